Source: an optimization exercise on an open RTL-to-GDS flow (aim: small area, a short achievable clock period and few clock cycles per item). Production flows keep margins and buffers that such runs may drop. At most, simulation tests tie the RTL to the original design; equivalence was not proved. Order is by start time. A run may have started before the one above it ended, and the first run may already hold edits. Not every run is shown, and edits may drop behaviour that the tests do not exercise. The RTL of runs 2 to 4, 13 and 16 was laid out without a check of its function. Power figures rest on the tool's default switching activity, not on a simulated workload.

<file path="flow/run.sh">
#!/bin/bash
# synth_recipe.tcl (not shown) runs the flow's synth.tcl, then flattens the netlist and writes it again
# the make line also repeats each setting of config.mk as NAME=value (left out here)
make -C /OpenROAD-flow-scripts/flow DESIGN_CONFIG=/design/flow/config.mk WORK_HOME=/design/flow/orfs CLKGATE_MAP_FILE= SYNTH_SCRIPT=/design/flow/synth_recipe.tcl finish
</file>
<file path="flow/config.mk">
export PLATFORM = sky130hd
export DESIGN_NAME = vector_mul_simple
export DESIGN_NICKNAME = vector_mul_simple
export VERILOG_FILES = /design/flow/design.v
export SDC_FILE = /design/flow/constraint.sdc
export NUM_CORES = 4
export LEC_CHECK = 0
export CAP_MARGIN = 20
export CORE_MARGIN = 2
export CORE_UTILIZATION = 40
export SLEW_MARGIN = 20
</file>
<file path="flow/constraint.sdc">
create_clock -name core_clock -period 8.0 [get_ports {clk_i}]
set_input_delay 1.6000 -clock core_clock [delete_from_list [all_inputs] [get_ports {clk_i}]]
set_output_delay 1.6000 -clock core_clock [all_outputs]
set_load 0.01 [all_outputs]
</file>
<file path="flow/design.v">
module vproc_mul_block #(
        parameter bit BUF_OPS  = 1'b0,  
        parameter bit BUF_MUL  = 1'b0,  
        parameter bit BUF_RES  = 1'b0   
    )(
        input  logic        clk_i,
        input  logic        async_rst_ni,
        input  logic        sync_rst_ni,
        input  logic [16:0] op1_i,
        input  logic [16:0] op2_i,
        input  logic [15:0] acc_i,
        input  logic        acc_flag_i,  
        input  logic        acc_sub_i,   
        output logic [32:0] res_o
    );
    logic [16:0] op1_q, op2_q;
    logic [32:0] mul_q, mul_d;
    logic [32:0] res_q, res_d;
    logic unused_acc_inputs;
    assign unused_acc_inputs = ^{acc_i, acc_flag_i, acc_sub_i};
    generate
        if (BUF_OPS) begin : gen_buf_ops
            always_ff @(posedge clk_i) begin
                op1_q <= op1_i;
                op2_q <= op2_i;
            end
        end else begin : gen_no_buf_ops
            always_comb begin
                op1_q = op1_i;
                op2_q = op2_i;
            end
        end
        if (BUF_MUL) begin : gen_buf_mul
            always_ff @(posedge clk_i) begin
                mul_q     <= mul_d;
            end
        end else begin : gen_no_buf_mul
            always_comb begin
                mul_q     = mul_d;
            end
        end
        if (BUF_RES) begin : gen_buf_res
            always_ff @(posedge clk_i) begin
                res_q <= res_d;
            end
        end else begin : gen_no_buf_res
            always_comb begin
                res_q = res_d;
            end
        end
    endgenerate
    assign mul_d = $signed(op1_q) * $signed(op2_q);
    assign res_d = mul_q;  
    assign res_o = res_q;
endmodule
module vector_mul_simple (
    input  logic               clk_i,
    input  logic               rst_ni,
    input  logic               in_valid_i,
    input  logic signed [31:0] in_a_i,
    input  logic signed [31:0] in_b_i,
    output logic               out_valid_o,
    output logic signed [63:0] out_result_o
);
    logic in_valid_q1, in_valid_q2;
    always_ff @(posedge clk_i or negedge rst_ni) begin
        if (!rst_ni) begin
            in_valid_q1 <= 1'b0;
            in_valid_q2 <= 1'b0;
        end else begin
            in_valid_q1 <= in_valid_i;
            in_valid_q2 <= in_valid_q1;
        end
    end
  logic signed [16:0] a_hi, b_hi;
  logic signed [16:0] a_lo, b_lo;
  always_comb begin
    a_hi = {in_a_i[31], in_a_i[31:16]};
    b_hi = {in_b_i[31], in_b_i[31:16]};
    a_lo = {1'b0, in_a_i[15:0]};
    b_lo = {1'b0, in_b_i[15:0]};
  end
  logic signed [32:0] pp_ll;  
  logic signed [32:0] pp_hl;  
  logic signed [32:0] pp_lh;  
  logic signed [32:0] pp_hh;  
  vproc_mul_block #(
      .BUF_OPS(1'b1),
      .BUF_MUL(1'b0),
      .BUF_RES(1'b1)
  ) u_mul_ll (
      .clk_i(clk_i),
      .async_rst_ni(rst_ni),
      .sync_rst_ni(rst_ni),
      .op1_i(a_lo),
      .op2_i(b_lo),
      .acc_i('0),
      .acc_flag_i(1'b0),
      .acc_sub_i(1'b0),
      .res_o(pp_ll)
  );
  vproc_mul_block #(
      .BUF_OPS(1'b1),
      .BUF_MUL(1'b0),
      .BUF_RES(1'b1)
  ) u_mul_hl (
      .clk_i(clk_i),
      .async_rst_ni(rst_ni),
      .sync_rst_ni(rst_ni),
      .op1_i(a_hi),
      .op2_i(b_lo),
      .acc_i('0),
      .acc_flag_i(1'b0),
      .acc_sub_i(1'b0),
      .res_o(pp_hl)
  );
  vproc_mul_block #(
      .BUF_OPS(1'b1),
      .BUF_MUL(1'b0),
      .BUF_RES(1'b1)
  ) u_mul_lh (
      .clk_i(clk_i),
      .async_rst_ni(rst_ni),
      .sync_rst_ni(rst_ni),
      .op1_i(a_lo),
      .op2_i(b_hi),
      .acc_i('0),
      .acc_flag_i(1'b0),
      .acc_sub_i(1'b0),
      .res_o(pp_lh)
  );
  vproc_mul_block #(
      .BUF_OPS(1'b1),
      .BUF_MUL(1'b0),
      .BUF_RES(1'b1)
  ) u_mul_hh (
      .clk_i(clk_i),
      .async_rst_ni(rst_ni),
      .sync_rst_ni(rst_ni),
      .op1_i(a_hi),
      .op2_i(b_hi),
      .acc_i('0),
      .acc_flag_i(1'b0),
      .acc_sub_i(1'b0),
      .res_o(pp_hh)
  );
    logic signed [63:0] mult_comb;
    logic signed [63:0] pp_ll_64, pp_hl_64, pp_lh_64, pp_hh_64;
    always_comb begin
        pp_ll_64 = {{(64-33){pp_ll[32]}}, pp_ll};
        pp_hl_64 = {{(64-33){pp_hl[32]}}, pp_hl};
        pp_lh_64 = {{(64-33){pp_lh[32]}}, pp_lh};
        pp_hh_64 = {{(64-33){pp_hh[32]}}, pp_hh};
        mult_comb = pp_ll_64 + ((pp_hl_64 + pp_lh_64) <<< 16) + (pp_hh_64 <<< 32);
    end
    assign out_valid_o = in_valid_q2;
    assign out_result_o = in_valid_q2 ? mult_comb : '0;
endmodule
</file>
==> metrics.cfg, run 1 <==
[yosys]
ys_seq_elements=196
yosys-top-cells-count=inv_1 (1012), fa_1 (846), nand2_1 (579), and2_1 (517), ha_1 (510)
postSynthCellCount=4953
synthDominantCellAreaShare_pct=38.3
yosysMostFrequentCell=inv_1
yosys_warnings=2
ys_seq_area_share_pct=8.90
ys_types=75
synthFlopType=dfxtp_1
synth_top_area_cell=fa_1
syn_area_sq_mm=0.0442
syn_area_per_cell_sq_um=8.92
synth_edf_count=0
synth_area_leaders=fa_1 (38%), ha_1 (14%), dfxtp_1 (8.8%), inv_1 (8.6%), and2_1 (7.3%)
async_flop_share_pct=1.02

[route]
drt_iter0_markers=1963
dr.pass1.iters=7
routedWlPerCell_um=18.5
postRouteAntennaNets=0
drc_errors=0
vias_per_cell=5.04
vias=32700
wirelength_mm=120

[setup_path]
critPathKind=flop to output port
cp_slowest_stage_delay_ps=550
path_common_cell=ha_1
path_buf_inv=3
cp_top_family=compound AO/OA/AOI/OAI gates
r2r-start=u_mul_lh.op2_q[1]$_DFF_P_
crit_arrival_ps=6030
worstPathRequired_ps=6400
cp_max_fo=5
start_kind=flop
r2r_end=u_mul_hh.res_q[30]$_DFF_P_
slowest_stage=clkdlybuf4s50_1
worstSetupEndpointType=output port
r2r_slack_ps=720
r2r_cells=19
crit_chain=ha_1, inv_1, fa_1, nor2b_1, o21a_1, o21ai_1, a21oi_2, a211oi_2, o31ai_2, buf_4, a31oi_1, o21bai_1, xor2_1, ha_1, and2_1, and4_1, o211ai_1, a41oi_2, a31oi_2, o31ai_1, xnor2_1, nor2_1, clkdlybuf4s50_1

[timing]
slew_headroom_pct=31.2
fin_setup_tns_ps=0
period_needed_ps=7630
finalSetupViolCount=0
finalMaxSlewViolations=0
skew_ps=28.4
max_freq_mhz=131
tightest_slew_ps=1030
rsz0062_at_grt=false
hold_viol_final=0
timing.final.crit_share_pct=95.4

[global_route]
grt_pass1_wl_mm=194
grt_max_degree=44
first_global_vias=34500
grtUsageTotal_pct=22.2
antenna_found_initial=6
overflow=0

[floorplanning]
core_sq_mm=0.109
die_h_um=336
fp.dieArea_sq_mm=0.113
die_x_um=336
row_count=121
ios=132
initial_core_util_pct=40.5

[clock_tree]
cts-buffers-inserted=17
cts_sinks=196
clkTransAtPathRegs_ps=80
ctsHoldBuffers=0
clockBufferDepth=2
cts_tree=done
cts-root-buf=clkbuf_16
cts.htree.levels=4
clk-insertion-delay-late_ps=540

[finish]
nets=6426
drive_above_1_share_pct=3.91
syn_to_final_growth_pct=9.13

[placed_design]
place_hpwl_mm=98.7
port_buffers=131
place_congestion=0.899

[min_path]
hold_start=in_valid_q1$_DFF_PN0_
hold_depth=0
min_delay_worst_endpoint=in_valid_q2$_DFF_PN0_
hold_path_class=flop to flop

[job]
max_cap_violations=0

[status]
outcome=finished clean

-- flip-flops by register name, summed over array words and instances (netlist names) --
name            cells
in_valid_q1         1
u_mul_hl.op2_q     16
u_mul_lh.res_q     33
u_mul_hh.res_q     32
u_mul_ll.res_q     32
u_mul_lh.op2_q     16
u_mul_lh.op1_q     16
u_mul_hl.res_q     33
u_mul_hl.op1_q     16
in_valid_q2         1
-- logic make-up after synthesis --
logic type / share of synthesized area [%]
compound gates: 7.86
xor+xnor: 3.59
fa+ha+maj: 52.8
buf+inv: 10.5
flops: 8.90
mux: 0.0934
simple gates: 16.3
-- what timing repair did --
action	in CTS	in global routing
hold endpoints to repair	0	0
cloned	0	0
gates resized for setup	6	11
setup endpoints to repair	6	12
buffers inserted	0	7
pin swaps	0	8
-- worst reg2reg max path, delay by kind of cell, from the launching register on --
family,cells,cell delay (ps)
xor gates and xnor gates,1,150
AOI/OAI and AO/OA,3,730
adders and majority gates,7,3980
DFF,1,940
buffers and inverters,3,290
and+or+nand+nor,5,1090
-- cell usage in the layout, fill, tap and decap left out, types with 17 or more instances in the layout --
cell type,instances
a211oi_1,17
a21o_1,89
a21oi_1,150
and2_1,517
buf_4,122
clkbuf_16,17
clkdlybuf4s50_1,130
dfxtp_1,188
fa_1,846
ha_1,509
inv_1,1012
nand2_1,579
nand2b_1,43
nand3_1,39
nand4_1,18
nor2_1,165
nor3_1,29
o211ai_1,18
o21a_1,30
o21ai_0,92
o21bai_1,22
xnor2_1,119
xor2_1,62
-- per-layer routing --
metal | vias to the layer above | track usage [%] | share of wire (%)
met5 | - | 0 | 0
met4 | 0 | 5.51 | 2.1
met3 | 122 | 4.60 | 7.1
met2 | 863 | 34.7 | 45
met1 | 16500 | 31.4 | 46
li1 | 15200 | - | -
-- through the flow --
stage / util [%] / cell area [sq um] / instances / worst slack (ps) / hold WS [ps]
detailed placement: 43.5 / 47400 / 6453 / 362 / 336
floorplan: - / 44200 / 4953 / 1270 / 331
finish: 44.2 / 48200 / 6493 / 371 / 353
CTS: 44.1 / 48100 / 6485 / 10.7 / 355
global placement: 43.5 / 47400 / 6453 / 383 / 335
global route: 44.2 / 48200 / 6492 / 18.4 / 367
-- how the worst max path moves through the flow --
| stage | slack [ps] | start | cells after the start | to |
|---|---|---|---|---|
| 6_report | 370 | u_mul_hl.res_q[0]$_DFF_P_ | 23 | out_result_o[61] |
| 2_1_floorplan | 1270 | u_mul_hl.res_q[1]$_DFF_P_ | 19 | out_result_o[63] |
| 3_5_place_dp | 360 | u_mul_hl.res_q[1]$_DFF_P_ | 20 | out_result_o[63] |
| 4_1_cts | 10 | u_mul_hl.res_q[0]$_DFF_P_ | 23 | out_result_o[63] |
| 5_1_grt | 20 | u_mul_lh.res_q[0]$_DFF_P_ | 23 | out_result_o[61] |
| 3_3_place_gp | 380 | u_mul_hl.res_q[1]$_DFF_P_ | 20 | out_result_o[63] |
-- final cells by class --
type,count,area [sq um]
diodes,1,2.50
clock buffers,19,443
clock inverters,13,184
fillers,10700,60900
inverters,1014,3810
multi-input cells,3518,35700
flip-flops and latches,196,3940
well taps,1476,1850
repair buffers,256,2290
Testbench counts, summed over its fixed seeds: cycles 16,008, items 16,000.
Power of run 1 is left out: the tool's default activity adds up to more than one toggle a clock period on the data nets, which glitch-free logic cannot reach.
## Run 2: large edit since run 1, in outline
flow/design.v: 158 -> 3702 lines; modules unchanged: 1
  vector_mul_simple: edited, 103 -> 3647 lines, shown in part
==> module vector_mul_simple, changes in run 2, first 67 of 3731 lines <==
@@ -8,96 +8,3640 @@
     output logic signed [63:0] out_result_o
 );
-    logic in_valid_q1, in_valid_q2;
-    always_ff @(posedge clk_i or negedge rst_ni) begin
-        if (!rst_ni) begin
-            in_valid_q1 <= 1'b0;
-            in_valid_q2 <= 1'b0;
-        end else begin
-            in_valid_q1 <= in_valid_i;
-            in_valid_q2 <= in_valid_q1;
-        end
+  logic v1_q, v2_q, v3_q;
+  always_ff @(posedge clk_i or negedge rst_ni) begin
+    if (!rst_ni) begin
+      v1_q <= 1'b0; v2_q <= 1'b0; v3_q <= 1'b0;
+    end else begin
+      v1_q <= in_valid_i; v2_q <= v1_q; v3_q <= v2_q;
     end
-  logic signed [16:0] a_hi, b_hi;
-  logic signed [16:0] a_lo, b_lo;
-  always_comb begin
-    a_hi = {in_a_i[31], in_a_i[31:16]};
-    b_hi = {in_b_i[31], in_b_i[31:16]};
-    a_lo = {1'b0, in_a_i[15:0]};
-    b_lo = {1'b0, in_b_i[15:0]};
   end
-  logic signed [32:0] pp_ll;  
-  logic signed [32:0] pp_hl;  
-  logic signed [32:0] pp_lh;  
-  logic signed [32:0] pp_hh;  
-  vproc_mul_block #(
-      .BUF_OPS(1'b1),
-      .BUF_MUL(1'b0),
-      .BUF_RES(1'b1)
-  ) u_mul_ll (
-      .clk_i(clk_i),
-      .async_rst_ni(rst_ni),
-      .sync_rst_ni(rst_ni),
-      .op1_i(a_lo),
-      .op2_i(b_lo),
-      .acc_i('0),
-      .acc_flag_i(1'b0),
-      .acc_sub_i(1'b0),
-      .res_o(pp_ll)
-  );
-  vproc_mul_block #(
-      .BUF_OPS(1'b1),
-      .BUF_MUL(1'b0),
-      .BUF_RES(1'b1)
-  ) u_mul_hl (
-      .clk_i(clk_i),
-      .async_rst_ni(rst_ni),
-      .sync_rst_ni(rst_ni),
-      .op1_i(a_hi),
-      .op2_i(b_lo),
-      .acc_i('0),
-      .acc_flag_i(1'b0),
-      .acc_sub_i(1'b0),
-      .res_o(pp_hl)
-  );
-  vproc_mul_block #(
-      .BUF_OPS(1'b1),
-      .BUF_MUL(1'b0),
-      .BUF_RES(1'b1)
-  ) u_mul_lh (
-      .clk_i(clk_i),
--- a/flow/config.mk
+++ b/flow/config.mk
@@ -9,3 +9,4 @@
 export CORE_MARGIN = 2
 export CORE_UTILIZATION = 40
+export SETUP_SLACK_MARGIN = 5
 export SLEW_MARGIN = 20
==> run 2 against run 1 <==
Against the previous run: global-route usage grew 4.1 points; first-iteration DRC count grew 35%; die area shrank 25%; worst hold slack lost 2.3 ps; sequential share of layout area grew 8.9 points; design area shrank 9.5%; final cell count shrank 23%; wire length shrank 3.2%; critical path depth shrank 6.
==> metrics.cfg, run 2 <==
[status]
outcome=finished clean  ; unchanged

[min_path]
hold_path_class=flop to flop  ; unchanged

[setup_path]
crit_arrival_ps=4740  ; was 6030 ps
cp_max_fo=6  ; was 5
worstSetupEndpointType=flop  ; was output port
worstPathRequired_ps=8530  ; was 6400 ps
critPathKind=flop to flop  ; was flop to output port
start_kind=flop  ; unchanged

[global_route]
antenna_found_initial=0  ; was 6
overflow=0  ; unchanged
grt_pass1_wl_mm=170  ; was 194 mm
first_global_vias=27800  ; was 34.5k
grt_max_degree=64  ; was 44
grtUsageTotal_pct=26.3  ; was 22.2%

[yosys]
syn_area_per_cell_sq_um=9.16  ; was 8.92 sq um
synth_area_leaders=fa_1 (26%), dfxtp_1 (22%), inv_1 (8.0%), xor2_1 (7.8%), xnor2_1 (6.5%)  ; was fa_1 (38%), ha_1 (14%), dfxtp_1 (8.8%), inv_1 (8.6%), and2_1 (7.3%)
ys_types=71  ; was 75
syn_area_sq_mm=0.0332  ; was 0.0442 sq mm
async_flop_share_pct=0.817  ; was 1.02%
synthAdderAreaFrac_pct=31.4  ; was 52.8%
synth.area.mux_share_pct=0.392  ; was 0.0934%
ys_seq_elements=367  ; was 196
synth_top_area_cell=fa_1  ; unchanged
synth-compound-area-share_pct=15.2  ; was 7.86%
synth_simple_gate_area_share_pct=5.68  ; was 16.3%
synthDominantCellAreaShare_pct=26.3  ; was 38.3%
ys_seq_area_share_pct=22.2  ; was 8.90%
synthFlopType=dfxtp_1  ; unchanged
yosys_warnings=1  ; was 2
synth_xor_area_share_pct=14.3  ; was 3.59%
synth_top_family_by_area=adder cells  ; unchanged
postSynthCellCount=3621  ; was 4953
yosys-top-cells-count=inv_1 (704), fa_1 (436), dfxtp_1 (364), xor2_1 (296), a22oi_1 (260)  ; was inv_1 (1012), fa_1 (846), nand2_1 (579), and2_1 (517), ha_1 (510)
yosysMostFrequentCell=inv_1  ; unchanged
synth_edf_count=0  ; unchanged

[clock_tree]
clk-insertion-delay-late_ps=590  ; was 540 ps
ctsHoldBuffers=0  ; unchanged
cts-buffers-inserted=46  ; was 17
clockBufferDepth=3  ; was 2
clkTransAtPathRegs_ps=60  ; was 80 ps
cts_sinks=367  ; was 196
cts_tree=done  ; unchanged
cts-root-buf=clkbuf_16  ; unchanged
cts.htree.levels=2  ; was 4

[placed_design]
place_congestion=0.916  ; was 0.899
port_buffers=131  ; unchanged
place_hpwl_mm=80.6  ; was 98.7 mm

[timing]
finalSetupViolCount=0  ; unchanged
hold_viol_final=0  ; unchanged
skew_ps=29.5  ; was 28.4 ps
max_freq_mhz=237  ; was 131 MHz
finalMaxSlewViolations=0  ; unchanged
tightest_slew_ps=712  ; was 1030 ps
fin_setup_tns_ps=0  ; unchanged
rsz0062_at_grt=true  ; was false
period_needed_ps=4210  ; was 7630 ps
slew_headroom_pct=52.5  ; was 31.2%
timing.final.crit_share_pct=52.7  ; was 95.4%

[finish]
syn_to_final_growth_pct=31.6  ; was 9.13%
drive_above_1_share_pct=27.1  ; was 3.91%
largest_reg_flops=64
final_cell_mix=inv_1 (587), dfxtp_1 (333), fa_1 (272)  ; was inv_1 (1012), fa_1 (846), nand2_1 (579)
nets=4516  ; was 6426
regMostFlops=res_q
largestRegisters=res_q: 64 flops, a_q: 32 flops, b_q: 32 flops  ; was u_mul_hl.res_q: 33 flops, u_mul_lh.res_q: 33 flops
layout_commonest_cell=inv_1  ; unchanged

[floorplanning]
ios=132  ; unchanged
initial_core_util_pct=40.4  ; was 40.5%
fp.dieArea_sq_mm=0.0852  ; was 0.113 sq mm
row_count=105  ; was 121
die_x_um=292  ; was 336 um
die_h_um=292  ; was 336 um
core_sq_mm=0.0821  ; was 0.109 sq mm

[route]
wirelength_mm=116  ; was 120 mm
drc_errors=0  ; unchanged
drt_iter0_markers=2651  ; was 1963
postRouteAntennaNets=0  ; unchanged
vias=27300  ; was 32.7k
dr.pass1.iters=6  ; was 7
routedWlPerCell_um=23.4  ; was 18.5 um
vias_per_cell=5.48  ; was 5.04

[job]
max_cap_violations=0  ; unchanged

-- run 2: cell types whose count changed in the layout (fill, tap and decap cells not counted), sizes merged, moves of 170 or more --
cell / change
and2: -515
xor2: +234
nand2: -439
inv: -315
buf: +184
dfxtp: +170
fa: -410
ha: -376
a22oi: +260
-- run 2: area by class of cell --
type | count | area, sq um
timing repair buffer | 452 | 4820
sequential | 367 | 7430
tap | 1070 | 1340
timing repair inverter | 4 | 46.3
clock inverter | 29 | 388
multi-input combinational | 2300 | 25600
clock buffer | 53 | 1240
inverter | 708 | 2760
fill | 7139 | 38500
antenna | 1 | 2.50
-- run 2: path summary, 6_finish.rpt --
check / from / end / slack (ps) / depth (start not counted)
min in group asynchronous: rst_ni / v2_q$_DFF_PN0_ / 1200 / 1
setup reg to reg: r1346$_DFF_P_ / res_q[53]$_DFF_P_ / 3790 / 17
hold reg to reg: v2_q$_DFF_PN0_ / v3_q$_DFF_PN0_ / 350 / 0
setup / recovery: r1346$_DFF_P_ / res_q[53]$_DFF_P_ / 3790 / 17
hold / removal: v2_q$_DFF_PN0_ / v3_q$_DFF_PN0_ / 350 / 0
max in group asynchronous: rst_ni / v1_q$_DFF_PN0_ / 6660 / 1
-- run 2: kinds of logic (layout without fill, tap and decap cells) --
| kind of cell | after synthesis | count (layout) |
|---|---|---|
| buffers and inverters | 955 | 1246 |
| adder cells (fa/ha/maj) | 570 | 570 |
| AND/OR/NAND/NOR | 406 | 407 |
| multiplexers | 13 | 13 |
| flip-flops | 367 | 367 |
| XOR/XNOR | 541 | 541 |
| other | 0 | 1 |
| AO/OA/AOI/OAI | 769 | 769 |
-- run 2: routing by layer --
layer  vias to the layer above  GRT usage (%)  part of all wire (%)  wire length [um]
met5                         -              0                     0                 0
met4                         0           10.4                   4.7              5430
met3                       390           6.51                    10             12200
met2                      1437           42.0                    45             52000
met1                     13400           34.3                    40             46800
li1                      12000              -                     -                 -
-- run 2: metrics by stage --
stage | cell area [sq um] | worst slack (ps) | utilization [%] | hold slack [ps] | instances
finish | 43600 | 3790 | 53.1 | 350 | 4984
global route | 43600 | 3650 | 53.1 | 363 | 4983
CTS | 41800 | 3760 | 50.9 | 353 | 4880
detailed placement | 36400 | 3260 | 44.3 | 343 | 4640
global placement | 36400 | 3280 | 44.3 | 336 | 4640
floorplan | 34800 | 4140 | - | 331 | 3621
-- run 2: repair_timing --
| action | 4_1_cts | 5_1_grt |
|---|---|---|
| pin swaps | 164 | 134 |
| setup endpoints to repair | 269 | 185 |
| buffers inserted | 136 | 100 |
| gates cloned | 22 | 3 |
| resized for setup | 552 | 236 |
-- run 2: critical path, stage by stage, from the launching register on --
cell and delay, ps:
dfxtp_2 320, inv_2 30, fa_2 560, fa_1 430, inv_2 90, ha_4 220
a21o_1 190, a31oi_1 150, nor3_1 80, or4b_4 520, o21ai_4 300, a2111oi_4 120
buf_6 160, o211ai_1 160, buf_4 150, or3b_4 390, a21oi_2 160, xnor2_1 120
Power of run 2 is left out for the same reason.
==> run 3, diff against run 2 <==
--- a/flow/config.mk
+++ b/flow/config.mk
@@ -9,4 +9,3 @@
 export CORE_MARGIN = 2
 export CORE_UTILIZATION = 40
-export SETUP_SLACK_MARGIN = 5
 export SLEW_MARGIN = 20
==> run 3 against run 2 <==
Against the previous run: fmax is 17% lower; area after synthesis did not move; design area down 15%; clock skew up 3.4 ps; global-route usage shrank 2.3 points; worst setup slack lost 860 ps; worst hold slack worse by 1.7 ps; highest routed layer is now met5.
==> metrics.cfg, run 3 <==
[clock_tree]
ctsHoldBuffers=0  ; unchanged
cts_tree=done  ; unchanged
clkTransAtPathRegs_ps=60  ; about the same
cts_sinks=367  ; unchanged
cts_setup_buffers=0  ; was 136
clk-insertion-delay-late_ps=600  ; was 590 ps
cts-buffers-inserted=44  ; was 46
ctsResizeCount=0  ; was 552
cts-root-buf=clkbuf_16  ; unchanged
clockBufferDepth=3  ; unchanged
cts.htree.levels=2  ; unchanged

[global_route]
overflow=0  ; unchanged
first_global_vias=25900  ; was 27.8k
grtUsageTotal_pct=24.0  ; was 26.3%
antenna_found_initial=4  ; was 0
grt_max_degree=69  ; was 64
grt_pass1_wl_mm=156  ; was 170 mm

[finish]
final_cell_mix=inv_1 (704), fa_1 (436), dfxtp_1 (362)  ; was inv_1 (587), dfxtp_1 (333), fa_1 (272)
regMostFlops=res_q  ; unchanged
syn_to_final_growth_pct=11.9  ; was 31.6%
layout_commonest_cell=inv_1  ; unchanged
final_cells=4740  ; was 4984
largest_reg_flops=64  ; unchanged
largestRegisters=res_q: 64 flops, a_q: 32 flops, b_q: 32 flops  ; unchanged
nets=4273  ; was 4516
fillers=7907  ; was 7139
drive_above_1_share_pct=5.21  ; was 27.1%
final_area_sq_mm=0.0371  ; was 0.0436 sq mm

[yosys]
yosys-top-cells-count=inv_1 (704), fa_1 (436), dfxtp_1 (364), xor2_1 (296), a22oi_1 (260)  ; unchanged
async_flop_share_pct=0.817  ; unchanged
ys_types=71  ; unchanged
postSynthCellCount=3621  ; unchanged
synthDominantCellAreaShare_pct=26.3  ; unchanged
syn_area_per_cell_sq_um=9.16  ; unchanged
ys_seq_area_share_pct=22.2  ; unchanged
synth_area_leaders=fa_1 (26%), dfxtp_1 (22%), inv_1 (8.0%), xor2_1 (7.8%), xnor2_1 (6.5%)  ; unchanged
synth_edf_count=0  ; unchanged
ys_seq_elements=367  ; unchanged
yosys_warnings=1  ; unchanged
synth_top_area_cell=fa_1  ; unchanged
yosysMostFrequentCell=inv_1  ; unchanged
syn_area_sq_mm=0.0332  ; unchanged
synthFlopType=dfxtp_1  ; unchanged

[setup_path]
start_kind=flop  ; unchanged
r2r_slack_ps=2920  ; was 3790 ps
worstSetupEndpointType=flop  ; unchanged
crit_chain=buf_4, ha_1, inv_1, a21boi_0, fa_1, fa_1, inv_1, fa_1, fa_1, inv_1  ; was inv_2, fa_2, fa_1, inv_2, ha_4, a21o_1, a31oi_1, nor3_1, or4b_4, o21ai_4, a2111oi_4, buf_6, o211ai_1, buf_4, or3b_4, a21oi_2, xnor2_1
crit_arrival_ps=5550  ; was 4740 ps
cp_slowest_stage_delay_ps=920  ; was 560 ps
worstPathRequired_ps=8480  ; was 8530 ps
cp_max_fo=68  ; was 6
critPathKind=flop to flop  ; unchanged
r2r_cells=10  ; was 17
path_common_cell=fa_1  ; was inv_2
slowest_stage=a21boi_0  ; was fa_2

[timing]
skew_ps=32.8  ; was 29.5 ps
hold_viol_final=0  ; unchanged
rsz0062_at_grt=false  ; was true
slew_headroom_pct=24.1  ; was 52.5%
tightest_slew_ps=1140  ; was 712 ps
fin_setup_tns_ps=0  ; unchanged
period_needed_ps=5080  ; was 4210 ps
finalSetupViolCount=0  ; unchanged
timing.final.crit_share_pct=63.4  ; was 52.7%
max_freq_mhz=197  ; was 237 MHz
finalMaxSlewViolations=0  ; unchanged

[floorplanning]
row_count=105  ; unchanged
core_sq_mm=0.0821  ; unchanged
die_h_um=292  ; unchanged
ios=132  ; unchanged
fp.dieArea_sq_mm=0.0852  ; unchanged
initial_core_util_pct=40.4  ; unchanged
die_x_um=292  ; unchanged

[route]
dr.pass1.iters=6  ; unchanged
drc_errors=0  ; unchanged
vias_per_cell=5.35  ; was 5.48
postRouteAntennaNets=0  ; unchanged
wirelength_mm=102  ; was 116 mm
routedWlPerCell_um=21.5  ; was 23.4 um
vias=25400  ; was 27.3k
drt_iter0_markers=2173  ; was 2651

[job]
max_cap_violations=0  ; unchanged

[placed_design]
dp.cells=4660  ; was 4640
place_hpwl_mm=78.6  ; was 80.6 mm
dpl_cell_area_sq_mm=0.0356  ; was 0.0364 sq mm
place_congestion=0.971  ; was 0.916
port_buffers=131  ; unchanged

[min_path]
hold_path_class=flop to flop  ; unchanged
hold_depth=0  ; unchanged

[status]
outcome=finished clean  ; unchanged

## run 3: cell counts after synthesis
No cell type changed its count.
## run 3: path summary, 6_finish.rpt
path,start,endpoint
worst max register to register,a_q[1]$_DFF_P_,r1442$_DFF_P_
min in group asynchronous,rst_ni,v3_q$_DFF_PN0_
worst max-delay path,a_q[1]$_DFF_P_,r1442$_DFF_P_
worst min register to register,v1_q$_DFF_PN0_,v2_q$_DFF_PN0_
worst min-delay path,v1_q$_DFF_PN0_,v2_q$_DFF_PN0_
max in group asynchronous,rst_ni,v1_q$_DFF_PN0_
## run 3: critical path: cells and delay by family, from the launching register on
kind	cells	cell delay (ps)
buffers and inverters	4	1020
adder cells (fa/ha/maj)	5	2690
AO/OA/AOI/OAI	1	920
flip-flops	1	310
## run 3: per-layer routing
layer	vias to the layer above	routed length, um	track usage [%]
met5	-	8	0
met4	2	3510	7.83
met3	228	8960	5.27
met2	1108	45200	37.9
met1	12500	44200	32.6
li1	11500	-	-
## run 3: cells by family after synthesis
| family | count (synthesis) | share of synthesized area [%] |
|---|---|---|
| buffers and inverters | 955 | 10.8 |
| AOI/OAI and AO/OA | 769 | 15.2 |
| xor gates and xnor gates | 541 | 14.3 |
| and+or+nand+nor | 406 | 5.68 |
| DFF | 367 | 22.2 |
| adders and majority gates | 570 | 31.4 |
| muxes | 13 | 0.392 |
## run 3: final cells by class
class | count | area [sq um] | share of cell area (%)
clock buffer | 52 | 1210 | 3.27
tap | 1070 | 1340 | 3.61
timing repair buffer | 216 | 1950 | 5.25
sequential | 367 | 7360 | 19.8
clock inverter | 26 | 280 | 0.755
multi-input combinational | 2299 | 22300 | 60.1
antenna | 2 | 5.00 | 0.0135
inverter | 708 | 2660 | 7.16
## run 3: metrics by stage
step,hold slack [ps],worst slack [ps],utilization [%]
floorplan,331,3890,-
global placement,334,2920,43.4
detailed placement,339,2910,43.4
CTS,350,2900,45.2
global route,353,2630,45.2
finish,349,2920,45.2
Power of run 3 is not shown: the default activity estimate is doubtful for this run.
--- run 4: outline of the changes from run 3 ---
flow/design.v: 3702 -> 3247 lines; modules unchanged: 1
  vector_mul_simple: edited, 3647 -> 3178 lines, shown in part
  mul_pp: new, 3 lines
  mul_ppn: new, 3 lines
  mul_fa: new, 4 lines
  mul_ha: new, 4 lines
==> module vector_mul_simple, changes in run 4, first 56 of 3772 lines <==
@@ -11,58 +11,64 @@
   always_ff @(posedge clk_i or negedge rst_ni) begin
     if (!rst_ni) begin
-      v1_q <= 1'b0; v2_q <= 1'b0; v3_q <= 1'b0;
+      v1_q <= 1'b0;
+      v2_q <= 1'b0;
+      v3_q <= 1'b0;
     end else begin
-      v1_q <= in_valid_i; v2_q <= v1_q; v3_q <= v2_q;
+      v1_q <= in_valid_i;
+      v2_q <= v1_q;
+      v3_q <= v2_q;
     end
   end
   assign out_valid_o = v3_q;
+  logic [15:0] n1, n2, neg, nneg;
   logic [31:0] b_q;
   always_ff @(posedge clk_i) b_q <= in_b_i;
-  logic [31:0] a_q;
-  always_ff @(posedge clk_i) a_q <= in_a_i;
-  logic [15:0] one, two, neg;
+  logic [15:0] n1_d, n2_d, neg_d;
   always_comb begin
     for (int i = 0; i < 16; i++) begin
-      logic hi, mid, lo;
-      hi  = a_q[2*i+1];
-      mid = a_q[2*i];
-      lo  = (i == 0) ? 1'b0 : a_q[2*i-1];
-      one[i] = mid ^ lo;
-      two[i] = (hi & ~mid & ~lo) | (~hi & mid & lo);
-      neg[i] = hi & ~(mid & lo);
+      n1_d[i] = ~(in_a_i[2*i] ^ ((i == 0) ? 1'b0 : in_a_i[2*i-1]));
+      n2_d[i] = ~((in_a_i[2*i+1] & ~in_a_i[2*i] & ~((i == 0) ? 1'b0 : in_a_i[2*i-1])) |
+                 (~in_a_i[2*i+1] & in_a_i[2*i] & ((i == 0) ? 1'b0 : in_a_i[2*i-1])));
+      neg_d[i] = in_a_i[2*i+1] & ~(in_a_i[2*i] & ((i == 0) ? 1'b0 : in_a_i[2*i-1]));
     end
   end
-  logic [31:0] x0;
-  assign x0 = b_q ^ {32{neg[0]}};
-  logic [31:0] x1;
-  assign x1 = b_q ^ {32{neg[1]}};
-  logic [31:0] x2;
-  assign x2 = b_q ^ {32{neg[2]}};
-  logic [31:0] x3;
-  assign x3 = b_q ^ {32{neg[3]}};
-  logic [31:0] x4;
-  assign x4 = b_q ^ {32{neg[4]}};
-  logic [31:0] x5;
-  assign x5 = b_q ^ {32{neg[5]}};
-  logic [31:0] x6;
-  assign x6 = b_q ^ {32{neg[6]}};
-  logic [31:0] x7;
-  assign x7 = b_q ^ {32{neg[7]}};
-  logic [31:0] x8;
-  assign x8 = b_q ^ {32{neg[8]}};
-  logic [31:0] x9;
==> module mul_pp as of run 4 <==
module mul_pp (input logic n1, n2, nx0, nx1, output logic p);
  assign p = ~((n1 | nx0) & (n2 | nx1));
endmodule
==> module mul_ppn as of run 4 <==
module mul_ppn (input logic n1, n2, nx0, nx1, output logic pn);
  assign pn = (n1 | nx0) & (n2 | nx1);
endmodule
==> module mul_fa as of run 4 <==
module mul_fa (input logic a, b, c, output logic s, co);
  assign s = a ^ b ^ c;
  assign co = (a & b) | (c & (a ^ b));
endmodule
==> module mul_ha as of run 4 <==
module mul_ha (input logic a, b, output logic s, co);
  assign s = a ^ b;
  assign co = a & b;
endmodule
--- a/flow/config.mk
+++ b/flow/config.mk
@@ -10,2 +10,4 @@
 export CORE_UTILIZATION = 40
 export SLEW_MARGIN = 20
+export SYNTH_HIERARCHICAL = 1
+export SYNTH_MINIMUM_KEEP_SIZE = 0
==> run 4 against run 3 <==
Against the previous run: sequential share of layout area increased by 1.6 points; first-iteration DRC count increased by 22%; design area shrank 8.6%; area after synthesis shrank 9.5%; fmax up 12%; critical path depth grew 2; critical path type unchanged; largest cell class unchanged; highest routed layer unchanged.
==> metrics.cfg, run 4 <==
[timing]
slew_headroom_pct=25.0  ; was 24.1%
tightest_slew_ps=1130  ; was 1140 ps
max_freq_mhz=220  ; was 197 MHz
finalMaxSlewViolations=0  ; unchanged
period_needed_ps=4540  ; was 5080 ps
finalSetupViolCount=0  ; unchanged
timing.final.ws_setup_ps=3460  ; was 2920 ps
hold_viol_final=0  ; unchanged
timing.final.crit_share_pct=56.8  ; was 63.4%
skew_ps=33.4  ; was 32.8 ps
rsz0062_at_grt=false  ; unchanged
fin_setup_tns_ps=0  ; unchanged

[floorplanning]
die_h_um=278  ; was 292 um
core_sq_mm=0.0743  ; was 0.0821 sq mm
ios=132  ; unchanged
fp.dieArea_sq_mm=0.0772  ; was 0.0852 sq mm
row_count=100  ; was 105
initial_core_util_pct=40.4  ; about the same
die_x_um=278  ; was 292 um

[clock_tree]
cts-buffers-inserted=43  ; was 44
cts_tree=done  ; unchanged
clockBufferDepth=3  ; unchanged
cts-root-buf=clkbuf_16  ; unchanged
cts_sinks=361  ; was 367
ctsHoldBuffers=0  ; unchanged
clk-insertion-delay-late_ps=590  ; was 600 ps
cts_setup_buffers=0  ; unchanged
cts.htree.levels=2  ; unchanged
ctsResizeCount=0  ; unchanged
clkTransAtPathRegs_ps=60  ; about the same

[placed_design]
place_hpwl_mm=72.3  ; was 78.6 mm
place_congestion=0.911  ; was 0.971
port_buffers=131  ; unchanged
dpl_cell_area_sq_mm=0.0325  ; was 0.0356 sq mm
post-place-ws_ps=3540  ; was 2910 ps

[yosys]
synth_area_leaders=fa_1 (30%), dfxtp_1 (24%), xnor2_1 (16%), o22ai_1 (11%), ha_1 (6.1%)  ; was fa_1 (26%), dfxtp_1 (22%), inv_1 (8.0%), xor2_1 (7.8%), xnor2_1 (6.5%)
ys_seq_area_share_pct=24.1  ; was 22.2%
synth_edf_count=0  ; unchanged
yosys_warnings=7  ; was 1
syn_area_per_cell_sq_um=11.0  ; was 9.16 sq um
synth_top_area_cell=fa_1  ; unchanged
yosysMostFrequentCell=xnor2_1  ; was inv_1
yosys-top-cells-count=xnor2_1 (552), o22ai_1 (528), fa_1 (454), dfxtp_1 (358), ha_1 (146)  ; was inv_1 (704), fa_1 (436), dfxtp_1 (364), xor2_1 (296), a22oi_1 (260)
ys_types=60  ; was 71
synthFlopType=dfxtp_1  ; unchanged
syn_area_sq_mm=0.0300  ; was 0.0332 sq mm
ys_seq_elements=361  ; was 367
postSynthCellCount=2730  ; was 3621
synthDominantCellAreaShare_pct=30.3  ; was 26.3%
async_flop_share_pct=0.831  ; was 0.817%

[setup_path]
crit_arrival_ps=4990  ; was 5550 ps
startpoint=m1441$_DFF_P_  ; was a_q[1]$_DFF_P_
r2r-start=m1441$_DFF_P_  ; was a_q[1]$_DFF_P_
start_kind=flop  ; unchanged
r2r_end=res_q[63]$_DFF_P_  ; was r1442$_DFF_P_
critPathKind=flop to flop  ; unchanged
cp-endpoint=res_q[63]$_DFF_P_  ; was r1442$_DFF_P_
r2r_cells=12  ; was 10
worstPathRequired_ps=8450  ; was 8480 ps
cp_max_fo=7  ; was 68
worstSetupEndpointType=flop  ; unchanged
r2r_slack_ps=3460  ; was 2920 ps

[route]
dr.pass1.iters=6  ; unchanged
drc_errors=0  ; unchanged
vias_per_cell=6.06  ; was 5.35
postRouteAntennaNets=0  ; unchanged
drt_iter0_markers=2643  ; was 2173
routedWlPerCell_um=25.4  ; was 21.5 um
wirelength_mm=97.0  ; was 102 mm
vias=23200  ; was 25.4k

[finish]
final_cell_mix=xnor2_1 (552), o22ai_1 (528), fa_1 (454)  ; was inv_1 (704), fa_1 (436), dfxtp_1 (362)
layout_commonest_cell=xnor2_1  ; was inv_1
largest_reg_flops=64  ; unchanged
drive_above_1_share_pct=5.82  ; was 5.21%
final_area_sq_mm=0.0339  ; was 0.0371 sq mm
largestRegisters=res_q: 64 flops, b_q: 32 flops  ; was res_q: 64 flops, a_q: 32 flops, b_q: 32 flops
regMostFlops=res_q  ; unchanged
nets=3490  ; was 4273
syn_to_final_growth_pct=13.1  ; was 11.9%

[global_route]
grt_pass1_wl_mm=148  ; was 156 mm
first_global_vias=24400  ; was 25.9k
grt_max_degree=35  ; was 69
antenna_found_initial=5  ; was 4
overflow=0  ; unchanged
grtUsageTotal_pct=24.9  ; was 24.0%

[status]
outcome=finished clean  ; unchanged

[job]
max_cap_violations=0  ; unchanged

[min_path]
hold_path_class=flop to flop  ; unchanged

run 4: cell count changes after synthesis, moves of 32 or more:
cell and delta:
nand2b_1 -32, xor2_1 -276, inv_1 -658, nand2_1 -91, a22oi_1 -258, xnor2_1 +307
o22ai_1 +428, nor2_1 -75, clkbuf_1 -81, o21ai_0 -77, a21oi_1 -75
run 4: logic make-up after synthesis:
kind of cell	Yosys count	synth area share, %
xor gates and xnor gates	572	16.7
and+or+nand+nor	222	3.83
adders and majority gates	600	36.4
other	1	0.0125
DFF	361	24.1
buffers and inverters	206	2.61
AOI/OAI and AO/OA	768	16.3
run 4: area by class of cell:
| cell class | instances | area, sq um |
|---|---|---|
| fillers | 6848 | 40400 |
| multi-input cells | 2178 | 22000 |
| flip-flops and latches | 361 | 7280 |
| repair buffers | 193 | 1780 |
| well taps | 969 | 1210 |
| clock buffers | 54 | 1170 |
| clock inverters | 19 | 274 |
| inverters | 46 | 173 |
| diodes | 4 | 10.0 |
run 4: per-module statistics from Yosys (local to each module, per instance):
module	cells inside	cell area, sq um	times used	flops+latches
mul_fa	1	20.0	454	0
mul_ha	1	12.5	73	0
vector_mul_simple	1659	16500	1	361
mul_ppn	1	8.76	16	0
mul_pp	1	6.26	528	0
run 4: critical path, stage by stage, from the launching register on:
cell and delay (ps):
dfxtp_1 320, fa_1 500, fa_1 520, fa_1 490, ha_1 410, nand2_1 170, nor4_1 470, o211ai_1 170
nand3_1 310, o2111ai_1 220, nor2b_1 220, o41ai_1 500, xnor2_1 130
run 4: worst min-delay path by stage:
stage / cells past startpoint / endpoint / startpoint / slack, ps
2_1_floorplan: 0 / m1358$_DFF_P_ / neg[0]$_DFF_P_ / 330
3_3_place_gp: 0 / v3_q$_DFF_PN0_ / v2_q$_DFF_PN0_ / 340
3_5_place_dp: 0 / v2_q$_DFF_PN0_ / v1_q$_DFF_PN0_ / 340
4_1_cts: 0 / v2_q$_DFF_PN0_ / v1_q$_DFF_PN0_ / 350
5_1_grt: 0 / v2_q$_DFF_PN0_ / v1_q$_DFF_PN0_ / 350
6_report: 0 / v2_q$_DFF_PN0_ / v1_q$_DFF_PN0_ / 350
run 4: per-layer routing:
metal | GRT usage (%) | up-vias | part of all wire, %
met5 | 0 | - | 0.013
met4 | 8.87 | 2 | 3.0
met3 | 8.25 | 220 | 12
met2 | 36.6 | 1489 | 42
met1 | 34.1 | 11500 | 42
li1 | - | 9959 | -
run 4: through the flow:
step                      hold WS [ps]  std cells  util [%]
final                              347       3824      45.6
after CTS                          348       3820      45.6
after global placement             335       3747      43.7
after floorplan                    329       2745         -
after global routing               351       3824      45.6
after detailed placement           339       3747      43.7
Power of run 4 is not shown: default switching activity piles up to over one toggle a cycle in this logic, so the estimate is an artifact.
==> run 5, diff against run 4 <==
--- a/flow/design.v
+++ b/flow/design.v
@@ -1482,124 +1482,124 @@
   logic s1355;
   logic c1356;
-  logic m1357;
-  logic m1358;
-  logic m1359;
-  logic m1360;
-  logic m1361;
-  logic m1362;
-  logic m1363;
-  logic m1364;
-  logic m1365;
-  logic m1366;
-  logic m1367;
-  logic m1368;
-  logic m1369;
-  logic m1370;
-  logic m1371;
-  logic m1372;
-  logic m1373;
-  logic m1374;
-  logic m1375;
-  logic m1376;
-  logic m1377;
-  logic m1378;
-  logic m1379;
-  logic m1380;
-  logic m1381;
-  logic m1382;
-  logic m1383;
-  logic m1384;
-  logic m1385;
-  logic m1386;
-  logic m1387;
-  logic m1388;
-  logic m1389;
-  logic m1390;
-  logic m1391;
-  logic m1392;
-  logic m1393;
-  logic m1394;
-  logic m1395;
-  logic m1396;
-  logic m1397;
-  logic m1398;
-  logic m1399;
-  logic m1400;
-  logic m1401;
-  logic m1402;
-  logic m1403;
-  logic m1404;
-  logic m1405;
-  logic m1406;
-  logic m1407;
-  logic m1408;
-  logic m1409;
-  logic m1410;
-  logic m1411;
-  logic m1412;
-  logic m1413;
-  logic m1414;
-  logic m1415;
-  logic m1416;
-  logic m1417;
-  logic m1418;
-  logic m1419;
-  logic m1420;
-  logic m1421;
-  logic m1422;
-  logic m1423;
-  logic m1424;
-  logic m1425;
-  logic m1426;
-  logic m1427;
-  logic m1428;
-  logic m1429;
-  logic m1430;
-  logic m1431;
-  logic m1432;
-  logic m1433;
-  logic m1434;
-  logic m1435;
-  logic m1436;
-  logic m1437;
-  logic m1438;
-  logic m1439;
-  logic m1440;
-  logic m1441;
-  logic m1442;
-  logic m1443;
-  logic m1444;
-  logic m1445;
-  logic m1446;
-  logic m1447;
-  logic m1448;
-  logic m1449;
-  logic m1450;
-  logic m1451;
-  logic m1452;
-  logic m1453;
-  logic m1454;
-  logic m1455;
-  logic m1456;
-  logic m1457;
-  logic m1458;
-  logic m1459;
-  logic m1460;
-  logic m1461;
-  logic m1462;
-  logic m1463;
-  logic m1464;
-  logic m1465;
-  logic m1466;
-  logic m1467;
-  logic m1468;
-  logic m1469;
-  logic m1470;
-  logic m1471;
-  logic m1472;
-  logic m1473;
-  logic m1474;
-  logic m1475;
-  logic m1476;
+  logic s1357;
+  logic c1358;
+  logic s1359;
+  logic c1360;
+  logic s1361;
+  logic c1362;
+  logic s1363;
+  logic c1364;
+  logic s1365;
+  logic c1366;
+  logic s1367;
+  logic c1368;
+  logic s1369;
+  logic c1370;
+  logic s1371;
+  logic c1372;
+  logic s1373;
+  logic c1374;
+  logic s1375;
+  logic c1376;
+  logic s1377;
+  logic c1378;
+  logic s1379;
+  logic c1380;
+  logic s1381;
+  logic c1382;
+  logic s1383;
+  logic c1384;
+  logic s1385;
+  logic c1386;
+  logic s1387;
+  logic c1388;
+  logic s1389;
+  logic c1390;
+  logic s1391;
+  logic c1392;
+  logic s1393;
+  logic c1394;
+  logic s1395;
+  logic c1396;
+  logic s1397;
+  logic c1398;
+  logic s1399;
+  logic c1400;
+  logic s1401;
+  logic c1402;
+  logic s1403;
+  logic c1404;
+  logic s1405;
+  logic c1406;
+  logic s1407;
+  logic c1408;
+  logic s1409;
+  logic c1410;
+  logic s1411;
+  logic c1412;
+  logic s1413;
+  logic c1414;
+  logic s1415;
+  logic c1416;
+  logic s1417;
+  logic c1418;
+  logic s1419;
+  logic c1420;
+  logic s1421;
+  logic c1422;
+  logic s1423;
+  logic c1424;
+  logic s1425;
+  logic c1426;
+  logic s1427;
+  logic c1428;
+  logic s1429;
+  logic c1430;
+  logic s1431;
+  logic c1432;
+  logic s1433;
+  logic c1434;
+  logic s1435;
+  logic c1436;
+  logic s1437;
+  logic c1438;
+  logic s1439;
+  logic c1440;
+  logic s1441;
+  logic c1442;
+  logic s1443;
+  logic c1444;
+  logic s1445;
+  logic c1446;
+  logic s1447;
+  logic c1448;
+  logic s1449;
+  logic c1450;
+  logic s1451;
+  logic c1452;
+  logic s1453;
+  logic c1454;
+  logic s1455;
+  logic c1456;
+  logic s1457;
+  logic c1458;
+  logic s1459;
+  logic c1460;
+  logic s1461;
+  logic c1462;
+  logic s1463;
+  logic c1464;
+  logic s1465;
+  logic c1466;
+  logic s1467;
+  logic c1468;
+  logic s1469;
+  logic c1470;
+  logic s1471;
+  logic c1472;
+  logic s1473;
+  logic c1474;
+  logic s1475;
+  logic c1476;
   logic m1477;
   logic m1478;
@@ -1696,72 +1696,72 @@
   logic m1569;
   logic m1570;
-  logic s1571;
-  logic c1572;
-  logic s1573;
-  logic c1574;
-  logic s1575;
-  logic c1576;
-  logic s1577;
-  logic c1578;
-  logic s1579;
-  logic c1580;
-  logic s1581;
-  logic c1582;
-  logic s1583;
-  logic c1584;
-  logic s1585;
-  logic c1586;
-  logic s1587;
-  logic c1588;
-  logic s1589;
-  logic c1590;
-  logic s1591;
-  logic c1592;
-  logic s1593;
-  logic c1594;
-  logic s1595;
-  logic c1596;
-  logic s1597;
-  logic c1598;
-  logic s1599;
-  logic c1600;
-  logic s1601;
-  logic c1602;
-  logic s1603;
-  logic c1604;
-  logic s1605;
-  logic c1606;
-  logic s1607;
-  logic c1608;
-  logic s1609;
-  logic c1610;
-  logic s1611;
-  logic c1612;
-  logic s1613;
-  logic c1614;
-  logic s1615;
-  logic c1616;
-  logic s1617;
-  logic c1618;
-  logic s1619;
-  logic c1620;
-  logic s1621;
-  logic c1622;
-  logic s1623;
-  logic c1624;
-  logic s1625;
-  logic c1626;
-  logic s1627;
-  logic c1628;
-  logic s1629;
-  logic c1630;
-  logic s1631;
-  logic c1632;
-  logic s1633;
-  logic c1634;
-  logic s1635;
-  logic c1636;
-  logic s1637;
-  logic c1638;
+  logic m1571;
+  logic m1572;
+  logic m1573;
+  logic m1574;
+  logic m1575;
+  logic m1576;
+  logic m1577;
+  logic m1578;
+  logic m1579;
+  logic m1580;
+  logic m1581;
+  logic m1582;
+  logic m1583;
+  logic m1584;
+  logic m1585;
+  logic m1586;
+  logic m1587;
+  logic m1588;
+  logic m1589;
+  logic m1590;
+  logic m1591;
+  logic m1592;
+  logic m1593;
+  logic m1594;
+  logic m1595;
+  logic m1596;
+  logic m1597;
+  logic m1598;
+  logic m1599;
+  logic m1600;
+  logic m1601;
+  logic m1602;
+  logic m1603;
+  logic m1604;
+  logic m1605;
+  logic m1606;
+  logic m1607;
+  logic m1608;
+  logic m1609;
+  logic m1610;
+  logic m1611;
+  logic m1612;
+  logic m1613;
+  logic m1614;
+  logic m1615;
+  logic m1616;
+  logic m1617;
+  logic m1618;
+  logic m1619;
+  logic m1620;
+  logic m1621;
+  logic m1622;
+  logic m1623;
+  logic m1624;
+  logic m1625;
+  logic m1626;
+  logic m1627;
+  logic m1628;
+  logic m1629;
+  logic m1630;
+  logic m1631;
+  logic m1632;
+  logic m1633;
+  logic m1634;
+  logic m1635;
+  logic m1636;
+  logic m1637;
+  logic m1638;
   logic s1639;
   logic c1640;
@@ -1892,50 +1892,4 @@
   logic s1765;
   logic c1766;
-  logic s1767;
-  logic c1768;
-  logic s1769;
-  logic c1770;
-  logic s1771;
-  logic c1772;
-  logic s1773;
-  logic c1774;
-  logic s1775;
-  logic c1776;
-  logic s1777;
-  logic c1778;
-  logic s1779;
-  logic c1780;
-  logic s1781;
-  logic c1782;
-  logic s1783;
-  logic c1784;
-  logic s1785;
-  logic c1786;
-  logic s1787;
-  logic c1788;
-  logic s1789;
-  logic c1790;
-  logic s1791;
-  logic c1792;
-  logic s1793;
-  logic c1794;
-  logic s1795;
-  logic c1796;
-  logic s1797;
-  logic c1798;
-  logic s1799;
-  logic c1800;
-  logic s1801;
-  logic c1802;
-  logic s1803;
-  logic c1804;
-  logic s1805;
-  logic c1806;
-  logic s1807;
-  logic c1808;
-  logic s1809;
-  logic c1810;
-  logic s1811;
-  logic c1812;
   mul_pp u_p1 (.n1(n1[0]), .n2(n2[0]), .nx0(nx0[0]), .nx1(nneg[0]), .p(p1));
   mul_pp u_p2 (.n1(n1[0]), .n2(n2[0]), .nx0(nx0[1]), .nx1(nx0[0]), .p(p2));
@@ -2888,344 +2842,295 @@
   mul_fa u_s1353 (.a(c1176), .b(c916), .c(s917), .s(s1353), .co(c1354));
   mul_fa u_s1355 (.a(c1178), .b(p543), .c(1'b1), .s(s1355), .co(c1356));
-  mul_ha u_s1571 (.a(m1422), .b(m1423), .s(s1571), .co(c1572));
-  mul_ha u_s1573 (.a(m1427), .b(m1428), .s(s1573), .co(c1574));
-  mul_fa u_s1575 (.a(m1431), .b(m1432), .c(m1433), .s(s1575), .co(c1576));
-  mul_fa u_s1577 (.a(m1436), .b(m1437), .c(m1438), .s(s1577), .co(c1578));
-  mul_fa u_s1579 (.a(m1441), .b(m1442), .c(m1443), .s(s1579), .co(c1580));
-  mul_fa u_s1581 (.a(m1446), .b(m1447), .c(m1448), .s(s1581), .co(c1582));
-  mul_ha u_s1583 (.a(m1449), .b(m1450), .s(s1583), .co(c1584));
-  mul_fa u_s1585 (.a(m1452), .b(m1453), .c(m1454), .s(s1585), .co(c1586));
-  mul_ha u_s1587 (.a(m1455), .b(m1456), .s(s1587), .co(c1588));
-  mul_fa u_s1589 (.a(m1457), .b(m1458), .c(m1459), .s(s1589), .co(c1590));
-  mul_fa u_s1591 (.a(m1460), .b(m1461), .c(m1462), .s(s1591), .co(c1592));
-  mul_fa u_s1593 (.a(m1463), .b(m1464), .c(m1465), .s(s1593), .co(c1594));
-  mul_fa u_s1595 (.a(m1466), .b(m1467), .c(m1468), .s(s1595), .co(c1596));
-  mul_fa u_s1597 (.a(m1469), .b(m1470), .c(m1471), .s(s1597), .co(c1598));
-  mul_fa u_s1599 (.a(m1472), .b(m1473), .c(m1474), .s(s1599), .co(c1600));
-  mul_fa u_s1601 (.a(m1475), .b(m1476), .c(m1477), .s(s1601), .co(c1602));
-  mul_fa u_s1603 (.a(m1478), .b(m1479), .c(m1480), .s(s1603), .co(c1604));
-  mul_fa u_s1605 (.a(m1481), .b(m1482), .c(m1483), .s(s1605), .co(c1606));
-  mul_fa u_s1607 (.a(m1484), .b(m1485), .c(m1486), .s(s1607), .co(c1608));
-  mul_fa u_s1609 (.a(m1487), .b(m1488), .c(m1489), .s(s1609), .co(c1610));
-  mul_ha u_s1611 (.a(m1490), .b(m1491), .s(s1611), .co(c1612));
-  mul_fa u_s1613 (.a(m1492), .b(m1493), .c(m1494), .s(s1613), .co(c1614));
-  mul_ha u_s1615 (.a(m1495), .b(m1496), .s(s1615), .co(c1616));
-  mul_fa u_s1617 (.a(m1497), .b(m1498), .c(m1499), .s(s1617), .co(c1618));
-  mul_ha u_s1619 (.a(m1500), .b(m1501), .s(s1619), .co(c1620));
-  mul_fa u_s1621 (.a(m1502), .b(m1503), .c(m1504), .s(s1621), .co(c1622));
-  mul_ha u_s1623 (.a(m1506), .b(m1507), .s(s1623), .co(c1624));
-  mul_ha u_s1625 (.a(m1510), .b(m1511), .s(s1625), .co(c1626));
-  mul_ha u_s1627 (.a(m1514), .b(m1515), .s(s1627), .co(c1628));
-  mul_ha u_s1629 (.a(m1518), .b(m1519), .s(s1629), .co(c1630));
-  mul_ha u_s1631 (.a(m1522), .b(m1523), .s(s1631), .co(c1632));
-  mul_ha u_s1633 (.a(m1526), .b(m1527), .s(s1633), .co(c1634));
-  mul_ha u_s1635 (.a(m1530), .b(m1531), .s(s1635), .co(c1636));
-  mul_ha u_s1637 (.a(m1391), .b(m1392), .s(s1637), .co(c1638));
-  mul_ha u_s1639 (.a(m1395), .b(m1396), .s(s1639), .co(c1640));
-  mul_fa u_s1641 (.a(m1398), .b(m1399), .c(m1400), .s(s1641), .co(c1642));
-  mul_fa u_s1643 (.a(m1402), .b(m1403), .c(m1404), .s(s1643), .co(c1644));
-  mul_fa u_s1645 (.a(m1406), .b(m1407), .c(m1408), .s(s1645), .co(c1646));
-  mul_fa u_s1647 (.a(m1410), .b(m1411), .c(m1412), .s(s1647), .co(c1648));
-  mul_fa u_s1649 (.a(m1414), .b(m1415), .c(m1416), .s(s1649), .co(c1650));
-  mul_fa u_s1651 (.a(m1418), .b(m1419), .c(m1420), .s(s1651), .co(c1652));
-  mul_fa u_s1653 (.a(s1571), .b(m1424), .c(m1425), .s(s1653), .co(c1654));
-  mul_fa u_s1655 (.a(s1573), .b(m1429), .c(m1430), .s(s1655), .co(c1656));
-  mul_fa u_s1657 (.a(s1575), .b(m1434), .c(m1435), .s(s1657), .co(c1658));
-  mul_fa u_s1659 (.a(s1577), .b(m1439), .c(m1440), .s(s1659), .co(c1660));
-  mul_fa u_s1661 (.a(s1579), .b(m1444), .c(m1445), .s(s1661), .co(c1662));
-  mul_fa u_s1663 (.a(s1581), .b(s1583), .c(m1451), .s(s1663), .co(c1664));
-  mul_fa u_s1665 (.a(s1585), .b(s1587), .c(c1582), .s(s1665), .co(c1666));
-  mul_fa u_s1667 (.a(s1589), .b(s1591), .c(c1586), .s(s1667), .co(c1668));
-  mul_fa u_s1669 (.a(s1593), .b(s1595), .c(c1590), .s(s1669), .co(c1670));
-  mul_fa u_s1671 (.a(s1597), .b(s1599), .c(c1594), .s(s1671), .co(c1672));
-  mul_fa u_s1673 (.a(s1601), .b(s1603), .c(c1598), .s(s1673), .co(c1674));
-  mul_fa u_s1675 (.a(s1605), .b(s1607), .c(c1602), .s(s1675), .co(c1676));
-  mul_fa u_s1677 (.a(s1609), .b(s1611), .c(c1606), .s(s1677), .co(c1678));
-  mul_fa u_s1679 (.a(s1613), .b(s1615), .c(c1610), .s(s1679), .co(c1680));
-  mul_fa u_s1681 (.a(s1617), .b(s1619), .c(c1614), .s(s1681), .co(c1682));
-  mul_fa u_s1683 (.a(s1621), .b(m1505), .c(c1618), .s(s1683), .co(c1684));
-  mul_fa u_s1685 (.a(s1623), .b(m1508), .c(m1509), .s(s1685), .co(c1686));
-  mul_fa u_s1687 (.a(s1625), .b(m1512), .c(m1513), .s(s1687), .co(c1688));
-  mul_fa u_s1689 (.a(s1627), .b(m1516), .c(m1517), .s(s1689), .co(c1690));
-  mul_fa u_s1691 (.a(s1629), .b(m1520), .c(m1521), .s(s1691), .co(c1692));
-  mul_fa u_s1693 (.a(s1631), .b(m1524), .c(m1525), .s(s1693), .co(c1694));
-  mul_fa u_s1695 (.a(s1633), .b(m1528), .c(m1529), .s(s1695), .co(c1696));
-  mul_fa u_s1697 (.a(s1635), .b(m1532), .c(m1533), .s(s1697), .co(c1698));
-  mul_fa u_s1699 (.a(m1534), .b(m1535), .c(m1536), .s(s1699), .co(c1700));
-  mul_ha u_s1701 (.a(m1537), .b(m1538), .s(s1701), .co(c1702));
-  mul_ha u_s1703 (.a(m1540), .b(m1541), .s(s1703), .co(c1704));
-  mul_ha u_s1705 (.a(m1543), .b(m1544), .s(s1705), .co(c1706));
-  mul_ha u_s1707 (.a(m1546), .b(m1547), .s(s1707), .co(c1708));
-  mul_ha u_s1709 (.a(m1549), .b(m1550), .s(s1709), .co(c1710));
-  mul_ha u_s1711 (.a(m1363), .b(m1364), .s(s1711), .co(c1712));
-  mul_ha u_s1713 (.a(m1368), .b(m1369), .s(s1713), .co(c1714));
-  mul_ha u_s1715 (.a(m1374), .b(m1375), .s(s1715), .co(c1716));
-  mul_ha u_s1717 (.a(m1377), .b(m1378), .s(s1717), .co(c1718));
-  mul_fa u_s1719 (.a(m1379), .b(m1380), .c(m1381), .s(s1719), .co(c1720));
-  mul_fa u_s1721 (.a(m1382), .b(m1383), .c(m1384), .s(s1721), .co(c1722));
-  mul_fa u_s1723 (.a(m1385), .b(m1386), .c(m1387), .s(s1723), .co(c1724));
-  mul_fa u_s1725 (.a(m1388), .b(m1389), .c(m1390), .s(s1725), .co(c1726));
-  mul_fa u_s1727 (.a(s1637), .b(m1393), .c(m1394), .s(s1727), .co(c1728));
-  mul_fa u_s1729 (.a(s1639), .b(m1397), .c(c1638), .s(s1729), .co(c1730));
-  mul_fa u_s1731 (.a(s1641), .b(m1401), .c(c1640), .s(s1731), .co(c1732));
-  mul_fa u_s1733 (.a(s1643), .b(m1405), .c(c1642), .s(s1733), .co(c1734));
-  mul_fa u_s1735 (.a(s1645), .b(m1409), .c(c1644), .s(s1735), .co(c1736));
-  mul_fa u_s1737 (.a(s1647), .b(m1413), .c(c1646), .s(s1737), .co(c1738));
-  mul_fa u_s1739 (.a(s1649), .b(m1417), .c(c1648), .s(s1739), .co(c1740));
-  mul_fa u_s1741 (.a(s1651), .b(m1421), .c(c1650), .s(s1741), .co(c1742));
-  mul_fa u_s1743 (.a(s1653), .b(m1426), .c(c1652), .s(s1743), .co(c1744));
-  mul_fa u_s1745 (.a(s1655), .b(c1572), .c(c1654), .s(s1745), .co(c1746));
-  mul_fa u_s1747 (.a(s1657), .b(c1574), .c(c1656), .s(s1747), .co(c1748));
-  mul_fa u_s1749 (.a(s1659), .b(c1576), .c(c1658), .s(s1749), .co(c1750));
-  mul_fa u_s1751 (.a(s1661), .b(c1578), .c(c1660), .s(s1751), .co(c1752));
-  mul_fa u_s1753 (.a(s1663), .b(c1580), .c(c1662), .s(s1753), .co(c1754));
-  mul_fa u_s1755 (.a(s1665), .b(c1584), .c(c1664), .s(s1755), .co(c1756));
-  mul_fa u_s1757 (.a(s1667), .b(c1588), .c(c1666), .s(s1757), .co(c1758));
-  mul_fa u_s1759 (.a(s1669), .b(c1592), .c(c1668), .s(s1759), .co(c1760));
-  mul_fa u_s1761 (.a(s1671), .b(c1596), .c(c1670), .s(s1761), .co(c1762));
-  mul_fa u_s1763 (.a(s1673), .b(c1600), .c(c1672), .s(s1763), .co(c1764));
-  mul_fa u_s1765 (.a(s1675), .b(c1604), .c(c1674), .s(s1765), .co(c1766));
-  mul_fa u_s1767 (.a(s1677), .b(c1608), .c(c1676), .s(s1767), .co(c1768));
-  mul_fa u_s1769 (.a(s1679), .b(c1612), .c(c1678), .s(s1769), .co(c1770));
-  mul_fa u_s1771 (.a(s1681), .b(c1616), .c(c1680), .s(s1771), .co(c1772));
-  mul_fa u_s1773 (.a(s1683), .b(c1620), .c(c1682), .s(s1773), .co(c1774));
-  mul_fa u_s1775 (.a(s1685), .b(c1622), .c(c1684), .s(s1775), .co(c1776));
-  mul_fa u_s1777 (.a(s1687), .b(c1624), .c(c1686), .s(s1777), .co(c1778));
-  mul_fa u_s1779 (.a(s1689), .b(c1626), .c(c1688), .s(s1779), .co(c1780));
-  mul_fa u_s1781 (.a(s1691), .b(c1628), .c(c1690), .s(s1781), .co(c1782));
-  mul_fa u_s1783 (.a(s1693), .b(c1630), .c(c1692), .s(s1783), .co(c1784));
-  mul_fa u_s1785 (.a(s1695), .b(c1632), .c(c1694), .s(s1785), .co(c1786));
-  mul_fa u_s1787 (.a(s1697), .b(c1634), .c(c1696), .s(s1787), .co(c1788));
-  mul_fa u_s1789 (.a(s1699), .b(c1636), .c(c1698), .s(s1789), .co(c1790));
-  mul_fa u_s1791 (.a(s1701), .b(m1539), .c(c1700), .s(s1791), .co(c1792));
-  mul_fa u_s1793 (.a(s1703), .b(m1542), .c(c1702), .s(s1793), .co(c1794));
-  mul_fa u_s1795 (.a(s1705), .b(m1545), .c(c1704), .s(s1795), .co(c1796));
-  mul_fa u_s1797 (.a(s1707), .b(m1548), .c(c1706), .s(s1797), .co(c1798));
-  mul_fa u_s1799 (.a(s1709), .b(m1551), .c(c1708), .s(s1799), .co(c1800));
-  mul_fa u_s1801 (.a(m1552), .b(m1553), .c(c1710), .s(s1801), .co(c1802));
-  mul_ha u_s1803 (.a(m1554), .b(m1555), .s(s1803), .co(c1804));
-  mul_ha u_s1805 (.a(m1556), .b(m1557), .s(s1805), .co(c1806));
-  mul_ha u_s1807 (.a(m1558), .b(m1559), .s(s1807), .co(c1808));
-  mul_fa u_s1809 (.a(m1560), .b(m1561), .c(m1562), .s(s1809), .co(c1810));
-  mul_ha u_s1811 (.a(m1564), .b(m1565), .s(s1811), .co(c1812));
+  mul_fa u_s1357 (.a(c1180), .b(c548), .c(s549), .s(s1357), .co(c1358));
+  mul_fa u_s1359 (.a(c1182), .b(c926), .c(s927), .s(s1359), .co(c1360));
+  mul_fa u_s1361 (.a(c1186), .b(s1187), .c(s571), .s(s1361), .co(c1362));
+  mul_fa u_s1363 (.a(c1190), .b(s1191), .c(s943), .s(s1363), .co(c1364));
+  mul_fa u_s1365 (.a(c1192), .b(s1193), .c(s947), .s(s1365), .co(c1366));
+  mul_fa u_s1367 (.a(c1194), .b(s1195), .c(s951), .s(s1367), .co(c1368));
+  mul_fa u_s1369 (.a(c1196), .b(s1197), .c(s1199), .s(s1369), .co(c1370));
+  mul_fa u_s1371 (.a(c1198), .b(c1200), .c(s1201), .s(s1371), .co(c1372));
+  mul_fa u_s1373 (.a(c1202), .b(s1203), .c(s1205), .s(s1373), .co(c1374));
+  mul_fa u_s1375 (.a(c1204), .b(c1206), .c(s1207), .s(s1375), .co(c1376));
+  mul_fa u_s1377 (.a(c1208), .b(c1210), .c(s1211), .s(s1377), .co(c1378));
+  mul_fa u_s1379 (.a(c1212), .b(c1214), .c(s1215), .s(s1379), .co(c1380));
+  mul_fa u_s1381 (.a(c1216), .b(c1218), .c(s1219), .s(s1381), .co(c1382));
+  mul_fa u_s1383 (.a(c1220), .b(c1222), .c(s1223), .s(s1383), .co(c1384));
+  mul_fa u_s1385 (.a(c1224), .b(c1226), .c(s1227), .s(s1385), .co(c1386));
+  mul_fa u_s1387 (.a(c1228), .b(c1230), .c(s1231), .s(s1387), .co(c1388));
+  mul_ha u_s1389 (.a(s1233), .b(p410), .s(s1389), .co(c1390));
+  mul_fa u_s1391 (.a(c1232), .b(c1234), .c(s1235), .s(s1391), .co(c1392));
+  mul_fa u_s1393 (.a(c1236), .b(c1238), .c(s1239), .s(s1393), .co(c1394));
+  mul_ha u_s1395 (.a(s1241), .b(s689), .s(s1395), .co(c1396));
+  mul_fa u_s1397 (.a(c1240), .b(c1242), .c(s1243), .s(s1397), .co(c1398));
+  mul_ha u_s1399 (.a(s1245), .b(s1023), .s(s1399), .co(c1400));
+  mul_fa u_s1401 (.a(c1244), .b(c1246), .c(s1247), .s(s1401), .co(c1402));
+  mul_ha u_s1403 (.a(s1249), .b(s1251), .s(s1403), .co(c1404));
+  mul_fa u_s1405 (.a(c1248), .b(c1250), .c(c1252), .s(s1405), .co(c1406));
+  mul_fa u_s1407 (.a(s1253), .b(s1255), .c(s1037), .s(s1407), .co(c1408));
+  mul_fa u_s1409 (.a(c1254), .b(c1256), .c(s1257), .s(s1409), .co(c1410));
+  mul_ha u_s1411 (.a(s1259), .b(s1261), .s(s1411), .co(c1412));
+  mul_fa u_s1413 (.a(c1258), .b(c1260), .c(c1262), .s(s1413), .co(c1414));
+  mul_fa u_s1415 (.a(s1263), .b(s1265), .c(s1267), .s(s1415), .co(c1416));
+  mul_fa u_s1417 (.a(c1264), .b(c1266), .c(c1268), .s(s1417), .co(c1418));
+  mul_fa u_s1419 (.a(s1269), .b(s1271), .c(s1273), .s(s1419), .co(c1420));
+  mul_fa u_s1421 (.a(c1270), .b(c1272), .c(c1274), .s(s1421), .co(c1422));
+  mul_fa u_s1423 (.a(s1275), .b(s1277), .c(s1279), .s(s1423), .co(c1424));
+  mul_fa u_s1425 (.a(c1276), .b(c1278), .c(c1280), .s(s1425), .co(c1426));
+  mul_fa u_s1427 (.a(s1281), .b(s1283), .c(s1285), .s(s1427), .co(c1428));
+  mul_fa u_s1429 (.a(c1282), .b(c1284), .c(c1286), .s(s1429), .co(c1430));
+  mul_fa u_s1431 (.a(s1287), .b(s1289), .c(s783), .s(s1431), .co(c1432));
+  mul_fa u_s1433 (.a(c1288), .b(c1290), .c(s1291), .s(s1433), .co(c1434));
+  mul_ha u_s1435 (.a(s1293), .b(s793), .s(s1435), .co(c1436));
+  mul_fa u_s1437 (.a(c1292), .b(c1294), .c(s1295), .s(s1437), .co(c1438));
+  mul_ha u_s1439 (.a(s1297), .b(s803), .s(s1439), .co(c1440));
+  mul_fa u_s1441 (.a(c1296), .b(c1298), .c(s1299), .s(s1441), .co(c1442));
+  mul_ha u_s1443 (.a(s1301), .b(p520), .s(s1443), .co(c1444));
+  mul_fa u_s1445 (.a(c1300), .b(c1302), .c(s1303), .s(s1445), .co(c1446));
+  mul_fa u_s1447 (.a(c1304), .b(c1306), .c(s1307), .s(s1447), .co(c1448));
+  mul_fa u_s1449 (.a(c1308), .b(c1310), .c(s1311), .s(s1449), .co(c1450));
+  mul_fa u_s1451 (.a(c1312), .b(c1314), .c(s1315), .s(s1451), .co(c1452));
+  mul_fa u_s1453 (.a(c1316), .b(c1318), .c(s1319), .s(s1453), .co(c1454));
+  mul_fa u_s1455 (.a(c1320), .b(c1322), .c(s1323), .s(s1455), .co(c1456));
+  mul_fa u_s1457 (.a(c1324), .b(c1326), .c(s1327), .s(s1457), .co(c1458));
+  mul_fa u_s1459 (.a(c1328), .b(c1330), .c(s1331), .s(s1459), .co(c1460));
+  mul_fa u_s1461 (.a(c1332), .b(s1333), .c(s1147), .s(s1461), .co(c1462));
+  mul_fa u_s1463 (.a(c1334), .b(s1335), .c(s1151), .s(s1463), .co(c1464));
+  mul_fa u_s1465 (.a(c1336), .b(s1337), .c(s1155), .s(s1465), .co(c1466));
+  mul_fa u_s1467 (.a(c1338), .b(s1339), .c(s1159), .s(s1467), .co(c1468));
+  mul_fa u_s1469 (.a(c1340), .b(s1341), .c(s1163), .s(s1469), .co(c1470));
+  mul_fa u_s1471 (.a(c1342), .b(s1343), .c(s899), .s(s1471), .co(c1472));
+  mul_fa u_s1473 (.a(c1352), .b(c1174), .c(s1175), .s(s1473), .co(c1474));
+  mul_fa u_s1475 (.a(c1354), .b(c918), .c(s919), .s(s1475), .co(c1476));
+  mul_ha u_s1639 (.a(m1529), .b(m1530), .s(s1639), .co(c1640));
+  mul_ha u_s1641 (.a(m1533), .b(m1534), .s(s1641), .co(c1642));
+  mul_fa u_s1643 (.a(m1536), .b(m1537), .c(m1538), .s(s1643), .co(c1644));
+  mul_fa u_s1645 (.a(m1540), .b(m1541), .c(m1542), .s(s1645), .co(c1646));
+  mul_fa u_s1647 (.a(m1544), .b(m1545), .c(m1546), .s(s1647), .co(c1648));
+  mul_fa u_s1649 (.a(m1548), .b(m1549), .c(m1550), .s(s1649), .co(c1650));
+  mul_fa u_s1651 (.a(m1552), .b(m1553), .c(m1554), .s(s1651), .co(c1652));
+  mul_fa u_s1653 (.a(m1556), .b(m1557), .c(m1558), .s(s1653), .co(c1654));
+  mul_fa u_s1655 (.a(m1560), .b(m1561), .c(m1562), .s(s1655), .co(c1656));
+  mul_fa u_s1657 (.a(m1564), .b(m1565), .c(m1566), .s(s1657), .co(c1658));
+  mul_fa u_s1659 (.a(m1568), .b(m1569), .c(m1570), .s(s1659), .co(c1660));
+  mul_fa u_s1661 (.a(m1572), .b(m1573), .c(m1574), .s(s1661), .co(c1662));
+  mul_fa u_s1663 (.a(m1576), .b(m1577), .c(m1578), .s(s1663), .co(c1664));
+  mul_fa u_s1665 (.a(m1580), .b(m1581), .c(m1582), .s(s1665), .co(c1666));
+  mul_fa u_s1667 (.a(m1584), .b(m1585), .c(m1586), .s(s1667), .co(c1668));
+  mul_ha u_s1669 (.a(m1588), .b(m1589), .s(s1669), .co(c1670));
+  mul_ha u_s1671 (.a(m1591), .b(m1592), .s(s1671), .co(c1672));
+  mul_ha u_s1673 (.a(m1594), .b(m1595), .s(s1673), .co(c1674));
+  mul_ha u_s1675 (.a(m1597), .b(m1598), .s(s1675), .co(c1676));
+  mul_ha u_s1677 (.a(m1600), .b(m1601), .s(s1677), .co(c1678));
+  mul_ha u_s1679 (.a(m1603), .b(m1604), .s(s1679), .co(c1680));
+  mul_ha u_s1681 (.a(m1606), .b(m1607), .s(s1681), .co(c1682));
+  mul_ha u_s1683 (.a(m1493), .b(m1494), .s(s1683), .co(c1684));
+  mul_ha u_s1685 (.a(m1503), .b(m1504), .s(s1685), .co(c1686));
+  mul_ha u_s1687 (.a(m1506), .b(m1507), .s(s1687), .co(c1688));
+  mul_fa u_s1689 (.a(m1508), .b(m1509), .c(m1510), .s(s1689), .co(c1690));
+  mul_fa u_s1691 (.a(m1511), .b(m1512), .c(m1513), .s(s1691), .co(c1692));
+  mul_fa u_s1693 (.a(m1514), .b(m1515), .c(m1516), .s(s1693), .co(c1694));
+  mul_fa u_s1695 (.a(m1517), .b(m1518), .c(m1519), .s(s1695), .co(c1696));
+  mul_fa u_s1697 (.a(m1520), .b(m1521), .c(m1522), .s(s1697), .co(c1698));
+  mul_fa u_s1699 (.a(m1523), .b(m1524), .c(m1525), .s(s1699), .co(c1700));
+  mul_fa u_s1701 (.a(m1526), .b(m1527), .c(m1528), .s(s1701), .co(c1702));
+  mul_fa u_s1703 (.a(s1639), .b(m1531), .c(m1532), .s(s1703), .co(c1704));
+  mul_fa u_s1705 (.a(s1641), .b(m1535), .c(c1640), .s(s1705), .co(c1706));
+  mul_fa u_s1707 (.a(s1643), .b(m1539), .c(c1642), .s(s1707), .co(c1708));
+  mul_fa u_s1709 (.a(s1645), .b(m1543), .c(c1644), .s(s1709), .co(c1710));
+  mul_fa u_s1711 (.a(s1647), .b(m1547), .c(c1646), .s(s1711), .co(c1712));
+  mul_fa u_s1713 (.a(s1649), .b(m1551), .c(c1648), .s(s1713), .co(c1714));
+  mul_fa u_s1715 (.a(s1651), .b(m1555), .c(c1650), .s(s1715), .co(c1716));
+  mul_fa u_s1717 (.a(s1653), .b(m1559), .c(c1652), .s(s1717), .co(c1718));
+  mul_fa u_s1719 (.a(s1655), .b(m1563), .c(c1654), .s(s1719), .co(c1720));
+  mul_fa u_s1721 (.a(s1657), .b(m1567), .c(c1656), .s(s1721), .co(c1722));
+  mul_fa u_s1723 (.a(s1659), .b(m1571), .c(c1658), .s(s1723), .co(c1724));
+  mul_fa u_s1725 (.a(s1661), .b(m1575), .c(c1660), .s(s1725), .co(c1726));
+  mul_fa u_s1727 (.a(s1663), .b(m1579), .c(c1662), .s(s1727), .co(c1728));
+  mul_fa u_s1729 (.a(s1665), .b(m1583), .c(c1664), .s(s1729), .co(c1730));
+  mul_fa u_s1731 (.a(s1667), .b(m1587), .c(c1666), .s(s1731), .co(c1732));
+  mul_fa u_s1733 (.a(s1669), .b(m1590), .c(c1668), .s(s1733), .co(c1734));
+  mul_fa u_s1735 (.a(s1671), .b(m1593), .c(c1670), .s(s1735), .co(c1736));
+  mul_fa u_s1737 (.a(s1673), .b(m1596), .c(c1672), .s(s1737), .co(c1738));
+  mul_fa u_s1739 (.a(s1675), .b(m1599), .c(c1674), .s(s1739), .co(c1740));
+  mul_fa u_s1741 (.a(s1677), .b(m1602), .c(c1676), .s(s1741), .co(c1742));
+  mul_fa u_s1743 (.a(s1679), .b(m1605), .c(c1678), .s(s1743), .co(c1744));
+  mul_fa u_s1745 (.a(s1681), .b(m1608), .c(c1680), .s(s1745), .co(c1746));
+  mul_fa u_s1747 (.a(m1609), .b(m1610), .c(c1682), .s(s1747), .co(c1748));
+  mul_ha u_s1749 (.a(m1611), .b(m1612), .s(s1749), .co(c1750));
+  mul_ha u_s1751 (.a(m1613), .b(m1614), .s(s1751), .co(c1752));
+  mul_ha u_s1753 (.a(m1615), .b(m1616), .s(s1753), .co(c1754));
+  mul_ha u_s1755 (.a(m1617), .b(m1618), .s(s1755), .co(c1756));
+  mul_ha u_s1757 (.a(m1619), .b(m1620), .s(s1757), .co(c1758));
+  mul_fa u_s1759 (.a(m1621), .b(m1622), .c(m1623), .s(s1759), .co(c1760));
+  mul_ha u_s1761 (.a(m1624), .b(m1625), .s(s1761), .co(c1762));
+  mul_ha u_s1763 (.a(m1626), .b(m1627), .s(s1763), .co(c1764));
+  mul_ha u_s1765 (.a(m1628), .b(m1629), .s(s1765), .co(c1766));
   always_ff @(posedge clk_i) begin
-    m1357 <= p1;
-    m1358 <= neg[0];
-    m1359 <= p2;
-    m1360 <= s545;
-    m1361 <= s921;
-    m1362 <= s1179;
-    m1363 <= c1180;
-    m1364 <= c548;
-    m1365 <= s549;
-    m1366 <= s923;
-    m1367 <= s1181;
-    m1368 <= c1182;
-    m1369 <= c926;
-    m1370 <= s927;
-    m1371 <= s1183;
-    m1372 <= c1184;
-    m1373 <= s1185;
-    m1374 <= c1186;
-    m1375 <= s1187;
-    m1376 <= s571;
-    m1377 <= c1188;
-    m1378 <= s1189;
-    m1379 <= c1190;
-    m1380 <= s1191;
-    m1381 <= s943;
-    m1382 <= c1192;
-    m1383 <= s1193;
-    m1384 <= s947;
-    m1385 <= c1194;
-    m1386 <= s1195;
-    m1387 <= s951;
-    m1388 <= c1196;
-    m1389 <= s1197;
-    m1390 <= s1199;
-    m1391 <= c1198;
-    m1392 <= c1200;
-    m1393 <= s1201;
-    m1394 <= s959;
-    m1395 <= c1202;
-    m1396 <= s1203;
-    m1397 <= s1205;
-    m1398 <= c1204;
-    m1399 <= c1206;
-    m1400 <= s1207;
-    m1401 <= s1209;
-    m1402 <= c1208;
-    m1403 <= c1210;
-    m1404 <= s1211;
-    m1405 <= s1213;
-    m1406 <= c1212;
-    m1407 <= c1214;
-    m1408 <= s1215;
-    m1409 <= s1217;
-    m1410 <= c1216;
-    m1411 <= c1218;
-    m1412 <= s1219;
-    m1413 <= s1221;
-    m1414 <= c1220;
-    m1415 <= c1222;
-    m1416 <= s1223;
-    m1417 <= s1225;
-    m1418 <= c1224;
-    m1419 <= c1226;
-    m1420 <= s1227;
-    m1421 <= s1229;
-    m1422 <= c1228;
-    m1423 <= c1230;
-    m1424 <= s1231;
-    m1425 <= s1233;
-    m1426 <= p410;
-    m1427 <= c1232;
-    m1428 <= c1234;
-    m1429 <= s1235;
-    m1430 <= s1237;
-    m1431 <= c1236;
-    m1432 <= c1238;
-    m1433 <= s1239;
-    m1434 <= s1241;
-    m1435 <= s689;
-    m1436 <= c1240;
-    m1437 <= c1242;
-    m1438 <= s1243;
-    m1439 <= s1245;
-    m1440 <= s1023;
-    m1441 <= c1244;
-    m1442 <= c1246;
-    m1443 <= s1247;
-    m1444 <= s1249;
-    m1445 <= s1251;
-    m1446 <= c1248;
-    m1447 <= c1250;
-    m1448 <= c1252;
-    m1449 <= s1253;
-    m1450 <= s1255;
-    m1451 <= s1037;
-    m1452 <= c1254;
-    m1453 <= c1256;
-    m1454 <= s1257;
-    m1455 <= s1259;
-    m1456 <= s1261;
-    m1457 <= c1258;
-    m1458 <= c1260;
-    m1459 <= c1262;
-    m1460 <= s1263;
-    m1461 <= s1265;
-    m1462 <= s1267;
-    m1463 <= c1264;
-    m1464 <= c1266;
-    m1465 <= c1268;
-    m1466 <= s1269;
-    m1467 <= s1271;
-    m1468 <= s1273;
-    m1469 <= c1270;
-    m1470 <= c1272;
-    m1471 <= c1274;
-    m1472 <= s1275;
-    m1473 <= s1277;
-    m1474 <= s1279;
-    m1475 <= c1276;
-    m1476 <= c1278;
-    m1477 <= c1280;
-    m1478 <= s1281;
-    m1479 <= s1283;
-    m1480 <= s1285;
-    m1481 <= c1282;
-    m1482 <= c1284;
-    m1483 <= c1286;
-    m1484 <= s1287;
-    m1485 <= s1289;
-    m1486 <= s783;
-    m1487 <= c1288;
-    m1488 <= c1290;
-    m1489 <= s1291;
-    m1490 <= s1293;
-    m1491 <= s793;
-    m1492 <= c1292;
-    m1493 <= c1294;
-    m1494 <= s1295;
-    m1495 <= s1297;
-    m1496 <= s803;
-    m1497 <= c1296;
-    m1498 <= c1298;
-    m1499 <= s1299;
-    m1500 <= s1301;
-    m1501 <= p520;
-    m1502 <= c1300;
-    m1503 <= c1302;
-    m1504 <= s1303;
-    m1505 <= s1305;
-    m1506 <= c1304;
-    m1507 <= c1306;
-    m1508 <= s1307;
-    m1509 <= s1309;
-    m1510 <= c1308;
-    m1511 <= c1310;
-    m1512 <= s1311;
-    m1513 <= s1313;
-    m1514 <= c1312;
-    m1515 <= c1314;
-    m1516 <= s1315;
-    m1517 <= s1317;
-    m1518 <= c1316;
-    m1519 <= c1318;
-    m1520 <= s1319;
-    m1521 <= s1321;
-    m1522 <= c1320;
-    m1523 <= c1322;
-    m1524 <= s1323;
-    m1525 <= s1325;
-    m1526 <= c1324;
-    m1527 <= c1326;
-    m1528 <= s1327;
-    m1529 <= s1329;
-    m1530 <= c1328;
-    m1531 <= c1330;
-    m1532 <= s1331;
-    m1533 <= s1143;
-    m1534 <= c1332;
-    m1535 <= s1333;
-    m1536 <= s1147;
-    m1537 <= c1334;
-    m1538 <= s1335;
-    m1539 <= s1151;
-    m1540 <= c1336;
-    m1541 <= s1337;
-    m1542 <= s1155;
-    m1543 <= c1338;
-    m1544 <= s1339;
-    m1545 <= s1159;
-    m1546 <= c1340;
-    m1547 <= s1341;
-    m1548 <= s1163;
-    m1549 <= c1342;
-    m1550 <= s1343;
-    m1551 <= s899;
-    m1552 <= c1344;
-    m1553 <= s1345;
-    m1554 <= c1346;
-    m1555 <= s1347;
-    m1556 <= c1348;
-    m1557 <= s1349;
-    m1558 <= c1350;
-    m1559 <= s1351;
-    m1560 <= c1352;
-    m1561 <= c1174;
-    m1562 <= s1175;
-    m1563 <= s1353;
-    m1564 <= c1354;
-    m1565 <= c918;
-    m1566 <= s919;
-    m1567 <= s1177;
-    m1568 <= s1355;
-    m1569 <= c1356;
-    m1570 <= p544;
+    m1477 <= p1;
+    m1478 <= neg[0];
+    m1479 <= p2;
+    m1480 <= s545;
+    m1481 <= s921;
+    m1482 <= s1179;
+    m1483 <= s1357;
+    m1484 <= c1358;
+    m1485 <= s923;
+    m1486 <= s1181;
+    m1487 <= s1359;
+    m1488 <= c1360;
+    m1489 <= s1183;
+    m1490 <= c1184;
+    m1491 <= s1185;
+    m1492 <= s1361;
+    m1493 <= c1362;
+    m1494 <= c1188;
+    m1495 <= s1189;
+    m1496 <= s1363;
+    m1497 <= c1364;
+    m1498 <= s1365;
+    m1499 <= c1366;
+    m1500 <= s1367;
+    m1501 <= c1368;
+    m1502 <= s1369;
+    m1503 <= c1370;
+    m1504 <= s1371;
+    m1505 <= s959;
+    m1506 <= c1372;
+    m1507 <= s1373;
+    m1508 <= c1374;
+    m1509 <= s1375;
+    m1510 <= s1209;
+    m1511 <= c1376;
+    m1512 <= s1377;
+    m1513 <= s1213;
+    m1514 <= c1378;
+    m1515 <= s1379;
+    m1516 <= s1217;
+    m1517 <= c1380;
+    m1518 <= s1381;
+    m1519 <= s1221;
+    m1520 <= c1382;
+    m1521 <= s1383;
+    m1522 <= s1225;
+    m1523 <= c1384;
+    m1524 <= s1385;
+    m1525 <= s1229;
+    m1526 <= c1386;
+    m1527 <= s1387;
+    m1528 <= s1389;
+    m1529 <= c1388;
+    m1530 <= c1390;
+    m1531 <= s1391;
+    m1532 <= s1237;
+    m1533 <= c1392;
+    m1534 <= s1393;
+    m1535 <= s1395;
+    m1536 <= c1394;
+    m1537 <= c1396;
+    m1538 <= s1397;
+    m1539 <= s1399;
+    m1540 <= c1398;
+    m1541 <= c1400;
+    m1542 <= s1401;
+    m1543 <= s1403;
+    m1544 <= c1402;
+    m1545 <= c1404;
+    m1546 <= s1405;
+    m1547 <= s1407;
+    m1548 <= c1406;
+    m1549 <= c1408;
+    m1550 <= s1409;
+    m1551 <= s1411;
+    m1552 <= c1410;
+    m1553 <= c1412;
+    m1554 <= s1413;
+    m1555 <= s1415;
+    m1556 <= c1414;
+    m1557 <= c1416;
+    m1558 <= s1417;
+    m1559 <= s1419;
+    m1560 <= c1418;
+    m1561 <= c1420;
+    m1562 <= s1421;
+    m1563 <= s1423;
+    m1564 <= c1422;
+    m1565 <= c1424;
+    m1566 <= s1425;
+    m1567 <= s1427;
+    m1568 <= c1426;
+    m1569 <= c1428;
+    m1570 <= s1429;
+    m1571 <= s1431;
+    m1572 <= c1430;
+    m1573 <= c1432;
+    m1574 <= s1433;
+    m1575 <= s1435;
+    m1576 <= c1434;
+    m1577 <= c1436;
+    m1578 <= s1437;
+    m1579 <= s1439;
+    m1580 <= c1438;
+    m1581 <= c1440;
+    m1582 <= s1441;
+    m1583 <= s1443;
+    m1584 <= c1442;
+    m1585 <= c1444;
+    m1586 <= s1445;
+    m1587 <= s1305;
+    m1588 <= c1446;
+    m1589 <= s1447;
+    m1590 <= s1309;
+    m1591 <= c1448;
+    m1592 <= s1449;
+    m1593 <= s1313;
+    m1594 <= c1450;
+    m1595 <= s1451;
+    m1596 <= s1317;
+    m1597 <= c1452;
+    m1598 <= s1453;
+    m1599 <= s1321;
+    m1600 <= c1454;
+    m1601 <= s1455;
+    m1602 <= s1325;
+    m1603 <= c1456;
+    m1604 <= s1457;
+    m1605 <= s1329;
+    m1606 <= c1458;
+    m1607 <= s1459;
+    m1608 <= s1143;
+    m1609 <= c1460;
+    m1610 <= s1461;
+    m1611 <= c1462;
+    m1612 <= s1463;
+    m1613 <= c1464;
+    m1614 <= s1465;
+    m1615 <= c1466;
+    m1616 <= s1467;
+    m1617 <= c1468;
+    m1618 <= s1469;
+    m1619 <= c1470;
+    m1620 <= s1471;
+    m1621 <= c1472;
+    m1622 <= c1344;
+    m1623 <= s1345;
+    m1624 <= c1346;
+    m1625 <= s1347;
+    m1626 <= c1348;
+    m1627 <= s1349;
+    m1628 <= c1350;
+    m1629 <= s1351;
+    m1630 <= s1473;
+    m1631 <= c1474;
+    m1632 <= s1353;
+    m1633 <= s1475;
+    m1634 <= c1476;
+    m1635 <= s1177;
+    m1636 <= s1355;
+    m1637 <= c1356;
+    m1638 <= p544;
   end
   logic [63:0] ra, rb;
-  assign ra = {m1569, m1568, m1567, s1811, m1563, s1809, s1807, s1805, s1803, s1801, s1799, s1797, s1795, s1793, s1791, s1789, s1787, s1785, s1783, s1781, s1779, s1777, s1775, s1773, s1771, s1769, s1767, s1765, s1763, s1761, s1759, s1757, s1755, s1753, s1751, s1749, s1747, s1745, s1743, s1741, s1739, s1737, s1735, s1733, s1731, s1729, s1727, s1725, s1723, s1721, s1719, s1717, s1715, m1372, m1371, s1713, m1367, m1366, s1711, m1362, m1361, m1360, m1359, m1357};
-  assign rb = {m1570, 1'b0, c1812, m1566, c1810, c1808, c1806, c1804, c1802, c1800, c1798, c1796, c1794, c1792, c1790, c1788, c1786, c1784, c1782, c1780, c1778, c1776, c1774, c1772, c1770, c1768, c1766, c1764, c1762, c1760, c1758, c1756, c1754, c1752, c1750, c1748, c1746, c1744, c1742, c1740, c1738, c1736, c1734, c1732, c1730, c1728, c1726, c1724, c1722, c1720, c1718, c1716, m1376, m1373, c1714, m1370, 1'b0, c1712, m1365, 1'b0, 1'b0, 1'b0, 1'b0, m1358};
+  assign ra = {m1637, m1636, m1634, m1633, m1631, m1630, s1765, s1763, s1761, s1759, s1757, s1755, s1753, s1751, s1749, s1747, s1745, s1743, s1741, s1739, s1737, s1735, s1733, s1731, s1729, s1727, s1725, s1723, s1721, s1719, s1717, s1715, s1713, s1711, s1709, s1707, s1705, s1703, s1701, s1699, s1697, s1695, s1693, s1691, s1689, s1687, s1685, m1501, m1499, m1497, m1496, s1683, m1492, m1490, m1488, m1487, m1486, m1484, m1483, m1482, m1481, m1480, m1479, m1477};
+  assign rb = {m1638, 1'b0, m1635, 1'b0, m1632, c1766, c1764, c1762, c1760, c1758, c1756, c1754, c1752, c1750, c1748, c1746, c1744, c1742, c1740, c1738, c1736, c1734, c1732, c1730, c1728, c1726, c1724, c1722, c1720, c1718, c1716, c1714, c1712, c1710, c1708, c1706, c1704, c1702, c1700, c1698, c1696, c1694, c1692, c1690, c1688, c1686, m1505, m1502, m1500, m1498, c1684, m1495, 1'b0, m1491, m1489, 1'b0, 1'b0, m1485, 1'b0, 1'b0, 1'b0, 1'b0, 1'b0, m1478};
   logic [63:0] res_q;
   always_ff @(posedge clk_i) res_q <= ra + rb;
==> run 5 against run 4 <==
Against the previous run: still clean; register-to-register slack improved by 420 ps; worst hold slack improved by 4.5 ps; area after synthesis decreased by 3.8%; largest cell class unchanged.
==> metrics.cfg, run 5 <==
[finish]
nets=3418  ; was 3490
final_area_sq_mm=0.0327  ; was 0.0339 sq mm
final_cell_mix=xnor2_1 (547), o22ai_1 (530), fa_1 (458)  ; was xnor2_1 (552), o22ai_1 (528), fa_1 (454)
regMostFlops=res_q  ; unchanged
syn_to_final_growth_pct=13.3  ; was 13.1%
layout_commonest_cell=xnor2_1  ; unchanged
diodes=0  ; was 4
largestRegisters=res_q: 64 flops, b_q: 32 flops  ; unchanged
largest_reg_flops=64  ; unchanged
drive_above_1_share_pct=6.15  ; was 5.82%

[clock_tree]
cts_sinks=309  ; was 361
ctsResizeCount=0  ; unchanged
cts_setup_buffers=0  ; unchanged
clockBufferDepth=3  ; unchanged
clkTransAtPathRegs_ps=60  ; about the same
ctsHoldBuffers=0  ; unchanged
cts.htree.levels=2  ; unchanged
clk-insertion-delay-late_ps=590  ; about the same
cts_tree=done  ; unchanged
cts-buffers-inserted=38  ; was 43
cts-root-buf=clkbuf_16  ; unchanged

[timing]
timing.final.ws_setup_ps=3880  ; was 3460 ps
timing.final.crit_share_pct=51.5  ; was 56.8%
period_needed_ps=4120  ; was 4540 ps
fin_setup_tns_ps=0  ; unchanged
max_freq_mhz=243  ; was 220 MHz
finalSetupViolCount=0  ; unchanged
finalMaxSlewViolations=0  ; unchanged
slew_headroom_pct=24.8  ; was 25.0%
hold_viol_final=0  ; unchanged
skew_ps=50.6  ; was 33.4 ps
rsz0062_at_grt=false  ; unchanged
tightest_slew_ps=1130  ; about the same
holdWs_ps=351  ; was 347 ps

[yosys]
syn_area_per_cell_sq_um=10.9  ; was 11.0 sq um
async_flop_share_pct=0.971  ; was 0.831%
ys_types=67  ; was 60
yosysMostFrequentCell=xnor2_1  ; unchanged
ys_seq_area_share_pct=21.5  ; was 24.1%
synth_top_area_cell=fa_1  ; unchanged
synthDominantCellAreaShare_pct=31.8  ; was 30.3%
syn_area_sq_mm=0.0288  ; was 0.0300 sq mm
postSynthCellCount=2655  ; was 2730
synth_edf_count=0  ; unchanged
synthFlopType=dfxtp_1  ; unchanged
ys_seq_elements=309  ; was 361
yosys-top-cells-count=xnor2_1 (547), o22ai_1 (530), fa_1 (458), dfxtp_1 (306), clkbuf_1 (143)  ; was xnor2_1 (552), o22ai_1 (528), fa_1 (454), dfxtp_1 (358), ha_1 (146)
synth_area_leaders=fa_1 (32%), dfxtp_1 (21%), xnor2_1 (17%), o22ai_1 (11%), ha_1 (6.1%)  ; was fa_1 (30%), dfxtp_1 (24%), xnor2_1 (16%), o22ai_1 (11%), ha_1 (6.1%)
yosys_warnings=7  ; unchanged

[setup_path]
critPathKind=flop to flop  ; unchanged
crit_arrival_ps=4570  ; was 4990 ps
start_kind=flop  ; unchanged
slowest_stage=a2111oi_1  ; was fa_1
worstSetupEndpointType=flop  ; unchanged
worstPathRequired_ps=8450  ; about the same
cp_slowest_stage_delay_ps=710  ; was 520 ps
cp_max_fo=7  ; unchanged
crit_chain=fa_1, fa_1, ha_1, a21oi_1, o21ai_1, a21oi_1, nor3b_1, a2111oi_1, o21ai_0, or4_1, and3_1  ; was fa_1, fa_1, fa_1, ha_1, nand2_1, nor4_1, o211ai_1, nand3_1, o2111ai_1, nor2b_1, o41ai_1, xnor2_1

[floorplanning]
ios=132  ; unchanged
core_sq_mm=0.0715  ; was 0.0743 sq mm
die_h_um=273  ; was 278 um
initial_core_util_pct=40.3  ; was 40.4%
die_x_um=273  ; was 278 um
row_count=98  ; was 100
fp.dieArea_sq_mm=0.0743  ; was 0.0772 sq mm

[global_route]
antenna_found_initial=2  ; was 5
first_global_vias=23500  ; was 24.4k
grt_pass1_wl_mm=146  ; was 148 mm
grt_max_degree=35  ; unchanged
grtUsageTotal_pct=25.6  ; was 24.9%
overflow=0  ; unchanged

[status]
outcome=finished clean  ; unchanged

[placed_design]
post-place-ws_ps=3950  ; was 3540 ps
place_hpwl_mm=70.0  ; was 72.3 mm
port_buffers=131  ; unchanged
place_congestion=0.955  ; was 0.911
dpl_cell_area_sq_mm=0.0313  ; was 0.0325 sq mm

[job]
max_cap_violations=0  ; unchanged

[route]
dr.pass1.iters=7  ; was 6
vias_per_cell=6.09  ; was 6.06
vias=22700  ; was 23.2k
drt_iter0_markers=2706  ; was 2643
postRouteAntennaNets=0  ; unchanged
wirelength_mm=95.9  ; was 97.0 mm
drc_errors=0  ; unchanged
routedWlPerCell_um=25.7  ; was 25.4 um

[min_path]
hold_path_class=flop to flop  ; unchanged

[run 5: layout make-up]
| class | count | area (sq um) |
|---|---|---|
| Clock buffer | 47 | 1070 |
| Clock inverter | 20 | 282 |
| Fill cell | 6605 | 38800 |
| Inverter | 43 | 161 |
| Multi-Input combinational cell | 2169 | 22000 |
| Sequential cell | 309 | 6250 |
| Tap cell | 950 | 1190 |
| Timing Repair Buffer | 191 | 1760 |
[run 5: worst max-delay path: cells and delay by family (launching register included)]
family,cells,cell delay (ps)
compound gates,5,1600
fa+ha+maj,3,1410
flops,1,320
simple gates,3,680
[run 5: final timing paths]
path	start	endpoint	slack [ps]	depth (start not counted)
worst max-delay path	m1576$_DFF_P_	res_q[63]$_DFF_P_	3880	11
worst min-delay path	v1_q$_DFF_PN0_	v2_q$_DFF_PN0_	350	0
worst max register to register	m1576$_DFF_P_	res_q[63]$_DFF_P_	3880	11
worst min register to register	v1_q$_DFF_PN0_	v2_q$_DFF_PN0_	350	0
max in group asynchronous	rst_ni	v3_q$_DFF_PN0_	6630	1
min in group asynchronous	rst_ni	v2_q$_DFF_PN0_	1220	1
[run 5: per-layer routing]
layer / GRT usage [%] / up-vias / routed length [um]
met5: 0 / - / 11
met2: 37.8 / 1502 / 40300
li1: - / 9717 / -
met3: 8.49 / 264 / 11700
met4: 9.96 / 2 / 3790
met1: 34.9 / 11200 / 40100
[run 5: kinds of logic after synthesis]
group | synth area share [%]
compound gates | 16.6
fa+ha+maj | 37.9
xor+xnor | 17.3
flops | 21.5
simple gates | 4.10
buf+inv | 2.52
other cells | 0.0130
[run 5: stage by stage]
step / util [%] / instances
final: 45.7 / 3729
after global routing: 45.7 / 3729
after CTS: 45.7 / 3729
after detailed placement: 43.8 / 3662
after global placement: 43.8 / 3662
after floorplan: - / 2670
[run 5: per-module statistics from Yosys, one instance, submodules excluded]
module             flops+latches  cells  area [sq um]  copies in the design
vector_mul_simple            309   1581         15300                     1
mul_fa                         0      1          20.0                   458
mul_ha                         0      1          12.5                    72
mul_ppn                        0      1          8.76                    16
mul_pp                         0      1          6.26                   528
Testbench counts for the RTL of run 5, summed over its fixed seeds: cycles 16,016, items 16,000.
Power of run 5 is not shown: the default activity estimate is doubtful for this run.
==> run 6, diff against run 5 <==
--- a/flow/config.mk
+++ b/flow/config.mk
@@ -9,4 +9,5 @@
 export CORE_MARGIN = 2
 export CORE_UTILIZATION = 40
+export SETUP_SLACK_MARGIN = 4.3
 export SLEW_MARGIN = 20
 export SYNTH_HIERARCHICAL = 1
==> run 6 against run 5 <==
Against the previous run: still clean; critical path depth did not move; first-iteration DRC count fell by 6.1%; register-to-register slack improved by 530 ps; wire length barely moved; non-clock buffer count rose by 3; die area did not move; design area rose by 0.49%; via count rose by 0.18%; flip-flop and latch count did not move; critical path type unchanged; highest routed layer unchanged.
==> metrics.cfg, run 6 <==
[yosys]
synth_edf_count=0  ; unchanged
syn_area_per_cell_sq_um=10.9  ; unchanged
synth_area_leaders=fa_1 (32%), dfxtp_1 (21%), xnor2_1 (17%), o22ai_1 (11%), ha_1 (6.1%)  ; unchanged
yosys-top-cells-count=xnor2_1 (547), o22ai_1 (530), fa_1 (458), dfxtp_1 (306), clkbuf_1 (143)  ; unchanged
async_flop_share_pct=0.971  ; unchanged
postSynthCellCount=2655  ; unchanged
ys_seq_elements=309  ; unchanged
synthFlopType=dfxtp_1  ; unchanged
synth_top_area_cell=fa_1  ; unchanged
ys_seq_area_share_pct=21.5  ; unchanged
syn_area_sq_mm=0.0288  ; unchanged
yosys_warnings=7  ; unchanged
yosysMostFrequentCell=xnor2_1  ; unchanged
synthDominantCellAreaShare_pct=31.8  ; unchanged
ys_types=67  ; unchanged

[route]
dr.pass1.iters=8  ; was 7
vias_per_cell=6.09  ; about the same
routedWlPerCell_um=25.7  ; about the same
wirelength_mm=96.0  ; was 95.9 mm
drc_errors=0  ; unchanged
vias=22700  ; about the same
drt_iter0_markers=2542  ; was 2706
postRouteAntennaNets=0  ; unchanged

[finish]
drive_above_1_share_pct=7.12  ; was 6.15%
nets=3421  ; was 3418
diodes=0  ; unchanged
final_cell_mix=xnor2_1 (547), o22ai_1 (530), fa_1 (458)  ; unchanged
seq_area_sq_mm=0.00625  ; about the same
syn_to_final_growth_pct=13.8  ; was 13.3%
multi_input_area_sq_mm=0.0221  ; was 0.0220 sq mm
regMostFlops=res_q  ; unchanged
largest_reg_flops=64  ; unchanged
layout_commonest_cell=xnor2_1  ; unchanged
largestRegisters=res_q: 64 flops, b_q: 32 flops  ; unchanged
fillers=6592  ; was 6605

[floorplanning]
die_x_um=273  ; unchanged
die_h_um=273  ; unchanged
row_count=98  ; unchanged
ios=132  ; unchanged
fp.dieArea_sq_mm=0.0743  ; unchanged
initial_core_util_pct=40.3  ; unchanged
core_sq_mm=0.0715  ; unchanged

[timing]
timing.final.crit_share_pct=45.0  ; was 51.5%
hold_viol_final=0  ; unchanged
finalSetupViolCount=0  ; unchanged
period_needed_ps=3600  ; was 4120 ps
skew_ps=47.8  ; was 50.6 ps
finalMaxSlewViolations=0  ; unchanged
rsz0062_at_grt=true  ; was false
slew_headroom_pct=29.1  ; was 24.8%
tightest_slew_ps=1060  ; was 1130 ps
timing.final.ws_setup_ps=4400  ; was 3880 ps
max_freq_mhz=278  ; was 243 MHz
fin_setup_tns_ps=0  ; unchanged

[setup_path]
r2r_end=res_q[63]$_DFF_P_  ; unchanged
r2r-start=m1544$_DFF_P_  ; was m1576$_DFF_P_
worstPathRequired_ps=8450  ; about the same
r2r_cells=11  ; unchanged
cp_max_fo=5  ; was 7
critPathKind=flop to flop  ; unchanged
start_kind=flop  ; unchanged
r2r_slack_ps=4400  ; was 3880 ps
startpoint=m1544$_DFF_P_  ; was m1576$_DFF_P_
crit_arrival_ps=4050  ; was 4570 ps
worstSetupEndpointType=flop  ; unchanged
cp-endpoint=res_q[63]$_DFF_P_  ; unchanged

[clock_tree]
cts-root-buf=clkbuf_16  ; unchanged
cts-buffers-inserted=38  ; unchanged
ctsHoldBuffers=0  ; unchanged
cts_sinks=309  ; unchanged
clockBufferDepth=3  ; unchanged
cts.htree.levels=2  ; unchanged
clkTransAtPathRegs_ps=60  ; about the same
clk-insertion-delay-late_ps=590  ; about the same
cts_tree=done  ; unchanged

[global_route]
grt_max_degree=35  ; unchanged
antenna_found_initial=2  ; unchanged
grt_pass1_wl_mm=146  ; about the same
overflow=0  ; unchanged
grtUsageTotal_pct=25.7  ; was 25.6%
first_global_vias=23400  ; was 23.5k

[placed_design]
place_congestion=0.955  ; unchanged
post-place-ws_ps=3950  ; unchanged
place_hpwl_mm=70.0  ; unchanged
port_buffers=131  ; unchanged

[min_path]
hold_start=v1_q$_DFF_PN0_  ; unchanged
hold_path_class=flop to flop  ; unchanged

[status]
outcome=finished clean  ; unchanged

[job]
max_cap_violations=0  ; unchanged

-- run 6: cell families (layout without fill, tap and decap cells) --
group | after synthesis | in the layout | synth area share, %
compound gates | 751 | 751 | 16.6
buf+inv | 192 | 304 | 2.52
other cells | 1 | 16 | 0.0130
simple gates | 232 | 232 | 4.10
fa+ha+maj | 599 | 599 | 37.9
xor+xnor | 571 | 571 | 17.3
flops | 309 | 309 | 21.5
-- run 6: through the flow --
step / instance area [sq um] / hold WS (ps) / instances / util, %
after global placement: 31300 / 339 / 3662 / 43.8
final: 32800 / 352 / 3732 / 45.9
after global routing: 32800 / 373 / 3732 / 45.9
after CTS: 32800 / 355 / 3731 / 45.8
after detailed placement: 31300 / 342 / 3662 / 43.8
after floorplan: 28900 / 329 / 2670 / -
-- run 6: area by class of cell --
cell class | count | area share, %
multi-input cells | 2169 | 67.3
well taps | 950 | 3.62
flip-flops and latches | 309 | 19.0
inverters | 43 | 0.492
clock inverters | 20 | 0.857
clock buffers | 47 | 3.25
repair buffers | 194 | 5.43
-- run 6: modules after synthesis (local to each module, per instance) --
module / area [sq um] / copies in the design
mul_fa: 20.0 / 458
mul_ha: 12.5 / 72
mul_pp: 6.26 / 528
mul_ppn: 8.76 / 16
vector_mul_simple: 15300 / 1
-- run 6: worst min-delay path by stage --
stage | depth (start not counted) | slack (ps) | to
6_report | 0 | 350 | v2_q$_DFF_PN0_
3_3_place_gp | 0 | 340 | v2_q$_DFF_PN0_
2_1_floorplan | 0 | 330 | m1478$_DFF_P_
5_1_grt | 0 | 370 | v2_q$_DFF_PN0_
3_5_place_dp | 0 | 340 | v2_q$_DFF_PN0_
4_1_cts | 0 | 350 | v2_q$_DFF_PN0_
-- run 6: repair_timing --
item,in CTS,in global routing
pin swaps,3,1
buffers inserted,2,1
gates resized for setup,15,18
setup endpoints to repair,39,12
-- run 6: routing by layer --
layer	vias up	global-route usage, %	part of all wire [%]	wire (um)
li1	9727	-	-	-
met4	2	9.98	3.9	3740
met5	-	0	0.011	11
met3	253	8.47	12	12000
met2	1509	37.8	42	40500
met1	11200	34.9	41	39800
-- run 6: worst max-delay path, stage by stage (launching register included) --
cell and delay, ps:
dfxtp_1 310, fa_1 500, fa_1 500, ha_1 380
a21oi_2 210, o21ai_0 160, a21oi_1 190, nor2_1 100
a2111oi_4 370, o21ai_0 180, or4_1 400, and3_1 170
Power of run 6 is not shown: the default activity estimate is doubtful for this run.
==> run 7, diff against run 6 <==
--- a/flow/config.mk
+++ b/flow/config.mk
@@ -9,5 +9,5 @@
 export CORE_MARGIN = 2
 export CORE_UTILIZATION = 40
-export SETUP_SLACK_MARGIN = 4.3
+export SETUP_SLACK_MARGIN = 4.7
 export SLEW_MARGIN = 20
 export SYNTH_HIERARCHICAL = 1
==> run 7 against run 6 <==
Against the previous run: still clean; global-route usage up 0.78 points; count of clock-buffer cells in the layout is 2 higher; via count increased by 3.9%; design area grew 4.8%; final cell count up 1.4%; utilization up 2.2 points; die area unchanged; critical path type unchanged.
==> metrics.cfg, run 7 <==
[finish]
drive_above_1_share_pct=11.5  ; was 7.12%
layout_commonest_cell=o22ai_1  ; was xnor2_1
fin_util_pct=48.2  ; was 45.9%
nets=3469  ; was 3421
largest_reg_flops=64  ; unchanged
regMostFlops=res_q  ; unchanged
multi_input_area_sq_mm=0.0228  ; was 0.0221 sq mm
fillers=6410  ; was 6592
final_cells=3784  ; was 3732
final_cell_mix=o22ai_1 (530), xnor2_1 (525), fa_1 (457)  ; was xnor2_1 (547), o22ai_1 (530), fa_1 (458)
syn_to_final_growth_pct=19.3  ; was 13.8%
largestRegisters=res_q: 64 flops, b_q: 32 flops  ; unchanged
seq_area_sq_mm=0.00631  ; was 0.00625 sq mm

[global_route]
first_global_vias=24400  ; was 23.4k
grtUsageTotal_pct=26.4  ; was 25.7%
antenna_found_initial=2  ; unchanged
grt_max_degree=35  ; unchanged
overflow=0  ; unchanged
grt_pass1_wl_mm=150  ; was 146 mm

[yosys]
yosys-top-cells-count=xnor2_1 (547), o22ai_1 (530), fa_1 (458), dfxtp_1 (306), clkbuf_1 (143)  ; unchanged
synth_edf_count=0  ; unchanged
synth_top_family_by_area=adder cells  ; unchanged
synth-compound-area-share_pct=16.6  ; unchanged
ys_types=67  ; unchanged
synth_area_leaders=fa_1 (32%), dfxtp_1 (21%), xnor2_1 (17%), o22ai_1 (11%), ha_1 (6.1%)  ; unchanged
yosysMostFrequentCell=xnor2_1  ; unchanged
synth_xor_area_share_pct=17.3  ; unchanged
synthAdderAreaFrac_pct=37.9  ; unchanged
ys_seq_area_share_pct=21.5  ; unchanged
syn_area_per_cell_sq_um=10.9  ; unchanged
syn_area_sq_mm=0.0288  ; unchanged
synth_top_area_cell=fa_1  ; unchanged
ys_seq_elements=309  ; unchanged
synth_simple_gate_area_share_pct=4.10  ; unchanged
async_flop_share_pct=0.971  ; unchanged
synthDominantCellAreaShare_pct=31.8  ; unchanged
postSynthCellCount=2655  ; unchanged
synthFlopType=dfxtp_1  ; unchanged
synth.area.mux_share_pct=0  ; unchanged
yosys_warnings=7  ; unchanged

[floorplanning]
die_x_um=273  ; unchanged
core_sq_mm=0.0715  ; unchanged
fp.dieArea_sq_mm=0.0743  ; unchanged
initial_core_util_pct=40.3  ; unchanged
die_h_um=273  ; unchanged
row_count=98  ; unchanged
ios=132  ; unchanged

[route]
vias=23600  ; was 22.7k
dr.pass1.iters=6  ; was 8
wirelength_mm=100  ; was 96.0 mm
drt_iter0_markers=2894  ; was 2542
postRouteAntennaNets=0  ; unchanged
routedWlPerCell_um=26.5  ; was 25.7 um
vias_per_cell=6.24  ; was 6.09
drc_errors=0  ; unchanged

[setup_path]
path_common_cell=fa_1
critPathKind=flop to flop  ; unchanged
crit_arrival_ps=3890  ; was 4050 ps
path_buf_inv=0  ; unchanged
worst-path-stages=11  ; unchanged
cp_slowest_stage_delay_ps=560  ; was 500 ps
r2r_end=res_q[58]$_DFF_P_  ; was res_q[63]$_DFF_P_
startpoint=m1540$_DFF_P_  ; was m1544$_DFF_P_
worstSetupEndpointType=flop  ; unchanged
cp-endpoint=res_q[58]$_DFF_P_  ; was res_q[63]$_DFF_P_
r2r_slack_ps=4560  ; was 4400 ps
start_kind=flop  ; unchanged
crit_chain=fa_1, fa_1, ha_4, nand4_1, nor3_2, a22o_1, a22oi_2, a31o_4, a211oi_4, o31ai_2, xnor2_1  ; was fa_1, fa_1, ha_1, a21oi_2, o21ai_0, a21oi_1, nor2_1, a2111oi_4, o21ai_0, or4_1, and3_1
cp_top_family=adder cells  ; unchanged
r2r-start=m1540$_DFF_P_  ; was m1544$_DFF_P_
cp_max_fo=5  ; unchanged
r2r_cells=11  ; unchanged
worstPathRequired_ps=8450  ; about the same
slowest_stage=fa_1  ; unchanged

[clock_tree]
cts-root-buf=clkbuf_16  ; unchanged
clk-insertion-delay-late_ps=580  ; was 590 ps
cts.htree.levels=2  ; unchanged
cts_tree=done  ; unchanged
clkTransAtPathRegs_ps=70  ; was 60 ps
ctsHoldBuffers=0  ; unchanged
clockBufferDepth=3  ; unchanged
cts_sinks=309  ; unchanged
cts-buffers-inserted=39  ; was 38

[timing]
finalSetupViolCount=0  ; unchanged
timing.final.ws_setup_ps=4560  ; was 4400 ps
period_needed_ps=3440  ; was 3600 ps
finalMaxSlewViolations=0  ; unchanged
max_freq_mhz=291  ; was 278 MHz
hold_viol_final=0  ; unchanged
rsz0062_at_grt=true  ; unchanged
timing.final.crit_share_pct=43.0  ; was 45.0%
skew_ps=20.5  ; was 47.8 ps
slew_headroom_pct=51.4  ; was 29.1%
tightest_slew_ps=726  ; was 1060 ps
fin_setup_tns_ps=0  ; unchanged

[min_path]
hold_path_class=flop to flop  ; unchanged

[placed_design]
dp.cells=3658  ; was 3662
place_hpwl_mm=69.7  ; was 70.0 mm
post-place-ws_ps=4110  ; was 3950 ps
place_congestion=0.974  ; was 0.955
port_buffers=131  ; unchanged

[status]
outcome=finished clean  ; unchanged

[job]
max_cap_violations=0  ; unchanged

run 7: cell counts after synthesis:
No cell type changed its count.
run 7: logic make-up after synthesis:
family                   count (synthesis)
buffers and inverters                  192
flip-flops                             309
AND/OR/NAND/NOR                        232
adder cells (fa/ha/maj)                599
other                                    1
AO/OA/AOI/OAI                          751
XOR/XNOR                               571
run 7: Yosys stat by module, one instance, submodules excluded:
module	flops+latches	cells
vector_mul_simple	309	1581
mul_ppn	0	1
mul_pp	0	1
mul_fa	0	1
mul_ha	0	1
run 7: per-layer routing:
metal / track usage, % / vias to the layer above / routed length, um
met5: 0 / - / 13
met4: 10.9 / 2 / 4370
met3: 11.2 / 349 / 14300
met2: 38.5 / 1778 / 42300
met1: 34.5 / 11600 / 39100
li1: - / 9837 / -
run 7: layout make-up:
cell class / count / share of cell area [%]
sequential: 309 / 18.3
inverter: 43 / 0.469
tap: 950 / 3.45
antenna: 1 / 0.00727
multi-input combinational: 2169 / 66.1
clock buffer: 49 / 3.09
clock inverter: 22 / 0.920
timing repair buffer: 241 / 7.63
run 7: worst min path at each step:
stage | end | slack, ps | cells after the start | start
floorplan | m1478$_DFF_P_ | 330 | 0 | neg[0]$_DFF_P_
global placement | v2_q$_DFF_PN0_ | 340 | 0 | v1_q$_DFF_PN0_
detailed placement | v3_q$_DFF_PN0_ | 340 | 0 | v2_q$_DFF_PN0_
CTS | v2_q$_DFF_PN0_ | 360 | 0 | v1_q$_DFF_PN0_
global route | v2_q$_DFF_PN0_ | 370 | 0 | v1_q$_DFF_PN0_
finish | v2_q$_DFF_PN0_ | 360 | 0 | v1_q$_DFF_PN0_
run 7: timing repair:
action / CTS / global route
gates resized for setup: 122 / 119
cloned: 0 / 2
pin swaps: 28 / 26
buffers inserted: 22 / 30
setup endpoints to repair: 160 / 111
run 7: through the flow:
step	hold slack, ps	cell area [sq um]
finish	357	34400
global route	373	34400
CTS	359	33500
detailed placement	336	31300
global placement	339	31300
floorplan	329	29000
Power of run 7 is not shown: the default activity estimate is doubtful for this run.
==> run 8, diff against run 7 <==
--- a/flow/design.v
+++ b/flow/design.v
@@ -3130,9 +3130,962 @@
     m1638 <= p544;
   end
-  logic [63:0] ra, rb;
-  assign ra = {m1637, m1636, m1634, m1633, m1631, m1630, s1765, s1763, s1761, s1759, s1757, s1755, s1753, s1751, s1749, s1747, s1745, s1743, s1741, s1739, s1737, s1735, s1733, s1731, s1729, s1727, s1725, s1723, s1721, s1719, s1717, s1715, s1713, s1711, s1709, s1707, s1705, s1703, s1701, s1699, s1697, s1695, s1693, s1691, s1689, s1687, s1685, m1501, m1499, m1497, m1496, s1683, m1492, m1490, m1488, m1487, m1486, m1484, m1483, m1482, m1481, m1480, m1479, m1477};
-  assign rb = {m1638, 1'b0, m1635, 1'b0, m1632, c1766, c1764, c1762, c1760, c1758, c1756, c1754, c1752, c1750, c1748, c1746, c1744, c1742, c1740, c1738, c1736, c1734, c1732, c1730, c1728, c1726, c1724, c1722, c1720, c1718, c1716, c1714, c1712, c1710, c1708, c1706, c1704, c1702, c1700, c1698, c1696, c1694, c1692, c1690, c1688, c1686, m1505, m1502, m1500, m1498, c1684, m1495, 1'b0, m1491, m1489, 1'b0, 1'b0, m1485, 1'b0, 1'b0, 1'b0, 1'b0, 1'b0, m1478};
+  logic g1767;
+  logic q1768;
+  logic g1769;
+  logic q1770;
+  logic g1771;
+  logic q1772;
+  logic g1773;
+  logic q1774;
+  logic g1775;
+  logic q1776;
+  logic g1777;
+  logic q1778;
+  logic g1779;
+  logic q1780;
+  logic g1781;
+  logic q1782;
+  logic g1783;
+  logic q1784;
+  logic g1785;
+  logic q1786;
+  logic g1787;
+  logic q1788;
+  logic g1789;
+  logic q1790;
+  logic g1791;
+  logic q1792;
+  logic g1793;
+  logic q1794;
+  logic g1795;
+  logic q1796;
+  logic g1797;
+  logic q1798;
+  logic g1799;
+  logic q1800;
+  logic g1801;
+  logic q1802;
+  logic g1803;
+  logic q1804;
+  logic g1805;
+  logic q1806;
+  logic g1807;
+  logic q1808;
+  logic g1809;
+  logic q1810;
+  logic g1811;
+  logic q1812;
+  logic g1813;
+  logic q1814;
+  logic g1815;
+  logic q1816;
+  logic g1817;
+  logic q1818;
+  logic g1819;
+  logic q1820;
+  logic g1821;
+  logic q1822;
+  logic g1823;
+  logic q1824;
+  logic g1825;
+  logic q1826;
+  logic g1827;
+  logic q1828;
+  logic g1829;
+  logic q1830;
+  logic g1831;
+  logic q1832;
+  logic g1833;
+  logic q1834;
+  logic g1835;
+  logic q1836;
+  logic g1837;
+  logic q1838;
+  logic g1839;
+  logic q1840;
+  logic g1841;
+  logic q1842;
+  logic g1843;
+  logic q1844;
+  logic g1845;
+  logic q1846;
+  logic g1847;
+  logic q1848;
+  logic g1849;
+  logic q1850;
+  logic g1851;
+  logic q1852;
+  logic g1853;
+  logic q1854;
+  logic g1855;
+  logic q1856;
+  logic g1857;
+  logic q1858;
+  logic g1859;
+  logic q1860;
+  logic g1861;
+  logic q1862;
+  logic g1863;
+  logic q1864;
+  logic g1865;
+  logic q1866;
+  logic g1867;
+  logic q1868;
+  logic g1869;
+  logic q1870;
+  logic g1871;
+  logic q1872;
+  logic g1873;
+  logic q1874;
+  logic g1875;
+  logic q1876;
+  logic q1877;
+  logic g1878;
+  logic q1879;
+  logic q1880;
+  logic g1881;
+  logic q1882;
+  logic g1883;
+  logic q1884;
+  logic g1885;
+  logic q1886;
+  logic g1887;
+  logic q1888;
+  logic g1889;
+  logic q1890;
+  logic g1891;
+  logic q1892;
+  logic g1893;
+  logic q1894;
+  logic g1895;
+  logic q1896;
+  logic g1897;
+  logic q1898;
+  logic g1899;
+  logic q1900;
+  logic g1901;
+  logic q1902;
+  logic g1903;
+  logic q1904;
+  logic g1905;
+  logic q1906;
+  logic g1907;
+  logic q1908;
+  logic g1909;
+  logic q1910;
+  logic g1911;
+  logic q1912;
+  logic g1913;
+  logic q1914;
+  logic g1915;
+  logic q1916;
+  logic g1917;
+  logic q1918;
+  logic g1919;
+  logic q1920;
+  logic g1921;
+  logic q1922;
+  logic g1923;
+  logic q1924;
+  logic g1925;
+  logic q1926;
+  logic g1927;
+  logic q1928;
+  logic g1929;
+  logic q1930;
+  logic q1931;
+  logic q1932;
+  logic g1933;
+  logic q1934;
+  logic q1935;
+  logic g1936;
+  logic i1937;
+  logic q1938;
+  logic g1939;
+  logic q1940;
+  logic g1941;
+  logic q1942;
+  logic g1943;
+  logic q1944;
+  logic g1945;
+  logic q1946;
+  logic g1947;
+  logic q1948;
+  logic g1949;
+  logic q1950;
+  logic g1951;
+  logic q1952;
+  logic g1953;
+  logic q1954;
+  logic g1955;
+  logic q1956;
+  logic g1957;
+  logic q1958;
+  logic g1959;
+  logic q1960;
+  logic g1961;
+  logic q1962;
+  logic g1963;
+  logic q1964;
+  logic g1965;
+  logic q1966;
+  logic g1967;
+  logic q1968;
+  logic g1969;
+  logic q1970;
+  logic g1971;
+  logic q1972;
+  logic g1973;
+  logic q1974;
+  logic g1975;
+  logic q1976;
+  logic g1977;
+  logic q1978;
+  logic g1979;
+  logic q1980;
+  logic g1981;
+  logic q1982;
+  logic g1983;
+  logic q1984;
+  logic g1985;
+  logic q1986;
+  logic g1987;
+  logic q1988;
+  logic g1989;
+  logic i1990;
+  logic q1991;
+  logic g1992;
+  logic i1993;
+  logic q1994;
+  logic g1995;
+  logic i1996;
+  logic g1997;
+  logic i1998;
+  logic q1999;
+  logic g2000;
+  logic q2001;
+  logic g2002;
+  logic q2003;
+  logic g2004;
+  logic q2005;
+  logic g2006;
+  logic q2007;
+  logic g2008;
+  logic q2009;
+  logic g2010;
+  logic q2011;
+  logic g2012;
+  logic q2013;
+  logic g2014;
+  logic q2015;
+  logic g2016;
+  logic q2017;
+  logic g2018;
+  logic q2019;
+  logic g2020;
+  logic q2021;
+  logic g2022;
+  logic q2023;
+  logic g2024;
+  logic q2025;
+  logic g2026;
+  logic q2027;
+  logic g2028;
+  logic q2029;
+  logic g2030;
+  logic q2031;
+  logic g2032;
+  logic q2033;
+  logic g2034;
+  logic q2035;
+  logic g2036;
+  logic q2037;
+  logic g2038;
+  logic q2039;
+  logic g2040;
+  logic q2041;
+  logic g2042;
+  logic q2043;
+  logic g2044;
+  logic q2045;
+  logic g2046;
+  logic q2047;
+  logic g2048;
+  logic q2049;
+  logic g2050;
+  logic q2051;
+  logic g2052;
+  logic q2053;
+  logic g2054;
+  logic i2055;
+  logic g2056;
+  logic i2057;
+  logic g2058;
+  logic g2059;
+  logic g2060;
+  logic q2061;
+  logic g2062;
+  logic q2063;
+  logic g2064;
+  logic q2065;
+  logic g2066;
+  logic q2067;
+  logic g2068;
+  logic q2069;
+  logic g2070;
+  logic q2071;
+  logic g2072;
+  logic q2073;
+  logic g2074;
+  logic q2075;
+  logic g2076;
+  logic q2077;
+  logic g2078;
+  logic q2079;
+  logic g2080;
+  logic q2081;
+  logic g2082;
+  logic q2083;
+  logic g2084;
+  logic q2085;
+  logic g2086;
+  logic q2087;
+  logic g2088;
+  logic q2089;
+  logic g2090;
+  logic q2091;
+  logic g2092;
+  logic q2093;
+  logic g2094;
+  logic q2095;
+  logic g2096;
+  logic q2097;
+  logic g2098;
+  logic q2099;
+  logic g2100;
+  logic q2101;
+  logic g2102;
+  logic q2103;
+  logic g2104;
+  logic q2105;
+  logic g2106;
+  logic q2107;
+  logic g2108;
+  logic g2109;
+  logic g2110;
+  logic i2111;
+  logic g2112;
+  logic i2113;
+  logic g2114;
+  logic g2115;
+  logic g2116;
+  logic g2117;
+  logic g2118;
+  logic q2119;
+  logic g2120;
+  logic q2121;
+  logic g2122;
+  logic q2123;
+  logic g2124;
+  logic q2125;
+  logic g2126;
+  logic q2127;
+  logic g2128;
+  logic q2129;
+  logic g2130;
+  logic q2131;
+  logic g2132;
+  logic q2133;
+  logic g2134;
+  logic q2135;
+  logic g2136;
+  logic q2137;
+  logic g2138;
+  logic q2139;
+  logic g2140;
+  logic q2141;
+  logic g2142;
+  logic q2143;
+  logic g2144;
+  logic q2145;
+  logic g2146;
+  logic q2147;
+  logic g2148;
+  logic q2149;
+  logic g2150;
+  logic g2151;
+  logic g2152;
+  logic g2153;
+  logic g2154;
+  logic i2155;
+  logic g2156;
+  logic i2157;
+  logic g2158;
+  logic i2159;
+  logic g2160;
+  logic i2161;
+  logic g2162;
+  logic g2163;
+  logic g2164;
+  logic g2165;
+  logic g2166;
+  logic g2167;
+  logic g2168;
+  logic g2169;
+  logic g2170;
+  logic g2171;
+  logic g2172;
+  logic g2173;
+  logic g2174;
+  logic g2175;
+  logic g2176;
+  logic g2177;
+  logic g2178;
+  logic i2179;
+  logic g2180;
+  logic i2181;
+  logic g2182;
+  logic i2183;
+  logic g2184;
+  logic i2185;
+  logic g2186;
+  logic i2187;
+  logic g2188;
+  logic i2189;
+  logic g2190;
+  logic i2191;
+  logic g2192;
+  logic i2193;
+  logic g2194;
+  logic g2195;
+  logic g2196;
+  logic g2197;
+  logic g2198;
+  logic g2199;
+  logic g2200;
+  logic g2201;
+  logic g2202;
+  logic g2203;
+  logic g2204;
+  logic g2205;
+  logic g2206;
+  logic g2207;
+  logic g2208;
+  logic r2209;
+  logic r2210;
+  logic r2211;
+  logic r2212;
+  logic r2213;
+  logic r2214;
+  logic r2215;
+  logic r2216;
+  logic r2217;
+  logic r2218;
+  logic r2219;
+  logic r2220;
+  logic r2221;
+  logic r2222;
+  logic r2223;
+  logic r2224;
+  logic r2225;
+  logic r2226;
+  logic r2227;
+  logic r2228;
+  logic r2229;
+  logic r2230;
+  logic r2231;
+  logic r2232;
+  logic r2233;
+  logic r2234;
+  logic r2235;
+  logic r2236;
+  logic r2237;
+  logic r2238;
+  logic r2239;
+  logic r2240;
+  logic r2241;
+  logic r2242;
+  logic r2243;
+  logic r2244;
+  logic r2245;
+  logic r2246;
+  logic r2247;
+  logic r2248;
+  logic r2249;
+  logic r2250;
+  logic r2251;
+  logic r2252;
+  logic r2253;
+  logic r2254;
+  logic r2255;
+  logic r2256;
+  logic r2257;
+  logic r2258;
+  logic r2259;
+  logic r2260;
+  logic r2261;
+  logic r2262;
+  logic r2263;
+  logic r2264;
+  logic r2265;
+  logic r2266;
+  logic r2267;
+  logic r2268;
+  logic r2269;
+  logic r2270;
+  logic r2271;
+  mul_ha u_g1767 (.a(m1477), .b(m1478), .s(q1768), .co(g1767));
+  mul_ha u_g1769 (.a(m1484), .b(m1485), .s(q1770), .co(g1769));
+  mul_ha u_g1771 (.a(m1488), .b(m1489), .s(q1772), .co(g1771));
+  mul_ha u_g1773 (.a(m1490), .b(m1491), .s(q1774), .co(g1773));
+  mul_ha u_g1775 (.a(s1683), .b(m1495), .s(q1776), .co(g1775));
+  mul_ha u_g1777 (.a(m1496), .b(c1684), .s(q1778), .co(g1777));
+  mul_ha u_g1779 (.a(m1497), .b(m1498), .s(q1780), .co(g1779));
+  mul_ha u_g1781 (.a(m1499), .b(m1500), .s(q1782), .co(g1781));
+  mul_ha u_g1783 (.a(m1501), .b(m1502), .s(q1784), .co(g1783));
+  mul_ha u_g1785 (.a(s1685), .b(m1505), .s(q1786), .co(g1785));
+  mul_ha u_g1787 (.a(s1687), .b(c1686), .s(q1788), .co(g1787));
+  mul_ha u_g1789 (.a(s1689), .b(c1688), .s(q1790), .co(g1789));
+  mul_ha u_g1791 (.a(s1691), .b(c1690), .s(q1792), .co(g1791));
+  mul_ha u_g1793 (.a(s1693), .b(c1692), .s(q1794), .co(g1793));
+  mul_ha u_g1795 (.a(s1695), .b(c1694), .s(q1796), .co(g1795));
+  mul_ha u_g1797 (.a(s1697), .b(c1696), .s(q1798), .co(g1797));
+  mul_ha u_g1799 (.a(s1699), .b(c1698), .s(q1800), .co(g1799));
+  mul_ha u_g1801 (.a(s1701), .b(c1700), .s(q1802), .co(g1801));
+  mul_ha u_g1803 (.a(s1703), .b(c1702), .s(q1804), .co(g1803));
+  mul_ha u_g1805 (.a(s1705), .b(c1704), .s(q1806), .co(g1805));
+  mul_ha u_g1807 (.a(s1707), .b(c1706), .s(q1808), .co(g1807));
+  mul_ha u_g1809 (.a(s1709), .b(c1708), .s(q1810), .co(g1809));
+  mul_ha u_g1811 (.a(s1711), .b(c1710), .s(q1812), .co(g1811));
+  mul_ha u_g1813 (.a(s1713), .b(c1712), .s(q1814), .co(g1813));
+  mul_ha u_g1815 (.a(s1715), .b(c1714), .s(q1816), .co(g1815));
+  mul_ha u_g1817 (.a(s1717), .b(c1716), .s(q1818), .co(g1817));
+  mul_ha u_g1819 (.a(s1719), .b(c1718), .s(q1820), .co(g1819));
+  mul_ha u_g1821 (.a(s1721), .b(c1720), .s(q1822), .co(g1821));
+  mul_ha u_g1823 (.a(s1723), .b(c1722), .s(q1824), .co(g1823));
+  mul_ha u_g1825 (.a(s1725), .b(c1724), .s(q1826), .co(g1825));
+  mul_ha u_g1827 (.a(s1727), .b(c1726), .s(q1828), .co(g1827));
+  mul_ha u_g1829 (.a(s1729), .b(c1728), .s(q1830), .co(g1829));
+  mul_ha u_g1831 (.a(s1731), .b(c1730), .s(q1832), .co(g1831));
+  mul_ha u_g1833 (.a(s1733), .b(c1732), .s(q1834), .co(g1833));
+  mul_ha u_g1835 (.a(s1735), .b(c1734), .s(q1836), .co(g1835));
+  mul_ha u_g1837 (.a(s1737), .b(c1736), .s(q1838), .co(g1837));
+  mul_ha u_g1839 (.a(s1739), .b(c1738), .s(q1840), .co(g1839));
+  mul_ha u_g1841 (.a(s1741), .b(c1740), .s(q1842), .co(g1841));
+  mul_ha u_g1843 (.a(s1743), .b(c1742), .s(q1844), .co(g1843));
+  mul_ha u_g1845 (.a(s1745), .b(c1744), .s(q1846), .co(g1845));
+  mul_ha u_g1847 (.a(s1747), .b(c1746), .s(q1848), .co(g1847));
+  mul_ha u_g1849 (.a(s1749), .b(c1748), .s(q1850), .co(g1849));
+  mul_ha u_g1851 (.a(s1751), .b(c1750), .s(q1852), .co(g1851));
+  mul_ha u_g1853 (.a(s1753), .b(c1752), .s(q1854), .co(g1853));
+  mul_ha u_g1855 (.a(s1755), .b(c1754), .s(q1856), .co(g1855));
+  mul_ha u_g1857 (.a(s1757), .b(c1756), .s(q1858), .co(g1857));
+  mul_ha u_g1859 (.a(s1759), .b(c1758), .s(q1860), .co(g1859));
+  mul_ha u_g1861 (.a(s1761), .b(c1760), .s(q1862), .co(g1861));
+  mul_ha u_g1863 (.a(s1763), .b(c1762), .s(q1864), .co(g1863));
+  mul_ha u_g1865 (.a(s1765), .b(c1764), .s(q1866), .co(g1865));
+  mul_ha u_g1867 (.a(m1630), .b(c1766), .s(q1868), .co(g1867));
+  mul_ha u_g1869 (.a(m1631), .b(m1632), .s(q1870), .co(g1869));
+  mul_ha u_g1871 (.a(m1634), .b(m1635), .s(q1872), .co(g1871));
+  mul_ha u_g1873 (.a(m1637), .b(m1638), .s(q1874), .co(g1873));
+  mul_nand u_g1875 (.a(m1479), .b(g1767), .y(g1875));
+  mul_nand u_q1876 (.a(m1481), .b(m1480), .y(q1876));
+  mul_nand u_q1877 (.a(m1483), .b(m1482), .y(q1877));
+  mul_nand u_g1878 (.a(m1486), .b(g1769), .y(g1878));
+  mul_nand u_q1879 (.a(m1486), .b(q1770), .y(q1879));
+  mul_nand u_q1880 (.a(q1772), .b(m1487), .y(q1880));
+  mul_nand u_g1881 (.a(m1492), .b(g1773), .y(g1881));
+  mul_nand u_q1882 (.a(m1492), .b(q1774), .y(q1882));
+  mul_aoi u_g1883 (.a(g1777), .b(q1778), .c(g1775), .y(g1883));
+  mul_nand u_q1884 (.a(q1778), .b(q1776), .y(q1884));
+  mul_aoi u_g1885 (.a(g1781), .b(q1782), .c(g1779), .y(g1885));
+  mul_nand u_q1886 (.a(q1782), .b(q1780), .y(q1886));
+  mul_aoi u_g1887 (.a(g1785), .b(q1786), .c(g1783), .y(g1887));
+  mul_nand u_q1888 (.a(q1786), .b(q1784), .y(q1888));
+  mul_aoi u_g1889 (.a(g1789), .b(q1790), .c(g1787), .y(g1889));
+  mul_nand u_q1890 (.a(q1790), .b(q1788), .y(q1890));
+  mul_aoi u_g1891 (.a(g1793), .b(q1794), .c(g1791), .y(g1891));
+  mul_nand u_q1892 (.a(q1794), .b(q1792), .y(q1892));
+  mul_aoi u_g1893 (.a(g1797), .b(q1798), .c(g1795), .y(g1893));
+  mul_nand u_q1894 (.a(q1798), .b(q1796), .y(q1894));
+  mul_aoi u_g1895 (.a(g1801), .b(q1802), .c(g1799), .y(g1895));
+  mul_nand u_q1896 (.a(q1802), .b(q1800), .y(q1896));
+  mul_aoi u_g1897 (.a(g1805), .b(q1806), .c(g1803), .y(g1897));
+  mul_nand u_q1898 (.a(q1806), .b(q1804), .y(q1898));
+  mul_aoi u_g1899 (.a(g1809), .b(q1810), .c(g1807), .y(g1899));
+  mul_nand u_q1900 (.a(q1810), .b(q1808), .y(q1900));
+  mul_aoi u_g1901 (.a(g1813), .b(q1814), .c(g1811), .y(g1901));
+  mul_nand u_q1902 (.a(q1814), .b(q1812), .y(q1902));
+  mul_aoi u_g1903 (.a(g1817), .b(q1818), .c(g1815), .y(g1903));
+  mul_nand u_q1904 (.a(q1818), .b(q1816), .y(q1904));
+  mul_aoi u_g1905 (.a(g1821), .b(q1822), .c(g1819), .y(g1905));
+  mul_nand u_q1906 (.a(q1822), .b(q1820), .y(q1906));
+  mul_aoi u_g1907 (.a(g1825), .b(q1826), .c(g1823), .y(g1907));
+  mul_nand u_q1908 (.a(q1826), .b(q1824), .y(q1908));
+  mul_aoi u_g1909 (.a(g1829), .b(q1830), .c(g1827), .y(g1909));
+  mul_nand u_q1910 (.a(q1830), .b(q1828), .y(q1910));
+  mul_aoi u_g1911 (.a(g1833), .b(q1834), .c(g1831), .y(g1911));
+  mul_nand u_q1912 (.a(q1834), .b(q1832), .y(q1912));
+  mul_aoi u_g1913 (.a(g1837), .b(q1838), .c(g1835), .y(g1913));
+  mul_nand u_q1914 (.a(q1838), .b(q1836), .y(q1914));
+  mul_aoi u_g1915 (.a(g1841), .b(q1842), .c(g1839), .y(g1915));
+  mul_nand u_q1916 (.a(q1842), .b(q1840), .y(q1916));
+  mul_aoi u_g1917 (.a(g1845), .b(q1846), .c(g1843), .y(g1917));
+  mul_nand u_q1918 (.a(q1846), .b(q1844), .y(q1918));
+  mul_aoi u_g1919 (.a(g1849), .b(q1850), .c(g1847), .y(g1919));
+  mul_nand u_q1920 (.a(q1850), .b(q1848), .y(q1920));
+  mul_aoi u_g1921 (.a(g1853), .b(q1854), .c(g1851), .y(g1921));
+  mul_nand u_q1922 (.a(q1854), .b(q1852), .y(q1922));
+  mul_aoi u_g1923 (.a(g1857), .b(q1858), .c(g1855), .y(g1923));
+  mul_nand u_q1924 (.a(q1858), .b(q1856), .y(q1924));
+  mul_aoi u_g1925 (.a(g1861), .b(q1862), .c(g1859), .y(g1925));
+  mul_nand u_q1926 (.a(q1862), .b(q1860), .y(q1926));
+  mul_aoi u_g1927 (.a(g1865), .b(q1866), .c(g1863), .y(g1927));
+  mul_nand u_q1928 (.a(q1866), .b(q1864), .y(q1928));
+  mul_aoi u_g1929 (.a(g1869), .b(q1870), .c(g1867), .y(g1929));
+  mul_nand u_q1930 (.a(q1870), .b(q1868), .y(q1930));
+  mul_nand u_q1931 (.a(q1872), .b(m1633), .y(q1931));
+  mul_nand u_q1932 (.a(q1874), .b(m1636), .y(q1932));
+  mul_nor u_g1933 (.a(q1876), .b(g1875), .y(g1933));
+  mul_nor u_q1934 (.a(q1877), .b(q1876), .y(q1934));
+  mul_nor u_q1935 (.a(q1879), .b(q1877), .y(q1935));
+  mul_inv u_i1937 (.a(g1771), .y(i1937));
+  mul_oai u_g1936 (.a(i1937), .b(q1880), .c(g1878), .y(g1936));
+  mul_nor u_q1938 (.a(q1880), .b(q1879), .y(q1938));
+  mul_oai u_g1939 (.a(g1881), .b(q1882), .c(i1937), .y(g1939));
+  mul_nor u_q1940 (.a(q1882), .b(q1880), .y(q1940));
+  mul_oai u_g1941 (.a(g1883), .b(q1884), .c(g1881), .y(g1941));
+  mul_nor u_q1942 (.a(q1884), .b(q1882), .y(q1942));
+  mul_oai u_g1943 (.a(g1885), .b(q1886), .c(g1883), .y(g1943));
+  mul_nor u_q1944 (.a(q1886), .b(q1884), .y(q1944));
+  mul_oai u_g1945 (.a(g1887), .b(q1888), .c(g1885), .y(g1945));
+  mul_nor u_q1946 (.a(q1888), .b(q1886), .y(q1946));
+  mul_oai u_g1947 (.a(g1889), .b(q1890), .c(g1887), .y(g1947));
+  mul_nor u_q1948 (.a(q1890), .b(q1888), .y(q1948));
+  mul_oai u_g1949 (.a(g1891), .b(q1892), .c(g1889), .y(g1949));
+  mul_nor u_q1950 (.a(q1892), .b(q1890), .y(q1950));
+  mul_oai u_g1951 (.a(g1893), .b(q1894), .c(g1891), .y(g1951));
+  mul_nor u_q1952 (.a(q1894), .b(q1892), .y(q1952));
+  mul_oai u_g1953 (.a(g1895), .b(q1896), .c(g1893), .y(g1953));
+  mul_nor u_q1954 (.a(q1896), .b(q1894), .y(q1954));
+  mul_oai u_g1955 (.a(g1897), .b(q1898), .c(g1895), .y(g1955));
+  mul_nor u_q1956 (.a(q1898), .b(q1896), .y(q1956));
+  mul_oai u_g1957 (.a(g1899), .b(q1900), .c(g1897), .y(g1957));
+  mul_nor u_q1958 (.a(q1900), .b(q1898), .y(q1958));
+  mul_oai u_g1959 (.a(g1901), .b(q1902), .c(g1899), .y(g1959));
+  mul_nor u_q1960 (.a(q1902), .b(q1900), .y(q1960));
+  mul_oai u_g1961 (.a(g1903), .b(q1904), .c(g1901), .y(g1961));
+  mul_nor u_q1962 (.a(q1904), .b(q1902), .y(q1962));
+  mul_oai u_g1963 (.a(g1905), .b(q1906), .c(g1903), .y(g1963));
+  mul_nor u_q1964 (.a(q1906), .b(q1904), .y(q1964));
+  mul_oai u_g1965 (.a(g1907), .b(q1908), .c(g1905), .y(g1965));
+  mul_nor u_q1966 (.a(q1908), .b(q1906), .y(q1966));
+  mul_oai u_g1967 (.a(g1909), .b(q1910), .c(g1907), .y(g1967));
+  mul_nor u_q1968 (.a(q1910), .b(q1908), .y(q1968));
+  mul_oai u_g1969 (.a(g1911), .b(q1912), .c(g1909), .y(g1969));
+  mul_nor u_q1970 (.a(q1912), .b(q1910), .y(q1970));
+  mul_oai u_g1971 (.a(g1913), .b(q1914), .c(g1911), .y(g1971));
+  mul_nor u_q1972 (.a(q1914), .b(q1912), .y(q1972));
+  mul_oai u_g1973 (.a(g1915), .b(q1916), .c(g1913), .y(g1973));
+  mul_nor u_q1974 (.a(q1916), .b(q1914), .y(q1974));
+  mul_oai u_g1975 (.a(g1917), .b(q1918), .c(g1915), .y(g1975));
+  mul_nor u_q1976 (.a(q1918), .b(q1916), .y(q1976));
+  mul_oai u_g1977 (.a(g1919), .b(q1920), .c(g1917), .y(g1977));
+  mul_nor u_q1978 (.a(q1920), .b(q1918), .y(q1978));
+  mul_oai u_g1979 (.a(g1921), .b(q1922), .c(g1919), .y(g1979));
+  mul_nor u_q1980 (.a(q1922), .b(q1920), .y(q1980));
+  mul_oai u_g1981 (.a(g1923), .b(q1924), .c(g1921), .y(g1981));
+  mul_nor u_q1982 (.a(q1924), .b(q1922), .y(q1982));
+  mul_oai u_g1983 (.a(g1925), .b(q1926), .c(g1923), .y(g1983));
+  mul_nor u_q1984 (.a(q1926), .b(q1924), .y(q1984));
+  mul_oai u_g1985 (.a(g1927), .b(q1928), .c(g1925), .y(g1985));
+  mul_nor u_q1986 (.a(q1928), .b(q1926), .y(q1986));
+  mul_oai u_g1987 (.a(g1929), .b(q1930), .c(g1927), .y(g1987));
+  mul_nor u_q1988 (.a(q1930), .b(q1928), .y(q1988));
+  mul_inv u_i1990 (.a(g1871), .y(i1990));
+  mul_oai u_g1989 (.a(i1990), .b(q1931), .c(g1929), .y(g1989));
+  mul_nor u_q1991 (.a(q1931), .b(q1930), .y(q1991));
+  mul_inv u_i1993 (.a(g1873), .y(i1993));
+  mul_oai u_g1992 (.a(i1993), .b(q1932), .c(i1990), .y(g1992));
+  mul_nor u_q1994 (.a(q1932), .b(q1931), .y(q1994));
+  mul_inv u_i1996 (.a(g1875), .y(i1996));
+  mul_nand u_g1995 (.a(q1934), .b(i1996), .y(g1995));
+  mul_inv u_i1998 (.a(g1878), .y(i1998));
+  mul_aoi u_g1997 (.a(i1998), .b(q1935), .c(g1933), .y(g1997));
+  mul_nand u_q1999 (.a(q1938), .b(q1934), .y(q1999));
+  mul_aoi u_g2000 (.a(g1939), .b(q1940), .c(i1998), .y(g2000));
+  mul_nand u_q2001 (.a(q1940), .b(q1935), .y(q2001));
+  mul_aoi u_g2002 (.a(g1941), .b(q1942), .c(g1936), .y(g2002));
+  mul_nand u_q2003 (.a(q1942), .b(q1938), .y(q2003));
+  mul_aoi u_g2004 (.a(g1943), .b(q1944), .c(g1939), .y(g2004));
+  mul_nand u_q2005 (.a(q1944), .b(q1940), .y(q2005));
+  mul_aoi u_g2006 (.a(g1945), .b(q1946), .c(g1941), .y(g2006));
+  mul_nand u_q2007 (.a(q1946), .b(q1942), .y(q2007));
+  mul_aoi u_g2008 (.a(g1947), .b(q1948), .c(g1943), .y(g2008));
+  mul_nand u_q2009 (.a(q1948), .b(q1944), .y(q2009));
+  mul_aoi u_g2010 (.a(g1949), .b(q1950), .c(g1945), .y(g2010));
+  mul_nand u_q2011 (.a(q1950), .b(q1946), .y(q2011));
+  mul_aoi u_g2012 (.a(g1951), .b(q1952), .c(g1947), .y(g2012));
+  mul_nand u_q2013 (.a(q1952), .b(q1948), .y(q2013));
+  mul_aoi u_g2014 (.a(g1953), .b(q1954), .c(g1949), .y(g2014));
+  mul_nand u_q2015 (.a(q1954), .b(q1950), .y(q2015));
+  mul_aoi u_g2016 (.a(g1955), .b(q1956), .c(g1951), .y(g2016));
+  mul_nand u_q2017 (.a(q1956), .b(q1952), .y(q2017));
+  mul_aoi u_g2018 (.a(g1957), .b(q1958), .c(g1953), .y(g2018));
+  mul_nand u_q2019 (.a(q1958), .b(q1954), .y(q2019));
+  mul_aoi u_g2020 (.a(g1959), .b(q1960), .c(g1955), .y(g2020));
+  mul_nand u_q2021 (.a(q1960), .b(q1956), .y(q2021));
+  mul_aoi u_g2022 (.a(g1961), .b(q1962), .c(g1957), .y(g2022));
+  mul_nand u_q2023 (.a(q1962), .b(q1958), .y(q2023));
+  mul_aoi u_g2024 (.a(g1963), .b(q1964), .c(g1959), .y(g2024));
+  mul_nand u_q2025 (.a(q1964), .b(q1960), .y(q2025));
+  mul_aoi u_g2026 (.a(g1965), .b(q1966), .c(g1961), .y(g2026));
+  mul_nand u_q2027 (.a(q1966), .b(q1962), .y(q2027));
+  mul_aoi u_g2028 (.a(g1967), .b(q1968), .c(g1963), .y(g2028));
+  mul_nand u_q2029 (.a(q1968), .b(q1964), .y(q2029));
+  mul_aoi u_g2030 (.a(g1969), .b(q1970), .c(g1965), .y(g2030));
+  mul_nand u_q2031 (.a(q1970), .b(q1966), .y(q2031));
+  mul_aoi u_g2032 (.a(g1971), .b(q1972), .c(g1967), .y(g2032));
+  mul_nand u_q2033 (.a(q1972), .b(q1968), .y(q2033));
+  mul_aoi u_g2034 (.a(g1973), .b(q1974), .c(g1969), .y(g2034));
+  mul_nand u_q2035 (.a(q1974), .b(q1970), .y(q2035));
+  mul_aoi u_g2036 (.a(g1975), .b(q1976), .c(g1971), .y(g2036));
+  mul_nand u_q2037 (.a(q1976), .b(q1972), .y(q2037));
+  mul_aoi u_g2038 (.a(g1977), .b(q1978), .c(g1973), .y(g2038));
+  mul_nand u_q2039 (.a(q1978), .b(q1974), .y(q2039));
+  mul_aoi u_g2040 (.a(g1979), .b(q1980), .c(g1975), .y(g2040));
+  mul_nand u_q2041 (.a(q1980), .b(q1976), .y(q2041));
+  mul_aoi u_g2042 (.a(g1981), .b(q1982), .c(g1977), .y(g2042));
+  mul_nand u_q2043 (.a(q1982), .b(q1978), .y(q2043));
+  mul_aoi u_g2044 (.a(g1983), .b(q1984), .c(g1979), .y(g2044));
+  mul_nand u_q2045 (.a(q1984), .b(q1980), .y(q2045));
+  mul_aoi u_g2046 (.a(g1985), .b(q1986), .c(g1981), .y(g2046));
+  mul_nand u_q2047 (.a(q1986), .b(q1982), .y(q2047));
+  mul_aoi u_g2048 (.a(g1987), .b(q1988), .c(g1983), .y(g2048));
+  mul_nand u_q2049 (.a(q1988), .b(q1984), .y(q2049));
+  mul_aoi u_g2050 (.a(g1989), .b(q1991), .c(g1985), .y(g2050));
+  mul_nand u_q2051 (.a(q1991), .b(q1986), .y(q2051));
+  mul_aoi u_g2052 (.a(g1992), .b(q1994), .c(g1987), .y(g2052));
+  mul_nand u_q2053 (.a(q1994), .b(q1988), .y(q2053));
+  mul_inv u_i2055 (.a(g1936), .y(i2055));
+  mul_oai u_g2054 (.a(i2055), .b(q1999), .c(g1875), .y(g2054));
+  mul_inv u_i2057 (.a(g1933), .y(i2057));
+  mul_oai u_g2056 (.a(g2000), .b(q2001), .c(i2057), .y(g2056));
+  mul_oai u_g2058 (.a(g2002), .b(q2003), .c(g1995), .y(g2058));
+  mul_oai u_g2059 (.a(g2004), .b(q2005), .c(g1997), .y(g2059));
+  mul_oai u_g2060 (.a(g2006), .b(q2007), .c(i2055), .y(g2060));
+  mul_nor u_q2061 (.a(q2007), .b(q1999), .y(q2061));
+  mul_oai u_g2062 (.a(g2008), .b(q2009), .c(g2000), .y(g2062));
+  mul_nor u_q2063 (.a(q2009), .b(q2001), .y(q2063));
+  mul_oai u_g2064 (.a(g2010), .b(q2011), .c(g2002), .y(g2064));
+  mul_nor u_q2065 (.a(q2011), .b(q2003), .y(q2065));
+  mul_oai u_g2066 (.a(g2012), .b(q2013), .c(g2004), .y(g2066));
+  mul_nor u_q2067 (.a(q2013), .b(q2005), .y(q2067));
+  mul_oai u_g2068 (.a(g2014), .b(q2015), .c(g2006), .y(g2068));
+  mul_nor u_q2069 (.a(q2015), .b(q2007), .y(q2069));
+  mul_oai u_g2070 (.a(g2016), .b(q2017), .c(g2008), .y(g2070));
+  mul_nor u_q2071 (.a(q2017), .b(q2009), .y(q2071));
+  mul_oai u_g2072 (.a(g2018), .b(q2019), .c(g2010), .y(g2072));
+  mul_nor u_q2073 (.a(q2019), .b(q2011), .y(q2073));
+  mul_oai u_g2074 (.a(g2020), .b(q2021), .c(g2012), .y(g2074));
+  mul_nor u_q2075 (.a(q2021), .b(q2013), .y(q2075));
+  mul_oai u_g2076 (.a(g2022), .b(q2023), .c(g2014), .y(g2076));
+  mul_nor u_q2077 (.a(q2023), .b(q2015), .y(q2077));
+  mul_oai u_g2078 (.a(g2024), .b(q2025), .c(g2016), .y(g2078));
+  mul_nor u_q2079 (.a(q2025), .b(q2017), .y(q2079));
+  mul_oai u_g2080 (.a(g2026), .b(q2027), .c(g2018), .y(g2080));
+  mul_nor u_q2081 (.a(q2027), .b(q2019), .y(q2081));
+  mul_oai u_g2082 (.a(g2028), .b(q2029), .c(g2020), .y(g2082));
+  mul_nor u_q2083 (.a(q2029), .b(q2021), .y(q2083));
+  mul_oai u_g2084 (.a(g2030), .b(q2031), .c(g2022), .y(g2084));
+  mul_nor u_q2085 (.a(q2031), .b(q2023), .y(q2085));
+  mul_oai u_g2086 (.a(g2032), .b(q2033), .c(g2024), .y(g2086));
+  mul_nor u_q2087 (.a(q2033), .b(q2025), .y(q2087));
+  mul_oai u_g2088 (.a(g2034), .b(q2035), .c(g2026), .y(g2088));
+  mul_nor u_q2089 (.a(q2035), .b(q2027), .y(q2089));
+  mul_oai u_g2090 (.a(g2036), .b(q2037), .c(g2028), .y(g2090));
+  mul_nor u_q2091 (.a(q2037), .b(q2029), .y(q2091));
+  mul_oai u_g2092 (.a(g2038), .b(q2039), .c(g2030), .y(g2092));
+  mul_nor u_q2093 (.a(q2039), .b(q2031), .y(q2093));
+  mul_oai u_g2094 (.a(g2040), .b(q2041), .c(g2032), .y(g2094));
+  mul_nor u_q2095 (.a(q2041), .b(q2033), .y(q2095));
+  mul_oai u_g2096 (.a(g2042), .b(q2043), .c(g2034), .y(g2096));
+  mul_nor u_q2097 (.a(q2043), .b(q2035), .y(q2097));
+  mul_oai u_g2098 (.a(g2044), .b(q2045), .c(g2036), .y(g2098));
+  mul_nor u_q2099 (.a(q2045), .b(q2037), .y(q2099));
+  mul_oai u_g2100 (.a(g2046), .b(q2047), .c(g2038), .y(g2100));
+  mul_nor u_q2101 (.a(q2047), .b(q2039), .y(q2101));
+  mul_oai u_g2102 (.a(g2048), .b(q2049), .c(g2040), .y(g2102));
+  mul_nor u_q2103 (.a(q2049), .b(q2041), .y(q2103));
+  mul_oai u_g2104 (.a(g2050), .b(q2051), .c(g2042), .y(g2104));
+  mul_nor u_q2105 (.a(q2051), .b(q2043), .y(q2105));
+  mul_oai u_g2106 (.a(g2052), .b(q2053), .c(g2044), .y(g2106));
+  mul_nor u_q2107 (.a(q2053), .b(q2045), .y(q2107));
+  mul_aoi u_g2108 (.a(g2060), .b(q2061), .c(i1996), .y(g2108));
+  mul_aoi u_g2109 (.a(g2062), .b(q2063), .c(g1933), .y(g2109));
+  mul_inv u_i2111 (.a(g1995), .y(i2111));
+  mul_aoi u_g2110 (.a(g2064), .b(q2065), .c(i2111), .y(g2110));
+  mul_inv u_i2113 (.a(g1997), .y(i2113));
+  mul_aoi u_g2112 (.a(g2066), .b(q2067), .c(i2113), .y(g2112));
+  mul_aoi u_g2114 (.a(g2068), .b(q2069), .c(g2054), .y(g2114));
+  mul_aoi u_g2115 (.a(g2070), .b(q2071), .c(g2056), .y(g2115));
+  mul_aoi u_g2116 (.a(g2072), .b(q2073), .c(g2058), .y(g2116));
+  mul_aoi u_g2117 (.a(g2074), .b(q2075), .c(g2059), .y(g2117));
+  mul_aoi u_g2118 (.a(g2076), .b(q2077), .c(g2060), .y(g2118));
+  mul_nand u_q2119 (.a(q2077), .b(q2061), .y(q2119));
+  mul_aoi u_g2120 (.a(g2078), .b(q2079), .c(g2062), .y(g2120));
+  mul_nand u_q2121 (.a(q2079), .b(q2063), .y(q2121));
+  mul_aoi u_g2122 (.a(g2080), .b(q2081), .c(g2064), .y(g2122));
+  mul_nand u_q2123 (.a(q2081), .b(q2065), .y(q2123));
+  mul_aoi u_g2124 (.a(g2082), .b(q2083), .c(g2066), .y(g2124));
+  mul_nand u_q2125 (.a(q2083), .b(q2067), .y(q2125));
+  mul_aoi u_g2126 (.a(g2084), .b(q2085), .c(g2068), .y(g2126));
+  mul_nand u_q2127 (.a(q2085), .b(q2069), .y(q2127));
+  mul_aoi u_g2128 (.a(g2086), .b(q2087), .c(g2070), .y(g2128));
+  mul_nand u_q2129 (.a(q2087), .b(q2071), .y(q2129));
+  mul_aoi u_g2130 (.a(g2088), .b(q2089), .c(g2072), .y(g2130));
+  mul_nand u_q2131 (.a(q2089), .b(q2073), .y(q2131));
+  mul_aoi u_g2132 (.a(g2090), .b(q2091), .c(g2074), .y(g2132));
+  mul_nand u_q2133 (.a(q2091), .b(q2075), .y(q2133));
+  mul_aoi u_g2134 (.a(g2092), .b(q2093), .c(g2076), .y(g2134));
+  mul_nand u_q2135 (.a(q2093), .b(q2077), .y(q2135));
+  mul_aoi u_g2136 (.a(g2094), .b(q2095), .c(g2078), .y(g2136));
+  mul_nand u_q2137 (.a(q2095), .b(q2079), .y(q2137));
+  mul_aoi u_g2138 (.a(g2096), .b(q2097), .c(g2080), .y(g2138));
+  mul_nand u_q2139 (.a(q2097), .b(q2081), .y(q2139));
+  mul_aoi u_g2140 (.a(g2098), .b(q2099), .c(g2082), .y(g2140));
+  mul_nand u_q2141 (.a(q2099), .b(q2083), .y(q2141));
+  mul_aoi u_g2142 (.a(g2100), .b(q2101), .c(g2084), .y(g2142));
+  mul_nand u_q2143 (.a(q2101), .b(q2085), .y(q2143));
+  mul_aoi u_g2144 (.a(g2102), .b(q2103), .c(g2086), .y(g2144));
+  mul_nand u_q2145 (.a(q2103), .b(q2087), .y(q2145));
+  mul_aoi u_g2146 (.a(g2104), .b(q2105), .c(g2088), .y(g2146));
+  mul_nand u_q2147 (.a(q2105), .b(q2089), .y(q2147));
+  mul_aoi u_g2148 (.a(g2106), .b(q2107), .c(g2090), .y(g2148));
+  mul_nand u_q2149 (.a(q2107), .b(q2091), .y(q2149));
+  mul_oai u_g2150 (.a(g2118), .b(q2119), .c(g1875), .y(g2150));
+  mul_oai u_g2151 (.a(g2120), .b(q2121), .c(i2057), .y(g2151));
+  mul_oai u_g2152 (.a(g2122), .b(q2123), .c(g1995), .y(g2152));
+  mul_oai u_g2153 (.a(g2124), .b(q2125), .c(g1997), .y(g2153));
+  mul_inv u_i2155 (.a(g2054), .y(i2155));
+  mul_oai u_g2154 (.a(g2126), .b(q2127), .c(i2155), .y(g2154));
+  mul_inv u_i2157 (.a(g2056), .y(i2157));
+  mul_oai u_g2156 (.a(g2128), .b(q2129), .c(i2157), .y(g2156));
+  mul_inv u_i2159 (.a(g2058), .y(i2159));
+  mul_oai u_g2158 (.a(g2130), .b(q2131), .c(i2159), .y(g2158));
+  mul_inv u_i2161 (.a(g2059), .y(i2161));
+  mul_oai u_g2160 (.a(g2132), .b(q2133), .c(i2161), .y(g2160));
+  mul_oai u_g2162 (.a(g2134), .b(q2135), .c(g2108), .y(g2162));
+  mul_oai u_g2163 (.a(g2136), .b(q2137), .c(g2109), .y(g2163));
+  mul_oai u_g2164 (.a(g2138), .b(q2139), .c(g2110), .y(g2164));
+  mul_oai u_g2165 (.a(g2140), .b(q2141), .c(g2112), .y(g2165));
+  mul_oai u_g2166 (.a(g2142), .b(q2143), .c(g2114), .y(g2166));
+  mul_oai u_g2167 (.a(g2144), .b(q2145), .c(g2115), .y(g2167));
+  mul_oai u_g2168 (.a(g2146), .b(q2147), .c(g2116), .y(g2168));
+  mul_oai u_g2169 (.a(g2148), .b(q2149), .c(g2117), .y(g2169));
+  mul_nand u_g2170 (.a(m1480), .b(i1996), .y(g2170));
+  mul_nand u_g2171 (.a(m1482), .b(g1933), .y(g2171));
+  mul_aoi u_g2172 (.a(g1769), .b(q1770), .c(i2111), .y(g2172));
+  mul_nand u_g2173 (.a(m1487), .b(i2113), .y(g2173));
+  mul_aoi u_g2174 (.a(g1773), .b(q1774), .c(g2054), .y(g2174));
+  mul_aoi u_g2175 (.a(g1775), .b(q1776), .c(g2056), .y(g2175));
+  mul_aoi u_g2176 (.a(g1779), .b(q1780), .c(g2058), .y(g2176));
+  mul_aoi u_g2177 (.a(g1783), .b(q1784), .c(g2059), .y(g2177));
+  mul_inv u_i2179 (.a(g2108), .y(i2179));
+  mul_aoi u_g2178 (.a(g1787), .b(q1788), .c(i2179), .y(g2178));
+  mul_inv u_i2181 (.a(g2109), .y(i2181));
+  mul_aoi u_g2180 (.a(g1791), .b(q1792), .c(i2181), .y(g2180));
+  mul_inv u_i2183 (.a(g2110), .y(i2183));
+  mul_aoi u_g2182 (.a(g1795), .b(q1796), .c(i2183), .y(g2182));
+  mul_inv u_i2185 (.a(g2112), .y(i2185));
+  mul_aoi u_g2184 (.a(g1799), .b(q1800), .c(i2185), .y(g2184));
+  mul_inv u_i2187 (.a(g2114), .y(i2187));
+  mul_aoi u_g2186 (.a(g1803), .b(q1804), .c(i2187), .y(g2186));
+  mul_inv u_i2189 (.a(g2115), .y(i2189));
+  mul_aoi u_g2188 (.a(g1807), .b(q1808), .c(i2189), .y(g2188));
+  mul_inv u_i2191 (.a(g2116), .y(i2191));
+  mul_aoi u_g2190 (.a(g1811), .b(q1812), .c(i2191), .y(g2190));
+  mul_inv u_i2193 (.a(g2117), .y(i2193));
+  mul_aoi u_g2192 (.a(g1815), .b(q1816), .c(i2193), .y(g2192));
+  mul_aoi u_g2194 (.a(g1819), .b(q1820), .c(g2150), .y(g2194));
+  mul_aoi u_g2195 (.a(g1823), .b(q1824), .c(g2151), .y(g2195));
+  mul_aoi u_g2196 (.a(g1827), .b(q1828), .c(g2152), .y(g2196));
+  mul_aoi u_g2197 (.a(g1831), .b(q1832), .c(g2153), .y(g2197));
+  mul_aoi u_g2198 (.a(g1835), .b(q1836), .c(g2154), .y(g2198));
+  mul_aoi u_g2199 (.a(g1839), .b(q1840), .c(g2156), .y(g2199));
+  mul_aoi u_g2200 (.a(g1843), .b(q1844), .c(g2158), .y(g2200));
+  mul_aoi u_g2201 (.a(g1847), .b(q1848), .c(g2160), .y(g2201));
+  mul_aoi u_g2202 (.a(g1851), .b(q1852), .c(g2162), .y(g2202));
+  mul_aoi u_g2203 (.a(g1855), .b(q1856), .c(g2163), .y(g2203));
+  mul_aoi u_g2204 (.a(g1859), .b(q1860), .c(g2164), .y(g2204));
+  mul_aoi u_g2205 (.a(g1863), .b(q1864), .c(g2165), .y(g2205));
+  mul_aoi u_g2206 (.a(g1867), .b(q1868), .c(g2166), .y(g2206));
+  mul_nand u_g2207 (.a(m1633), .b(g2167), .y(g2207));
+  mul_nand u_g2208 (.a(m1636), .b(g2168), .y(g2208));
+  assign r2209 = (m1479 ^ g1767);
+  assign r2210 = ~(m1480 ^ g1875);
+  assign r2211 = ~(m1481 ^ g2170);
+  assign r2212 = (m1482 ^ g1933);
+  assign r2213 = ~(m1483 ^ g2171);
+  assign r2214 = ~(q1770 ^ g1995);
+  assign r2215 = ~(m1486 ^ g2172);
+  assign r2216 = ~(m1487 ^ g1997);
+  assign r2217 = ~(q1772 ^ g2173);
+  assign r2218 = (q1774 ^ g2054);
+  assign r2219 = ~(m1492 ^ g2174);
+  assign r2220 = (q1776 ^ g2056);
+  assign r2221 = ~(q1778 ^ g2175);
+  assign r2222 = (q1780 ^ g2058);
+  assign r2223 = ~(q1782 ^ g2176);
+  assign r2224 = (q1784 ^ g2059);
+  assign r2225 = ~(q1786 ^ g2177);
+  assign r2226 = ~(q1788 ^ g2108);
+  assign r2227 = ~(q1790 ^ g2178);
+  assign r2228 = ~(q1792 ^ g2109);
+  assign r2229 = ~(q1794 ^ g2180);
+  assign r2230 = ~(q1796 ^ g2110);
+  assign r2231 = ~(q1798 ^ g2182);
+  assign r2232 = ~(q1800 ^ g2112);
+  assign r2233 = ~(q1802 ^ g2184);
+  assign r2234 = ~(q1804 ^ g2114);
+  assign r2235 = ~(q1806 ^ g2186);
+  assign r2236 = ~(q1808 ^ g2115);
+  assign r2237 = ~(q1810 ^ g2188);
+  assign r2238 = ~(q1812 ^ g2116);
+  assign r2239 = ~(q1814 ^ g2190);
+  assign r2240 = ~(q1816 ^ g2117);
+  assign r2241 = ~(q1818 ^ g2192);
+  assign r2242 = (q1820 ^ g2150);
+  assign r2243 = ~(q1822 ^ g2194);
+  assign r2244 = (q1824 ^ g2151);
+  assign r2245 = ~(q1826 ^ g2195);
+  assign r2246 = (q1828 ^ g2152);
+  assign r2247 = ~(q1830 ^ g2196);
+  assign r2248 = (q1832 ^ g2153);
+  assign r2249 = ~(q1834 ^ g2197);
+  assign r2250 = (q1836 ^ g2154);
+  assign r2251 = ~(q1838 ^ g2198);
+  assign r2252 = (q1840 ^ g2156);
+  assign r2253 = ~(q1842 ^ g2199);
+  assign r2254 = (q1844 ^ g2158);
+  assign r2255 = ~(q1846 ^ g2200);
+  assign r2256 = (q1848 ^ g2160);
+  assign r2257 = ~(q1850 ^ g2201);
+  assign r2258 = (q1852 ^ g2162);
+  assign r2259 = ~(q1854 ^ g2202);
+  assign r2260 = (q1856 ^ g2163);
+  assign r2261 = ~(q1858 ^ g2203);
+  assign r2262 = (q1860 ^ g2164);
+  assign r2263 = ~(q1862 ^ g2204);
+  assign r2264 = (q1864 ^ g2165);
+  assign r2265 = ~(q1866 ^ g2205);
+  assign r2266 = (q1868 ^ g2166);
+  assign r2267 = ~(q1870 ^ g2206);
+  assign r2268 = (m1633 ^ g2167);
+  assign r2269 = ~(q1872 ^ g2207);
+  assign r2270 = (m1636 ^ g2168);
+  assign r2271 = ~(q1874 ^ g2208);
   logic [63:0] res_q;
-  always_ff @(posedge clk_i) res_q <= ra + rb;
+  always_ff @(posedge clk_i) res_q <= {r2271, r2270, r2269, r2268, r2267, r2266, r2265, r2264, r2263, r2262, r2261, r2260, r2259, r2258, r2257, r2256, r2255, r2254, r2253, r2252, r2251, r2250, r2249, r2248, r2247, r2246, r2245, r2244, r2243, r2242, r2241, r2240, r2239, r2238, r2237, r2236, r2235, r2234, r2233, r2232, r2231, r2230, r2229, r2228, r2227, r2226, r2225, r2224, r2223, r2222, r2221, r2220, r2219, r2218, r2217, r2216, r2215, r2214, r2213, r2212, r2211, r2210, r2209, q1768};
   assign out_result_o = res_q;
 endmodule
@@ -3147,4 +4100,19 @@
   assign co = (a & b) | (c & (a ^ b));
 endmodule
+module mul_aoi (input logic a, b, c, output logic y);
+  assign y = ~(a | (b & c));
+endmodule
+module mul_oai (input logic a, b, c, output logic y);
+  assign y = ~(a & (b | c));
+endmodule
+module mul_nand (input logic a, b, output logic y);
+  assign y = ~(a & b);
+endmodule
+module mul_nor (input logic a, b, output logic y);
+  assign y = ~(a | b);
+endmodule
+module mul_inv (input logic a, output logic y);
+  assign y = ~a;
+endmodule
 module mul_ha (input logic a, b, output logic s, co);
   assign s = a ^ b;
--- a/flow/config.mk
+++ b/flow/config.mk
@@ -9,5 +9,7 @@
 export CORE_MARGIN = 2
 export CORE_UTILIZATION = 40
-export SETUP_SLACK_MARGIN = 4.7
+export CTS_BUF_LIST = sky130_fd_sc_hd__clkbuf_8
+export CTS_CLUSTER_SIZE = 30
+export SETUP_SLACK_MARGIN = 4.5
 export SLEW_MARGIN = 20
 export SYNTH_HIERARCHICAL = 1
==> run 8 against run 7 <==
Against the previous run: largest cell class unchanged; clock skew is 25 ps higher; final cell count is 2.0% lower; critical path depth is 6 lower; wire length is 2.1% lower; worst setup slack worse by 26 ps; sequential share of layout area is 1.0 points higher; via count is 5.7% lower; synthesized cell count is 3.1% lower; first-iteration DRC count is 2.8% lower; highest routed layer unchanged; flip-flop and latch count stayed put; utilization is 3.8 points lower; area after synthesis is 3.0% higher.
==> metrics.cfg, run 8 <==
[timing]
timing.final.ws_setup_ps=4530  ; was 4560 ps
rsz0062_at_grt=true  ; unchanged
fin_setup_tns_ps=0  ; unchanged
finalMaxSlewViolations=0  ; unchanged
slew_headroom_pct=37.9  ; was 51.4%
holdWs_ps=349  ; was 357 ps
period_needed_ps=3470  ; was 3440 ps
finalSetupViolCount=0  ; unchanged
tightest_slew_ps=931  ; was 726 ps
skew_ps=45.6  ; was 20.5 ps
hold_viol_final=0  ; unchanged
timing.final.crit_share_pct=43.3  ; was 43.0%
max_freq_mhz=288  ; was 291 MHz

[global_route]
grt_max_degree=35  ; unchanged
first_global_vias=23300  ; was 24.4k
overflow=0  ; unchanged
grt_pass1_wl_mm=146  ; was 150 mm
grtUsageTotal_pct=25.2  ; was 26.4%
antenna_found_initial=5  ; was 2

[yosys]
syn_area_sq_mm=0.0297  ; was 0.0288 sq mm
postSynthCellCount=2572  ; was 2655
synthDominantCellAreaShare_pct=30.9  ; was 31.8%
yosys-top-cells-count=xnor2_1 (553), o22ai_1 (528), fa_1 (458), dfxtp_1 (306), ha_1 (141)  ; was xnor2_1 (547), o22ai_1 (530), fa_1 (458), dfxtp_1 (306), clkbuf_1 (143)
ys_seq_area_share_pct=20.9  ; was 21.5%
async_flop_share_pct=0.971  ; unchanged
yosysMostFrequentCell=xnor2_1  ; unchanged
synth_area_leaders=fa_1 (31%), dfxtp_1 (21%), xnor2_1 (16%), o22ai_1 (11%), ha_1 (5.9%)  ; was fa_1 (32%), dfxtp_1 (21%), xnor2_1 (17%), o22ai_1 (11%), ha_1 (6.1%)
synth_top_area_cell=fa_1  ; unchanged
synth.area.mux_share_pct=0  ; unchanged
synth_simple_gate_area_share_pct=2.71  ; was 4.10%
synthAdderAreaFrac_pct=36.8  ; was 37.9%
yosys_warnings=7  ; unchanged
synthFlopType=dfxtp_1  ; unchanged
ys_types=22  ; was 67
synth_xor_area_share_pct=17.0  ; was 17.3%
synth_top_family_by_area=adder cells  ; unchanged
syn_area_per_cell_sq_um=11.5  ; was 10.9 sq um
synth-compound-area-share_pct=16.0  ; was 16.6%
ys_seq_elements=309  ; unchanged
synth_edf_count=0  ; unchanged

[floorplanning]
fp.dieArea_sq_mm=0.0765  ; was 0.0743 sq mm
die_h_um=277  ; was 273 um
row_count=99  ; was 98
core_sq_mm=0.0732  ; was 0.0715 sq mm
die_x_um=277  ; was 273 um
ios=132  ; unchanged
initial_core_util_pct=40.6  ; was 40.3%

[clock_tree]
clockBufferDepth=3  ; unchanged
clk-insertion-delay-late_ps=700  ; was 580 ps
cts_sinks=309  ; unchanged
cts-root-buf=clkbuf_8  ; was clkbuf_16
ctsHoldBuffers=0  ; unchanged
clkTransAtPathRegs_ps=60  ; was 70 ps
cts-buffers-inserted=56  ; was 39
cts.htree.levels=2  ; unchanged
cts_tree=done  ; unchanged

[setup_path]
cp_max_fo=34  ; was 5
start_kind=flop  ; unchanged
cp-endpoint=m1531$_DFF_P_  ; was res_q[58]$_DFF_P_
worstPathRequired_ps=8590  ; was 8450 ps
slowest_stage=dfxtp_2  ; was fa_1
r2r-start=n2[6]$_DFF_P_  ; was m1540$_DFF_P_
r2r_cells=5  ; was 11
critPathKind=flop to flop  ; unchanged
worst-path-stages=5  ; was 11
path_buf_inv=0  ; unchanged
crit_chain=o22ai_1, fa_1, fa_1, fa_1, fa_1  ; was fa_1, fa_1, ha_4, nand4_1, nor3_2, a22o_1, a22oi_2, a31o_4, a211oi_4, o31ai_2, xnor2_1
r2r_slack_ps=4530  ; was 4560 ps
r2r_end=m1531$_DFF_P_  ; was res_q[58]$_DFF_P_
startpoint=n2[6]$_DFF_P_  ; was m1540$_DFF_P_
cp_top_family=adder cells  ; unchanged
worstSetupEndpointType=flop  ; unchanged
crit_arrival_ps=4060  ; was 3890 ps
cp_slowest_stage_delay_ps=910  ; was 560 ps
path_common_cell=fa_1  ; unchanged

[route]
wirelength_mm=98.1  ; was 100 mm
postRouteAntennaNets=0  ; unchanged
dr.pass1.iters=5  ; was 6
vias=22300  ; was 23.6k
vias_per_cell=6.01  ; was 6.24
drt_iter0_markers=2814  ; was 2894
routedWlPerCell_um=26.4  ; was 26.5 um
drc_errors=0  ; unchanged

[finish]
syn_to_final_growth_pct=9.21  ; was 19.3%
regMostFlops=res_q  ; unchanged
largestRegisters=res_q: 64 flops, b_q: 32 flops  ; unchanged
fin_util_pct=44.3  ; was 48.2%
layout_commonest_cell=xnor2_1  ; was o22ai_1
largest_reg_flops=64  ; unchanged
drive_above_1_share_pct=11.0  ; was 11.5%
nets=3372  ; was 3469
final_cell_mix=xnor2_1 (545), o22ai_1 (528), fa_1 (458)  ; was o22ai_1 (530), xnor2_1 (525), fa_1 (457)

[placed_design]
place_hpwl_mm=71.5  ; was 69.7 mm
post-place-ws_ps=4320  ; was 4110 ps
place_congestion=0.935  ; was 0.974
port_buffers=131  ; unchanged

[min_path]
hold_depth=0  ; unchanged
hold_path_class=flop to flop  ; unchanged

[job]
max_cap_violations=0  ; unchanged

[status]
outcome=finished clean  ; unchanged

## run 8: cell count changes in the layout (fill, tap and decap cells not counted), sizes merged, moves of 9 or more
cell	delta
o21ai	+34
nor2	+9
a31oi	-12
o21a	-10
buf	-54
a21oi	+39
clkbuf	+17
nand2	+20
a21o	-16
nor3	-11
nand3	-18
o21bai	-11
nand4	-23
inv	+16
## run 8: worst register-to-register path: cells and delay by family, from the launching register on
kind | cells | cell delay, ps
fa+ha+maj | 4 | 2160
flops | 1 | 910
compound gates | 1 | 290
## run 8: final cells by class
cell class                      instances  area (sq um)
Antenna cell                            2          5.00
Clock buffer                           64           881
Clock inverter                         35           322
Fill cell                            6794         40800
Inverter                               52           195
Multi-Input combinational cell       2098         21700
Sequential cell                       309          6280
Tap cell                              959          1200
Timing Repair Buffer                  189          1850
## run 8: cell families after synthesis
family,count (synthesis)
flip-flops,309
adder cells (fa/ha/maj),599
buffers and inverters,180
XOR/XNOR,575
AO/OA/AOI/OAI,728
AND/OR/NAND/NOR,180
other,1
## run 8: metrics by stage
step,cells,instance area [sq um]
after floorplan,2587,29800
final,3708,32400
after global routing,3707,32400
after detailed placement,3606,31000
after global placement,3606,31000
after CTS,3705,32200
## run 8: what timing repair did
| item | in CTS | in global routing |
|---|---|---|
| setup endpoints to repair | 43 | 67 |
| hold endpoints to repair | 0 | 0 |
| buffers inserted | 0 | 1 |
| gates resized for setup | 15 | 47 |
| gates cloned | 0 | 0 |
## run 8: how the worst min path moves through the flow
stage	start	endpoint	slack [ps]
final	v1_q$_DFF_PN0_	v2_q$_DFF_PN0_	350
after global routing	v1_q$_DFF_PN0_	v2_q$_DFF_PN0_	370
after CTS	v1_q$_DFF_PN0_	v2_q$_DFF_PN0_	350
after detailed placement	v1_q$_DFF_PN0_	v2_q$_DFF_PN0_	340
after global placement	v2_q$_DFF_PN0_	v3_q$_DFF_PN0_	340
after floorplan	v1_q$_DFF_PN0_	v2_q$_DFF_PN0_	330
## run 8: per-layer routing
metal | vias to the layer above | part of all wire, % | wire length (um) | global-route usage [%]
li1 | 9374 | - | - | -
met1 | 10900 | 39 | 38400 | 32.6
met2 | 1633 | 43 | 42200 | 37.9
met3 | 337 | 13 | 12500 | 8.64
met4 | 2 | 5.1 | 4970 | 11.5
met5 | - | 0.0092 | 9 | 0
## run 8: per-module statistics from Yosys, one instance, submodules excluded, a selection
module / cells / copies in the design
vector_mul_simple: 1121 / 1
mul_fa: 1 / 458
mul_ha: 1 / 126
mul_aoi: 1 / 100
mul_pp: 1 / 528
mul_nor: 1 / 53
mul_inv: 1 / 20
Testbench counts for the RTL of run 8, summed over its fixed seeds: cycles 16,016, items 16,000.
Power of run 8 is not shown: the default activity estimate is doubtful for this run.
==> run 9, diff against run 8 <==
--- a/flow/config.mk
+++ b/flow/config.mk
@@ -11,5 +11,5 @@
 export CTS_BUF_LIST = sky130_fd_sc_hd__clkbuf_8
 export CTS_CLUSTER_SIZE = 30
-export SETUP_SLACK_MARGIN = 4.5
+export SETUP_SLACK_MARGIN = 4.8
 export SLEW_MARGIN = 20
 export SYNTH_HIERARCHICAL = 1
==> run 9 against run 8 <==
Against the previous run: clock skew increased by 4.8 ps; flip-flop and latch count unchanged; critical endpoint is now m1589$_DFF_P_; via count increased by 3.6%; count of clock-buffer cells in the layout unchanged; largest cell class unchanged; design area increased by 7.5%; critical path type unchanged; global-route usage increased by 0.78 points; highest routed layer unchanged; first-iteration DRC count decreased by 1.1%; utilization increased by 3.3 points.
==> metrics.cfg, run 9 <==
[clock_tree]
ctsHoldBuffers=0  ; unchanged
clk-insertion-delay-late_ps=720  ; was 700 ps
cts-root-buf=clkbuf_8  ; unchanged
cts-buffers-inserted=56  ; unchanged
cts.htree.levels=2  ; unchanged
cts_sinks=309  ; unchanged
cts_tree=done  ; unchanged
clockBufferDepth=3  ; unchanged
clkTransAtPathRegs_ps=60  ; about the same

[floorplanning]
fp.dieArea_sq_mm=0.0765  ; unchanged
die_x_um=277  ; unchanged
die_h_um=277  ; unchanged
initial_core_util_pct=40.6  ; unchanged
row_count=99  ; unchanged
core_sq_mm=0.0732  ; unchanged
ios=132  ; unchanged

[yosys]
syn_area_per_cell_sq_um=11.5  ; unchanged
synth_top_family_by_area=adder cells  ; unchanged
postSynthCellCount=2572  ; unchanged
ys_types=22  ; unchanged
synthFlopType=dfxtp_1  ; unchanged
synth-compound-area-share_pct=16.0  ; unchanged
yosys_warnings=7  ; unchanged
async_flop_share_pct=0.971  ; unchanged
synthDominantCellAreaShare_pct=30.9  ; unchanged
synth_edf_count=0  ; unchanged
synthAdderAreaFrac_pct=36.8  ; unchanged
syn_area_sq_mm=0.0297  ; unchanged
synth_area_leaders=fa_1 (31%), dfxtp_1 (21%), xnor2_1 (16%), o22ai_1 (11%), ha_1 (5.9%)  ; unchanged
yosysMostFrequentCell=xnor2_1  ; unchanged
synth.area.mux_share_pct=0  ; unchanged
ys_seq_elements=309  ; unchanged
ys_seq_area_share_pct=20.9  ; unchanged
synth_xor_area_share_pct=17.0  ; unchanged
synth_simple_gate_area_share_pct=2.71  ; unchanged
synth_top_area_cell=fa_1  ; unchanged
yosys-top-cells-count=xnor2_1 (553), o22ai_1 (528), fa_1 (458), dfxtp_1 (306), ha_1 (141)  ; unchanged

[global_route]
grt_pass1_wl_mm=150  ; was 146 mm
overflow=0  ; unchanged
first_global_vias=23700  ; was 23.3k
antenna_found_initial=4  ; was 5
grtUsageTotal_pct=26.0  ; was 25.2%
grt_max_degree=35  ; unchanged

[placed_design]
place_congestion=0.935  ; unchanged
place_hpwl_mm=71.5  ; unchanged
dp.cells=3606  ; unchanged
port_buffers=131  ; unchanged

[timing]
finalMaxSlewViolations=0  ; unchanged
fin_setup_tns_ps=0  ; unchanged
slew_headroom_pct=44.3  ; was 37.9%
max_freq_mhz=305  ; was 288 MHz
tightest_slew_ps=829  ; was 931 ps
hold_viol_final=0  ; unchanged
rsz0062_at_grt=true  ; unchanged
timing.final.crit_share_pct=41.0  ; was 43.3%
period_needed_ps=3280  ; was 3470 ps
finalSetupViolCount=0  ; unchanged
holdWs_ps=349  ; unchanged
skew_ps=50.4  ; was 45.6 ps

[setup_path]
start_kind=flop  ; unchanged
slowest_stage=fa_2  ; was dfxtp_2
path_common_cell=fa_1  ; unchanged
worstPathRequired_ps=8590  ; about the same
path_buf_inv=1  ; was 0
worstSetupEndpointType=flop  ; unchanged
cp_max_fo=16  ; was 34
r2r_end=m1589$_DFF_P_  ; was m1531$_DFF_P_
cp_slowest_stage_delay_ps=640  ; was 910 ps
r2r_cells=7  ; was 5
critPathKind=flop to flop  ; unchanged
cp_top_family=adder cells  ; unchanged
r2r-start=b_q[20]$_DFF_P_  ; was n2[6]$_DFF_P_
crit_arrival_ps=3870  ; was 4060 ps
startpoint=b_q[20]$_DFF_P_  ; was n2[6]$_DFF_P_
r2r_slack_ps=4720  ; was 4530 ps
crit_chain=clkbuf_8, xnor2_1, o22ai_1, fa_1, fa_1, fa_1, fa_2  ; was o22ai_1, fa_1, fa_1, fa_1, fa_1

[finish]
largest_reg_flops=64  ; unchanged
drive_above_1_share_pct=18.6  ; was 11.0%
final_cells=3764  ; was 3708
nets=3428  ; was 3372
final_cell_mix=o22ai_1 (509), xnor2_1 (488), fa_1 (419)  ; was xnor2_1 (545), o22ai_1 (528), fa_1 (458)
regMostFlops=res_q  ; unchanged
largestRegisters=res_q: 64 flops, b_q: 32 flops  ; unchanged
layout_commonest_cell=o22ai_1  ; was xnor2_1
syn_to_final_growth_pct=17.4  ; was 9.21%

[route]
drc_errors=0  ; unchanged
dr.pass1.iters=9  ; was 5
postRouteAntennaNets=0  ; unchanged
routedWlPerCell_um=27.7  ; was 26.4 um
vias=23100  ; was 22.3k
wirelength_mm=104  ; was 98.1 mm
drt_iter0_markers=2782  ; was 2814
vias_per_cell=6.13  ; was 6.01

[job]
max_cap_violations=0  ; unchanged

[min_path]
hold_path_class=flop to flop  ; unchanged
min_delay_worst_endpoint=v2_q$_DFF_PN0_  ; unchanged
hold_depth=0  ; unchanged
hold_start=v1_q$_DFF_PN0_  ; unchanged

[status]
outcome=finished clean  ; unchanged

[run 9: cell counts after synthesis]
Identical to the previous run, type by type.
[run 9: per-stage QoR]
step	utilization (%)	worst slack [ps]	instance area (sq um)
floorplan	-	4890	29800
global placement	42.3	4340	31000
detailed placement	42.3	4320	31000
CTS	45.6	4730	33400
global route	47.6	4680	34900
finish	47.6	4720	34900
[run 9: cell type report]
type	instances	area [sq um]
Sequential cell	309	6320
Inverter	52	195
Clock inverter	35	322
Clock buffer	64	881
Antenna cell	2	5.00
Tap cell	959	1200
Fill cell	6543	38300
Timing Repair Buffer	245	3140
Multi-Input combinational cell	2098	22800
[run 9: logic make-up (layout without fill, tap and decap cells)]
family	Yosys count	in the layout
AOI/OAI and AO/OA	728	728
xor gates and xnor gates	575	575
adders and majority gates	599	599
buffers and inverters	180	396
DFF	309	309
other	1	18
and+or+nand+nor	180	180
[run 9: worst max-delay path by stage]
stage,to,slack (ps),cells after the start
6_report,m1589$_DFF_P_,4720,7
4_1_cts,res_q[37]$_DFF_P_,4730,11
2_1_floorplan,m1547$_DFF_P_,4890,5
3_3_place_gp,res_q[37]$_DFF_P_,4340,11
3_5_place_dp,m1592$_DFF_P_,4320,7
5_1_grt,m1571$_DFF_P_,4680,7
[run 9: timing repair]
action / CTS / global route
cloned: 8 / 10
setup buffers: 22 / 17
endpoints found under the setup margin: 157 / 135
pin swaps: 1 / 30
resized for setup: 177 / 213
[run 9: per-layer routing]
| metal | wire [um] | up-vias | part of all wire [%] | global-route usage, % |
|---|---|---|---|---|
| met5 | 106 | - | 0.10 | 0 |
| met4 | 6070 | 9 | 5.8 | 12.5 |
| met3 | 13700 | 404 | 13 | 8.89 |
| met2 | 44800 | 1864 | 43 | 39.4 |
| met1 | 39500 | 11300 | 38 | 33.1 |
| li1 | - | 9532 | - | - |
[run 9: per-module statistics from Yosys, one instance, submodules excluded]
module | flops+latches | cells
mul_nand | 0 | 1
mul_oai | 0 | 1
mul_nor | 0 | 1
mul_pp | 0 | 1
mul_inv | 0 | 1
mul_aoi | 0 | 1
mul_ha | 0 | 1
mul_ppn | 0 | 1
vector_mul_simple | 309 | 1121
mul_fa | 0 | 1
Power of run 9 is not shown: the default activity estimate is doubtful for this run.
==> run 10, diff against run 9 <==
--- a/flow/config.mk
+++ b/flow/config.mk
@@ -9,7 +9,5 @@
 export CORE_MARGIN = 2
 export CORE_UTILIZATION = 40
-export CTS_BUF_LIST = sky130_fd_sc_hd__clkbuf_8
-export CTS_CLUSTER_SIZE = 30
-export SETUP_SLACK_MARGIN = 4.8
+export SETUP_SLACK_MARGIN = 4.5
 export SLEW_MARGIN = 20
 export SYNTH_HIERARCHICAL = 1
==> run 10 against run 9 <==
Against the previous run: via count decreased by 3.5%; first-iteration DRC count down 5.5%; count of clock-buffer cells in the layout shrank 14; synthesized cell count stayed put; area after synthesis unchanged; critical endpoint unchanged.
==> metrics.cfg, run 10 <==
[setup_path]
path_common_cell=fa_1  ; unchanged
worstSetupEndpointType=flop  ; unchanged
worstPathRequired_ps=8460  ; was 8590 ps
critPathKind=flop to flop  ; unchanged
path_buf_inv=0  ; was 1
crit_chain=o22ai_1, fa_1, fa_1, fa_1, fa_1  ; was clkbuf_8, xnor2_1, o22ai_1, fa_1, fa_1, fa_1, fa_2
cp_slowest_stage_delay_ps=930  ; was 640 ps
r2r_slack_ps=4530  ; was 4720 ps
crit_arrival_ps=3930  ; was 3870 ps
cp_top_family=adder cells  ; unchanged
slowest_stage=dfxtp_2  ; was fa_2
cp_max_fo=34  ; was 16
start_kind=flop  ; unchanged

[clock_tree]
cts.htree.levels=2  ; unchanged
ctsHoldBuffers=0  ; unchanged
cts_tree=done  ; unchanged
cts-root-buf=clkbuf_16  ; was clkbuf_8
clockBufferDepth=3  ; unchanged
clkTransAtPathRegs_ps=60  ; about the same
clk-insertion-delay-late_ps=600  ; was 720 ps
cts_sinks=309  ; unchanged
cts-buffers-inserted=39  ; was 56

[floorplanning]
core_sq_mm=0.0732  ; unchanged
initial_core_util_pct=40.6  ; unchanged
die_h_um=277  ; unchanged
ios=132  ; unchanged
row_count=99  ; unchanged
fp.dieArea_sq_mm=0.0765  ; unchanged
die_x_um=277  ; unchanged

[placed_design]
port_buffers=131  ; unchanged
post-place-ws_ps=4320  ; unchanged
place_hpwl_mm=71.5  ; unchanged
place_congestion=0.935  ; unchanged

[global_route]
grtUsageTotal_pct=25.2  ; was 26.0%
grt_pass1_wl_mm=146  ; was 150 mm
grt_max_degree=35  ; unchanged
first_global_vias=23100  ; was 23.7k
overflow=0  ; unchanged
antenna_found_initial=4  ; unchanged

[yosys]
synthDominantCellAreaShare_pct=30.9  ; unchanged
synthFlopType=dfxtp_1  ; unchanged
synth_area_leaders=fa_1 (31%), dfxtp_1 (21%), xnor2_1 (16%), o22ai_1 (11%), ha_1 (5.9%)  ; unchanged
ys_seq_area_share_pct=20.9  ; unchanged
async_flop_share_pct=0.971  ; unchanged
syn_area_per_cell_sq_um=11.5  ; unchanged
ys_types=22  ; unchanged
syn_area_sq_mm=0.0297  ; unchanged
synth_edf_count=0  ; unchanged
yosysMostFrequentCell=xnor2_1  ; unchanged
yosys-top-cells-count=xnor2_1 (553), o22ai_1 (528), fa_1 (458), dfxtp_1 (306), ha_1 (141)  ; unchanged
synth_top_area_cell=fa_1  ; unchanged
postSynthCellCount=2572  ; unchanged
ys_seq_elements=309  ; unchanged
yosys_warnings=7  ; unchanged

[finish]
largestRegisters=res_q: 64 flops, b_q: 32 flops  ; unchanged
multi_input_area_sq_mm=0.0217  ; was 0.0228 sq mm
seq_area_sq_mm=0.00627  ; was 0.00632 sq mm
fillers=6755  ; was 6543
drive_above_1_share_pct=10.4  ; was 18.6%
final_cell_mix=xnor2_1 (543), o22ai_1 (528), fa_1 (458)  ; was o22ai_1 (509), xnor2_1 (488), fa_1 (419)
syn_to_final_growth_pct=9.66  ; was 17.4%
nets=3355  ; was 3428
largest_reg_flops=64  ; unchanged
layout_commonest_cell=xnor2_1  ; was o22ai_1
regMostFlops=res_q  ; unchanged

[route]
drc_errors=0  ; unchanged
vias=22300  ; was 23.1k
drt_iter0_markers=2628  ; was 2782
wirelength_mm=97.9  ; was 104 mm
postRouteAntennaNets=0  ; unchanged
routedWlPerCell_um=26.6  ; was 27.7 um
vias_per_cell=6.05  ; was 6.13
dr.pass1.iters=8  ; was 9

[timing]
tightest_slew_ps=978  ; was 829 ps
fin_setup_tns_ps=0  ; unchanged
skew_ps=42.3  ; was 50.4 ps
timing.final.ws_setup_ps=4530  ; was 4720 ps
finalMaxSlewViolations=0  ; unchanged
max_freq_mhz=288  ; was 305 MHz
period_needed_ps=3470  ; was 3280 ps
finalSetupViolCount=0  ; unchanged
timing.final.crit_share_pct=43.4  ; was 41.0%
rsz0062_at_grt=true  ; unchanged
slew_headroom_pct=34.8  ; was 44.3%
hold_viol_final=0  ; unchanged

[job]
max_cap_violations=0  ; unchanged

[status]
outcome=finished clean  ; unchanged

[min_path]
hold_path_class=flop to flop  ; unchanged

## run 10: final cells by class
type | count | area share, %
multi-input combinational | 2098 | 66.6
sequential | 309 | 19.3
timing repair buffer | 189 | 5.68
tap | 959 | 3.68
clock buffer | 50 | 3.28
clock inverter | 21 | 0.864
inverter | 52 | 0.599
antenna | 1 | 0.00768
## run 10: per-layer routing
metal,share of wire (%),vias up,track usage (%)
met2,43,1648,37.8
met4,5.0,0,11.1
met5,0,-,0
li1,-,9327,-
met3,13,324,8.02
met1,39,11000,33.2
## run 10: worst register-to-register path, delay by kind of cell, from the launching register on
| kind | cells | cell delay [ps] |
|---|---|---|
| AOI/OAI and AO/OA | 1 | 260 |
| adders and majority gates | 4 | 2170 |
| DFF | 1 | 930 |
## run 10: path summary, 6_finish.rpt
kind | cells past startpoint | end | from
min reg2reg | 0 | v2_q$_DFF_PN0_ | v1_q$_DFF_PN0_
max in group asynchronous | 1 | v1_q$_DFF_PN0_ | rst_ni
min in group asynchronous | 1 | v2_q$_DFF_PN0_ | rst_ni
min | 0 | v2_q$_DFF_PN0_ | v1_q$_DFF_PN0_
max reg2reg | 5 | m1589$_DFF_P_ | n1[7]$_DFF_P_
max | 5 | m1589$_DFF_P_ | n1[7]$_DFF_P_
## run 10: cells by family (layout without fill, tap and decap cells)
kind of cell / Yosys count / count (layout) / synth area share (%)
other: 1 / 17 / 0.0126
AO/OA/AOI/OAI: 728 / 728 / 16.0
adder cells (fa/ha/maj): 599 / 599 / 36.8
XOR/XNOR: 575 / 575 / 17.0
buffers and inverters: 180 / 312 / 6.66
flip-flops: 309 / 309 / 20.9
AND/OR/NAND/NOR: 180 / 180 / 2.71
## run 10: modules after synthesis (local to each module, per instance)
module | flip-flops and latches | area, sq um | times used | cells inside
mul_aoi | 0 | 8.76 | 100 | 1
mul_fa | 0 | 20.0 | 458 | 1
mul_ha | 0 | 12.5 | 126 | 1
mul_inv | 0 | 3.75 | 20 | 1
mul_nand | 0 | 3.75 | 81 | 1
mul_nor | 0 | 3.75 | 53 | 1
mul_oai | 0 | 5.00 | 69 | 1
mul_pp | 0 | 6.26 | 528 | 1
mul_ppn | 0 | 8.76 | 16 | 1
vector_mul_simple | 309 | 13700 | 1 | 1121
## run 10: through the flow
stage / util (%) / instance area (sq um) / instances / hold WS, ps
2_1_floorplan: - / 29800 / 2587 / 331
3_3_place_gp: 42.3 / 31000 / 3606 / 341
3_5_place_dp: 42.3 / 31000 / 3606 / 340
4_1_cts: 44.2 / 32400 / 3677 / 354
5_1_grt: 44.5 / 32600 / 3678 / 368
6_report: 44.5 / 32600 / 3679 / 349
## run 10: what timing repair did
item / 4_1_cts / 5_1_grt
hold endpoints to repair: 0 / 0
gates cloned: 0 / 0
setup endpoints to repair: 47 / 70
resized for setup: 14 / 46
pin swaps: 0 / 0
setup buffers: 0 / 1
Power of run 10 is not shown: the default activity estimate is doubtful for this run.
==> run 11, diff against run 10 <==
==> flow/flow/run.sh (new file) <==
#!/bin/bash
# Layout flow: the standard ORFS flow (standard.sh, unchanged synthesis), except that the
# buffers placed on the input and output ports are sky130_fd_sc_hd__buf_2 instead of the
# resizer's default pick (clkdlybuf4s50_1, which is twice the area and slow).
set -euo pipefail
export BUFFER_PORTS_ARGS="-buffer_cell sky130_fd_sc_hd__buf_2"
bash standard.sh > standard.log 2>&1
==> flow/standard.sh (new file) <==
#!/bin/bash
# synth_recipe.tcl (not shown) runs the flow's synth.tcl, then flattens the netlist and writes it again
# the make line also repeats each setting of config.mk as NAME=value (left out here)
make -C /OpenROAD-flow-scripts/flow DESIGN_CONFIG=/design/flow/config.mk WORK_HOME=/design/flow/orfs CLKGATE_MAP_FILE= SYNTH_SCRIPT=/design/flow/synth_recipe.tcl "${@:-finish}"
removed: flow/run.sh
==> run 11 against run 10 <==
Against the previous run: worst setup slack worse by 5.0 ps; clock skew is 20 ps lower; count of clock-buffer cells in the layout is 6 higher; die area stayed put; critical path depth is 2 higher; non-clock buffer count is 2 lower; sequential share of layout area is 0.41 points higher; still clean; final cell count hardly changed; flip-flop and latch count stayed put; first-iteration DRC count is 4.2% higher; register-to-register slack hardly changed.
==> metrics.cfg, run 11 <==
[setup_path]
r2r_slack_ps=4520  ; was 4530 ps
worstPathRequired_ps=8480  ; was 8460 ps
cp_slowest_stage_delay_ps=680  ; was 930 ps
critPathKind=flop to flop  ; unchanged
path_common_cell=fa_1  ; unchanged
worstSetupEndpointType=flop  ; unchanged
slowest_stage=fa_1  ; was dfxtp_2
cp_max_fo=16  ; was 34
path_buf_inv=1  ; was 0
crit_arrival_ps=3950  ; was 3930 ps
cp_top_family=adder cells  ; unchanged
start_kind=flop  ; unchanged
crit_chain=buf_4, xnor2_1, o22ai_1, fa_1, fa_1, fa_1, fa_1  ; was o22ai_1, fa_1, fa_1, fa_1, fa_1

[route]
postRouteAntennaNets=0  ; unchanged
vias_per_cell=6.08  ; was 6.05
drt_iter0_markers=2739  ; was 2628
wirelength_mm=97.4  ; was 97.9 mm
drc_errors=0  ; unchanged
wl_met1_mm=38.6  ; was 38.5 mm
routedWlPerCell_um=26.5  ; was 26.6 um
vias=22400  ; was 22.3k
dr_wl_met3_mm=11.6  ; was 12.5 mm
wl_met2_mm=42.0  ; was 41.9 mm
highest_layer=met5  ; was met4
dr.pass1.iters=7  ; was 8

[yosys]
syn_area_per_cell_sq_um=11.5  ; unchanged
synth_top_area_cell=fa_1  ; unchanged
synth_edf_count=0  ; unchanged
synthDominantCellAreaShare_pct=30.9  ; unchanged
synthFlopType=dfxtp_1  ; unchanged
syn_area_sq_mm=0.0297  ; unchanged
async_flop_share_pct=0.971  ; unchanged
postSynthCellCount=2572  ; unchanged
ys_types=22  ; unchanged
ys_seq_elements=309  ; unchanged
yosys-top-cells-count=xnor2_1 (553), o22ai_1 (528), fa_1 (458), dfxtp_1 (306), ha_1 (141)  ; unchanged
ys_seq_area_share_pct=20.9  ; unchanged
yosysMostFrequentCell=xnor2_1  ; unchanged
yosys_warnings=7  ; unchanged
synth_area_leaders=fa_1 (31%), dfxtp_1 (21%), xnor2_1 (16%), o22ai_1 (11%), ha_1 (5.9%)  ; unchanged

[clock_tree]
cts-buffers-inserted=41  ; was 39
cts_tree=done  ; unchanged
cts_sinks=309  ; unchanged
cts.htree.levels=2  ; unchanged
clkTransAtPathRegs_ps=60  ; about the same
cts-root-buf=clkbuf_16  ; unchanged
clockBufferDepth=3  ; unchanged
clk-insertion-delay-late_ps=580  ; was 600 ps

[timing]
finalSetupViolCount=0  ; unchanged
fin_setup_tns_ps=0  ; unchanged
tightest_slew_ps=982  ; was 978 ps
max_freq_mhz=288  ; about the same
timing.final.crit_share_pct=43.5  ; was 43.4%
hold_viol_final=0  ; unchanged
slew_headroom_pct=34.6  ; was 34.8%
skew_ps=21.9  ; was 42.3 ps
rsz0062_at_grt=true  ; unchanged
finalMaxSlewViolations=0  ; unchanged
period_needed_ps=3480  ; was 3470 ps

[global_route]
antenna_found_initial=1  ; was 4
grt_max_degree=35  ; unchanged
grt_pass1_wl_mm=147  ; was 146 mm
grtUsageTotal_pct=25.1  ; was 25.2%
overflow=0  ; unchanged
first_global_vias=23500  ; was 23.1k

[finish]
fillers=6809  ; was 6755
fin_util_pct=43.5  ; was 44.5%
regMostFlops=res_q  ; unchanged
diodes=0  ; was 1
drive_above_1_share_pct=15.0  ; was 10.4%
largest_reg_flops=64  ; unchanged
seq_area_sq_mm=0.00626  ; was 0.00627 sq mm
final_area_sq_mm=0.0319  ; was 0.0326 sq mm
largestRegisters=res_q: 64 flops, b_q: 32 flops  ; unchanged
multi_input_area_sq_mm=0.0217  ; about the same
layout_commonest_cell=xnor2_1  ; unchanged
nets=3355  ; unchanged
final_cell_mix=xnor2_1 (547), o22ai_1 (528), fa_1 (458)  ; was xnor2_1 (543), o22ai_1 (528), fa_1 (458)
syn_to_final_growth_pct=7.25  ; was 9.66%

[placed_design]
place_congestion=0.936  ; was 0.935
port_buffers=131  ; unchanged
place_hpwl_mm=71.4  ; was 71.5 mm
dpl_cell_area_sq_mm=0.0303  ; was 0.0310 sq mm

[job]
max_cap_violations=0  ; unchanged

[floorplanning]
row_count=99  ; unchanged
ios=132  ; unchanged
core_sq_mm=0.0732  ; unchanged
die_h_um=277  ; unchanged
die_x_um=277  ; unchanged
initial_core_util_pct=40.6  ; unchanged
fp.dieArea_sq_mm=0.0765  ; unchanged

[min_path]
hold_path_class=flop to flop  ; unchanged

[status]
outcome=finished clean  ; unchanged

run 11: cell counts after synthesis:
No cell type changed its count.
run 11: cells by family after synthesis:
| family | Yosys count | synth area share [%] |
|---|---|---|
| AOI/OAI and AO/OA | 728 | 16.0 |
| adders and majority gates | 599 | 36.8 |
| xor gates and xnor gates | 575 | 17.0 |
| DFF | 309 | 20.9 |
| buffers and inverters | 180 | 6.66 |
| and+or+nand+nor | 180 | 2.71 |
| other | 1 | 0.0126 |
run 11: path summary, 6_finish.rpt:
path                             endpoint       startpoint  cells past startpoint
setup / recovery            m1586$_DFF_P_  b_q[18]$_DFF_P_                      7
hold / removal             v3_q$_DFF_PN0_   v2_q$_DFF_PN0_                      0
setup reg to reg            m1586$_DFF_P_  b_q[18]$_DFF_P_                      7
hold reg to reg            v3_q$_DFF_PN0_   v2_q$_DFF_PN0_                      0
max in group asynchronous  v1_q$_DFF_PN0_           rst_ni                      1
min in group asynchronous  v2_q$_DFF_PN0_           rst_ni                      1
run 11: repair_timing:
item                       CTS  global route
gates cloned                 0             0
setup endpoints to repair   97            52
buffers inserted             0             1
hold buffers                 0             0
pin swaps                    0             0
resized for setup           16            28
run 11: routing by layer:
metal  vias up  global-route usage, %
met5         -                      0
met4         2                   12.6
met3       320                   7.76
met2      1631                   37.6
met1     11100                   32.7
li1       9350                      -
run 11: area by class of cell:
| type | count | area share (%) |
|---|---|---|
| Tap cell | 959 | 3.77 |
| Multi-Input combinational cell | 2098 | 68.0 |
| Clock inverter | 16 | 0.699 |
| Inverter | 52 | 0.613 |
| Sequential cell | 309 | 19.7 |
| Clock buffer | 56 | 3.62 |
| Timing Repair Buffer | 187 | 3.61 |
run 11: stage by stage:
stage / instances / worst slack, ps / hold slack [ps]
finish: 3677 / 4520 / 351
global route: 3677 / 4470 / 368
CTS: 3676 / 4500 / 355
detailed placement: 3604 / 4200 / 341
global placement: 3604 / 4240 / 339
floorplan: 2587 / 4890 / 331
run 11: per-module statistics from Yosys, one instance, submodules excluded:
module | cells inside | cell area [sq um] | flops+latches
mul_oai | 1 | 5.00 | 0
mul_nor | 1 | 3.75 | 0
mul_ha | 1 | 12.5 | 0
mul_ppn | 1 | 8.76 | 0
mul_inv | 1 | 3.75 | 0
vector_mul_simple | 1121 | 13700 | 309
mul_pp | 1 | 6.26 | 0
mul_aoi | 1 | 8.76 | 0
mul_nand | 1 | 3.75 | 0
mul_fa | 1 | 20.0 | 0
Power of run 11 is not shown: the default activity estimate is doubtful for this run.
==> run 12, diff against run 11 <==
==> flow/flow/run.sh (replaced) <==
#!/bin/bash
# Layout flow: the standard ORFS flow (standard.sh, unchanged synthesis), except that
#  - the buffers placed on the input and output ports are sky130_fd_sc_hd__buf_2 instead of the
#    resizer's default pick (clkdlybuf4s50_1, twice the area and slow), and
#  - the buffers that abc put in the synthesized netlist are removed at floorplan, so that the
#    resizer buffers the design for the layout it actually has.
set -euo pipefail
export BUFFER_PORTS_ARGS="-buffer_cell sky130_fd_sc_hd__buf_2"
export REMOVE_ABC_BUFFERS=1
bash standard.sh > standard.log 2>&1
==> run 12 against run 11 <==
Against the previous run: critical path depth is 3 higher; final cell count is the same; fmax is 0.96% lower; utilization rose by 0.13 points; area after synthesis stayed put; synthesized cell count is the same; global-route usage up 0.74 points; critical path type unchanged.
==> metrics.cfg, run 12 <==
[route]
drt_iter0_markers=2707  ; was 2739
wirelength_mm=101  ; was 97.4 mm
postRouteAntennaNets=0  ; unchanged
vias_per_cell=6.13  ; was 6.08
drc_errors=0  ; unchanged
vias=22500  ; was 22.4k
routedWlPerCell_um=27.3  ; was 26.5 um
dr.pass1.iters=6  ; was 7

[finish]
largest_reg_flops=64  ; unchanged
regMostFlops=res_q  ; unchanged
final_area_sq_mm=0.0320  ; was 0.0319 sq mm
nets=3354  ; was 3355
multi_input_area_sq_mm=0.0217  ; about the same
syn_to_final_growth_pct=7.57  ; was 7.25%
largestRegisters=res_q: 64 flops, b_q: 32 flops  ; unchanged
fillers=6832  ; was 6809
fin_util_pct=43.6  ; was 43.5%
layout_commonest_cell=xnor2_1  ; unchanged
final_cell_mix=xnor2_1 (545), o22ai_1 (527), fa_1 (458)  ; was xnor2_1 (547), o22ai_1 (528), fa_1 (458)
seq_area_sq_mm=0.00628  ; was 0.00626 sq mm
diodes=0  ; unchanged
drive_above_1_share_pct=15.3  ; was 15.0%

[clock_tree]
cts.htree.levels=2  ; unchanged
clk-insertion-delay-late_ps=560  ; was 580 ps
clkTransAtPathRegs_ps=60  ; about the same
cts-buffers-inserted=39  ; was 41
cts-root-buf=clkbuf_16  ; unchanged
cts_sinks=309  ; unchanged
clockBufferDepth=3  ; unchanged
cts_tree=done  ; unchanged
ctsHoldBuffers=0  ; unchanged

[setup_path]
worstPathRequired_ps=8440  ; was 8480 ps
cp_max_fo=3  ; was 16
critPathKind=flop to flop  ; unchanged
startpoint=m1523$_DFF_P_  ; was b_q[18]$_DFF_P_
crit_arrival_ps=3950  ; about the same
worstSetupEndpointType=flop  ; unchanged
start_kind=flop  ; unchanged
r2r-start=m1523$_DFF_P_  ; was b_q[18]$_DFF_P_

[yosys]
async_flop_share_pct=0.971  ; unchanged
synth_simple_gate_area_share_pct=2.71  ; unchanged
synth_xor_area_share_pct=17.0  ; unchanged
synth_edf_count=0  ; unchanged
syn_area_sq_mm=0.0297  ; unchanged
yosysMostFrequentCell=xnor2_1  ; unchanged
ys_seq_area_share_pct=20.9  ; unchanged
ys_types=22  ; unchanged
postSynthCellCount=2572  ; unchanged
synth_top_area_cell=fa_1  ; unchanged
yosys-top-cells-count=xnor2_1 (553), o22ai_1 (528), fa_1 (458), dfxtp_1 (306), ha_1 (141)  ; unchanged
synth_top_family_by_area=adder cells  ; unchanged
yosys_warnings=7  ; unchanged
syn_area_per_cell_sq_um=11.5  ; unchanged
synthAdderAreaFrac_pct=36.8  ; unchanged
synth_area_leaders=fa_1 (31%), dfxtp_1 (21%), xnor2_1 (16%), o22ai_1 (11%), ha_1 (5.9%)  ; unchanged
synth-compound-area-share_pct=16.0  ; unchanged
ys_seq_elements=309  ; unchanged
synthDominantCellAreaShare_pct=30.9  ; unchanged
synthFlopType=dfxtp_1  ; unchanged
synth.area.mux_share_pct=0  ; unchanged

[timing]
fin_setup_tns_ps=0  ; unchanged
period_needed_ps=3510  ; was 3480 ps
timing.final.ws_setup_ps=4490  ; was 4520 ps
finalMaxSlewViolations=0  ; unchanged
hold_viol_final=0  ; unchanged
finalSetupViolCount=0  ; unchanged
timing.final.crit_share_pct=43.9  ; was 43.5%
tightest_slew_ps=990  ; was 982 ps
skew_ps=18.3  ; was 21.9 ps
slew_headroom_pct=34.0  ; was 34.6%
rsz0062_at_grt=true  ; unchanged
max_freq_mhz=285  ; was 288 MHz

[placed_design]
port_buffers=131  ; unchanged
dpl_cell_area_sq_mm=0.0303  ; unchanged
post-place-ws_ps=4110  ; was 4200 ps
place_hpwl_mm=71.4  ; about the same
place_congestion=0.921  ; was 0.936

[status]
outcome=finished clean  ; unchanged

[floorplanning]
die_h_um=277  ; unchanged
core_sq_mm=0.0732  ; unchanged
initial_core_util_pct=40.6  ; unchanged
die_x_um=277  ; unchanged
row_count=99  ; unchanged
ios=132  ; unchanged
fp.dieArea_sq_mm=0.0765  ; unchanged

[global_route]
antenna_found_initial=1  ; unchanged
grt_max_degree=35  ; unchanged
first_global_vias=23700  ; was 23.5k
grtUsageTotal_pct=25.8  ; was 25.1%
overflow=0  ; unchanged
grt_pass1_wl_mm=150  ; was 147 mm

[job]
max_cap_violations=0  ; unchanged

[min_path]
hold_start=v1_q$_DFF_PN0_  ; was v2_q$_DFF_PN0_
hold_path_class=flop to flop  ; unchanged

==> run 12: cell count changes in the layout (fill, tap and decap cells not counted), moves of 2 or more <==
cell       change
inv_8          +2
clkbuf_1       -4
bufinv_16      +2
nor2_1         +2
clkinv_4       +2
xnor2_1        -2
xnor2_2        +2
nor2_2         -3
dfxtp_2        -5
dfxtp_4        +5
==> run 12: final cells by class <==
cell class                 count  area share (%)
sequential                   309            19.6
clock buffer                  51            3.49
tap                          959            3.76
clock inverter                20           0.905
timing repair buffer         188            3.67
inverter                      52           0.611
multi-input combinational   2098            67.9
==> run 12: Yosys stat by module, one instance, submodules excluded <==
| module | cells inside | cell area (sq um) | copies in the design |
|---|---|---|---|
| mul_nor | 1 | 3.75 | 53 |
| mul_fa | 1 | 20.0 | 458 |
| mul_oai | 1 | 5.00 | 69 |
| mul_nand | 1 | 3.75 | 81 |
| mul_pp | 1 | 6.26 | 528 |
| vector_mul_simple | 1121 | 13700 | 1 |
| mul_aoi | 1 | 8.76 | 100 |
| mul_ha | 1 | 12.5 | 126 |
| mul_ppn | 1 | 8.76 | 16 |
| mul_inv | 1 | 3.75 | 20 |
==> run 12: timing repair <==
item,CTS,global route
hold endpoints to repair,0,0
endpoints found under the setup margin,99,77
resized for setup,14,40
setup buffers,0,2
pin swaps,0,0
==> run 12: through the flow <==
stage / hold WS [ps] / cells
2_1_floorplan: 331 / 2459
3_3_place_gp: 338 / 3604
3_5_place_dp: 336 / 3604
4_1_cts: 350 / 3675
5_1_grt: 367 / 3677
6_report: 346 / 3677
==> run 12: cells by family (layout without fill, tap and decap cells) <==
group	after synthesis	in the layout
other cells	1	16
compound gates	728	728
buf+inv	180	311
flops	309	309
xor+xnor	575	575
simple gates	180	180
fa+ha+maj	599	599
==> run 12: worst max-delay path, stage by stage (launching register included) <==
cell,delay (ps)
dfxtp_1,360
fa_1,490
ha_1,390
nand2_1,240
nor2_1,420
nand2_1,280
nor2_1,420
a21oi_2,220
o21ai_1,350
a21oi_2,100
xnor2_1,130
==> run 12: final timing paths <==
kind | cells past startpoint | slack (ps) | to
setup / recovery | 10 | 4490 | res_q[59]$_DFF_P_
setup reg to reg | 10 | 4490 | res_q[59]$_DFF_P_
min in group asynchronous | 1 | 820 | v2_q$_DFF_PN0_
max in group asynchronous | 1 | 7070 | v1_q$_DFF_PN0_
hold reg to reg | 0 | 350 | v2_q$_DFF_PN0_
hold / removal | 0 | 350 | v2_q$_DFF_PN0_
==> run 12: layer usage <==
layer  part of all wire (%)  track usage [%]  vias to the layer above
li1                       -                -                     9351
met1                     39             33.5                    11100
met2                     43             39.3                     1784
met3                     12             8.21                      330
met4                    5.0             11.9                        2
met5                 0.0099            0.625                        -
Power of run 12 is not shown: the default activity estimate is doubtful for this run.
## Run 13: large edit since run 12, in outline
flow/design.v: 4120 -> 4177 lines; modules unchanged: 10
  vector_mul_simple: edited, 4036 -> 4086 lines, shown in part
  mul_rec: new, 7 lines
==> module vector_mul_simple, changes in run 13, first 32 of 1290 lines <==
@@ -21,54 +21,104 @@
   end
   assign out_valid_o = v3_q;
-  logic [15:0] n1, n2, neg, nneg;
+  logic [31:0] n1, n2, neg;
+  logic [15:0] nneg;
   logic [31:0] b_q;
   always_ff @(posedge clk_i) b_q <= in_b_i;
-  logic [15:0] n1_d, n2_d, neg_d;
-  always_comb begin
-    for (int i = 0; i < 16; i++) begin
-      n1_d[i] = ~(in_a_i[2*i] ^ ((i == 0) ? 1'b0 : in_a_i[2*i-1]));
-      n2_d[i] = ~((in_a_i[2*i+1] & ~in_a_i[2*i] & ~((i == 0) ? 1'b0 : in_a_i[2*i-1])) |
-                 (~in_a_i[2*i+1] & in_a_i[2*i] & ((i == 0) ? 1'b0 : in_a_i[2*i-1])));
-      neg_d[i] = in_a_i[2*i+1] & ~(in_a_i[2*i] & ((i == 0) ? 1'b0 : in_a_i[2*i-1]));
-    end
-  end
-  always_ff @(posedge clk_i) begin
-    n1 <= n1_d;
-    n2 <= n2_d;
-    neg <= neg_d;
-  end
-  assign nneg = ~neg;
+  mul_rec u_rec0_0 (.clk(clk_i), .a({in_a_i[1], in_a_i[0], 1'b0}), .n1(n1[0]), .n2(n2[0]), .neg(neg[0]));
+  mul_rec u_rec0_1 (.clk(clk_i), .a({in_a_i[1], in_a_i[0], 1'b0}), .n1(n1[1]), .n2(n2[1]), .neg(neg[1]));
+  mul_rec u_rec1_0 (.clk(clk_i), .a({in_a_i[3], in_a_i[2], in_a_i[1]}), .n1(n1[2]), .n2(n2[2]), .neg(neg[2]));
+  mul_rec u_rec1_1 (.clk(clk_i), .a({in_a_i[3], in_a_i[2], in_a_i[1]}), .n1(n1[3]), .n2(n2[3]), .neg(neg[3]));
+  mul_rec u_rec2_0 (.clk(clk_i), .a({in_a_i[5], in_a_i[4], in_a_i[3]}), .n1(n1[4]), .n2(n2[4]), .neg(neg[4]));
+  mul_rec u_rec2_1 (.clk(clk_i), .a({in_a_i[5], in_a_i[4], in_a_i[3]}), .n1(n1[5]), .n2(n2[5]), .neg(neg[5]));
+  mul_rec u_rec3_0 (.clk(clk_i), .a({in_a_i[7], in_a_i[6], in_a_i[5]}), .n1(n1[6]), .n2(n2[6]), .neg(neg[6]));
+  mul_rec u_rec3_1 (.clk(clk_i), .a({in_a_i[7], in_a_i[6], in_a_i[5]}), .n1(n1[7]), .n2(n2[7]), .neg(neg[7]));
+  mul_rec u_rec4_0 (.clk(clk_i), .a({in_a_i[9], in_a_i[8], in_a_i[7]}), .n1(n1[8]), .n2(n2[8]), .neg(neg[8]));
==> module mul_rec as of run 13 <==
module mul_rec (input logic clk, input logic [2:0] a, output logic n1, n2, neg);
  always_ff @(posedge clk) begin
    n1 <= ~(a[1] ^ a[0]);
    n2 <= ~((a[2] & ~a[1] & ~a[0]) | (~a[2] & a[1] & a[0]));
    neg <= a[2] & ~(a[1] & a[0]);
  end
endmodule
==> run 13 against run 12 <==
Against the previous run: wire length shrank 13%; design area grew 5.3%; first-iteration DRC count shrank 25%; clock skew shrank 3.3 ps; flip-flop and latch count grew 48; final cell count grew 6.2%; via count shrank 2.9%; register-to-register slack gained 110 ps.
==> metrics.cfg, run 13 <==
[status]
outcome=finished clean  ; unchanged

[placed_design]
place_hpwl_mm=72.0  ; was 71.4 mm
place_congestion=0.934  ; was 0.921
port_buffers=131  ; unchanged

[timing]
max_freq_mhz=294  ; was 285 MHz
finalMaxSlewViolations=0  ; unchanged
hold_viol_final=0  ; unchanged
skew_ps=14.9  ; was 18.3 ps
slew_headroom_pct=45.2  ; was 34.0%
finalSetupViolCount=0  ; unchanged
rsz0062_at_grt=true  ; unchanged
timing.final.crit_share_pct=42.5  ; was 43.9%
period_needed_ps=3400  ; was 3510 ps
fin_setup_tns_ps=0  ; unchanged
tightest_slew_ps=821  ; was 990 ps

[floorplanning]
fp.dieArea_sq_mm=0.0815  ; was 0.0765 sq mm
initial_core_util_pct=40.3  ; was 40.6%
die_h_um=286  ; was 277 um
core_sq_mm=0.0787  ; was 0.0732 sq mm
die_x_um=286  ; was 277 um
row_count=103  ; was 99
ios=132  ; unchanged

[yosys]
ys_types=19  ; was 22
ys_seq_area_share_pct=22.6  ; was 20.9%
synth_xor_area_share_pct=15.9  ; was 17.0%
synth_top_family_by_area=adder cells  ; unchanged
yosysMostFrequentCell=xnor2_1  ; unchanged
syn_area_per_cell_sq_um=11.6  ; was 11.5 sq um
synth_edf_count=0  ; unchanged
synthDominantCellAreaShare_pct=28.9  ; was 30.9%
postSynthCellCount=2721  ; was 2572
async_flop_share_pct=0.840  ; was 0.971%
synth.area.mux_share_pct=0  ; unchanged
synth_area_leaders=fa_1 (29%), dfxtp_1 (22%), xnor2_1 (15%), o22ai_1 (10%), ha_1 (6.2%)  ; was fa_1 (31%), dfxtp_1 (21%), xnor2_1 (16%), o22ai_1 (11%), ha_1 (5.9%)
yosys_warnings=8  ; was 7
synthFlopType=dfxtp_1  ; unchanged
synth-compound-area-share_pct=15.6  ; was 16.0%
yosys-top-cells-count=xnor2_1 (554), o22ai_1 (528), fa_1 (458), dfxtp_1 (354), ha_1 (158)  ; was xnor2_1 (553), o22ai_1 (528), fa_1 (458), dfxtp_1 (306), ha_1 (141)
synth_simple_gate_area_share_pct=4.11  ; was 2.71%
synthAdderAreaFrac_pct=35.2  ; was 36.8%
ys_seq_elements=357  ; was 309
synth_top_area_cell=fa_1  ; unchanged
syn_area_sq_mm=0.0317  ; was 0.0297 sq mm

[clock_tree]
ctsHoldBuffers=0  ; unchanged
clkTransAtPathRegs_ps=60  ; about the same
cts_setup_buffers=0  ; unchanged
cts-buffers-inserted=41  ; was 39
clk-insertion-delay-late_ps=570  ; was 560 ps
cts_sinks=357  ; was 309
cts-root-buf=clkbuf_16  ; unchanged
ctsResizeCount=27  ; was 14
clockBufferDepth=3  ; unchanged
cts.htree.levels=2  ; unchanged
cts_tree=done  ; unchanged

[finish]
largestRegisters=res_q: 64 flops, b_q: 32 flops  ; unchanged
largest_reg_flops=64  ; unchanged
layout_commonest_cell=xnor2_1  ; unchanged
regMostFlops=res_q  ; unchanged
nets=3506  ; was 3354
final_cell_mix=xnor2_1 (552), o22ai_1 (528), fa_1 (458)  ; was xnor2_1 (545), o22ai_1 (527), fa_1 (458)
syn_to_final_growth_pct=6.14  ; was 7.57%
fillers=7525  ; was 6832
drive_above_1_share_pct=15.7  ; was 15.3%

[setup_path]
startpoint=m1556$_DFF_P_  ; was m1523$_DFF_P_
path_common_cell=nand2_1
worstSetupEndpointType=flop  ; unchanged
critPathKind=flop to flop  ; unchanged
slowest_stage=fa_1  ; unchanged
cp_slowest_stage_delay_ps=510  ; was 490 ps
crit_arrival_ps=3850  ; was 3950 ps
r2r-start=m1556$_DFF_P_  ; was m1523$_DFF_P_
start_kind=flop  ; unchanged
cp_max_fo=3  ; unchanged
crit_chain=fa_1, fa_1, ha_1, nand2_1, nor2_1, nand2_1, nor2_1, nand2_1, o21ai_2, a21oi_2, xnor2_1  ; was fa_1, ha_1, nand2_1, nor2_1, nand2_1, nor2_1, a21oi_2, o21ai_1, a21oi_2, xnor2_1
worstPathRequired_ps=8450  ; was 8440 ps

[min_path]
hold_start=v2_q$_DFF_PN0_  ; was v1_q$_DFF_PN0_
hold_path_class=flop to flop  ; unchanged

[global_route]
antenna_found_initial=3  ; was 1
grtUsageTotal_pct=21.3  ; was 25.8%
overflow=0  ; unchanged
grt_max_degree=19  ; was 35
first_global_vias=22700  ; was 23.7k
grt_pass1_wl_mm=135  ; was 150 mm

[route]
vias_per_cell=5.60  ; was 6.13
routedWlPerCell_um=22.3  ; was 27.3 um
vias=21900  ; was 22.5k
wirelength_mm=87.1  ; was 101 mm
dr.pass1.iters=7  ; was 6
drc_errors=0  ; unchanged
postRouteAntennaNets=0  ; unchanged
drt_iter0_markers=2037  ; was 2707

[job]
max_cap_violations=0  ; unchanged

[run 13: changes by cell type after synthesis, sizes merged]
| cell | delta |
|---|---|
| nand2 | -1 |
| dfxtp | +48 |
| inv | +16 |
| and3b | -1 |
| nor2b | +35 |
| nor3b | +18 |
| a21oi | +17 |
| conb | +1 |
| ha | +17 |
| nor2 | -1 |
[run 13: routing by layer]
layer,vias to the layer above,share of wire (%),track usage [%]
met5,-,0.015,0
met4,2,3.6,7.62
met3,194,8.6,4.41
met2,1024,44,32.9
met1,10900,44,29.5
li1,9809,-,-
[run 13: critical path, delay by kind of cell, from the launching register on]
family / cells / cell delay, ps
adder cells (fa/ha/maj): 3 / 1360
AO/OA/AOI/OAI: 2 / 350
XOR/XNOR: 1 / 300
flip-flops: 1 / 320
AND/OR/NAND/NOR: 5 / 950
[run 13: per-module statistics from Yosys, one instance, submodules excluded]
module / cells / cell area (sq um)
mul_nor: 1 / 3.75
mul_oai: 1 / 5.00
mul_nand: 1 / 3.75
mul_fa: 1 / 20.0
mul_inv: 1 / 3.75
mul_ppn: 1 / 8.76
vector_mul_simple: 982 / 12200
mul_pp: 1 / 6.26
mul_aoi: 1 / 8.76
mul_rec: 9 / 110
mul_ha: 1 / 12.5
[run 13: final timing paths]
check                                    end  slack [ps]  depth (start not counted)
max in group asynchronous     v1_q$_DFF_PN0_        7080                          1
setup / recovery           res_q[37]$_DFF_P_        4600                         11
setup reg to reg           res_q[37]$_DFF_P_        4600                         11
hold reg to reg               v3_q$_DFF_PN0_         340                          0
hold / removal                v3_q$_DFF_PN0_         340                          0
min in group asynchronous     v3_q$_DFF_PN0_         810                          1
[run 13: logic make-up after synthesis]
| kind of cell | after synthesis |
|---|---|
| buffers and inverters | 196 |
| adders and majority gates | 616 |
| DFF | 357 |
| other | 2 |
| AOI/OAI and AO/OA | 745 |
| xor gates and xnor gates | 575 |
| and+or+nand+nor | 230 |
[run 13: area by class of cell]
class                   count  area, sq um  area share, %
multi-input cells        2188        22600           67.1
clock buffers              51         1130           3.37
well taps                1050         1310           3.90
flip-flops and latches    357         7200           21.4
diodes                      1         2.50        0.00744
inverters                  68          255          0.759
repair buffers            167          930           2.76
clock inverters            24          234          0.695
[run 13: metrics by stage]
step | setup WS [ps] | std cells | util (%) | hold slack, ps | cell area (sq um)
after detailed placement | 4290 | 3830 | 40.9 | 335 | 32200
after global routing | 4440 | 3906 | 42.7 | 362 | 33600
after floorplan | 4680 | 2613 | - | 331 | 29900
after global placement | 4310 | 3830 | 40.9 | 332 | 32200
after CTS | 4520 | 3905 | 42.6 | 344 | 33600
final | 4600 | 3906 | 42.7 | 345 | 33600
Power of run 13 is not shown: the default activity estimate is doubtful for this run.
==> run 14, diff against run 13 <==
==> flow/design.v: back to that of run 8 <==
==> flow/flow/run.sh (replaced) <==
#!/bin/bash
# Layout flow: the standard ORFS flow (standard.sh, unchanged synthesis), except that the
# buffers placed on the input and output ports are sky130_fd_sc_hd__buf_2 instead of the
# resizer's default pick (clkdlybuf4s50_1, which is twice the area and slow).
set -euo pipefail
export BUFFER_PORTS_ARGS="-buffer_cell sky130_fd_sc_hd__buf_2"
bash standard.sh > standard.log 2>&1
--- a/flow/config.mk
+++ b/flow/config.mk
@@ -8,5 +8,5 @@
 export CAP_MARGIN = 20
 export CORE_MARGIN = 2
-export CORE_UTILIZATION = 40
+export CORE_UTILIZATION = 70
 export SETUP_SLACK_MARGIN = 4.5
 export SLEW_MARGIN = 20
==> run 14 against run 13 <==
Against the previous run: first-iteration DRC count rose by 82%; utilization rose by 32 points; synthesized cell count fell by 5.5%; flip-flop and latch count fell by 48; final cell count fell by 16%; clock skew rose by 1.3 ps; critical path depth did not move; die area fell by 46%; critical path type unchanged; worst setup slack got worse by 110 ps; area after synthesis fell by 6.3%.
==> metrics.cfg, run 14 <==
[status]
outcome=finished clean  ; unchanged

[setup_path]
worstPathRequired_ps=8450  ; about the same
start_kind=flop  ; unchanged
cp_max_fo=3  ; unchanged
slowest_stage=fa_1  ; unchanged
worstSetupEndpointType=flop  ; unchanged
path_common_cell=nand2_1  ; unchanged
crit_chain=fa_1, fa_1, ha_1, nand2_1, nor2_1, nand2_1, nor2_2, nand2_1, o21ai_4, a21oi_2, xnor2_2  ; was fa_1, fa_1, ha_1, nand2_1, nor2_1, nand2_1, nor2_1, nand2_1, o21ai_2, a21oi_2, xnor2_1
cp_slowest_stage_delay_ps=520  ; was 510 ps
crit_arrival_ps=3960  ; was 3850 ps
critPathKind=flop to flop  ; unchanged

[clock_tree]
cts.htree.levels=2  ; unchanged
cts-root-buf=clkbuf_16  ; unchanged
cts_tree=done  ; unchanged
clk-insertion-delay-late_ps=560  ; was 570 ps
clockBufferDepth=3  ; unchanged
cts-buffers-inserted=36  ; was 41
cts_sinks=309  ; was 357
clkTransAtPathRegs_ps=60  ; about the same

[floorplanning]
ios=132  ; unchanged
row_count=75  ; was 103
die_x_um=210  ; was 286 um
fp.dieArea_sq_mm=0.0441  ; was 0.0815 sq mm
die_h_um=210  ; was 286 um
initial_core_util_pct=70.8  ; was 40.3%
core_sq_mm=0.0419  ; was 0.0787 sq mm

[min_path]
hold_path_class=flop to flop  ; unchanged

[route]
highest_layer=met5  ; unchanged
wl_met2_mm=39.7  ; was 38.5 mm
postRouteAntennaNets=0  ; unchanged
wl_met1_mm=34.9  ; was 38.0 mm
drt_iter0_markers=3705  ; was 2037
vias_per_cell=7.09  ; was 5.60
dr.pass1.iters=9  ; was 7
drc_errors=0  ; unchanged
wirelength_mm=95.2  ; was 87.1 mm
routedWlPerCell_um=29.1  ; was 22.3 um
vias=23200  ; was 21.9k
dr_wl_met3_mm=14.7  ; was 7.51 mm

[global_route]
overflow=0  ; unchanged
grt_pass1_wl_mm=141  ; was 135 mm
grtUsageTotal_pct=42.9  ; was 21.3%
antenna_found_initial=5  ; was 3
grt_max_degree=35  ; was 19
first_global_vias=23600  ; was 22.7k

[yosys]
synthDominantCellAreaShare_pct=30.9  ; was 28.9%
synth_simple_gate_area_share_pct=2.71  ; was 4.11%
yosys-top-cells-count=xnor2_1 (553), o22ai_1 (528), fa_1 (458), dfxtp_1 (306), ha_1 (141)  ; was xnor2_1 (554), o22ai_1 (528), fa_1 (458), dfxtp_1 (354), ha_1 (158)
synth_xor_area_share_pct=17.0  ; was 15.9%
syn_area_sq_mm=0.0297  ; was 0.0317 sq mm
synth-compound-area-share_pct=16.0  ; was 15.6%
yosysMostFrequentCell=xnor2_1  ; unchanged
synth_area_leaders=fa_1 (31%), dfxtp_1 (21%), xnor2_1 (16%), o22ai_1 (11%), ha_1 (5.9%)  ; was fa_1 (29%), dfxtp_1 (22%), xnor2_1 (15%), o22ai_1 (10%), ha_1 (6.2%)
syn_area_per_cell_sq_um=11.5  ; was 11.6 sq um
ys_seq_area_share_pct=20.9  ; was 22.6%
synth_edf_count=0  ; unchanged
synth_top_family_by_area=adder cells  ; unchanged
synthFlopType=dfxtp_1  ; unchanged
ys_types=22  ; was 19
synthAdderAreaFrac_pct=36.8  ; was 35.2%
synth_top_area_cell=fa_1  ; unchanged
yosys_warnings=7  ; was 8
synth.area.mux_share_pct=0  ; unchanged
ys_seq_elements=309  ; was 357
async_flop_share_pct=0.971  ; was 0.840%
postSynthCellCount=2572  ; was 2721

[finish]
drive_above_1_share_pct=14.8  ; was 15.7%
fillers=2924  ; was 7525
largestRegisters=res_q: 64 flops, b_q: 32 flops  ; unchanged
nets=3369  ; was 3506
final_cell_mix=xnor2_1 (551), o22ai_1 (528), fa_1 (458)  ; was xnor2_1 (552), o22ai_1 (528), fa_1 (458)
layout_commonest_cell=xnor2_1  ; unchanged
syn_to_final_growth_pct=5.82  ; was 6.14%
largest_reg_flops=64  ; unchanged
regMostFlops=res_q  ; unchanged

[timing]
skew_ps=16.2  ; was 14.9 ps
finalMaxSlewViolations=0  ; unchanged
max_freq_mhz=285  ; was 294 MHz
finalSetupViolCount=0  ; unchanged
slew_headroom_pct=35.2  ; was 45.2%
fin_setup_tns_ps=0  ; unchanged
hold_viol_final=0  ; unchanged
period_needed_ps=3510  ; was 3400 ps
holdWs_ps=360  ; was 345 ps
timing.final.crit_share_pct=43.9  ; was 42.5%
tightest_slew_ps=971  ; was 821 ps
rsz0062_at_grt=true  ; unchanged

[placed_design]
place_hpwl_mm=66.1  ; was 72.0 mm
place_congestion=1.00  ; was 0.934
port_buffers=131  ; unchanged

[job]
max_cap_violations=0  ; unchanged

[run 14: cell types whose count changed after synthesis, sizes merged]
| cell | previous run | this run |
|---|---|---|
| dfxtp | 354 | 306 |
| nor2b | 64 | 29 |
| nor3b | 32 | 14 |
| a21oi | 132 | 115 |
| ha | 158 | 141 |
| inv | 68 | 52 |
| and3b | 0 | 1 |
| conb | 2 | 1 |
| nand2 | 81 | 82 |
| nor2 | 53 | 54 |
[run 14: final timing paths]
check | from | slack (ps) | end | depth (start not counted)
worst max-delay path | m1560$_DFF_P_ | 4490 | res_q[41]$_DFF_P_ | 11
worst min-delay path | v1_q$_DFF_PN0_ | 360 | v2_q$_DFF_PN0_ | 0
worst max register to register | m1560$_DFF_P_ | 4490 | res_q[41]$_DFF_P_ | 11
worst min register to register | v1_q$_DFF_PN0_ | 360 | v2_q$_DFF_PN0_ | 0
max in group asynchronous | rst_ni | 7060 | v3_q$_DFF_PN0_ | 1
min in group asynchronous | rst_ni | 830 | v2_q$_DFF_PN0_ | 1
[run 14: critical path, delay by kind of cell, from the launching register on]
| kind | cells | cell delay (ps) |
|---|---|---|
| DFF | 1 | 320 |
| adders and majority gates | 3 | 1420 |
| and+or+nand+nor | 5 | 990 |
| AOI/OAI and AO/OA | 2 | 390 |
| xor gates and xnor gates | 1 | 300 |
[run 14: logic make-up (layout without fill, tap and decap cells)]
family | after synthesis | in the layout
AOI/OAI and AO/OA | 728 | 728
adders and majority gates | 599 | 599
xor gates and xnor gates | 575 | 575
DFF | 309 | 309
and+or+nand+nor | 180 | 180
buffers and inverters | 180 | 321
other | 1 | 17
[run 14: stage by stage]
step	instances	setup slack, ps	area [sq um]	utilization, %
floorplan	2587	4890	29800	-
global placement	3196	4160	29800	71.1
detailed placement	3196	4100	29800	71.1
CTS	3259	4500	31200	74.4
global route	3267	4450	31400	74.9
finish	3268	4490	31400	74.9
[run 14: cell type report]
cell class | count | area, sq um | area share, %
multi-input cells | 2098 | 21700 | 68.9
flip-flops and latches | 309 | 6270 | 19.9
repair buffers | 206 | 1340 | 4.26
clock buffers | 43 | 968 | 3.08
well taps | 539 | 674 | 2.15
clock inverters | 20 | 335 | 1.07
inverters | 52 | 195 | 0.621
diodes | 1 | 2.50 | 0.00796
[run 14: metal layers]
metal	GRT usage, %	vias to the layer above
met2	62.5	2168
met3	15.8	452
met1	57.4	11200
met4	19.6	10
li1	-	9375
met5	1.11	-
[run 14: Yosys stat by module, one instance, submodules excluded]
module,cell area [sq um],flops+latches,copies in the design,cells inside
vector_mul_simple,13700,309,1,1121
mul_fa,20.0,0,458,1
mul_ha,12.5,0,126,1
mul_aoi,8.76,0,100,1
mul_ppn,8.76,0,16,1
mul_pp,6.26,0,528,1
mul_oai,5.00,0,69,1
mul_inv,3.75,0,20,1
mul_nand,3.75,0,81,1
mul_nor,3.75,0,53,1
[run 14: repair_timing]
| action | 4_1_cts | 5_1_grt |
|---|---|---|
| setup buffers | 0 | 8 |
| setup endpoints to repair | 122 | 56 |
| resized for setup | 28 | 17 |
| endpoints found under the hold margin | 0 | 0 |
| hold buffers | 0 | 0 |
Testbench counts for the RTL of run 14, summed over its fixed seeds: cycles 16,016, items 16,000.
Power of run 14 is not shown: the default activity estimate is doubtful for this run.
==> run 15, diff against run 14 <==
--- a/flow/config.mk
+++ b/flow/config.mk
@@ -8,5 +8,5 @@
 export CAP_MARGIN = 20
 export CORE_MARGIN = 2
-export CORE_UTILIZATION = 70
+export CORE_UTILIZATION = 55
 export SETUP_SLACK_MARGIN = 4.5
 export SLEW_MARGIN = 20
==> run 15 against run 14 <==
Against the previous run: critical endpoint is now m1504$_DFF_P_; flip-flop and latch count unchanged; register-to-register slack improved by 60 ps; still clean on timing, DRC and antenna; count of clock-buffer cells in the layout rose by 5; first-iteration DRC count fell by 16%; clock skew increased by 8.1 ps; largest cell class unchanged; fmax up 1.8%; final cell count is 4.2% higher.
==> metrics.cfg, run 15 <==
[status]
outcome=finished clean  ; unchanged

[route]
vias_per_cell=6.53  ; was 7.09
wl_met2_mm=40.9  ; was 39.7 mm
wirelength_mm=96.9  ; was 95.2 mm
dr.pass1.iters=6  ; was 9
dr_wl_met3_mm=12.3  ; was 14.7 mm
routedWlPerCell_um=28.5  ; was 29.1 um
drt_iter0_markers=3096  ; was 3705
postRouteAntennaNets=0  ; unchanged
highest_layer=met4  ; was met5
vias=22200  ; was 23.2k
drc_errors=0  ; unchanged
wl_met1_mm=39.7  ; was 34.9 mm

[timing]
holdWs_ps=348  ; was 360 ps
fin_setup_tns_ps=0  ; unchanged
period_needed_ps=3450  ; was 3510 ps
tightest_slew_ps=999  ; was 971 ps
finalMaxSlewViolations=0  ; unchanged
max_freq_mhz=290  ; was 285 MHz
hold_viol_final=0  ; unchanged
skew_ps=24.3  ; was 16.2 ps
timing.final.crit_share_pct=43.1  ; was 43.9%
rsz0062_at_grt=true  ; unchanged
finalSetupViolCount=0  ; unchanged
slew_headroom_pct=33.4  ; was 35.2%

[clock_tree]
cts-buffers-inserted=39  ; was 36
cts-root-buf=clkbuf_16  ; unchanged
cts_sinks=309  ; unchanged
clkTransAtPathRegs_ps=60  ; about the same
cts_tree=done  ; unchanged
cts.htree.levels=2  ; unchanged
clk-insertion-delay-late_ps=580  ; was 560 ps
clockBufferDepth=3  ; unchanged

[finish]
layout_commonest_cell=xnor2_1  ; unchanged
fillers=4685  ; was 2924
drive_above_1_share_pct=14.9  ; was 14.8%
regMostFlops=res_q  ; unchanged
largestRegisters=res_q: 64 flops, b_q: 32 flops  ; unchanged
syn_to_final_growth_pct=5.51  ; was 5.82%
diodes=0  ; was 1
largest_reg_flops=64  ; unchanged
nets=3349  ; was 3369
final_cell_mix=xnor2_1 (552), o22ai_1 (528), fa_1 (458)  ; was xnor2_1 (551), o22ai_1 (528), fa_1 (458)

[global_route]
grt_pass1_wl_mm=144  ; was 141 mm
grt_max_degree=35  ; unchanged
first_global_vias=23000  ; was 23.6k
overflow=0  ; unchanged
grtUsageTotal_pct=34.5  ; was 42.9%
antenna_found_initial=0  ; was 5

[job]
max_cap_violations=0  ; unchanged

[floorplanning]
core_sq_mm=0.0536  ; was 0.0419 sq mm
ios=132  ; unchanged
fp.dieArea_sq_mm=0.0559  ; was 0.0441 sq mm
die_x_um=236  ; was 210 um
row_count=85  ; was 75
die_h_um=236  ; was 210 um
initial_core_util_pct=55.4  ; was 70.8%

[yosys]
yosysMostFrequentCell=xnor2_1  ; unchanged
postSynthCellCount=2572  ; unchanged
async_flop_share_pct=0.971  ; unchanged
syn_area_per_cell_sq_um=11.5  ; unchanged
ys_seq_area_share_pct=20.9  ; unchanged
synthDominantCellAreaShare_pct=30.9  ; unchanged
synthFlopType=dfxtp_1  ; unchanged
ys_types=22  ; unchanged
ys_seq_elements=309  ; unchanged
synth_top_area_cell=fa_1  ; unchanged
syn_area_sq_mm=0.0297  ; unchanged
synth_edf_count=0  ; unchanged
yosys_warnings=7  ; unchanged
synth_area_leaders=fa_1 (31%), dfxtp_1 (21%), xnor2_1 (16%), o22ai_1 (11%), ha_1 (5.9%)  ; unchanged
yosys-top-cells-count=xnor2_1 (553), o22ai_1 (528), fa_1 (458), dfxtp_1 (306), ha_1 (141)  ; unchanged

[min_path]
hold_path_class=flop to flop  ; unchanged

[placed_design]
place_hpwl_mm=68.7  ; was 66.1 mm
port_buffers=131  ; unchanged
place_congestion=0.954  ; was 1.00

[setup_path]
worstPathRequired_ps=8440  ; was 8450 ps
crit_arrival_ps=3890  ; was 3960 ps
critPathKind=flop to flop  ; unchanged
worstSetupEndpointType=flop  ; unchanged
start_kind=flop  ; unchanged
cp_max_fo=16  ; was 3

[run 15: worst paths after layout]
kind                                     start              to  slack (ps)  cells after the start
min in group asynchronous               rst_ni  v1_q$_DFF_PN0_         810                      1
worst max-delay path            b_q[4]$_DFF_P_   m1504$_DFF_P_        4550                      6
max in group asynchronous               rst_ni  v3_q$_DFF_PN0_        7080                      1
worst min-delay path            v1_q$_DFF_PN0_  v2_q$_DFF_PN0_         350                      0
worst max register to register  b_q[4]$_DFF_P_   m1504$_DFF_P_        4550                      6
worst min register to register  v1_q$_DFF_PN0_  v2_q$_DFF_PN0_         350                      0
[run 15: worst max-delay path: stages (launching register included)]
cell and delay (ps):
dfxtp_2 880, xnor2_1 260, o22ai_1 280, fa_1 470, fa_1 410, fa_1 540, fa_1 460
[run 15: kinds of logic (layout without fill, tap and decap cells)]
group           count (synthesis)  in the layout  share of synthesized area (%)
flops                         309            309                           20.9
fa+ha+maj                     599            599                           36.8
xor+xnor                      575            575                           17.0
other cells                     1             16                         0.0126
simple gates                  180            180                           2.71
buf+inv                       180            303                           6.66
compound gates                728            728                           16.0
[run 15: layout make-up]
type | instances | area (sq um) | share of cell area (%)
clock buffer | 48 | 1050 | 3.35
clock inverter | 20 | 205 | 0.655
inverter | 52 | 195 | 0.623
multi-input combinational | 2098 | 21600 | 69.0
sequential | 309 | 6270 | 20.0
tap | 696 | 871 | 2.78
timing repair buffer | 183 | 1120 | 3.56
[run 15: metal layers]
metal  vias to the layer above  global-route usage, %
met4                         0                   12.9
li1                       9305                      -
met2                      1633                   50.0
met1                     11000                   47.6
met5                         -                      0
met3                       282                   12.3
[run 15: timing repair]
item / 4_1_cts / 5_1_grt
endpoints found under the hold margin: 0 / 0
setup buffers: 0 / 2
hold buffers: 0 / 0
endpoints found under the setup margin: 95 / 80
pin swaps: 0 / 0
resized for setup: 7 / 24
[run 15: Yosys stat by module (local to each module, per instance)]
module	copies in the design	cell area (sq um)
mul_nor	53	3.75
mul_nand	81	3.75
mul_oai	69	5.00
mul_ppn	16	8.76
mul_pp	528	6.26
mul_ha	126	12.5
mul_aoi	100	8.76
mul_fa	458	20.0
mul_inv	20	3.75
vector_mul_simple	1	13700
[run 15: metrics by stage]
stage | setup slack (ps) | area (sq um) | utilization, % | instances
detailed placement | 4160 | 29900 | 55.8 | 3336
global route | 4410 | 31300 | 58.5 | 3406
floorplan | 4890 | 29800 | - | 2587
CTS | 4500 | 31200 | 58.2 | 3404
finish | 4550 | 31300 | 58.5 | 3406
global placement | 4160 | 29900 | 55.8 | 3336
Power of run 15 is not shown: the default activity estimate is doubtful for this run.
==> run 16, diff against run 15 <==
--- a/flow/design.v
+++ b/flow/design.v
@@ -76,5 +76,6 @@
   end
   assign out_valid_o = v3_q;
-  logic [15:0] n1, n2, neg, nneg;
+  logic [15:0] n1, n2, neg;
+  logic [15:0] nneg;
   logic [31:0] b_q;
   always_ff @(posedge clk_i) b_q <= in_b_i;
@@ -93,37 +94,52 @@
     neg <= neg_d;
   end
-  assign nneg = ~neg;
+  assign nneg[0] = ~neg[0];
+  assign nneg[1] = ~neg[1];
+  assign nneg[2] = ~neg[2];
+  assign nneg[3] = ~neg[3];
+  assign nneg[4] = ~neg[4];
+  assign nneg[5] = ~neg[5];
+  assign nneg[6] = ~neg[6];
+  assign nneg[7] = ~neg[7];
+  assign nneg[8] = ~neg[8];
+  assign nneg[9] = ~neg[9];
+  assign nneg[10] = ~neg[10];
+  assign nneg[11] = ~neg[11];
+  assign nneg[12] = ~neg[12];
+  assign nneg[13] = ~neg[13];
+  assign nneg[14] = ~neg[14];
+  assign nneg[15] = ~neg[15];
   logic [31:0] nx0;
-  assign nx0 = ~(b_q ^ {32{neg[0]}});
+  assign nx0[31:0] = ~(b_q[31:0] ^ {32{neg[0]}});
   logic [31:0] nx1;
-  assign nx1 = ~(b_q ^ {32{neg[1]}});
+  assign nx1[31:0] = ~(b_q[31:0] ^ {32{neg[1]}});
   logic [31:0] nx2;
-  assign nx2 = ~(b_q ^ {32{neg[2]}});
+  assign nx2[31:0] = ~(b_q[31:0] ^ {32{neg[2]}});
   logic [31:0] nx3;
-  assign nx3 = ~(b_q ^ {32{neg[3]}});
+  assign nx3[31:0] = ~(b_q[31:0] ^ {32{neg[3]}});
   logic [31:0] nx4;
-  assign nx4 = ~(b_q ^ {32{neg[4]}});
+  assign nx4[31:0] = ~(b_q[31:0] ^ {32{neg[4]}});
   logic [31:0] nx5;
-  assign nx5 = ~(b_q ^ {32{neg[5]}});
+  assign nx5[31:0] = ~(b_q[31:0] ^ {32{neg[5]}});
   logic [31:0] nx6;
-  assign nx6 = ~(b_q ^ {32{neg[6]}});
+  assign nx6[31:0] = ~(b_q[31:0] ^ {32{neg[6]}});
   logic [31:0] nx7;
-  assign nx7 = ~(b_q ^ {32{neg[7]}});
+  assign nx7[31:0] = ~(b_q[31:0] ^ {32{neg[7]}});
   logic [31:0] nx8;
-  assign nx8 = ~(b_q ^ {32{neg[8]}});
+  assign nx8[31:0] = ~(b_q[31:0] ^ {32{neg[8]}});
   logic [31:0] nx9;
-  assign nx9 = ~(b_q ^ {32{neg[9]}});
+  assign nx9[31:0] = ~(b_q[31:0] ^ {32{neg[9]}});
   logic [31:0] nx10;
-  assign nx10 = ~(b_q ^ {32{neg[10]}});
+  assign nx10[31:0] = ~(b_q[31:0] ^ {32{neg[10]}});
   logic [31:0] nx11;
-  assign nx11 = ~(b_q ^ {32{neg[11]}});
+  assign nx11[31:0] = ~(b_q[31:0] ^ {32{neg[11]}});
   logic [31:0] nx12;
-  assign nx12 = ~(b_q ^ {32{neg[12]}});
+  assign nx12[31:0] = ~(b_q[31:0] ^ {32{neg[12]}});
   logic [31:0] nx13;
-  assign nx13 = ~(b_q ^ {32{neg[13]}});
+  assign nx13[31:0] = ~(b_q[31:0] ^ {32{neg[13]}});
   logic [31:0] nx14;
-  assign nx14 = ~(b_q ^ {32{neg[14]}});
+  assign nx14[31:0] = ~(b_q[31:0] ^ {32{neg[14]}});
   logic [31:0] nx15;
-  assign nx15 = ~(b_q ^ {32{neg[15]}});
+  assign nx15[31:0] = ~(b_q[31:0] ^ {32{neg[15]}});
   logic p1;
   logic p2;
@@ -2555,5 +2571,5 @@
   mul_fa u_s779 (.a(p293), .b(p325), .c(p357), .s(s779), .co(c780));
   mul_fa u_s781 (.a(p389), .b(p421), .c(p453), .s(s781), .co(c782));
-  mul_fa u_s783 (.a(p485), .b(p517), .c(1'b1), .s(s783), .co(c784));
+  mul_fa u_s783 (.a(1'b1), .b(p485), .c(p517), .s(s783), .co(c784));
   mul_fa u_s785 (.a(p102), .b(p134), .c(p166), .s(s785), .co(c786));
   mul_fa u_s787 (.a(p198), .b(p230), .c(p262), .s(s787), .co(c788));
@@ -2581,5 +2597,5 @@
   mul_fa u_s831 (.a(p299), .b(p331), .c(p363), .s(s831), .co(c832));
   mul_fa u_s833 (.a(p395), .b(p427), .c(p459), .s(s833), .co(c834));
-  mul_fa u_s835 (.a(p491), .b(p523), .c(1'b1), .s(s835), .co(c836));
+  mul_fa u_s835 (.a(1'b1), .b(p491), .c(p523), .s(s835), .co(c836));
   mul_fa u_s837 (.a(p204), .b(p236), .c(p268), .s(s837), .co(c838));
   mul_fa u_s839 (.a(p300), .b(p332), .c(p364), .s(s839), .co(c840));
@@ -2601,5 +2617,5 @@
   mul_fa u_s871 (.a(p305), .b(p337), .c(p369), .s(s871), .co(c872));
   mul_fa u_s873 (.a(p401), .b(p433), .c(p465), .s(s873), .co(c874));
-  mul_fa u_s875 (.a(p497), .b(p529), .c(1'b1), .s(s875), .co(c876));
+  mul_fa u_s875 (.a(1'b1), .b(p497), .c(p529), .s(s875), .co(c876));
   mul_fa u_s877 (.a(p306), .b(p338), .c(p370), .s(s877), .co(c878));
   mul_fa u_s879 (.a(p402), .b(p434), .c(p466), .s(s879), .co(c880));
@@ -2615,5 +2631,5 @@
   mul_fa u_s899 (.a(p470), .b(p502), .c(p534), .s(s899), .co(c900));
   mul_fa u_s901 (.a(p407), .b(p439), .c(p471), .s(s901), .co(c902));
-  mul_fa u_s903 (.a(p503), .b(p535), .c(1'b1), .s(s903), .co(c904));
+  mul_fa u_s903 (.a(1'b1), .b(p503), .c(p535), .s(s903), .co(c904));
   mul_fa u_s905 (.a(p408), .b(p440), .c(p472), .s(s905), .co(c906));
   mul_ha u_s907 (.a(p504), .b(p536), .s(s907), .co(c908));
@@ -2623,113 +2639,113 @@
   mul_fa u_s915 (.a(p475), .b(p507), .c(p539), .s(s915), .co(c916));
   mul_fa u_s917 (.a(p476), .b(p508), .c(p540), .s(s917), .co(c918));
-  mul_fa u_s919 (.a(p509), .b(p541), .c(1'b1), .s(s919), .co(c920));
-  mul_fa u_s921 (.a(c546), .b(p4), .c(p36), .s(s921), .co(c922));
-  mul_fa u_s923 (.a(c550), .b(s551), .c(s553), .s(s923), .co(c924));
-  mul_fa u_s925 (.a(c552), .b(c554), .c(s555), .s(s925), .co(c926));
+  mul_fa u_s919 (.a(1'b1), .b(p509), .c(p541), .s(s919), .co(c920));
+  mul_fa u_s921 (.a(p4), .b(p36), .c(c546), .s(s921), .co(c922));
+  mul_fa u_s923 (.a(s553), .b(c550), .c(s551), .s(s923), .co(c924));
+  mul_fa u_s925 (.a(p104), .b(c554), .c(c552), .s(s925), .co(c926));
   mul_fa u_s927 (.a(c556), .b(s557), .c(s559), .s(s927), .co(c928));
-  mul_fa u_s929 (.a(c558), .b(c560), .c(s561), .s(s929), .co(c930));
-  mul_fa u_s931 (.a(c562), .b(c564), .c(s565), .s(s931), .co(c932));
-  mul_ha u_s933 (.a(s567), .b(neg[5]), .s(s933), .co(c934));
+  mul_fa u_s929 (.a(s563), .b(c558), .c(c560), .s(s929), .co(c930));
+  mul_fa u_s931 (.a(neg[5]), .b(c564), .c(c562), .s(s931), .co(c932));
+  mul_ha u_s933 (.a(s565), .b(s567), .s(s933), .co(c934));
   mul_fa u_s935 (.a(c566), .b(c568), .c(s569), .s(s935), .co(c936));
-  mul_fa u_s937 (.a(c570), .b(c572), .c(s573), .s(s937), .co(c938));
-  mul_ha u_s939 (.a(s575), .b(s577), .s(s939), .co(c940));
-  mul_fa u_s941 (.a(c574), .b(c576), .c(c578), .s(s941), .co(c942));
-  mul_fa u_s943 (.a(s579), .b(s581), .c(p206), .s(s943), .co(c944));
+  mul_fa u_s937 (.a(s577), .b(c570), .c(c572), .s(s937), .co(c938));
+  mul_ha u_s939 (.a(s573), .b(s575), .s(s939), .co(c940));
+  mul_fa u_s941 (.a(p206), .b(c578), .c(c574), .s(s941), .co(c942));
+  mul_fa u_s943 (.a(c576), .b(s579), .c(s581), .s(s943), .co(c944));
   mul_fa u_s945 (.a(c580), .b(c582), .c(s583), .s(s945), .co(c946));
   mul_ha u_s947 (.a(s585), .b(s587), .s(s947), .co(c948));
-  mul_fa u_s949 (.a(c584), .b(c586), .c(c588), .s(s949), .co(c950));
-  mul_fa u_s951 (.a(s589), .b(s591), .c(s593), .s(s951), .co(c952));
-  mul_fa u_s953 (.a(c590), .b(c592), .c(c594), .s(s953), .co(c954));
-  mul_fa u_s955 (.a(s595), .b(s597), .c(s599), .s(s955), .co(c956));
+  mul_fa u_s949 (.a(s593), .b(c584), .c(c586), .s(s949), .co(c950));
+  mul_fa u_s951 (.a(c588), .b(s589), .c(s591), .s(s951), .co(c952));
+  mul_fa u_s953 (.a(neg[8]), .b(c594), .c(c590), .s(s953), .co(c954));
+  mul_fa u_s955 (.a(c592), .b(s595), .c(s597), .s(s955), .co(c956));
   mul_fa u_s957 (.a(c596), .b(c598), .c(c600), .s(s957), .co(c958));
   mul_fa u_s959 (.a(s601), .b(s603), .c(s605), .s(s959), .co(c960));
-  mul_fa u_s961 (.a(c602), .b(c604), .c(c606), .s(s961), .co(c962));
-  mul_fa u_s963 (.a(s607), .b(s609), .c(s611), .s(s963), .co(c964));
-  mul_fa u_s965 (.a(c608), .b(c610), .c(c612), .s(s965), .co(c966));
-  mul_fa u_s967 (.a(c614), .b(s615), .c(s617), .s(s967), .co(c968));
-  mul_ha u_s969 (.a(s619), .b(p308), .s(s969), .co(c970));
+  mul_fa u_s961 (.a(s613), .b(c602), .c(c604), .s(s961), .co(c962));
+  mul_fa u_s963 (.a(c606), .b(s607), .c(s609), .s(s963), .co(c964));
+  mul_fa u_s965 (.a(p308), .b(c614), .c(c608), .s(s965), .co(c966));
+  mul_fa u_s967 (.a(c610), .b(c612), .c(s615), .s(s967), .co(c968));
+  mul_ha u_s969 (.a(s617), .b(s619), .s(s969), .co(c970));
   mul_fa u_s971 (.a(c616), .b(c618), .c(c620), .s(s971), .co(c972));
   mul_fa u_s973 (.a(s621), .b(s623), .c(s625), .s(s973), .co(c974));
-  mul_fa u_s975 (.a(c622), .b(c624), .c(c626), .s(s975), .co(c976));
-  mul_fa u_s977 (.a(c628), .b(s629), .c(s631), .s(s977), .co(c978));
-  mul_ha u_s979 (.a(s633), .b(s635), .s(s979), .co(c980));
-  mul_fa u_s981 (.a(c630), .b(c632), .c(c634), .s(s981), .co(c982));
-  mul_fa u_s983 (.a(c636), .b(s637), .c(s639), .s(s983), .co(c984));
-  mul_fa u_s985 (.a(s641), .b(s643), .c(neg[11]), .s(s985), .co(c986));
+  mul_fa u_s975 (.a(s635), .b(c622), .c(c624), .s(s975), .co(c976));
+  mul_fa u_s977 (.a(c626), .b(c628), .c(s629), .s(s977), .co(c978));
+  mul_ha u_s979 (.a(s631), .b(s633), .s(s979), .co(c980));
+  mul_fa u_s981 (.a(neg[11]), .b(c636), .c(c630), .s(s981), .co(c982));
+  mul_fa u_s983 (.a(c632), .b(c634), .c(s637), .s(s983), .co(c984));
+  mul_fa u_s985 (.a(s639), .b(s641), .c(s643), .s(s985), .co(c986));
   mul_fa u_s987 (.a(c638), .b(c640), .c(c642), .s(s987), .co(c988));
   mul_fa u_s989 (.a(c644), .b(s645), .c(s647), .s(s989), .co(c990));
   mul_ha u_s991 (.a(s649), .b(s651), .s(s991), .co(c992));
-  mul_fa u_s993 (.a(c646), .b(c648), .c(c650), .s(s993), .co(c994));
-  mul_fa u_s995 (.a(c652), .b(s653), .c(s655), .s(s995), .co(c996));
-  mul_fa u_s997 (.a(s657), .b(s659), .c(s661), .s(s997), .co(c998));
-  mul_fa u_s999 (.a(c654), .b(c656), .c(c658), .s(s999), .co(c1000));
-  mul_fa u_s1001 (.a(c660), .b(c662), .c(s663), .s(s1001), .co(c1002));
-  mul_fa u_s1003 (.a(s665), .b(s667), .c(s669), .s(s1003), .co(c1004));
+  mul_fa u_s993 (.a(s661), .b(c646), .c(c648), .s(s993), .co(c994));
+  mul_fa u_s995 (.a(c650), .b(c652), .c(s653), .s(s995), .co(c996));
+  mul_fa u_s997 (.a(s655), .b(s657), .c(s659), .s(s997), .co(c998));
+  mul_fa u_s999 (.a(p410), .b(c662), .c(c654), .s(s999), .co(c1000));
+  mul_fa u_s1001 (.a(c656), .b(c658), .c(c660), .s(s1001), .co(c1002));
+  mul_fa u_s1003 (.a(s663), .b(s665), .c(s667), .s(s1003), .co(c1004));
   mul_fa u_s1005 (.a(c664), .b(c666), .c(c668), .s(s1005), .co(c1006));
   mul_fa u_s1007 (.a(c670), .b(s671), .c(s673), .s(s1007), .co(c1008));
   mul_fa u_s1009 (.a(s675), .b(s677), .c(s679), .s(s1009), .co(c1010));
-  mul_fa u_s1011 (.a(c672), .b(c674), .c(c676), .s(s1011), .co(c1012));
-  mul_fa u_s1013 (.a(c678), .b(c680), .c(s681), .s(s1013), .co(c1014));
-  mul_fa u_s1015 (.a(s683), .b(s685), .c(s687), .s(s1015), .co(c1016));
-  mul_fa u_s1017 (.a(c682), .b(c684), .c(c686), .s(s1017), .co(c1018));
-  mul_fa u_s1019 (.a(c688), .b(c690), .c(s691), .s(s1019), .co(c1020));
-  mul_fa u_s1021 (.a(s693), .b(s695), .c(s697), .s(s1021), .co(c1022));
-  mul_ha u_s1023 (.a(s699), .b(neg[14]), .s(s1023), .co(c1024));
+  mul_fa u_s1011 (.a(s689), .b(c672), .c(c674), .s(s1011), .co(c1012));
+  mul_fa u_s1013 (.a(c676), .b(c678), .c(c680), .s(s1013), .co(c1014));
+  mul_fa u_s1015 (.a(s681), .b(s683), .c(s685), .s(s1015), .co(c1016));
+  mul_fa u_s1017 (.a(neg[14]), .b(c690), .c(c682), .s(s1017), .co(c1018));
+  mul_fa u_s1019 (.a(c684), .b(c686), .c(c688), .s(s1019), .co(c1020));
+  mul_fa u_s1021 (.a(s691), .b(s693), .c(s695), .s(s1021), .co(c1022));
+  mul_ha u_s1023 (.a(s697), .b(s699), .s(s1023), .co(c1024));
   mul_fa u_s1025 (.a(c692), .b(c694), .c(c696), .s(s1025), .co(c1026));
   mul_fa u_s1027 (.a(c698), .b(c700), .c(s701), .s(s1027), .co(c1028));
   mul_fa u_s1029 (.a(s703), .b(s705), .c(s707), .s(s1029), .co(c1030));
-  mul_fa u_s1031 (.a(c702), .b(c704), .c(c706), .s(s1031), .co(c1032));
-  mul_fa u_s1033 (.a(c708), .b(c710), .c(s711), .s(s1033), .co(c1034));
-  mul_fa u_s1035 (.a(s713), .b(s715), .c(s717), .s(s1035), .co(c1036));
-  mul_ha u_s1037 (.a(s719), .b(s721), .s(s1037), .co(c1038));
-  mul_fa u_s1039 (.a(c712), .b(c714), .c(c716), .s(s1039), .co(c1040));
-  mul_fa u_s1041 (.a(c718), .b(c720), .c(c722), .s(s1041), .co(c1042));
-  mul_fa u_s1043 (.a(s723), .b(s725), .c(s727), .s(s1043), .co(c1044));
-  mul_fa u_s1045 (.a(s729), .b(s731), .c(p512), .s(s1045), .co(c1046));
-  mul_fa u_s1047 (.a(c724), .b(c726), .c(c728), .s(s1047), .co(c1048));
-  mul_fa u_s1049 (.a(c730), .b(c732), .c(s733), .s(s1049), .co(c1050));
-  mul_fa u_s1051 (.a(s735), .b(s737), .c(s739), .s(s1051), .co(c1052));
-  mul_ha u_s1053 (.a(s741), .b(p513), .s(s1053), .co(c1054));
-  mul_fa u_s1055 (.a(c734), .b(c736), .c(c738), .s(s1055), .co(c1056));
-  mul_fa u_s1057 (.a(c740), .b(c742), .c(s743), .s(s1057), .co(c1058));
-  mul_fa u_s1059 (.a(s745), .b(s747), .c(s749), .s(s1059), .co(c1060));
-  mul_ha u_s1061 (.a(s751), .b(s753), .s(s1061), .co(c1062));
-  mul_fa u_s1063 (.a(c744), .b(c746), .c(c748), .s(s1063), .co(c1064));
-  mul_fa u_s1065 (.a(c750), .b(c752), .c(c754), .s(s1065), .co(c1066));
+  mul_fa u_s1031 (.a(s721), .b(c702), .c(c704), .s(s1031), .co(c1032));
+  mul_fa u_s1033 (.a(c706), .b(c708), .c(c710), .s(s1033), .co(c1034));
+  mul_fa u_s1035 (.a(s711), .b(s713), .c(s715), .s(s1035), .co(c1036));
+  mul_ha u_s1037 (.a(s717), .b(s719), .s(s1037), .co(c1038));
+  mul_fa u_s1039 (.a(p512), .b(c722), .c(c712), .s(s1039), .co(c1040));
+  mul_fa u_s1041 (.a(c714), .b(c716), .c(c718), .s(s1041), .co(c1042));
+  mul_fa u_s1043 (.a(c720), .b(s723), .c(s725), .s(s1043), .co(c1044));
+  mul_fa u_s1045 (.a(s727), .b(s729), .c(s731), .s(s1045), .co(c1046));
+  mul_fa u_s1047 (.a(p513), .b(c724), .c(c726), .s(s1047), .co(c1048));
+  mul_fa u_s1049 (.a(c728), .b(c730), .c(c732), .s(s1049), .co(c1050));
+  mul_fa u_s1051 (.a(s733), .b(s735), .c(s737), .s(s1051), .co(c1052));
+  mul_ha u_s1053 (.a(s739), .b(s741), .s(s1053), .co(c1054));
+  mul_fa u_s1055 (.a(s753), .b(c734), .c(c736), .s(s1055), .co(c1056));
+  mul_fa u_s1057 (.a(c738), .b(c740), .c(c742), .s(s1057), .co(c1058));
+  mul_fa u_s1059 (.a(s743), .b(s745), .c(s747), .s(s1059), .co(c1060));
+  mul_ha u_s1061 (.a(s749), .b(s751), .s(s1061), .co(c1062));
+  mul_fa u_s1063 (.a(c754), .b(c744), .c(c746), .s(s1063), .co(c1064));
+  mul_fa u_s1065 (.a(c748), .b(c750), .c(c752), .s(s1065), .co(c1066));
   mul_fa u_s1067 (.a(s755), .b(s757), .c(s759), .s(s1067), .co(c1068));
-  mul_fa u_s1069 (.a(s761), .b(s763), .c(1'b1), .s(s1069), .co(c1070));
+  mul_fa u_s1069 (.a(1'b1), .b(s761), .c(s763), .s(s1069), .co(c1070));
   mul_fa u_s1071 (.a(c756), .b(c758), .c(c760), .s(s1071), .co(c1072));
   mul_fa u_s1073 (.a(c762), .b(c764), .c(s765), .s(s1073), .co(c1074));
   mul_fa u_s1075 (.a(s767), .b(s769), .c(s771), .s(s1075), .co(c1076));
   mul_fa u_s1077 (.a(c766), .b(c768), .c(c770), .s(s1077), .co(c1078));
-  mul_fa u_s1079 (.a(c772), .b(c774), .c(s775), .s(s1079), .co(c1080));
-  mul_fa u_s1081 (.a(s777), .b(s779), .c(s781), .s(s1081), .co(c1082));
-  mul_fa u_s1083 (.a(c776), .b(c778), .c(c780), .s(s1083), .co(c1084));
-  mul_fa u_s1085 (.a(c782), .b(c784), .c(s785), .s(s1085), .co(c1086));
-  mul_fa u_s1087 (.a(s787), .b(s789), .c(s791), .s(s1087), .co(c1088));
-  mul_fa u_s1089 (.a(c786), .b(c788), .c(c790), .s(s1089), .co(c1090));
-  mul_fa u_s1091 (.a(c792), .b(c794), .c(s795), .s(s1091), .co(c1092));
-  mul_fa u_s1093 (.a(s797), .b(s799), .c(s801), .s(s1093), .co(c1094));
-  mul_fa u_s1095 (.a(c796), .b(c798), .c(c800), .s(s1095), .co(c1096));
-  mul_fa u_s1097 (.a(c802), .b(c804), .c(s805), .s(s1097), .co(c1098));
-  mul_fa u_s1099 (.a(s807), .b(s809), .c(s811), .s(s1099), .co(c1100));
+  mul_fa u_s1079 (.a(c772), .b(c774), .c(s783), .s(s1079), .co(c1080));
+  mul_fa u_s1081 (.a(s775), .b(s777), .c(s779), .s(s1081), .co(c1082));
+  mul_fa u_s1083 (.a(s793), .b(c784), .c(c776), .s(s1083), .co(c1084));
+  mul_fa u_s1085 (.a(c778), .b(c780), .c(c782), .s(s1085), .co(c1086));
+  mul_fa u_s1087 (.a(s785), .b(s787), .c(s789), .s(s1087), .co(c1088));
+  mul_fa u_s1089 (.a(c794), .b(s803), .c(c786), .s(s1089), .co(c1090));
+  mul_fa u_s1091 (.a(c788), .b(c790), .c(c792), .s(s1091), .co(c1092));
+  mul_fa u_s1093 (.a(s795), .b(s797), .c(s799), .s(s1093), .co(c1094));
+  mul_fa u_s1095 (.a(p520), .b(c804), .c(c796), .s(s1095), .co(c1096));
+  mul_fa u_s1097 (.a(c798), .b(c800), .c(c802), .s(s1097), .co(c1098));
+  mul_fa u_s1099 (.a(s805), .b(s807), .c(s809), .s(s1099), .co(c1100));
   mul_fa u_s1101 (.a(c806), .b(c808), .c(c810), .s(s1101), .co(c1102));
   mul_fa u_s1103 (.a(c812), .b(s813), .c(s815), .s(s1103), .co(c1104));
-  mul_fa u_s1105 (.a(s817), .b(s819), .c(1'b1), .s(s1105), .co(c1106));
+  mul_fa u_s1105 (.a(1'b1), .b(s817), .c(s819), .s(s1105), .co(c1106));
   mul_fa u_s1107 (.a(c814), .b(c816), .c(c818), .s(s1107), .co(c1108));
   mul_fa u_s1109 (.a(c820), .b(s821), .c(s823), .s(s1109), .co(c1110));
   mul_ha u_s1111 (.a(s825), .b(s827), .s(s1111), .co(c1112));
   mul_fa u_s1113 (.a(c822), .b(c824), .c(c826), .s(s1113), .co(c1114));
-  mul_fa u_s1115 (.a(c828), .b(s829), .c(s831), .s(s1115), .co(c1116));
-  mul_ha u_s1117 (.a(s833), .b(s835), .s(s1117), .co(c1118));
-  mul_fa u_s1119 (.a(c830), .b(c832), .c(c834), .s(s1119), .co(c1120));
-  mul_fa u_s1121 (.a(c836), .b(s837), .c(s839), .s(s1121), .co(c1122));
-  mul_ha u_s1123 (.a(s841), .b(s843), .s(s1123), .co(c1124));
-  mul_fa u_s1125 (.a(c838), .b(c840), .c(c842), .s(s1125), .co(c1126));
-  mul_fa u_s1127 (.a(c844), .b(s845), .c(s847), .s(s1127), .co(c1128));
-  mul_ha u_s1129 (.a(s849), .b(s851), .s(s1129), .co(c1130));
-  mul_fa u_s1131 (.a(c846), .b(c848), .c(c850), .s(s1131), .co(c1132));
-  mul_fa u_s1133 (.a(c852), .b(s853), .c(s855), .s(s1133), .co(c1134));
-  mul_ha u_s1135 (.a(s857), .b(p526), .s(s1135), .co(c1136));
+  mul_fa u_s1115 (.a(c828), .b(s835), .c(s829), .s(s1115), .co(c1116));
+  mul_ha u_s1117 (.a(s831), .b(s833), .s(s1117), .co(c1118));
+  mul_fa u_s1119 (.a(s843), .b(c836), .c(c830), .s(s1119), .co(c1120));
+  mul_fa u_s1121 (.a(c832), .b(c834), .c(s837), .s(s1121), .co(c1122));
+  mul_ha u_s1123 (.a(s839), .b(s841), .s(s1123), .co(c1124));
+  mul_fa u_s1125 (.a(c844), .b(s851), .c(c838), .s(s1125), .co(c1126));
+  mul_fa u_s1127 (.a(c840), .b(c842), .c(s845), .s(s1127), .co(c1128));
+  mul_ha u_s1129 (.a(s847), .b(s849), .s(s1129), .co(c1130));
+  mul_fa u_s1131 (.a(p526), .b(c852), .c(c846), .s(s1131), .co(c1132));
+  mul_fa u_s1133 (.a(c848), .b(c850), .c(s853), .s(s1133), .co(c1134));
+  mul_ha u_s1135 (.a(s855), .b(s857), .s(s1135), .co(c1136));
   mul_fa u_s1137 (.a(c854), .b(c856), .c(c858), .s(s1137), .co(c1138));
   mul_fa u_s1139 (.a(s859), .b(s861), .c(s863), .s(s1139), .co(c1140));
@@ -2737,169 +2753,169 @@
   mul_fa u_s1143 (.a(s865), .b(s867), .c(s869), .s(s1143), .co(c1144));
   mul_fa u_s1145 (.a(c866), .b(c868), .c(c870), .s(s1145), .co(c1146));
-  mul_fa u_s1147 (.a(s871), .b(s873), .c(s875), .s(s1147), .co(c1148));
-  mul_fa u_s1149 (.a(c872), .b(c874), .c(c876), .s(s1149), .co(c1150));
-  mul_fa u_s1151 (.a(s877), .b(s879), .c(s881), .s(s1151), .co(c1152));
-  mul_fa u_s1153 (.a(c878), .b(c880), .c(c882), .s(s1153), .co(c1154));
-  mul_fa u_s1155 (.a(s883), .b(s885), .c(s887), .s(s1155), .co(c1156));
-  mul_fa u_s1157 (.a(c884), .b(c886), .c(c888), .s(s1157), .co(c1158));
-  mul_fa u_s1159 (.a(s889), .b(s891), .c(p532), .s(s1159), .co(c1160));
+  mul_fa u_s1147 (.a(s875), .b(s871), .c(s873), .s(s1147), .co(c1148));
+  mul_fa u_s1149 (.a(s881), .b(c876), .c(c872), .s(s1149), .co(c1150));
+  mul_fa u_s1151 (.a(c874), .b(s877), .c(s879), .s(s1151), .co(c1152));
+  mul_fa u_s1153 (.a(c882), .b(s887), .c(c878), .s(s1153), .co(c1154));
+  mul_fa u_s1155 (.a(c880), .b(s883), .c(s885), .s(s1155), .co(c1156));
+  mul_fa u_s1157 (.a(p532), .b(c888), .c(c884), .s(s1157), .co(c1158));
+  mul_fa u_s1159 (.a(c886), .b(s889), .c(s891), .s(s1159), .co(c1160));
   mul_fa u_s1161 (.a(c890), .b(c892), .c(s893), .s(s1161), .co(c1162));
   mul_ha u_s1163 (.a(s895), .b(1'b1), .s(s1163), .co(c1164));
   mul_fa u_s1165 (.a(c894), .b(c896), .c(s897), .s(s1165), .co(c1166));
-  mul_fa u_s1167 (.a(c898), .b(c900), .c(s901), .s(s1167), .co(c1168));
-  mul_fa u_s1169 (.a(c902), .b(c904), .c(s905), .s(s1169), .co(c1170));
-  mul_fa u_s1171 (.a(c906), .b(c908), .c(s909), .s(s1171), .co(c1172));
-  mul_fa u_s1173 (.a(c910), .b(c912), .c(s913), .s(s1173), .co(c1174));
-  mul_fa u_s1175 (.a(c914), .b(s915), .c(1'b1), .s(s1175), .co(c1176));
-  mul_fa u_s1177 (.a(c920), .b(p510), .c(p542), .s(s1177), .co(c1178));
-  mul_fa u_s1179 (.a(c922), .b(s547), .c(neg[2]), .s(s1179), .co(c1180));
-  mul_fa u_s1181 (.a(c924), .b(s925), .c(p104), .s(s1181), .co(c1182));
-  mul_fa u_s1183 (.a(c928), .b(s929), .c(s563), .s(s1183), .co(c1184));
-  mul_fa u_s1185 (.a(c930), .b(s931), .c(s933), .s(s1185), .co(c1186));
-  mul_fa u_s1187 (.a(c932), .b(c934), .c(s935), .s(s1187), .co(c1188));
-  mul_fa u_s1189 (.a(c936), .b(s937), .c(s939), .s(s1189), .co(c1190));
-  mul_fa u_s1191 (.a(c938), .b(c940), .c(s941), .s(s1191), .co(c1192));
-  mul_fa u_s1193 (.a(c942), .b(c944), .c(s945), .s(s1193), .co(c1194));
-  mul_fa u_s1195 (.a(c946), .b(c948), .c(s949), .s(s1195), .co(c1196));
-  mul_fa u_s1197 (.a(c950), .b(c952), .c(s953), .s(s1197), .co(c1198));
-  mul_ha u_s1199 (.a(s955), .b(neg[8]), .s(s1199), .co(c1200));
+  mul_fa u_s1167 (.a(c898), .b(c900), .c(s903), .s(s1167), .co(c1168));
+  mul_fa u_s1169 (.a(s907), .b(c904), .c(c902), .s(s1169), .co(c1170));
+  mul_fa u_s1171 (.a(c908), .b(s911), .c(c906), .s(s1171), .co(c1172));
+  mul_fa u_s1173 (.a(p538), .b(c912), .c(c910), .s(s1173), .co(c1174));
+  mul_fa u_s1175 (.a(1'b1), .b(c914), .c(s915), .s(s1175), .co(c1176));
+  mul_fa u_s1177 (.a(p510), .b(p542), .c(c920), .s(s1177), .co(c1178));
+  mul_fa u_s1179 (.a(neg[2]), .b(s547), .c(c922), .s(s1179), .co(c1180));
+  mul_fa u_s1181 (.a(s555), .b(c924), .c(s925), .s(s1181), .co(c1182));
+  mul_fa u_s1183 (.a(s561), .b(c928), .c(s929), .s(s1183), .co(c1184));
+  mul_fa u_s1185 (.a(c930), .b(s933), .c(s931), .s(s1185), .co(c1186));
+  mul_fa u_s1187 (.a(s571), .b(c934), .c(c932), .s(s1187), .co(c1188));
+  mul_fa u_s1189 (.a(s939), .b(c936), .c(s937), .s(s1189), .co(c1190));
+  mul_fa u_s1191 (.a(c940), .b(c938), .c(s941), .s(s1191), .co(c1192));
+  mul_fa u_s1193 (.a(c942), .b(s947), .c(c944), .s(s1193), .co(c1194));
+  mul_fa u_s1195 (.a(c948), .b(c946), .c(s949), .s(s1195), .co(c1196));
+  mul_fa u_s1197 (.a(s599), .b(c950), .c(s953), .s(s1197), .co(c1198));
+  mul_ha u_s1199 (.a(c952), .b(s955), .s(s1199), .co(c1200));
   mul_fa u_s1201 (.a(c954), .b(c956), .c(s957), .s(s1201), .co(c1202));
-  mul_fa u_s1203 (.a(c958), .b(c960), .c(s961), .s(s1203), .co(c1204));
-  mul_ha u_s1205 (.a(s963), .b(s613), .s(s1205), .co(c1206));
-  mul_fa u_s1207 (.a(c962), .b(c964), .c(s965), .s(s1207), .co(c1208));
-  mul_ha u_s1209 (.a(s967), .b(s969), .s(s1209), .co(c1210));
-  mul_fa u_s1211 (.a(c966), .b(c968), .c(c970), .s(s1211), .co(c1212));
-  mul_fa u_s1213 (.a(s971), .b(s973), .c(s627), .s(s1213), .co(c1214));
-  mul_fa u_s1215 (.a(c972), .b(c974), .c(s975), .s(s1215), .co(c1216));
-  mul_ha u_s1217 (.a(s977), .b(s979), .s(s1217), .co(c1218));
-  mul_fa u_s1219 (.a(c976), .b(c978), .c(c980), .s(s1219), .co(c1220));
+  mul_fa u_s1203 (.a(s611), .b(c958), .c(s961), .s(s1203), .co(c1204));
+  mul_ha u_s1205 (.a(c960), .b(s963), .s(s1205), .co(c1206));
+  mul_fa u_s1207 (.a(c962), .b(s969), .c(s965), .s(s1207), .co(c1208));
+  mul_ha u_s1209 (.a(c964), .b(s967), .s(s1209), .co(c1210));
+  mul_fa u_s1211 (.a(s627), .b(c970), .c(c966), .s(s1211), .co(c1212));
+  mul_fa u_s1213 (.a(c968), .b(s971), .c(s973), .s(s1213), .co(c1214));
+  mul_fa u_s1215 (.a(s979), .b(c972), .c(s975), .s(s1215), .co(c1216));
+  mul_ha u_s1217 (.a(c974), .b(s977), .s(s1217), .co(c1218));
+  mul_fa u_s1219 (.a(c980), .b(c976), .c(c978), .s(s1219), .co(c1220));
   mul_fa u_s1221 (.a(s981), .b(s983), .c(s985), .s(s1221), .co(c1222));
-  mul_fa u_s1223 (.a(c982), .b(c984), .c(c986), .s(s1223), .co(c1224));
-  mul_fa u_s1225 (.a(s987), .b(s989), .c(s991), .s(s1225), .co(c1226));
-  mul_fa u_s1227 (.a(c988), .b(c990), .c(c992), .s(s1227), .co(c1228));
+  mul_fa u_s1223 (.a(c982), .b(s991), .c(c984), .s(s1223), .co(c1224));
+  mul_fa u_s1225 (.a(c986), .b(s987), .c(s989), .s(s1225), .co(c1226));
+  mul_fa u_s1227 (.a(c992), .b(c988), .c(c990), .s(s1227), .co(c1228));
   mul_fa u_s1229 (.a(s993), .b(s995), .c(s997), .s(s1229), .co(c1230));
-  mul_fa u_s1231 (.a(c994), .b(c996), .c(c998), .s(s1231), .co(c1232));
-  mul_fa u_s1233 (.a(s999), .b(s1001), .c(s1003), .s(s1233), .co(c1234));
+  mul_fa u_s1231 (.a(s669), .b(c994), .c(c996), .s(s1231), .co(c1232));
+  mul_fa u_s1233 (.a(s999), .b(c998), .c(s1001), .s(s1233), .co(c1234));
   mul_fa u_s1235 (.a(c1000), .b(c1002), .c(c1004), .s(s1235), .co(c1236));
   mul_fa u_s1237 (.a(s1005), .b(s1007), .c(s1009), .s(s1237), .co(c1238));
-  mul_fa u_s1239 (.a(c1006), .b(c1008), .c(c1010), .s(s1239), .co(c1240));
-  mul_fa u_s1241 (.a(s1011), .b(s1013), .c(s1015), .s(s1241), .co(c1242));
-  mul_fa u_s1243 (.a(c1012), .b(c1014), .c(c1016), .s(s1243), .co(c1244));
-  mul_fa u_s1245 (.a(s1017), .b(s1019), .c(s1021), .s(s1245), .co(c1246));
-  mul_fa u_s1247 (.a(c1018), .b(c1020), .c(c1022), .s(s1247), .co(c1248));
-  mul_fa u_s1249 (.a(c1024), .b(s1025), .c(s1027), .s(s1249), .co(c1250));
-  mul_ha u_s1251 (.a(s1029), .b(s709), .s(s1251), .co(c1252));
-  mul_fa u_s1253 (.a(c1026), .b(c1028), .c(c1030), .s(s1253), .co(c1254));
-  mul_fa u_s1255 (.a(s1031), .b(s1033), .c(s1035), .s(s1255), .co(c1256));
-  mul_fa u_s1257 (.a(c1032), .b(c1034), .c(c1036), .s(s1257), .co(c1258));
-  mul_fa u_s1259 (.a(c1038), .b(s1039), .c(s1041), .s(s1259), .co(c1260));
+  mul_fa u_s1239 (.a(s687), .b(c1006), .c(c1008), .s(s1239), .co(c1240));
+  mul_fa u_s1241 (.a(s1011), .b(c1010), .c(s1013), .s(s1241), .co(c1242));
+  mul_fa u_s1243 (.a(c1012), .b(s1023), .c(c1014), .s(s1243), .co(c1244));
+  mul_fa u_s1245 (.a(s1017), .b(c1016), .c(s1019), .s(s1245), .co(c1246));
+  mul_fa u_s1247 (.a(s709), .b(c1024), .c(c1018), .s(s1247), .co(c1248));
+  mul_fa u_s1249 (.a(c1020), .b(c1022), .c(s1025), .s(s1249), .co(c1250));
+  mul_ha u_s1251 (.a(s1027), .b(s1029), .s(s1251), .co(c1252));
+  mul_fa u_s1253 (.a(s1037), .b(c1026), .c(c1028), .s(s1253), .co(c1254));
+  mul_fa u_s1255 (.a(s1031), .b(c1030), .c(s1033), .s(s1255), .co(c1256));
+  mul_fa u_s1257 (.a(c1038), .b(c1032), .c(c1034), .s(s1257), .co(c1258));
+  mul_fa u_s1259 (.a(s1039), .b(c1036), .c(s1041), .s(s1259), .co(c1260));
   mul_ha u_s1261 (.a(s1043), .b(s1045), .s(s1261), .co(c1262));
-  mul_fa u_s1263 (.a(c1040), .b(c1042), .c(c1044), .s(s1263), .co(c1264));
-  mul_fa u_s1265 (.a(c1046), .b(s1047), .c(s1049), .s(s1265), .co(c1266));
-  mul_ha u_s1267 (.a(s1051), .b(s1053), .s(s1267), .co(c1268));
-  mul_fa u_s1269 (.a(c1048), .b(c1050), .c(c1052), .s(s1269), .co(c1270));
-  mul_fa u_s1271 (.a(c1054), .b(s1055), .c(s1057), .s(s1271), .co(c1272));
-  mul_ha u_s1273 (.a(s1059), .b(s1061), .s(s1273), .co(c1274));
-  mul_fa u_s1275 (.a(c1056), .b(c1058), .c(c1060), .s(s1275), .co(c1276));
-  mul_fa u_s1277 (.a(c1062), .b(s1063), .c(s1065), .s(s1277), .co(c1278));
-  mul_ha u_s1279 (.a(s1067), .b(s1069), .s(s1279), .co(c1280));
-  mul_fa u_s1281 (.a(c1064), .b(c1066), .c(c1068), .s(s1281), .co(c1282));
-  mul_fa u_s1283 (.a(c1070), .b(s1071), .c(s1073), .s(s1283), .co(c1284));
-  mul_ha u_s1285 (.a(s1075), .b(s773), .s(s1285), .co(c1286));
-  mul_fa u_s1287 (.a(c1072), .b(c1074), .c(c1076), .s(s1287), .co(c1288));
-  mul_fa u_s1289 (.a(s1077), .b(s1079), .c(s1081), .s(s1289), .co(c1290));
-  mul_fa u_s1291 (.a(c1078), .b(c1080), .c(c1082), .s(s1291), .co(c1292));
-  mul_fa u_s1293 (.a(s1083), .b(s1085), .c(s1087), .s(s1293), .co(c1294));
-  mul_fa u_s1295 (.a(c1084), .b(c1086), .c(c1088), .s(s1295), .co(c1296));
-  mul_fa u_s1297 (.a(s1089), .b(s1091), .c(s1093), .s(s1297), .co(c1298));
-  mul_fa u_s1299 (.a(c1090), .b(c1092), .c(c1094), .s(s1299), .co(c1300));
-  mul_fa u_s1301 (.a(s1095), .b(s1097), .c(s1099), .s(s1301), .co(c1302));
+  mul_fa u_s1263 (.a(c1040), .b(s1053), .c(c1042), .s(s1263), .co(c1264));
+  mul_fa u_s1265 (.a(c1044), .b(s1047), .c(c1046), .s(s1265), .co(c1266));
+  mul_ha u_s1267 (.a(s1049), .b(s1051), .s(s1267), .co(c1268));
+  mul_fa u_s1269 (.a(c1054), .b(c1048), .c(s1061), .s(s1269), .co(c1270));
+  mul_fa u_s1271 (.a(c1050), .b(s1055), .c(c1052), .s(s1271), .co(c1272));
+  mul_ha u_s1273 (.a(s1057), .b(s1059), .s(s1273), .co(c1274));
+  mul_fa u_s1275 (.a(c1062), .b(c1056), .c(c1058), .s(s1275), .co(c1276));
+  mul_fa u_s1277 (.a(s1063), .b(c1060), .c(s1065), .s(s1277), .co(c1278));
+  mul_ha u_s1279 (.a(s1069), .b(s1067), .s(s1279), .co(c1280));
+  mul_fa u_s1281 (.a(s773), .b(c1064), .c(c1066), .s(s1281), .co(c1282));
+  mul_fa u_s1283 (.a(c1070), .b(c1068), .c(s1071), .s(s1283), .co(c1284));
+  mul_ha u_s1285 (.a(s1073), .b(s1075), .s(s1285), .co(c1286));
+  mul_fa u_s1287 (.a(s781), .b(c1072), .c(c1074), .s(s1287), .co(c1288));
+  mul_fa u_s1289 (.a(c1076), .b(s1077), .c(s1079), .s(s1289), .co(c1290));
+  mul_fa u_s1291 (.a(s791), .b(c1078), .c(c1080), .s(s1291), .co(c1292));
+  mul_fa u_s1293 (.a(s1083), .b(c1082), .c(s1085), .s(s1293), .co(c1294));
+  mul_fa u_s1295 (.a(s801), .b(c1084), .c(c1086), .s(s1295), .co(c1296));
+  mul_fa u_s1297 (.a(s1089), .b(c1088), .c(s1091), .s(s1297), .co(c1298));
+  mul_fa u_s1299 (.a(s811), .b(c1090), .c(c1092), .s(s1299), .co(c1300));
+  mul_fa u_s1301 (.a(s1095), .b(c1094), .c(s1097), .s(s1301), .co(c1302));
   mul_fa u_s1303 (.a(c1096), .b(c1098), .c(c1100), .s(s1303), .co(c1304));
   mul_fa u_s1305 (.a(s1101), .b(s1103), .c(s1105), .s(s1305), .co(c1306));
-  mul_fa u_s1307 (.a(c1102), .b(c1104), .c(c1106), .s(s1307), .co(c1308));
-  mul_fa u_s1309 (.a(s1107), .b(s1109), .c(s1111), .s(s1309), .co(c1310));
-  mul_fa u_s1311 (.a(c1108), .b(c1110), .c(c1112), .s(s1311), .co(c1312));
-  mul_fa u_s1313 (.a(s1113), .b(s1115), .c(s1117), .s(s1313), .co(c1314));
-  mul_fa u_s1315 (.a(c1114), .b(c1116), .c(c1118), .s(s1315), .co(c1316));
-  mul_fa u_s1317 (.a(s1119), .b(s1121), .c(s1123), .s(s1317), .co(c1318));
-  mul_fa u_s1319 (.a(c1120), .b(c1122), .c(c1124), .s(s1319), .co(c1320));
-  mul_fa u_s1321 (.a(s1125), .b(s1127), .c(s1129), .s(s1321), .co(c1322));
-  mul_fa u_s1323 (.a(c1126), .b(c1128), .c(c1130), .s(s1323), .co(c1324));
-  mul_fa u_s1325 (.a(s1131), .b(s1133), .c(s1135), .s(s1325), .co(c1326));
-  mul_fa u_s1327 (.a(c1132), .b(c1134), .c(c1136), .s(s1327), .co(c1328));
-  mul_fa u_s1329 (.a(s1137), .b(s1139), .c(1'b1), .s(s1329), .co(c1330));
+  mul_fa u_s1307 (.a(s1111), .b(c1102), .c(c1104), .s(s1307), .co(c1308));
+  mul_fa u_s1309 (.a(c1106), .b(s1107), .c(s1109), .s(s1309), .co(c1310));
+  mul_fa u_s1311 (.a(c1112), .b(s1117), .c(c1108), .s(s1311), .co(c1312));
+  mul_fa u_s1313 (.a(c1110), .b(s1113), .c(s1115), .s(s1313), .co(c1314));
+  mul_fa u_s1315 (.a(c1118), .b(s1123), .c(c1114), .s(s1315), .co(c1316));
+  mul_fa u_s1317 (.a(c1116), .b(s1119), .c(s1121), .s(s1317), .co(c1318));
+  mul_fa u_s1319 (.a(c1124), .b(c1120), .c(s1129), .s(s1319), .co(c1320));
+  mul_fa u_s1321 (.a(c1122), .b(s1125), .c(s1127), .s(s1321), .co(c1322));
+  mul_fa u_s1323 (.a(c1130), .b(c1126), .c(s1135), .s(s1323), .co(c1324));
+  mul_fa u_s1325 (.a(c1128), .b(s1131), .c(s1133), .s(s1325), .co(c1326));
+  mul_fa u_s1327 (.a(c1136), .b(c1132), .c(c1134), .s(s1327), .co(c1328));
+  mul_fa u_s1329 (.a(1'b1), .b(s1137), .c(s1139), .s(s1329), .co(c1330));
   mul_fa u_s1331 (.a(c1138), .b(c1140), .c(s1141), .s(s1331), .co(c1332));
   mul_fa u_s1333 (.a(c1142), .b(c1144), .c(s1145), .s(s1333), .co(c1334));
-  mul_fa u_s1335 (.a(c1146), .b(c1148), .c(s1149), .s(s1335), .co(c1336));
-  mul_fa u_s1337 (.a(c1150), .b(c1152), .c(s1153), .s(s1337), .co(c1338));
-  mul_fa u_s1339 (.a(c1154), .b(c1156), .c(s1157), .s(s1339), .co(c1340));
-  mul_fa u_s1341 (.a(c1158), .b(c1160), .c(s1161), .s(s1341), .co(c1342));
-  mul_fa u_s1343 (.a(c1162), .b(c1164), .c(s1165), .s(s1343), .co(c1344));
-  mul_fa u_s1345 (.a(c1166), .b(s1167), .c(s903), .s(s1345), .co(c1346));
-  mul_fa u_s1347 (.a(c1168), .b(s1169), .c(s907), .s(s1347), .co(c1348));
-  mul_fa u_s1349 (.a(c1170), .b(s1171), .c(s911), .s(s1349), .co(c1350));
-  mul_fa u_s1351 (.a(c1172), .b(s1173), .c(p538), .s(s1351), .co(c1352));
-  mul_fa u_s1353 (.a(c1176), .b(c916), .c(s917), .s(s1353), .co(c1354));
-  mul_fa u_s1355 (.a(c1178), .b(p543), .c(1'b1), .s(s1355), .co(c1356));
-  mul_fa u_s1357 (.a(c1180), .b(c548), .c(s549), .s(s1357), .co(c1358));
-  mul_fa u_s1359 (.a(c1182), .b(c926), .c(s927), .s(s1359), .co(c1360));
-  mul_fa u_s1361 (.a(c1186), .b(s1187), .c(s571), .s(s1361), .co(c1362));
-  mul_fa u_s1363 (.a(c1190), .b(s1191), .c(s943), .s(s1363), .co(c1364));
-  mul_fa u_s1365 (.a(c1192), .b(s1193), .c(s947), .s(s1365), .co(c1366));
-  mul_fa u_s1367 (.a(c1194), .b(s1195), .c(s951), .s(s1367), .co(c1368));
-  mul_fa u_s1369 (.a(c1196), .b(s1197), .c(s1199), .s(s1369), .co(c1370));
-  mul_fa u_s1371 (.a(c1198), .b(c1200), .c(s1201), .s(s1371), .co(c1372));
-  mul_fa u_s1373 (.a(c1202), .b(s1203), .c(s1205), .s(s1373), .co(c1374));
-  mul_fa u_s1375 (.a(c1204), .b(c1206), .c(s1207), .s(s1375), .co(c1376));
-  mul_fa u_s1377 (.a(c1208), .b(c1210), .c(s1211), .s(s1377), .co(c1378));
-  mul_fa u_s1379 (.a(c1212), .b(c1214), .c(s1215), .s(s1379), .co(c1380));
-  mul_fa u_s1381 (.a(c1216), .b(c1218), .c(s1219), .s(s1381), .co(c1382));
-  mul_fa u_s1383 (.a(c1220), .b(c1222), .c(s1223), .s(s1383), .co(c1384));
+  mul_fa u_s1335 (.a(c1146), .b(s1149), .c(c1148), .s(s1335), .co(c1336));
+  mul_fa u_s1337 (.a(c1150), .b(s1153), .c(c1152), .s(s1337), .co(c1338));
+  mul_fa u_s1339 (.a(c1154), .b(s1157), .c(c1156), .s(s1339), .co(c1340));
+  mul_fa u_s1341 (.a(c1158), .b(s1163), .c(c1160), .s(s1341), .co(c1342));
+  mul_fa u_s1343 (.a(s899), .b(c1164), .c(c1162), .s(s1343), .co(c1344));
+  mul_fa u_s1345 (.a(s901), .b(c1166), .c(s1167), .s(s1345), .co(c1346));
+  mul_fa u_s1347 (.a(s905), .b(c1168), .c(s1169), .s(s1347), .co(c1348));
+  mul_fa u_s1349 (.a(s909), .b(c1170), .c(s1171), .s(s1349), .co(c1350));
+  mul_fa u_s1351 (.a(s913), .b(c1172), .c(s1173), .s(s1351), .co(c1352));
+  mul_fa u_s1353 (.a(c916), .b(s917), .c(c1176), .s(s1353), .co(c1354));
+  mul_fa u_s1355 (.a(1'b1), .b(p543), .c(c1178), .s(s1355), .co(c1356));
+  mul_fa u_s1357 (.a(c548), .b(s549), .c(c1180), .s(s1357), .co(c1358));
+  mul_fa u_s1359 (.a(c926), .b(s927), .c(c1182), .s(s1359), .co(c1360));
+  mul_fa u_s1361 (.a(s935), .b(c1186), .c(s1187), .s(s1361), .co(c1362));
+  mul_fa u_s1363 (.a(s943), .b(c1190), .c(s1191), .s(s1363), .co(c1364));
+  mul_fa u_s1365 (.a(s945), .b(c1192), .c(s1193), .s(s1365), .co(c1366));
+  mul_fa u_s1367 (.a(s951), .b(c1194), .c(s1195), .s(s1367), .co(c1368));
+  mul_fa u_s1369 (.a(c1196), .b(s1199), .c(s1197), .s(s1369), .co(c1370));
+  mul_fa u_s1371 (.a(s959), .b(c1200), .c(c1198), .s(s1371), .co(c1372));
+  mul_fa u_s1373 (.a(c1202), .b(s1205), .c(s1203), .s(s1373), .co(c1374));
+  mul_fa u_s1375 (.a(c1206), .b(c1204), .c(s1209), .s(s1375), .co(c1376));
+  mul_fa u_s1377 (.a(c1210), .b(c1208), .c(s1211), .s(s1377), .co(c1378));
+  mul_fa u_s1379 (.a(c1212), .b(s1217), .c(s1215), .s(s1379), .co(c1380));
+  mul_fa u_s1381 (.a(c1218), .b(c1216), .c(s1219), .s(s1381), .co(c1382));
+  mul_fa u_s1383 (.a(c1220), .b(s1223), .c(c1222), .s(s1383), .co(c1384));
   mul_fa u_s1385 (.a(c1224), .b(c1226), .c(s1227), .s(s1385), .co(c1386));
-  mul_fa u_s1387 (.a(c1228), .b(c1230), .c(s1231), .s(s1387), .co(c1388));
-  mul_ha u_s1389 (.a(s1233), .b(p410), .s(s1389), .co(c1390));
+  mul_fa u_s1387 (.a(s1003), .b(c1228), .c(s1231), .s(s1387), .co(c1388));
+  mul_ha u_s1389 (.a(c1230), .b(s1233), .s(s1389), .co(c1390));
   mul_fa u_s1391 (.a(c1232), .b(c1234), .c(s1235), .s(s1391), .co(c1392));
-  mul_fa u_s1393 (.a(c1236), .b(c1238), .c(s1239), .s(s1393), .co(c1394));
-  mul_ha u_s1395 (.a(s1241), .b(s689), .s(s1395), .co(c1396));
-  mul_fa u_s1397 (.a(c1240), .b(c1242), .c(s1243), .s(s1397), .co(c1398));
-  mul_ha u_s1399 (.a(s1245), .b(s1023), .s(s1399), .co(c1400));
-  mul_fa u_s1401 (.a(c1244), .b(c1246), .c(s1247), .s(s1401), .co(c1402));
-  mul_ha u_s1403 (.a(s1249), .b(s1251), .s(s1403), .co(c1404));
-  mul_fa u_s1405 (.a(c1248), .b(c1250), .c(c1252), .s(s1405), .co(c1406));
-  mul_fa u_s1407 (.a(s1253), .b(s1255), .c(s1037), .s(s1407), .co(c1408));
-  mul_fa u_s1409 (.a(c1254), .b(c1256), .c(s1257), .s(s1409), .co(c1410));
-  mul_ha u_s1411 (.a(s1259), .b(s1261), .s(s1411), .co(c1412));
-  mul_fa u_s1413 (.a(c1258), .b(c1260), .c(c1262), .s(s1413), .co(c1414));
-  mul_fa u_s1415 (.a(s1263), .b(s1265), .c(s1267), .s(s1415), .co(c1416));
-  mul_fa u_s1417 (.a(c1264), .b(c1266), .c(c1268), .s(s1417), .co(c1418));
-  mul_fa u_s1419 (.a(s1269), .b(s1271), .c(s1273), .s(s1419), .co(c1420));
-  mul_fa u_s1421 (.a(c1270), .b(c1272), .c(c1274), .s(s1421), .co(c1422));
-  mul_fa u_s1423 (.a(s1275), .b(s1277), .c(s1279), .s(s1423), .co(c1424));
-  mul_fa u_s1425 (.a(c1276), .b(c1278), .c(c1280), .s(s1425), .co(c1426));
-  mul_fa u_s1427 (.a(s1281), .b(s1283), .c(s1285), .s(s1427), .co(c1428));
-  mul_fa u_s1429 (.a(c1282), .b(c1284), .c(c1286), .s(s1429), .co(c1430));
-  mul_fa u_s1431 (.a(s1287), .b(s1289), .c(s783), .s(s1431), .co(c1432));
-  mul_fa u_s1433 (.a(c1288), .b(c1290), .c(s1291), .s(s1433), .co(c1434));
-  mul_ha u_s1435 (.a(s1293), .b(s793), .s(s1435), .co(c1436));
-  mul_fa u_s1437 (.a(c1292), .b(c1294), .c(s1295), .s(s1437), .co(c1438));
-  mul_ha u_s1439 (.a(s1297), .b(s803), .s(s1439), .co(c1440));
-  mul_fa u_s1441 (.a(c1296), .b(c1298), .c(s1299), .s(s1441), .co(c1442));
-  mul_ha u_s1443 (.a(s1301), .b(p520), .s(s1443), .co(c1444));
+  mul_fa u_s1393 (.a(s1015), .b(c1236), .c(s1239), .s(s1393), .co(c1394));
+  mul_ha u_s1395 (.a(c1238), .b(s1241), .s(s1395), .co(c1396));
+  mul_fa u_s1397 (.a(s1021), .b(c1240), .c(s1243), .s(s1397), .co(c1398));
+  mul_ha u_s1399 (.a(c1242), .b(s1245), .s(s1399), .co(c1400));
+  mul_fa u_s1401 (.a(c1244), .b(s1247), .c(c1246), .s(s1401), .co(c1402));
+  mul_ha u_s1403 (.a(s1251), .b(s1249), .s(s1403), .co(c1404));
+  mul_fa u_s1405 (.a(s1035), .b(c1248), .c(c1252), .s(s1405), .co(c1406));
+  mul_fa u_s1407 (.a(c1250), .b(s1253), .c(s1255), .s(s1407), .co(c1408));
+  mul_fa u_s1409 (.a(c1254), .b(s1257), .c(c1256), .s(s1409), .co(c1410));
+  mul_ha u_s1411 (.a(s1261), .b(s1259), .s(s1411), .co(c1412));
+  mul_fa u_s1413 (.a(c1258), .b(c1262), .c(s1263), .s(s1413), .co(c1414));
+  mul_fa u_s1415 (.a(c1260), .b(s1267), .c(s1265), .s(s1415), .co(c1416));
+  mul_fa u_s1417 (.a(c1264), .b(c1268), .c(s1269), .s(s1417), .co(c1418));
+  mul_fa u_s1419 (.a(c1266), .b(s1273), .c(s1271), .s(s1419), .co(c1420));
+  mul_fa u_s1421 (.a(c1270), .b(c1274), .c(c1272), .s(s1421), .co(c1422));
+  mul_fa u_s1423 (.a(s1275), .b(s1279), .c(s1277), .s(s1423), .co(c1424));
+  mul_fa u_s1425 (.a(c1276), .b(c1280), .c(s1281), .s(s1425), .co(c1426));
+  mul_fa u_s1427 (.a(c1278), .b(s1285), .c(s1283), .s(s1427), .co(c1428));
+  mul_fa u_s1429 (.a(s1081), .b(c1282), .c(c1286), .s(s1429), .co(c1430));
+  mul_fa u_s1431 (.a(c1284), .b(s1287), .c(s1289), .s(s1431), .co(c1432));
+  mul_fa u_s1433 (.a(s1087), .b(c1288), .c(s1291), .s(s1433), .co(c1434));
+  mul_ha u_s1435 (.a(c1290), .b(s1293), .s(s1435), .co(c1436));
+  mul_fa u_s1437 (.a(s1093), .b(c1292), .c(s1295), .s(s1437), .co(c1438));
+  mul_ha u_s1439 (.a(c1294), .b(s1297), .s(s1439), .co(c1440));
+  mul_fa u_s1441 (.a(s1099), .b(c1296), .c(s1299), .s(s1441), .co(c1442));
+  mul_ha u_s1443 (.a(c1298), .b(s1301), .s(s1443), .co(c1444));
   mul_fa u_s1445 (.a(c1300), .b(c1302), .c(s1303), .s(s1445), .co(c1446));
-  mul_fa u_s1447 (.a(c1304), .b(c1306), .c(s1307), .s(s1447), .co(c1448));
-  mul_fa u_s1449 (.a(c1308), .b(c1310), .c(s1311), .s(s1449), .co(c1450));
-  mul_fa u_s1451 (.a(c1312), .b(c1314), .c(s1315), .s(s1451), .co(c1452));
-  mul_fa u_s1453 (.a(c1316), .b(c1318), .c(s1319), .s(s1453), .co(c1454));
-  mul_fa u_s1455 (.a(c1320), .b(c1322), .c(s1323), .s(s1455), .co(c1456));
+  mul_fa u_s1447 (.a(c1304), .b(s1307), .c(c1306), .s(s1447), .co(c1448));
+  mul_fa u_s1449 (.a(c1308), .b(s1311), .c(c1310), .s(s1449), .co(c1450));
+  mul_fa u_s1451 (.a(c1312), .b(s1315), .c(c1314), .s(s1451), .co(c1452));
+  mul_fa u_s1453 (.a(c1316), .b(s1319), .c(c1318), .s(s1453), .co(c1454));
+  mul_fa u_s1455 (.a(c1320), .b(s1323), .c(c1322), .s(s1455), .co(c1456));
   mul_fa u_s1457 (.a(c1324), .b(c1326), .c(s1327), .s(s1457), .co(c1458));
-  mul_fa u_s1459 (.a(c1328), .b(c1330), .c(s1331), .s(s1459), .co(c1460));
-  mul_fa u_s1461 (.a(c1332), .b(s1333), .c(s1147), .s(s1461), .co(c1462));
-  mul_fa u_s1463 (.a(c1334), .b(s1335), .c(s1151), .s(s1463), .co(c1464));
-  mul_fa u_s1465 (.a(c1336), .b(s1337), .c(s1155), .s(s1465), .co(c1466));
-  mul_fa u_s1467 (.a(c1338), .b(s1339), .c(s1159), .s(s1467), .co(c1468));
-  mul_fa u_s1469 (.a(c1340), .b(s1341), .c(s1163), .s(s1469), .co(c1470));
-  mul_fa u_s1471 (.a(c1342), .b(s1343), .c(s899), .s(s1471), .co(c1472));
-  mul_fa u_s1473 (.a(c1352), .b(c1174), .c(s1175), .s(s1473), .co(c1474));
-  mul_fa u_s1475 (.a(c1354), .b(c918), .c(s919), .s(s1475), .co(c1476));
+  mul_fa u_s1459 (.a(s1143), .b(c1328), .c(c1330), .s(s1459), .co(c1460));
+  mul_fa u_s1461 (.a(s1147), .b(c1332), .c(s1333), .s(s1461), .co(c1462));
+  mul_fa u_s1463 (.a(s1151), .b(c1334), .c(s1335), .s(s1463), .co(c1464));
+  mul_fa u_s1465 (.a(s1155), .b(c1336), .c(s1337), .s(s1465), .co(c1466));
+  mul_fa u_s1467 (.a(s1159), .b(c1338), .c(s1339), .s(s1467), .co(c1468));
+  mul_fa u_s1469 (.a(s1161), .b(c1340), .c(s1341), .s(s1469), .co(c1470));
+  mul_fa u_s1471 (.a(s1165), .b(c1342), .c(s1343), .s(s1471), .co(c1472));
+  mul_fa u_s1473 (.a(c1174), .b(s1175), .c(c1352), .s(s1473), .co(c1474));
+  mul_fa u_s1475 (.a(c918), .b(s919), .c(c1354), .s(s1475), .co(c1476));
   mul_ha u_s1639 (.a(m1529), .b(m1530), .s(s1639), .co(c1640));
   mul_ha u_s1641 (.a(m1533), .b(m1534), .s(s1641), .co(c1642));
@@ -2934,26 +2950,26 @@
   mul_fa u_s1699 (.a(m1523), .b(m1524), .c(m1525), .s(s1699), .co(c1700));
   mul_fa u_s1701 (.a(m1526), .b(m1527), .c(m1528), .s(s1701), .co(c1702));
-  mul_fa u_s1703 (.a(s1639), .b(m1531), .c(m1532), .s(s1703), .co(c1704));
-  mul_fa u_s1705 (.a(s1641), .b(m1535), .c(c1640), .s(s1705), .co(c1706));
-  mul_fa u_s1707 (.a(s1643), .b(m1539), .c(c1642), .s(s1707), .co(c1708));
-  mul_fa u_s1709 (.a(s1645), .b(m1543), .c(c1644), .s(s1709), .co(c1710));
-  mul_fa u_s1711 (.a(s1647), .b(m1547), .c(c1646), .s(s1711), .co(c1712));
-  mul_fa u_s1713 (.a(s1649), .b(m1551), .c(c1648), .s(s1713), .co(c1714));
-  mul_fa u_s1715 (.a(s1651), .b(m1555), .c(c1650), .s(s1715), .co(c1716));
-  mul_fa u_s1717 (.a(s1653), .b(m1559), .c(c1652), .s(s1717), .co(c1718));
-  mul_fa u_s1719 (.a(s1655), .b(m1563), .c(c1654), .s(s1719), .co(c1720));
-  mul_fa u_s1721 (.a(s1657), .b(m1567), .c(c1656), .s(s1721), .co(c1722));
-  mul_fa u_s1723 (.a(s1659), .b(m1571), .c(c1658), .s(s1723), .co(c1724));
-  mul_fa u_s1725 (.a(s1661), .b(m1575), .c(c1660), .s(s1725), .co(c1726));
-  mul_fa u_s1727 (.a(s1663), .b(m1579), .c(c1662), .s(s1727), .co(c1728));
-  mul_fa u_s1729 (.a(s1665), .b(m1583), .c(c1664), .s(s1729), .co(c1730));
-  mul_fa u_s1731 (.a(s1667), .b(m1587), .c(c1666), .s(s1731), .co(c1732));
-  mul_fa u_s1733 (.a(s1669), .b(m1590), .c(c1668), .s(s1733), .co(c1734));
-  mul_fa u_s1735 (.a(s1671), .b(m1593), .c(c1670), .s(s1735), .co(c1736));
-  mul_fa u_s1737 (.a(s1673), .b(m1596), .c(c1672), .s(s1737), .co(c1738));
-  mul_fa u_s1739 (.a(s1675), .b(m1599), .c(c1674), .s(s1739), .co(c1740));
-  mul_fa u_s1741 (.a(s1677), .b(m1602), .c(c1676), .s(s1741), .co(c1742));
-  mul_fa u_s1743 (.a(s1679), .b(m1605), .c(c1678), .s(s1743), .co(c1744));
-  mul_fa u_s1745 (.a(s1681), .b(m1608), .c(c1680), .s(s1745), .co(c1746));
+  mul_fa u_s1703 (.a(m1531), .b(m1532), .c(s1639), .s(s1703), .co(c1704));
+  mul_fa u_s1705 (.a(m1535), .b(c1640), .c(s1641), .s(s1705), .co(c1706));
+  mul_fa u_s1707 (.a(m1539), .b(c1642), .c(s1643), .s(s1707), .co(c1708));
+  mul_fa u_s1709 (.a(m1543), .b(c1644), .c(s1645), .s(s1709), .co(c1710));
+  mul_fa u_s1711 (.a(m1547), .b(c1646), .c(s1647), .s(s1711), .co(c1712));
+  mul_fa u_s1713 (.a(m1551), .b(c1648), .c(s1649), .s(s1713), .co(c1714));
+  mul_fa u_s1715 (.a(m1555), .b(c1650), .c(s1651), .s(s1715), .co(c1716));
+  mul_fa u_s1717 (.a(m1559), .b(c1652), .c(s1653), .s(s1717), .co(c1718));
+  mul_fa u_s1719 (.a(m1563), .b(c1654), .c(s1655), .s(s1719), .co(c1720));
+  mul_fa u_s1721 (.a(m1567), .b(c1656), .c(s1657), .s(s1721), .co(c1722));
+  mul_fa u_s1723 (.a(m1571), .b(c1658), .c(s1659), .s(s1723), .co(c1724));
+  mul_fa u_s1725 (.a(m1575), .b(c1660), .c(s1661), .s(s1725), .co(c1726));
+  mul_fa u_s1727 (.a(m1579), .b(c1662), .c(s1663), .s(s1727), .co(c1728));
+  mul_fa u_s1729 (.a(m1583), .b(c1664), .c(s1665), .s(s1729), .co(c1730));
+  mul_fa u_s1731 (.a(m1587), .b(c1666), .c(s1667), .s(s1731), .co(c1732));
+  mul_fa u_s1733 (.a(m1590), .b(s1669), .c(c1668), .s(s1733), .co(c1734));
+  mul_fa u_s1735 (.a(m1593), .b(c1670), .c(s1671), .s(s1735), .co(c1736));
+  mul_fa u_s1737 (.a(m1596), .b(c1672), .c(s1673), .s(s1737), .co(c1738));
+  mul_fa u_s1739 (.a(m1599), .b(c1674), .c(s1675), .s(s1739), .co(c1740));
+  mul_fa u_s1741 (.a(m1602), .b(c1676), .c(s1677), .s(s1741), .co(c1742));
+  mul_fa u_s1743 (.a(m1605), .b(c1678), .c(s1679), .s(s1743), .co(c1744));
+  mul_fa u_s1745 (.a(m1608), .b(c1680), .c(s1681), .s(s1745), .co(c1746));
   mul_fa u_s1747 (.a(m1609), .b(m1610), .c(c1682), .s(s1747), .co(c1748));
   mul_ha u_s1749 (.a(m1611), .b(m1612), .s(s1749), .co(c1750));
@@ -2995,10 +3011,10 @@
     m1503 <= c1370;
     m1504 <= s1371;
-    m1505 <= s959;
+    m1505 <= s1201;
     m1506 <= c1372;
     m1507 <= s1373;
     m1508 <= c1374;
     m1509 <= s1375;
-    m1510 <= s1209;
+    m1510 <= s1207;
     m1511 <= c1376;
     m1512 <= s1377;
@@ -3006,5 +3022,5 @@
     m1514 <= c1378;
     m1515 <= s1379;
-    m1516 <= s1217;
+    m1516 <= c1214;
     m1517 <= c1380;
     m1518 <= s1381;
@@ -3098,5 +3114,5 @@
     m1606 <= c1458;
     m1607 <= s1459;
-    m1608 <= s1143;
+    m1608 <= s1331;
     m1609 <= c1460;
     m1610 <= s1461;
@@ -3127,6 +3143,6 @@
     m1635 <= s1177;
     m1636 <= s1355;
-    m1637 <= c1356;
-    m1638 <= p544;
+    m1637 <= p544;
+    m1638 <= c1356;
   end
   logic g1767;
--- a/flow/config.mk
+++ b/flow/config.mk
@@ -8,5 +8,5 @@
 export CAP_MARGIN = 20
 export CORE_MARGIN = 2
-export CORE_UTILIZATION = 55
+export CORE_UTILIZATION = 60
 export SETUP_SLACK_MARGIN = 4.5
 export SLEW_MARGIN = 20
==> run 16 against run 15 <==
Against the previous run: still clean on timing, DRC and antenna; flip-flop and latch count is the same; global-route usage grew 4.4 points; via count grew 2.0%; final cell count shrank 0.85%; worst hold slack gained 15 ps; utilization grew 5.7 points; sequential share of layout area is essentially flat; synthesized cell count is the same; highest routed layer is now met5.
==> metrics.cfg, run 16 <==
[floorplanning]
initial_core_util_pct=60.7  ; was 55.4%
die_h_um=227  ; was 236 um
fp.dieArea_sq_mm=0.0513  ; was 0.0559 sq mm
core_sq_mm=0.0490  ; was 0.0536 sq mm
row_count=81  ; was 85
die_x_um=227  ; was 236 um
ios=132  ; unchanged

[finish]
diodes=0  ; unchanged
syn_to_final_growth_pct=5.80  ; was 5.51%
largest_reg_flops=64  ; unchanged
fillers=4054  ; was 4685
largestRegisters=res_q: 64 flops, b_q: 32 flops  ; unchanged
nets=3349  ; unchanged
final_cell_mix=xnor2_1 (553), o22ai_1 (528), fa_1 (458)  ; was xnor2_1 (552), o22ai_1 (528), fa_1 (458)
layout_commonest_cell=xnor2_1  ; unchanged
drive_above_1_share_pct=15.0  ; was 14.9%
regMostFlops=res_q  ; unchanged
final_area_sq_mm=0.0314  ; was 0.0313 sq mm

[setup_path]
cp_top_family=adder cells  ; unchanged
cp_max_fo=16  ; unchanged
crit_arrival_ps=3900  ; was 3890 ps
path_buf_inv=0  ; unchanged
slowest_stage=dfxtp_2  ; unchanged
crit_chain=xnor2_1, o22ai_1, fa_1, fa_1, fa_1, fa_1  ; unchanged
worstPathRequired_ps=8430  ; was 8440 ps
cp_slowest_stage_delay_ps=920  ; was 880 ps
path_common_cell=fa_1  ; unchanged
start_kind=flop  ; unchanged
critPathKind=flop to flop  ; unchanged
worstSetupEndpointType=flop  ; unchanged

[clock_tree]
cts.htree.levels=2  ; unchanged
cts_sinks=309  ; unchanged
clockBufferDepth=3  ; unchanged
cts_tree=done  ; unchanged
cts-root-buf=clkbuf_16  ; unchanged
clkTransAtPathRegs_ps=60  ; about the same
cts-buffers-inserted=39  ; unchanged
clk-insertion-delay-late_ps=570  ; was 580 ps
ctsHoldBuffers=0  ; unchanged

[route]
vias_per_cell=6.72  ; was 6.53
dr.pass1.iters=9  ; was 6
postRouteAntennaNets=0  ; unchanged
vias=22700  ; was 22.2k
drt_iter0_markers=3308  ; was 3096
routedWlPerCell_um=29.3  ; was 28.5 um
drc_errors=0  ; unchanged
wirelength_mm=99.0  ; was 96.9 mm

[yosys]
synth_area_leaders=fa_1 (31%), dfxtp_1 (21%), xnor2_1 (16%), o22ai_1 (11%), ha_1 (5.9%)  ; unchanged
synth_edf_count=0  ; unchanged
ys_seq_elements=309  ; unchanged
syn_area_per_cell_sq_um=11.5  ; unchanged
ys_types=22  ; unchanged
synth_top_area_cell=fa_1  ; unchanged
synthFlopType=dfxtp_1  ; unchanged
yosys_warnings=7  ; unchanged
postSynthCellCount=2572  ; unchanged
ys_seq_area_share_pct=20.9  ; unchanged
async_flop_share_pct=0.971  ; unchanged
syn_area_sq_mm=0.0297  ; unchanged
yosys-top-cells-count=xnor2_1 (553), o22ai_1 (528), fa_1 (458), dfxtp_1 (306), ha_1 (141)  ; unchanged
yosysMostFrequentCell=xnor2_1  ; unchanged
synthDominantCellAreaShare_pct=30.9  ; unchanged

[timing]
period_needed_ps=3470  ; was 3450 ps
max_freq_mhz=288  ; was 290 MHz
hold_viol_final=0  ; unchanged
rsz0062_at_grt=true  ; unchanged
tightest_slew_ps=1030  ; was 999 ps
timing.final.crit_share_pct=43.4  ; was 43.1%
finalSetupViolCount=0  ; unchanged
slew_headroom_pct=31.5  ; was 33.4%
skew_ps=17.9  ; was 24.3 ps
finalMaxSlewViolations=0  ; unchanged
fin_setup_tns_ps=0  ; unchanged

[job]
max_cap_violations=0  ; unchanged

[min_path]
hold_path_class=flop to flop  ; unchanged

[global_route]
antenna_found_initial=2  ; was 0
grtUsageTotal_pct=38.9  ; was 34.5%
grt_pass1_wl_mm=147  ; was 144 mm
grt_max_degree=35  ; unchanged
overflow=0  ; unchanged
first_global_vias=23300  ; was 23.0k

[status]
outcome=finished clean  ; unchanged

[placed_design]
place_hpwl_mm=69.0  ; was 68.7 mm
place_congestion=0.990  ; was 0.954
dpl_cell_area_sq_mm=0.0299  ; about the same
port_buffers=131  ; unchanged

==> run 16: cell counts after synthesis <==
No cell type changed its count.
==> run 16: logic make-up (layout without fill, tap and decap cells) <==
logic type,count (synthesis),count (layout),share of synthesized area (%)
AO/OA/AOI/OAI,728,728,16.0
adder cells (fa/ha/maj),599,599,36.8
other,1,16,0.0126
AND/OR/NAND/NOR,180,180,2.71
XOR/XNOR,575,575,17.0
buffers and inverters,180,306,6.66
flip-flops,309,309,20.9
==> run 16: timing repair <==
item / 4_1_cts / 5_1_grt
buffers inserted: 0 / 4
setup endpoints to repair: 92 / 46
resized for setup: 7 / 25
==> run 16: path summary, 6_finish.rpt <==
| path | from | endpoint | cells after the start | slack (ps) |
|---|---|---|---|---|
| max in group asynchronous | rst_ni | v1_q$_DFF_PN0_ | 1 | 7080 |
| min in group asynchronous | rst_ni | v2_q$_DFF_PN0_ | 1 | 820 |
| hold / removal | v2_q$_DFF_PN0_ | v3_q$_DFF_PN0_ | 0 | 360 |
| hold reg to reg | v2_q$_DFF_PN0_ | v3_q$_DFF_PN0_ | 0 | 360 |
| setup reg to reg | b_q[18]$_DFF_P_ | m1559$_DFF_P_ | 6 | 4530 |
| setup / recovery | b_q[18]$_DFF_P_ | m1559$_DFF_P_ | 6 | 4530 |
==> run 16: layout make-up <==
cell class	instances	area [sq um]	area share, %
inverters	52	195	0.621
well taps	664	831	2.64
flip-flops and latches	309	6280	20.0
repair buffers	183	1140	3.62
clock inverters	18	203	0.645
clock buffers	53	1160	3.69
multi-input cells	2098	21600	68.8
==> run 16: through the flow <==
step / hold slack, ps / std cells / setup slack, ps / util, %
floorplan: 331 / 2587 / 4910 / -
global placement: 340 / 3302 / 4300 / 61.0
detailed placement: 345 / 3302 / 4240 / 61.0
CTS: 365 / 3373 / 4510 / 63.9
global route: 368 / 3377 / 4460 / 64.2
finish: 362 / 3377 / 4530 / 64.2
==> run 16: Yosys stat by module, one instance, submodules excluded <==
| module | copies in the design | cells | flip-flops and latches | cell area (sq um) |
|---|---|---|---|---|
| vector_mul_simple | 1 | 1121 | 309 | 13700 |
| mul_fa | 458 | 1 | 0 | 20.0 |
| mul_oai | 69 | 1 | 0 | 5.00 |
| mul_ppn | 16 | 1 | 0 | 8.76 |
| mul_nand | 81 | 1 | 0 | 3.75 |
| mul_aoi | 100 | 1 | 0 | 8.76 |
| mul_nor | 53 | 1 | 0 | 3.75 |
| mul_pp | 528 | 1 | 0 | 6.26 |
| mul_inv | 20 | 1 | 0 | 3.75 |
| mul_ha | 126 | 1 | 0 | 12.5 |
==> run 16: routing by layer <==
layer	wire [um]	vias up	track usage, %
met4	4680	4	15.7
met2	41800	1892	56.9
met1	37600	11100	51.8
met3	14900	402	15.2
li1	-	9317	-
met5	27	-	0
Power of run 16 is not shown: the default activity estimate is doubtful for this run.
==> run 17: too many edits to list; what changed since run 16 <==
flow/design.v: 4136 -> 4639 lines; modules unchanged: 10
  vector_mul_simple: edited, 4052 -> 4555 lines, shown in part
==> module vector_mul_simple, changes in run 17, first 101 of 4082 lines <==
@@ -8,5 +8,5 @@
     output logic signed [63:0] out_result_o
 );
-  logic v1_q, v2_q, v3_q;
+  logic v1_q, v2_q, v3_q, v4_q;
   always_ff @(posedge clk_i or negedge rst_ni) begin
     if (!rst_ni) begin
@@ -14,11 +14,13 @@
       v2_q <= 1'b0;
       v3_q <= 1'b0;
+      v4_q <= 1'b0;
     end else begin
       v1_q <= in_valid_i;
       v2_q <= v1_q;
       v3_q <= v2_q;
+      v4_q <= v3_q;
     end
   end
-  assign out_valid_o = v3_q;
+  assign out_valid_o = v4_q;
   logic [15:0] n1, n2, neg;
   logic [15:0] nneg;
@@ -1265,592 +1267,825 @@
   logic s1177;
   logic c1178;
-  logic s1179;
-  logic c1180;
-  logic s1181;
-  logic c1182;
-  logic s1183;
-  logic c1184;
-  logic s1185;
-  logic c1186;
-  logic s1187;
-  logic c1188;
-  logic s1189;
-  logic c1190;
-  logic s1191;
-  logic c1192;
-  logic s1193;
-  logic c1194;
-  logic s1195;
-  logic c1196;
-  logic s1197;
-  logic c1198;
-  logic s1199;
-  logic c1200;
-  logic s1201;
-  logic c1202;
-  logic s1203;
-  logic c1204;
-  logic s1205;
-  logic c1206;
-  logic s1207;
-  logic c1208;
-  logic s1209;
-  logic c1210;
-  logic s1211;
-  logic c1212;
-  logic s1213;
-  logic c1214;
-  logic s1215;
-  logic c1216;
-  logic s1217;
-  logic c1218;
-  logic s1219;
-  logic c1220;
-  logic s1221;
-  logic c1222;
-  logic s1223;
-  logic c1224;
-  logic s1225;
-  logic c1226;
-  logic s1227;
-  logic c1228;
-  logic s1229;
-  logic c1230;
-  logic s1231;
-  logic c1232;
-  logic s1233;
-  logic c1234;
-  logic s1235;
-  logic c1236;
-  logic s1237;
-  logic c1238;
-  logic s1239;
-  logic c1240;
-  logic s1241;
-  logic c1242;
-  logic s1243;
-  logic c1244;
-  logic s1245;
-  logic c1246;
-  logic s1247;
-  logic c1248;
-  logic s1249;
-  logic c1250;
-  logic s1251;
-  logic c1252;
-  logic s1253;
-  logic c1254;
--- a/flow/config.mk
+++ b/flow/config.mk
@@ -8,6 +8,5 @@
 export CAP_MARGIN = 20
 export CORE_MARGIN = 2
-export CORE_UTILIZATION = 60
-export SETUP_SLACK_MARGIN = 4.5
+export CORE_UTILIZATION = 55
 export SLEW_MARGIN = 20
 export SYNTH_HIERARCHICAL = 1
==> run 17 against run 16 <==
Against the previous run: non-clock buffer count rose by 5; first-iteration DRC count shrank 3.3%; area after synthesis is 17% higher; critical path type unchanged; design area up 19%; sequential share of layout area rose by 10 points; utilization shrank 4.7 points; worst hold slack worse by 39 ps; fmax rose by 19%; flip-flop and latch count grew 254; via count grew 6.4%; register-to-register slack improved by 560 ps.
==> metrics.cfg, run 17 <==
[floorplanning]
die_x_um=255  ; was 227 um
core_sq_mm=0.0627  ; was 0.0490 sq mm
row_count=92  ; was 81
ios=132  ; unchanged
initial_core_util_pct=55.4  ; was 60.7%
fp.dieArea_sq_mm=0.0652  ; was 0.0513 sq mm
die_h_um=255  ; was 227 um

[setup_path]
r2r_cells=9  ; was 6
worstSetupEndpointType=flop  ; unchanged
critPathKind=flop to flop  ; unchanged
r2r_slack_ps=5090  ; was 4530 ps
cp_max_fo=5  ; was 16
cp_slowest_stage_delay_ps=600  ; was 920 ps
r2r-start=m1876$_DFF_P_  ; was b_q[18]$_DFF_P_
crit_arrival_ps=3430  ; was 3900 ps
r2r_end=res_q[49]$_DFF_P_  ; was m1559$_DFF_P_
slowest_stage=o21ai_1  ; was dfxtp_2
crit_chain=ha_1, nand2_1, nor2_1, a21oi_2, o21ai_1, inv_1, o21ai_1, a21oi_2, xnor2_1  ; was xnor2_1, o22ai_1, fa_1, fa_1, fa_1, fa_1
start_kind=flop  ; unchanged
worstPathRequired_ps=8520  ; was 8430 ps

[clock_tree]
cts.htree.levels=2  ; unchanged
cts_setup_buffers=0  ; unchanged
cts_sinks=563  ; was 309
ctsHoldBuffers=0  ; unchanged
cts_tree=done  ; unchanged
clkTransAtPathRegs_ps=60  ; about the same
clk-insertion-delay-late_ps=650  ; was 570 ps
cts-buffers-inserted=61  ; was 39
clockBufferDepth=3  ; unchanged
cts-root-buf=clkbuf_16  ; unchanged
ctsResizeCount=0  ; was 7

[route]
postRouteAntennaNets=0  ; unchanged
drc_errors=0  ; unchanged
wirelength_mm=107  ; was 99.0 mm
vias=24100  ; was 22.7k
drt_iter0_markers=3199  ; was 3308
routedWlPerCell_um=27.7  ; was 29.3 um
dr.pass1.iters=6  ; was 9
vias_per_cell=6.25  ; was 6.72

[min_path]
hold_path_class=flop to flop  ; unchanged
min_delay_worst_endpoint=m1882$_DFF_P_  ; was v3_q$_DFF_PN0_
hold_depth=0  ; unchanged
hold_start=m1186$_DFF_P_  ; was v2_q$_DFF_PN0_

[placed_design]
post-place-ws_ps=5040  ; was 4240 ps
place_hpwl_mm=76.2  ; was 69.0 mm
place_congestion=0.947  ; was 0.990
port_buffers=131  ; unchanged
dpl_cell_area_sq_mm=0.0352  ; was 0.0299 sq mm

[finish]
final_area_sq_mm=0.0374  ; was 0.0314 sq mm
regMostFlops=res_q  ; unchanged
final_cell_mix=xnor2_1 (553), o22ai_1 (528), dfxtp_1 (522)  ; was xnor2_1 (553), o22ai_1 (528), fa_1 (458)
syn_to_final_growth_pct=7.44  ; was 5.80%
nets=3626  ; was 3349
largest_reg_flops=64  ; unchanged
layout_commonest_cell=xnor2_1  ; unchanged
drive_above_1_share_pct=14.5  ; was 15.0%
fin_util_pct=59.5  ; was 64.2%
largestRegisters=res_q: 64 flops, b_q: 32 flops  ; unchanged
fillers=5255  ; was 4054

[power_and_ir_drop]
leakagePower_nw=14.2
ir_drop_mv=0.335
p_per_area_mw_per_mm2=479

[global_route]
grt_max_degree=35  ; unchanged
grt_pass1_wl_mm=159  ; was 147 mm
overflow=0  ; unchanged
antenna_found_initial=5  ; was 2
grtUsageTotal_pct=32.6  ; was 38.9%
first_global_vias=24800  ; was 23.3k

[timing]
hold_viol_final=0  ; unchanged
slew_headroom_pct=25.0  ; was 31.5%
fin_setup_tns_ps=0  ; unchanged
max_freq_mhz=343  ; was 288 MHz
finalMaxSlewViolations=0  ; unchanged
timing.final.ws_setup_ps=5090  ; was 4530 ps
finalSetupViolCount=0  ; unchanged
period_needed_ps=2910  ; was 3470 ps
timing.final.crit_share_pct=36.4  ; was 43.4%
tightest_slew_ps=1120  ; was 1030 ps
rsz0062_at_grt=false  ; was true
skew_ps=32.6  ; was 17.9 ps

[job]
max_cap_violations=0  ; unchanged

[status]
outcome=finished clean  ; unchanged

[yosys]
yosys-top-cells-count=dfxtp_1 (559), xnor2_1 (553), o22ai_1 (528), fa_1 (451), ha_1 (145)  ; was xnor2_1 (553), o22ai_1 (528), fa_1 (458), dfxtp_1 (306), ha_1 (141)
syn_area_sq_mm=0.0348  ; was 0.0297 sq mm
ys_seq_elements=563  ; was 309
synth_edf_count=0  ; unchanged
synthFlopType=dfxtp_1  ; unchanged
synth_area_leaders=dfxtp_1 (32%), fa_1 (26%), xnor2_1 (14%), o22ai_1 (9.5%), ha_1 (5.2%)  ; was fa_1 (31%), dfxtp_1 (21%), xnor2_1 (16%), o22ai_1 (11%), ha_1 (5.9%)
yosysMostFrequentCell=dfxtp_1  ; was xnor2_1
ys_seq_area_share_pct=32.5  ; was 20.9%
async_flop_share_pct=0.710  ; was 0.971%
synthDominantCellAreaShare_pct=32.2  ; was 30.9%
postSynthCellCount=2825  ; was 2572
ys_types=22  ; unchanged
syn_area_per_cell_sq_um=12.3  ; was 11.5 sq um
yosys_warnings=7  ; unchanged
synth_top_area_cell=dfxtp_1  ; was fa_1

[run 17: cell families (layout without fill, tap and decap cells)]
kind of cell | count (synthesis) | after routing | share of synthesized area (%)
AOI/OAI and AO/OA | 740 | 740 | 13.9
xor gates and xnor gates | 575 | 575 | 14.5
adders and majority gates | 596 | 596 | 31.2
buffers and inverters | 177 | 350 | 5.65
DFF | 563 | 563 | 32.5
other | 1 | 18 | 0.0108
and+or+nand+nor | 173 | 173 | 2.24
[run 17: metal layers]
layer	wire (um)	global-route usage, %
met5	0	0
met4	4710	13.0
met3	12800	9.69
met2	44000	46.5
met1	45400	46.6
[run 17: per-module statistics from Yosys (local to each module, per instance)]
module | area [sq um] | flip-flops and latches
mul_oai | 5.00 | 0
mul_pp | 6.26 | 0
mul_ha | 12.5 | 0
mul_fa | 20.0 | 0
mul_inv | 3.75 | 0
mul_aoi | 8.76 | 0
mul_nand | 3.75 | 0
mul_ppn | 8.76 | 0
vector_mul_simple | 18800 | 563
mul_nor | 3.75 | 0
[run 17: cell type report]
class | instances | area [sq um] | share of cell area [%]
Antenna cell | 2 | 5.00 | 0.0134
Multi-Input combinational cell | 2100 | 21600 | 57.7
Tap cell | 846 | 1060 | 2.83
Clock inverter | 24 | 335 | 0.898
Sequential cell | 563 | 11300 | 30.4
Clock buffer | 89 | 1780 | 4.77
Inverter | 49 | 184 | 0.492
Timing Repair Buffer | 188 | 1080 | 2.90
[run 17: power breakdown]
part	total, mW	internal (mW)	switching, mW	leakage, nW
Clock	2.93	1.74	1.19	1.02
Sequential	4.80	4.18	0.625	4.75
Combinational	10.2	4.05	6.11	8.47
Total	17.9	9.97	7.92	14.2
[run 17: worst max-delay path by stage]
stage,endpoint,slack [ps],from
floorplan,m1937$_DFF_P_,5780,m1310$_DFF_P_
global placement,res_q[49]$_DFF_P_,5030,m1876$_DFF_P_
detailed placement,res_q[49]$_DFF_P_,5040,m1876$_DFF_P_
CTS,res_q[49]$_DFF_P_,5020,m1876$_DFF_P_
global route,res_q[49]$_DFF_P_,4910,m1877$_DFF_P_
finish,res_q[49]$_DFF_P_,5090,m1876$_DFF_P_
[run 17: stage by stage]
| step | hold WS (ps) | total power [mW] | std cells |
|---|---|---|---|
| floorplan | 310 | 10.4 | 2840 |
| global placement | 312 | 14.6 | 3746 |
| detailed placement | 312 | 14.8 | 3746 |
| CTS | 326 | 17.8 | 3859 |
| global route | 330 | 19.1 | 3859 |
| finish | 323 | 17.9 | 3861 |
[run 17: worst max-delay path, delay by kind of cell (launching register included)]
family | cells | cell delay (ps)
AOI/OAI and AO/OA | 4 | 1370
and+or+nand+nor | 2 | 680
adders and majority gates | 1 | 180
xor gates and xnor gates | 1 | 140
DFF | 1 | 310
buffers and inverters | 1 | 90
Testbench counts for the RTL of run 17, summed over its fixed seeds: cycles 16,024, items 16,000.
==> run 18, diff against run 17 <==
--- a/flow/config.mk
+++ b/flow/config.mk
@@ -9,4 +9,5 @@
 export CORE_MARGIN = 2
 export CORE_UTILIZATION = 55
+export SETUP_SLACK_MARGIN = 5
 export SLEW_MARGIN = 20
 export SYNTH_HIERARCHICAL = 1
==> run 18 against run 17 <==
Against the previous run: still clean on timing, DRC and antenna; sequential power hardly changed; fmax is 4.0% higher; synthesized cell count stayed put; register-to-register slack better by 150 ps; utilization hardly changed; die area stayed put; global-route usage stayed put; largest cell class unchanged.
==> metrics.cfg, run 18 <==
[yosys]
async_flop_share_pct=0.710  ; unchanged
syn_area_per_cell_sq_um=12.3  ; unchanged
synth_simple_gate_area_share_pct=2.24  ; unchanged
synth_edf_count=0  ; unchanged
synth_top_family_by_area=adder cells  ; unchanged
ys_seq_elements=563  ; unchanged
postSynthCellCount=2825  ; unchanged
synth-compound-area-share_pct=13.9  ; unchanged
yosys_warnings=7  ; unchanged
yosysMostFrequentCell=dfxtp_1  ; unchanged
synth_xor_area_share_pct=14.5  ; unchanged
synth_top_area_cell=dfxtp_1  ; unchanged
synthAdderAreaFrac_pct=31.2  ; unchanged
ys_seq_area_share_pct=32.5  ; unchanged
synth.area.mux_share_pct=0  ; unchanged
synthDominantCellAreaShare_pct=32.2  ; unchanged
synth_area_leaders=dfxtp_1 (32%), fa_1 (26%), xnor2_1 (14%), o22ai_1 (9.5%), ha_1 (5.2%)  ; unchanged
synthFlopType=dfxtp_1  ; unchanged
syn_area_sq_mm=0.0348  ; unchanged
ys_types=22  ; unchanged
yosys-top-cells-count=dfxtp_1 (559), xnor2_1 (553), o22ai_1 (528), fa_1 (451), ha_1 (145)  ; unchanged

[timing]
hold_viol_final=0  ; unchanged
finalMaxSlewViolations=0  ; unchanged
fin_setup_tns_ps=0  ; unchanged
tightest_slew_ps=1010  ; was 1120 ps
slew_headroom_pct=32.7  ; was 25.0%
finalSetupViolCount=0  ; unchanged
timing.final.ws_setup_ps=5200  ; was 5090 ps
rsz0062_at_grt=false  ; unchanged
skew_ps=29.7  ; was 32.6 ps
timing.final.crit_share_pct=35.0  ; was 36.4%
period_needed_ps=2800  ; was 2910 ps
max_freq_mhz=357  ; was 343 MHz

[floorplanning]
core_sq_mm=0.0627  ; unchanged
ios=132  ; unchanged
die_x_um=255  ; unchanged
initial_core_util_pct=55.4  ; unchanged
row_count=92  ; unchanged
fp.dieArea_sq_mm=0.0652  ; unchanged
die_h_um=255  ; unchanged

[route]
routedWlPerCell_um=27.7  ; about the same
drt_iter0_markers=3330  ; was 3199
wirelength_mm=107  ; about the same
vias_per_cell=6.25  ; about the same
postRouteAntennaNets=0  ; unchanged
drc_errors=0  ; unchanged
dr.pass1.iters=6  ; unchanged
vias=24100  ; about the same

[power_and_ir_drop]
leakagePower_nw=14.2  ; about the same
ir_drop_mv=0.338  ; was 0.335 mV
p_per_area_mw_per_mm2=479  ; about the same

[finish]
final_cell_mix=xnor2_1 (553), o22ai_1 (528), dfxtp_1 (522)  ; unchanged
syn_to_final_growth_pct=7.46  ; was 7.44%
largestRegisters=res_q: 64 flops, b_q: 32 flops  ; unchanged
fillers=5254  ; was 5255
regMostFlops=res_q  ; unchanged
largest_reg_flops=64  ; unchanged
fin_util_pct=59.6  ; was 59.5%
nets=3626  ; unchanged
layout_commonest_cell=xnor2_1  ; unchanged
drive_above_1_share_pct=14.6  ; was 14.5%

[placed_design]
port_buffers=131  ; unchanged
place_hpwl_mm=76.2  ; unchanged
post-place-ws_ps=5040  ; unchanged
place_congestion=0.947  ; unchanged

[clock_tree]
cts-root-buf=clkbuf_16  ; unchanged
cts_sinks=563  ; unchanged
cts_tree=done  ; unchanged
clk-insertion-delay-late_ps=650  ; about the same
cts-buffers-inserted=61  ; unchanged
ctsHoldBuffers=0  ; unchanged
cts_setup_buffers=0  ; unchanged
clkTransAtPathRegs_ps=60  ; about the same
clockBufferDepth=3  ; unchanged
ctsResizeCount=0  ; unchanged
cts.htree.levels=2  ; unchanged

[job]
max_cap_violations=0  ; unchanged

[global_route]
grt_pass1_wl_mm=159  ; unchanged
first_global_vias=24800  ; unchanged
antenna_found_initial=5  ; unchanged
overflow=0  ; unchanged
grt_max_degree=35  ; unchanged
grtUsageTotal_pct=32.6  ; unchanged

[setup_path]
worstSetupEndpointType=output port  ; was flop
cp_slowest_stage_delay_ps=390  ; was 600 ps
start_kind=flop  ; unchanged
worstPathRequired_ps=6400  ; was 8520 ps
path_buf_inv=1  ; unchanged
crit_arrival_ps=1200  ; was 3430 ps
cp_top_family=flip-flops  ; was compound AO/OA/AOI/OAI gates
critPathKind=flop to output port  ; was flop to flop
slowest_stage=dfxtp_1  ; was o21ai_1
cp_max_fo=1  ; was 5
crit_chain=buf_2  ; was ha_1, nand2_1, nor2_1, a21oi_2, o21ai_1, inv_1, o21ai_1, a21oi_2, xnor2_1

[status]
outcome=finished clean  ; unchanged

[min_path]
hold_path_class=flop to flop  ; unchanged

-- run 18: cell counts after synthesis --
No cell type changed its count.
-- run 18: Yosys stat by module, one instance, submodules excluded, a selection --
module / cells / flops+latches / copies in the design / area, sq um
mul_aoi: 1 / 0 / 111 / 8.76
mul_ha: 1 / 0 / 130 / 12.5
mul_inv: 1 / 0 / 17 / 3.75
mul_nand: 1 / 0 / 74 / 3.75
mul_nor: 1 / 0 / 53 / 3.75
mul_pp: 1 / 0 / 528 / 6.26
mul_ppn: 1 / 0 / 16 / 8.76
vector_mul_simple: 1375 / 563 / 1 / 18800
-- run 18: worst register-to-register path, stage by stage (launching register included) --
cell and delay [ps]:
dfxtp_2 310, buf_4 290, xnor2_1 690, o22ai_1 230
fa_1 590, fa_1 500
-- run 18: area by class of cell --
type	instances	area, sq um	share of cell area [%]
Inverter	49	184	0.492
Clock buffer	89	1780	4.77
Timing Repair Buffer	188	1080	2.90
Sequential cell	563	11300	30.4
Clock inverter	24	335	0.897
Tap cell	846	1060	2.83
Multi-Input combinational cell	2100	21600	57.7
Antenna cell	1	2.50	0.00670
-- run 18: power breakdown --
| part | internal, mW | switching, mW |
|---|---|---|
| sequential | 4.18 | 0.624 |
| clock | 1.74 | 1.19 |
| combinational | 4.06 | 6.10 |
| total | 9.97 | 7.91 |
-- run 18: layer usage --
metal	share of wire (%)	track usage, %
met5	0	0
met4	4.4	13.0
met3	12	9.69
met2	41	46.5
met1	42	46.6
-- run 18: worst paths after layout --
check | from | endpoint | slack [ps] | cells past startpoint
min reg2reg | m1466$_DFF_P_ | m1995$_DFF_P_ | 320 | 0
max | res_q[22]$_DFF_P_ | out_result_o[22] | 5200 | 1
min | m1466$_DFF_P_ | m1995$_DFF_P_ | 320 | 0
max reg2reg | neg[2]$_DFF_P_ | m1355$_DFF_P_ | 5240 | 5
min in group asynchronous | rst_ni | v2_q$_DFF_PN0_ | 740 | 1
max in group asynchronous | rst_ni | v4_q$_DFF_PN0_ | 7130 | 1
-- run 18: per-stage QoR --
| stage | instances | hold WS [ps] | area (sq um) | power, mW |
|---|---|---|---|---|
| after floorplan | 2840 | 310 | 34800 | 10.4 |
| after global placement | 3746 | 312 | 35200 | 14.6 |
| after detailed placement | 3746 | 312 | 35200 | 14.8 |
| after CTS | 3859 | 326 | 37300 | 17.8 |
| after global routing | 3859 | 330 | 37400 | 19.1 |
| final | 3860 | 322 | 37400 | 17.9 |
-- run 18: logic make-up after synthesis --
logic type | after synthesis
compound gates | 740
xor+xnor | 575
simple gates | 173
fa+ha+maj | 596
buf+inv | 177
other cells | 1
flops | 563
==> run 19, diff against run 18 <==
==> flow/flow/run.sh (replaced) <==
#!/bin/bash
# Layout flow: the standard ORFS flow (standard.sh, unchanged synthesis), except that
#  - the buffers placed on the input and output ports are sky130_fd_sc_hd__buf_2 instead of the
#    resizer's default pick (clkdlybuf4s50_1, twice the area and slow), and
set -euo pipefail
export BUFFER_PORTS_ARGS="-buffer_cell sky130_fd_sc_hd__buf_2"
export SETUP_SLACK_MARGIN=5.5
bash standard.sh > standard.log 2>&1
--- a/flow/config.mk
+++ b/flow/config.mk
@@ -9,5 +9,4 @@
 export CORE_MARGIN = 2
 export CORE_UTILIZATION = 55
-export SETUP_SLACK_MARGIN = 5
 export SLEW_MARGIN = 20
 export SYNTH_HIERARCHICAL = 1
==> run 19 against run 18 <==
Against the previous run: largest cell class unchanged; highest routed layer is now met5; power up 1.1%; worst hold slack about the same; utilization up 0.80 points; critical endpoint is now out_valid_o; area after synthesis unchanged; design area up 1.3%; final cell count up 0.34%; register-to-register slack better by 240 ps; flip-flop and latch count unchanged; first-iteration DRC count up 2.2%.
==> metrics.cfg, run 19 <==
[status]
outcome=finished clean  ; unchanged

[yosys]
synthFlopType=dfxtp_1  ; unchanged
yosys_warnings=7  ; unchanged
yosys-top-cells-count=dfxtp_1 (559), xnor2_1 (553), o22ai_1 (528), fa_1 (451), ha_1 (145)  ; unchanged
async_flop_share_pct=0.710  ; unchanged
ys_seq_elements=563  ; unchanged
syn_area_per_cell_sq_um=12.3  ; unchanged
yosysMostFrequentCell=dfxtp_1  ; unchanged
synth_edf_count=0  ; unchanged
ys_seq_area_share_pct=32.5  ; unchanged
synthDominantCellAreaShare_pct=32.2  ; unchanged
ys_types=22  ; unchanged
postSynthCellCount=2825  ; unchanged
synth_top_area_cell=dfxtp_1  ; unchanged
syn_area_sq_mm=0.0348  ; unchanged
synth_area_leaders=dfxtp_1 (32%), fa_1 (26%), xnor2_1 (14%), o22ai_1 (9.5%), ha_1 (5.2%)  ; unchanged

[global_route]
grt_max_degree=35  ; unchanged
antenna_found_initial=6  ; was 5
first_global_vias=24800  ; about the same
grtUsageTotal_pct=32.8  ; was 32.6%
overflow=0  ; unchanged
grt_pass1_wl_mm=160  ; was 159 mm

[power_and_ir_drop]
ir_drop_mv=0.332  ; was 0.338 mV
leakagePower_nw=14.4  ; was 14.2 nW
p_per_area_mw_per_mm2=478  ; was 479 mW/mm^2
total_power_mw=18.1  ; was 17.9 mW

[job]
max_cap_violations=0  ; unchanged

[setup_path]
cp_top_family=flip-flops  ; unchanged
worstPathRequired_ps=6400  ; about the same
worst-path-stages=1  ; unchanged
cp_slowest_stage_delay_ps=360  ; was 390 ps
cp_max_fo=1  ; unchanged
crit_arrival_ps=1140  ; was 1200 ps
r2r-start=neg[4]$_DFF_P_  ; was neg[2]$_DFF_P_
r2r_cells=5  ; unchanged
worstSetupEndpointType=output port  ; unchanged
r2r_end=m1376$_DFF_P_  ; was m1355$_DFF_P_
critPathKind=flop to output port  ; unchanged
r2r_slack_ps=5480  ; was 5240 ps
slowest_stage=dfrtp_1  ; was dfxtp_1
start_kind=flop  ; unchanged
crit_chain=buf_2  ; unchanged
path_buf_inv=1  ; unchanged

[placed_design]
dpl_cell_area_sq_mm=0.0352  ; unchanged
place_hpwl_mm=76.2  ; unchanged
port_buffers=131  ; unchanged
dp.cells=3746  ; unchanged
place_congestion=0.947  ; unchanged

[route]
drc_errors=0  ; unchanged
vias_per_cell=6.28  ; was 6.25
wirelength_mm=108  ; was 107 mm
drt_iter0_markers=3404  ; was 3330
postRouteAntennaNets=0  ; unchanged
routedWlPerCell_um=27.9  ; was 27.7 um
dr.pass1.iters=6  ; unchanged
vias=24300  ; was 24.1k

[clock_tree]
cts.htree.levels=2  ; unchanged
cts_tree=done  ; unchanged
cts-buffers-inserted=61  ; unchanged
clockBufferDepth=3  ; unchanged
cts-root-buf=clkbuf_16  ; unchanged
clk-insertion-delay-late_ps=650  ; about the same
clkTransAtPathRegs_ps=60  ; about the same
cts_sinks=563  ; unchanged

[floorplanning]
core_sq_mm=0.0627  ; unchanged
row_count=92  ; unchanged
initial_core_util_pct=55.4  ; unchanged
ios=132  ; unchanged
die_x_um=255  ; unchanged
die_h_um=255  ; unchanged
fp.dieArea_sq_mm=0.0652  ; unchanged

[finish]
final_cells=3873  ; was 3860
final_area_sq_mm=0.0379  ; was 0.0374 sq mm
regMostFlops=res_q  ; unchanged
final_cell_mix=xnor2_1 (548), o22ai_1 (527), dfxtp_1 (500)  ; was xnor2_1 (553), o22ai_1 (528), dfxtp_1 (522)
nets=3639  ; was 3626
syn_to_final_growth_pct=8.91  ; was 7.46%
largestRegisters=res_q: 64 flops, b_q: 32 flops  ; unchanged
layout_commonest_cell=xnor2_1  ; unchanged
drive_above_1_share_pct=16.4  ; was 14.6%
largest_reg_flops=64  ; unchanged

[min_path]
hold_start=m1466$_DFF_P_  ; unchanged
hold_depth=0  ; unchanged
min_delay_worst_endpoint=m1995$_DFF_P_  ; unchanged
hold_path_class=flop to flop  ; unchanged

[timing]
fin_setup_tns_ps=0  ; unchanged
timing.final.crit_share_pct=34.3  ; was 35.0%
finalSetupViolCount=0  ; unchanged
rsz0062_at_grt=true  ; was false
skew_ps=28.7  ; was 29.7 ps
period_needed_ps=2740  ; was 2800 ps
tightest_slew_ps=1010  ; about the same
slew_headroom_pct=32.9  ; was 32.7%
finalMaxSlewViolations=0  ; unchanged
hold_viol_final=0  ; unchanged
max_freq_mhz=364  ; was 357 MHz

## run 19: cell count changes in the layout (fill, tap and decap cells not counted), moves of 5 or more
cell,change
dfxtp_2,+17
xnor2_1,-5
buf_2,-22
dfxtp_4,+5
nor2_2,+5
o21ai_2,+9
o21ai_1,-11
clkbuf_8,+5
xnor2_2,+5
buf_6,+30
dfxtp_1,-22
nor2_1,-6
## run 19: worst max path at each step
| stage | startpoint | endpoint | slack (ps) |
|---|---|---|---|
| 2_1_floorplan | m1310$_DFF_P_ | m1937$_DFF_P_ | 5780 |
| 3_3_place_gp | m1876$_DFF_P_ | res_q[49]$_DFF_P_ | 5030 |
| 3_5_place_dp | m1876$_DFF_P_ | res_q[49]$_DFF_P_ | 5040 |
| 4_1_cts | v4_q$_DFF_PN0_ | out_valid_o | 5220 |
| 5_1_grt | v4_q$_DFF_PN0_ | out_valid_o | 5220 |
| 6_report | v4_q$_DFF_PN0_ | out_valid_o | 5260 |
## run 19: area by class of cell
| cell class | count | area (sq um) |
|---|---|---|
| Multi-Input combinational cell | 2100 | 21700 |
| Fill cell | 5197 | 24900 |
| Inverter | 49 | 184 |
| Timing Repair Buffer | 201 | 1430 |
| Tap cell | 846 | 1060 |
| Clock inverter | 24 | 335 |
| Antenna cell | 1 | 2.50 |
| Sequential cell | 563 | 11400 |
| Clock buffer | 89 | 1780 |
## run 19: metal layers
metal	part of all wire [%]	up-vias	wire [um]	track usage (%)
met1	42	12100	45100	46.4
met4	4.4	2	4720	13.1
met2	41	1723	44600	46.8
li1	-	10200	-	-
met5	0.013	-	14	0
met3	12	315	13400	10.1
## run 19: logic make-up after synthesis
family | after synthesis | synth area share, %
buf+inv | 177 | 5.65
xor+xnor | 575 | 14.5
flops | 563 | 32.5
other cells | 1 | 0.0108
compound gates | 740 | 13.9
fa+ha+maj | 596 | 31.2
simple gates | 173 | 2.24
## run 19: modules after synthesis (local to each module, per instance)
| module | cell area, sq um | flip-flops and latches | cells inside |
|---|---|---|---|
| vector_mul_simple | 18800 | 563 | 1375 |
| mul_fa | 20.0 | 0 | 1 |
| mul_ha | 12.5 | 0 | 1 |
| mul_aoi | 8.76 | 0 | 1 |
| mul_ppn | 8.76 | 0 | 1 |
| mul_pp | 6.26 | 0 | 1 |
| mul_oai | 5.00 | 0 | 1 |
| mul_inv | 3.75 | 0 | 1 |
| mul_nand | 3.75 | 0 | 1 |
| mul_nor | 3.75 | 0 | 1 |
## run 19: repair_timing
action | in CTS | in global routing
setup buffers | 1 | 12
endpoints found under the setup margin | 237 | 126
resized for setup | 58 | 44
hold buffers | 0 | 0
## run 19: report_power, final
part           switching [mW]  internal (mW)  total, mW
combinational            6.17           4.17       10.3
clock                    1.19           1.74       2.93
sequential              0.631           4.19       4.82
## run 19: per-stage QoR
step | utilization (%) | setup WS [ps] | hold WS, ps
2_1_floorplan | - | 5780 | 310
3_3_place_gp | 56.2 | 5030 | 312
3_5_place_dp | 56.2 | 5040 | 312
4_1_cts | 59.9 | 5220 | 326
5_1_grt | 60.4 | 5220 | 330
6_report | 60.4 | 5260 | 323
==> run 20, diff against run 19 <==
--- a/flow/flow/run.sh
+++ b/flow/flow/run.sh
@@ -5,4 +5,4 @@
 set -euo pipefail
 export BUFFER_PORTS_ARGS="-buffer_cell sky130_fd_sc_hd__buf_2"
-export SETUP_SLACK_MARGIN=5.5
+export SETUP_SLACK_MARGIN=5.3
 bash standard.sh > standard.log 2>&1
==> run 20 against run 19 <==
Against the previous run: design area down 0.81%; sequential share of layout area up 0.22 points; final cell count down 0.31%; first-iteration DRC count down 5.2%; area after synthesis unchanged; global-route usage down 0.11 points; still clean on timing, DRC and antenna; utilization down 0.49 points; critical path type unchanged; synthesized cell count unchanged; highest routed layer is now met4; worst hold slack about the same.
==> metrics.cfg, run 20 <==
[clock_tree]
clk-insertion-delay-late_ps=650  ; about the same
cts_tree=done  ; unchanged
clkTransAtPathRegs_ps=60  ; about the same
cts.htree.levels=2  ; unchanged
cts-buffers-inserted=61  ; unchanged
cts_sinks=563  ; unchanged
cts-root-buf=clkbuf_16  ; unchanged
clockBufferDepth=3  ; unchanged
ctsHoldBuffers=0  ; unchanged

[finish]
fillers=5225  ; was 5197
nets=3626  ; was 3639
largest_reg_flops=64  ; unchanged
regMostFlops=res_q  ; unchanged
final_cell_mix=xnor2_1 (552), o22ai_1 (528), dfxtp_1 (501)  ; was xnor2_1 (548), o22ai_1 (527), dfxtp_1 (500)
syn_to_final_growth_pct=8.03  ; was 8.91%
fin_util_pct=59.9  ; was 60.4%
largestRegisters=res_q: 64 flops, b_q: 32 flops  ; unchanged
drive_above_1_share_pct=15.4  ; was 16.4%
layout_commonest_cell=xnor2_1  ; unchanged

[global_route]
antenna_found_initial=5  ; was 6
grt_pass1_wl_mm=159  ; was 160 mm
grt_max_degree=35  ; unchanged
grtUsageTotal_pct=32.6  ; was 32.8%
first_global_vias=24800  ; about the same
overflow=0  ; unchanged

[floorplanning]
die_x_um=255  ; unchanged
ios=132  ; unchanged
core_sq_mm=0.0627  ; unchanged
initial_core_util_pct=55.4  ; unchanged
row_count=92  ; unchanged
fp.dieArea_sq_mm=0.0652  ; unchanged
die_h_um=255  ; unchanged

[timing]
rsz0062_at_grt=true  ; unchanged
fin_setup_tns_ps=0  ; unchanged
slew_headroom_pct=32.3  ; was 32.9%
period_needed_ps=2740  ; about the same
hold_viol_final=0  ; unchanged
finalMaxSlewViolations=0  ; unchanged
tightest_slew_ps=1020  ; was 1010 ps
skew_ps=29.3  ; was 28.7 ps
finalSetupViolCount=0  ; unchanged
max_freq_mhz=364  ; about the same
timing.final.crit_share_pct=34.3  ; about the same

[yosys]
synthFlopType=dfxtp_1  ; unchanged
synthDominantCellAreaShare_pct=32.2  ; unchanged
synth_area_leaders=dfxtp_1 (32%), fa_1 (26%), xnor2_1 (14%), o22ai_1 (9.5%), ha_1 (5.2%)  ; unchanged
ys_types=22  ; unchanged
yosys-top-cells-count=dfxtp_1 (559), xnor2_1 (553), o22ai_1 (528), fa_1 (451), ha_1 (145)  ; unchanged
yosysMostFrequentCell=dfxtp_1  ; unchanged
synth_top_area_cell=dfxtp_1  ; unchanged
synth_edf_count=0  ; unchanged
yosys_warnings=7  ; unchanged
async_flop_share_pct=0.710  ; unchanged
ys_seq_elements=563  ; unchanged
syn_area_sq_mm=0.0348  ; unchanged
postSynthCellCount=2825  ; unchanged
syn_area_per_cell_sq_um=12.3  ; unchanged
ys_seq_area_share_pct=32.5  ; unchanged

[route]
postRouteAntennaNets=0  ; unchanged
dr.pass1.iters=6  ; unchanged
vias=24200  ; was 24.3k
drc_errors=0  ; unchanged
wirelength_mm=107  ; was 108 mm
routedWlPerCell_um=27.8  ; was 27.9 um
vias_per_cell=6.27  ; was 6.28
drt_iter0_markers=3227  ; was 3404

[placed_design]
port_buffers=131  ; unchanged
place_hpwl_mm=76.2  ; unchanged
place_congestion=0.947  ; unchanged

[setup_path]
cp_slowest_stage_delay_ps=360  ; about the same
r2r_end=m1406$_DFF_P_  ; was m1376$_DFF_P_
cp_max_fo=1  ; unchanged
path_buf_inv=1  ; unchanged
r2r_slack_ps=5350  ; was 5480 ps
startpoint=v4_q$_DFF_PN0_  ; unchanged
crit_chain=buf_2  ; unchanged
r2r-start=neg[6]$_DFF_P_  ; was neg[4]$_DFF_P_
r2r_cells=5  ; unchanged
crit_arrival_ps=1140  ; about the same
cp_top_family=flip-flops  ; unchanged
worstPathRequired_ps=6400  ; about the same
critPathKind=flop to output port  ; unchanged
start_kind=flop  ; unchanged
worstSetupEndpointType=output port  ; unchanged
slowest_stage=dfrtp_1  ; unchanged

[min_path]
hold_start=m1466$_DFF_P_  ; unchanged
min_delay_worst_endpoint=m1995$_DFF_P_  ; unchanged
hold_depth=0  ; unchanged
hold_path_class=flop to flop  ; unchanged

[status]
outcome=finished clean  ; unchanged

[power_and_ir_drop]
leakagePower_nw=14.3  ; was 14.4 nW
p_per_area_mw_per_mm2=479  ; was 478 mW/mm^2
ir_drop_mv=0.340  ; was 0.332 mV

[job]
max_cap_violations=0  ; unchanged

==> run 20: cell types whose count changed in the layout (fill, tap and decap cells not counted), sizes merged <==
cell	before	now
buf	196	188
clkbuf	94	89
diode	1	2
==> run 20: power by group <==
part | total (mW) | leakage [nW] | switching (mW) | internal (mW)
clock network | 2.93 | 1.02 | 1.19 | 1.74
logic | 10.2 | 8.53 | 6.10 | 4.12
registers | 4.83 | 4.75 | 0.637 | 4.19
==> run 20: logic make-up after synthesis <==
| logic type | synth area share (%) |
|---|---|
| buf+inv | 5.65 |
| compound gates | 13.9 |
| flops | 32.5 |
| simple gates | 2.24 |
| fa+ha+maj | 31.2 |
| other cells | 0.0108 |
| xor+xnor | 14.5 |
==> run 20: layer usage <==
layer  global-route usage, %  vias up  wire length [um]
met5                       0        -                 0
met4                    12.9        0              4820
met3                    9.85      326             13100
met2                    46.7     1729             44200
met1                    46.4    12000             45300
li1                        -    10200                 -
==> run 20: worst max-delay path by stage <==
stage	end	slack, ps	depth (start not counted)
2_1_floorplan	m1937$_DFF_P_	5780	4
3_3_place_gp	res_q[49]$_DFF_P_	5030	9
3_5_place_dp	res_q[49]$_DFF_P_	5040	9
4_1_cts	res_q[49]$_DFF_P_	5210	9
5_1_grt	out_valid_o	5220	1
6_report	out_valid_o	5260	1
==> run 20: area by class of cell <==
class / count / area [sq um] / share of cell area (%)
Antenna cell: 2 / 5.00 / 0.0133
Tap cell: 846 / 1060 / 2.82
Inverter: 49 / 184 / 0.490
Clock inverter: 24 / 335 / 0.893
Multi-Input combinational cell: 2100 / 21600 / 57.5
Sequential cell: 563 / 11400 / 30.3
Timing Repair Buffer: 188 / 1230 / 3.27
Clock buffer: 89 / 1780 / 4.74
==> run 20: stage by stage <==
stage                     cells  instance area [sq um]  worst slack [ps]  total power, mW  hold WS [ps]
after global placement     3746                  35200              5030             14.6           312
final                      3861                  37600              5260             18.0           322
after CTS                  3859                  37500              5210             17.9           326
after detailed placement   3746                  35200              5040             14.8           312
after global routing       3859                  37600              5220             19.2           330
after floorplan            2840                  34800              5780             10.4           310
==> run 20: what timing repair did <==
item / 4_1_cts / 5_1_grt
buffers inserted: 0 / 0
gates resized for setup: 38 / 22
endpoints found under the setup margin: 62 / 53
==> run 20: worst register-to-register path, delay by kind of cell, from the launching register on <==
family / cells / cell delay, ps
AOI/OAI and AO/OA: 1 / 430
buffers and inverters: 1 / 520
adders and majority gates: 2 / 950
DFF: 1 / 310
xor gates and xnor gates: 1 / 310
==> run 20: modules after synthesis, one instance, submodules excluded <==
module	area [sq um]	cells inside
mul_ha	12.5	1
mul_nor	3.75	1
mul_oai	5.00	1
mul_nand	3.75	1
mul_pp	6.26	1
mul_aoi	8.76	1
vector_mul_simple	18800	1375
mul_inv	3.75	1
mul_ppn	8.76	1
mul_fa	20.0	1
==> run 21, diff against run 20 <==
--- a/flow/config.mk
+++ b/flow/config.mk
@@ -9,4 +9,7 @@
 export CORE_MARGIN = 2
 export CORE_UTILIZATION = 55
+export CTS_BUF_LIST = sky130_fd_sc_hd__clkbuf_16 sky130_fd_sc_hd__clkbuf_8
+export CTS_CLUSTER_DIAMETER = 80
+export CTS_CLUSTER_SIZE = 30
 export SLEW_MARGIN = 20
 export SYNTH_HIERARCHICAL = 1
==> run 21 against run 20 <==
Against the previous run: still clean on timing, DRC and antenna; global-route usage down 0.25 points; first-iteration DRC count down 8.7%; clock power down 32%; via count down 1.1%; power down 5.3%; critical endpoint unchanged; largest power group unchanged; highest routed layer unchanged.
==> metrics.cfg, run 21 <==
[yosys]
yosys-top-cells-count=dfxtp_1 (559), xnor2_1 (553), o22ai_1 (528), fa_1 (451), ha_1 (145)  ; unchanged
ys_seq_elements=563  ; unchanged
ys_seq_area_share_pct=32.5  ; unchanged
synthAdderAreaFrac_pct=31.2  ; unchanged
syn_area_sq_mm=0.0348  ; unchanged
synth.area.mux_share_pct=0  ; unchanged
ys_types=22  ; unchanged
syn_area_per_cell_sq_um=12.3  ; unchanged
synthDominantCellAreaShare_pct=32.2  ; unchanged
synth_top_family_by_area=adder cells  ; unchanged
synth_area_leaders=dfxtp_1 (32%), fa_1 (26%), xnor2_1 (14%), o22ai_1 (9.5%), ha_1 (5.2%)  ; unchanged
yosys_warnings=7  ; unchanged
postSynthCellCount=2825  ; unchanged
synth_simple_gate_area_share_pct=2.24  ; unchanged
async_flop_share_pct=0.710  ; unchanged
synth_xor_area_share_pct=14.5  ; unchanged
yosysMostFrequentCell=dfxtp_1  ; unchanged
synthFlopType=dfxtp_1  ; unchanged
synth_top_area_cell=dfxtp_1  ; unchanged
synth_edf_count=0  ; unchanged
synth-compound-area-share_pct=13.9  ; unchanged

[placed_design]
port_buffers=131  ; unchanged
post-place-ws_ps=5040  ; unchanged
dp.cells=3746  ; unchanged
place_congestion=0.947  ; unchanged
dpl_cell_area_sq_mm=0.0352  ; unchanged
place_hpwl_mm=76.2  ; unchanged

[setup_path]
slowest_stage=dfrtp_1  ; unchanged
cp_max_fo=1  ; unchanged
crit_arrival_ps=1180  ; was 1140 ps
r2r_end=m1362$_DFF_P_  ; was m1406$_DFF_P_
cp_slowest_stage_delay_ps=380  ; was 360 ps
cp_top_family=flip-flops  ; unchanged
start_kind=flop  ; unchanged
worstPathRequired_ps=6400  ; about the same
critPathKind=flop to output port  ; unchanged
crit_chain=buf_2  ; unchanged
r2r-start=neg[2]$_DFF_P_  ; was neg[6]$_DFF_P_
worstSetupEndpointType=output port  ; unchanged
path_buf_inv=1  ; unchanged
r2r_slack_ps=5380  ; was 5350 ps
r2r_cells=5  ; unchanged

[clock_tree]
cts.htree.levels=1  ; was 2
cts-root-buf=clkbuf_16  ; unchanged
cts_tree=done  ; unchanged
ctsHoldBuffers=0  ; unchanged
clk-insertion-delay-late_ps=670  ; was 650 ps
clkTransAtPathRegs_ps=110  ; was 60 ps
cts-buffers-inserted=31  ; was 61
cts_sinks=563  ; unchanged
clockBufferDepth=3  ; unchanged

[global_route]
grtUsageTotal_pct=32.4  ; was 32.6%
first_global_vias=24400  ; was 24.8k
grt_pass1_wl_mm=158  ; was 159 mm
antenna_found_initial=6  ; was 5
overflow=0  ; unchanged
grt_max_degree=35  ; unchanged

[timing]
finalMaxSlewViolations=0  ; unchanged
tightest_slew_ps=1000  ; was 1020 ps
timing.final.crit_share_pct=34.8  ; was 34.3%
timing.final.ws_setup_ps=5220  ; was 5260 ps
fin_setup_tns_ps=0  ; unchanged
rsz0062_at_grt=true  ; unchanged
slew_headroom_pct=33.3  ; was 32.3%
period_needed_ps=2780  ; was 2740 ps
holdWs_ps=323  ; was 322 ps
skew_ps=37.0  ; was 29.3 ps
finalSetupViolCount=0  ; unchanged
hold_viol_final=0  ; unchanged
max_freq_mhz=359  ; was 364 MHz

[min_path]
hold_depth=0  ; unchanged
hold_start=m1186$_DFF_P_  ; was m1466$_DFF_P_
hold_path_class=flop to flop  ; unchanged
min_delay_worst_endpoint=m1882$_DFF_P_  ; was m1995$_DFF_P_

[finish]
multi_input_area_sq_mm=0.0216  ; about the same
final_area_sq_mm=0.0366  ; was 0.0376 sq mm
largest_reg_flops=64  ; unchanged
largestRegisters=res_q: 64 flops, b_q: 32 flops  ; unchanged
final_cells=3804  ; was 3861
fillers=5314  ; was 5225
layout_commonest_cell=xnor2_1  ; unchanged
fin_util_pct=58.4  ; was 59.9%
final_cell_mix=xnor2_1 (552), o22ai_1 (528), dfxtp_1 (500)  ; was xnor2_1 (552), o22ai_1 (528), dfxtp_1 (501)
seq_area_sq_mm=0.0114  ; about the same
drive_above_1_share_pct=14.2  ; was 15.4%
syn_to_final_growth_pct=5.35  ; was 8.03%
regMostFlops=res_q  ; unchanged
nets=3596  ; was 3626

[power_and_ir_drop]
p_per_area_mw_per_mm2=465  ; was 479 mW/mm^2
leakagePower_nw=13.8  ; was 14.3 nW
total_power_mw=17.0  ; was 18.0 mW
ir_drop_mv=0.319  ; was 0.340 mV

[floorplanning]
initial_core_util_pct=55.4  ; unchanged
fp.dieArea_sq_mm=0.0652  ; unchanged
core_sq_mm=0.0627  ; unchanged
die_x_um=255  ; unchanged
row_count=92  ; unchanged
ios=132  ; unchanged
die_h_um=255  ; unchanged

[route]
dr.pass1.iters=6  ; unchanged
drc_errors=0  ; unchanged
vias_per_cell=6.29  ; was 6.27
wirelength_mm=107  ; about the same
drt_iter0_markers=2947  ; was 3227
routedWlPerCell_um=28.0  ; was 27.8 um
vias=23900  ; was 24.2k
postRouteAntennaNets=0  ; unchanged

[job]
max_cap_violations=0  ; unchanged

[status]
outcome=finished clean  ; unchanged

-- run 21: layout make-up --
type                       count  share of cell area [%]
antenna                        2                  0.0137
clock buffer                  31                    2.12
clock inverter                25                    1.08
inverter                      49                   0.502
multi-input combinational   2100                    59.0
sequential                   563                    31.0
tap                          846                    2.89
timing repair buffer         188                    3.39
-- run 21: timing repair --
action                                  4_1_cts  5_1_grt
endpoints found under the setup margin       99       83
buffers inserted                              0        0
gates resized for setup                      38       26
-- run 21: how the worst max path moves through the flow --
stage          depth (start not counted)            from                end
3_5_place_dp                           9   m1876$_DFF_P_  res_q[49]$_DFF_P_
5_1_grt                                1  v4_q$_DFF_PN0_        out_valid_o
2_1_floorplan                          4   m1310$_DFF_P_      m1937$_DFF_P_
4_1_cts                                1  v4_q$_DFF_PN0_        out_valid_o
6_report                               1  v4_q$_DFF_PN0_        out_valid_o
3_3_place_gp                           9   m1876$_DFF_P_  res_q[49]$_DFF_P_
-- run 21: cell families (layout without fill, tap and decap cells) --
logic type / Yosys count / count (layout)
buffers and inverters: 177 / 293
flip-flops: 563 / 563
AO/OA/AOI/OAI: 740 / 740
other: 1 / 18
XOR/XNOR: 575 / 575
adder cells (fa/ha/maj): 596 / 596
AND/OR/NAND/NOR: 173 / 173
-- run 21: per-module statistics from Yosys (local to each module, per instance) --
module	copies in the design	flip-flops and latches	cells inside
mul_pp	528	0	1
mul_fa	451	0	1
vector_mul_simple	1	563	1375
mul_oai	70	0	1
mul_nand	74	0	1
mul_aoi	111	0	1
mul_ppn	16	0	1
mul_nor	53	0	1
mul_inv	17	0	1
mul_ha	130	0	1
-- run 21: metal layers --
metal | track usage [%] | vias up | part of all wire, %
met5 | 0 | - | 0
met4 | 12.8 | 0 | 4.5
met3 | 9.13 | 307 | 12
met2 | 46.5 | 1671 | 41
met1 | 46.3 | 11900 | 42
li1 | - | 10100 | -
-- run 21: power by group --
group	internal, mW	total (mW)	switching, mW
combinational	4.12	10.2	6.11
clock	0.857	1.98	1.12
sequential	4.18	4.82	0.635
total	9.16	17.0	7.86
==> run 22, diff against run 21 <==
==> flow/flow/run.sh (replaced) <==
#!/bin/bash
# Layout flow: the standard ORFS flow (standard.sh, unchanged synthesis), except that
#  - the buffers placed on the input and output ports are sky130_fd_sc_hd__buf_2 instead of the
#    resizer's default pick (clkdlybuf4s50_1, twice the area and slow),
#  - flow/downsize.tcl, run when the synthesized netlist is loaded into OpenROAD, starts the
#    a21oi cells that abc sized _2 at _1 (the resizer upsizes those that timing needs).
set -euo pipefail
export BUFFER_PORTS_ARGS="-buffer_cell sky130_fd_sc_hd__buf_2"
export SETUP_SLACK_MARGIN=5.3
export POST_SYNTH_TCL="$PWD/flow/downsize.tcl"
bash standard.sh > standard.log 2>&1
==> flow/flow/downsize.tcl (new file) <==
# Sourced by ORFS's synth_odb step (POST_SYNTH_TCL) with the synthesized netlist loaded:
# abc maps the prefix adder's AOI cells to a21oi_2; start them at a21oi_1 and let the
# resizer upsize the ones that timing needs.
set db [ord::get_db]
set small [$db findMaster sky130_fd_sc_hd__a21oi_1]
set n 0
foreach inst [[ord::get_db_block] getInsts] {
  if {[[$inst getMaster] getName] eq "sky130_fd_sc_hd__a21oi_2"} {
    $inst swapMaster $small
    incr n
  }
}
puts "downsize.tcl: a21oi_2 -> a21oi_1 on $n instances"
--- a/flow/config.mk
+++ b/flow/config.mk
@@ -8,5 +8,5 @@
 export CAP_MARGIN = 20
 export CORE_MARGIN = 2
-export CORE_UTILIZATION = 55
+export CORE_UTILIZATION = 65
 export CTS_BUF_LIST = sky130_fd_sc_hd__clkbuf_16 sky130_fd_sc_hd__clkbuf_8
 export CTS_CLUSTER_DIAMETER = 80
==> run 22 against run 21 <==
Against the previous run: utilization up 10 points; largest cell class unchanged; synthesized cell count unchanged; non-clock buffer count up 4; critical path depth is the same; critical path type unchanged; area after synthesis down 1.2%; count of clock-buffer cells in the layout rose by 1; final cell count shrank 4.1%; flip-flop and latch count unchanged; wire length down 2.7%; power decreased by 1.2%.
==> metrics.cfg, run 22 <==
[placed_design]
dp.cells=3592  ; was 3746
post-place-ws_ps=4970  ; was 5040 ps
place_hpwl_mm=74.5  ; was 76.2 mm
port_buffers=131  ; unchanged
dpl_cell_area_sq_mm=0.0346  ; was 0.0352 sq mm
place_congestion=0.954  ; was 0.947

[setup_path]
slowest_stage=dfxtp_4  ; was dfrtp_1
crit_chain=buf_6  ; was buf_2
crit_arrival_ps=1140  ; was 1180 ps
critPathKind=flop to output port  ; unchanged
worstSetupEndpointType=output port  ; unchanged
worstPathRequired_ps=6400  ; about the same
cp_slowest_stage_delay_ps=380  ; about the same
cp_max_fo=1  ; unchanged
start_kind=flop  ; unchanged
path_buf_inv=1  ; unchanged
cp_top_family=flip-flops  ; unchanged

[clock_tree]
cts-buffers-inserted=31  ; unchanged
cts_setup_buffers=0  ; unchanged
clk-insertion-delay-late_ps=650  ; was 670 ps
cts-root-buf=clkbuf_16  ; unchanged
cts_tree=done  ; unchanged
cts_sinks=563  ; unchanged
clkTransAtPathRegs_ps=110  ; about the same
clockBufferDepth=3  ; unchanged
cts.htree.levels=1  ; unchanged

[timing]
fin_setup_tns_ps=0  ; unchanged
skew_ps=28.1  ; was 37.0 ps
hold_viol_final=0  ; unchanged
rsz0062_at_grt=true  ; unchanged
slew_headroom_pct=34.5  ; was 33.3%
tightest_slew_ps=982  ; was 1000 ps
finalMaxSlewViolations=0  ; unchanged
finalSetupViolCount=0  ; unchanged
timing.final.crit_share_pct=34.2  ; was 34.8%
max_freq_mhz=365  ; was 359 MHz
period_needed_ps=2740  ; was 2780 ps
timing.final.ws_setup_ps=5260  ; was 5220 ps

[min_path]
hold_path_class=flop to flop  ; unchanged

[floorplanning]
die_x_um=234  ; was 255 um
initial_core_util_pct=65.5  ; was 55.4%
fp.dieArea_sq_mm=0.0547  ; was 0.0652 sq mm
ios=132  ; unchanged
core_sq_mm=0.0524  ; was 0.0627 sq mm
row_count=84  ; was 92
die_h_um=234  ; was 255 um

[finish]
drive_above_1_share_pct=10.5  ; was 14.2%
layout_commonest_cell=xnor2_1  ; unchanged
seq_area_sq_mm=0.0114  ; about the same
final_cells=3648  ; was 3804
syn_to_final_growth_pct=5.05  ; was 5.35%
final_cell_mix=xnor2_1 (553), o22ai_1 (528), dfxtp_1 (504)  ; was xnor2_1 (552), o22ai_1 (528), dfxtp_1 (500)
largestRegisters=res_q: 64 flops, b_q: 32 flops  ; unchanged
multi_input_area_sq_mm=0.0212  ; was 0.0216 sq mm
regMostFlops=res_q  ; unchanged
fillers=3915  ; was 5314
final_area_sq_mm=0.0361  ; was 0.0366 sq mm
largest_reg_flops=64  ; unchanged
nets=3600  ; was 3596

[global_route]
grtUsageTotal_pct=38.3  ; was 32.4%
grt_max_degree=35  ; unchanged
first_global_vias=24700  ; was 24.4k
grt_pass1_wl_mm=154  ; was 158 mm
overflow=0  ; unchanged
antenna_found_initial=9  ; was 6

[route]
dr.pass1.iters=8  ; was 6
drt_iter0_markers=3484  ; was 2947
drc_errors=0  ; unchanged
postRouteAntennaNets=0  ; unchanged
routedWlPerCell_um=28.4  ; was 28.0 um
wirelength_mm=104  ; was 107 mm
vias_per_cell=6.68  ; was 6.29
vias=24400  ; was 23.9k

[yosys]
yosys_warnings=7  ; unchanged
syn_area_sq_mm=0.0344  ; was 0.0348 sq mm
postSynthCellCount=2825  ; unchanged
syn_area_per_cell_sq_um=12.2  ; was 12.3 sq um

[power_and_ir_drop]
p_per_area_mw_per_mm2=466  ; was 465 mW/mm^2
leakagePower_nw=13.8  ; about the same
ir_drop_mv=0.689  ; was 0.319 mV

[job]
max_cap_violations=0  ; unchanged

[status]
outcome=finished clean  ; unchanged

run 22: cell types whose count changed in the layout (fill, tap and decap cells not counted), sizes merged:
cell	change
clkinvlp	-1
buf	+4
bufinv	-1
inv	+1
clkbuf	+1
diode	-1
clkinv	-1
run 22: area by class of cell:
| cell class | instances | area share [%] |
|---|---|---|
| well taps | 688 | 2.39 |
| inverters | 49 | 0.510 |
| flip-flops and latches | 563 | 31.6 |
| clock inverters | 23 | 0.985 |
| repair buffers | 192 | 3.63 |
| clock buffers | 32 | 2.19 |
| multi-input cells | 2100 | 58.7 |
| diodes | 1 | 0.00693 |
run 22: metrics by stage:
stage | power (mW) | hold slack, ps | util, %
floorplan | 10.0 | 310 | -
global placement | 14.2 | 313 | 66.0
detailed placement | 14.4 | 313 | 66.0
CTS | 16.4 | 339 | 68.5
global route | 17.8 | 343 | 68.8
finish | 16.8 | 338 | 68.8
run 22: final timing paths:
kind	endpoint	depth (start not counted)	start	slack, ps
setup reg to reg	res_q[53]$_DFF_P_	9	m1911$_DFF_P_	5300
min in group asynchronous	v4_q$_DFF_PN0_	1	rst_ni	740
hold / removal	m1998$_DFF_P_	0	m1469$_DFF_P_	340
setup / recovery	out_result_o[24]	1	res_q[24]$_DFF_P_	5260
max in group asynchronous	v3_q$_DFF_PN0_	1	rst_ni	7140
hold reg to reg	m1998$_DFF_P_	0	m1469$_DFF_P_	340
run 22: timing repair:
action / 4_1_cts / 5_1_grt
resized for setup: 41 / 48
hold buffers: 0 / 0
endpoints found under the setup margin: 99 / 70
run 22: layer usage:
layer	global-route usage, %	up-vias	part of all wire (%)
li1	-	10100	-
met1	52.2	12000	38
met2	55.7	1952	42
met3	13.7	377	14
met4	15.9	4	5.0
met5	0	-	0.063
run 22: report_power, final:
group | switching [mW] | internal (mW)
registers | 0.651 | 4.19
logic | 6.01 | 4.02
clock network | 1.11 | 0.833
total | 7.77 | 9.04
run 22: worst register-to-register path, cell delays in order, from the launching register on:
cell and delay, ps:
dfxtp_1 330, ha_1 340, a21oi_1 240, o21ai_1 150
a21oi_1 330, o21ai_1 180, a21oi_2 430, o21ai_1 280
a21oi_1 220, xnor2_1 140
==> run 23, diff against run 22 <==
--- a/flow/config.mk
+++ b/flow/config.mk
@@ -8,5 +8,5 @@
 export CAP_MARGIN = 20
 export CORE_MARGIN = 2
-export CORE_UTILIZATION = 65
+export CORE_UTILIZATION = 55
 export CTS_BUF_LIST = sky130_fd_sc_hd__clkbuf_16 sky130_fd_sc_hd__clkbuf_8
 export CTS_CLUSTER_DIAMETER = 80
==> run 23 against run 22 <==
Against the previous run: still clean; wire length is 3.8% higher; final cell count is 4.0% higher; utilization is 10 points lower; highest routed layer unchanged.
==> metrics.cfg, run 23 <==
[route]
vias_per_cell=6.30  ; was 6.68
drc_errors=0  ; unchanged
drt_iter0_markers=3278  ; was 3484
wl_met2_mm=44.7  ; was 43.7 mm
wl_met1_mm=44.7  ; was 39.8 mm
postRouteAntennaNets=0  ; unchanged
vias=23900  ; was 24.4k
wirelength_mm=108  ; was 104 mm
highest_layer=met5  ; unchanged
dr.pass1.iters=6  ; was 8
dr_wl_met3_mm=13.4  ; was 15.0 mm
routedWlPerCell_um=28.4  ; about the same

[floorplanning]
core_sq_mm=0.0617  ; was 0.0524 sq mm
die_h_um=254  ; was 234 um
ios=132  ; unchanged
die_x_um=254  ; was 234 um
fp.dieArea_sq_mm=0.0645  ; was 0.0547 sq mm
row_count=91  ; was 84
initial_core_util_pct=55.7  ; was 65.5%

[min_path]
min_delay_worst_endpoint=m1885$_DFF_P_  ; was m1998$_DFF_P_
hold_depth=0  ; unchanged
hold_start=m1189$_DFF_P_  ; was m1469$_DFF_P_
hold_path_class=flop to flop  ; unchanged

[clock_tree]
clkTransAtPathRegs_ps=100  ; was 110 ps
cts.htree.levels=2  ; was 1
cts-buffers-inserted=34  ; was 31
clockBufferDepth=3  ; unchanged
cts_tree=done  ; unchanged
clk-insertion-delay-late_ps=600  ; was 650 ps
cts_sinks=563  ; unchanged
cts-root-buf=clkbuf_16  ; unchanged

[yosys]
syn_area_per_cell_sq_um=12.2  ; unchanged
postSynthCellCount=2825  ; unchanged
syn_area_sq_mm=0.0344  ; unchanged
yosys_warnings=7  ; unchanged

[placed_design]
dp.cells=3730  ; was 3592
place_hpwl_mm=77.3  ; was 74.5 mm
place_congestion=1.02  ; was 0.954
dpl_cell_area_sq_mm=0.0348  ; was 0.0346 sq mm
port_buffers=131  ; unchanged

[setup_path]
cp_slowest_stage_delay_ps=370  ; was 380 ps
cp_max_fo=1  ; unchanged
critPathKind=flop to output port  ; unchanged
cp_top_family=flip-flops  ; unchanged
worstSetupEndpointType=output port  ; unchanged
r2r-start=b_q[27]$_DFF_P_  ; was m1911$_DFF_P_
path_buf_inv=1  ; unchanged
start_kind=flop  ; unchanged
crit_chain=buf_2  ; was buf_6
r2r_end=m1362$_DFF_P_  ; was res_q[53]$_DFF_P_
slowest_stage=dfrtp_1  ; was dfxtp_4
r2r_cells=4  ; was 9
worstPathRequired_ps=6400  ; about the same
crit_arrival_ps=1080  ; was 1140 ps
r2r_slack_ps=5330  ; was 5300 ps

[finish]
drive_above_1_share_pct=10.8  ; was 10.5%
final_cell_mix=xnor2_1 (552), o22ai_1 (528), dfxtp_1 (497)  ; was xnor2_1 (553), o22ai_1 (528), dfxtp_1 (504)
regMostFlops=res_q  ; unchanged
final_area_sq_mm=0.0361  ; about the same
layout_commonest_cell=xnor2_1  ; unchanged
syn_to_final_growth_pct=5.23  ; was 5.05%
largest_reg_flops=64  ; unchanged
fin_util_pct=58.6  ; was 68.8%
nets=3592  ; was 3600
largestRegisters=res_q: 64 flops, b_q: 32 flops  ; unchanged
final_cells=3793  ; was 3648

[timing]
holdWs_ps=339  ; was 338 ps
hold_viol_final=0  ; unchanged
finalSetupViolCount=0  ; unchanged
finalMaxSlewViolations=0  ; unchanged
fin_setup_tns_ps=0  ; unchanged
skew_ps=27.6  ; was 28.1 ps
timing.final.crit_share_pct=33.5  ; was 34.2%
slew_headroom_pct=33.0  ; was 34.5%
tightest_slew_ps=1000  ; was 982 ps
max_freq_mhz=373  ; was 365 MHz
period_needed_ps=2680  ; was 2740 ps
rsz0062_at_grt=true  ; unchanged

[global_route]
grt_max_degree=35  ; unchanged
overflow=0  ; unchanged
first_global_vias=24500  ; was 24.7k
grtUsageTotal_pct=33.9  ; was 38.3%
grt_pass1_wl_mm=160  ; was 154 mm
antenna_found_initial=7  ; was 9

[job]
max_cap_violations=0  ; unchanged

[power_and_ir_drop]
ir_drop_mv=0.394  ; was 0.689 mV
leakagePower_nw=13.8  ; about the same
p_per_area_mw_per_mm2=469  ; was 466 mW/mm^2

[status]
outcome=finished clean  ; unchanged

run 23: cell type report:
cell class | instances | area [sq um]
Antenna cell | 2 | 5.00
Clock buffer | 37 | 926
Clock inverter | 24 | 290
Fill cell | 5236 | 25600
Inverter | 49 | 184
Multi-Input combinational cell | 2100 | 21200
Sequential cell | 563 | 11400
Tap cell | 837 | 1050
Timing Repair Buffer | 181 | 1100
run 23: per-stage QoR:
step	setup WS (ps)	power, mW
2_1_floorplan	5780	10.0
3_3_place_gp	5000	14.6
3_5_place_dp	4990	14.6
4_1_cts	5280	16.8
5_1_grt	5270	18.1
6_report	5320	17.0
run 23: what timing repair did:
action / CTS / global route
hold buffers: 0 / 0
setup endpoints to repair: 18 / 50
buffers inserted: 0 / 0
resized for setup: 20 / 30
run 23: worst max-delay path by stage:
stage	to	cells past startpoint	start
2_1_floorplan	m1937$_DFF_P_	4	m1310$_DFF_P_
3_3_place_gp	res_q[55]$_DFF_P_	9	m1883$_DFF_P_
3_5_place_dp	res_q[55]$_DFF_P_	9	m1883$_DFF_P_
4_1_cts	out_valid_o	1	v4_q$_DFF_PN0_
5_1_grt	out_valid_o	1	v4_q$_DFF_PN0_
6_report	out_valid_o	1	v4_q$_DFF_PN0_
run 23: power breakdown:
group	total, mW	switching [mW]	internal [mW]
clock	2.04	1.11	0.937
combinational	10.1	6.07	3.99
sequential	4.85	0.670	4.18
total	17.0	7.85	9.11
run 23: layer usage:
| metal | vias up | global-route usage (%) |
|---|---|---|
| li1 | 10100 | - |
| met1 | 11700 | 47.4 |
| met2 | 1728 | 48.5 |
| met3 | 300 | 10.8 |
| met4 | 4 | 13.8 |
| met5 | - | 0 |
==> run 24, diff against run 23 <==
==> flow/flow/run.sh (replaced) <==
#!/bin/bash
# Layout flow: the standard ORFS flow (standard.sh, unchanged synthesis), except that
#  - the buffers placed on the input and output ports are sky130_fd_sc_hd__buf_1 instead of the
#    resizer's default pick (clkdlybuf4s50_1, nearly three times the area and slow),
#  - flow/downsize.tcl, run when the synthesized netlist is loaded into OpenROAD, starts the
#    a21oi cells that abc sized _2 at _1 (the resizer upsizes those that timing needs).
set -euo pipefail
export BUFFER_PORTS_ARGS="-buffer_cell sky130_fd_sc_hd__buf_1"
export SETUP_SLACK_MARGIN=5.3
export POST_SYNTH_TCL="$PWD/flow/downsize.tcl"
bash standard.sh > standard.log 2>&1
==> run 24 against run 23 <==
Against the previous run: still clean; power down 0.75%; combinational power about the same; clock power fell by 2%; non-clock buffer count down 1; largest power group unchanged; highest routed layer is now met4.
==> metrics.cfg, run 24 <==
[setup_path]
slowest_stage=dfrtp_1  ; unchanged
cp_slowest_stage_delay_ps=370  ; about the same
cp_top_family=flip-flops  ; unchanged
r2r_cells=4  ; unchanged
worstSetupEndpointType=output port  ; unchanged
path_buf_inv=1  ; unchanged
crit_chain=clkbuf_2  ; was buf_2
cp_max_fo=1  ; unchanged
worstPathRequired_ps=6400  ; about the same
r2r-start=b_q[11]$_DFF_P_  ; was b_q[27]$_DFF_P_
start_kind=flop  ; unchanged
startpoint=v4_q$_DFF_PN0_  ; unchanged
crit_arrival_ps=1090  ; was 1080 ps
critPathKind=flop to output port  ; unchanged
worst-path-stages=1  ; unchanged

[route]
dr.pass1.iters=6  ; unchanged
drc_errors=0  ; unchanged
routedWlPerCell_um=28.6  ; was 28.4 um
drt_iter0_markers=3256  ; was 3278
vias_per_cell=6.36  ; was 6.30
postRouteAntennaNets=0  ; unchanged
wirelength_mm=108  ; about the same
vias=24100  ; was 23.9k

[power_and_ir_drop]
p_per_area_mw_per_mm2=469  ; about the same
leakagePower_nw=13.5  ; was 13.8 nW
ir_drop_mv=0.787  ; was 0.394 mV
total_power_mw=16.8  ; was 17.0 mW

[finish]
syn_to_final_growth_pct=4.52  ; was 5.23%
fillers=5347  ; was 5236
layout_commonest_cell=xnor2_1  ; unchanged
largestRegisters=res_q: 64 flops, b_q: 32 flops  ; unchanged
largest_reg_flops=64  ; unchanged
drive_above_1_share_pct=7.46  ; was 10.8%
regMostFlops=res_q  ; unchanged
nets=3591  ; was 3592
seq_area_sq_mm=0.0114  ; about the same
final_cell_mix=xnor2_1 (553), o22ai_1 (528), dfxtp_1 (499)  ; was xnor2_1 (552), o22ai_1 (528), dfxtp_1 (497)
multi_input_area_sq_mm=0.0212  ; about the same
diodes=0  ; was 2

[timing]
finalMaxSlewViolations=0  ; unchanged
skew_ps=32.3  ; was 27.6 ps
rsz0062_at_grt=true  ; unchanged
hold_viol_final=0  ; unchanged
slew_headroom_pct=26.9  ; was 33.0%
timing.final.crit_share_pct=33.6  ; was 33.5%
fin_setup_tns_ps=0  ; unchanged
finalSetupViolCount=0  ; unchanged
period_needed_ps=2690  ; was 2680 ps
max_freq_mhz=372  ; was 373 MHz
tightest_slew_ps=1100  ; was 1000 ps

[clock_tree]
cts-buffers-inserted=34  ; unchanged
ctsHoldBuffers=0  ; unchanged
clockBufferDepth=3  ; unchanged
cts_sinks=563  ; unchanged
cts.htree.levels=2  ; unchanged
clk-insertion-delay-late_ps=600  ; about the same
cts-root-buf=clkbuf_16  ; unchanged
clkTransAtPathRegs_ps=110  ; was 100 ps
cts_tree=done  ; unchanged

[floorplanning]
initial_core_util_pct=55.7  ; unchanged
die_h_um=254  ; unchanged
ios=132  ; unchanged
row_count=91  ; unchanged
fp.dieArea_sq_mm=0.0645  ; unchanged
die_x_um=254  ; unchanged
core_sq_mm=0.0617  ; unchanged

[global_route]
overflow=0  ; unchanged
grt_pass1_wl_mm=160  ; about the same
antenna_found_initial=8  ; was 7
grt_max_degree=35  ; unchanged
first_global_vias=24600  ; was 24.5k
grtUsageTotal_pct=34.0  ; was 33.9%

[placed_design]
place_congestion=0.932  ; was 1.02
place_hpwl_mm=76.8  ; was 77.3 mm
port_buffers=131  ; unchanged

[min_path]
hold_depth=0  ; unchanged
hold_start=m1183$_DFF_P_  ; was m1189$_DFF_P_
hold_path_class=flop to flop  ; unchanged

[yosys]
yosys_warnings=7  ; unchanged
syn_area_per_cell_sq_um=12.2  ; unchanged
postSynthCellCount=2825  ; unchanged
syn_area_sq_mm=0.0344  ; unchanged

[job]
max_cap_violations=0  ; unchanged

[status]
outcome=finished clean  ; unchanged

## run 24: cell types whose count changed in the layout (fill, tap and decap cells not counted), sizes merged
cell	before	now
clkinvlp	1	2
diode	2	0
clkinv	8	4
clkbuf	37	57
bufinv	1	2
buf	181	159
inv	63	61
## run 24: repair_timing
action,4_1_cts,5_1_grt
buffers inserted,0,2
resized for setup,36,44
setup endpoints to repair,77,63
## run 24: layout make-up
cell class / count / share of cell area (%)
well taps: 837 / 2.92
clock buffers: 36 / 2.48
clock inverters: 20 / 0.756
inverters: 49 / 0.512
flip-flops and latches: 563 / 31.7
repair buffers: 180 / 2.63
multi-input cells: 2100 / 59.0
## run 24: per-stage QoR
step                      std cells  utilization, %  setup WS, ps  hold WS (ps)  area (sq um)
after floorplan                2840               -          5780           310         34400
after global placement         3727            56.0          5120           311         34600
after detailed placement       3727            56.0          5070           314         34600
after CTS                      3783            58.0          5280           339         35800
after global routing           3785            58.2          5250           345         35900
final                          3785            58.2          5310           337         35900
## run 24: layer usage
| layer | routed length (um) | up-vias | GRT usage [%] |
|---|---|---|---|
| li1 | - | 10100 | - |
| met1 | 43800 | 11900 | 46.8 |
| met2 | 45400 | 1771 | 49.6 |
| met3 | 13800 | 307 | 10.9 |
| met4 | 5090 | 0 | 14.1 |
| met5 | 0 | - | 0 |
## run 24: final timing paths
path	endpoint	slack [ps]
max	out_valid_o	5310
min	m1880$_DFF_P_	340
min reg2reg	m1880$_DFF_P_	340
min in group asynchronous	v1_q$_DFF_PN0_	800
max reg2reg	m1317$_DFF_P_	5320
max in group asynchronous	v3_q$_DFF_PN0_	7020
## run 24: report_power, final
| group | internal (mW) | leakage [nW] | switching (mW) |
|---|---|---|---|
| sequential | 4.18 | 4.75 | 0.695 |
| clock | 0.924 | 0.574 | 1.07 |
| combinational | 3.92 | 8.16 | 6.04 |
## Run 25: large edit since run 24, in outline
flow/design.v: 4639 -> 4554 lines; modules unchanged: 10
  vector_mul_simple: edited, 4555 -> 4470 lines, shown in part
==> module vector_mul_simple, changes in run 25, first 111 of 4831 lines <==
@@ -1199,72 +1199,72 @@
   logic s1109;
   logic c1110;
-  logic s1111;
-  logic c1112;
-  logic s1113;
-  logic c1114;
-  logic s1115;
-  logic c1116;
-  logic s1117;
-  logic c1118;
-  logic s1119;
-  logic c1120;
-  logic s1121;
-  logic c1122;
-  logic s1123;
-  logic c1124;
-  logic s1125;
-  logic c1126;
-  logic s1127;
-  logic c1128;
-  logic s1129;
-  logic c1130;
-  logic s1131;
-  logic c1132;
-  logic s1133;
-  logic c1134;
-  logic s1135;
-  logic c1136;
-  logic s1137;
-  logic c1138;
-  logic s1139;
-  logic c1140;
-  logic s1141;
-  logic c1142;
-  logic s1143;
-  logic c1144;
-  logic s1145;
-  logic c1146;
-  logic s1147;
-  logic c1148;
-  logic s1149;
-  logic c1150;
-  logic s1151;
-  logic c1152;
-  logic s1153;
-  logic c1154;
-  logic s1155;
-  logic c1156;
-  logic s1157;
-  logic c1158;
-  logic s1159;
-  logic c1160;
-  logic s1161;
-  logic c1162;
-  logic s1163;
-  logic c1164;
-  logic s1165;
-  logic c1166;
-  logic s1167;
-  logic c1168;
-  logic s1169;
-  logic c1170;
-  logic s1171;
-  logic c1172;
-  logic s1173;
-  logic c1174;
-  logic s1175;
-  logic c1176;
-  logic s1177;
-  logic c1178;
+  logic m1111;
+  logic m1112;
+  logic m1113;
+  logic m1114;
+  logic m1115;
+  logic m1116;
+  logic m1117;
+  logic m1118;
+  logic m1119;
+  logic m1120;
+  logic m1121;
+  logic m1122;
+  logic m1123;
+  logic m1124;
+  logic m1125;
+  logic m1126;
+  logic m1127;
+  logic m1128;
+  logic m1129;
+  logic m1130;
+  logic m1131;
+  logic m1132;
+  logic m1133;
+  logic m1134;
+  logic m1135;
+  logic m1136;
+  logic m1137;
+  logic m1138;
+  logic m1139;
+  logic m1140;
+  logic m1141;
+  logic m1142;
+  logic m1143;
+  logic m1144;
+  logic m1145;
+  logic m1146;
+  logic m1147;
+  logic m1148;
+  logic m1149;
+  logic m1150;
==> flow/flow/run.sh (replaced) <==
#!/bin/bash
# Layout flow: the standard ORFS flow (standard.sh, unchanged synthesis), except that
#  - the buffers placed on the input and output ports are sky130_fd_sc_hd__buf_2 instead of the
#    resizer's default pick (clkdlybuf4s50_1, twice the area and slow),
#  - flow/downsize.tcl, run when the synthesized netlist is loaded into OpenROAD, starts the
#    a21oi cells that abc sized _2 at _1 (the resizer upsizes those that timing needs).
set -euo pipefail
export BUFFER_PORTS_ARGS="-buffer_cell sky130_fd_sc_hd__buf_2"
export SETUP_SLACK_MARGIN=5.3
export POST_SYNTH_TCL="$PWD/flow/downsize.tcl"
bash standard.sh > standard.log 2>&1
==> run 25 against run 24 <==
Against the previous run: worst hold slack gained 2.9 ps; global-route usage shrank 0.83 points; via count shrank 2.9%; register-to-register slack gained 40 ps; die area shrank 1.2%; final cell count shrank 2.1%; critical path type unchanged.
==> metrics.cfg, run 25 <==
[status]
outcome=finished clean  ; unchanged

[timing]
timing.final.crit_share_pct=34.5  ; was 33.6%
skew_ps=35.7  ; was 32.3 ps
finalMaxSlewViolations=0  ; unchanged
hold_viol_final=0  ; unchanged
rsz0062_at_grt=true  ; unchanged
holdWs_ps=340  ; was 337 ps
slew_headroom_pct=27.8  ; was 26.9%
tightest_slew_ps=1080  ; was 1100 ps
period_needed_ps=2760  ; was 2690 ps
finalSetupViolCount=0  ; unchanged
fin_setup_tns_ps=0  ; unchanged
timing.final.ws_setup_ps=5240  ; was 5310 ps
max_freq_mhz=363  ; was 372 MHz

[clock_tree]
cts.htree.levels=1  ; was 2
ctsHoldBuffers=0  ; unchanged
clk-insertion-delay-late_ps=660  ; was 600 ps
clkTransAtPathRegs_ps=110  ; about the same
cts_setup_buffers=0  ; unchanged
clockBufferDepth=3  ; unchanged
cts_sinks=558  ; was 563
cts-root-buf=clkbuf_16  ; unchanged
cts-buffers-inserted=31  ; was 34
cts_tree=done  ; unchanged

[min_path]
hold_path_class=flop to flop  ; unchanged

[power_and_ir_drop]
total_power_mw=17.0  ; was 16.8 mW
switchingPower_mw=7.91  ; was 7.81 mW
p_clk_share_pct=11.3  ; was 11.9%
seqPwrFrac_pct=28.4  ; was 28.9%
ir_drop_mv=0.933  ; was 0.787 mV
leakagePower_nw=13.5  ; about the same
p_sw_share_pct=46.6  ; was 46.4%
combPwrFrac_pct=60.3  ; was 59.2%
p_per_area_mw_per_mm2=476  ; was 469 mW/mm^2
p_int_mw=9.07  ; was 9.02 mW

[finish]
largest_reg_flops=64  ; unchanged
nets=3530  ; was 3591
layout_commonest_cell=xnor2_1  ; unchanged
drive_above_1_share_pct=11.0  ; was 7.46%
largestRegisters=res_q: 64 flops, b_q: 32 flops  ; unchanged
diodes=0  ; unchanged
regMostFlops=res_q  ; unchanged
final_cell_mix=xnor2_1 (553), o22ai_1 (528), dfxtp_1 (480)  ; was xnor2_1 (553), o22ai_1 (528), dfxtp_1 (499)
syn_to_final_growth_pct=5.22  ; was 4.52%

[global_route]
met1_usage_pct=46.2  ; was 46.8%
grt_max_degree=35  ; unchanged
overflow=0  ; unchanged
grtUsageTotal_pct=33.2  ; was 34.0%
grt_use_met2_pct=49.2  ; was 49.6%
grtUsageMet3_pct=9.85  ; was 10.9%
antenna_found_initial=7  ; was 8
first_global_vias=24100  ; was 24.6k
grt_busiest_layer=met2  ; unchanged
grt_pass1_wl_mm=156  ; was 160 mm

[placed_design]
place_congestion=0.982  ; was 0.932
port_buffers=131  ; unchanged
place_hpwl_mm=75.3  ; was 76.8 mm
post-place-ws_ps=5050  ; was 5070 ps

[floorplanning]
initial_core_util_pct=55.3  ; was 55.7%
fp.dieArea_sq_mm=0.0637  ; was 0.0645 sq mm
row_count=91  ; unchanged
core_sq_mm=0.0614  ; was 0.0617 sq mm
ios=132  ; unchanged
die_x_um=252  ; was 254 um
die_h_um=252  ; was 254 um

[route]
routedWlPerCell_um=28.5  ; was 28.6 um
drc_errors=0  ; unchanged
vias=23400  ; was 24.1k
postRouteAntennaNets=0  ; unchanged
drt_iter0_markers=2860  ; was 3256
vias_per_cell=6.31  ; was 6.36
dr.pass1.iters=6  ; unchanged
wirelength_mm=106  ; was 108 mm

[yosys]
yosys_warnings=7  ; unchanged
syn_area_sq_mm=0.0339  ; was 0.0344 sq mm
postSynthCellCount=2795  ; was 2825
syn_area_per_cell_sq_um=12.1  ; was 12.2 sq um

[setup_path]
cp_slowest_stage_delay_ps=370  ; about the same
worstPathRequired_ps=6400  ; about the same
cp_top_family=flip-flops  ; unchanged
crit_arrival_ps=1160  ; was 1090 ps
start_kind=flop  ; unchanged
cp_max_fo=1  ; unchanged
crit_chain=buf_2  ; was clkbuf_2
worstSetupEndpointType=output port  ; unchanged
slowest_stage=dfrtp_1  ; unchanged
critPathKind=flop to output port  ; unchanged
path_buf_inv=1  ; unchanged

[job]
max_cap_violations=0  ; unchanged

run 25: path summary, 6_finish.rpt:
kind	from	slack [ps]	end	cells past startpoint
max in group asynchronous	rst_ni	7160	v4_q$_DFF_PN0_	1
worst min-delay path	m1393$_DFF_P_	340	m1940$_DFF_P_	0
worst max register to register	neg[6]$_DFF_P_	5360	m1341$_DFF_P_	5
worst max-delay path	v4_q$_DFF_PN0_	5240	out_valid_o	1
worst min register to register	m1393$_DFF_P_	340	m1940$_DFF_P_	0
min in group asynchronous	rst_ni	730	v1_q$_DFF_PN0_	1
run 25: power by group through the flow:
stage / combinational, mW / clock (mW) / sequential (mW)
2_1_floorplan: 5.31 / 0 / 4.72
3_3_place_gp: 9.81 / 0 / 4.83
3_5_place_dp: 9.87 / 0 / 4.86
4_1_cts: 9.93 / 1.96 / 4.82
5_1_grt: 11.1 / 2.06 / 4.94
6_report: 10.2 / 1.92 / 4.83
run 25: area by class of cell:
class                   count  area, sq um
clock buffers              32          790
clock inverters            24          357
fillers                  5162        25700
inverters                  49          184
repair buffers            177         1190
well taps                 790          988
flip-flops and latches    558        11300
multi-input cells        2075        20900
run 25: metal layers:
layer  up-vias  share of wire (%)
li1       9961                  -
met1     11600                 41
met2      1573                 43
met3       265                 12
met4         2                4.1
met5         -              0.012
run 25: repair_timing:
item / 4_1_cts / 5_1_grt
resized for setup: 40 / 48
endpoints found under the setup margin: 123 / 82
cloned: 0 / 0
pin swaps: 0 / 0
run 25: stage by stage:
step / cells / utilization (%) / area (sq um)
6_report: 3705 / 58.2 / 35700
5_1_grt: 3705 / 58.2 / 35700
4_1_cts: 3705 / 57.9 / 35500
3_5_place_dp: 3649 / 55.8 / 34300
3_3_place_gp: 3649 / 55.8 / 34300
2_1_floorplan: 2810 / - / 34000
Testbench counts for the RTL of run 25, summed over its fixed seeds: cycles 16,024, items 16,000.
==> run 26, diff against run 25 <==
--- a/flow/flow/run.sh
+++ b/flow/flow/run.sh
@@ -9,3 +9,4 @@
 export SETUP_SLACK_MARGIN=5.3
 export POST_SYNTH_TCL="$PWD/flow/downsize.tcl"
+export CTS_ARGS="-sink_clustering_enable -repair_clock_nets -sink_clustering_size 30 -sink_clustering_max_diameter 80 -buf_list {sky130_fd_sc_hd__clkbuf_16 sky130_fd_sc_hd__clkbuf_8} -root_buf sky130_fd_sc_hd__clkbuf_16 -sink_clustering_levels 1"
 bash standard.sh > standard.log 2>&1
==> run 26 against run 25 <==
Against the previous run: count of clock-buffer cells in the layout unchanged; area after synthesis unchanged; first-iteration DRC count unchanged; worst setup slack unchanged; clock power about the same; critical path depth unchanged; design area unchanged; sequential share of layout area unchanged; power unchanged; non-clock buffer count unchanged; largest power group unchanged; flip-flop and latch count unchanged.
==> metrics.cfg, run 26 <==
[status]
outcome=finished clean  ; unchanged

[yosys]
syn_area_sq_mm=0.0339  ; unchanged
syn_area_per_cell_sq_um=12.1  ; unchanged
yosys_warnings=7  ; unchanged
postSynthCellCount=2795  ; unchanged

[global_route]
met1_usage_pct=46.2  ; unchanged
grtUsageTotal_pct=33.2  ; unchanged
grt_use_met2_pct=49.2  ; unchanged
overflow=0  ; unchanged
grt_max_degree=35  ; unchanged
grt_busiest_layer=met2  ; unchanged
grtUsageMet3_pct=9.85  ; unchanged
antenna_found_initial=7  ; unchanged
first_global_vias=24100  ; unchanged
grt_pass1_wl_mm=156  ; unchanged

[timing]
slew_headroom_pct=27.8  ; unchanged
timing.final.crit_share_pct=34.5  ; unchanged
finalMaxSlewViolations=0  ; unchanged
fin_setup_tns_ps=0  ; unchanged
tightest_slew_ps=1080  ; unchanged
finalSetupViolCount=0  ; unchanged
rsz0062_at_grt=true  ; unchanged
max_freq_mhz=363  ; unchanged
hold_viol_final=0  ; unchanged
skew_ps=35.7  ; unchanged
period_needed_ps=2760  ; unchanged

[floorplanning]
initial_core_util_pct=55.3  ; unchanged
row_count=91  ; unchanged
fp.dieArea_sq_mm=0.0637  ; unchanged
core_sq_mm=0.0614  ; unchanged
die_x_um=252  ; unchanged
ios=132  ; unchanged
die_h_um=252  ; unchanged

[finish]
nets=3530  ; unchanged
final_area_sq_mm=0.0357  ; unchanged
layout_commonest_cell=xnor2_1  ; unchanged
final_cell_mix=xnor2_1 (553), o22ai_1 (528), dfxtp_1 (480)  ; unchanged
largestRegisters=res_q: 64 flops, b_q: 32 flops  ; unchanged
largest_reg_flops=64  ; unchanged
fillers=5162  ; unchanged
drive_above_1_share_pct=11.0  ; unchanged
diodes=0  ; unchanged
syn_to_final_growth_pct=5.22  ; unchanged
regMostFlops=res_q  ; unchanged

[setup_path]
critPathKind=flop to output port  ; unchanged
crit_arrival_ps=1160  ; about the same
r2r-start=neg[6]$_DFF_P_  ; unchanged
worstPathRequired_ps=6400  ; about the same
path_buf_inv=1  ; unchanged
cp_slowest_stage_delay_ps=370  ; about the same
cp_top_family=flip-flops  ; unchanged
slowest_stage=dfrtp_1  ; unchanged
startpoint=v4_q$_DFF_PN0_  ; unchanged
crit_chain=buf_2  ; unchanged
cp_max_fo=1  ; unchanged
worstSetupEndpointType=output port  ; unchanged
start_kind=flop  ; unchanged

[min_path]
hold_start=m1393$_DFF_P_  ; unchanged
hold_path_class=flop to flop  ; unchanged

[clock_tree]
clockBufferDepth=3  ; unchanged
clk-insertion-delay-late_ps=660  ; about the same
cts_sinks=558  ; unchanged
cts_setup_buffers=0  ; unchanged
cts-root-buf=clkbuf_16  ; unchanged
cts-buffers-inserted=31  ; unchanged
cts.htree.levels=1  ; unchanged
cts_tree=done  ; unchanged
clkTransAtPathRegs_ps=110  ; about the same

[route]
routedWlPerCell_um=28.5  ; unchanged
drt_iter0_markers=2860  ; unchanged
dr.pass1.iters=6  ; unchanged
wirelength_mm=106  ; unchanged
vias=23400  ; unchanged
vias_per_cell=6.31  ; unchanged
postRouteAntennaNets=0  ; unchanged
drc_errors=0  ; unchanged

[power_and_ir_drop]
p_per_area_mw_per_mm2=476  ; unchanged
leakagePower_nw=13.5  ; unchanged
ir_drop_mv=0.933  ; unchanged

[placed_design]
place_hpwl_mm=75.3  ; unchanged
dpl_cell_area_sq_mm=0.0343  ; unchanged
place_congestion=0.982  ; unchanged
port_buffers=131  ; unchanged

[job]
max_cap_violations=0  ; unchanged

run 26: final cells by class:
| class | count | area (sq um) | area share [%] |
|---|---|---|---|
| Multi-Input combinational cell | 2075 | 20900 | 58.5 |
| Sequential cell | 558 | 11300 | 31.6 |
| Timing Repair Buffer | 177 | 1190 | 3.33 |
| Tap cell | 790 | 988 | 2.77 |
| Clock buffer | 32 | 790 | 2.21 |
| Clock inverter | 24 | 357 | 0.999 |
| Inverter | 49 | 184 | 0.515 |
run 26: where the power goes:
| group | total [mW] | leakage [nW] | internal (mW) | switching (mW) |
|---|---|---|---|---|
| combinational | 10.2 | 8.20 | 4.12 | 6.12 |
| clock | 1.92 | 0.557 | 0.805 | 1.11 |
| sequential | 4.83 | 4.71 | 4.15 | 0.678 |
| total | 17.0 | 13.5 | 9.07 | 7.91 |
run 26: final timing paths:
kind,depth (start not counted),slack [ps],to
worst max-delay path,1,5240,out_valid_o
worst min-delay path,0,340,m1940$_DFF_P_
worst max register to register,5,5360,m1341$_DFF_P_
worst min register to register,0,340,m1940$_DFF_P_
max in group asynchronous,1,7160,v4_q$_DFF_PN0_
min in group asynchronous,1,730,v1_q$_DFF_PN0_
run 26: timing repair:
item | 4_1_cts | 5_1_grt
resized for setup | 40 | 48
endpoints found under the setup margin | 123 | 82
hold buffers | 0 | 0
cloned | 0 | 0
run 26: per-layer routing:
layer	routed length [um]	up-vias
met5	13	-
met3	12800	265
met2	44900	1573
met4	4350	2
li1	-	9961
met1	43400	11600
run 26: through the flow:
step                      utilization [%]  hold WS [ps]  total power [mW]  std cells  setup slack, ps
after floorplan                         -           310              10.0       2810             5740
after global placement               55.8           311              14.6       3649             5000
after detailed placement             55.8           316              14.7       3649             5050
after CTS                            57.9           341              16.7       3705             5210
after global routing                 58.2           352              18.1       3705             5200
final                                58.2           340              17.0       3705             5240
==> run 27, diff against run 26 <==
--- a/flow/flow/run.sh
+++ b/flow/flow/run.sh
@@ -7,6 +7,5 @@
 set -euo pipefail
 export BUFFER_PORTS_ARGS="-buffer_cell sky130_fd_sc_hd__buf_2"
-export SETUP_SLACK_MARGIN=5.3
+export SETUP_SLACK_MARGIN=5.2
 export POST_SYNTH_TCL="$PWD/flow/downsize.tcl"
-export CTS_ARGS="-sink_clustering_enable -repair_clock_nets -sink_clustering_size 30 -sink_clustering_max_diameter 80 -buf_list {sky130_fd_sc_hd__clkbuf_16 sky130_fd_sc_hd__clkbuf_8} -root_buf sky130_fd_sc_hd__clkbuf_16 -sink_clustering_levels 1"
 bash standard.sh > standard.log 2>&1
==> run 27 against run 26 <==
Against the previous run: still clean on timing, DRC and antenna; utilization fell by 0.38 points; fmax is 0.37% lower; area after synthesis stayed put; flip-flop and latch count stayed put; register-to-register slack got worse by 80 ps; power fell by 0.85%; synthesized cell count stayed put; combinational power is essentially flat; count of clock-buffer cells in the layout is the same; non-clock buffer count unchanged; worst hold slack is essentially flat; via count up 0.24%; largest cell class unchanged; largest power group unchanged.
==> metrics.cfg, run 27 <==
[setup_path]
r2r-start=m1821$_DFF_P_  ; was neg[6]$_DFF_P_
path_buf_inv=1  ; unchanged
r2r_cells=9  ; was 5
start_kind=flop  ; unchanged
cp_top_family=flip-flops  ; unchanged
crit_chain=buf_2  ; unchanged
critPathKind=flop to output port  ; unchanged
worstPathRequired_ps=6400  ; about the same
startpoint=res_q[39]$_DFF_P_  ; was v4_q$_DFF_PN0_
slowest_stage=dfxtp_2  ; was dfrtp_1
cp_max_fo=1  ; unchanged
cp-endpoint=out_result_o[39]  ; was out_valid_o
crit_arrival_ps=1170  ; was 1160 ps
r2r_end=res_q[47]$_DFF_P_  ; was m1341$_DFF_P_
r2r_slack_ps=5280  ; was 5360 ps
worst-path-stages=1  ; unchanged
cp_slowest_stage_delay_ps=380  ; was 370 ps
worstSetupEndpointType=output port  ; unchanged

[finish]
layout_commonest_cell=xnor2_1  ; unchanged
regMostFlops=res_q  ; unchanged
fin_util_pct=57.8  ; was 58.2%
final_area_sq_mm=0.0355  ; was 0.0357 sq mm
seq_area_sq_mm=0.0113  ; about the same
drive_above_1_share_pct=9.98  ; was 11.0%
nets=3530  ; unchanged
diodes=0  ; unchanged
syn_to_final_growth_pct=4.53  ; was 5.22%
multi_input_area_sq_mm=0.0209  ; about the same
fillers=5162  ; unchanged
final_cells=3705  ; unchanged
final_cell_mix=xnor2_1 (553), o22ai_1 (528), dfxtp_1 (501)  ; was xnor2_1 (553), o22ai_1 (528), dfxtp_1 (480)
largest_reg_flops=64  ; unchanged
largestRegisters=res_q: 64 flops, b_q: 32 flops  ; unchanged

[floorplanning]
ios=132  ; unchanged
row_count=91  ; unchanged
core_sq_mm=0.0614  ; unchanged
initial_core_util_pct=55.3  ; unchanged
fp.dieArea_sq_mm=0.0637  ; unchanged
die_h_um=252  ; unchanged
die_x_um=252  ; unchanged

[route]
vias_per_cell=6.33  ; was 6.31
drc_errors=0  ; unchanged
routedWlPerCell_um=28.5  ; about the same
vias=23400  ; about the same
wirelength_mm=105  ; was 106 mm
postRouteAntennaNets=0  ; unchanged
drt_iter0_markers=2708  ; was 2860
dr.pass1.iters=8  ; was 6

[status]
outcome=finished clean  ; unchanged

[clock_tree]
clk-insertion-delay-late_ps=660  ; about the same
cts_sinks=558  ; unchanged
cts.htree.levels=1  ; unchanged
cts-buffers-inserted=31  ; unchanged
cts_tree=done  ; unchanged
ctsHoldBuffers=0  ; unchanged
cts-root-buf=clkbuf_16  ; unchanged
clockBufferDepth=3  ; unchanged
clkTransAtPathRegs_ps=110  ; about the same
cts_setup_buffers=0  ; unchanged

[placed_design]
place_hpwl_mm=75.3  ; unchanged
dp.cells=3649  ; unchanged
port_buffers=131  ; unchanged
place_congestion=0.982  ; unchanged
dpl_cell_area_sq_mm=0.0343  ; unchanged

[timing]
slew_headroom_pct=26.5  ; was 27.8%
hold_viol_final=0  ; unchanged
finalSetupViolCount=0  ; unchanged
tightest_slew_ps=1100  ; was 1080 ps
finalMaxSlewViolations=0  ; unchanged
period_needed_ps=2770  ; was 2760 ps
fin_setup_tns_ps=0  ; unchanged
max_freq_mhz=361  ; was 363 MHz
timing.final.crit_share_pct=34.6  ; was 34.5%
rsz0062_at_grt=true  ; unchanged
skew_ps=35.1  ; was 35.7 ps

[yosys]
syn_area_per_cell_sq_um=12.1  ; unchanged
yosys_warnings=7  ; unchanged
postSynthCellCount=2795  ; unchanged
syn_area_sq_mm=0.0339  ; unchanged

[global_route]
first_global_vias=24100  ; about the same
antenna_found_initial=7  ; unchanged
grtUsageTotal_pct=33.2  ; about the same
grt_max_degree=35  ; unchanged
overflow=0  ; unchanged
grt_pass1_wl_mm=156  ; about the same

[power_and_ir_drop]
leakagePower_nw=13.4  ; was 13.5 nW
ir_drop_mv=0.856  ; was 0.933 mV
p_per_area_mw_per_mm2=475  ; was 476 mW/mm^2

[job]
max_cap_violations=0  ; unchanged

[min_path]
hold_depth=0  ; unchanged
hold_path_class=flop to flop  ; unchanged

run 27: cell count changes in the layout (fill, tap and decap cells not counted), moves of 2 or more:
cell,delta
a21oi_1,+3
a21oi_2,-2
buf_2,+22
buf_4,+7
buf_6,-29
dfxtp_1,+21
dfxtp_2,-19
dfxtp_4,-2
o21ai_1,+4
o21ai_2,-4
run 27: layout make-up:
type	instances	area share [%]
clock buffers	32	2.23
clock inverters	24	1.01
inverters	49	0.518
multi-input cells	2075	58.8
flip-flops and latches	558	31.8
well taps	790	2.79
repair buffers	177	2.89
run 27: how the worst min path moves through the flow:
stage	slack (ps)	to	start
2_1_floorplan	310	m1821$_DFF_P_	m1111$_DFF_P_
3_3_place_gp	310	m1823$_DFF_P_	m1113$_DFF_P_
3_5_place_dp	320	m1940$_DFF_P_	m1393$_DFF_P_
4_1_cts	340	m1821$_DFF_P_	m1111$_DFF_P_
5_1_grt	350	m1822$_DFF_P_	m1112$_DFF_P_
6_report	340	m1940$_DFF_P_	m1393$_DFF_P_
run 27: routing by layer:
metal	vias to the layer above	global-route usage, %	part of all wire [%]
met4	2	12.1	4.2
li1	9971	-	-
met5	-	0	0.012
met3	278	10.1	12
met1	11600	46.0	42
met2	1572	49.2	42
run 27: where the power goes:
| part | switching [mW] | total [mW] | internal (mW) | leakage, nW |
|---|---|---|---|---|
| combinational | 6.11 | 10.1 | 4.02 | 8.14 |
| clock | 1.11 | 1.91 | 0.805 | 0.557 |
| sequential | 0.662 | 4.80 | 4.14 | 4.71 |
run 27: through the flow:
stage / worst slack, ps / total power [mW] / hold WS, ps
after floorplan: 5740 / 10.0 / 310
after global placement: 5000 / 14.6 / 311
after detailed placement: 5050 / 14.7 / 316
after CTS: 5200 / 16.7 / 341
after global routing: 5150 / 18.0 / 352
final: 5230 / 16.8 / 340
run 27: what timing repair did:
item	4_1_cts	5_1_grt
resized for setup	19	7
endpoints found under the setup margin	26	13
endpoints found under the hold margin	0	0
==> run 28, diff against run 27 <==
--- a/flow/flow/run.sh
+++ b/flow/flow/run.sh
@@ -7,5 +7,5 @@
 set -euo pipefail
 export BUFFER_PORTS_ARGS="-buffer_cell sky130_fd_sc_hd__buf_2"
-export SETUP_SLACK_MARGIN=5.2
+export SETUP_SLACK_MARGIN=5.3
 export POST_SYNTH_TCL="$PWD/flow/downsize.tcl"
 bash standard.sh > standard.log 2>&1
--- a/flow/config.mk
+++ b/flow/config.mk
@@ -8,5 +8,5 @@
 export CAP_MARGIN = 20
 export CORE_MARGIN = 2
-export CORE_UTILIZATION = 55
+export CORE_UTILIZATION = 50
 export CTS_BUF_LIST = sky130_fd_sc_hd__clkbuf_16 sky130_fd_sc_hd__clkbuf_8
 export CTS_CLUSTER_DIAMETER = 80
==> run 28 against run 27 <==
Against the previous run: combinational power about the same; non-clock buffer count is 4 higher; die area grew 9.8%; critical path depth stayed put; design area up 0.89%; utilization shrank 4.5 points; sequential power hardly changed; largest cell class unchanged; synthesized cell count unchanged; area after synthesis unchanged; wire length is 1.5% higher; worst setup slack gained 70 ps; highest routed layer unchanged; largest power group unchanged; power grew 0.28%.
==> metrics.cfg, run 28 <==
[yosys]
yosys_warnings=7  ; unchanged
postSynthCellCount=2795  ; unchanged
syn_area_per_cell_sq_um=12.1  ; unchanged
syn_area_sq_mm=0.0339  ; unchanged

[floorplanning]
fp.dieArea_sq_mm=0.0700  ; was 0.0637 sq mm
core_sq_mm=0.0672  ; was 0.0614 sq mm
die_h_um=265  ; was 252 um
ios=132  ; unchanged
initial_core_util_pct=50.5  ; was 55.3%
die_x_um=265  ; was 252 um
row_count=95  ; was 91

[setup_path]
worstSetupEndpointType=output port  ; unchanged
path_buf_inv=1  ; unchanged
cp_slowest_stage_delay_ps=380  ; about the same
r2r_cells=9  ; unchanged
r2r-start=m1844$_DFF_P_  ; was m1821$_DFF_P_
cp_top_family=flip-flops  ; unchanged
crit_chain=buf_6  ; was buf_2
worstPathRequired_ps=6400  ; about the same
r2r_end=res_q[61]$_DFF_P_  ; was res_q[47]$_DFF_P_
crit_arrival_ps=1100  ; was 1170 ps
critPathKind=flop to output port  ; unchanged
r2r_slack_ps=5310  ; was 5280 ps
start_kind=flop  ; unchanged
cp_max_fo=1  ; unchanged
slowest_stage=dfxtp_4  ; was dfxtp_2

[timing]
max_freq_mhz=371  ; was 361 MHz
finalMaxSlewViolations=0  ; unchanged
fin_setup_tns_ps=0  ; unchanged
hold_viol_final=0  ; unchanged
rsz0062_at_grt=true  ; unchanged
finalSetupViolCount=0  ; unchanged
period_needed_ps=2700  ; was 2770 ps
tightest_slew_ps=1090  ; was 1100 ps
skew_ps=28.2  ; was 35.1 ps
slew_headroom_pct=27.3  ; was 26.5%
timing.final.crit_share_pct=33.7  ; was 34.6%

[placed_design]
place_congestion=0.962  ; was 0.982
port_buffers=131  ; unchanged
place_hpwl_mm=75.6  ; was 75.3 mm

[finish]
final_cell_mix=xnor2_1 (553), o22ai_1 (528), dfxtp_1 (503)  ; was xnor2_1 (553), o22ai_1 (528), dfxtp_1 (501)
largestRegisters=res_q: 64 flops, b_q: 32 flops  ; unchanged
fin_util_pct=53.3  ; was 57.8%
layout_commonest_cell=xnor2_1  ; unchanged
nets=3537  ; was 3530
largest_reg_flops=64  ; unchanged
syn_to_final_growth_pct=5.46  ; was 4.53%
drive_above_1_share_pct=10.5  ; was 9.98%
regMostFlops=res_q  ; unchanged

[route]
vias=23600  ; was 23.4k
postRouteAntennaNets=0  ; unchanged
drt_iter0_markers=2701  ; was 2708
drc_errors=0  ; unchanged
wirelength_mm=107  ; was 105 mm
dr.pass1.iters=8  ; unchanged
vias_per_cell=6.20  ; was 6.33
routedWlPerCell_um=28.2  ; was 28.5 um

[min_path]
hold_start=m1115$_DFF_P_  ; was m1393$_DFF_P_
hold_depth=0  ; unchanged
min_delay_worst_endpoint=m1825$_DFF_P_  ; was m1940$_DFF_P_
hold_path_class=flop to flop  ; unchanged

[clock_tree]
ctsHoldBuffers=0  ; unchanged
cts_sinks=558  ; unchanged
clk-insertion-delay-late_ps=590  ; was 660 ps
clockBufferDepth=3  ; unchanged
cts_tree=done  ; unchanged
cts-root-buf=clkbuf_16  ; unchanged
cts.htree.levels=2  ; was 1
clkTransAtPathRegs_ps=110  ; about the same
cts-buffers-inserted=34  ; was 31

[global_route]
antenna_found_initial=10  ; was 7
first_global_vias=24600  ; was 24.1k
grt_max_degree=35  ; unchanged
grtUsageTotal_pct=30.6  ; was 33.2%
grt_pass1_wl_mm=158  ; was 156 mm
overflow=0  ; unchanged

[power_and_ir_drop]
p_per_area_mw_per_mm2=472  ; was 475 mW/mm^2
ir_drop_mv=0.485  ; was 0.856 mV
leakagePower_nw=13.5  ; was 13.4 nW

[job]
max_cap_violations=0  ; unchanged

[status]
outcome=finished clean  ; unchanged

[run 28: metrics by stage]
step	instance area, sq um	setup WS, ps	hold WS [ps]	std cells	power (mW)
floorplan	34000	5740	310	2810	10.0
global route	35800	5230	348	3798	18.0
CTS	35800	5250	336	3798	16.8
global placement	34400	5050	311	3736	14.6
detailed placement	34400	5050	312	3736	14.7
finish	35800	5300	338	3800	16.9
[run 28: worst max path at each step]
stage,startpoint,to,depth (start not counted)
floorplan,m1259$_DFF_P_,m1886$_DFF_P_,4
global placement,b_q[31]$_DFF_P_,m1331$_DFF_P_,4
detailed placement,m1821$_DFF_P_,res_q[45]$_DFF_P_,9
CTS,res_q[39]$_DFF_P_,out_result_o[39],1
global route,m1844$_DFF_P_,res_q[61]$_DFF_P_,9
finish,res_q[43]$_DFF_P_,out_result_o[43],1
[run 28: final cells by class]
type	count	area [sq um]
clock inverters	25	339
repair buffers	181	1080
clock buffers	37	926
well taps	873	1090
diodes	2	5.00
inverters	49	184
fillers	5895	31400
multi-input cells	2075	20900
flip-flops and latches	558	11300
[run 28: routing by layer]
| metal | GRT usage, % | up-vias | wire (um) | share of wire [%] |
|---|---|---|---|---|
| met1 | 41.1 | 11700 | 43200 | 40 |
| met2 | 45.9 | 1623 | 46300 | 43 |
| li1 | - | 9994 | - | - |
| met3 | 9.08 | 290 | 12300 | 11 |
| met4 | 13.7 | 4 | 5260 | 4.9 |
| met5 | 0 | - | 27 | 0.025 |
[run 28: worst register-to-register path, stage by stage (launching register included)]
cell,delay (ps)
dfxtp_1,310
ha_1,330
a21oi_1,350
o21ai_1,170
a21oi_1,270
o21ai_1,150
a21oi_1,510
o21ai_1,210
a21oi_1,190
xnor2_1,130
[run 28: what timing repair did]
| action | in CTS | in global routing |
|---|---|---|
| setup buffers | 0 | 0 |
| gates resized for setup | 38 | 6 |
| setup endpoints to repair | 49 | 29 |
[run 28: power by group]
group	switching (mW)	leakage [nW]	internal [mW]
Sequential	0.672	4.71	4.14
Combinational	6.03	8.18	4.00
Clock	1.12	0.620	0.925
Total	7.82	13.5	9.06
==> run 29, diff against run 28 <==
--- a/flow/flow/run.sh
+++ b/flow/flow/run.sh
@@ -7,5 +7,5 @@
 set -euo pipefail
 export BUFFER_PORTS_ARGS="-buffer_cell sky130_fd_sc_hd__buf_2"
-export SETUP_SLACK_MARGIN=5.3
+export SETUP_SLACK_MARGIN=5.4
 export POST_SYNTH_TCL="$PWD/flow/downsize.tcl"
 bash standard.sh > standard.log 2>&1
==> run 29 against run 28 <==
Against the previous run: still clean on timing, DRC and antenna; critical path depth stayed put; clock skew is 2.0 ps lower; die area stayed put; fmax hardly changed; worst hold slack better by 0.99 ps; critical endpoint is now out_result_o[39]; highest routed layer unchanged.
==> metrics.cfg, run 29 <==
[setup_path]
r2r_slack_ps=5390  ; was 5310 ps
cp_top_family=flip-flops  ; unchanged
r2r-start=m1302$_DFF_P_  ; was m1844$_DFF_P_
slowest_stage=dfxtp_4  ; unchanged
start_kind=flop  ; unchanged
critPathKind=flop to output port  ; unchanged
r2r_end=m1898$_DFF_P_  ; was res_q[61]$_DFF_P_
startpoint=res_q[39]$_DFF_P_  ; was res_q[43]$_DFF_P_
cp-endpoint=out_result_o[39]  ; was out_result_o[43]
r2r_cells=4  ; was 9
cp_slowest_stage_delay_ps=400  ; was 380 ps
crit_chain=buf_6  ; unchanged
path_buf_inv=1  ; unchanged
worst-path-stages=1  ; unchanged
worstSetupEndpointType=output port  ; unchanged
cp_max_fo=1  ; unchanged
crit_arrival_ps=1100  ; about the same
worstPathRequired_ps=6400  ; about the same

[route]
drc_errors=0  ; unchanged
vias=23500  ; was 23.6k
routedWlPerCell_um=28.2  ; about the same
postRouteAntennaNets=0  ; unchanged
drt_iter0_markers=2704  ; was 2701
wirelength_mm=107  ; about the same
vias_per_cell=6.19  ; was 6.20
dr.pass1.iters=7  ; was 8

[placed_design]
port_buffers=131  ; unchanged
place_hpwl_mm=75.6  ; unchanged
place_congestion=0.962  ; unchanged

[yosys]
postSynthCellCount=2795  ; unchanged
syn_area_sq_mm=0.0339  ; unchanged
syn_area_per_cell_sq_um=12.1  ; unchanged
yosys_warnings=7  ; unchanged

[finish]
drive_above_1_share_pct=11.9  ; was 10.5%
largestRegisters=res_q: 64 flops, b_q: 32 flops  ; unchanged
syn_to_final_growth_pct=6.36  ; was 5.46%
regMostFlops=res_q  ; unchanged
nets=3538  ; was 3537
layout_commonest_cell=xnor2_1  ; unchanged
largest_reg_flops=64  ; unchanged
final_cell_mix=xnor2_1 (552), o22ai_1 (528), dfxtp_1 (477)  ; was xnor2_1 (553), o22ai_1 (528), dfxtp_1 (503)

[floorplanning]
fp.dieArea_sq_mm=0.0700  ; unchanged
die_h_um=265  ; unchanged
row_count=95  ; unchanged
die_x_um=265  ; unchanged
core_sq_mm=0.0672  ; unchanged
ios=132  ; unchanged
initial_core_util_pct=50.5  ; unchanged

[clock_tree]
clockBufferDepth=3  ; unchanged
ctsHoldBuffers=0  ; unchanged
clkTransAtPathRegs_ps=100  ; was 110 ps
clk-insertion-delay-late_ps=590  ; about the same
cts_tree=done  ; unchanged
cts.htree.levels=2  ; unchanged
cts_sinks=558  ; unchanged
cts-buffers-inserted=34  ; unchanged
cts-root-buf=clkbuf_16  ; unchanged

[timing]
hold_viol_final=0  ; unchanged
slew_headroom_pct=27.7  ; was 27.3%
skew_ps=26.2  ; was 28.2 ps
max_freq_mhz=371  ; about the same
rsz0062_at_grt=true  ; unchanged
tightest_slew_ps=1080  ; was 1090 ps
finalMaxSlewViolations=0  ; unchanged
fin_setup_tns_ps=0  ; unchanged
holdWs_ps=339  ; was 338 ps
timing.final.crit_share_pct=33.7  ; about the same
finalSetupViolCount=0  ; unchanged
period_needed_ps=2700  ; about the same

[job]
max_cap_violations=0  ; unchanged

[status]
outcome=finished clean  ; unchanged

[global_route]
antenna_found_initial=10  ; unchanged
grt_max_degree=35  ; unchanged
overflow=0  ; unchanged
grt_pass1_wl_mm=159  ; was 158 mm
grtUsageTotal_pct=30.7  ; was 30.6%
first_global_vias=24600  ; about the same

[power_and_ir_drop]
ir_drop_mv=0.499  ; was 0.485 mV
leakagePower_nw=13.6  ; was 13.5 nW
p_per_area_mw_per_mm2=475  ; was 472 mW/mm^2

[min_path]
hold_path_class=flop to flop  ; unchanged

[run 29: changes by cell type in the layout (fill, tap and decap cells not counted), sizes merged]
cell | before | now
clkbuf | 37 | 38
diode | 2 | 1
[run 29: per-stage QoR]
stage / utilization [%] / cell area (sq um) / setup WS [ps] / power, mW / std cells
3_3_place_gp: 51.2 / 34400 / 5050 / 14.6 / 3736
5_1_grt: 53.7 / 36100 / 5260 / 18.3 / 3799
2_1_floorplan: - / 34000 / 5740 / 10.0 / 2810
3_5_place_dp: 51.2 / 34400 / 5050 / 14.7 / 3736
6_report: 53.7 / 36100 / 5300 / 17.1 / 3800
4_1_cts: 53.4 / 35900 / 5250 / 16.9 / 3798
[run 29: worst min path at each step]
stage | endpoint | slack [ps] | cells past startpoint | startpoint
2_1_floorplan | m1821$_DFF_P_ | 310 | 0 | m1111$_DFF_P_
3_3_place_gp | m1823$_DFF_P_ | 310 | 0 | m1113$_DFF_P_
3_5_place_dp | m1822$_DFF_P_ | 310 | 0 | m1112$_DFF_P_
4_1_cts | m1822$_DFF_P_ | 340 | 0 | m1112$_DFF_P_
5_1_grt | m1822$_DFF_P_ | 350 | 0 | m1112$_DFF_P_
6_report | m1822$_DFF_P_ | 340 | 0 | m1112$_DFF_P_
[run 29: power breakdown]
group / switching [mW] / total (mW) / internal, mW
sequential: 0.689 / 4.85 / 4.16
combinational: 6.06 / 10.2 / 4.18
clock: 1.12 / 2.05 / 0.925
total: 7.87 / 17.1 / 9.26
[run 29: repair_timing]
item	CTS	global route
pin swaps	0	0
buffers inserted	0	1
gates resized for setup	68	55
endpoints found under the setup margin	156	107
hold endpoints to repair	0	0
[run 29: cell type report]
| cell class | count | area, sq um |
|---|---|---|
| sequential | 558 | 11300 |
| antenna | 1 | 2.50 |
| fill | 5888 | 31100 |
| tap | 873 | 1090 |
| timing repair buffer | 182 | 1300 |
| inverter | 49 | 184 |
| clock inverter | 25 | 339 |
| clock buffer | 37 | 926 |
| multi-input combinational | 2075 | 20900 |
[run 29: routing by layer]
layer | track usage (%) | vias up | part of all wire (%)
met4 | 14.0 | 4 | 4.9
met3 | 9.00 | 303 | 11
li1 | - | 9994 | -
met5 | 0 | - | 0.025
met2 | 45.9 | 1573 | 43
met1 | 41.1 | 11600 | 41
==> run 30, diff against run 29 <==
--- a/flow/flow/run.sh
+++ b/flow/flow/run.sh
@@ -7,5 +7,5 @@
 set -euo pipefail
 export BUFFER_PORTS_ARGS="-buffer_cell sky130_fd_sc_hd__buf_2"
-export SETUP_SLACK_MARGIN=5.4
+export SETUP_SLACK_MARGIN=5.5
 export POST_SYNTH_TCL="$PWD/flow/downsize.tcl"
 bash standard.sh > standard.log 2>&1
==> run 30 against run 29 <==
Against the previous run: die area unchanged; clock power about the same; clock skew up 2.4 ps; utilization up 0.35 points; synthesized cell count unchanged; critical path depth unchanged; critical path type unchanged.
==> metrics.cfg, run 30 <==
[setup_path]
crit_chain=buf_6  ; unchanged
worstSetupEndpointType=output port  ; unchanged
start_kind=flop  ; unchanged
crit_arrival_ps=1100  ; about the same
path_buf_inv=1  ; unchanged
critPathKind=flop to output port  ; unchanged
cp_top_family=flip-flops  ; unchanged
slowest_stage=dfxtp_4  ; unchanged
cp_max_fo=1  ; unchanged
cp_slowest_stage_delay_ps=400  ; about the same
worstPathRequired_ps=6400  ; about the same

[placed_design]
port_buffers=131  ; unchanged
place_hpwl_mm=75.6  ; unchanged
post-place-ws_ps=5050  ; unchanged
dp.cells=3736  ; unchanged
dpl_cell_area_sq_mm=0.0344  ; unchanged
place_congestion=0.962  ; unchanged

[finish]
layout_commonest_cell=xnor2_1  ; unchanged
syn_to_final_growth_pct=7.06  ; was 6.36%
final_cell_mix=xnor2_1 (550), o22ai_1 (528), dfxtp_1 (477)  ; was xnor2_1 (552), o22ai_1 (528), dfxtp_1 (477)
fin_util_pct=54.1  ; was 53.7%
fillers=5859  ; was 5888
final_area_sq_mm=0.0363  ; was 0.0361 sq mm
drive_above_1_share_pct=12.8  ; was 11.9%
nets=3544  ; was 3538
largestRegisters=res_q: 64 flops, b_q: 32 flops  ; unchanged
largest_reg_flops=64  ; unchanged
final_cells=3806  ; was 3800
regMostFlops=res_q  ; unchanged

[timing]
timing.final.ws_setup_ps=5300  ; about the same
fin_setup_tns_ps=0  ; unchanged
slew_headroom_pct=31.1  ; was 27.7%
finalMaxSlewViolations=0  ; unchanged
tightest_slew_ps=1030  ; was 1080 ps
holdWs_ps=339  ; about the same
rsz0062_at_grt=true  ; unchanged
finalSetupViolCount=0  ; unchanged
period_needed_ps=2700  ; about the same
max_freq_mhz=371  ; about the same
timing.final.crit_share_pct=33.7  ; about the same
hold_viol_final=0  ; unchanged
skew_ps=28.6  ; was 26.2 ps

[floorplanning]
die_h_um=265  ; unchanged
core_sq_mm=0.0672  ; unchanged
die_x_um=265  ; unchanged
row_count=95  ; unchanged
fp.dieArea_sq_mm=0.0700  ; unchanged
initial_core_util_pct=50.5  ; unchanged
ios=132  ; unchanged

[global_route]
grt_pass1_wl_mm=159  ; about the same
antenna_found_initial=10  ; unchanged
grt_max_degree=35  ; unchanged
overflow=0  ; unchanged
grtUsageTotal_pct=30.7  ; about the same
first_global_vias=24600  ; about the same

[job]
max_cap_violations=0  ; unchanged

[clock_tree]
cts_sinks=558  ; unchanged
cts_tree=done  ; unchanged
cts.htree.levels=2  ; unchanged
clk-insertion-delay-late_ps=600  ; was 590 ps
clkTransAtPathRegs_ps=100  ; about the same
clockBufferDepth=3  ; unchanged
cts-buffers-inserted=34  ; unchanged
ctsHoldBuffers=0  ; unchanged
cts-root-buf=clkbuf_16  ; unchanged

[route]
drt_iter0_markers=2901  ; was 2704
drc_errors=0  ; unchanged
vias=23500  ; about the same
wirelength_mm=108  ; was 107 mm
dr.pass1.iters=8  ; was 7
postRouteAntennaNets=0  ; unchanged
vias_per_cell=6.18  ; was 6.19
routedWlPerCell_um=28.3  ; was 28.2 um

[power_and_ir_drop]
ir_drop_mv=0.515  ; was 0.499 mV
total_power_mw=17.3  ; was 17.1 mW
p_per_area_mw_per_mm2=475  ; about the same
leakagePower_nw=13.7  ; was 13.6 nW

[status]
outcome=finished clean  ; unchanged

[yosys]
yosys_warnings=7  ; unchanged
postSynthCellCount=2795  ; unchanged
syn_area_sq_mm=0.0339  ; unchanged
syn_area_per_cell_sq_um=12.1  ; unchanged

[min_path]
hold_path_class=flop to flop  ; unchanged

-- run 30: changes by cell type in the layout (fill, tap and decap cells not counted), sizes merged --
| cell | before | now |
|---|---|---|
| buf | 181 | 185 |
| clkbuf | 38 | 40 |
-- run 30: final cells by class --
cell class                 count  area (sq um)  share of cell area [%]
inverter                      49           184                   0.506
multi-input combinational   2075         21100                    58.0
timing repair buffer         188          1390                    3.82
antenna                        1          2.50                 0.00689
clock inverter                25           339                   0.933
clock buffer                  37           926                    2.55
tap                          873          1090                    3.01
sequential                   558         11300                    31.2
-- run 30: worst paths after layout --
check / startpoint / end / slack [ps] / depth (start not counted)
hold / removal: m1115$_DFF_P_ / m1825$_DFF_P_ / 340 / 0
max in group asynchronous: rst_ni / v3_q$_DFF_PN0_ / 7090 / 1
hold reg to reg: m1115$_DFF_P_ / m1825$_DFF_P_ / 340 / 0
setup reg to reg: n1[6]$_DFF_P_ / m1241$_DFF_P_ / 5470 / 3
min in group asynchronous: rst_ni / v2_q$_DFF_PN0_ / 800 / 1
setup / recovery: res_q[39]$_DFF_P_ / out_result_o[39] / 5300 / 1
-- run 30: layer usage --
| layer | wire (um) | vias to the layer above | global-route usage [%] |
|---|---|---|---|
| met4 | 5420 | 4 | 13.7 |
| li1 | - | 9995 | - |
| met3 | 12300 | 297 | 9.02 |
| met2 | 46300 | 1568 | 46.0 |
| met5 | 27 | - | 0 |
| met1 | 43600 | 11700 | 41.2 |
-- run 30: repair_timing --
item                       in CTS  in global routing
pin swaps                       4                  3
setup endpoints to repair     253                140
resized for setup              85                 77
hold endpoints to repair        0                  0
setup buffers                   2                  5
-- run 30: report_power, final --
group	leakage (nW)	internal, mW	switching, mW
sequential	4.71	4.16	0.686
clock	0.620	0.925	1.13
combinational	8.32	4.26	6.12

[what the ideal ports hide]
The flow's constraints put no driver on any port. The routed layouts listed below were extracted and timed again, unchanged, in two steps. Step 1 (the two cells are an assumption about what drives the block):
set clk [get_ports {clk_i}]
set_driving_cell -lib_cell sky130_fd_sc_hd__clkbuf_16 $clk
set_driving_cell -lib_cell sky130_fd_sc_hd__buf_2 [delete_from_list [all_inputs] $clk]
Step 2 times the ports against the registers' clock, not the clock port: input delays grow and output delays shrink by t, the midpoint of the rising clock arrivals with the driver on. Slacks: no drivers / after step 1 / after step 2; pairs: no drivers / after step 1.
run	t, ns	setup slack, ns	worst setup path after step 2	clock arrival spread, ns	worst register clock-pin slew, ns
run 1	0.602	0.371 / 0.300 / 0.717	register to register	0.031 / 0.032	0.10 / 0.10
run 2	0.646	3.785 / 3.785 / 3.785	register to register	0.029 / 0.030	0.07 / 0.07
run 3	0.641	2.924 / 2.924 / 2.924	register to register	0.033 / 0.033	0.07 / 0.07
run 4	0.632	3.456 / 3.456 / 3.456	register to register	0.035 / 0.034	0.06 / 0.06
run 5	0.626	3.877 / 3.877 / 3.877	register to register	0.052 / 0.052	0.07 / 0.07
run 6	0.625	4.403 / 4.403 / 4.403	register to register	0.049 / 0.049	0.07 / 0.07
run 7	0.627	4.559 / 4.559 / 4.559	register to register	0.021 / 0.021	0.07 / 0.07
run 8	0.737	4.533 / 4.533 / 4.533	register to register	0.046 / 0.046	0.07 / 0.07
run 9	0.746	4.717 / 4.717 / 4.717	register to register	0.052 / 0.053	0.08 / 0.08
run 10	0.645	4.529 / 4.529 / 4.529	register to register	0.043 / 0.042	0.08 / 0.08
run 11	0.633	4.524 / 4.524 / 4.524	register to register	0.022 / 0.022	0.06 / 0.06
run 12	0.613	4.490 / 4.490 / 4.490	register to register	0.020 / 0.021	0.07 / 0.07
run 13	0.625	4.602 / 4.602 / 4.602	register to register	0.015 / 0.015	0.07 / 0.07
run 14	0.613	4.491 / 4.491 / 4.491	register to register	0.017 / 0.017	0.06 / 0.06
run 15	0.627	4.552 / 4.552 / 4.552	register to register	0.024 / 0.024	0.06 / 0.06
run 16	0.619	4.531 / 4.531 / 4.531	register to register	0.019 / 0.019	0.07 / 0.07
run 17	0.699	5.088 / 5.088 / 5.088	register to register	0.034 / 0.034	0.06 / 0.06
run 18	0.697	5.200 / 5.135 / 5.242	register to register	0.031 / 0.032	0.06 / 0.06
run 19	0.697	5.256 / 5.192 / 5.485	register to register	0.030 / 0.030	0.06 / 0.06
run 20	0.697	5.256 / 5.192 / 5.353	register to register	0.031 / 0.031	0.06 / 0.06
run 21	0.715	5.215 / 5.152 / 5.377	register to register	0.038 / 0.038	0.12 / 0.12
run 22	0.700	5.262 / 5.199 / 5.298	register to register	0.028 / 0.029	0.11 / 0.11
run 23	0.647	5.322 / 5.260 / 5.334	register to register	0.034 / 0.034	0.11 / 0.11
run 24	0.648	5.314 / 5.249 / 5.324	register to register	0.032 / 0.032	0.11 / 0.11
run 25	0.705	5.242 / 5.176 / 5.365	register to register	0.037 / 0.036	0.11 / 0.11
run 26	0.705	5.242 / 5.176 / 5.365	register to register	0.037 / 0.036	0.11 / 0.11
run 27	0.706	5.232 / 5.165 / 5.275	register to register	0.035 / 0.035	0.11 / 0.11
run 28	0.645	5.302 / 5.239 / 5.311	register to register	0.029 / 0.029	0.11 / 0.11
run 29	0.643	5.304 / 5.241 / 5.394	register to register	0.028 / 0.028	0.11 / 0.11
run 30	0.645	5.304 / 5.241 / 5.469	register to register	0.029 / 0.029	0.11 / 0.11
After both steps setup and hold are still met in every run listed.
